Context: an optimization exercise on an open-source flow, tuned for small area and a short achievable clock period. The choices shown serve that exercise and are no tape-out recipe.
Where RTL was checked, it was by simulation tests only, not by an equivalence proof against the original.
Runs are listed by start time; runs that overlapped did not see each other's results, and the first one shown may already differ from the original design.
Some runs may be left out. An edit can pass the tests and still lose a function that they never use.
No functional check of the RTL was part of runs 2 to 15, 17 and 21.
Power and IR drop assume default switching activity.

==> flow/design.v <==
`timescale 1ns / 100ps
module pre_norm(clk, rmode, add, opa, opb, opa_nan, opb_nan, fracta_out,
		fractb_out, exp_dn_out, sign, nan_sign, result_zero_sign,
		fasu_op);
input		clk;
input	[1:0]	rmode;
input		add;
input	[31:0]	opa, opb;
input		opa_nan, opb_nan;
output	[26:0]	fracta_out, fractb_out;
output	[7:0]	exp_dn_out;
output		sign;
output		nan_sign, result_zero_sign;
output		fasu_op;			 
wire		signa, signb;		 
wire	[7:0]	expa, expb;		 
wire	[22:0]	fracta, fractb;		 
wire		expa_lt_expb;		 
wire		fractb_lt_fracta;	 
reg	[7:0]	exp_dn_out;		 
wire	[7:0]	exp_small, exp_large;
wire	[7:0]	exp_diff;		 
wire	[22:0]	adj_op;			 
wire	[26:0]	adj_op_tmp;
wire	[26:0]	adj_op_out;		 
wire	[26:0]	fracta_n, fractb_n;	 
wire	[26:0]	fracta_s, fractb_s;	 
reg	[26:0]	fracta_out, fractb_out;	 
reg		sign, sign_d;		 
reg		add_d;			 
reg		fasu_op;		 
wire		expa_dn, expb_dn;
reg		sticky;
reg		result_zero_sign;
reg		add_r, signa_r, signb_r;
wire	[4:0]	exp_diff_sft;
wire		exp_lt_27;
wire		op_dn;
wire	[26:0]	adj_op_out_sft;
reg		fracta_lt_fractb, fracta_eq_fractb;
wire		nan_sign1;
reg		nan_sign;
assign  signa = opa[31];
assign  signb = opb[31];
assign   expa = opa[30:23];
assign   expb = opb[30:23];
assign fracta = opa[22:0];
assign fractb = opb[22:0];
assign expa_lt_expb = expa > expb;		 
assign expa_dn = !(|expa);			 
assign expb_dn = !(|expb);			 
wire	[7:0]	exp_diff1, exp_diff1a, exp_diff2;
assign exp_small  = expa_lt_expb ? expb : expa;
assign exp_large  = expa_lt_expb ? expa : expb;
assign exp_diff1  = exp_large - exp_small;
assign exp_diff1a = exp_diff1-1;
assign exp_diff2  = (expa_dn | expb_dn) ? exp_diff1a : exp_diff1;
assign  exp_diff  = (expa_dn & expb_dn) ? 8'h0 : exp_diff2;
always @(posedge clk)	 
	exp_dn_out <= (!add_d & expa==expb & fracta==fractb) ? 8'h0 : exp_large;
assign op_dn	  = expa_lt_expb ? expb_dn : expa_dn;
assign adj_op     = expa_lt_expb ? fractb : fracta;
assign adj_op_tmp = { ~op_dn, adj_op, 3'b0 };	 
assign exp_lt_27	= exp_diff  > 8'd27;
assign exp_diff_sft	= exp_lt_27 ? 5'd27 : exp_diff[4:0];
assign adj_op_out_sft	= adj_op_tmp >> exp_diff_sft;
assign adj_op_out	= {adj_op_out_sft[26:1], adj_op_out_sft[0] | sticky };
always @(exp_diff_sft or adj_op_tmp)
   case(exp_diff_sft)
	00: sticky = 1'h0;
	01: sticky =  adj_op_tmp[0]; 
	02: sticky = |adj_op_tmp[01:0];
	03: sticky = |adj_op_tmp[02:0];
	04: sticky = |adj_op_tmp[03:0];
	05: sticky = |adj_op_tmp[04:0];
	06: sticky = |adj_op_tmp[05:0];
	07: sticky = |adj_op_tmp[06:0];
	08: sticky = |adj_op_tmp[07:0];
	09: sticky = |adj_op_tmp[08:0];
	10: sticky = |adj_op_tmp[09:0];
	11: sticky = |adj_op_tmp[10:0];
	12: sticky = |adj_op_tmp[11:0];
	13: sticky = |adj_op_tmp[12:0];
	14: sticky = |adj_op_tmp[13:0];
	15: sticky = |adj_op_tmp[14:0];
	16: sticky = |adj_op_tmp[15:0];
	17: sticky = |adj_op_tmp[16:0];
	18: sticky = |adj_op_tmp[17:0];
	19: sticky = |adj_op_tmp[18:0];
	20: sticky = |adj_op_tmp[19:0];
	21: sticky = |adj_op_tmp[20:0];
	22: sticky = |adj_op_tmp[21:0];
	23: sticky = |adj_op_tmp[22:0];
	24: sticky = |adj_op_tmp[23:0];
	25: sticky = |adj_op_tmp[24:0];
	26: sticky = |adj_op_tmp[25:0];
	27: sticky = |adj_op_tmp[26:0];
	default: sticky = 1'h0;
   endcase
assign fracta_n = expa_lt_expb ? {~expa_dn, fracta, 3'b0} : adj_op_out;
assign fractb_n = expa_lt_expb ? adj_op_out : {~expb_dn, fractb, 3'b0};
assign fractb_lt_fracta = fractb_n > fracta_n;	 
assign fracta_s = fractb_lt_fracta ? fractb_n : fracta_n;
assign fractb_s = fractb_lt_fracta ? fracta_n : fractb_n;
always @(posedge clk)
	fracta_out <= fracta_s;
always @(posedge clk)
	fractb_out <= fractb_s;
always @(signa or signb or add or fractb_lt_fracta)
   case({signa, signb, add})
	3'b0_0_1: sign_d = 0;
	3'b0_1_1: sign_d = fractb_lt_fracta;
	3'b1_0_1: sign_d = !fractb_lt_fracta;
	3'b1_1_1: sign_d = 1;
	3'b0_0_0: sign_d = fractb_lt_fracta;
	3'b0_1_0: sign_d = 0;
	3'b1_0_0: sign_d = 1;
	3'b1_1_0: sign_d = !fractb_lt_fracta;
   endcase
always @(posedge clk)
	sign <= sign_d;
always @(posedge clk)
	signa_r <= signa;
always @(posedge clk)
	signb_r <= signb;
always @(posedge clk)
	add_r <= add;
always @(posedge clk)
	result_zero_sign <= ( add_r &  signa_r &  signb_r) |
				(!add_r &  signa_r & !signb_r) |
				( add_r & (signa_r |  signb_r) & (rmode==3)) |
				(!add_r & (signa_r == signb_r) & (rmode==3));
always @(posedge clk)
	fracta_lt_fractb <= fracta < fractb;
always @(posedge clk)
	fracta_eq_fractb <= fracta == fractb;
assign nan_sign1 = fracta_eq_fractb ? (signa_r & signb_r) : fracta_lt_fractb ? signb_r : signa_r;
always @(posedge clk)
	nan_sign <= (opa_nan & opb_nan) ? nan_sign1 : opb_nan ? signb_r : signa_r;
always @(signa or signb or add)
   case({signa, signb, add})
	3'b0_0_1: add_d = 1;
	3'b0_1_1: add_d = 0;
	3'b1_0_1: add_d = 0;
	3'b1_1_1: add_d = 1;
	3'b0_0_0: add_d = 0;
	3'b0_1_0: add_d = 1;
	3'b1_0_0: add_d = 1;
	3'b1_1_0: add_d = 0;
   endcase
always @(posedge clk)
	fasu_op <= add_d;
endmodule
==> flow/run.sh <==
#!/bin/bash
# synth_recipe.tcl (not shown) runs the flow's synth.tcl, then flattens the netlist and writes it again
# the make line also repeats each setting of config.mk as NAME=value (left out here)
make -C /OpenROAD-flow-scripts/flow DESIGN_CONFIG=/design/flow/config.mk WORK_HOME=/design/flow/orfs CLKGATE_MAP_FILE= SYNTH_SCRIPT=/design/flow/synth_recipe.tcl finish
==> flow/config.mk <==
export PLATFORM = sky130hd
export DESIGN_NAME = pre_norm
export DESIGN_NICKNAME = pre_norm
export VERILOG_FILES = /design/flow/design.v
export SDC_FILE = /design/flow/constraint.sdc
export NUM_CORES = 4
export LEC_CHECK = 0
export CAP_MARGIN = 20
export CORE_MARGIN = 2
export CORE_UTILIZATION = 40
export SETUP_SLACK_MARGIN = 0.3
export SLEW_MARGIN = 20
==> flow/constraint.sdc <==
create_clock -name core_clock -period 9.5 [get_ports {clk}]
set_input_delay 1.9000 -clock core_clock [delete_from_list [all_inputs] [get_ports {clk}]]
set_output_delay 1.9000 -clock core_clock [all_outputs]
set_load 0.01 [all_outputs]
==> notes.md, run 1 <==
Status = finished clean
R2R depth = 6
Root Driver = clkbuf_16
Worst Path Required = 9710 ps
Prevailing post-synth register cell = dfxtp_1
Synth area leader = dfxtp_1
Mapped Area = 0.00775 sq mm
Number of CTS-inserted buffers = 9
Port-buffer cells = 135
Asr flop ratio synth = 0%
Detailed placer's ending HPWL = 24,300 um
Post-synth top area share = 18.3%
Largest net degree at the start of global routing = 78
Startpoint Class = input port
Hold Crit Start = signa_r
Final ANT Viol Nets = 0
Worst VDD drop = 0.0893 mV
Hold Slack = 546 ps
Share of cells above drive strength 1 = 18.0%
Synth unique cells = 85
Worst Setup Path Type = input port to register
Multi-input combinational cell area = 0.00620 sq mm
Register area share after synthesis = 18.3%
Slew @ Worst Pin = 832 ps
Overall Power = 1.75 mW
Slowest-stage cell, CP = clkdlybuf4s50_1
Skew final = 1.84 ps
Worst-skew pair later-pin latency = 330 ps
TritonCTS clock tree = yes
Post-synth EDFFs = 0
First-pass GRT wire length = 47,200 um
Final Max Slew Viols = 0
Clk slew on worst S/H paths = 60 ps
Setup WS pre-CTS = -51.9 ps
Via count = 9,071
RSZ-0062 raised after global routing = no
Pleak = 4.58 nW
Bufs on Longest Clock Path = 2
#FFs+latches synth = 71
N_diodes = 0
Via-to-Cell Ratio = 5.98
H-tree depth = 3
Tcrit/Tclk final = 93.8%
Final setup fails = 0
Setup ws final = 588 ps
CORE AREA = 0.0188 sq mm
Clock sink count = 71
M1 GR Usage = 43.4%
Top cell by count, worst path = o21ai_1
Worst hold path class = register to register
Hold buffer count at CTS = 0
DRT iter0 DRCs = 1,034
Syn-to-layout area delta = 38.3%
Nets = 1,386
Grt ovf = 0
RR Endpoint = nan_sign
Setup TNS Final = 0 ps
Max_slew headroom = 44.2%
Hold Vio Cnt, Final = 0
Max-cap violations = 0
Final Critical Period = 8910 ps
GRT met3 Usage = 6.44%
Fillcell total = 1,810
IO Count = 136
Worst Hold End = nan_sign
Global routing usage on met2 = 44.0%
DRC = 0
Number of global-route vias before repair = 8,276
Register area = 0.00142 sq mm
Post-Syn Instances = 1,055
Starting Density = 41.1%
PD cells = 164 mW/mm^2
Synth area leaders = dfxtp_1 18%, ha_1 10%, a21oi_1 7.8%, mux2i_1 6.5%, nand2_1 5.0%
Most Used Layer, Global Route = met2
WL/cell = 20.5 um
CP max FO = 9
Pre-Repair DR Iteration Count = 7
Initial antenna violation count = 0
Worst path arrival time = 9120 ps
CP peak stage delay = 530 ps
Worst reg2reg startpoint = signb_r
Total wire length = 31,200 um
Hold Crit Depth = 2
Die Y-Extent = 143 um
Max Clock Freq = 112 MHz
Site Rows = 50
Crit. End Element = register
Chip width = 143 um
GP Congestion = 1.02
Tot GR Track Use = 29.6%
Die area = 0.0205 sq mm
Syn avg cell area = 7.34 sq um
FF-to-FF setup slack = 8440 ps
Yosys warning count = 1
Final Util = 56.9%
state kept, by name, summed over array words and instances, names as in the netlist:
name              cells
add_r                 1
exp_dn_out            8
fasu_op               1
fracta_eq_fractb      1
fracta_lt_fractb      1
fracta_out           27
fractb_out           27
nan_sign              1
result_zero_sign      1
sign                  1
signa_r               1
signb_r               1
cells by family after synthesis:
kind of cell / Yosys count / share of synthesized area, %
flip-flops: 71 / 18.3
XOR/XNOR: 7 / 0.969
AND/OR/NAND/NOR: 366 / 23.8
multiplexers: 69 / 9.22
adder cells (fa/ha/maj): 63 / 10.2
AO/OA/AOI/OAI: 355 / 30.5
buffers and inverters: 124 / 7.01
area by class of cell:
| cell class | instances | share of cell area (%) |
|---|---|---|
| Clock buffer | 11 | 2.36 |
| Clock inverter | 5 | 0.304 |
| Inverter | 64 | 2.24 |
| Tap cell | 260 | 3.04 |
| Multi-Input combinational cell | 861 | 57.9 |
| Timing Repair Buffer | 246 | 20.9 |
| Sequential cell | 71 | 13.3 |
placed cells by master (no fill, tap or decap), types with 8 or more instances in the layout:
| cell | Yosys | routed |
|---|---|---|
| nor4_1 | 19 | 14 |
| a211o_1 | 8 | 8 |
| clkbuf_16 | 0 | 9 |
| and2_1 | 11 | 9 |
| nand2_1 | 103 | 99 |
| clkdlybuf4s50_1 | 0 | 133 |
| mux2i_1 | 50 | 49 |
| mux2_2 | 12 | 11 |
| buf_4 | 7 | 104 |
| ha_1 | 63 | 58 |
| o211ai_1 | 13 | 13 |
| nand4_1 | 18 | 18 |
| o21ai_0 | 62 | 53 |
| inv_1 | 64 | 61 |
| a21oi_1 | 121 | 117 |
| nand2b_1 | 15 | 15 |
| a21o_1 | 19 | 19 |
| o21ai_1 | 6 | 13 |
| nand3_1 | 19 | 18 |
| nor2_1 | 82 | 79 |
| nor3_1 | 34 | 29 |
| dfxtp_1 | 71 | 71 |
| o22ai_1 | 13 | 12 |
| and3_1 | 11 | 11 |
| nor2b_1 | 21 | 19 |
critical path, delay by kind of cell:
family / cells / cell delay [ps]
AOI/OAI and AO/OA: 14 / 2900
and+or+nand+nor: 13 / 1710
muxes: 2 / 550
buffers and inverters: 6 / 1240
adders and majority gates: 3 / 810
cell usage after synthesis, types with 5 or more instances:
cell type,count
o211ai_1,13
a31oi_1,13
dfxtp_1,71
a221o_1,6
o21ai_0,62
nor2b_1,21
a221oi_1,9
nor3_1,34
ha_1,63
nand2_1,103
mux2_1,7
and3_1,11
a22oi_1,7
a21oi_1,121
nor4_1,19
buf_2,10
and2_1,11
a21o_1,19
o31ai_1,8
nor2_1,82
mux2i_1,50
or3_1,7
a211oi_1,6
clkbuf_1,34
o22a_1,5
buf_1,5
buf_4,7
mux2_2,12
o21ai_1,6
nand3_1,19
a211o_1,8
inv_1,64
nand4_1,18
nand2b_1,15
o22ai_1,13
what timing repair did:
action                                  4_1_cts  5_1_grt
setup buffers                                 3        8
gates resized for setup                       0       70
endpoints found under the setup margin       10       55
cloned                                        0        2
pin swaps                                     1       16
worst max-delay path by stage:
stage / from / endpoint / slack, ps / cells past startpoint
after floorplan: opb[26] / fracta_out[22] / 310 / 42
after CTS: opb[29] / fracta_out[13] / 330 / 36
final: opb[30] / fractb_out[19] / 590 / 38
after detailed placement: opb[29] / fracta_out[13] / -50 / 40
after global routing: opb[24] / fracta_out[4] / 240 / 36
after global placement: opb[29] / fractb_out[8] / 40 / 40
through the flow:
step | cells | area (sq um)
finish | 1518 | 10700
global route | 1518 | 10700
CTS | 1508 | 10300
detailed placement | 1489 | 9980
global placement | 1489 | 9980
floorplan | 1055 | 7900
layer usage:
metal	vias up	share of wire, %	wire length, um
met5	-	0	0
met4	0	2.0	608
met3	58	9.2	2870
met2	455	42	13200
met1	4228	47	14500
li1	4330	-	-
power breakdown:
part / leakage, nW / total (mW) / switching [mW] / internal, mW
clock: 0.134 / 0.311 / 0.121 / 0.190
sequential: 0.594 / 0.386 / 0.0193 / 0.366
combinational: 3.85 / 1.06 / 0.588 / 0.468
==> run 2, diff against run 1 <==
==> flow/design.v (replaced) <==
`timescale 1ns / 100ps
module pre_norm(clk, rmode, add, opa, opb, opa_nan, opb_nan, fracta_out,
		fractb_out, exp_dn_out, sign, nan_sign, result_zero_sign,
		fasu_op);
input		clk;
input	[1:0]	rmode;
input		add;
input	[31:0]	opa, opb;
input		opa_nan, opb_nan;
output	[26:0]	fracta_out, fractb_out;
output	[7:0]	exp_dn_out;
output		sign;
output		nan_sign, result_zero_sign;
output		fasu_op;
reg	[26:0]	fracta_out, fractb_out;
reg	[7:0]	exp_dn_out;
reg		sign, fasu_op, nan_sign, result_zero_sign;
reg		signa_r, signb_r, nan_sign1_r;
wire		signa = opa[31];
wire		signb = opb[31];
wire	[7:0]	expa = opa[30:23];
wire	[7:0]	expb = opb[30:23];
wire	[22:0]	fracta = opa[22:0];
wire	[22:0]	fractb = opb[22:0];
wire		expa_nz = |expa;
wire		expb_nz = |expb;
wire		b_gt_a = opb[30:0] > opa[30:0];
wire		mag_eq = opb[30:0] == opa[30:0];
wire		add_d = add ^ signa ^ signb;	 
wire	[7:0]	ea = {expa[7:1], expa[0] | ~expa_nz};
wire	[7:0]	eb = {expb[7:1], expb[0] | ~expb_nz};
wire	[8:0]	d_ab = {1'b0, ea} - {1'b0, eb};
wire	[8:0]	d_ba = {1'b0, eb} - {1'b0, ea};
wire	[7:0]	exp_diff = d_ab[8] ? d_ba[7:0] : d_ab[7:0];
wire		diff_big = |exp_diff[7:5];
wire	[26:0]	small = b_gt_a ? {expa_nz, fracta, 3'b0} : {expb_nz, fractb, 3'b0};
wire	[26:0]	large = b_gt_a ? {expb_nz, fractb, 3'b0} : {expa_nz, fracta, 3'b0};
wire	[26:0]	small_sft = diff_big ? 27'h0 : small >> exp_diff[4:0];
wire	[31:0]	lowmask = ~(32'hffffffff << exp_diff[4:0]);
wire		sticky = diff_big ? |small : |(small & lowmask[26:0]);
always @(posedge clk) begin
	fracta_out <= large;
	fractb_out <= {small_sft[26:1], small_sft[0] | sticky};
	exp_dn_out <= (!add_d & mag_eq) ? 8'h0 : (b_gt_a ? expb : expa);
	sign       <= b_gt_a ? (signb ^ ~add) : signa;
	fasu_op    <= add_d;
end
always @(posedge clk) begin
	signa_r     <= signa;
	signb_r     <= signb;
	nan_sign1_r <= (fracta == fractb) ? (signa & signb) :
		       (fracta < fractb) ? signb : signa;
end
wire		add_r = fasu_op ^ signa_r ^ signb_r;
wire		rm3 = rmode == 2'd3;
always @(posedge clk) begin
	result_zero_sign <= ( add_r &  signa_r &  signb_r) |
			    (!add_r &  signa_r & !signb_r) |
			    ( add_r & (signa_r |  signb_r) & rm3) |
			    (!add_r & (signa_r == signb_r) & rm3);
	nan_sign <= (opa_nan & opb_nan) ? nan_sign1_r :
		    opb_nan ? signb_r : signa_r;
end
endmodule
==> notes.md, run 2 <==
Status = finished clean
Total wire length = 20,800 um (-33%)
N_diodes = 0 (unchanged)
Most flops, register = fractb_out
#FFs+latches synth = 66 (-7.0%)
Clock sink count = 66 (-7.0%)
Root Driver = clkbuf_16
Synth area leaders = dfxtp_1 21%, ha_1 12%, mux2i_1 11%, a21oi_1 5.0%, mux4_2 4.9%
Tot GR Track Use = 24.8% (-4.8 points)
Yosys warning count = 1 (unchanged)
Asr flop ratio synth = 0% (unchanged)
Hold Vio Cnt, Final = 0 (unchanged)
Setup TNS Final = 0 ps (unchanged)
Crit. Startpoint = opb[28]
IO Count = 136 (unchanged)
Pre-Repair DR Iteration Count = 5 (-2)
Flip-flop count of the largest register after layout = 27
DRT iter0 DRCs = 592 (-43%)
Syn avg cell area = 7.95 sq um (+8.2%)
Worst hold path class = register to register
Share of cells above drive strength 1 = 6.32% (-12 points)
Tcrit/Tclk final = 66.6% (-27 points)
Startpoint Class = input port
RSZ-0062 raised after global routing = no
Initial antenna violation count = 0 (unchanged)
Fin cells = 1,133 (-25%)
Fillcell total = 1,611 (-11%)
Synth area leader = dfxtp_1
Syn-to-layout area delta = 26.1%
Bufs on Longest Clock Path = 2 (unchanged)
Port-buffer cells = 132 (-2.2%)
Via count = 6,344 (-30%)
Worst path arrival time = 6540 ps (-2580 ps)
Slew @ Worst Pin = 1080 ps (+252 ps)
CORE AREA = 0.0158 sq mm (-16%)
P_int = 0.789 mW (-23%)
Setup ws final = 3170 ps (+2590 ps)
Chip width = 131 um (-8.8%)
Dpl cell area = 0.00778 sq mm (-22%)
Grt ovf = 0 (unchanged)
Post-CTS sizing = 0 (unchanged)
Max_slew headroom = 27.5% (-17 points)
Number of CTS-inserted buffers = 9 (unchanged)
Worst-skew pair later-pin latency = 340 ps (about the same)
Die Y-Extent = 131 um (-8.8%)
Overall Power = 1.30 mW (-26%)
Via-to-Cell Ratio = 5.60 (-6.3%)
Switching share of power = 39.2% (-2.3 points)
Dpl cells = 1,117 (-25%)
Worst Setup Path Type = input port to register
Nets = 1,048 (-24%)
Die area = 0.0171 sq mm (-17%)
Site Rows = 46 (-8.0%)
First-pass GRT wire length = 32,400 um (-31%)
Cell with the most instances after synthesis = nand2_1
Prevailing post-synth register cell = dfxtp_1
Final Max Slew Viols = 0 (unchanged)
Worst Path Required = 9720 ps (about the same)
Switching power = 0.509 mW (-30%)
Post-Syn Instances = 807 (-24%)
Clock power share = 27.1% (+9.4 points)
Max Clock Freq = 158 MHz (+41%)
Most frequent cells in the layout = 132 x clkdlybuf4s50_1, 84 x nand2_1, 71 x inv_1, 71 x mux2i_1, 66 x dfxtp_1
Register area share after synthesis = 20.6% (+2.2 points)
GP Congestion = 0.912 (-10%)
H-tree depth = 3 (unchanged)
Starting Density = 40.7% (-0.46 points)
Final instance area = 0.00809 sq mm (-25%)
Post-synth EDFFs = 0 (unchanged)
Combinational power share = 48.6% (-12 points)
Skew final = 1.42 ps (-0.420 ps)
CP max FO = 41 (+32)
Setup WS pre-CTS = 2850 ps (+2900 ps)
Synth unique cells = 66 (-22%)
PD cells = 161 mW/mm^2 (-1.8%)
Final Util = 51.3% (-5.6 points)
Number of global-route vias before repair = 5,925 (-28%)
Post-CTS Setup Repair Bufs = 0 (-3)
WL/cell = 18.4 um (-11%)
Top cells by count, synth = 84 x nand2_1, 71 x inv_1, 71 x mux2i_1
Post-synth top area share = 20.6% (+2.2 points)
DRC = 0 (unchanged)
Worst VDD drop = 0.108 mV (+21%)
TritonCTS clock tree = yes
Max-cap violations = 0 (unchanged)
Hold buffer count at CTS = 0 (unchanged)
Top flop regs = fractb_out x27, fracta_out x24, exp_dn_out x8
Crit. End Element = register
Hold Slack = 518 ps (-28.8 ps)
Most common library cell in the layout ignoring fill and taps = clkdlybuf4s50_1
Flop pwr share = 24.3% (+2.3 points)
Clk slew on worst S/H paths = 60 ps (about the same)
Detailed placer's ending HPWL = 15,900 um (-35%)
Worst reg2reg startpoint = signa_r
Pleak = 3.57 nW (-22%)
Final ANT Viol Nets = 0 (unchanged)
Hold Crit Start = fasu_op
Largest net degree at the start of global routing = 69 (-12%)
Mapped Area = 0.00642 sq mm (-17%)
Final Critical Period = 6330 ps (-2590 ps)
Final setup fails = 0 (unchanged)
run 2: kinds of logic after synthesis:
group,after synthesis,synth area share (%)
AOI/OAI and AO/OA,211,20.9
xor gates and xnor gates,11,1.62
adders and majority gates,66,13.1
buffers and inverters,120,8.97
DFF,66,20.6
muxes,94,17.7
other,1,0.0584
and+or+nand+nor,238,17.1
run 2: cell type report:
type                    instances  area [sq um]  share of cell area [%]
clock buffers                  12           256                    3.17
clock inverters                 4          50.0                   0.619
inverters                      71           267                    3.30
multi-input cells             623          4530                    56.1
flip-flops and latches         66          1320                    16.3
well taps                     216           270                    3.34
repair buffers                141          1390                    17.2
run 2: worst paths after layout:
kind	cells past startpoint	endpoint	slack, ps
max	16	fractb_out[10]	3170
min	1	result_zero_sign	520
max reg2reg	4	result_zero_sign	8340
min reg2reg	1	result_zero_sign	520
run 2: per-layer routing:
metal,global-route usage (%),up-vias,wire [um]
li1,-,3093,-
met1,34.0,2950,9420
met2,39.2,269,9380
met3,5.01,32,1450
met4,8.26,0,548
met5,0,-,0
run 2: critical path: stages:
cell and delay [ps]:
clkdlybuf4s50_1 450, nor4_1 320, nand2_1 140, nand2b_1 120, ha_1 170, inv_1 50, fa_1 460, and3_1 250
o21ai_2 150, nor2b_4 400, mux2_4 670, mux2i_1 280, mux2i_1 210, mux4_2 560, a221oi_1 300, nor2_1 70
run 2: power by group through the flow:
| stage | clock, mW | combinational [mW] | sequential [mW] |
|---|---|---|---|
| 2_1_floorplan | 0 | 0.412 | 0.337 |
| 3_3_place_gp | 0 | 0.616 | 0.323 |
| 3_5_place_dp | 0 | 0.619 | 0.322 |
| 4_1_cts | 0.359 | 0.622 | 0.317 |
| 5_1_grt | 0.369 | 0.687 | 0.319 |
| 6_report | 0.352 | 0.631 | 0.316 |
==> run 3, diff against run 2 <==
--- a/flow/config.mk
+++ b/flow/config.mk
@@ -8,5 +8,5 @@
 export CAP_MARGIN = 20
 export CORE_MARGIN = 2
 export CORE_UTILIZATION = 40
-export SETUP_SLACK_MARGIN = 0.3
+export SETUP_SLACK_MARGIN = 4.0
 export SLEW_MARGIN = 20
==> notes.md, run 3 <==
Largest net degree at the start of global routing = 50 (-28%)
Tot GR Track Use = 27.1% (+2.3 points)
Yosys warning count = 1 (unchanged)
Post-Synth XOR/XNOR Area = 1.62% (unchanged)
Via-to-Cell Ratio = 5.78 (+3.2%)
Crit. Startpoint = opa[14]
Root Driver = clkbuf_16
Nets = 1,106 (+5.5%)
Hold buffer count at CTS = 0 (unchanged)
IO Count = 136 (unchanged)
Cell with the most instances after synthesis = nand2_1
Share of cells above drive strength 1 = 18.2% (+12 points)
Max-cap violations = 0 (unchanged)
Most frequent cells in the layout = 96 x clkdlybuf4s50_1, 81 x nand2_1, 70 x inv_1
PD cells = 162 mW/mm^2 (+0.61%)
Final setup fails = 0 (unchanged)
Setup TNS Final = 0 ps (unchanged)
Port-buffer cells = 132 (unchanged)
TritonCTS clock tree = yes
Pre-Repair DR Iteration Count = 7 (+2)
Worst path arrival time = 5660 ps (-880 ps)
Clk slew on worst S/H paths = 60 ps (about the same)
DR top layer = met4
CORE AREA = 0.0158 sq mm (unchanged)
Syn-to-layout area delta = 42.4%
Synth unique cells = 66 (unchanged)
Asr flop ratio synth = 0% (unchanged)
Final Max Slew Viols = 0 (unchanged)
Worst Path Required = 9690 ps (-30 ps)
Worst hold path class = register to register
DRC = 0 (unchanged)
Post-Syn Instances = 807 (unchanged)
Met3 WL = 2090 um (+44%)
Worst reg2reg startpoint = signa_r
Worst Setup Path Type = input port to register
Largest family of logic cells by synthesized area = compound AO/OA/AOI/OAI gates
Post-synth EDFFs = 0 (unchanged)
Synth area leader = dfxtp_1
Register area share after synthesis = 20.6% (unchanged)
Chip width = 131 um (unchanged)
Syn avg cell area = 7.95 sq um (unchanged)
Most flops, register = fractb_out
Hold Crit Start = fasu_op
Worst-skew pair later-pin latency = 350 ps (about the same)
Post-Synth Simple-Gate Area = 17.1% (unchanged)
Overall Power = 1.48 mW (+14%)
Die Y-Extent = 131 um (unchanged)
Total wire length = 23,600 um (+14%)
Top flop regs = fractb_out x27, fracta_out x24, exp_dn_out x8
Bufs on Longest Clock Path = 2 (unchanged)
Via count = 6,883 (+8.5%)
Most common library cell in the layout ignoring fill and taps = clkdlybuf4s50_1
Max_slew headroom = 49.9% (+22 points)
DRT met1 WL = 10,100 um (+7.0%)
CP max FO = 17 (-59%)
DRT iter0 DRCs = 689 (+16%)
Final ANT Viol Nets = 0 (unchanged)
Prevailing post-synth register cell = dfxtp_1
Site Rows = 46 (unchanged)
RSZ-0062 raised after global routing = yes
Flip-flop count of the largest register after layout = 27 (unchanged)
Hold Vio Cnt, Final = 0 (unchanged)
Synth area leaders = dfxtp_1 21%, ha_1 12%, mux2i_1 11%, a21oi_1 5.0%, mux4_2 4.9%
Setup WS pre-CTS = 2850 ps (unchanged)
WL/cell = 19.8 um (+8.0%)
Detailed placer's ending HPWL = 15,900 um (unchanged)
Number of global-route vias before repair = 6,402 (+8.1%)
N_diodes = 0 (unchanged)
Max Clock Freq = 183 MHz (+16%)
Die area = 0.0171 sq mm (unchanged)
Status = finished clean
Crit. End Element = register
Clock sink count = 66 (unchanged)
Setup ws final = 4040 ps (+864 ps)
First-pass GRT wire length = 35,200 um (+8.4%)
GP Congestion = 0.912 (unchanged)
Top cells by count, synth = 84 x nand2_1, 71 x inv_1, 71 x mux2i_1
Hold Slack = 513 ps (-4.48 ps)
Final Util = 57.9% (+6.6 points)
Tcrit/Tclk final = 57.5% (-9.1 points)
H-tree depth = 3 (unchanged)
Mux contribution to synthesized area = 17.7% (unchanged)
Starting Density = 40.7% (unchanged)
#FFs+latches synth = 66 (unchanged)
Initial antenna violation count = 0 (unchanged)
Grt ovf = 0 (unchanged)
Mapped Area = 0.00642 sq mm (unchanged)
Adder-Cell Fraction of Synth Area = 13.1% (unchanged)
Skew final = 2.55 ps (+1.13 ps)
Worst VDD drop = 0.109 mV (+0.91%)
Startpoint Class = input port
Final Critical Period = 5460 ps (-864 ps)
Complex-gate fraction of the synthesized area = 20.9% (unchanged)
Number of CTS-inserted buffers = 9 (unchanged)
Post-synth top area share = 20.6% (unchanged)
WL met2 = 10,500 um (+12%)
Slew @ Worst Pin = 751 ps (-333 ps)
Pleak = 4.16 nW (+16%)
## run 3: cell counts after synthesis
Identical to the previous run, type by type.
## run 3: per-stage QoR
step	cells	instance area [sq um]
after floorplan	809	6420
after global placement	1117	7780
after detailed placement	1117	7780
after CTS	1174	8780
after global routing	1191	9140
final	1191	9140
## run 3: report_power, final
group	switching, mW	internal (mW)
Combinational	0.438	0.369
Sequential	0.00875	0.307
Clock	0.135	0.217
## run 3: cell type report
cell class,instances,area (sq um)
inverters,71,267
repair buffers,193,1980
clock buffers,12,256
flip-flops and latches,66,1320
fillers,1482,6630
clock inverters,4,50.0
multi-input cells,629,4990
well taps,216,270
## run 3: per-layer routing
metal | global-route usage [%] | up-vias
li1 | - | 3219
met1 | 35.8 | 3192
met2 | 42.4 | 396
met3 | 6.31 | 76
met4 | 11.6 | 0
met5 | 0 | -
## run 3: final timing paths
| kind | to | slack (ps) | depth (start not counted) |
|---|---|---|---|
| hold reg to reg | result_zero_sign | 510 | 1 |
| setup reg to reg | result_zero_sign | 8340 | 4 |
| setup / recovery | fractb_out[2] | 4040 | 13 |
| hold / removal | result_zero_sign | 510 | 1 |
## run 3: kinds of logic after synthesis
logic type                 Yosys count
AOI/OAI and AO/OA                  211
xor gates and xnor gates            11
adders and majority gates           66
buffers and inverters              120
DFF                                 66
muxes                               94
other                                1
and+or+nand+nor                    238
## run 3: critical path, stage by stage
cell and delay (ps):
dlygate4sd2_1 430, inv_1 140, ha_1 370, and4_1 260
a221oi_2 420, nand2_1 160, a32oi_4 400, buf_12 240
mux4_2 530, mux2i_2 270, a211oi_1 150, a211oi_1 290
a211oi_1 80
## run 3: repair_timing
item | CTS | global route
resized for setup | 79 | 84
gates cloned | 12 | 3
endpoints found under the setup margin | 27 | 27
pin swaps | 20 | 23
setup buffers | 29 | 14
==> run 4, diff against run 3 <==
--- a/flow/design.v
+++ b/flow/design.v
@@ -12,7 +12,7 @@
 output		sign;
 output		nan_sign, result_zero_sign;
 output		fasu_op;
-reg	[26:0]	fracta_out, fractb_out;
+reg	[26:0]	fracta_out;
 reg	[7:0]	exp_dn_out;
 reg		sign, fasu_op, nan_sign, result_zero_sign;
 reg		signa_r, signb_r, nan_sign1_r;
@@ -33,18 +33,24 @@
 wire	[8:0]	d_ba = {1'b0, eb} - {1'b0, ea};
 wire	[7:0]	exp_diff = d_ab[8] ? d_ba[7:0] : d_ab[7:0];
 wire		diff_big = |exp_diff[7:5];
-wire	[26:0]	small = b_gt_a ? {expa_nz, fracta, 3'b0} : {expb_nz, fractb, 3'b0};
-wire	[26:0]	large = b_gt_a ? {expb_nz, fractb, 3'b0} : {expa_nz, fracta, 3'b0};
-wire	[26:0]	small_sft = diff_big ? 27'h0 : small >> exp_diff[4:0];
-wire	[31:0]	lowmask = ~(32'hffffffff << exp_diff[4:0]);
-wire		sticky = diff_big ? |small : |(small & lowmask[26:0]);
+wire	[23:0]	small = b_gt_a ? {expa_nz, fracta} : {expb_nz, fractb};
+wire	[23:0]	large = b_gt_a ? {expb_nz, fractb} : {expa_nz, fracta};
+wire	[4:0]	shamt = diff_big ? 5'd31 : exp_diff[4:0];
+reg	[23:0]	small_r;
+reg	[4:0]	shamt_r;
 always @(posedge clk) begin
-	fracta_out <= large;
-	fractb_out <= {small_sft[26:1], small_sft[0] | sticky};
+	fracta_out <= {large, 3'b0};
+	small_r    <= small;
+	shamt_r    <= shamt;
 	exp_dn_out <= (!add_d & mag_eq) ? 8'h0 : (b_gt_a ? expb : expa);
 	sign       <= b_gt_a ? (signb ^ ~add) : signa;
 	fasu_op    <= add_d;
 end
+wire	[26:0]	small_f = {small_r, 3'b0};
+wire	[26:0]	small_sft = small_f >> shamt_r;
+wire	[31:0]	lowmask = ~(32'hffffffff << shamt_r);
+wire		sticky = |(small_f & lowmask[26:0]);
+assign fractb_out = {small_sft[26:1], small_sft[0] | sticky};
 always @(posedge clk) begin
 	signa_r     <= signa;
 	signb_r     <= signb;
--- a/flow/config.mk
+++ b/flow/config.mk
@@ -8,5 +8,5 @@
 export CAP_MARGIN = 20
 export CORE_MARGIN = 2
 export CORE_UTILIZATION = 40
-export SETUP_SLACK_MARGIN = 4.0
+export SETUP_SLACK_MARGIN = 0.3
 export SLEW_MARGIN = 20
==> notes.md, run 4 <==
Status = finished clean
H-tree depth = 3 (unchanged)
CP Cell Sequence = clkdlybuf4s50_1 -> inv_1 -> ha_1 -> nand4_1 -> nor4_2 -> and2_1 -> a221o_2 -> buf_4 -> mux2_1
Tot GR Track Use = 20.3% (-6.7 points)
Hold Crit Start = fasu_op
Initial antenna violation count = 0 (unchanged)
Top flop regs = fracta_out x24, small_r x24, exp_dn_out x8
PD cells = 162 mW/mm^2 (+0.40%)
#FFs+latches synth = 68 (+3.0%)
GP Congestion = 0.872 (-4.4%)
Clk slew on worst S/H paths = 50 ps (about the same)
Starting Density = 41.2% (+0.52 points)
Pleak = 3.53 nW (-15%)
P_int = 0.800 mW (-10%)
Share of cells above drive strength 1 = 5.64% (-13 points)
Yosys warning count = 1 (unchanged)
Hold Vio Cnt, Final = 0 (unchanged)
Slew @ Worst Pin = 912 ps (+161 ps)
Die area = 0.0146 sq mm (-14%)
Setup TNS Final = 0 ps (unchanged)
Top cells by count, synth = 84 x mux2i_1, 70 x inv_1, 68 x dfxtp_1
Number of CTS-inserted buffers = 9 (unchanged)
Worst Path Required = 9710 ps (+20 ps)
First-pass GRT wire length = 23,900 um (-32%)
Synth area leader = dfxtp_1
CORE AREA = 0.0133 sq mm (-16%)
Die Y-Extent = 121 um (-7.4%)
Final Critical Period = 5140 ps (-325 ps)
RR Endpoint = result_zero_sign
Bufs on Longest Clock Path = 2 (unchanged)
Clock power share = 33.6% (+9.8 points)
Delay-heaviest family, CP = buffers and inverters
Fin cells = 938 (-21%)
TritonCTS clock tree = yes
Synth unique cells = 56 (-15%)
Hold Crit Depth = 1 (unchanged)
Hold buffer count at CTS = 0 (unchanged)
Final Max Slew Viols = 0 (unchanged)
Most frequent cells in the layout = 132 x clkdlybuf4s50_1, 84 x mux2i_1, 70 x inv_1
Worst VDD drop = 0.111 mV (+1.7%)
DRC = 0 (unchanged)
Clock sink count = 68 (+3.0%)
Port-buffer cells = 132 (unchanged)
Slowest-stage cell, CP = a221o_2
Fillcell total = 1,257 (-15%)
Register area = 0.00136 sq mm (+3.1%)
Post-Syn Instances = 644 (-20%)
Register area share after synthesis = 24.8% (+4.3 points)
DRT iter0 DRCs = 302 (-56%)
N_diodes = 0 (unchanged)
Worst Hold End = result_zero_sign
WL/cell = 15.8 um (-21%)
Switching power = 0.373 mW (-36%)
Synth area leaders = dfxtp_1 25%, mux2i_1 15%, ha_1 15%, a21oi_1 5.0%, inv_1 4.8%
Post-synth top area share = 24.8% (+4.3 points)
Crit. End Element = register
Detailed placer's ending HPWL = 11,700 um (-26%)
Multi-input combinational cell area = 0.00367 sq mm (-26%)
Syn avg cell area = 8.51 sq um (+7.0%)
Max-cap violations = 0 (unchanged)
Dpl cells = 922 (-17%)
FF-to-FF setup slack = 8370 ps (+30 ps)
Cell with the most instances after synthesis = mux2i_1
Nets = 893 (-19%)
Final setup fails = 0 (unchanged)
Worst reg2reg startpoint = signa_r
Site Rows = 42 (-8.7%)
Number of global-route vias before repair = 4,976 (-22%)
Via-to-Cell Ratio = 5.33 (-7.7%)
R2R depth = 4 (unchanged)
Total wire length = 14,800 um (-37%)
Final ANT Viol Nets = 0 (unchanged)
IO Count = 136 (unchanged)
Mapped Area = 0.00548 sq mm (-15%)
Worst Setup Path Type = input port to register
Combinational power share = 36.0% (-19 points)
Worst path arrival time = 5350 ps (-310 ps)
Pre-Repair DR Iteration Count = 4 (-3)
Flop pwr share = 30.3% (+8.9 points)
CP peak stage delay = 630 ps (+100 ps)
Chip width = 121 um (-7.4%)
CP max FO = 35 (+18)
Prevailing post-synth register cell = dfxtp_1
Skew final = 0.611 ps (-1.94 ps)
Asr flop ratio synth = 0% (unchanged)
Worst-skew pair later-pin latency = 330 ps (-20 ps)
Via count = 5,001 (-27%)
Post-CTS Setup Repair Bufs = 0 (-100%)
Worst hold path class = register to register
Max_slew headroom = 39.2% (-11 points)
Most common library cell in the layout ignoring fill and taps = clkdlybuf4s50_1
Max Clock Freq = 195 MHz (+6.3%)
Tcrit/Tclk final = 54.1% (-3.4 points)
RSZ-0062 raised after global routing = no
Grt ovf = 0 (unchanged)
Root Driver = clkbuf_16
Startpoint Class = input port
Largest net degree at the start of global routing = 58 (+16%)
Post-CTS sizing = 0 (-100%)
Switching share of power = 31.8% (-7.6 points)
Worst Path Buf+Inv = 3 (unchanged)
Syn-to-layout area delta = 32.1%
Post-synth EDFFs = 0 (unchanged)
[run 4: stage by stage]
step	hold slack [ps]	setup WS [ps]	utilization [%]	area, sq um	power, mW
final	502	4360	54.4	7240	1.17
after global routing	537	4160	54.4	7240	1.24
after CTS	514	4340	54.4	7240	1.18
after detailed placement	497	4010	51.7	6880	0.784
after global placement	506	4070	51.7	6880	0.781
after floorplan	487	5400	-	5490	0.632
[run 4: metal layers]
layer | up-vias | part of all wire [%] | routed length (um) | track usage (%)
met4 | 0 | 1.8 | 266 | 6.76
met3 | 21 | 4.6 | 679 | 3.81
met2 | 152 | 49 | 7260 | 35.1
met5 | - | 0 | 0 | 0
li1 | 2517 | - | - | -
met1 | 2311 | 45 | 6580 | 25.4
[run 4: worst max path at each step]
stage | from | to | slack (ps) | cells after the start
6_report | opa[22] | fracta_out[26] | 4360 | 9
5_1_grt | opa[22] | fracta_out[26] | 4160 | 9
4_1_cts | opa[22] | fracta_out[26] | 4340 | 9
3_5_place_dp | opa[22] | small_r[23] | 4010 | 9
3_3_place_gp | opa[22] | small_r[23] | 4070 | 9
2_1_floorplan | opa[23] | shamt_r[1] | 5400 | 11
[run 4: power by group through the flow]
stage | clock network, mW | logic, mW | registers [mW]
6_report | 0.394 | 0.423 | 0.356
4_1_cts | 0.403 | 0.425 | 0.356
5_1_grt | 0.416 | 0.466 | 0.361
2_1_floorplan | 0 | 0.275 | 0.356
3_5_place_dp | 0 | 0.422 | 0.362
3_3_place_gp | 0 | 0.420 | 0.361
[run 4: worst register-to-register path: stages, from the launching register on]
cell and delay (ps):
dfxtp_1 360, inv_1 60, ha_1 270, mux2i_1 70
a32o_1 260
[run 4: layout make-up]
class                      instances  share of cell area, %
clock buffer                      11                   3.49
tap                              176                   3.04
clock inverter                     5                   1.49
sequential                        68                   18.8
timing repair buffer             137                   18.8
inverter                          70                   3.63
multi-input combinational        471                   50.7
[run 4: cells by family after synthesis]
| kind of cell | count (synthesis) | synth area share, % |
|---|---|---|
| compound gates | 163 | 18.2 |
| simple gates | 129 | 11.1 |
| buf+inv | 107 | 8.29 |
| mux | 100 | 20.5 |
| flops | 68 | 24.8 |
| fa+ha+maj | 67 | 15.5 |
| xor+xnor | 9 | 1.44 |
| other cells | 1 | 0.0684 |
==> run 5, diff against run 4 <==
==> flow/flow/run.sh (new file) <==
#!/bin/bash
set -euo pipefail
bash standard.sh "BUFFER_PORTS_ARGS=-buffer_cell sky130_fd_sc_hd__buf_1" finish > standard_make.log 2>&1
==> flow/standard.sh (new file) <==
#!/bin/bash
# synth_recipe.tcl (not shown) runs the flow's synth.tcl, then flattens the netlist and writes it again
# the make line also repeats each setting of config.mk as NAME=value (left out here)
make -C /OpenROAD-flow-scripts/flow DESIGN_CONFIG=/design/flow/config.mk WORK_HOME=/design/flow/orfs CLKGATE_MAP_FILE= SYNTH_SCRIPT=/design/flow/synth_recipe.tcl "${@:-finish}"
removed: flow/run.sh
==> notes.md, run 5 <==
M1 GR Usage = 24.2% (-1.1 points)
Die area = 0.0146 sq mm (unchanged)
Number of global-route vias before repair = 4,796 (-3.6%)
Final Util = 47.7% (-6.7 points)
Skew final = 0.569 ps (-0.0421 ps)
Worst VDD drop = 0.0900 mV (-19%)
CP max FO = 35 (unchanged)
Worst path arrival time = 4920 ps (-430 ps)
Post-CTS sizing = 0 (unchanged)
Final setup fails = 0 (unchanged)
Nets = 893 (unchanged)
Grt ovf = 0 (unchanged)
Top cells by count, synth = 84 x mux2i_1, 70 x inv_1, 68 x dfxtp_1
Final instance area = 0.00635 sq mm (-12%)
Switching share of power = 34.9% (+3.1 points)
Switching power = 0.368 mW (-1.6%)
Total wire length = 14,500 um (-2.2%)
Startpoint Class = input port
DRC = 0 (unchanged)
Combinational power share = 35.1% (-0.9 points)
CP peak stage delay = 620 ps (about the same)
Multi-input combinational cell area = 0.00367 sq mm (unchanged)
Mux contribution to synthesized area = 20.5% (unchanged)
Prevailing post-synth register cell = dfxtp_1
Worst Path Required = 9710 ps (about the same)
Clk slew on worst S/H paths = 50 ps (about the same)
Hold buffer count at CTS = 0 (unchanged)
Final Critical Period = 4710 ps (-432 ps)
Bufs on Longest Clock Path = 2 (unchanged)
Pleak = 3.15 nW (-11%)
Asr flop ratio synth = 0% (unchanged)
Post-Syn Instances = 644 (unchanged)
TritonCTS clock tree = yes
N_diodes = 0 (unchanged)
Most frequent cells in the layout = 132 x buf_1, 84 x mux2i_1, 70 x inv_1
Via count = 5,040 (+0.78%)
Most Used Layer, Global Route = met2
Clock power share = 31.1% (-2.5 points)
WL/cell = 15.4 um (-2.2%)
PD cells = 166 mW/mm^2 (+2.3%)
Final Max Slew Viols = 0 (unchanged)
Via-to-Cell Ratio = 5.37 (+0.78%)
Post-synth top area share = 24.8% (unchanged)
Top flop regs = fracta_out x24, small_r x24, exp_dn_out x8
First-pass GRT wire length = 23,000 um (-3.6%)
Synth unique cells = 56 (unchanged)
Setup TNS Final = 0 ps (unchanged)
RSZ-0062 raised after global routing = no
Root Driver = clkbuf_16
H-tree depth = 3 (unchanged)
Slowest-stage cell, CP = a221o_2
Worst hold path class = register to register
Number of CTS-inserted buffers = 9 (unchanged)
Die Y-Extent = 121 um (unchanged)
GP Congestion = 0.891 (+2.2%)
Hold Slack = 517 ps (+14.2 ps)
Post-Synth XOR/XNOR Area = 1.44% (unchanged)
Register area = 0.00136 sq mm (unchanged)
Largest net degree at the start of global routing = 58 (unchanged)
Post-synth EDFFs = 0 (unchanged)
Crit. End Element = register
Worst-skew pair later-pin latency = 330 ps (about the same)
Chip width = 121 um (unchanged)
Dpl cell area = 0.00605 sq mm (-12%)
Global routing usage on met2 = 34.2% (-0.95 points)
Register area share after synthesis = 24.8% (unchanged)
Site Rows = 42 (unchanged)
Post-Synth Simple-Gate Area = 11.1% (unchanged)
CP Cell Sequence = buf_1 -> inv_1 -> ha_1 -> nand4_1 -> nor4_2 -> and2_1 -> a221o_2 -> buf_4 -> mux2_1
Pre-Repair DR Iteration Count = 5 (+1)
Slew @ Worst Pin = 910 ps (-1.29 ps)
Starting Density = 41.2% (unchanged)
Hold Vio Cnt, Final = 0 (unchanged)
Post-CTS Setup Repair Bufs = 0 (unchanged)
Tcrit/Tclk final = 49.5% (-4.5 points)
Clock sink count = 68 (unchanged)
Synth area leaders = dfxtp_1 25%, mux2i_1 15%, ha_1 15%, a21oi_1 5.0%, inv_1 4.8%
Share of cells above drive strength 1 = 5.38% (-0.26 points)
Most common library cell in the layout ignoring fill and taps = buf_1
Fin cells = 938 (unchanged)
Status = finished clean
Dpl cells = 922 (unchanged)
Largest family of logic cells by synthesized area = multiplexers
CORE AREA = 0.0133 sq mm (unchanged)
Mapped Area = 0.00548 sq mm (unchanged)
#FFs+latches synth = 68 (unchanged)
Flop pwr share = 33.8% (+3.5 points)
Synth area leader = dfxtp_1
Max Clock Freq = 213 MHz (+9.2%)
Max-cap violations = 0 (unchanged)
Yosys warning count = 1 (unchanged)
Tot GR Track Use = 19.7% (-0.69 points)
Port-buffer cells = 132 (unchanged)
Final ANT Viol Nets = 0 (unchanged)
Cell with the most instances after synthesis = mux2i_1
P_int = 0.686 mW (-14%)
DRT iter0 DRCs = 342 (+13%)
Worst Setup Path Type = input port to register
Syn-to-layout area delta = 15.8%
GRT met3 Usage = 3.95% (+0.14 points)
Syn avg cell area = 8.51 sq um (unchanged)
IO Count = 136 (unchanged)
Initial antenna violation count = 0 (unchanged)
Fillcell total = 1,288 (+2.5%)
Adder-Cell Fraction of Synth Area = 15.5% (unchanged)
Complex-gate fraction of the synthesized area = 18.2% (unchanged)
Detailed placer's ending HPWL = 11,500 um (-2.3%)
Max_slew headroom = 39.3% (+0.086 points)
## run 5: cell types whose count changed in the layout (fill, tap and decap cells not counted)
cell and change:
clkdlybuf4s50_1 -132, bufinv_16 -2, clkbuf_1 +2, clkbuf_8 -1, clkinv_2 +2, buf_1 +132, clkinv_4 -1
## run 5: cell type report
type | count | share of cell area, %
inverter | 70 | 4.14
timing repair buffer | 137 | 8.40
clock buffer | 12 | 3.88
multi-input combinational | 471 | 57.9
clock inverter | 4 | 0.769
sequential | 68 | 21.5
tap | 176 | 3.47
## run 5: worst paths after layout
kind                              start                to  slack [ps]  cells after the start
worst max-delay path            opa[21]       small_r[23]        4790                      9
worst max register to register  signa_r  result_zero_sign        8370                      4
worst min register to register  fasu_op  result_zero_sign         520                      1
worst min-delay path            fasu_op  result_zero_sign         520                      1
## run 5: metrics by stage
| step | total power, mW | setup slack [ps] |
|---|---|---|
| 6_report | 1.05 | 4790 |
| 5_1_grt | 1.12 | 4570 |
| 4_1_cts | 1.06 | 4770 |
| 3_5_place_dp | 0.730 | 4440 |
| 3_3_place_gp | 0.724 | 4510 |
| 2_1_floorplan | 0.632 | 5400 |
## run 5: kinds of logic (layout without fill, tap and decap cells)
family	Yosys count	after routing
fa+ha+maj	67	67
buf+inv	107	223
mux	100	100
xor+xnor	9	9
flops	68	68
compound gates	163	163
simple gates	129	129
other cells	1	3
## run 5: routing by layer
metal | share of wire [%] | wire length (um)
met1 | 44 | 6310
met2 | 49 | 7140
met3 | 5.5 | 791
met4 | 1.6 | 232
met5 | 0 | 0
## run 5: power groups by stage
| stage | Sequential [mW] | Combinational, mW | Clock (mW) |
|---|---|---|---|
| 2_1_floorplan | 0.356 | 0.275 | 0 |
| 3_3_place_gp | 0.360 | 0.364 | 0 |
| 3_5_place_dp | 0.361 | 0.368 | 0 |
| 4_1_cts | 0.356 | 0.370 | 0.337 |
| 5_1_grt | 0.360 | 0.410 | 0.352 |
| 6_report | 0.356 | 0.370 | 0.328 |
## run 5: critical path, delay by kind of cell
family	cells	cell delay (ps)
muxes	1	380
buffers and inverters	3	780
adders and majority gates	1	360
AOI/OAI and AO/OA	1	620
and+or+nand+nor	3	860
==> run 6, diff against run 5 <==
--- a/flow/design.v
+++ b/flow/design.v
@@ -24,8 +24,27 @@
 wire	[22:0]	fractb = opb[22:0];
 wire		expa_nz = |expa;
 wire		expb_nz = |expb;
-wire		b_gt_a = opb[30:0] > opa[30:0];
-wire		mag_eq = opb[30:0] == opa[30:0];
+function [1:0] cmp_gt_eq;	 
+	input [31:0] x, y;
+	integer i, w;
+	reg [31:0] g, e;
+	begin
+		g = x & ~y;
+		e = ~(x ^ y);
+		for (w = 1; w < 32; w = w * 2)
+			for (i = 0; i < 32; i = i + 2 * w) begin
+				g[i] = g[i + w] | (e[i + w] & g[i]);
+				e[i] = e[i + w] & e[i];
+			end
+		cmp_gt_eq = {g[0], e[0]};
+	end
+endfunction
+wire	[1:0]	f_cmp = cmp_gt_eq({9'b0, fractb}, {9'b0, fracta});
+wire	[1:0]	e_cmp = cmp_gt_eq({24'b0, expb}, {24'b0, expa});
+wire		fb_gt_fa = f_cmp[1];
+wire		f_eq = f_cmp[0];
+wire		b_gt_a = e_cmp[1] | (e_cmp[0] & fb_gt_fa);
+wire		mag_eq = e_cmp[0] & f_eq;
 wire		add_d = add ^ signa ^ signb;	 
 wire	[7:0]	ea = {expa[7:1], expa[0] | ~expa_nz};
 wire	[7:0]	eb = {expb[7:1], expb[0] | ~expb_nz};
@@ -54,8 +73,7 @@
 always @(posedge clk) begin
 	signa_r     <= signa;
 	signb_r     <= signb;
-	nan_sign1_r <= (fracta == fractb) ? (signa & signb) :
-		       (fracta < fractb) ? signb : signa;
+	nan_sign1_r <= f_eq ? (signa & signb) : fb_gt_fa ? signb : signa;
 end
 wire		add_r = fasu_op ^ signa_r ^ signb_r;
 wire		rm3 = rmode == 2'd3;
==> notes.md, run 6 <==
Asr flop ratio synth = 0% (unchanged)
Post-Synth XOR/XNOR Area = 1.52% (+0.085 points)
Synth area leader = dfxtp_1
Flop pwr share = 34.9% (+1.1 points)
Starting Density = 41.0% (-0.22 points)
RSZ-0062 raised after global routing = no
PD cells = 169 mW/mm^2 (+1.9%)
Fin cells = 894 (-4.7%)
Combinational power share = 33.5% (-1.6 points)
Top flop regs = fracta_out x24, small_r x24, exp_dn_out x8
Slew @ Worst Pin = 931 ps (+21.1 ps)
Fillcell total = 1,296 (+0.62%)
Setup ws final = 4800 ps (+3.04 ps)
DRT met1 WL = 6490 um (+2.9%)
Post-Synth Simple-Gate Area = 12.8% (+1.7 points)
Met3 WL = 783 um (-1.0%)
Site Rows = 41 (-2.4%)
Synth area leaders = dfxtp_1 26%, ha_1 9.9%, mux2i_1 8.7%, mux2_2 7.4%, mux2_1 4.8%
Startpoint Class = input port
Clock power share = 31.6% (+0.5 points)
Tot GR Track Use = 18.9% (-0.77 points)
R2R depth = 4 (unchanged)
Final ANT Viol Nets = 0 (unchanged)
Status = finished clean
Tcrit/Tclk final = 49.5% (about the same)
Crit. End Element = register
Die Y-Extent = 118 um (-2.7%)
Mux contribution to synthesized area = 24.4% (+3.9 points)
Via count = 4,716 (-6.4%)
Nets = 830 (-7.1%)
Mapped Area = 0.00517 sq mm (-5.6%)
Detailed placer's ending HPWL = 10,300 um (-10%)
Most common library cell in the layout ignoring fill and taps = buf_1
Max Clock Freq = 213 MHz (about the same)
First-pass GRT wire length = 21,800 um (-5.5%)
Worst hold path class = register to register
Share of cells above drive strength 1 = 9.42% (+4.0 points)
DR top layer = met4
Final Critical Period = 4700 ps (-3.04 ps)
Complex-gate fraction of the synthesized area = 16.6% (-1.6 points)
Post-CTS Setup Repair Bufs = 0 (unchanged)
Worst reg2reg startpoint = signa_r
GP Congestion = 0.874 (-1.9%)
P_int = 0.671 mW (-2.2%)
Top cells by count, synth = 68 x dfxtp_1, 59 x nand2_1, 50 x inv_1
Hold Crit Depth = 1 (unchanged)
Port-buffer cells = 132 (unchanged)
Syn avg cell area = 8.54 sq um (+0.32%)
Clock sink count = 68 (unchanged)
DRC = 0 (unchanged)
Number of CTS-inserted buffers = 9 (unchanged)
Post-Syn Instances = 606 (-5.9%)
Prevailing post-synth register cell = dfxtp_1
Hold buffer count at CTS = 0 (unchanged)
CORE AREA = 0.0126 sq mm (-5.1%)
RR Endpoint = result_zero_sign
H-tree depth = 3 (unchanged)
Cell with the most instances after synthesis = dfxtp_1
Worst Setup Path Type = input port to register
Total wire length = 13,400 um (-7.4%)
Register area share after synthesis = 26.3% (+1.5 points)
Top cell by count, worst path = a221o_1
Slowest-stage cell, CP = buf_4
CP Cell Sequence = buf_1 -> inv_1 -> ha_1 -> a21o_1 -> a221o_1 -> a221o_1 -> o211a_1 -> a211oi_4 -> buf_4 -> mux2_2
Setup WS pre-CTS = 3980 ps (-462 ps)
DRT iter0 DRCs = 302 (-12%)
Yosys warning count = 1 (unchanged)
Setup TNS Final = 0 ps (unchanged)
CP peak stage delay = 520 ps (-100 ps)
Chip width = 118 um (-2.7%)
Syn-to-layout area delta = 16.8%
Hold Crit Start = fasu_op
Number of global-route vias before repair = 4,503 (-6.1%)
WL met2 = 5930 um (-17%)
Crit. Startpoint = opa[6]
Worst VDD drop = 0.111 mV (+23%)
Root Driver = clkbuf_16
#FFs+latches synth = 68 (unchanged)
Worst path arrival time = 4910 ps (about the same)
Final setup fails = 0 (unchanged)
Hold Vio Cnt, Final = 0 (unchanged)
Initial antenna violation count = 0 (unchanged)
Largest net degree at the start of global routing = 60 (+3.4%)
TritonCTS clock tree = yes
WL/cell = 15.0 um (-2.8%)
Switching share of power = 34.4% (-0.55 points)
Post-synth EDFFs = 0 (unchanged)
Post-synth top area share = 26.3% (+1.5 points)
Adder-Cell Fraction of Synth Area = 10.9% (-4.6 points)
Max-cap violations = 0 (unchanged)
FF-to-FF setup slack = 8350 ps (-20 ps)
Worst-skew pair later-pin latency = 320 ps (about the same)
Largest family of logic cells by synthesized area = multiplexers
Dpl cells = 877 (-4.9%)
Worst Hold End = result_zero_sign
Max_slew headroom = 37.9% (-1.4 points)
Overall Power = 1.02 mW (-3.0%)
Synth unique cells = 55 (-1.8%)
N_diodes = 0 (unchanged)
CP max FO = 37 (+5.7%)
Most frequent cells in the layout = 132 x buf_1, 66 x dfxtp_1, 59 x nand2_1
Post-CTS sizing = 0 (unchanged)
Skew final = 1.56 ps (+0.988 ps)
Switching power = 0.351 mW (-4.5%)
Via-to-Cell Ratio = 5.28 (-1.8%)
IO Count = 136 (unchanged)
Final Max Slew Viols = 0 (unchanged)
Die area = 0.0139 sq mm (-5.4%)
Worst Path Required = 9700 ps (about the same)
Clk slew on worst S/H paths = 50 ps (about the same)
Bufs on Longest Clock Path = 2 (unchanged)
Grt ovf = 0 (unchanged)
Pre-Repair DR Iteration Count = 5 (unchanged)
Pleak = 2.76 nW (-12%)
==> run 6: changes by cell type after synthesis, moves of 6 or more <==
| cell | change |
|---|---|
| a21oi_1 | -6 |
| ha_1 | -23 |
| mux2_1 | +19 |
| inv_1 | -20 |
| o21ai_0 | -8 |
| o2bb2ai_1 | -8 |
| nor2_1 | +9 |
| clkbuf_1 | +7 |
| mux2_2 | +30 |
| nand2_1 | +8 |
| mux2i_1 | -39 |
==> run 6: through the flow <==
stage	util, %	cell area, sq um	hold slack (ps)
2_1_floorplan	-	5180	487
3_3_place_gp	45.5	5740	529
3_5_place_dp	45.5	5740	531
4_1_cts	47.8	6030	550
5_1_grt	47.9	6040	578
6_report	47.9	6040	541
==> run 6: worst max-delay path: cells and delay by family <==
family                     cells  cell delay (ps)
adders and majority gates      1              310
AOI/OAI and AO/OA              5             1580
muxes                          1              400
buffers and inverters          3              700
==> run 6: logic make-up (layout without fill, tap and decap cells) <==
family	after synthesis	in the layout
DFF	68	68
buffers and inverters	89	203
other	1	3
and+or+nand+nor	146	146
AOI/OAI and AO/OA	140	140
adders and majority gates	44	44
muxes	109	109
xor gates and xnor gates	9	9
==> run 6: power by group through the flow <==
stage | Sequential (mW) | Combinational [mW] | Clock (mW)
floorplan | 0.350 | 0.258 | 0
global placement | 0.360 | 0.333 | 0
detailed placement | 0.361 | 0.339 | 0
CTS | 0.356 | 0.342 | 0.330
global route | 0.361 | 0.380 | 0.343
finish | 0.357 | 0.343 | 0.323
==> run 6: final cells by class <==
class | count | area, sq um | area share [%]
clock buffers | 9 | 225 | 3.73
clock inverters | 7 | 66.3 | 1.10
inverters | 50 | 188 | 3.11
multi-input cells | 451 | 3450 | 57.1
flip-flops and latches | 68 | 1360 | 22.6
well taps | 172 | 215 | 3.56
repair buffers | 137 | 537 | 8.88
==> run 6: layer usage <==
metal  GRT usage, %  vias to the layer above
li1               -                     2378
met4           6.17                        0
met3           3.73                       19
met2           29.7                      147
met1           26.0                     2172
met5              0                        -
==> run 6: worst max path at each step <==
stage,slack [ps],cells past startpoint,endpoint
after floorplan,5210,12,shamt_r[3]
after global placement,4050,10,small_r[6]
after detailed placement,3980,10,small_r[18]
after CTS,4310,10,small_r[18]
after global routing,4580,13,shamt_r[3]
final,4800,10,small_r[18]
==> run 7, diff against run 6 <==
--- a/flow/config.mk
+++ b/flow/config.mk
@@ -8,5 +8,5 @@
 export CAP_MARGIN = 20
 export CORE_MARGIN = 2
 export CORE_UTILIZATION = 40
-export SETUP_SLACK_MARGIN = 0.3
+export SETUP_SLACK_MARGIN = 5.0
 export SLEW_MARGIN = 20
==> notes.md, run 7 <==
Cell with the most instances after synthesis = dfxtp_1
Bufs on Longest Clock Path = 2 (unchanged)
H-tree depth = 3 (unchanged)
Startpoint Class = input port
#FFs+latches synth = 68 (unchanged)
Pleak = 2.80 nW (+1.4%)
DR top layer = met4
Prevailing post-synth register cell = dfxtp_1
Via count = 4,790 (+1.6%)
CORE AREA = 0.0126 sq mm (unchanged)
R2R depth = 4 (unchanged)
DRT iter0 DRCs = 301 (-0.33%)
CP max FO = 10 (-73%)
Clk slew on worst S/H paths = 50 ps (about the same)
Port-buffer cells = 132 (unchanged)
Fin cells = 898 (+0.45%)
Yosys warning count = 1 (unchanged)
Slowest-stage cell, CP = a211oi_4
Worst Path Required = 9710 ps (about the same)
Dpl cells = 877 (unchanged)
Hold buffer count at CTS = 0 (unchanged)
Status = finished clean
RSZ-0062 raised after global routing = no
DRT met1 WL = 6620 um (+2.0%)
Worst reg2reg startpoint = signa_r
TritonCTS clock tree = yes
Detailed placer's ending HPWL = 10,300 um (unchanged)
CP peak stage delay = 630 ps (+110 ps)
Hold Crit Start = fasu_op
Tot GR Track Use = 19.1% (+0.24 points)
Most frequent cells in the layout = 132 x buf_1, 66 x dfxtp_1, 58 x nand2_1
Max-cap violations = 0 (unchanged)
Register area share after synthesis = 26.3% (unchanged)
Fillcell total = 1,276 (-1.5%)
Synth unique cells = 55 (unchanged)
Worst path arrival time = 4600 ps (-310 ps)
Clock sink count = 68 (unchanged)
IO Count = 136 (unchanged)
WL/cell = 15.3 um (+2.0%)
Final setup fails = 0 (unchanged)
Final Critical Period = 4390 ps (-308 ps)
Starting Density = 41.0% (unchanged)
Worst VDD drop = 0.108 mV (-2.5%)
Syn avg cell area = 8.54 sq um (unchanged)
Tcrit/Tclk final = 46.3% (-3.2 points)
GP Congestion = 0.874 (unchanged)
Final Max Slew Viols = 0 (unchanged)
Largest net degree at the start of global routing = 60 (unchanged)
WL met2 = 6120 um (+3.3%)
DRC = 0 (unchanged)
Worst Setup Path Type = input port to register
N_diodes = 0 (unchanged)
Asr flop ratio synth = 0% (unchanged)
Setup TNS Final = 0 ps (unchanged)
RR Endpoint = result_zero_sign
CP Cell Sequence = buf_1 -> inv_1 -> ha_1 -> a21o_1 -> a221o_1 -> a221o_1 -> o211a_1 -> a211oi_4 -> mux2_1
Die Y-Extent = 118 um (unchanged)
PD cells = 168 mW/mm^2 (-0.90%)
Grt ovf = 0 (unchanged)
Hold Crit Depth = 1 (unchanged)
Synth area leaders = dfxtp_1 26%, ha_1 9.9%, mux2i_1 8.7%, mux2_2 7.4%, mux2_1 4.8%
Synth area leader = dfxtp_1
Post-Syn Instances = 606 (unchanged)
Slew @ Worst Pin = 954 ps (+22.3 ps)
Worst Hold End = result_zero_sign
Crit. End Element = register
Mapped Area = 0.00517 sq mm (unchanged)
First-pass GRT wire length = 22,000 um (+1.2%)
Post-synth top area share = 26.3% (unchanged)
Hold Vio Cnt, Final = 0 (unchanged)
Total wire length = 13,700 um (+2.4%)
Top cells by count, synth = 68 x dfxtp_1, 59 x nand2_1, 50 x inv_1
Die area = 0.0139 sq mm (unchanged)
Delay-heaviest family, CP = compound AO/OA/AOI/OAI gates
Via-to-Cell Ratio = 5.33 (+1.1%)
Syn-to-layout area delta = 19.2%
Final ANT Viol Nets = 0 (unchanged)
Root Driver = clkbuf_16
Max_slew headroom = 35.7% (-2.2 points)
Logic depth of the worst path, buffers included = 9 (-1)
Initial antenna violation count = 0 (unchanged)
Nets = 834 (+0.48%)
Worst Path Buf+Inv = 2 (-1)
Skew final = 1.90 ps (+0.343 ps)
FF-to-FF setup slack = 8350 ps (about the same)
Top cell by count, worst path = a221o_1
Max Clock Freq = 228 MHz (+7.0%)
Met3 WL = 775 um (-1.0%)
Top flop regs = fracta_out x24, small_r x24, exp_dn_out x8
Register area = 0.00137 sq mm (+0.37%)
Most common library cell in the layout ignoring fill and taps = buf_1
Share of cells above drive strength 1 = 11.4% (+2.0 points)
Multi-input combinational cell area = 0.00353 sq mm (+2.5%)
Number of CTS-inserted buffers = 9 (unchanged)
Number of global-route vias before repair = 4,546 (+0.95%)
Pre-Repair DR Iteration Count = 5 (unchanged)
Worst-skew pair later-pin latency = 320 ps (about the same)
Post-synth EDFFs = 0 (unchanged)
Worst hold path class = register to register
Site Rows = 41 (unchanged)
Chip width = 118 um (unchanged)
[run 7: cell counts after synthesis]
No cell type changed its count.
[run 7: report_power, final]
| part | leakage (nW) | internal, mW | switching (mW) |
|---|---|---|---|
| logic | 2.08 | 0.155 | 0.202 |
| registers | 0.572 | 0.320 | 0.0352 |
| clock network | 0.145 | 0.202 | 0.120 |
| total | 2.80 | 0.676 | 0.358 |
[run 7: timing repair]
item | 4_1_cts | 5_1_grt
setup endpoints to repair | 76 | 76
pin swaps | 1 | 5
buffers inserted | 1 | 2
resized for setup | 7 | 14
cloned | 1 | 1
[run 7: metal layers]
metal  global-route usage, %  up-vias
li1                        -     2388
met1                    26.3     2221
met2                    30.3      162
met3                    3.44       19
met4                    6.33        0
met5                       0        -
[run 7: worst max-delay path by stage]
stage,start,end
after CTS,opa[6],fracta_out[25]
after floorplan,opa[23],shamt_r[3]
after global routing,opa[28],shamt_r[3]
after detailed placement,opa[6],small_r[18]
after global placement,opa[6],small_r[6]
final,opa[6],fracta_out[25]
[run 7: cell type report]
| class | instances | area share [%] |
|---|---|---|
| clock inverter | 7 | 1.08 |
| sequential | 68 | 22.2 |
| inverter | 50 | 3.10 |
| clock buffer | 9 | 3.65 |
| timing repair inverter | 1 | 0.0812 |
| timing repair buffer | 139 | 9.13 |
| tap | 172 | 3.49 |
| multi-input combinational | 452 | 57.3 |
[run 7: cells by family (layout without fill, tap and decap cells)]
logic type | count (synthesis) | after routing | synth area share [%]
and+or+nand+nor | 146 | 146 | 12.8
AOI/OAI and AO/OA | 140 | 141 | 16.6
muxes | 109 | 109 | 24.4
buffers and inverters | 89 | 206 | 7.33
DFF | 68 | 68 | 26.3
adders and majority gates | 44 | 44 | 10.9
xor gates and xnor gates | 9 | 9 | 1.52
other | 1 | 3 | 0.0725
[run 7: worst register-to-register path, stage by stage (launching register included)]
cell     delay, ps
dfxtp_1        390
inv_1           60
ha_1           270
mux2i_1         70
a32o_1         260
[run 7: stage by stage]
step	util, %	hold slack (ps)	worst slack [ps]	area, sq um	power [mW]
detailed placement	45.5	531	3980	5740	0.701
floorplan	-	487	5210	5180	0.609
finish	48.9	541	5110	6170	1.03
CTS	48.1	550	4890	6070	1.03
global placement	45.5	529	4050	5740	0.694
global route	48.9	578	4990	6170	1.10
==> run 8, diff against run 7 <==
==> flow/flow/run.sh (replaced) <==
#!/bin/bash
set -euo pipefail
bash standard.sh "BUFFER_PORTS_ARGS=-buffer_cell sky130_fd_sc_hd__buf_1" SETUP_SLACK_MARGIN=6.0 finish > standard_make.log 2>&1
==> notes.md, run 8 <==
Final ANT Viol Nets = 0 (unchanged)
Site Rows = 41 (unchanged)
Final setup fails = 0 (unchanged)
Share of cells above drive strength 1 = 36.7% (+25 points)
Worst-skew pair later-pin latency = 340 ps (+20 ps)
Tcrit/Tclk final = 44.0% (-2.2 points)
Most frequent cells in the layout = 91 x buf_1, 65 x dfxtp_1, 52 x mux2_4
Post-Syn Instances = 606 (unchanged)
Chip width = 118 um (unchanged)
Worst VDD drop = 0.136 mV (+26%)
N_diodes = 0 (unchanged)
Prevailing post-synth register cell = dfxtp_1
CP max FO = 6 (-4)
Setup WS pre-CTS = 4750 ps (+775 ps)
Fillcell total = 1,053 (-17%)
Post-synth EDFFs = 0 (unchanged)
GP Congestion = 0.857 (-2.0%)
Clk slew on worst S/H paths = 50 ps (about the same)
Pre-Repair DR Iteration Count = 4 (-1)
Final Critical Period = 4180 ps (-211 ps)
TritonCTS clock tree = yes
Synth unique cells = 55 (unchanged)
Die area = 0.0139 sq mm (unchanged)
Hold Vio Cnt, Final = 0 (unchanged)
CP Cell Sequence = mux4_2 -> nor2_1 -> a21oi_1 -> a22o_1 -> o22ai_4 -> nand2_2 -> buf_6
Worst hold path class = register to register
Largest net degree at the start of global routing = 60 (unchanged)
First-pass GRT wire length = 26,100 um (+18%)
Bufs on Longest Clock Path = 2 (unchanged)
Total wire length = 16,700 um (+21%)
Slowest-stage cell, CP = mux4_2
Synth area leaders = dfxtp_1 26%, ha_1 9.9%, mux2i_1 8.7%, mux2_2 7.4%, mux2_1 4.8%
Setup ws final = 5320 ps (+211 ps)
Crit. End Element = primary output
Grt ovf = 0 (unchanged)
Pleak = 3.70 nW (+32%)
WL/cell = 17.4 um (+14%)
Multi-input combinational cell area = 0.00419 sq mm (+19%)
Worst path arrival time = 2280 ps (-2320 ps)
Via count = 5,281 (+10%)
Initial antenna violation count = 0 (unchanged)
Port-buffer cells = 132 (unchanged)
Syn avg cell area = 8.54 sq um (unchanged)
Starting Density = 41.0% (unchanged)
Synth area leader = dfxtp_1
DR top layer = met4
Max_slew headroom = 65.4% (+30 points)
DRT iter0 DRCs = 298 (-1.0%)
Worst Path Required = 7600 ps (-2110 ps)
Status = finished clean
Clock sink count = 68 (unchanged)
Nets = 898 (+7.7%)
Root Driver = clkbuf_16
H-tree depth = 3 (unchanged)
CP peak stage delay = 570 ps (-60 ps)
Mapped Area = 0.00517 sq mm (unchanged)
Most common library cell in the layout ignoring fill and taps = buf_1
Number of global-route vias before repair = 5,165 (+14%)
Number of CTS-inserted buffers = 9 (unchanged)
DRT met1 WL = 6960 um (+5.1%)
Slew @ Worst Pin = 514 ps (-440 ps)
Tot GR Track Use = 23.3% (+4.1 points)
Max-cap violations = 0 (unchanged)
Met3 WL = 1230 um (+59%)
CORE AREA = 0.0126 sq mm (unchanged)
Hold buffer count at CTS = 0 (unchanged)
Detailed placer's ending HPWL = 10,400 um (+1.0%)
Max Clock Freq = 239 MHz (+5.0%)
#FFs+latches synth = 68 (unchanged)
Skew final = 3.27 ps (+1.37 ps)
Syn-to-layout area delta = 53.7%
Yosys warning count = 1 (unchanged)
Asr flop ratio synth = 0% (unchanged)
Final Max Slew Viols = 0 (unchanged)
Register area = 0.00137 sq mm (about the same)
RSZ-0062 raised after global routing = yes
Via-to-Cell Ratio = 5.51 (+3.2%)
Setup TNS Final = 0 ps (unchanged)
Top flop regs = fracta_out x24, small_r x24, exp_dn_out x8
Worst Setup Path Type = register to primary output
Startpoint Class = register
IO Count = 136 (unchanged)
Register area share after synthesis = 26.3% (unchanged)
DRC = 0 (unchanged)
Post-synth top area share = 26.3% (unchanged)
Cell with the most instances after synthesis = dfxtp_1
Die Y-Extent = 118 um (unchanged)
PD cells = 157 mW/mm^2 (-6.4%)
WL met2 = 8080 um (+32%)
Top cells by count, synth = 68 x dfxtp_1, 59 x nand2_1, 50 x inv_1
run 8: cell counts after synthesis:
Identical to the previous run, type by type.
run 8: area by class of cell:
| cell class | count | share of cell area, % |
|---|---|---|
| clock buffers | 11 | 3.18 |
| clock inverters | 2 | 0.157 |
| inverters | 50 | 2.50 |
| multi-input cells | 451 | 52.7 |
| flip-flops and latches | 68 | 17.2 |
| well taps | 172 | 2.71 |
| repair buffers | 204 | 21.4 |
| repair inverters | 1 | 0.0945 |
run 8: routing by layer:
layer  track usage [%]  vias up
met5                 0        -
met4              7.53        0
met3              5.77       36
met2              39.8      235
met1              28.6     2491
li1                  -     2519
run 8: path summary, 6_finish.rpt:
check,startpoint,to,slack (ps),depth (start not counted)
worst min register to register,fasu_op,result_zero_sign,510,1
worst max-delay path,shamt_r[0],fractb_out[0],5320,7
worst min-delay path,fasu_op,result_zero_sign,510,1
worst max register to register,signa_r,result_zero_sign,8370,4
run 8: kinds of logic after synthesis:
group,Yosys count,share of synthesized area [%]
muxes,109,24.4
and+or+nand+nor,146,12.8
AOI/OAI and AO/OA,140,16.6
other,1,0.0725
buffers and inverters,89,7.33
DFF,68,26.3
adders and majority gates,44,10.9
xor gates and xnor gates,9,1.52
run 8: critical path: cells and delay by family, from the launching register on:
family | cells | cell delay, ps
AOI/OAI and AO/OA | 3 | 590
muxes | 1 | 570
DFF | 1 | 430
and+or+nand+nor | 2 | 230
buffers and inverters | 1 | 130
run 8: per-stage QoR:
step                      power (mW)  std cells  cell area, sq um  utilization, %  hold slack (ps)
final                           1.25        959              7950            63.0              513
after global routing            1.31        959              7950            63.0              537
after CTS                       1.19        946              7480            59.3              520
after detailed placement       0.717        878              5920            46.9              505
after global placement         0.711        878              5920            46.9              508
after floorplan                0.628        608              5380               -              487
run 8: repair_timing:
item	in CTS	in global routing
buffers inserted	42	12
gates resized for setup	171	103
setup endpoints to repair	89	90
gates cloned	13	1
pin swaps	33	30
run 8: where the power goes:
part	switching [mW]	internal, mW	leakage (nW)	total [mW]
Sequential	0.0320	0.320	0.571	0.352
Combinational	0.282	0.310	3.00	0.592
Clock	0.117	0.186	0.129	0.303
Total	0.432	0.815	3.70	1.25
==> run 9, diff against run 8 <==
==> flow/flow/run.sh (replaced) <==
#!/bin/bash
set -euo pipefail
bash standard.sh "BUFFER_PORTS_ARGS=-buffer_cell sky130_fd_sc_hd__buf_1" SETUP_SLACK_MARGIN=7.0 finish > standard_make.log 2>&1
==> notes.md, run 9 <==
N_diodes = 0 (unchanged)
Post-Syn Instances = 606 (unchanged)
Die Y-Extent = 118 um (unchanged)
Most common library cell in the layout ignoring fill and taps = buf_1
Via count = 5,226 (-1.0%)
Max-cap violations = 0 (unchanged)
DRC = 0 (unchanged)
CP max FO = 6 (unchanged)
PD cells = 159 mW/mm^2 (+1.7%)
Worst VDD drop = 0.112 mV (-18%)
Die area = 0.0139 sq mm (unchanged)
Hold buffer count at CTS = 0 (unchanged)
Setup WS pre-CTS = 4770 ps (+11.4 ps)
Top cells by count, synth = 68 x dfxtp_1, 59 x nand2_1, 50 x inv_1
WL/cell = 17.8 um (+2.5%)
Startpoint Class = input port
Setup ws final = 5350 ps (+36.9 ps)
Worst-skew pair later-pin latency = 330 ps (about the same)
Pre-Repair DR Iteration Count = 5 (+1)
GP Congestion = 0.882 (+2.9%)
First-pass GRT wire length = 26,000 um (-0.18%)
Number of CTS-inserted buffers = 9 (unchanged)
Prevailing post-synth register cell = dfxtp_1
Register area share after synthesis = 26.3% (unchanged)
Max Clock Freq = 241 MHz (+0.89%)
Detailed placer's ending HPWL = 10,500 um (+1.3%)
Syn avg cell area = 8.54 sq um (unchanged)
TritonCTS clock tree = yes
Pleak = 3.81 nW (+3.0%)
Final Max Slew Viols = 0 (unchanged)
Via-to-Cell Ratio = 5.42 (-1.6%)
#FFs+latches synth = 68 (unchanged)
Site Rows = 41 (unchanged)
Dpl cells = 877 (-0.11%)
Total wire length = 17,200 um (+3.0%)
Tcrit/Tclk final = 43.7% (-0.39 points)
Yosys warning count = 1 (unchanged)
CORE AREA = 0.0126 sq mm (unchanged)
Post-synth top area share = 26.3% (unchanged)
Bufs on Longest Clock Path = 2 (unchanged)
Synth area leaders = dfxtp_1 26%, ha_1 9.9%, mux2i_1 8.7%, mux2_2 7.4%, mux2_1 4.8%
Grt ovf = 0 (unchanged)
Final Critical Period = 4150 ps (-36.9 ps)
Largest net degree at the start of global routing = 32 (-47%)
Final setup fails = 0 (unchanged)
Chip width = 118 um (unchanged)
Root Driver = clkbuf_16
Worst Path Required = 9760 ps (+2160 ps)
Skew final = 2.10 ps (-1.17 ps)
Cell with the most instances after synthesis = dfxtp_1
Synth unique cells = 55 (unchanged)
Max_slew headroom = 56.5% (-8.9 points)
Final ANT Viol Nets = 0 (unchanged)
Clock sink count = 68 (unchanged)
Slew @ Worst Pin = 646 ps (+132 ps)
IO Count = 136 (unchanged)
Top flop regs = fracta_out x24, small_r x24, exp_dn_out x8
Worst path arrival time = 4410 ps (+2130 ps)
Setup TNS Final = 0 ps (unchanged)
Initial antenna violation count = 0 (unchanged)
Syn-to-layout area delta = 58.2%
Post-synth EDFFs = 0 (unchanged)
Starting Density = 41.0% (unchanged)
Status = finished clean
Asr flop ratio synth = 0% (unchanged)
Multi-input combinational cell area = 0.00425 sq mm (+1.4%)
Worst Setup Path Type = input port to register
DRT iter0 DRCs = 221 (-26%)
Tot GR Track Use = 22.9% (-0.39 points)
Nets = 900 (+0.22%)
Fin cells = 964 (+0.52%)
H-tree depth = 3 (unchanged)
Synth area leader = dfxtp_1
Fillcell total = 1,034 (-1.8%)
Register area = 0.00140 sq mm (+2.5%)
Port-buffer cells = 132 (unchanged)
Number of global-route vias before repair = 5,140 (-0.48%)
Crit. End Element = register
Worst hold path class = register to register
Clk slew on worst S/H paths = 60 ps (about the same)
Mapped Area = 0.00517 sq mm (unchanged)
Most frequent cells in the layout = 59 x buf_1, 54 x mux2_4, 53 x nand2_1
Hold Vio Cnt, Final = 0 (unchanged)
Share of cells above drive strength 1 = 44.6% (+7.8 points)
RSZ-0062 raised after global routing = yes
==> run 9: cell counts after synthesis <==
No cell type changed its count.
==> run 9: path summary, 6_finish.rpt <==
path	slack (ps)	startpoint	endpoint	cells past startpoint
worst min register to register	530	signa_r	nan_sign	2
worst max-delay path	5350	opa[6]	exp_dn_out[5]	14
worst max register to register	8170	fasu_op	result_zero_sign	6
worst min-delay path	530	signa_r	nan_sign	2
==> run 9: repair_timing <==
action,in CTS,in global routing
gates resized for setup,199,96
setup endpoints to repair,126,126
cloned,8,3
pin swaps,36,20
setup buffers,44,16
==> run 9: per-stage QoR <==
stage | hold WS, ps | area (sq um) | total power, mW | utilization, %
4_1_cts | 534 | 7640 | 1.23 | 60.5
6_report | 530 | 8180 | 1.30 | 64.8
5_1_grt | 578 | 8180 | 1.37 | 64.8
3_5_place_dp | 527 | 6110 | 0.747 | 48.4
2_1_floorplan | 487 | 5690 | 0.668 | -
3_3_place_gp | 514 | 6110 | 0.741 | 48.4
==> run 9: area by class of cell <==
type | count | share of cell area, %
Tap cell | 172 | 2.63
Timing Repair inverter | 1 | 0.0918
Sequential cell | 68 | 17.2
Multi-Input combinational cell | 451 | 52.0
Clock inverter | 7 | 0.918
Timing Repair Buffer | 206 | 22.1
Inverter | 50 | 2.40
Clock buffer | 9 | 2.75
==> run 9: power by group <==
| part | total, mW | switching, mW | internal (mW) | leakage (nW) |
|---|---|---|---|---|
| clock network | 0.333 | 0.129 | 0.204 | 0.138 |
| registers | 0.364 | 0.0422 | 0.322 | 0.571 |
| logic | 0.607 | 0.282 | 0.325 | 3.10 |
| total | 1.30 | 0.453 | 0.852 | 3.81 |
==> run 9: critical path, stage by stage <==
cell	delay, ps
buf_8	100
inv_4	50
ha_4	200
a21o_1	180
a221o_1	310
a221o_1	400
o211a_1	260
a211oi_4	190
buf_6	180
buf_12	110
buf_16	120
buf_8	120
buf_6	100
mux2i_1	170
==> run 9: cell families after synthesis <==
family,Yosys count,synth area share [%]
compound gates,140,16.6
buf+inv,89,7.33
flops,68,26.3
other cells,1,0.0725
mux,109,24.4
fa+ha+maj,44,10.9
xor+xnor,9,1.52
simple gates,146,12.8
==> run 9: per-layer routing <==
metal / wire length, um / GRT usage (%) / share of wire [%]
met1: 7420 / 29.2 / 43
met4: 230 / 5.12 / 1.3
met5: 0 / 0 / 0
met3: 957 / 4.02 / 5.6
met2: 8550 / 40.2 / 50
==> run 10, diff against run 9 <==
==> flow/flow/run.sh (replaced) <==
#!/bin/bash
set -euo pipefail
bash standard.sh "BUFFER_PORTS_ARGS=-buffer_cell sky130_fd_sc_hd__buf_1" finish > standard_make.log 2>&1
--- a/flow/config.mk
+++ b/flow/config.mk
@@ -8,5 +8,7 @@
 export CAP_MARGIN = 20
 export CORE_MARGIN = 2
 export CORE_UTILIZATION = 40
+export CTS_BUF_LIST = sky130_fd_sc_hd__clkbuf_8
+export CTS_CLUSTER_SIZE = 40
 export SETUP_SLACK_MARGIN = 5.0
 export SLEW_MARGIN = 20
==> notes.md, run 10 <==
DRT iter0 DRCs = 320 (+45%)
Number of CTS-inserted buffers = 9 (unchanged)
Bufs on Longest Clock Path = 2 (unchanged)
Worst VDD drop = 0.0897 mV (-20%)
Most common library cell in the layout ignoring fill and taps = buf_1
Top flop regs = fracta_out x24, small_r x24, exp_dn_out x8
Post-Syn Instances = 606 (unchanged)
Yosys warning count = 1 (unchanged)
Port-buffer cells = 132 (unchanged)
Worst Setup Path Type = input port to register
Slowest-stage cell, CP = mux2_2
Final Critical Period = 4390 ps (+246 ps)
Grt ovf = 0 (unchanged)
Fillcell total = 1,290 (+25%)
Cell with the most instances after synthesis = dfxtp_1
Nets = 834 (-7.3%)
Top cell by count, worst path = a221o_1
Hold Vio Cnt, Final = 0 (unchanged)
TritonCTS clock tree = yes
Pre-Repair DR Iteration Count = 5 (unchanged)
Via count = 4,742 (-9.3%)
Tcrit/Tclk final = 46.2% (+2.6 points)
DRC = 0 (unchanged)
WL/cell = 15.1 um (-15%)
Worst hold path class = register to register
Mapped Area = 0.00517 sq mm (unchanged)
Site Rows = 41 (unchanged)
Final Max Slew Viols = 0 (unchanged)
CP Cell Sequence = buf_1 -> inv_1 -> ha_1 -> a21o_1 -> a221o_1 -> a221o_1 -> o211a_1 -> a211oi_4 -> buf_6 -> mux2_2
Syn avg cell area = 8.54 sq um (unchanged)
Prevailing post-synth register cell = dfxtp_1
RSZ-0062 raised after global routing = no
Worst-skew pair later-pin latency = 340 ps (about the same)
First-pass GRT wire length = 21,800 um (-16%)
Syn-to-layout area delta = 17.0%
Max_slew headroom = 38.0% (-19 points)
Via-to-Cell Ratio = 5.28 (-2.6%)
Detailed placer's ending HPWL = 10,300 um (-2.3%)
Synth area leaders = dfxtp_1 26%, ha_1 9.9%, mux2i_1 8.7%, mux2_2 7.4%, mux2_1 4.8%
Total wire length = 13,600 um (-21%)
Slew @ Worst Pin = 921 ps (+275 ps)
Root Driver = clkbuf_8
CORE AREA = 0.0126 sq mm (unchanged)
CP peak stage delay = 390 ps (about the same)
Max Clock Freq = 228 MHz (-5.6%)
Register area share after synthesis = 26.3% (unchanged)
Asr flop ratio synth = 0% (unchanged)
Top cells by count, synth = 68 x dfxtp_1, 59 x nand2_1, 50 x inv_1
Skew final = 1.05 ps (-1.05 ps)
GP Congestion = 0.874 (-0.85%)
Largest net degree at the start of global routing = 60 (+88%)
Final ANT Viol Nets = 0 (unchanged)
Final setup fails = 0 (unchanged)
PD cells = 155 mW/mm^2 (-2.9%)
Initial antenna violation count = 0 (unchanged)
N_diodes = 0 (unchanged)
Worst path arrival time = 4610 ps (+200 ps)
Worst Path Required = 9720 ps (-40 ps)
Post-synth top area share = 26.3% (unchanged)
CP max FO = 37 (+31)
Starting Density = 41.0% (unchanged)
Startpoint Class = input port
Die Y-Extent = 118 um (unchanged)
Most frequent cells in the layout = 132 x buf_1, 66 x dfxtp_1, 59 x nand2_1
Pleak = 2.75 nW (-28%)
Number of global-route vias before repair = 4,500 (-12%)
Chip width = 118 um (unchanged)
Clock sink count = 68 (unchanged)
Share of cells above drive strength 1 = 11.0% (-34 points)
Post-synth EDFFs = 0 (unchanged)
Synth unique cells = 55 (unchanged)
Tot GR Track Use = 18.9% (-3.9 points)
IO Count = 136 (unchanged)
Crit. End Element = register
Synth area leader = dfxtp_1
Die area = 0.0139 sq mm (unchanged)
Setup TNS Final = 0 ps (unchanged)
Status = finished clean
Max-cap violations = 0 (unchanged)
H-tree depth = 3 (unchanged)
Overall Power = 0.937 mW (-28%)
Clk slew on worst S/H paths = 70 ps (about the same)
#FFs+latches synth = 68 (unchanged)
[run 10: final cells by class]
type                    instances  area (sq um)  area share, %
clock buffers                   9           124           2.05
clock inverters                 7          66.3           1.10
inverters                      50           191           3.16
multi-input cells             452          3520           58.2
flip-flops and latches         68          1370           22.6
well taps                     172           215           3.56
repair buffers                139           559           9.24
repair inverters                1          5.00         0.0827
[run 10: power breakdown]
part	internal [mW]	switching, mW
registers	0.319	0.0351
logic	0.154	0.201
clock network	0.120	0.108
[run 10: logic make-up after synthesis]
| kind of cell | synth area share, % |
|---|---|
| simple gates | 12.8 |
| mux | 24.4 |
| other cells | 0.0725 |
| flops | 26.3 |
| compound gates | 16.6 |
| buf+inv | 7.33 |
| fa+ha+maj | 10.9 |
| xor+xnor | 1.52 |
[run 10: routing by layer]
layer / global-route usage, % / routed length, um / up-vias
li1: - / - / 2389
met1: 26.1 / 6480 / 2187
met2: 29.9 / 6090 / 151
met3: 3.44 / 835 / 15
met4: 6.10 / 189 / 0
met5: 0 / 0 / -
[run 10: repair_timing]
| action | 4_1_cts | 5_1_grt |
|---|---|---|
| pin swaps | 1 | 3 |
| setup buffers | 1 | 2 |
| endpoints found under the setup margin | 76 | 77 |
| hold buffers | 0 | 0 |
| resized for setup | 6 | 10 |
| gates cloned | 1 | 1 |
[run 10: path summary, 6_finish.rpt]
path / start / end / slack (ps) / cells past startpoint
worst max-delay path: opa[6] / small_r[18] / 5110 / 10
worst max register to register: signa_r / result_zero_sign / 8340 / 4
worst min register to register: fasu_op / result_zero_sign / 550 / 1
worst min-delay path: fasu_op / result_zero_sign / 550 / 1
[run 10: metrics by stage]
step	cell area [sq um]	instances	util (%)	setup slack, ps	hold WS, ps
finish	6050	898	48.0	5110	547
global route	6050	898	48.0	4980	582
CTS	5970	895	47.3	4930	555
detailed placement	5740	877	45.5	3980	531
global placement	5740	877	45.5	4050	529
floorplan	5180	608	-	5210	487
[run 10: worst max-delay path, delay by kind of cell]
family / cells / cell delay (ps)
AOI/OAI and AO/OA: 5 / 1460
buffers and inverters: 3 / 530
muxes: 1 / 390
adders and majority gates: 1 / 310
==> run 11, diff against run 10 <==
--- a/flow/config.mk
+++ b/flow/config.mk
@@ -7,8 +7,7 @@
 export LEC_CHECK = 0
 export CAP_MARGIN = 20
 export CORE_MARGIN = 2
-export CORE_UTILIZATION = 40
-export CTS_BUF_LIST = sky130_fd_sc_hd__clkbuf_8
-export CTS_CLUSTER_SIZE = 40
+export CORE_UTILIZATION = 70
+export PLACE_DENSITY = 0.8
 export SETUP_SLACK_MARGIN = 5.0
 export SLEW_MARGIN = 20
==> notes.md, run 11 <==
Tot GR Track Use = 32.4% (+13 points)
Dpl cell area = 0.00565 sq mm (-1.5%)
Final ANT Viol Nets = 0 (unchanged)
GP Congestion = 0.959 (+9.7%)
DRT iter0 DRCs = 260 (-19%)
Grt ovf = 0 (unchanged)
Largest net degree at the start of global routing = 60 (unchanged)
Tcrit/Tclk final = 46.2% (-0.079 points)
Chip width = 90.0 um (-24%)
Post-Syn Instances = 606 (unchanged)
Worst hold path class = register to register
Worst path arrival time = 2490 ps (-2120 ps)
Final setup fails = 0 (unchanged)
Syn-to-layout area delta = 14.7%
Max-cap violations = 0 (unchanged)
Root Driver = clkbuf_8
Starting Density = 71.7% (+31 points)
Detailed placer's ending HPWL = 9770 um (-4.9%)
GRT met3 Usage = 4.44% (+1.0 points)
First-pass GRT wire length = 21,900 um (+0.16%)
Post-synth EDFFs = 0 (unchanged)
Hold Slack = 524 ps (-22.8 ps)
Pre-Repair DR Iteration Count = 5 (unchanged)
Synth area leaders = dfxtp_1 26%, ha_1 9.9%, mux2i_1 8.7%, mux2_2 7.4%, mux2_1 4.8%
Mapped Area = 0.00517 sq mm (unchanged)
PD cells = 161 mW/mm^2 (+4.1%)
CP peak stage delay = 700 ps (+310 ps)
Via count = 5,003 (+5.5%)
Worst-skew pair later-pin latency = 350 ps (about the same)
Slew @ Worst Pin = 748 ps (-173 ps)
CP max FO = 39 (+5.4%)
Max_slew headroom = 50.1% (+12 points)
Post-synth top area share = 26.3% (unchanged)
Most frequent cells in the layout = 132 x buf_1, 67 x dfxtp_1, 59 x nand2_1
WL/cell = 16.1 um (+6.2%)
Delay-heaviest family, CP = flip-flops
Overall Power = 0.956 mW (+2.0%)
Die area = 0.00809 sq mm (-42%)
Skew final = 1.11 ps (+0.0630 ps)
Prevailing post-synth register cell = dfxtp_1
Asr flop ratio synth = 0% (unchanged)
Setup TNS Final = 0 ps (unchanged)
H-tree depth = 3 (unchanged)
Synth unique cells = 55 (unchanged)
Final Max Slew Viols = 0 (unchanged)
Port-buffer cells = 132 (unchanged)
Worst Path Required = 7600 ps (-2120 ps)
Via-to-Cell Ratio = 6.06 (+15%)
N_diodes = 0 (unchanged)
Setup WS pre-CTS = 4070 ps (+92.0 ps)
Status = finished clean
Setup ws final = 5110 ps (+7.48 ps)
Global routing usage on met2 = 58.6% (+29 points)
Clock sink count = 68 (unchanged)
CORE AREA = 0.00721 sq mm (-43%)
Total wire length = 13,300 um (-2.5%)
CP Cell Sequence = mux4_2 -> nor2_1 -> a21oi_1 -> a22o_1 -> o22ai_1 -> nand2_1 -> buf_1
Die Y-Extent = 90.0 um (-24%)
Syn avg cell area = 8.54 sq um (unchanged)
Crit. End Element = primary output
Site Rows = 31 (-24%)
Hold Vio Cnt, Final = 0 (unchanged)
DRC = 0 (unchanged)
Startpoint Class = register
Worst VDD drop = 0.114 mV (+27%)
Final Critical Period = 4390 ps (-7.48 ps)
TritonCTS clock tree = yes
Share of cells above drive strength 1 = 10.5% (-0.55 points)
Worst Path Buf+Inv = 1 (-2)
Nets = 834 (unchanged)
Slowest-stage cell, CP = dfxtp_4
Clk slew on worst S/H paths = 80 ps (about the same)
Top cells by count, synth = 68 x dfxtp_1, 59 x nand2_1, 50 x inv_1
Hold buffer count at CTS = 0 (unchanged)
Yosys warning count = 1 (unchanged)
Initial antenna violation count = 0 (unchanged)
#FFs+latches synth = 68 (unchanged)
Top flop regs = fracta_out x24, small_r x24, exp_dn_out x8
Cell with the most instances after synthesis = dfxtp_1
Pleak = 2.75 nW (about the same)
Synth area leader = dfxtp_1
Most common library cell in the layout ignoring fill and taps = buf_1
Most Used Layer, Global Route = met2
Bufs on Longest Clock Path = 2 (unchanged)
Worst Setup Path Type = register to primary output
Number of global-route vias before repair = 4,889 (+8.6%)
Final instance area = 0.00593 sq mm (-2.0%)
Number of CTS-inserted buffers = 9 (unchanged)
RSZ-0062 raised after global routing = no
Max Clock Freq = 228 MHz (+0.17%)
IO Count = 136 (unchanged)
Register area share after synthesis = 26.3% (unchanged)
M1 GR Usage = 38.3% (+12 points)
## run 11: cell families (layout without fill, tap and decap cells)
| kind of cell | count (synthesis) | after routing | synth area share (%) |
|---|---|---|---|
| simple gates | 146 | 146 | 12.8 |
| compound gates | 140 | 140 | 16.6 |
| mux | 109 | 109 | 24.4 |
| buf+inv | 89 | 207 | 7.33 |
| flops | 68 | 68 | 26.3 |
| fa+ha+maj | 44 | 44 | 10.9 |
| xor+xnor | 9 | 9 | 1.52 |
| other cells | 1 | 3 | 0.0725 |
## run 11: power breakdown
part           total (mW)  leakage (nW)  switching (mW)  internal (mW)
logic               0.355          2.08           0.201          0.154
registers           0.349         0.572          0.0299          0.319
clock network       0.252         0.106           0.116          0.136
## run 11: layout make-up
class	count	area, sq um
clock inverters	5	60.1
repair buffers	141	567
clock buffers	11	151
well taps	99	124
inverters	50	188
fillers	521	1280
flip-flops and latches	68	1370
multi-input cells	451	3480
## run 11: stage by stage
stage	std cells	utilization [%]
finish	825	82.2
global route	825	82.2
CTS	823	81.7
detailed placement	805	78.4
global placement	805	78.4
floorplan	608	-
## run 11: tightest hold or removal path: stages (launching register included)
cell     delay [ps]
dfxtp_1         340
nor2_1          100
a21oi_1          40
## run 11: metal layers
layer | wire length [um] | vias up
li1 | - | 2380
met1 | 5380 | 2386
met2 | 6760 | 186
met3 | 667 | 51
met4 | 450 | 0
met5 | 0 | -
## run 11: worst paths after layout
kind / startpoint / end / slack [ps] / depth (start not counted)
setup / recovery: shamt_r[0] / fractb_out[0] / 5110 / 7
hold / removal: signa_r / nan_sign / 520 / 2
setup reg to reg: signa_r / result_zero_sign / 8350 / 4
hold reg to reg: signa_r / nan_sign / 520 / 2
## run 11: what timing repair did
action,4_1_cts,5_1_grt
gates resized for setup,4,6
setup buffers,2,2
setup endpoints to repair,54,40
pin swaps,2,3
==> run 12, diff against run 11 <==
==> flow/flow/run.sh (replaced) <==
#!/bin/bash
# The standard layout (standard.sh), with three changes:
#  - synthesis maps the logic with flow/abc_map.script in place of ORFS's
#    abc_speed.script (same Yosys script otherwise, so the same registers);
#  - the port buffers are buf_1 cells;
#  - repair aims at the setup margin given below.
# Each tool's full output goes to ORFS's own logs under orfs/logs/, and
# make's output to standard_make.log here.
set -euo pipefail
here=$(pwd)
sed "s#log_cmd abc {\*}\$abc_args#log_cmd abc -script $here/flow/abc_map.script {*}[lrange \$abc_args 2 end]#" \
  "$FLOW_HOME/scripts/synth.tcl" > "$here/synth_own.tcl"
grep -q "flow/abc_map.script" "$here/synth_own.tcl"
sed "s#\$::env(SCRIPTS_DIR)/synth.tcl#$here/synth_own.tcl#" synth_recipe.tcl > "$here/synth_recipe_own.tcl"
grep -q "synth_own.tcl" "$here/synth_recipe_own.tcl"
bash standard.sh SYNTH_SCRIPT="$here/synth_recipe_own.tcl" \
  "BUFFER_PORTS_ARGS=-buffer_cell sky130_fd_sc_hd__buf_1" \
  SETUP_SLACK_MARGIN=${OWN_SETUP_MARGIN:-5.0} finish > standard_make.log 2>&1
==> flow/flow/abc_map.script (new file) <==
strash
dch
map
topo
stime -c
buffer -c
upsize -c
dnsize -c
--- a/flow/config.mk
+++ b/flow/config.mk
@@ -8,6 +8,7 @@
 export CAP_MARGIN = 20
 export CORE_MARGIN = 2
 export CORE_UTILIZATION = 70
+export CTS_BUF_LIST = sky130_fd_sc_hd__clkbuf_8
 export PLACE_DENSITY = 0.8
 export SETUP_SLACK_MARGIN = 5.0
 export SLEW_MARGIN = 20
==> notes.md, run 12 <==
Final Max Slew Viols = 0 (unchanged)
CP peak stage delay = 900 ps (+200 ps)
Initial antenna violation count = 0 (unchanged)
Detailed placer's ending HPWL = 11,100 um (+13%)
GP Congestion = 0.987 (+2.9%)
Max_slew headroom = 29.9% (-20 points)
Via count = 5,714 (+14%)
Hold buffer count at CTS = 0 (unchanged)
Slowest-stage cell, CP = o21a_2
TritonCTS clock tree = yes
Bufs on Longest Clock Path = 2 (unchanged)
Clock sink count = 68 (unchanged)
Starting Density = 71.3% (-0.40 points)
Prevailing post-synth register cell = dfxtp_1
Switching power = 0.414 mW (+19%)
P_int = 0.580 mW (-4.8%)
Worst-skew pair later-pin latency = 360 ps (about the same)
Post-Syn Instances = 718 (+18%)
Post-synth EDFFs = 0 (unchanged)
DRT iter0 DRCs = 454 (+75%)
#FFs+latches synth = 68 (unchanged)
Tot GR Track Use = 36.6% (+4.2 points)
Setup ws final = 4970 ps (-145 ps)
Register area share after synthesis = 26.6% (+0.29 points)
Startpoint Class = input port
Hold Slack = 549 ps (+25.2 ps)
Delay-heaviest family, CP = compound AO/OA/AOI/OAI gates
Clock power share = 25.4% (-1.0 points)
Crit. End Element = register
Largest net degree at the start of global routing = 47 (-22%)
Syn avg cell area = 7.13 sq um (-17%)
Die Y-Extent = 89.5 um (-0.52%)
Switching share of power = 41.7% (+5.4 points)
Root Driver = clkbuf_8
Grt ovf = 0 (unchanged)
Chip width = 89.5 um (-0.52%)
Pleak = 2.56 nW (-6.8%)
CP Cell Sequence = buf_1 -> inv_1 -> ha_1 -> a21o_1 -> a21oi_1 -> nand2_1 -> o21bai_4 -> a21oi_4 -> o21a_2 -> nand2_1 -> o21ai_2
Site Rows = 31 (unchanged)
First-pass GRT wire length = 22,900 um (+4.7%)
Final setup fails = 0 (unchanged)
N_diodes = 0 (unchanged)
Syn-to-layout area delta = 12.5%
Setup WS pre-CTS = 4640 ps (+570 ps)
CORE AREA = 0.00718 sq mm (-0.54%)
Mapped Area = 0.00512 sq mm (-1.1%)
Worst hold path class = register to register
Port-buffer cells = 132 (unchanged)
Flop pwr share = 36.3% (-0.2 points)
Number of CTS-inserted buffers = 9 (unchanged)
Dpl cell area = 0.00551 sq mm (-2.5%)
Pre-Repair DR Iteration Count = 5 (unchanged)
H-tree depth = 3 (unchanged)
Share of cells above drive strength 1 = 7.21% (-3.3 points)
Hold Vio Cnt, Final = 0 (unchanged)
Top flop regs = fracta_out x24, small_r x24, exp_dn_out x8
WL/cell = 16.5 um (+3.0%)
Top cell by count, worst path = nand2_1
Worst Setup Path Type = input port to register
Synth unique cells = 51 (-7.3%)
Clk slew on worst S/H paths = 90 ps (about the same)
Synth area leader = dfxtp_1
Top cells by count, synth = 150 x nand2_1, 76 x inv_1, 68 x dfxtp_1
Slew @ Worst Pin = 1050 ps (+304 ps)
Tcrit/Tclk final = 47.7% (+1.5 points)
Asr flop ratio synth = 0% (unchanged)
Worst VDD drop = 0.144 mV (+26%)
Fin cells = 931 (+13%)
Final instance area = 0.00575 sq mm (-3.0%)
Worst path arrival time = 4800 ps (+2310 ps)
Final Critical Period = 4530 ps (+145 ps)
Synth area leaders = dfxtp_1 27%, nand2_1 11%, ha_1 10%, inv_1 5.6%, o21ai_1 4.6%
DRC = 0 (unchanged)
Cell with the most instances after synthesis = nand2_1
IO Count = 136 (unchanged)
Die area = 0.00801 sq mm (-1.0%)
Setup TNS Final = 0 ps (unchanged)
Worst Path Required = 9770 ps (+2170 ps)
Skew final = 0.496 ps (-0.619 ps)
Max-cap violations = 0 (unchanged)
RSZ-0062 raised after global routing = yes
Dpl cells = 913 (+13%)
Yosys warning count = 1 (unchanged)
Nets = 940 (+13%)
Combinational power share = 38.3% (+1.1 points)
Most common library cell in the layout ignoring fill and taps = nand2_1
Via-to-Cell Ratio = 6.14 (+1.2%)
Status = finished clean
Post-synth top area share = 26.6% (+0.29 points)
Most frequent cells in the layout = 150 x nand2_1, 132 x buf_1, 75 x inv_1
Max Clock Freq = 221 MHz (-3.2%)
PD cells = 173 mW/mm^2 (+7.2%)
Final ANT Viol Nets = 0 (unchanged)
Total wire length = 15,400 um (+16%)
Worst Path Buf+Inv = 2 (+1)
Number of global-route vias before repair = 5,103 (+4.4%)
CP max FO = 46 (+18%)
[run 12: worst register-to-register path, cell delays in order (launching register included)]
cell and delay [ps]:
dfxtp_1 420, xnor2_1 160, xor2_1 200, nor3b_1 260, a21oi_1 80, o31ai_1 70
[run 12: metal layers]
metal | track usage [%] | part of all wire [%]
met5 | 0 | 0
met4 | 19.3 | 4.7
met3 | 7.29 | 8.6
met2 | 64.8 | 50
met1 | 41.3 | 36
[run 12: logic make-up (layout without fill, tap and decap cells)]
group                    after synthesis  after routing  synth area share [%]
adder cells (fa/ha/maj)               43             43                  10.8
buffers and inverters                120            231                  10.6
AO/OA/AOI/OAI                        216            217                  26.5
other                                  1              3                0.0733
AND/OR/NAND/NOR                      241            241                  20.1
flip-flops                            68             68                  26.6
XOR/XNOR                              16             16                  2.74
multiplexers                          13             13                  2.57
[run 12: timing repair]
item	in CTS	in global routing
endpoints found under the setup margin	12	34
pin swaps	1	0
buffers inserted	0	1
gates cloned	1	0
gates resized for setup	1	4
[run 12: power groups by stage]
| stage | logic (mW) | registers (mW) | clock network [mW] |
|---|---|---|---|
| global route | 0.418 | 0.363 | 0.261 |
| global placement | 0.348 | 0.362 | 0 |
| floorplan | 0.272 | 0.358 | 0 |
| detailed placement | 0.361 | 0.363 | 0 |
| CTS | 0.368 | 0.358 | 0.250 |
| finish | 0.381 | 0.360 | 0.252 |
[run 12: final cells by class]
class,count,area (sq um)
inverter,81,308
timing repair buffer,134,514
sequential,68,1360
multi-input combinational,533,3240
clock buffer,9,124
tap,99,124
clock inverter,7,82.6
fill,501,1420
[run 12: path summary, 6_finish.rpt]
kind	endpoint	slack (ps)	from	cells past startpoint
worst max-delay path	small_r[15]	4970	opa[15]	11
worst min-delay path	nan_sign	550	signb_r	2
worst max register to register	result_zero_sign	8230	fasu_op	5
worst min register to register	nan_sign	550	signb_r	2
[run 12: stage by stage]
stage / power [mW] / utilization [%]
after floorplan: 0.630 / -
after global placement: 0.711 / 76.8
after detailed placement: 0.724 / 76.8
after CTS: 0.976 / 79.9
after global routing: 1.04 / 80.2
final: 0.994 / 80.2
==> run 13, diff against run 12 <==
==> flow/flow/run.sh (replaced) <==
#!/bin/bash
set -euo pipefail
bash standard.sh "BUFFER_PORTS_ARGS=-buffer_cell sky130_fd_sc_hd__buf_1" finish > standard_make.log 2>&1
removed: flow/flow/abc_map.script
==> notes.md, run 13 <==
Multi-input combinational cell area = 0.00348 sq mm (+7.4%)
Total wire length = 13,300 um (-14%)
H-tree depth = 3 (unchanged)
Clk slew on worst S/H paths = 80 ps (about the same)
Via-to-Cell Ratio = 6.06 (-1.2%)
Synth area leader = dfxtp_1
Setup TNS Final = 0 ps (unchanged)
Top cells by count, synth = 68 x dfxtp_1, 59 x nand2_1, 50 x inv_1
Yosys warning count = 1 (unchanged)
Post-synth EDFFs = 0 (unchanged)
Starting Density = 71.7% (+0.40 points)
Prevailing post-synth register cell = dfxtp_1
Most frequent cells in the layout = 132 x buf_1, 67 x dfxtp_1, 59 x nand2_1
Worst Setup Path Type = register to primary output
Most common library cell in the layout ignoring fill and taps = buf_1
#FFs+latches synth = 68 (unchanged)
Syn avg cell area = 8.54 sq um (+20%)
Worst-skew pair later-pin latency = 350 ps (about the same)
Slowest-stage cell, CP = dfxtp_4
Tcrit/Tclk final = 46.2% (-1.5 points)
GP Congestion = 0.959 (-2.8%)
Site Rows = 31 (unchanged)
Via count = 5,003 (-12%)
Nets = 834 (-11%)
Pleak = 2.75 nW (+7.3%)
Share of cells above drive strength 1 = 10.5% (+3.3 points)
CP max FO = 39 (-15%)
PD cells = 161 mW/mm^2 (-6.7%)
WL/cell = 16.1 um (-2.9%)
Worst hold path class = register to register
Synth area leaders = dfxtp_1 26%, ha_1 9.9%, mux2i_1 8.7%, mux2_2 7.4%, mux2_1 4.8%
Initial antenna violation count = 0 (unchanged)
Final Critical Period = 4390 ps (-145 ps)
Tot GR Track Use = 32.4% (-4.2 points)
N_diodes = 0 (unchanged)
Clock sink count = 68 (unchanged)
Top flop regs = fracta_out x24, small_r x24, exp_dn_out x8
Hold buffer count at CTS = 0 (unchanged)
First-pass GRT wire length = 21,900 um (-4.5%)
Asr flop ratio synth = 0% (unchanged)
Final ANT Viol Nets = 0 (unchanged)
Final Max Slew Viols = 0 (unchanged)
DRC = 0 (unchanged)
Register area = 0.00137 sq mm (about the same)
Grt ovf = 0 (unchanged)
Fin cells = 825 (-11%)
Post-Syn Instances = 606 (-16%)
CP peak stage delay = 700 ps (-200 ps)
Die area = 0.00809 sq mm (+1.1%)
Status = finished clean
CP Cell Sequence = mux4_2 -> nor2_1 -> a21oi_1 -> a22o_1 -> o22ai_1 -> nand2_1 -> buf_1
Worst path arrival time = 2490 ps (-2310 ps)
Slew @ Worst Pin = 748 ps (-304 ps)
Root Driver = clkbuf_8
Die Y-Extent = 90.0 um (+0.53%)
DRT iter0 DRCs = 260 (-43%)
Cell with the most instances after synthesis = dfxtp_1
Max-cap violations = 0 (unchanged)
Largest net degree at the start of global routing = 60 (+28%)
Final setup fails = 0 (unchanged)
Worst VDD drop = 0.114 mV (-21%)
Dpl cells = 805 (-12%)
Skew final = 1.11 ps (+0.619 ps)
Bufs on Longest Clock Path = 2 (unchanged)
TritonCTS clock tree = yes
RSZ-0062 raised after global routing = no
Crit. End Element = primary output
Worst Path Required = 7600 ps (-2170 ps)
Post-synth top area share = 26.3% (-0.29 points)
Chip width = 90.0 um (+0.53%)
Number of global-route vias before repair = 4,889 (-4.2%)
Fillcell total = 521 (+4.0%)
Number of CTS-inserted buffers = 9 (unchanged)
Startpoint Class = register
Hold Vio Cnt, Final = 0 (unchanged)
Pre-Repair DR Iteration Count = 5 (unchanged)
Register area share after synthesis = 26.3% (-0.29 points)
Mapped Area = 0.00517 sq mm (+1.1%)
Port-buffer cells = 132 (unchanged)
Max_slew headroom = 50.1% (+20 points)
CORE AREA = 0.00721 sq mm (+0.54%)
Max Clock Freq = 228 MHz (+3.3%)
Synth unique cells = 55 (+7.8%)
Syn-to-layout area delta = 14.7%
IO Count = 136 (unchanged)
Detailed placer's ending HPWL = 9770 um (-12%)
==> run 13: changes by cell type in the layout (fill, tap and decap cells not counted), sizes merged, moves of 33 or more <==
cell	before	now
o21ai	110	32
nand2	152	59
mux2	1	56
inv	83	50
mux2i	12	45
==> run 13: stage by stage <==
| step | setup slack (ps) | power, mW | hold WS (ps) | instance area [sq um] | util, % |
|---|---|---|---|---|---|
| final | 5110 | 0.956 | 524 | 5930 | 82.2 |
| after global routing | 5000 | 1.01 | 568 | 5930 | 82.2 |
| after CTS | 5010 | 0.950 | 519 | 5890 | 81.7 |
| after detailed placement | 4070 | 0.696 | 512 | 5650 | 78.4 |
| after global placement | 4230 | 0.683 | 487 | 5650 | 78.4 |
| after floorplan | 5210 | 0.609 | 487 | 5180 | - |
==> run 13: area by class of cell <==
class                      count  share of cell area [%]
clock buffer                  11                    2.55
clock inverter                 5                    1.01
inverter                      50                    3.16
multi-input combinational    451                    58.6
sequential                    68                    23.0
tap                           99                    2.09
timing repair buffer         141                    9.55
==> run 13: cell families (layout without fill, tap and decap cells) <==
| group | Yosys count | after routing | share of synthesized area [%] |
|---|---|---|---|
| XOR/XNOR | 9 | 9 | 1.52 |
| flip-flops | 68 | 68 | 26.3 |
| AO/OA/AOI/OAI | 140 | 140 | 16.6 |
| buffers and inverters | 89 | 207 | 7.33 |
| other | 1 | 3 | 0.0725 |
| adder cells (fa/ha/maj) | 44 | 44 | 10.9 |
| AND/OR/NAND/NOR | 146 | 146 | 12.8 |
| multiplexers | 109 | 109 | 24.4 |
==> run 13: worst paths after layout <==
check | from | to | slack, ps | cells past startpoint
setup / recovery | shamt_r[0] | fractb_out[0] | 5110 | 7
setup reg to reg | signa_r | result_zero_sign | 8350 | 4
hold reg to reg | signa_r | nan_sign | 520 | 2
hold / removal | signa_r | nan_sign | 520 | 2
==> run 13: report_power, final <==
group	internal, mW	switching [mW]
clock	0.136	0.116
combinational	0.154	0.201
sequential	0.319	0.0299
total	0.609	0.347
==> run 13: per-layer routing <==
layer / up-vias / GRT usage (%) / wire [um]
met2: 186 / 58.6 / 6760
met5: - / 0 / 0
met4: 0 / 14.4 / 450
met3: 51 / 4.44 / 667
li1: 2380 / - / -
met1: 2386 / 38.3 / 5380
==> run 13: repair_timing <==
| item | in CTS | in global routing |
|---|---|---|
| cloned | 0 | 0 |
| gates resized for setup | 4 | 6 |
| setup buffers | 2 | 2 |
| pin swaps | 2 | 3 |
| setup endpoints to repair | 54 | 40 |
==> run 13: worst max-delay path: cells and delay by family (launching register included) <==
family	cells	cell delay (ps)
mux	1	620
simple gates	2	180
flops	1	700
buf+inv	1	120
compound gates	3	510
==> run 14, diff against run 13 <==
--- a/flow/design.v
+++ b/flow/design.v
@@ -48,27 +48,48 @@
 wire		add_d = add ^ signa ^ signb;	 
 wire	[7:0]	ea = {expa[7:1], expa[0] | ~expa_nz};
 wire	[7:0]	eb = {expb[7:1], expb[0] | ~expb_nz};
-wire	[8:0]	d_ab = {1'b0, ea} - {1'b0, eb};
-wire	[8:0]	d_ba = {1'b0, eb} - {1'b0, ea};
+function [8:0] sub8;
+	input [7:0] x, y;
+	integer i, w;
+	reg [7:0] g, p, c;
+	begin
+		g = ~x & y;		 
+		p = ~(x ^ y);		 
+		c = g;
+		for (w = 1; w < 8; w = w * 2)
+			for (i = 7; i >= w; i = i - 1) begin
+				c[i] = c[i] | (p[i] & c[i - w]);
+				p[i] = p[i] & p[i - w];
+			end
+		sub8 = {c[7], (x ^ y) ^ {c[6:0], 1'b0}};
+	end
+endfunction
+wire	[8:0]	d_ab = sub8(ea, eb);
+wire	[8:0]	d_ba = sub8(eb, ea);
 wire	[7:0]	exp_diff = d_ab[8] ? d_ba[7:0] : d_ab[7:0];
 wire		diff_big = |exp_diff[7:5];
 wire	[23:0]	small = b_gt_a ? {expa_nz, fracta} : {expb_nz, fractb};
 wire	[23:0]	large = b_gt_a ? {expb_nz, fractb} : {expa_nz, fracta};
-wire	[4:0]	shamt = diff_big ? 5'd31 : exp_diff[4:0];
-reg	[23:0]	small_r;
-reg	[4:0]	shamt_r;
+wire	[1:0]	sh_lo = b_gt_a ? d_ba[1:0] : d_ab[1:0];
+wire	[2:0]	shamt = diff_big ? 3'd7 : exp_diff[4:2];
+wire	[26:0]	small_p = {small, 3'b0} >> sh_lo;
+reg	[26:0]	small_r;
+reg	[2:0]	shamt_r;
 always @(posedge clk) begin
 	fracta_out <= {large, 3'b0};
-	small_r    <= small;
+	small_r    <= small_p;
 	shamt_r    <= shamt;
 	exp_dn_out <= (!add_d & mag_eq) ? 8'h0 : (b_gt_a ? expb : expa);
 	sign       <= b_gt_a ? (signb ^ ~add) : signa;
 	fasu_op    <= add_d;
 end
-wire	[26:0]	small_f = {small_r, 3'b0};
-wire	[26:0]	small_sft = small_f >> shamt_r;
-wire	[31:0]	lowmask = ~(32'hffffffff << shamt_r);
-wire		sticky = |(small_f & lowmask[26:0]);
+wire	[26:0]	sft0 = small_r;
+wire	[26:0]	sft1 = shamt_r[2] ? {16'b0, sft0[26:16]} : sft0;
+wire		stk1 = shamt_r[2] & |sft0[15:0];
+wire	[26:0]	sft2 = shamt_r[1] ? {8'b0, sft1[26:8]} : sft1;
+wire		stk2 = stk1 | (shamt_r[1] & |sft1[7:0]);
+wire	[26:0]	small_sft = shamt_r[0] ? {4'b0, sft2[26:4]} : sft2;
+wire		sticky = stk2 | (shamt_r[0] & |sft2[3:0]);
 assign fractb_out = {small_sft[26:1], small_sft[0] | sticky};
 always @(posedge clk) begin
 	signa_r     <= signa;
==> flow/flow/run.sh (replaced) <==
#!/bin/bash
# The standard layout (standard.sh), with three changes:
#  - synthesis maps the logic with flow/abc_map.script in place of ORFS's
#    abc_speed.script (same Yosys script otherwise, so the same registers);
#  - the port buffers are buf_1 cells;
#  - repair aims at the setup margin given below.
# Each tool's full output goes to ORFS's own logs under orfs/logs/, and
# make's output to standard_make.log here.
set -euo pipefail
here=$(pwd)
sed "s#log_cmd abc {\*}\$abc_args#log_cmd abc -script $here/flow/abc_map.script {*}[lrange \$abc_args 2 end]#" \
  "$FLOW_HOME/scripts/synth.tcl" > "$here/synth_own.tcl"
grep -q "flow/abc_map.script" "$here/synth_own.tcl"
sed "s#\$::env(SCRIPTS_DIR)/synth.tcl#$here/synth_own.tcl#" synth_recipe.tcl > "$here/synth_recipe_own.tcl"
grep -q "synth_own.tcl" "$here/synth_recipe_own.tcl"
bash standard.sh SYNTH_SCRIPT="$here/synth_recipe_own.tcl" \
  "BUFFER_PORTS_ARGS=-buffer_cell sky130_fd_sc_hd__buf_1" \
  SETUP_SLACK_MARGIN=${OWN_SETUP_MARGIN:-5.0} finish > standard_make.log 2>&1
==> flow/flow/abc_map.script (new file) <==
strash
dch
map
topo
stime -c
buffer -c
upsize -c
dnsize -c
==> notes.md, run 14 <==
Setup TNS Final = 0 ps (unchanged)
Startpoint Class = input port
Top cell by count, worst path = nand2_1
Status = finished clean
N_diodes = 0 (unchanged)
Initial antenna violation count = 0 (unchanged)
Chip width = 88.7 um (-1.4%)
Switching power = 0.449 mW (+29%)
P_int = 0.602 mW (-1.1%)
IO Count = 136 (unchanged)
Synth unique cells = 48 (-13%)
PD cells = 180 mW/mm^2 (+12%)
DRC = 0 (unchanged)
Nets = 958 (+15%)
Final setup fails = 0 (unchanged)
GP Congestion = 0.912 (-4.9%)
Tot GR Track Use = 37.9% (+5.5 points)
Prevailing post-synth register cell = dfxtp_1
First-pass GRT wire length = 23,700 um (+8.5%)
Final Critical Period = 4530 ps (+143 ps)
Delay-heaviest family, CP = compound AO/OA/AOI/OAI gates
Bufs on Longest Clock Path = 2 (unchanged)
Slowest-stage cell, CP = o211ai_1
Top flop regs = small_r x27, fracta_out x24, exp_dn_out x8
Skew final = 0.728 ps (-0.386 ps)
CORE AREA = 0.00687 sq mm (-4.8%)
Most frequent cells in the layout = 140 x nand2_1, 132 x buf_1, 100 x nand3_1
Flop pwr share = 37.4% (+0.9 points)
DRT iter0 DRCs = 817 (+210%)
Syn-to-layout area delta = 16.1%
Yosys warning count = 1 (unchanged)
CP Cell Sequence = buf_1 -> inv_1 -> ha_1 -> nand2_1 -> o21a_1 -> o211ai_1 -> a21oi_4 -> o21bai_4 -> clkbuf_16 -> nand2_1 -> o21ai_4 -> nand3_1 -> nand2_1
Worst hold path class = register to register
Mapped Area = 0.00502 sq mm (-3.0%)
WL/cell = 18.0 um (+12%)
Detailed placer's ending HPWL = 10,800 um (+10%)
Register area share after synthesis = 27.5% (+1.2 points)
Grt ovf = 0 (unchanged)
Worst path arrival time = 4830 ps (+2340 ps)
Synth area leader = dfxtp_1
Max-cap violations = 0 (unchanged)
TritonCTS clock tree = yes
Share of cells above drive strength 1 = 5.64% (-4.8 points)
Worst VDD drop = 0.114 mV (about the same)
Clock sink count = 69 (+1.5%)
RSZ-0062 raised after global routing = yes
Top cells by count, synth = 140 x nand2_1, 100 x nand3_1, 80 x inv_1
Synth area leaders = dfxtp_1 28%, nand2_1 10%, ha_1 10%, nand3_1 10%, o21ai_0 7.3%
Pleak = 2.66 nW (-3.3%)
Cell with the most instances after synthesis = nand2_1
Combinational power share = 38.4% (+1.2 points)
Number of global-route vias before repair = 5,276 (+7.9%)
Post-synth EDFFs = 0 (unchanged)
Flip-flop count of the largest register after layout = 27
Most flops, register = small_r
Starting Density = 73.1% (+1.4 points)
Site Rows = 30 (-3.2%)
Max_slew headroom = 34.3% (-16 points)
Dpl cells = 921 (+14%)
Worst-skew pair later-pin latency = 370 ps (+20 ps)
Pre-Repair DR Iteration Count = 7 (+2)
Number of CTS-inserted buffers = 9 (unchanged)
Hold buffer count at CTS = 0 (unchanged)
Post-synth top area share = 27.5% (+1.2 points)
Largest net degree at the start of global routing = 96 (+60%)
Syn avg cell area = 6.87 sq um (-20%)
CP peak stage delay = 570 ps (-130 ps)
Port-buffer cells = 132 (unchanged)
Via count = 6,163 (+23%)
Slew @ Worst Pin = 977 ps (+229 ps)
Die area = 0.00786 sq mm (-2.8%)
Tcrit/Tclk final = 47.7% (+1.5 points)
Crit. End Element = register
Worst Setup Path Type = input port to register
Total wire length = 17,100 um (+29%)
Most common library cell in the layout ignoring fill and taps = nand2_1
Asr flop ratio synth = 0% (unchanged)
Via-to-Cell Ratio = 6.51 (+7.3%)
Clk slew on worst S/H paths = 90 ps (about the same)
Max Clock Freq = 221 MHz (-3.2%)
Root Driver = clkbuf_8
Die Y-Extent = 88.7 um (-1.4%)
#FFs+latches synth = 69 (+1.5%)
Fin cells = 947 (+15%)
CP max FO = 48 (+23%)
Final ANT Viol Nets = 0 (unchanged)
Worst Path Required = 9800 ps (+2200 ps)
H-tree depth = 3 (unchanged)
Switching share of power = 42.7% (+6.4 points)
Final Max Slew Viols = 0 (unchanged)
Post-Syn Instances = 731 (+21%)
Worst Path Buf+Inv = 3 (+2)
Hold Vio Cnt, Final = 0 (unchanged)
Clock power share = 24.2% (-2.2 points)
[run 14: changes by cell type in the layout (fill, tap and decap cells not counted), sizes merged, moves of 20 or more]
cell    change
inv        +37
o21ai      +45
mux2       -56
nand2      +82
a21oi      -20
o211ai     +24
nand3      +95
mux2i      -36
[run 14: what timing repair did]
action	CTS	global route
endpoints found under the hold margin	0	0
pin swaps	2	5
setup endpoints to repair	28	50
gates cloned	2	4
resized for setup	6	13
buffers inserted	0	4
[run 14: worst paths after layout]
kind | start | to | slack, ps | cells past startpoint
setup reg to reg | fasu_op | result_zero_sign | 8420 | 5
hold / removal | fasu_op | result_zero_sign | 500 | 2
hold reg to reg | fasu_op | result_zero_sign | 500 | 2
setup / recovery | opa[19] | small_r[16] | 4970 | 13
[run 14: cells by family (layout without fill, tap and decap cells)]
logic type	count (synthesis)	in the layout	share of synthesized area [%]
AND/OR/NAND/NOR	313	314	27.9
AO/OA/AOI/OAI	159	163	19.4
buffers and inverters	127	240	10.6
flip-flops	69	69	27.5
adder cells (fa/ha/maj)	42	42	10.8
XOR/XNOR	11	11	1.92
multiplexers	9	9	1.79
other	1	3	0.0747
[run 14: per-layer routing]
layer / part of all wire (%) / track usage [%]
met5: 0 / 0
met4: 6.8 / 17.2
met3: 12 / 7.84
met2: 47 / 66.6
met1: 35 / 44.1
[run 14: power by group through the flow]
stage | Sequential [mW] | Combinational (mW) | Clock, mW
2_1_floorplan | 0.384 | 0.263 | 0
3_3_place_gp | 0.393 | 0.334 | 0
3_5_place_dp | 0.395 | 0.348 | 0
4_1_cts | 0.389 | 0.361 | 0.246
5_1_grt | 0.397 | 0.438 | 0.263
6_report | 0.393 | 0.404 | 0.254
[run 14: worst min-delay path, delay by kind of cell (launching register included)]
kind	cells	cell delay, ps
DFF	1	340
and+or+nand+nor	2	120
[run 14: cell type report]
| class | instances | area [sq um] |
|---|---|---|
| clock buffers | 9 | 124 |
| clock inverters | 7 | 75.1 |
| fillers | 427 | 1040 |
| inverters | 86 | 328 |
| multi-input cells | 542 | 3220 |
| flip-flops and latches | 69 | 1380 |
| well taps | 96 | 120 |
| repair buffers | 138 | 574 |
[run 14: through the flow]
step	power [mW]	area (sq um)	hold WS [ps]	worst slack [ps]	util (%)
global route	1.10	5830	518	4930	84.8
finish	1.05	5830	498	4970	84.8
detailed placement	0.743	5440	479	4010	79.2
CTS	0.995	5680	491	5020	82.8
floorplan	0.647	5030	458	5390	-
global placement	0.727	5440	460	4280	79.2
==> run 15, diff against run 14 <==
==> flow/flow/run.sh (replaced) <==
#!/bin/bash
set -euo pipefail
bash standard.sh "BUFFER_PORTS_ARGS=-buffer_cell sky130_fd_sc_hd__buf_1" finish > standard_make.log 2>&1
removed: flow/flow/abc_map.script
==> notes.md, run 15 <==
#FFs+latches synth = 69 (unchanged)
Clk slew on worst S/H paths = 80 ps (about the same)
RR Endpoint = result_zero_sign
Fillcell total = 324 (-24%)
Number of global-route vias before repair = 4,770 (-9.6%)
Share of cells above drive strength 1 = 22.6% (+17 points)
Clock power share = 28.5% (+4.3 points)
Grt ovf = 0 (unchanged)
Slew @ Worst Pin = 1040 ps (+63.2 ps)
Root Driver = clkbuf_8
CP peak stage delay = 400 ps (-170 ps)
Fin cells = 761 (-20%)
Worst Setup Path Type = input port to register
DRT iter0 DRCs = 469 (-43%)
Final Max Slew Viols = 0 (unchanged)
Tcrit/Tclk final = 49.0% (+1.4 points)
Max_slew headroom = 30.5% (-3.9 points)
Final setup fails = 0 (unchanged)
Port-buffer cells = 132 (unchanged)
DRC = 0 (unchanged)
Worst path arrival time = 4890 ps (+60 ps)
Pleak = 2.63 nW (-1.1%)
Most flops, register = small_r
Startpoint Class = input port
Clock sink count = 69 (unchanged)
GP Congestion = 1.07 (+18%)
CORE AREA = 0.00687 sq mm (unchanged)
Final ANT Viol Nets = 0 (unchanged)
Hold buffer count at CTS = 0 (unchanged)
Most frequent cells in the layout = 123 x buf_1, 67 x dfxtp_1, 49 x a21oi_1
Largest net degree at the start of global routing = 60 (-38%)
Flip-flop count of the largest register after layout = 27 (unchanged)
Via-to-Cell Ratio = 6.80 (+4.5%)
Die area = 0.00787 sq mm (+0.12%)
Final Critical Period = 4660 ps (+130 ps)
Top flop regs = small_r x27, fracta_out x24, exp_dn_out x8
Worst VDD drop = 0.132 mV (+16%)
Most common library cell in the layout ignoring fill and taps = buf_1
Combinational power share = 34.2% (-4.2 points)
Worst Path Buf+Inv = 4 (+1)
N_diodes = 0 (unchanged)
Initial antenna violation count = 0 (unchanged)
Worst hold path class = register to register
Hold Vio Cnt, Final = 0 (unchanged)
Dpl cell area = 0.00551 sq mm (+1.4%)
H-tree depth = 3 (unchanged)
Worst Path Required = 9730 ps (-70 ps)
Top cell by count, worst path = inv_2
Flop pwr share = 37.3% (about the same)
Logic depth of the worst path, buffers included = 16 (+3)
Tot GR Track Use = 37.5% (-0.36 points)
Hold Crit Start = fasu_op
Setup TNS Final = 0 ps (unchanged)
Crit. Startpoint = opa[25]
Bufs on Longest Clock Path = 2 (unchanged)
Setup ws final = 4840 ps (-130 ps)
Worst reg2reg startpoint = signb_r
Pre-Repair DR Iteration Count = 5 (-2)
FF-to-FF setup slack = 8350 ps (-70 ps)
Synth area leader = dfxtp_1
Top cells by count, synth = 69 x dfxtp_1, 50 x inv_1, 49 x a21oi_1
P_int = 0.698 mW (+16%)
Number of CTS-inserted buffers = 9 (unchanged)
CP max FO = 5 (-90%)
Status = finished clean
Max-cap violations = 0 (unchanged)
First-pass GRT wire length = 22,500 um (-5.1%)
PD cells = 178 mW/mm^2 (-1.5%)
Syn-to-layout area delta = 20.2%
Total wire length = 16,600 um (-2.6%)
Nets = 772 (-19%)
Chip width = 88.7 um (about the same)
Switching share of power = 35.0% (-7.7 points)
Slowest-stage cell, CP = fa_2
Site Rows = 30 (unchanged)
Switching power = 0.375 mW (-16%)
Critical Path Sink = shamt_r[2]
Register area share after synthesis = 27.5% (-0.034 points)
Detailed placer's ending HPWL = 10,500 um (-3.1%)
TritonCTS clock tree = yes
CP Cell Sequence = clkbuf_2 -> inv_2 -> nand4_1 -> nor2_2 -> inv_2 -> nand2_2 -> inv_2 -> ha_4 -> fa_2 -> a21o_1 -> a21o_1 -> a21o_4 -> mux2_4 -> a221o_1 -> a211oi_2 -> nand4_1
Crit. End Element = register
Post-synth top area share = 27.5% (-0.034 points)
Starting Density = 73.2% (+0.091 points)
Worst-skew pair later-pin latency = 360 ps (about the same)
Skew final = 0.434 ps (-0.294 ps)
R2R depth = 4 (-1)
Post-synth EDFFs = 0 (unchanged)
Asr flop ratio synth = 0% (unchanged)
Synth area leaders = dfxtp_1 27%, mux4_2 10%, ha_1 10%, mux2_2 9.6%, mux2i_1 5.4%
Max Clock Freq = 215 MHz (-2.8%)
Syn avg cell area = 9.61 sq um (+40%)
Overall Power = 1.07 mW (+2.1%)
Mapped Area = 0.00503 sq mm (+0.12%)
WL/cell = 21.8 um (+21%)
Setup WS pre-CTS = 4390 ps (+383 ps)
Final instance area = 0.00604 sq mm (+3.7%)
Synth unique cells = 55 (+15%)
Prevailing post-synth register cell = dfxtp_1
Cell with the most instances after synthesis = dfxtp_1
Dpl cells = 727 (-21%)
IO Count = 136 (unchanged)
Post-Syn Instances = 523 (-28%)
Delay-heaviest family, CP = compound AO/OA/AOI/OAI gates
Die Y-Extent = 88.7 um (about the same)
Via count = 5,175 (-16%)
RSZ-0062 raised after global routing = yes
Yosys warning count = 1 (unchanged)
[run 15: cell types whose count changed after synthesis, sizes merged, moves of 26 or more]
cell,delta
nand2,-115
nand3,-94
o21ai,-56
mux2,+52
inv,-34
o211ai,-26
[run 15: power groups by stage]
stage	sequential (mW)	clock (mW)	combinational (mW)
floorplan	0.382	0	0.250
global placement	0.400	0	0.314
detailed placement	0.401	0	0.325
CTS	0.396	0.302	0.336
global route	0.403	0.317	0.391
finish	0.400	0.306	0.367
[run 15: final cells by class]
type / instances / area [sq um] / area share [%]
well taps: 96 / 120 / 1.99
clock buffers: 10 / 138 / 2.28
flip-flops and latches: 69 / 1380 / 22.9
repair buffers: 151 / 731 / 12.1
inverters: 50 / 196 / 3.25
clock inverters: 6 / 110 / 1.82
multi-input cells: 379 / 3360 / 55.7
[run 15: through the flow]
step	utilization (%)	hold WS, ps
final	88.0	531
after global placement	80.3	505
after global routing	88.0	551
after CTS	84.7	535
after floorplan	-	486
after detailed placement	80.3	513
[run 15: logic make-up after synthesis]
| group | Yosys count | share of synthesized area, % |
|---|---|---|
| other cells | 1 | 0.0746 |
| flops | 69 | 27.5 |
| simple gates | 118 | 11.9 |
| xor+xnor | 6 | 1.05 |
| buf+inv | 77 | 6.77 |
| mux | 102 | 28.0 |
| fa+ha+maj | 42 | 10.8 |
| compound gates | 108 | 14.0 |
[run 15: worst min path at each step]
stage | endpoint | slack, ps | cells past startpoint
2_1_floorplan | result_zero_sign | 490 | 1
3_3_place_gp | nan_sign | 510 | 2
3_5_place_dp | result_zero_sign | 510 | 1
4_1_cts | result_zero_sign | 540 | 1
5_1_grt | result_zero_sign | 550 | 1
6_report | result_zero_sign | 530 | 1
[run 15: timing repair]
action,CTS,global route
buffers inserted,5,12
setup endpoints to repair,38,28
gates resized for setup,7,47
gates cloned,0,1
pin swaps,4,11
[run 15: per-layer routing]
layer	vias up	wire length, um	global-route usage, %
met5	-	0	0
met4	0	1200	21.8
met3	149	1580	8.21
met2	435	8110	65.9
met1	2410	5730	41.6
li1	2181	-	-
[run 15: worst register-to-register path: stages, from the launching register on]
cell     delay (ps)
dfxtp_1         390
inv_1            70
ha_1            270
mux2i_1          60
a32o_1          250
==> run 16, diff against run 15 <==
--- a/flow/design.v
+++ b/flow/design.v
@@ -48,48 +48,27 @@
 wire		add_d = add ^ signa ^ signb;	 
 wire	[7:0]	ea = {expa[7:1], expa[0] | ~expa_nz};
 wire	[7:0]	eb = {expb[7:1], expb[0] | ~expb_nz};
-function [8:0] sub8;
-	input [7:0] x, y;
-	integer i, w;
-	reg [7:0] g, p, c;
-	begin
-		g = ~x & y;		 
-		p = ~(x ^ y);		 
-		c = g;
-		for (w = 1; w < 8; w = w * 2)
-			for (i = 7; i >= w; i = i - 1) begin
-				c[i] = c[i] | (p[i] & c[i - w]);
-				p[i] = p[i] & p[i - w];
-			end
-		sub8 = {c[7], (x ^ y) ^ {c[6:0], 1'b0}};
-	end
-endfunction
-wire	[8:0]	d_ab = sub8(ea, eb);
-wire	[8:0]	d_ba = sub8(eb, ea);
+wire	[8:0]	d_ab = {1'b0, ea} - {1'b0, eb};
+wire	[8:0]	d_ba = {1'b0, eb} - {1'b0, ea};
 wire	[7:0]	exp_diff = d_ab[8] ? d_ba[7:0] : d_ab[7:0];
 wire		diff_big = |exp_diff[7:5];
-wire	[23:0]	small = b_gt_a ? {expa_nz, fracta} : {expb_nz, fractb};
-wire	[23:0]	large = b_gt_a ? {expb_nz, fractb} : {expa_nz, fracta};
-wire	[1:0]	sh_lo = b_gt_a ? d_ba[1:0] : d_ab[1:0];
-wire	[2:0]	shamt = diff_big ? 3'd7 : exp_diff[4:2];
-wire	[26:0]	small_p = {small, 3'b0} >> sh_lo;
-reg	[26:0]	small_r;
-reg	[2:0]	shamt_r;
+wire	[23:0]	op_small = b_gt_a ? {expa_nz, fracta} : {expb_nz, fractb};
+wire	[23:0]	op_large = b_gt_a ? {expb_nz, fractb} : {expa_nz, fracta};
+wire	[4:0]	shamt = diff_big ? 5'd31 : exp_diff[4:0];
+reg	[23:0]	small_r;
+reg	[4:0]	shamt_r;
 always @(posedge clk) begin
-	fracta_out <= {large, 3'b0};
-	small_r    <= small_p;
+	fracta_out <= {op_large, 3'b0};
+	small_r    <= op_small;
 	shamt_r    <= shamt;
 	exp_dn_out <= (!add_d & mag_eq) ? 8'h0 : (b_gt_a ? expb : expa);
 	sign       <= b_gt_a ? (signb ^ ~add) : signa;
 	fasu_op    <= add_d;
 end
-wire	[26:0]	sft0 = small_r;
-wire	[26:0]	sft1 = shamt_r[2] ? {16'b0, sft0[26:16]} : sft0;
-wire		stk1 = shamt_r[2] & |sft0[15:0];
-wire	[26:0]	sft2 = shamt_r[1] ? {8'b0, sft1[26:8]} : sft1;
-wire		stk2 = stk1 | (shamt_r[1] & |sft1[7:0]);
-wire	[26:0]	small_sft = shamt_r[0] ? {4'b0, sft2[26:4]} : sft2;
-wire		sticky = stk2 | (shamt_r[0] & |sft2[3:0]);
+wire	[26:0]	small_f = {small_r, 3'b0};
+wire	[26:0]	small_sft = small_f >> shamt_r;
+wire	[31:0]	lowmask = ~(32'hffffffff << shamt_r);
+wire		sticky = |(small_f & lowmask[26:0]);
 assign fractb_out = {small_sft[26:1], small_sft[0] | sticky};
 always @(posedge clk) begin
 	signa_r     <= signa;
==> notes.md, run 16 <==
Status = finished clean
Crit. End Element = register
PD cells = 161 mW/mm^2 (-9.4%)
Mapped Area = 0.00517 sq mm (+2.9%)
Asr flop ratio synth = 0% (unchanged)
Setup WS pre-CTS = 4070 ps (-321 ps)
Synth area leader = dfxtp_1
Worst Path Buf+Inv = 3 (-1)
Initial antenna violation count = 0 (unchanged)
Nets = 834 (+8.0%)
Clock power share = 26.3% (-2.2 points)
Root Driver = clkbuf_8
Tot GR Track Use = 32.4% (-5.1 points)
Worst Path Required = 9730 ps (about the same)
Slew @ Worst Pin = 748 ps (-293 ps)
Total wire length = 13,200 um (-21%)
Prevailing post-synth register cell = dfxtp_1
TritonCTS clock tree = yes
Skew final = 1.04 ps (+0.602 ps)
Setup TNS Final = 0 ps (unchanged)
Chip width = 90.0 um (+1.4%)
Multi-input combinational cell area = 0.00348 sq mm (+3.4%)
Clk slew on worst S/H paths = 80 ps (about the same)
Yosys warning count = 1 (unchanged)
Final ANT Viol Nets = 0 (unchanged)
Pleak = 2.75 nW (+4.6%)
Number of CTS-inserted buffers = 9 (unchanged)
Worst hold path class = register to register
Setup ws final = 5120 ps (+275 ps)
CP max FO = 39 (+34)
Fillcell total = 521 (+61%)
Grt ovf = 0 (unchanged)
Largest net degree at the start of global routing = 60 (unchanged)
Final setup fails = 0 (unchanged)
Logic depth of the worst path, buffers included = 10 (-6)
Site Rows = 31 (+3.3%)
Most frequent cells in the layout = 132 x buf_1, 67 x dfxtp_1, 59 x nand2_1
Pre-Repair DR Iteration Count = 5 (unchanged)
Worst Setup Path Type = input port to register
IO Count = 136 (unchanged)
N_diodes = 0 (unchanged)
Tcrit/Tclk final = 46.1% (-2.9 points)
Critical Path Sink = small_r[22]
Register area share after synthesis = 26.3% (-1.2 points)
Post-synth top area share = 26.3% (-1.2 points)
Synth unique cells = 55 (unchanged)
Slowest-stage cell, CP = a221o_1
Combinational power share = 37.2% (+3.0 points)
Worst reg2reg startpoint = signa_r
RSZ-0062 raised after global routing = no
Final Util = 82.2% (-5.7 points)
Hold Slack = 528 ps (-3.23 ps)
Syn avg cell area = 8.54 sq um (-11%)
DRC = 0 (unchanged)
Synth area leaders = dfxtp_1 26%, ha_1 9.9%, mux2i_1 8.7%, mux2_2 7.4%, mux2_1 4.8%
Clock sink count = 68 (-1.4%)
H-tree depth = 3 (unchanged)
WL/cell = 16.0 um (-27%)
Worst VDD drop = 0.114 mV (-14%)
#FFs+latches synth = 68 (-1.4%)
Top cell by count, worst path = a221o_1
Syn-to-layout area delta = 14.7%
CP Cell Sequence = buf_1 -> inv_1 -> ha_1 -> a21o_1 -> a221o_1 -> a221o_1 -> o211a_1 -> a211oi_4 -> buf_6 -> mux2_2
Startpoint Class = input port
Switching share of power = 36.2% (+1.3 points)
RR Endpoint = result_zero_sign
CP peak stage delay = 410 ps (about the same)
Delay-heaviest family, CP = compound AO/OA/AOI/OAI gates
Port-buffer cells = 132 (unchanged)
Starting Density = 71.7% (-1.5 points)
Switching power = 0.346 mW (-7.8%)
Max-cap violations = 0 (unchanged)
Max_slew headroom = 50.1% (+20 points)
Die Y-Extent = 90.0 um (+1.4%)
Post-Syn Instances = 606 (+16%)
Bufs on Longest Clock Path = 2 (unchanged)
Register area = 0.00137 sq mm (-1.4%)
Number of global-route vias before repair = 4,889 (+2.5%)
Final Critical Period = 4380 ps (-275 ps)
Cell with the most instances after synthesis = dfxtp_1
Share of cells above drive strength 1 = 10.5% (-12 points)
Max Clock Freq = 228 MHz (+6.3%)
Flop pwr share = 36.5% (-0.8 points)
Die area = 0.00809 sq mm (+2.8%)
Final Max Slew Viols = 0 (unchanged)
DRT iter0 DRCs = 263 (-44%)
Via-to-Cell Ratio = 6.01 (-12%)
R2R depth = 4 (unchanged)
Detailed placer's ending HPWL = 9770 um (-6.5%)
First-pass GRT wire length = 21,900 um (-2.9%)
Via count = 4,961 (-4.1%)
P_int = 0.609 mW (-13%)
FF-to-FF setup slack = 8340 ps (about the same)
Worst-skew pair later-pin latency = 350 ps (about the same)
Hold Vio Cnt, Final = 0 (unchanged)
Crit. Startpoint = opa[6]
Top cells by count, synth = 68 x dfxtp_1, 59 x nand2_1, 50 x inv_1
Top flop regs = fracta_out x24, small_r x24, exp_dn_out x8
CORE AREA = 0.00721 sq mm (+5.0%)
Most common library cell in the layout ignoring fill and taps = buf_1
Worst path arrival time = 4620 ps (-270 ps)
Overall Power = 0.955 mW (-11%)
Post-synth EDFFs = 0 (unchanged)
GP Congestion = 0.959 (-11%)
-- run 16: cell count changes after synthesis, sizes merged, moves of 5 or more --
cell,change
a21o,+5
and2,-9
clkbuf,+12
mux2i,+18
mux4,-15
nand2,+33
nand4,-5
nor3,+7
o21ai,+13
o22ai,+7
-- run 16: stage by stage --
step	std cells	area [sq um]
5_1_grt	825	5930
3_3_place_gp	805	5650
3_5_place_dp	805	5650
4_1_cts	823	5890
6_report	825	5930
2_1_floorplan	608	5180
-- run 16: worst min-delay path, delay by kind of cell, from the launching register on --
kind,cells,cell delay [ps]
compound gates,1,120
flops,1,320
mux,1,60
-- run 16: repair_timing --
item / 4_1_cts / 5_1_grt
setup buffers: 2 / 2
hold buffers: 0 / 0
pin swaps: 2 / 3
gates resized for setup: 4 / 6
endpoints found under the setup margin: 54 / 40
-- run 16: layout make-up --
cell class	count	share of cell area (%)
clock inverters	5	1.01
repair buffers	141	9.55
clock buffers	11	2.55
inverters	50	3.16
well taps	99	2.09
flip-flops and latches	68	23.0
multi-input cells	451	58.6
-- run 16: logic make-up after synthesis --
family | count (synthesis) | synth area share [%]
other cells | 1 | 0.0725
xor+xnor | 9 | 1.52
mux | 109 | 24.4
buf+inv | 89 | 7.33
fa+ha+maj | 44 | 10.9
flops | 68 | 26.3
simple gates | 146 | 12.8
compound gates | 140 | 16.6
-- run 16: power by group through the flow --
stage / Sequential, mW / Clock (mW) / Combinational [mW]
final: 0.349 / 0.251 / 0.355
after global routing: 0.352 / 0.265 / 0.393
after CTS: 0.348 / 0.254 / 0.348
after detailed placement: 0.354 / 0 / 0.342
after global placement: 0.353 / 0 / 0.330
after floorplan: 0.350 / 0 / 0.258
-- run 16: how the worst min path moves through the flow --
stage | startpoint | end | slack (ps) | cells after the start
6_report | nan_sign1_r | nan_sign | 530 | 2
5_1_grt | nan_sign1_r | nan_sign | 570 | 2
3_3_place_gp | fasu_op | result_zero_sign | 490 | 1
4_1_cts | signa_r | nan_sign | 520 | 2
3_5_place_dp | signa_r | nan_sign | 510 | 2
2_1_floorplan | signa_r | result_zero_sign | 490 | 1
-- run 16: per-layer routing --
layer / part of all wire (%) / GRT usage [%]
met5: 0 / 0
met4: 3.5 / 14.4
met3: 4.3 / 4.44
met2: 51 / 58.6
met1: 41 / 38.3
==> run 17, diff against run 16 <==
--- a/flow/design.v
+++ b/flow/design.v
@@ -48,27 +48,50 @@
 wire		add_d = add ^ signa ^ signb;	 
 wire	[7:0]	ea = {expa[7:1], expa[0] | ~expa_nz};
 wire	[7:0]	eb = {expb[7:1], expb[0] | ~expb_nz};
-wire	[8:0]	d_ab = {1'b0, ea} - {1'b0, eb};
-wire	[8:0]	d_ba = {1'b0, eb} - {1'b0, ea};
+function [8:0] sub8;
+	input [7:0] x, y;
+	integer i, w;
+	reg [7:0] g, p, c;
+	begin
+		g = ~x & y;		 
+		p = ~(x ^ y);		 
+		c = g;
+		for (w = 1; w < 8; w = w * 2)
+			for (i = 7; i >= w; i = i - 1) begin
+				c[i] = c[i] | (p[i] & c[i - w]);
+				p[i] = p[i] & p[i - w];
+			end
+		sub8 = {c[7], (x ^ y) ^ {c[6:0], 1'b0}};
+	end
+endfunction
+wire	[8:0]	d_ab = sub8(ea, eb);
+wire	[8:0]	d_ba = sub8(eb, ea);
 wire	[7:0]	exp_diff = d_ab[8] ? d_ba[7:0] : d_ab[7:0];
 wire		diff_big = |exp_diff[7:5];
 wire	[23:0]	op_small = b_gt_a ? {expa_nz, fracta} : {expb_nz, fractb};
 wire	[23:0]	op_large = b_gt_a ? {expb_nz, fractb} : {expa_nz, fracta};
-wire	[4:0]	shamt = diff_big ? 5'd31 : exp_diff[4:0];
-reg	[23:0]	small_r;
-reg	[4:0]	shamt_r;
+wire		sh0 = b_gt_a ? d_ba[0] : d_ab[0];
+wire	[3:0]	shamt = diff_big ? 4'd15 : exp_diff[4:1];
+wire	[24:0]	small_p = sh0 ? {1'b0, op_small} : {op_small, 1'b0};
+reg	[24:0]	small_r;
+reg	[3:0]	shamt_r;
 always @(posedge clk) begin
 	fracta_out <= {op_large, 3'b0};
-	small_r    <= op_small;
+	small_r    <= small_p;
 	shamt_r    <= shamt;
 	exp_dn_out <= (!add_d & mag_eq) ? 8'h0 : (b_gt_a ? expb : expa);
 	sign       <= b_gt_a ? (signb ^ ~add) : signa;
 	fasu_op    <= add_d;
 end
-wire	[26:0]	small_f = {small_r, 3'b0};
-wire	[26:0]	small_sft = small_f >> shamt_r;
-wire	[31:0]	lowmask = ~(32'hffffffff << shamt_r);
-wire		sticky = |(small_f & lowmask[26:0]);
+wire	[26:0]	sft0 = {small_r, 2'b0};
+wire	[26:0]	sft1 = shamt_r[3] ? {16'b0, sft0[26:16]} : sft0;
+wire		stk1 = shamt_r[3] & |sft0[15:0];
+wire	[26:0]	sft2 = shamt_r[2] ? {8'b0, sft1[26:8]} : sft1;
+wire		stk2 = stk1 | (shamt_r[2] & |sft1[7:0]);
+wire	[26:0]	sft3 = shamt_r[1] ? {4'b0, sft2[26:4]} : sft2;
+wire		stk3 = stk2 | (shamt_r[1] & |sft2[3:0]);
+wire	[26:0]	small_sft = shamt_r[0] ? {2'b0, sft3[26:2]} : sft3;
+wire		sticky = stk3 | (shamt_r[0] & |sft3[1:0]);
 assign fractb_out = {small_sft[26:1], small_sft[0] | sticky};
 always @(posedge clk) begin
 	signa_r     <= signa;
==> flow/flow/run.sh (replaced) <==
#!/bin/bash
# The standard layout (standard.sh), with three changes:
#  - synthesis maps the logic with flow/abc_map.script in place of ORFS's
#    abc_speed.script (same Yosys script otherwise, so the same registers);
#  - the port buffers are buf_1 cells;
#  - repair aims at the setup margin given below.
# Each tool's full output goes to ORFS's own logs under orfs/logs/, and
# make's output to standard_make.log here.
set -euo pipefail
here=$(pwd)
sed "s#log_cmd abc {\*}\$abc_args#log_cmd abc -script $here/flow/abc_map.script {*}[lrange \$abc_args 2 end]#" \
  "$FLOW_HOME/scripts/synth.tcl" > "$here/synth_own.tcl"
grep -q "flow/abc_map.script" "$here/synth_own.tcl"
sed "s#\$::env(SCRIPTS_DIR)/synth.tcl#$here/synth_own.tcl#" synth_recipe.tcl > "$here/synth_recipe_own.tcl"
grep -q "synth_own.tcl" "$here/synth_recipe_own.tcl"
bash standard.sh SYNTH_SCRIPT="$here/synth_recipe_own.tcl" \
  "BUFFER_PORTS_ARGS=-buffer_cell sky130_fd_sc_hd__buf_1" \
  SETUP_SLACK_MARGIN=${OWN_SETUP_MARGIN:-5.0} finish > standard_make.log 2>&1
==> flow/flow/abc_map.script (new file) <==
strash
dch
map
topo
stime -c
buffer -c
upsize -c
dnsize -c
==> notes.md, run 17 <==
Fillcell total = 438 (-16%)
Worst Path Required = 9790 ps (+60 ps)
Synth area leader = dfxtp_1
Mapped Area = 0.00506 sq mm (-2.2%)
N_diodes = 0 (unchanged)
Synth unique cells = 48 (-13%)
PD cells = 157 mW/mm^2 (-2.5%)
Most common library cell in the layout ignoring fill and taps = nand2_1
Worst-skew pair later-pin latency = 350 ps (about the same)
Detailed placer's ending HPWL = 10,200 um (+4.6%)
Chip width = 89 um (-1.1%)
FF-to-FF setup slack = 8300 ps (-40 ps)
Post-synth EDFFs = 0 (unchanged)
Clk slew on worst S/H paths = 80 ps (about the same)
Site Rows = 30 (-3.2%)
Die Y-Extent = 89 um (-1.1%)
Via count = 5,814 (+17%)
Worst path arrival time = 4690 ps (+70 ps)
Syn-to-layout area delta = 13.7%
Nets = 982 (+18%)
Yosys warning count = 1 (unchanged)
Most frequent cells in the layout = 178 x nand2_1, 132 x buf_1, 102 x inv_1
Top cells by count, synth = 178 x nand2_1, 103 x inv_1, 79 x o21ai_0
Pleak = 2.69 nW (-2.1%)
Final instance area = 0.00575 sq mm (-3.0%)
Port-buffer cells = 132 (unchanged)
Number of global-route vias before repair = 4,994 (+2.1%)
Top flop regs = small_r x25, fracta_out x24, exp_dn_out x8
Share of cells above drive strength 1 = 4.33% (-6.1 points)
WL/cell = 15.3 um (-4.1%)
Syn avg cell area = 6.60 sq um (-23%)
IO Count = 136 (unchanged)
Slowest-stage cell, CP = a21oi_4
Setup TNS Final = 0 ps (unchanged)
Slew @ Worst Pin = 815 ps (+67.8 ps)
DRT iter0 DRCs = 494 (+88%)
Synth area leaders = dfxtp_1 27%, nand2_1 13%, ha_1 9.9%, o21ai_0 7.8%, inv_1 7.6%
DRC = 0 (unchanged)
Clock sink count = 68 (unchanged)
Starting Density = 73.2% (+1.5 points)
Dpl cell area = 0.00547 sq mm (-3.3%)
Final Max Slew Viols = 0 (unchanged)
Worst Path Buf+Inv = 3 (unchanged)
Hold Vio Cnt, Final = 0 (unchanged)
Total wire length = 14,900 um (+13%)
Delay-heaviest family, CP = compound AO/OA/AOI/OAI gates
Via-to-Cell Ratio = 5.98 (-0.63%)
H-tree depth = 3 (unchanged)
Max_slew headroom = 45.5% (-4.6 points)
Startpoint Class = input port
CP max FO = 59 (+51%)
Worst VDD drop = 0.110 mV (-3.4%)
Most flops, register = small_r
Crit. End Element = register
Max-cap violations = 0 (unchanged)
Status = finished clean
Tot GR Track Use = 36.3% (+3.9 points)
Post-synth top area share = 26.9% (+0.60 points)
Largest net degree at the start of global routing = 60 (unchanged)
Grt ovf = 0 (unchanged)
Pre-Repair DR Iteration Count = 6 (+1)
CP Cell Sequence = buf_1 -> inv_1 -> ha_1 -> a21oi_1 -> o21ai_0 -> a21oi_1 -> o21bai_1 -> a21oi_4 -> o21bai_4 -> buf_6 -> nand2_1 -> nand3_1 -> nand2_1
Prevailing post-synth register cell = dfxtp_1
First-pass GRT wire length = 22,800 um (+4.3%)
RSZ-0062 raised after global routing = yes
Worst hold path class = register to register
Register area share after synthesis = 26.9% (+0.60 points)
CORE AREA = 0.00691 sq mm (-4.3%)
Cell with the most instances after synthesis = nand2_1
Worst Setup Path Type = input port to register
Flip-flop count of the largest register after layout = 25
Tcrit/Tclk final = 46.4% (+0.21 points)
Root Driver = clkbuf_8
Final Critical Period = 4400 ps (+19.7 ps)
Post-Syn Instances = 766 (+26%)
Bufs on Longest Clock Path = 2 (unchanged)
Number of CTS-inserted buffers = 9 (unchanged)
#FFs+latches synth = 68 (unchanged)
Final ANT Viol Nets = 0 (unchanged)
Die area = 0.00792 sq mm (-2.1%)
Asr flop ratio synth = 0% (unchanged)
Max Clock Freq = 227 MHz (-0.45%)
CP peak stage delay = 680 ps (+270 ps)
Initial antenna violation count = 0 (unchanged)
TritonCTS clock tree = yes
Final setup fails = 0 (unchanged)
GP Congestion = 0.902 (-6.0%)
Skew final = 0.796 ps (-0.240 ps)
run 17: changes by cell type in the layout (fill, tap and decap cells not counted), moves of 22 or more:
cell      previous run  this run
o21ai_0             31        79
mux2_2              34         0
mux2_1              22         0
inv_1               50       102
mux2i_1             45         5
o211ai_1             2        31
nand2_1             59       178
nand3_1              5        70
run 17: kinds of logic after synthesis:
kind of cell	count (synthesis)	synth area share, %
buffers and inverters	149	12.4
DFF	68	26.9
xor gates and xnor gates	6	1.04
muxes	5	0.990
and+or+nand+nor	312	26.9
adders and majority gates	40	9.90
AOI/OAI and AO/OA	185	21.8
other	1	0.0741
run 17: area by class of cell:
class | instances | area, sq um | area share, %
inverter | 103 | 390 | 6.79
sequential | 68 | 1370 | 23.8
tap | 96 | 120 | 2.09
timing repair buffer | 136 | 529 | 9.20
clock inverter | 5 | 58.8 | 1.02
timing repair inverter | 1 | 5.00 | 0.0870
clock buffer | 11 | 151 | 2.63
multi-input combinational | 553 | 3130 | 54.4
run 17: power breakdown:
group	switching (mW)	total (mW)	internal, mW
logic	0.193	0.288	0.0946
clock network	0.122	0.258	0.136
registers	0.0289	0.357	0.328
total	0.344	0.903	0.559
run 17: layer usage:
layer,routed length [um],track usage (%),vias to the layer above
met2,6850,60.2,388
met1,6070,45.9,2564
li1,-,-,2790
met5,0,0,-
met3,1420,7.20,72
met4,578,15.7,0
run 17: final timing paths:
kind / start / endpoint / cells past startpoint
max: opa[5] / small_r[18] / 13
min: fasu_op / result_zero_sign / 2
max reg2reg: signa_r / result_zero_sign / 7
min reg2reg: fasu_op / result_zero_sign / 2
run 17: tightest hold or removal path, delay by kind of cell, from the launching register on:
family	cells	cell delay [ps]
AO/OA/AOI/OAI	1	70
flip-flops	1	340
buffers and inverters	1	70
run 17: through the flow:
stage	setup WS [ps]	std cells	hold WS [ps]	util [%]	total power [mW]
2_1_floorplan	5630	768	477	-	0.556
3_3_place_gp	4390	952	488	79.1	0.616
3_5_place_dp	4190	952	499	79.1	0.627
4_1_cts	5010	969	529	82.7	0.886
5_1_grt	4970	973	539	83.3	0.947
6_report	5100	973	533	83.3	0.903
run 17: repair_timing:
item / 4_1_cts / 5_1_grt
gates resized for setup: 5 / 3
hold buffers: 0 / 0
pin swaps: 1 / 2
setup buffers: 0 / 2
endpoints found under the setup margin: 49 / 39
gates cloned: 1 / 2
==> run 18, diff against run 17 <==
--- a/flow/design.v
+++ b/flow/design.v
@@ -70,28 +70,28 @@
 wire		diff_big = |exp_diff[7:5];
 wire	[23:0]	op_small = b_gt_a ? {expa_nz, fracta} : {expb_nz, fractb};
 wire	[23:0]	op_large = b_gt_a ? {expb_nz, fractb} : {expa_nz, fracta};
-wire		sh0 = b_gt_a ? d_ba[0] : d_ab[0];
-wire	[3:0]	shamt = diff_big ? 4'd15 : exp_diff[4:1];
-wire	[24:0]	small_p = sh0 ? {1'b0, op_small} : {op_small, 1'b0};
-reg	[24:0]	small_r;
-reg	[3:0]	shamt_r;
+wire	[4:0]	shamt = diff_big ? 5'd31 : exp_diff[4:0];
+reg	[23:0]	small_r;
+reg	[4:0]	shamt_r;
 always @(posedge clk) begin
 	fracta_out <= {op_large, 3'b0};
-	small_r    <= small_p;
+	small_r    <= op_small;
 	shamt_r    <= shamt;
 	exp_dn_out <= (!add_d & mag_eq) ? 8'h0 : (b_gt_a ? expb : expa);
 	sign       <= b_gt_a ? (signb ^ ~add) : signa;
 	fasu_op    <= add_d;
 end
-wire	[26:0]	sft0 = {small_r, 2'b0};
-wire	[26:0]	sft1 = shamt_r[3] ? {16'b0, sft0[26:16]} : sft0;
-wire		stk1 = shamt_r[3] & |sft0[15:0];
-wire	[26:0]	sft2 = shamt_r[2] ? {8'b0, sft1[26:8]} : sft1;
-wire		stk2 = stk1 | (shamt_r[2] & |sft1[7:0]);
-wire	[26:0]	sft3 = shamt_r[1] ? {4'b0, sft2[26:4]} : sft2;
-wire		stk3 = stk2 | (shamt_r[1] & |sft2[3:0]);
-wire	[26:0]	small_sft = shamt_r[0] ? {2'b0, sft3[26:2]} : sft3;
-wire		sticky = stk3 | (shamt_r[0] & |sft3[1:0]);
+wire	[26:0]	sft0 = {small_r, 3'b0};
+wire	[26:0]	sft1 = shamt_r[4] ? {16'b0, sft0[26:16]} : sft0;
+wire		stk1 = shamt_r[4] & |sft0[15:0];
+wire	[26:0]	sft2 = shamt_r[3] ? {8'b0, sft1[26:8]} : sft1;
+wire		stk2 = stk1 | (shamt_r[3] & |sft1[7:0]);
+wire	[26:0]	sft3 = shamt_r[2] ? {4'b0, sft2[26:4]} : sft2;
+wire		stk3 = stk2 | (shamt_r[2] & |sft2[3:0]);
+wire	[26:0]	sft4 = shamt_r[1] ? {2'b0, sft3[26:2]} : sft3;
+wire		stk4 = stk3 | (shamt_r[1] & |sft3[1:0]);
+wire	[26:0]	small_sft = shamt_r[0] ? {1'b0, sft4[26:1]} : sft4;
+wire		sticky = stk4 | (shamt_r[0] & sft4[0]);
 assign fractb_out = {small_sft[26:1], small_sft[0] | sticky};
 always @(posedge clk) begin
 	signa_r     <= signa;
==> flow/flow/run.sh (replaced) <==
#!/bin/bash
# The standard layout (standard.sh), with these changes:
#  - synthesis maps the logic with flow/abc_map.script in place of ORFS's
#    abc_speed.script (same Yosys script otherwise, so the same registers);
#  - the port buffers are buf_1 cells;
#  - clock tree synthesis inserts no dummy loads;
#  - repair aims at the setup margin given below.
# Each tool's full output goes to ORFS's own logs under orfs/logs/, and
# make's output to standard_make.log here.
set -euo pipefail
here=$(pwd)
args=()
if [[ -f flow/abc_map.script ]]; then
  sed "s#log_cmd abc {\*}\$abc_args#log_cmd abc -script $here/flow/abc_map.script {*}[lrange \$abc_args 2 end]#" \
    "$FLOW_HOME/scripts/synth.tcl" > "$here/synth_own.tcl"
  grep -q "flow/abc_map.script" "$here/synth_own.tcl"
  sed "s#\$::env(SCRIPTS_DIR)/synth.tcl#$here/synth_own.tcl#" synth_recipe.tcl > "$here/synth_recipe_own.tcl"
  grep -q "synth_own.tcl" "$here/synth_recipe_own.tcl"
  args+=(SYNTH_SCRIPT="$here/synth_recipe_own.tcl")
fi
bash standard.sh ${args[@]+"${args[@]}"} \
  "BUFFER_PORTS_ARGS=-buffer_cell sky130_fd_sc_hd__buf_1" \
  "CTS_ARGS=-sink_clustering_enable -repair_clock_nets -buf_list sky130_fd_sc_hd__clkbuf_8 -dont_use_dummy_load" \
  SETUP_SLACK_MARGIN=5.0 finish > standard_make.log 2>&1
==> notes.md, run 18 <==
Hold Crit Start = nan_sign1_r
Via count = 5,562 (-4.3%)
Number of global-route vias before repair = 4,728 (-5.3%)
Worst VDD drop = 0.127 mV (+15%)
Bufs on Longest Clock Path = 2 (unchanged)
Yosys warning count = 1 (unchanged)
IO Count = 136 (unchanged)
Worst-skew pair later-pin latency = 360 ps (about the same)
Port-buffer cells = 132 (unchanged)
GP Congestion = 0.946 (+4.9%)
Die area = 0.00771 sq mm (-2.7%)
Worst Path Required = 9690 ps (-100 ps)
Synth area leaders = dfxtp_1 28%, nand2_1 14%, o21ai_0 12%, ha_1 10%, inv_1 6.6%
Top flop regs = fracta_out x24, small_r x24, exp_dn_out x8
Slowest-stage cell, CP = a21oi_2
Synth unique cells = 52 (+8.3%)
Starting Density = 72.4% (-0.87 points)
Detailed placer's ending HPWL = 9960 um (-2.6%)
Final ANT Viol Nets = 0 (unchanged)
Worst path arrival time = 4480 ps (-210 ps)
Status = finished clean
Max-cap violations = 0 (unchanged)
Register area share after synthesis = 27.7% (+0.77 points)
Most frequent cells in the layout = 178 x nand2_1, 132 x buf_1, 116 x o21ai_0
Clk slew on worst S/H paths = 80 ps (about the same)
CP Cell Sequence = buf_1 -> inv_1 -> ha_1 -> and2_1 -> a21oi_1 -> nand2_1 -> o21bai_1 -> a21oi_2 -> o21a_1 -> buf_4 -> o21ai_0
Final Max Slew Viols = 0 (unchanged)
RSZ-0062 raised after global routing = no
Max Clock Freq = 233 MHz (+2.5%)
Pre-Repair DR Iteration Count = 6 (unchanged)
Delay-heaviest family, CP = compound AO/OA/AOI/OAI gates
Top cells by count, synth = 179 x nand2_1, 116 x o21ai_0, 86 x inv_1
#FFs+latches synth = 68 (unchanged)
Initial antenna violation count = 0 (unchanged)
Cell with the most instances after synthesis = nand2_1
Dpl cell area = 0.00533 sq mm (-2.5%)
Via-to-Cell Ratio = 5.89 (-1.4%)
PD cells = 153 mW/mm^2 (-2.3%)
Post-synth EDFFs = 0 (unchanged)
WL/cell = 14.9 um (-3.1%)
Final instance area = 0.00554 sq mm (-3.8%)
Syn-to-layout area delta = 12.6%
Syn avg cell area = 6.68 sq um (+1.2%)
Prevailing post-synth register cell = dfxtp_1
CP peak stage delay = 700 ps (+20 ps)
Hold Slack = 526 ps (-6.94 ps)
R2R depth = 5 (-2)
Hold Crit Depth = 2 (unchanged)
Post-Syn Instances = 736 (-3.9%)
TritonCTS clock tree = yes
Max_slew headroom = 42.7% (-2.8 points)
Slew @ Worst Pin = 859 ps (+43.7 ps)
Tcrit/Tclk final = 45.2% (-1.2 points)
Tot GR Track Use = 34.3% (-2.0 points)
Final Critical Period = 4290 ps (-109 ps)
Mapped Area = 0.00492 sq mm (-2.8%)
Site Rows = 30 (unchanged)
Synth area leader = dfxtp_1
Hold Vio Cnt, Final = 0 (unchanged)
Worst hold path class = register to register
RR Endpoint = result_zero_sign
First-pass GRT wire length = 21,200 um (-7.1%)
Crit. End Element = register
Asr flop ratio synth = 0% (unchanged)
Final setup fails = 0 (unchanged)
N_diodes = 0 (unchanged)
Post-synth top area share = 27.7% (+0.77 points)
FF-to-FF setup slack = 8240 ps (-60 ps)
Pleak = 2.49 nW (-7.5%)
Die Y-Extent = 87.8 um (-1.3%)
Largest net degree at the start of global routing = 47 (-22%)
DRC = 0 (unchanged)
Grt ovf = 0 (unchanged)
CORE AREA = 0.00679 sq mm (-1.6%)
Chip width = 87.8 um (-1.3%)
DRT iter0 DRCs = 474 (-4.0%)
Logic depth of the worst path, buffers included = 11 (-2)
Startpoint Class = input port
Nets = 960 (-2.2%)
Skew final = 17.4 ps (+16.6 ps)
Worst Setup Path Type = input port to register
Clock sink count = 68 (unchanged)
CP max FO = 46 (-22%)
Worst reg2reg startpoint = signa_r
Worst Hold End = nan_sign
Root Driver = clkbuf_8
Setup TNS Final = 0 ps (unchanged)
Most common library cell in the layout ignoring fill and taps = nand2_1
H-tree depth = 3 (unchanged)
Number of CTS-inserted buffers = 9 (unchanged)
Share of cells above drive strength 1 = 5.07% (+0.74 points)
Worst Path Buf+Inv = 3 (unchanged)
Total wire length = 14,000 um (-6.0%)
run 18: cell types whose count changed after synthesis, sizes merged, moves of 4 or more:
cell    previous run  this run
clkbuf            24        19
o21ai             88       128
o31ai              5         1
nand3             70        13
nand3b             1         7
inv              103        87
nor2              30        40
a31oi              5        16
or2                0         4
a211oi             4         0
o211ai            31        14
run 18: how the worst max path moves through the flow:
stage                     startpoint  slack (ps)              to
final                        opa[15]        5210     small_r[20]
after global routing         opa[15]        5040     small_r[20]
after CTS                    opa[28]        4990   exp_dn_out[3]
after detailed placement     opa[28]        4700   exp_dn_out[2]
after global placement       opa[28]        4890  fracta_out[17]
after floorplan              opa[27]        5710      shamt_r[0]
run 18: report_power, final:
part / switching [mW] / internal, mW
sequential: 0.0342 / 0.325
clock: 0.0961 / 0.0842
combinational: 0.203 / 0.106
total: 0.333 / 0.516
run 18: layer usage:
metal  track usage [%]  wire length [um]  vias up
met5                 0                 0        -
met4              12.7               515        0
met3              7.63              1150       60
met2              59.0              6910      316
met1              42.0              5430     2499
li1                  -                 -     2687
run 18: stage by stage:
step	total power [mW]	instances	setup WS, ps	utilization (%)
global placement	0.646	928	4890	78.4
global route	0.901	944	5040	81.5
finish	0.849	944	5210	81.5
detailed placement	0.656	928	4700	78.4
CTS	0.835	938	4990	80.5
floorplan	0.576	738	5710	-
run 18: logic make-up (layout without fill, tap and decap cells):
| logic type | after synthesis | count (layout) | synth area share, % |
|---|---|---|---|
| AOI/OAI and AO/OA | 213 | 215 | 24.8 |
| buffers and inverters | 126 | 234 | 11.1 |
| other | 1 | 3 | 0.0763 |
| and+or+nand+nor | 278 | 278 | 24.3 |
| DFF | 68 | 68 | 27.7 |
| muxes | 4 | 4 | 0.814 |
| adders and majority gates | 40 | 40 | 10.2 |
| xor gates and xnor gates | 6 | 6 | 1.07 |
run 18: worst reg2reg max path, stage by stage (launching register included):
cell and delay [ps]:
dfxtp_1 340, xnor2_1 210, xor2_1 240, nor3b_1 250, a21oi_1 80, o31ai_1 60
run 18: layout make-up:
type | count | area (sq um)
Multi-Input combinational cell | 546 | 3050
Sequential cell | 68 | 1370
Fill cell | 483 | 1260
Timing Repair Buffer | 136 | 526
Inverter | 87 | 334
Clock buffer | 9 | 124
Tap cell | 96 | 120
Timing Repair inverter | 2 | 10.0
run 18: repair_timing:
item,in CTS,in global routing
cloned,1,3
gates resized for setup,2,7
endpoints found under the setup margin,19,56
pin swaps,1,2
hold buffers,0,0
setup buffers,0,3
==> run 19, diff against run 18 <==
--- a/flow/flow/run.sh
+++ b/flow/flow/run.sh
@@ -21,4 +21,4 @@
 bash standard.sh ${args[@]+"${args[@]}"} \
   "BUFFER_PORTS_ARGS=-buffer_cell sky130_fd_sc_hd__buf_1" \
   "CTS_ARGS=-sink_clustering_enable -repair_clock_nets -buf_list sky130_fd_sc_hd__clkbuf_8 -dont_use_dummy_load" \
-  SETUP_SLACK_MARGIN=5.0 finish > standard_make.log 2>&1
+  SETUP_SLACK_MARGIN=5.6 finish > standard_make.log 2>&1
==> notes.md, run 19 <==
Mapped Area = 0.00492 sq mm (unchanged)
TritonCTS clock tree = yes
Slew @ Worst Pin = 577 ps (-282 ps)
Hold buffer count at CTS = 0 (unchanged)
WL/cell = 21.3 um (+43%)
Slowest-stage cell, CP = o21ai_0
DRT iter0 DRCs = 1,258 (+170%)
Chip width = 87.8 um (unchanged)
Post-synth EDFFs = 0 (unchanged)
CP Cell Sequence = buf_1 -> inv_1 -> ha_1 -> nand2_1 -> inv_1 -> nand2_1 -> nand2_1 -> nand2_1 -> nand2_2 -> inv_2 -> o21a_1 -> buf_12 -> o21ai_0
Final ANT Viol Nets = 0 (unchanged)
Complex-gate fraction of the synthesized area = 24.8% (unchanged)
Root Driver = clkbuf_8
IO Count = 136 (unchanged)
Hold Crit Start = nan_sign1_r
RSZ-0062 raised after global routing = yes
Most frequent cells in the layout = 175 x nand2_1, 114 x buf_1, 78 x inv_1
Worst Path Required = 9680 ps (about the same)
Pleak = 2.80 nW (+12%)
CP peak stage delay = 490 ps (-210 ps)
RR Endpoint = result_zero_sign
Startpoint Class = input port
Via count = 6,800 (+22%)
PD cells = 158 mW/mm^2 (+2.9%)
Die Y-Extent = 87.8 um (unchanged)
Detailed placer's ending HPWL = 9960 um (unchanged)
Clock sink count = 68 (unchanged)
Post-Syn Instances = 736 (unchanged)
Register area share after synthesis = 27.7% (unchanged)
Skew final = 13.2 ps (-4.19 ps)
Tot GR Track Use = 39.4% (+5.0 points)
Synth area leaders = dfxtp_1 28%, nand2_1 14%, o21ai_0 12%, ha_1 10%, inv_1 6.6%
#FFs+latches synth = 68 (unchanged)
Post-Synth XOR/XNOR Area = 1.07% (unchanged)
Number of CTS-inserted buffers = 9 (unchanged)
Worst reg2reg startpoint = signa_r
Hold Vio Cnt, Final = 0 (unchanged)
Tcrit/Tclk final = 43.8% (-1.4 points)
Total wire length = 20,900 um (+49%)
Multi-input combinational cell area = 0.00337 sq mm (+11%)
Status = finished clean
Syn-to-layout area delta = 26.9%
Most common library cell in the layout ignoring fill and taps = nand2_1
Final Critical Period = 4160 ps (-135 ps)
Asr flop ratio synth = 0% (unchanged)
Register area = 0.00138 sq mm (+0.64%)
Synth area leader = dfxtp_1
Worst path arrival time = 4340 ps (-140 ps)
Top flop regs = fracta_out x24, small_r x24, exp_dn_out x8
Largest family of logic cells by synthesized area = compound AO/OA/AOI/OAI gates
Port-buffer cells = 132 (unchanged)
Synth unique cells = 52 (unchanged)
Nets = 996 (+3.8%)
Max Clock Freq = 240 MHz (+3.2%)
Post-synth top area share = 27.7% (unchanged)
Max_slew headroom = 61.1% (+18 points)
Crit. End Element = register
GP Congestion = 0.946 (unchanged)
Final Max Slew Viols = 0 (unchanged)
Worst VDD drop = 0.127 mV (about the same)
H-tree depth = 3 (unchanged)
Top cell by count, worst path = nand2_1
Cell with the most instances after synthesis = nand2_1
Hold Slack = 526 ps (+0.698 ps)
Worst Hold End = nan_sign
Yosys warning count = 1 (unchanged)
Setup TNS Final = 0 ps (unchanged)
Grt ovf = 0 (unchanged)
R2R depth = 5 (unchanged)
Die area = 0.00771 sq mm (unchanged)
Fillcell total = 275 (-43%)
Syn avg cell area = 6.68 sq um (unchanged)
Share of cells above drive strength 1 = 16.6% (+12 points)
Largest net degree at the start of global routing = 47 (unchanged)
Worst hold path class = register to register
Top cells by count, synth = 179 x nand2_1, 116 x o21ai_0, 86 x inv_1
Number of global-route vias before repair = 5,284 (+12%)
Worst-skew pair later-pin latency = 360 ps (about the same)
DRC = 0 (unchanged)
Starting Density = 72.4% (unchanged)
Overall Power = 0.985 mW (+16%)
Via-to-Cell Ratio = 6.94 (+18%)
Max-cap violations = 0 (unchanged)
Adder-Cell Fraction of Synth Area = 10.2% (unchanged)
CP max FO = 46 (unchanged)
Pre-Repair DR Iteration Count = 15 (+9)
Mux contribution to synthesized area = 0.814% (unchanged)
First-pass GRT wire length = 24,000 um (+13%)
Prevailing post-synth register cell = dfxtp_1
N_diodes = 0 (unchanged)
Worst Setup Path Type = input port to register
Initial antenna violation count = 0 (unchanged)
Post-Synth Simple-Gate Area = 24.3% (unchanged)
Bufs on Longest Clock Path = 2 (unchanged)
CORE AREA = 0.00679 sq mm (unchanged)
FF-to-FF setup slack = 8240 ps (about the same)
Hold Crit Depth = 2 (unchanged)
Clk slew on worst S/H paths = 80 ps (about the same)
Site Rows = 30 (unchanged)
Final setup fails = 0 (unchanged)
==> run 19: through the flow <==
stage	util (%)	setup slack (ps)	instances	area, sq um
floorplan	-	5710	738	4920
global placement	78.4	4890	928	5330
detailed placement	78.4	4700	928	5330
CTS	83.8	5530	953	5690
global route	91.8	5290	980	6240
finish	91.8	5340	980	6240
==> run 19: where the power goes <==
part           internal, mW  switching [mW]  leakage [nW]
combinational         0.150           0.282          2.16
sequential            0.326          0.0364         0.572
clock                0.0846           0.107        0.0647
total                 0.560           0.425          2.80
==> run 19: area by class of cell <==
class,instances,share of cell area [%]
Multi-Input combinational cell,547,54.1
Timing Repair inverter,5,0.562
Inverter,87,5.48
Sequential cell,68,22.1
Tap cell,96,1.93
Timing Repair Buffer,168,13.8
Clock buffer,9,1.99
==> run 19: cell families after synthesis <==
logic type	after synthesis
xor gates and xnor gates	6
and+or+nand+nor	278
muxes	4
DFF	68
adders and majority gates	40
buffers and inverters	126
AOI/OAI and AO/OA	213
other	1
==> run 19: per-layer routing <==
metal | part of all wire (%) | wire [um] | track usage [%]
met1 | 31 | 6520 | 46.6
met2 | 43 | 8970 | 65.9
met3 | 14 | 3030 | 9.33
met4 | 11 | 2360 | 21.0
met5 | 0 | 0 | 0
==> run 19: how the worst max path moves through the flow <==
stage / depth (start not counted) / start / endpoint
2_1_floorplan: 14 / opa[27] / shamt_r[0]
3_3_place_gp: 8 / opa[28] / fracta_out[17]
3_5_place_dp: 9 / opa[28] / exp_dn_out[2]
4_1_cts: 15 / opb[28] / shamt_r[3]
5_1_grt: 13 / opa[26] / small_r[22]
6_report: 13 / opa[26] / small_r[22]
==> run 19: critical path: cells and delay by family <==
kind / cells / cell delay (ps)
adder cells (fa/ha/maj): 1 / 430
AND/OR/NAND/NOR: 5 / 600
buffers and inverters: 5 / 740
AO/OA/AOI/OAI: 2 / 670
==> run 19: timing repair <==
action                     CTS  global route
resized for setup           41           133
setup buffers                9            26
setup endpoints to repair   88            61
hold endpoints to repair     0             0
pin swaps                    5            23
gates cloned                 7             1
==> run 20, diff against run 19 <==
--- a/flow/flow/run.sh
+++ b/flow/flow/run.sh
@@ -21,4 +21,4 @@
 bash standard.sh ${args[@]+"${args[@]}"} \
   "BUFFER_PORTS_ARGS=-buffer_cell sky130_fd_sc_hd__buf_1" \
   "CTS_ARGS=-sink_clustering_enable -repair_clock_nets -buf_list sky130_fd_sc_hd__clkbuf_8 -dont_use_dummy_load" \
-  SETUP_SLACK_MARGIN=5.6 finish > standard_make.log 2>&1
+  SETUP_SLACK_MARGIN=5.0 finish > standard_make.log 2>&1
==> flow/flow/abc_map.script (replaced) <==
&get -n
&st
&dch
&nf
&put
topo
stime -c
buffer -c
upsize -c
dnsize -c
==> notes.md, run 20 <==
CP peak stage delay = 350 ps (-140 ps)
Grt ovf = 0 (unchanged)
Initial antenna violation count = 0 (unchanged)
Complex-gate fraction of the synthesized area = 17.4% (-7.4 points)
Detailed placer's ending HPWL = 9570 um (-4.0%)
Syn-to-layout area delta = 13.4%
Post-synth EDFFs = 0 (unchanged)
Synth unique cells = 53 (+1.9%)
Via-to-Cell Ratio = 5.81 (-16%)
GP Congestion = 0.915 (-3.3%)
Largest family of logic cells by synthesized area = multiplexers
Post-Syn Instances = 589 (-20%)
Worst Setup Path Type = input port to register
Post-synth top area share = 27.4% (-0.29 points)
Max_slew headroom = 48.4% (-13 points)
First-pass GRT wire length = 20,000 um (-17%)
Nets = 817 (-18%)
Worst path arrival time = 4600 ps (+260 ps)
Clock sink count = 68 (unchanged)
WL/cell = 15.7 um (-26%)
Die area = 0.00779 sq mm (+1.0%)
Max Clock Freq = 228 MHz (-5.0%)
Post-Synth Simple-Gate Area = 15.0% (-9.3 points)
Asr flop ratio synth = 0% (unchanged)
Tot GR Track Use = 32.7% (-6.6 points)
Worst reg2reg startpoint = signa_r
Synth area leaders = dfxtp_1 27%, ha_1 10%, mux2_2 8.4%, a21oi_1 6.0%, mux2_4 6.0%
RSZ-0062 raised after global routing = no
Prevailing post-synth register cell = dfxtp_1
Setup ws final = 5120 ps (-221 ps)
Hold Vio Cnt, Final = 0 (unchanged)
Total wire length = 12,600 um (-40%)
Clk slew on worst S/H paths = 80 ps (about the same)
Setup WS pre-CTS = 4170 ps (-536 ps)
Startpoint Class = input port
Most common library cell in the layout ignoring fill and taps = buf_1
Synth area leader = dfxtp_1
R2R depth = 5 (unchanged)
Via count = 4,650 (-32%)
Worst VDD drop = 0.103 mV (-19%)
TritonCTS clock tree = yes
Syn avg cell area = 8.43 sq um (+26%)
FF-to-FF setup slack = 8360 ps (+120 ps)
Root Driver = clkbuf_8
Bufs on Longest Clock Path = 2 (unchanged)
DRT iter0 DRCs = 198 (-84%)
Status = finished clean
DRC = 0 (unchanged)
Worst hold path class = register to register
Mux contribution to synthesized area = 20.5% (+20 points)
Final Max Slew Viols = 0 (unchanged)
Tcrit/Tclk final = 46.1% (+2.3 points)
Crit. End Element = register
Top cells by count, synth = 68 x dfxtp_1, 60 x a21oi_1, 51 x nand2_1
CP Cell Sequence = buf_1 -> nor4_2 -> nand4_1 -> o21ai_2 -> buf_4 -> ha_1 -> a21oi_2 -> o21ai_2 -> a21oi_4 -> mux2i_1 -> xnor2_1 -> a2111oi_4 -> buf_4 -> nand2_1
Cell with the most instances after synthesis = dfxtp_1
Pre-Repair DR Iteration Count = 5 (-10)
Most frequent cells in the layout = 132 x buf_1, 66 x dfxtp_1, 59 x a21oi_1
Yosys warning count = 1 (unchanged)
H-tree depth = 3 (unchanged)
PD cells = 153 mW/mm^2 (-2.9%)
Starting Density = 72.7% (+0.35 points)
CP max FO = 8 (-83%)
N_diodes = 0 (unchanged)
Max-cap violations = 0 (unchanged)
Number of global-route vias before repair = 4,398 (-17%)
Mapped Area = 0.00497 sq mm (+1.0%)
CORE AREA = 0.00683 sq mm (+0.55%)
Setup TNS Final = 0 ps (unchanged)
Adder-Cell Fraction of Synth Area = 10.1% (-0.11 points)
IO Count = 136 (unchanged)
Hold Crit Start = fasu_op
Die Y-Extent = 88.2 um (+0.50%)
Final Critical Period = 4380 ps (+221 ps)
Port-buffer cells = 132 (unchanged)
#FFs+latches synth = 68 (unchanged)
Skew final = 0.486 ps (-12.7 ps)
Slowest-stage cell, CP = nor4_2
Final Util = 82.5% (-9.3 points)
Top flop regs = fracta_out x24, small_r x24, exp_dn_out x8
Site Rows = 30 (unchanged)
Dpl cells = 787 (-15%)
Register area share after synthesis = 27.4% (-0.29 points)
Worst Path Required = 9720 ps (+40 ps)
RR Endpoint = result_zero_sign
Worst Hold End = result_zero_sign
Worst-skew pair later-pin latency = 350 ps (about the same)
Final setup fails = 0 (unchanged)
Largest net degree at the start of global routing = 47 (unchanged)
Slew @ Worst Pin = 768 ps (+191 ps)
Number of CTS-inserted buffers = 9 (unchanged)
Final ANT Viol Nets = 0 (unchanged)
Pleak = 2.47 nW (-12%)
Post-Synth XOR/XNOR Area = 1.76% (+0.69 points)
Fin cells = 801 (-18%)
Hold Crit Depth = 2 (unchanged)
Share of cells above drive strength 1 = 13.9% (-2.7 points)
Chip width = 88.2 um (+0.50%)
[run 20: kinds of logic (layout without fill, tap and decap cells)]
kind of cell,count (synthesis),after routing
buffers and inverters,84,198
AO/OA/AOI/OAI,146,146
adder cells (fa/ha/maj),40,40
AND/OR/NAND/NOR,153,153
XOR/XNOR,10,10
multiplexers,87,87
flip-flops,68,68
other,1,3
[run 20: power breakdown]
group | leakage, nW | total (mW) | internal, mW | switching, mW
combinational | 1.84 | 0.343 | 0.145 | 0.198
clock | 0.0647 | 0.175 | 0.0842 | 0.0911
sequential | 0.571 | 0.346 | 0.321 | 0.0246
[run 20: metrics by stage]
step / area [sq um] / hold WS (ps) / power, mW
finish: 5630 / 549 / 0.864
global route: 5630 / 579 / 0.916
CTS: 5580 / 547 / 0.857
detailed placement: 5420 / 518 / 0.678
global placement: 5420 / 509 / 0.667
floorplan: 4970 / 466 / 0.597
[run 20: worst max path at each step]
stage	startpoint	to	slack [ps]	depth (start not counted)
5_1_grt	opb[30]	shamt_r[4]	4990	14
3_5_place_dp	opa[21]	small_r[21]	4170	10
3_3_place_gp	opa[21]	small_r[15]	4340	10
6_report	opb[30]	shamt_r[4]	5120	14
2_1_floorplan	opb[28]	shamt_r[0]	5300	12
4_1_cts	opb[28]	shamt_r[4]	5020	13
[run 20: layout make-up]
type,instances,area [sq um]
well taps,96,120
repair buffers,141,567
clock buffers,9,124
inverters,48,180
flip-flops and latches,68,1370
fillers,466,1200
multi-input cells,439,3280
[run 20: worst max-delay path, delay by kind of cell]
kind	cells	cell delay [ps]
xor+xnor	1	140
fa+ha+maj	1	240
buf+inv	3	430
compound gates	5	1020
simple gates	3	630
mux	1	230
[run 20: per-layer routing]
layer	vias to the layer above	part of all wire (%)	GRT usage (%)
met5	-	0	0
li1	2301	-	-
met4	0	2.4	11.0
met3	33	6.1	6.16
met2	181	51	60.6
met1	2135	40	37.7
[run 20: timing repair]
item,in CTS,in global routing
gates cloned,0,0
hold buffers,0,0
setup endpoints to repair,41,44
pin swaps,1,5
buffers inserted,1,4
resized for setup,5,9
==> run 21, diff against run 20 <==
--- a/flow/design.v
+++ b/flow/design.v
@@ -72,25 +72,32 @@
 wire	[23:0]	op_large = b_gt_a ? {expb_nz, fractb} : {expa_nz, fracta};
 wire	[4:0]	shamt = diff_big ? 5'd31 : exp_diff[4:0];
 reg	[23:0]	small_r;
-reg	[4:0]	shamt_r;
+reg	[4:0]	shamt_r, shamt_n_r;	 
 always @(posedge clk) begin
 	fracta_out <= {op_large, 3'b0};
 	small_r    <= op_small;
 	shamt_r    <= shamt;
+	shamt_n_r  <= ~shamt;
 	exp_dn_out <= (!add_d & mag_eq) ? 8'h0 : (b_gt_a ? expb : expa);
 	sign       <= b_gt_a ? (signb ^ ~add) : signa;
 	fasu_op    <= add_d;
 end
+function [26:0] step;	 
+	input [26:0] x;
+	input integer k;
+	input s, sn;
+	step = ({27{s}} & (x >> k)) | ({27{sn}} & x);
+endfunction
 wire	[26:0]	sft0 = {small_r, 3'b0};
-wire	[26:0]	sft1 = shamt_r[4] ? {16'b0, sft0[26:16]} : sft0;
+wire	[26:0]	sft1 = step(sft0, 16, shamt_r[4], shamt_n_r[4]);
 wire		stk1 = shamt_r[4] & |sft0[15:0];
-wire	[26:0]	sft2 = shamt_r[3] ? {8'b0, sft1[26:8]} : sft1;
+wire	[26:0]	sft2 = step(sft1, 8, shamt_r[3], shamt_n_r[3]);
 wire		stk2 = stk1 | (shamt_r[3] & |sft1[7:0]);
-wire	[26:0]	sft3 = shamt_r[2] ? {4'b0, sft2[26:4]} : sft2;
+wire	[26:0]	sft3 = step(sft2, 4, shamt_r[2], shamt_n_r[2]);
 wire		stk3 = stk2 | (shamt_r[2] & |sft2[3:0]);
-wire	[26:0]	sft4 = shamt_r[1] ? {2'b0, sft3[26:2]} : sft3;
+wire	[26:0]	sft4 = step(sft3, 2, shamt_r[1], shamt_n_r[1]);
 wire		stk4 = stk3 | (shamt_r[1] & |sft3[1:0]);
-wire	[26:0]	small_sft = shamt_r[0] ? {1'b0, sft4[26:1]} : sft4;
+wire	[26:0]	small_sft = step(sft4, 1, shamt_r[0], shamt_n_r[0]);
 wire		sticky = stk4 | (shamt_r[0] & sft4[0]);
 assign fractb_out = {small_sft[26:1], small_sft[0] | sticky};
 always @(posedge clk) begin
==> flow/flow/abc_map.script (replaced) <==
strash
dch
map
topo
stime -c
buffer -c
upsize -c
dnsize -c
==> notes.md, run 21 <==
Status = finished clean
Hold Slack = 486 ps (-63.0 ps)
Worst-skew pair later-pin latency = 350 ps (about the same)
DRT iter0 DRCs = 462 (+130%)
CP Cell Sequence = buf_1 -> nor4_1 -> nand4_1 -> inv_1 -> nor2_1 -> inv_1 -> ha_1 -> a21oi_1 -> o21ai_1 -> nand2_1 -> nand2_2 -> o211ai_1 -> nand2_1 -> nand2_1 -> nand2_1 -> o2111a_1
Synth area leaders = dfxtp_1 30%, ha_1 10%, nand2_1 9.9%, o21ai_0 6.6%, inv_1 6.1%
Final Util = 81.8% (-0.64 points)
Max_slew headroom = 48.5% (+0.13 points)
Most common library cell in the layout ignoring fill and taps = buf_1
Delay-heaviest family, CP = simple AND/OR/NAND/NOR gates
Clk slew on worst S/H paths = 80 ps (about the same)
Site Rows = 30 (unchanged)
N_diodes = 0 (unchanged)
Hold Vio Cnt, Final = 0 (unchanged)
WL/cell = 15.8 um (+0.70%)
Post-synth top area share = 29.5% (+2.1 points)
Startpoint Class = input port
Slew @ Worst Pin = 773 ps (+4.41 ps)
Pleak = 2.36 nW (-4.6%)
CP peak stage delay = 340 ps (about the same)
Number of CTS-inserted buffers = 9 (unchanged)
Post-synth EDFFs = 0 (unchanged)
Skew final = 16.1 ps (+15.6 ps)
Final setup fails = 0 (unchanged)
Worst Setup Path Type = input port to register
Top cell by count, worst path = nand2_1
Asr flop ratio synth = 0% (unchanged)
Worst VDD drop = 0.109 mV (+5.9%)
Combinational power share = 32.3% (-7.4 points)
Worst Path Buf+Inv = 3 (unchanged)
Pre-Repair DR Iteration Count = 6 (+1)
P_int = 0.523 mW (-5.0%)
Synth area leader = dfxtp_1
R2R depth = 7 (+2)
Switching share of power = 37.6% (+1.3 points)
Number of global-route vias before repair = 4,815 (+9.5%)
Die Y-Extent = 88.1 um (-0.15%)
PD cells = 150 mW/mm^2 (-2.3%)
DRC = 0 (unchanged)
Top flop regs = fracta_out x24, small_r x24, exp_dn_out x8
Tot GR Track Use = 34.7% (+2.0 points)
Mapped Area = 0.00495 sq mm (-0.30%)
Setup TNS Final = 0 ps (unchanged)
TritonCTS clock tree = yes
Die area = 0.00776 sq mm (-0.29%)
Nets = 919 (+12%)
Port-buffer cells = 132 (unchanged)
Share of cells above drive strength 1 = 4.34% (-9.6 points)
Largest net degree at the start of global routing = 47 (unchanged)
Post-Syn Instances = 696 (+18%)
Detailed placer's ending HPWL = 10,200 um (+6.5%)
CP max FO = 15 (+7)
Crit. End Element = register
Grt ovf = 0 (unchanged)
Syn-to-layout area delta = 12.9%
Root Driver = clkbuf_8
Max Clock Freq = 230 MHz (+0.72%)
Fin cells = 903 (+13%)
Via count = 5,569 (+20%)
Clock sink count = 73 (+7.4%)
Max-cap violations = 0 (unchanged)
H-tree depth = 3 (unchanged)
Initial antenna violation count = 0 (unchanged)
Prevailing post-synth register cell = dfxtp_1
Worst hold path class = register to register
Tcrit/Tclk final = 45.8% (-0.33 points)
Syn avg cell area = 7.12 sq um (-16%)
Hold Crit Depth = 2 (unchanged)
Final Critical Period = 4350 ps (-31.5 ps)
Total wire length = 14,300 um (+14%)
First-pass GRT wire length = 21,400 um (+7.2%)
#FFs+latches synth = 73 (+7.4%)
Logic depth of the worst path, buffers included = 16 (+2)
CORE AREA = 0.00683 sq mm (unchanged)
Via-to-Cell Ratio = 6.17 (+6.2%)
RSZ-0062 raised after global routing = no
Final ANT Viol Nets = 0 (unchanged)
Slowest-stage cell, CP = nor4_1
Hold buffer count at CTS = 0 (unchanged)
Starting Density = 72.5% (-0.22 points)
Worst Path Required = 9770 ps (+50 ps)
Dpl cells = 886 (+13%)
GP Congestion = 0.959 (+4.8%)
Clock power share = 22.1% (+1.8 points)
Cell with the most instances after synthesis = nand2_1
Most frequent cells in the layout = 132 x buf_1, 130 x nand2_1, 80 x inv_1
Chip width = 88.1 um (-0.15%)
Synth unique cells = 49 (-7.5%)
Register area share after synthesis = 29.5% (+2.1 points)
Switching power = 0.315 mW (+0.50%)
Top cells by count, synth = 130 x nand2_1, 80 x inv_1, 73 x dfxtp_1
Yosys warning count = 1 (unchanged)
Bufs on Longest Clock Path = 2 (unchanged)
Worst path arrival time = 4620 ps (+20 ps)
Flop pwr share = 45.6% (+5.6 points)
Final Max Slew Viols = 0 (unchanged)
IO Count = 136 (unchanged)
Fillcell total = 461 (-1.1%)
run 21: cells by family (layout without fill, tap and decap cells):
group | count (synthesis) | after routing | synth area share [%]
adder cells (fa/ha/maj) | 40 | 40 | 10.1
XOR/XNOR | 3 | 3 | 0.531
flip-flops | 73 | 73 | 29.5
AO/OA/AOI/OAI | 234 | 237 | 29.6
AND/OR/NAND/NOR | 222 | 222 | 19.5
other | 1 | 3 | 0.0757
buffers and inverters | 123 | 229 | 10.7
run 21: worst min-delay path, stage by stage (launching register included):
cell and delay [ps]:
dfxtp_1 320, inv_1 70, o21ai_0 70
run 21: worst paths after layout:
kind	startpoint	end	slack (ps)
setup reg to reg	signa_r	result_zero_sign	8360
hold / removal	fasu_op	result_zero_sign	490
setup / recovery	opb[28]	shamt_n_r[3]	5150
hold reg to reg	fasu_op	result_zero_sign	490
run 21: power by group through the flow:
stage	registers [mW]	logic, mW	clock network (mW)
after floorplan	0.380	0.189	0
after global placement	0.385	0.243	0
after detailed placement	0.385	0.253	0
after CTS	0.379	0.258	0.183
after global routing	0.386	0.299	0.194
final	0.382	0.271	0.185
run 21: routing by layer:
layer / wire, um / GRT usage, %
met1: 5670 / 43.0
met2: 6870 / 60.5
met3: 1400 / 7.26
met4: 351 / 10.7
met5: 0 / 0
run 21: per-stage QoR:
step / setup slack (ps) / area, sq um / power [mW]
3_3_place_gp: 4600 / 5360 / 0.628
2_1_floorplan: 5670 / 4960 / 0.569
5_1_grt: 4930 / 5590 / 0.879
3_5_place_dp: 4520 / 5360 / 0.638
6_report: 5150 / 5590 / 0.838
4_1_cts: 5030 / 5500 / 0.820
run 21: area by class of cell:
type                       instances  area, sq um  share of cell area (%)
multi-input combinational        505         3030                    54.3
clock buffer                       9          124                    2.22
tap                               96          120                    2.15
sequential                        73         1470                    26.2
timing repair buffer             137          533                    9.54
inverter                          83          312                    5.57
run 21: repair_timing:
item                       4_1_cts  5_1_grt
pin swaps                        1        3
setup endpoints to repair       41       72
gates cloned                     1        2
setup buffers                    0        5
gates resized for setup          2        5
==> run 22, diff against run 21 <==
--- a/flow/design.v
+++ b/flow/design.v
@@ -72,32 +72,25 @@
 wire	[23:0]	op_large = b_gt_a ? {expb_nz, fractb} : {expa_nz, fracta};
 wire	[4:0]	shamt = diff_big ? 5'd31 : exp_diff[4:0];
 reg	[23:0]	small_r;
-reg	[4:0]	shamt_r, shamt_n_r;	 
+reg	[4:0]	shamt_r;
 always @(posedge clk) begin
 	fracta_out <= {op_large, 3'b0};
 	small_r    <= op_small;
 	shamt_r    <= shamt;
-	shamt_n_r  <= ~shamt;
 	exp_dn_out <= (!add_d & mag_eq) ? 8'h0 : (b_gt_a ? expb : expa);
 	sign       <= b_gt_a ? (signb ^ ~add) : signa;
 	fasu_op    <= add_d;
 end
-function [26:0] step;	 
-	input [26:0] x;
-	input integer k;
-	input s, sn;
-	step = ({27{s}} & (x >> k)) | ({27{sn}} & x);
-endfunction
 wire	[26:0]	sft0 = {small_r, 3'b0};
-wire	[26:0]	sft1 = step(sft0, 16, shamt_r[4], shamt_n_r[4]);
+wire	[26:0]	sft1 = shamt_r[4] ? {16'b0, sft0[26:16]} : sft0;
 wire		stk1 = shamt_r[4] & |sft0[15:0];
-wire	[26:0]	sft2 = step(sft1, 8, shamt_r[3], shamt_n_r[3]);
+wire	[26:0]	sft2 = shamt_r[3] ? {8'b0, sft1[26:8]} : sft1;
 wire		stk2 = stk1 | (shamt_r[3] & |sft1[7:0]);
-wire	[26:0]	sft3 = step(sft2, 4, shamt_r[2], shamt_n_r[2]);
+wire	[26:0]	sft3 = shamt_r[2] ? {4'b0, sft2[26:4]} : sft2;
 wire		stk3 = stk2 | (shamt_r[2] & |sft2[3:0]);
-wire	[26:0]	sft4 = step(sft3, 2, shamt_r[1], shamt_n_r[1]);
+wire	[26:0]	sft4 = shamt_r[1] ? {2'b0, sft3[26:2]} : sft3;
 wire		stk4 = stk3 | (shamt_r[1] & |sft3[1:0]);
-wire	[26:0]	small_sft = step(sft4, 1, shamt_r[0], shamt_n_r[0]);
+wire	[26:0]	small_sft = shamt_r[0] ? {1'b0, sft4[26:1]} : sft4;
 wire		sticky = stk4 | (shamt_r[0] & sft4[0]);
 assign fractb_out = {small_sft[26:1], small_sft[0] | sticky};
 always @(posedge clk) begin
==> flow/flow/run.sh (replaced) <==
#!/bin/bash
# The standard layout (standard.sh), with three changes:
#  - synthesis maps the logic with flow/abc_map.script in place of ORFS's
#    abc_speed.script (same Yosys script otherwise, so the same registers);
#  - the port buffers are buf_1 cells;
#  - repair aims at the setup margin given below.
# Each tool's full output goes to ORFS's own logs under orfs/logs/, and
# make's output to standard_make.log here.
set -euo pipefail
here=$(pwd)
sed "s#log_cmd abc {\*}\$abc_args#log_cmd abc -script $here/flow/abc_map.script {*}[lrange \$abc_args 2 end]#" \
  "$FLOW_HOME/scripts/synth.tcl" > "$here/synth_own.tcl"
grep -q "flow/abc_map.script" "$here/synth_own.tcl"
sed "s#\$::env(SCRIPTS_DIR)/synth.tcl#$here/synth_own.tcl#" synth_recipe.tcl > "$here/synth_recipe_own.tcl"
grep -q "synth_own.tcl" "$here/synth_recipe_own.tcl"
bash standard.sh SYNTH_SCRIPT="$here/synth_recipe_own.tcl" \
  "BUFFER_PORTS_ARGS=-buffer_cell sky130_fd_sc_hd__buf_1" \
  SETUP_SLACK_MARGIN=${OWN_SETUP_MARGIN:-5.0} finish > standard_make.log 2>&1
==> notes.md, run 22 <==
Tot GR Track Use = 33.2% (-1.5 points)
CORE AREA = 0.00679 sq mm (-0.55%)
Detailed placer's ending HPWL = 9960 um (-2.3%)
DRT iter0 DRCs = 361 (-22%)
Root Driver = clkbuf_8
Crit. End Element = primary output
Setup TNS Final = 0 ps (unchanged)
Worst Hold End = nan_sign
Setup WS pre-CTS = 4700 ps (+187 ps)
Via count = 5,389 (-3.2%)
Worst-skew pair later-pin latency = 360 ps (about the same)
Slew @ Worst Pin = 831 ps (+58.9 ps)
Worst hold path class = register to register
Register area = 0.00137 sq mm (-6.5%)
Final ANT Viol Nets = 0 (unchanged)
Hold Slack = 521 ps (+35.7 ps)
Hold Crit Start = nan_sign1_r
Share of cells above drive strength 1 = 5.41% (+1.1 points)
PD cells = 158 mW/mm^2 (+5.4%)
Worst reg2reg startpoint = signa_r
R2R depth = 5 (-2)
#FFs+latches synth = 68 (-6.8%)
Final Critical Period = 4220 ps (-130 ps)
Worst Setup Path Type = register to primary output
Fillcell total = 475 (+3.0%)
Max Clock Freq = 237 MHz (+3.1%)
Post-Syn Instances = 736 (+5.7%)
Setup ws final = 5280 ps (+130 ps)
Largest net degree at the start of global routing = 61 (+30%)
RR Endpoint = result_zero_sign
Max-cap violations = 0 (unchanged)
Die Y-Extent = 87.8 um (-0.35%)
Prevailing post-synth register cell = dfxtp_1
P_int = 0.527 mW (+0.75%)
Asr flop ratio synth = 0% (unchanged)
Switching power = 0.352 mW (+12%)
WL/cell = 13.9 um (-12%)
Yosys warning count = 1 (unchanged)
GP Congestion = 0.946 (-1.4%)
Combinational power share = 34.6% (+2.3 points)
Status = finished clean
Mapped Area = 0.00492 sq mm (-0.73%)
Fin cells = 948 (+5.0%)
DRC = 0 (unchanged)
Hold Vio Cnt, Final = 0 (unchanged)
Clk slew on worst S/H paths = 80 ps (about the same)
Post-synth EDFFs = 0 (unchanged)
Most common library cell in the layout ignoring fill and taps = nand2_1
Overall Power = 0.878 mW (+4.8%)
Synth area leaders = dfxtp_1 28%, nand2_1 14%, o21ai_0 12%, ha_1 10%, inv_1 6.6%
Worst VDD drop = 0.137 mV (+26%)
Cell with the most instances after synthesis = nand2_1
Dpl cells = 928 (+4.7%)
Skew final = 2.56 ps (-13.6 ps)
Starting Density = 72.4% (-0.13 points)
Number of CTS-inserted buffers = 9 (unchanged)
Clock power share = 24.6% (+2.5 points)
Chip width = 87.8 um (-0.35%)
Syn avg cell area = 6.68 sq um (-6.1%)
FF-to-FF setup slack = 8250 ps (-110 ps)
Grt ovf = 0 (unchanged)
Hold Crit Depth = 2 (unchanged)
TritonCTS clock tree = yes
Site Rows = 30 (unchanged)
Switching share of power = 40.0% (+2.4 points)
Total wire length = 13,200 um (-7.5%)
Synth unique cells = 52 (+6.1%)
Register area share after synthesis = 27.7% (-1.8 points)
Startpoint Class = register
Post-synth top area share = 27.7% (-1.8 points)
Synth area leader = dfxtp_1
Final setup fails = 0 (unchanged)
First-pass GRT wire length = 20,400 um (-4.8%)
H-tree depth = 3 (unchanged)
Pre-Repair DR Iteration Count = 9 (+3)
Dpl cell area = 0.00533 sq mm (-0.58%)
Pleak = 2.50 nW (+6.0%)
Number of global-route vias before repair = 4,586 (-4.8%)
Nets = 956 (+4.0%)
Final instance area = 0.00556 sq mm (-0.58%)
Initial antenna violation count = 0 (unchanged)
Multi-input combinational cell area = 0.00302 sq mm (-0.45%)
Final Max Slew Viols = 0 (unchanged)
Max_slew headroom = 44.5% (-4.0 points)
Die area = 0.00771 sq mm (-0.70%)
CP max FO = 24 (+9)
Most frequent cells in the layout = 178 x nand2_1, 132 x buf_1, 116 x o21ai_0
Top flop regs = fracta_out x24, small_r x24, exp_dn_out x8
Final Util = 81.8% (about the same)
Syn-to-layout area delta = 13.0%
Worst path arrival time = 2320 ps (-2300 ps)
RSZ-0062 raised after global routing = no
IO Count = 136 (unchanged)
Worst Path Required = 7600 ps (-2170 ps)
Top cells by count, synth = 179 x nand2_1, 116 x o21ai_0, 86 x inv_1
Port-buffer cells = 132 (unchanged)
Bufs on Longest Clock Path = 2 (unchanged)
Clock sink count = 68 (-6.8%)
Via-to-Cell Ratio = 5.68 (-7.8%)
Flop pwr share = 40.8% (-4.8 points)
Tcrit/Tclk final = 44.4% (-1.4 points)
[run 22: cell count changes in the layout (fill, tap and decap cells not counted), sizes merged, moves of 5 or more]
cell	previous run	this run
dfxtp	73	68
clkinvlp	0	6
a32oi	8	0
o21ai	80	128
nand2	132	181
o21bai	7	2
o22ai	33	3
a21oi	49	36
a31oi	3	16
a22oi	21	1
nand3b	0	7
[run 22: critical path, stage by stage (launching register included)]
cell        delay [ps]
dfxtp_4            490
clkinvlp_2         390
a31oi_1            330
nand2_1             80
o21ai_0            120
nor2_1              60
a31oi_1            220
mux2i_1            110
buf_1              160
[run 22: power groups by stage]
stage	clock (mW)	combinational (mW)	sequential, mW
global placement	0	0.284	0.362
CTS	0.216	0.296	0.356
detailed placement	0	0.294	0.362
finish	0.216	0.304	0.359
global route	0.228	0.341	0.364
floorplan	0	0.222	0.354
[run 22: layout make-up]
class | count | share of cell area (%)
Tap cell | 96 | 2.16
Clock inverter | 7 | 0.923
Multi-Input combinational cell | 544 | 54.4
Sequential cell | 68 | 24.7
Inverter | 87 | 6.01
Clock buffer | 9 | 2.23
Antenna cell | 1 | 0.0450
Timing Repair Buffer | 134 | 9.41
Timing Repair inverter | 2 | 0.180
[run 22: per-layer routing]
layer	track usage (%)	share of wire, %	routed length [um]
met5	0	0	0
met4	11.7	2.8	365
met3	8.48	7.5	995
met2	56.7	50	6550
met1	40.4	40	5310
[run 22: what timing repair did]
| item | CTS | global route |
|---|---|---|
| resized for setup | 2 | 7 |
| setup endpoints to repair | 18 | 27 |
| hold buffers | 0 | 0 |
| cloned | 0 | 2 |
| pin swaps | 0 | 0 |
| buffers inserted | 0 | 0 |
[run 22: how the worst max path moves through the flow]
stage,startpoint,to,slack [ps]
after global routing,shamt_r[0],fractb_out[23],5090
after detailed placement,opa[28],exp_dn_out[2],4700
final,shamt_r[3],fractb_out[7],5280
after floorplan,opa[27],shamt_r[0],5710
after CTS,shamt_r[2],fractb_out[11],5040
after global placement,opa[28],fracta_out[17],4890
[run 22: kinds of logic (layout without fill, tap and decap cells)]
kind of cell / Yosys count / after routing / synth area share, %
XOR/XNOR: 6 / 6 / 1.07
adder cells (fa/ha/maj): 40 / 40 / 10.2
multiplexers: 4 / 4 / 0.814
AND/OR/NAND/NOR: 278 / 278 / 24.3
buffers and inverters: 126 / 239 / 11.1
flip-flops: 68 / 68 / 27.7
AO/OA/AOI/OAI: 213 / 213 / 24.8
other: 1 / 4 / 0.0763
==> run 23, diff against run 22 <==
==> flow/flow/run.sh (replaced) <==
#!/bin/bash
# The standard layout (standard.sh), with these changes:
#  - synthesis maps the logic with flow/abc_map.script in place of ORFS's
#    abc_speed.script (same Yosys script otherwise, so the same registers);
#  - the port buffers are buf_1 cells;
#  - clock tree synthesis inserts no dummy loads;
#  - repair aims at the setup margin given below.
# Each tool's full output goes to ORFS's own logs under orfs/logs/, and
# make's output to standard_make.log here.
set -euo pipefail
here=$(pwd)
args=()
if [[ -f flow/abc_map.script ]]; then
  sed "s#log_cmd abc {\*}\$abc_args#log_cmd abc -script $here/flow/abc_map.script {*}[lrange \$abc_args 2 end]#" \
    "$FLOW_HOME/scripts/synth.tcl" > "$here/synth_own.tcl"
  grep -q "flow/abc_map.script" "$here/synth_own.tcl"
  sed "s#\$::env(SCRIPTS_DIR)/synth.tcl#$here/synth_own.tcl#" synth_recipe.tcl > "$here/synth_recipe_own.tcl"
  grep -q "synth_own.tcl" "$here/synth_recipe_own.tcl"
  args+=(SYNTH_SCRIPT="$here/synth_recipe_own.tcl")
fi
bash standard.sh ${args[@]+"${args[@]}"} \
  "BUFFER_PORTS_ARGS=-buffer_cell sky130_fd_sc_hd__buf_1" \
  "CTS_ARGS=-sink_clustering_enable -repair_clock_nets -buf_list sky130_fd_sc_hd__clkbuf_8 -dont_use_dummy_load" \
  SETUP_SLACK_MARGIN=4.0 finish > standard_make.log 2>&1
==> notes.md, run 23 <==
Status = finished clean
Clock sink count = 68 (unchanged)
Worst-skew pair later-pin latency = 360 ps (about the same)
Starting Density = 72.4% (unchanged)
IO Count = 136 (unchanged)
Worst path arrival time = 2800 ps (+480 ps)
N_diodes = 0 (-1)
Top flop regs = fracta_out x24, small_r x24, exp_dn_out x8
RSZ-0062 raised after global routing = no
Asr flop ratio synth = 0% (unchanged)
DRT iter0 DRCs = 406 (+12%)
M1 GR Usage = 41.0% (+0.62 points)
Detailed placer's ending HPWL = 9960 um (unchanged)
Adder-Cell Fraction of Synth Area = 10.2% (unchanged)
Synth area leaders = dfxtp_1 28%, nand2_1 14%, o21ai_0 12%, ha_1 10%, inv_1 6.6%
Slew @ Worst Pin = 827 ps (-4.07 ps)
Chip width = 87.8 um (unchanged)
H-tree depth = 3 (unchanged)
Pleak = 2.50 nW (about the same)
Die area = 0.00771 sq mm (unchanged)
CORE AREA = 0.00679 sq mm (unchanged)
First-pass GRT wire length = 20,700 um (+1.5%)
Most Used Layer, Global Route = met2
CP max FO = 24 (unchanged)
Most frequent cells in the layout = 179 x nand2_1, 132 x buf_1, 116 x o21ai_0
Syn-to-layout area delta = 11.4%
Skew final = 15.1 ps (+12.6 ps)
Hold buffer count at CTS = 0 (unchanged)
Fillcell total = 496 (+4.4%)
Root Driver = clkbuf_8
Tcrit/Tclk final = 49.5% (+5.1 points)
Yosys warning count = 1 (unchanged)
Largest family of logic cells by synthesized area = compound AO/OA/AOI/OAI gates
Crit. End Element = primary output
Hold Slack = 523 ps (+2.13 ps)
Final Max Slew Viols = 0 (unchanged)
Post-Synth Simple-Gate Area = 24.3% (unchanged)
Startpoint Class = register
WL/cell = 14.0 um (+0.33%)
Setup WS pre-CTS = 4700 ps (unchanged)
PD cells = 153 mW/mm^2 (-2.9%)
Post-Synth XOR/XNOR Area = 1.07% (unchanged)
Crit. Startpoint = shamt_r[3]
Synth area leader = dfxtp_1
DRC = 0 (unchanged)
Post-synth EDFFs = 0 (unchanged)
Share of cells above drive strength 1 = 3.68% (-1.7 points)
Post-synth top area share = 27.7% (unchanged)
Final ANT Viol Nets = 0 (unchanged)
Final setup fails = 0 (unchanged)
Initial antenna violation count = 0 (unchanged)
Global routing usage on met2 = 57.6% (+0.90 points)
Dpl cell area = 0.00533 sq mm (unchanged)
Register area share after synthesis = 27.7% (unchanged)
Bufs on Longest Clock Path = 2 (unchanged)
Post-Syn Instances = 736 (unchanged)
Worst Path Required = 7600 ps (about the same)
Clk slew on worst S/H paths = 80 ps (about the same)
Setup TNS Final = 0 ps (unchanged)
Complex-gate fraction of the synthesized area = 24.8% (unchanged)
Worst hold path class = register to register
Syn avg cell area = 6.68 sq um (unchanged)
Worst reg2reg startpoint = signa_r
Tot GR Track Use = 33.4% (+0.27 points)
Top cells by count, synth = 179 x nand2_1, 116 x o21ai_0, 86 x inv_1
Final Critical Period = 4700 ps (+481 ps)
Synth unique cells = 52 (unchanged)
Largest net degree at the start of global routing = 61 (unchanged)
Max-cap violations = 0 (unchanged)
Post-CTS Setup Repair Bufs = 0 (unchanged)
Worst VDD drop = 0.133 mV (-2.4%)
Hold Vio Cnt, Final = 0 (unchanged)
Number of global-route vias before repair = 4,668 (+1.8%)
GRT met3 Usage = 7.73% (-0.75 points)
Prevailing post-synth register cell = dfxtp_1
Total wire length = 13,100 um (-0.73%)
Mapped Area = 0.00492 sq mm (unchanged)
Final instance area = 0.00547 sq mm (-1.5%)
Max_slew headroom = 44.8% (+0.27 points)
Post-CTS sizing = 0 (-2)
GP Congestion = 0.946 (unchanged)
Via-to-Cell Ratio = 5.75 (+1.2%)
Max Clock Freq = 213 MHz (-10%)
Most common library cell in the layout ignoring fill and taps = nand2_1
Die Y-Extent = 87.8 um (unchanged)
Setup ws final = 4800 ps (-481 ps)
Port-buffer cells = 132 (unchanged)
Grt ovf = 0 (unchanged)
Hold Crit Start = nan_sign1_r
TritonCTS clock tree = yes
#FFs+latches synth = 68 (unchanged)
Site Rows = 30 (unchanged)
Pre-Repair DR Iteration Count = 6 (-3)
Via count = 5,398 (+0.17%)
Mux contribution to synthesized area = 0.814% (unchanged)
Cell with the most instances after synthesis = nand2_1
Number of CTS-inserted buffers = 9 (unchanged)
Nets = 954 (-0.21%)
Worst Setup Path Type = register to primary output
run 23: final cells by class:
class                   instances  area, sq um  area share [%]
repair buffers                134          523            9.55
well taps                      96          120            2.19
multi-input cells             544         3020            55.1
flip-flops and latches         68         1360            24.9
clock buffers                   9          124            2.26
inverters                      87          327            5.97
run 23: cell families after synthesis:
family | after synthesis
buffers and inverters | 126
adder cells (fa/ha/maj) | 40
XOR/XNOR | 6
AO/OA/AOI/OAI | 213
other | 1
AND/OR/NAND/NOR | 278
multiplexers | 4
flip-flops | 68
run 23: power breakdown:
part	switching (mW)	internal (mW)	total (mW)	leakage, nW
Sequential	0.0330	0.325	0.358	0.572
Clock	0.0954	0.0843	0.180	0.0647
Combinational	0.197	0.106	0.302	1.86
run 23: metal layers:
layer  vias up  share of wire [%]
li1       2671                  -
met1      2427                 40
met2       258                 50
met3        42                7.1
met4         0                2.6
met5         -                  0
run 23: path summary, 6_finish.rpt:
path	endpoint	slack (ps)	cells after the start
hold / removal	nan_sign	520	2
hold reg to reg	nan_sign	520	2
setup / recovery	fractb_out[11]	4800	10
setup reg to reg	result_zero_sign	8250	5
run 23: critical path, cell delays in order (launching register included):
cell	delay (ps)
dfxtp_1	730
inv_1	470
o21ai_0	170
o21ai_0	140
or2_2	310
o21ai_0	90
nand2_1	70
nand2_1	100
nor2_1	40
a31oi_1	160
buf_1	160
run 23: through the flow:
stage / instances / power [mW] / util (%)
2_1_floorplan: 738 / 0.576 / -
3_3_place_gp: 928 / 0.646 / 78.4
3_5_place_dp: 928 / 0.656 / 78.4
4_1_cts: 937 / 0.833 / 80.3
5_1_grt: 938 / 0.894 / 80.6
6_report: 938 / 0.840 / 80.6
==> run 24, diff against run 23 <==
--- a/flow/flow/run.sh
+++ b/flow/flow/run.sh
@@ -21,4 +21,4 @@
 bash standard.sh ${args[@]+"${args[@]}"} \
   "BUFFER_PORTS_ARGS=-buffer_cell sky130_fd_sc_hd__buf_1" \
   "CTS_ARGS=-sink_clustering_enable -repair_clock_nets -buf_list sky130_fd_sc_hd__clkbuf_8 -dont_use_dummy_load" \
-  SETUP_SLACK_MARGIN=4.0 finish > standard_make.log 2>&1
+  SETUP_SLACK_MARGIN=5.0 finish > standard_make.log 2>&1
==> flow/flow/abc_map.script (replaced) <==
strash
dch
map -D 1500
topo
stime -c
buffer -c
upsize -c
dnsize -c
==> notes.md, run 24 <==
Status = finished clean
Final Max Slew Viols = 0 (unchanged)
Hold Vio Cnt, Final = 0 (unchanged)
Adder-Cell Fraction of Synth Area = 10.7% (+0.49 points)
RR Endpoint = result_zero_sign
Dpl cell area = 0.00511 sq mm (-4.0%)
Site Rows = 29 (-3.3%)
Via count = 5,051 (-6.4%)
Largest net degree at the start of global routing = 65 (+6.6%)
Final Critical Period = 4370 ps (-334 ps)
First-pass GRT wire length = 19,200 um (-7.3%)
Post-CTS Setup Repair Bufs = 0 (unchanged)
Worst Hold End = result_zero_sign
Final setup fails = 0 (unchanged)
Via-to-Cell Ratio = 5.77 (+0.31%)
Max_slew headroom = 44.8% (about the same)
Worst reg2reg startpoint = fasu_op
Worst Setup Path Type = input port to register
Post-Synth XOR/XNOR Area = 2.05% (+0.98 points)
R2R depth = 5 (unchanged)
DRC = 0 (unchanged)
Most common library cell in the layout ignoring fill and taps = buf_1
Mux contribution to synthesized area = 3.41% (+2.6 points)
N_diodes = 0 (unchanged)
Asr flop ratio synth = 0% (unchanged)
Setup TNS Final = 0 ps (unchanged)
Synth area leaders = dfxtp_1 29%, o21ai_0 11%, ha_1 11%, nand2_1 9.8%, inv_1 7.5%
Top cells by count, synth = 122 x nand2_1, 105 x o21ai_0, 94 x inv_1
Clk slew on worst S/H paths = 70 ps (about the same)
PD cells = 157 mW/mm^2 (+2.6%)
FF-to-FF setup slack = 8320 ps (+70 ps)
Synth area leader = dfxtp_1
Yosys warning count = 1 (unchanged)
Chip width = 85.9 um (-2.2%)
Tot GR Track Use = 31.6% (-1.8 points)
Cell with the most instances after synthesis = nand2_1
Final instance area = 0.00527 sq mm (-3.7%)
WL met2 = 5880 um (-10%)
Port-buffer cells = 132 (unchanged)
Post-synth top area share = 29.0% (+1.3 points)
Startpoint Class = input port
Most frequent cells in the layout = 132 x buf_1, 122 x nand2_1, 105 x o21ai_0
Slew @ Worst Pin = 822 ps (-4.98 ps)
Number of CTS-inserted buffers = 9 (unchanged)
Bufs on Longest Clock Path = 2 (unchanged)
Total wire length = 11,800 um (-9.8%)
WL/cell = 13.5 um (-3.3%)
TritonCTS clock tree = yes
Worst hold path class = register to register
CP max FO = 64 (+170%)
Die Y-Extent = 85.9 um (-2.2%)
Share of cells above drive strength 1 = 3.63% (-0.048 points)
Hold Crit Depth = 2 (unchanged)
Detailed placer's ending HPWL = 9150 um (-8.2%)
Pleak = 2.49 nW (-0.39%)
Largest family of logic cells by synthesized area = compound AO/OA/AOI/OAI gates
Hold Crit Start = signa_r
Prevailing post-synth register cell = dfxtp_1
Root Driver = clkbuf_8
Max-cap violations = 0 (unchanged)
Max Clock Freq = 229 MHz (+7.6%)
Crit. End Element = register
Post-synth EDFFs = 0 (unchanged)
Worst-skew pair later-pin latency = 330 ps (-30 ps)
Post-Synth Simple-Gate Area = 20.0% (-4.3 points)
Worst VDD drop = 0.108 mV (-19%)
RSZ-0062 raised after global routing = no
Tcrit/Tclk final = 45.9% (-3.5 points)
Register area share after synthesis = 29.0% (+1.3 points)
Grt ovf = 0 (unchanged)
Final ANT Viol Nets = 0 (unchanged)
Syn avg cell area = 6.81 sq um (+1.9%)
IO Count = 136 (unchanged)
Mapped Area = 0.00469 sq mm (-4.6%)
DR top layer = met4
Clock sink count = 68 (unchanged)
Syn-to-layout area delta = 12.4%
Nets = 910 (-4.6%)
Post-Syn Instances = 689 (-6.4%)
Worst Path Required = 9690 ps (+2090 ps)
Number of global-route vias before repair = 4,459 (-4.5%)
Skew final = 1.89 ps (-13.2 ps)
Initial antenna violation count = 0 (unchanged)
Top flop regs = fracta_out x24, small_r x24, exp_dn_out x8
Met3 WL = 936 um (+0.97%)
Worst path arrival time = 4560 ps (+1760 ps)
DRT met1 WL = 4720 um (-11%)
#FFs+latches synth = 68 (unchanged)
Synth unique cells = 45 (-13%)
Final Util = 82.1% (+1.5 points)
DRT iter0 DRCs = 469 (+16%)
Pre-Repair DR Iteration Count = 23 (+17)
H-tree depth = 3 (unchanged)
Complex-gate fraction of the synthesized area = 23.0% (-1.8 points)
CORE AREA = 0.00642 sq mm (-5.5%)
Die area = 0.00737 sq mm (-4.4%)
GP Congestion = 0.931 (-1.5%)
Starting Density = 73.0% (+0.68 points)
## run 24: changes by cell type after synthesis, moves of 6 or more
cell	delta
a21oi_1	+18
buf_4	-6
o211ai_1	-12
a211oi_1	+8
inv_1	+8
mux2i_1	+12
a31oi_1	-8
o21ai_1	-7
nand3b_1	-6
nand2_1	-57
nor2_1	+21
o21ai_0	-11
## run 24: power breakdown
part           internal (mW)  total, mW  switching [mW]
registers              0.325      0.360          0.0349
clock network         0.0843      0.177          0.0923
logic                  0.102      0.293           0.191
## run 24: area by class of cell
type | count | area (sq um)
repair inverters | 1 | 7.51
well taps | 77 | 96.3
fillers | 458 | 1150
clock buffers | 9 | 124
repair buffers | 133 | 507
inverters | 96 | 368
multi-input cells | 491 | 2800
flip-flops and latches | 68 | 1370
## run 24: kinds of logic after synthesis
logic type               count (synthesis)
adder cells (fa/ha/maj)                 40
flip-flops                              68
AO/OA/AOI/OAI                          196
other                                    1
multiplexers                            16
XOR/XNOR                                11
buffers and inverters                  133
AND/OR/NAND/NOR                        224
## run 24: how the worst max path moves through the flow
stage,from,end,slack (ps),cells after the start
after floorplan,opb[28],shamt_r[0],5630,16
final,opa[3],fracta_out[25],5130,12
after global routing,shamt_r[3],fractb_out[3],5010,8
after detailed placement,opa[11],fracta_out[25],4590,13
after global placement,opa[11],fracta_out[16],4700,13
after CTS,shamt_r[3],fractb_out[4],5010,10
## run 24: routing by layer
layer | global-route usage [%] | vias to the layer above
met5 | 0 | -
met2 | 55.4 | 274
met3 | 6.74 | 42
met4 | 11.0 | 0
met1 | 38.2 | 2232
li1 | - | 2503
## run 24: per-stage QoR
step | hold slack [ps] | worst slack (ps) | instances | total power [mW]
floorplan | 477 | 5630 | 691 | 0.571
global placement | 497 | 4700 | 864 | 0.638
detailed placement | 518 | 4590 | 864 | 0.649
CTS | 534 | 5010 | 874 | 0.825
global route | 573 | 5010 | 875 | 0.886
finish | 534 | 5130 | 875 | 0.830
## run 24: repair_timing
item / 4_1_cts / 5_1_grt
hold endpoints to repair: 0 / 0
hold buffers: 0 / 0
setup endpoints to repair: 45 / 56
resized for setup: 1 / 8
cloned: 1 / 1
pin swaps: 1 / 0
## run 24: critical path, stage by stage
cell and delay, ps:
buf_1 70, inv_1 70, ha_1 340, a21oi_1 160
o21ai_1 100, a21oi_1 280, o2111ai_1 220, a221oi_2 590
o21ai_4 290, buf_6 310, nand2_1 100, o21ai_0 100
==> run 25, diff against run 24 <==
--- a/flow/design.v
+++ b/flow/design.v
@@ -12,7 +12,7 @@
 output		sign;
 output		nan_sign, result_zero_sign;
 output		fasu_op;
-reg	[26:0]	fracta_out;
+reg	[25:3]	fracta_r;	 
 reg	[7:0]	exp_dn_out;
 reg		sign, fasu_op, nan_sign, result_zero_sign;
 reg		signa_r, signb_r, nan_sign1_r;
@@ -74,7 +74,7 @@
 reg	[23:0]	small_r;
 reg	[4:0]	shamt_r;
 always @(posedge clk) begin
-	fracta_out <= {op_large, 3'b0};
+	fracta_r   <= op_large[22:0];
 	small_r    <= op_small;
 	shamt_r    <= shamt;
 	exp_dn_out <= (!add_d & mag_eq) ? 8'h0 : (b_gt_a ? expb : expa);
@@ -92,6 +92,7 @@
 wire		stk4 = stk3 | (shamt_r[1] & |sft3[1:0]);
 wire	[26:0]	small_sft = shamt_r[0] ? {1'b0, sft4[26:1]} : sft4;
 wire		sticky = stk4 | (shamt_r[0] & sft4[0]);
+assign fracta_out = {(|exp_dn_out) | small_r[23], fracta_r, 3'b0};
 assign fractb_out = {small_sft[26:1], small_sft[0] | sticky};
 always @(posedge clk) begin
 	signa_r     <= signa;
--- a/flow/flow/run.sh
+++ b/flow/flow/run.sh
@@ -20,5 +20,5 @@
 fi
 bash standard.sh ${args[@]+"${args[@]}"} \
   "BUFFER_PORTS_ARGS=-buffer_cell sky130_fd_sc_hd__buf_1" \
-  "CTS_ARGS=-sink_clustering_enable -repair_clock_nets -buf_list sky130_fd_sc_hd__clkbuf_8 -dont_use_dummy_load" \
+  "CTS_ARGS=-sink_clustering_enable -repair_clock_nets -buf_list sky130_fd_sc_hd__clkbuf_4 -dont_use_dummy_load" \
   SETUP_SLACK_MARGIN=5.0 finish > standard_make.log 2>&1
--- a/flow/config.mk
+++ b/flow/config.mk
@@ -7,8 +7,7 @@
 export LEC_CHECK = 0
 export CAP_MARGIN = 20
 export CORE_MARGIN = 2
-export CORE_UTILIZATION = 70
-export CTS_BUF_LIST = sky130_fd_sc_hd__clkbuf_8
-export PLACE_DENSITY = 0.8
+export CORE_UTILIZATION = 60
+export PLACE_DENSITY = 0.7
 export SETUP_SLACK_MARGIN = 5.0
 export SLEW_MARGIN = 20
==> notes.md, run 25 <==
Switching power = 0.316 mW (-0.59%)
DRC = 0 (unchanged)
Site Rows = 32 (+10%)
Tcrit/Tclk final = 44.8% (-1.1 points)
Critical Path Sink = fractb_out[0]
Flop pwr share = 45.6% (+2.2 points)
Register area = 0.00135 sq mm (-1.3%)
Post-Syn Instances = 688 (-0.15%)
Syn-to-layout area delta = 12.1%
Post-Synth Simple-Gate Area = 19.8% (-0.18 points)
Worst Setup Path Type = register to primary output
Largest net degree at the start of global routing = 71 (+9.2%)
TritonCTS clock tree = yes
Worst hold path class = register to register
FF-to-FF setup slack = 8410 ps (+90 ps)
Chip width = 92.1 um (+7.3%)
Status = finished clean
IO Count = 136 (unchanged)
Cell with the most instances after synthesis = nand2_1
Mux contribution to synthesized area = 3.44% (+0.025 points)
Port-buffer cells = 132 (unchanged)
CP Cell Sequence = clkinv_1 -> nand3_1 -> o21ai_0 -> o21ai_0 -> o221ai_1 -> nand2_1 -> o2111ai_1 -> buf_1
Syn avg cell area = 6.77 sq um (-0.58%)
DRT iter0 DRCs = 255 (-46%)
Initial antenna violation count = 0 (unchanged)
Synth area leaders = dfxtp_1 29%, ha_1 11%, nand2_1 10%, o21ai_0 8.5%, inv_1 7.3%
Startpoint Class = register
Setup TNS Final = 0 ps (unchanged)
H-tree depth = 3 (unchanged)
Slowest-stage cell, CP = dfxtp_4
Largest family of logic cells by synthesized area = compound AO/OA/AOI/OAI gates
CORE AREA = 0.00761 sq mm (+18%)
Final Util = 68.6% (-13 points)
Post-synth EDFFs = 0 (unchanged)
Adder-Cell Fraction of Synth Area = 10.7% (+0.077 points)
Synth unique cells = 42 (-6.7%)
Worst reg2reg startpoint = signa_r
Post-synth top area share = 28.8% (-0.22 points)
CP peak stage delay = 560 ps (-30 ps)
Die Y-Extent = 92.1 um (+7.3%)
Crit. End Element = primary output
Top flop regs = small_r x24, fracta_r x23, exp_dn_out x8
Combinational power share = 38.3% (+3.0 points)
Bufs on Longest Clock Path = 2 (unchanged)
Clock sink count = 67 (-1.5%)
Flip-flop count of the largest register after layout = 24
Worst VDD drop = 0.126 mV (+17%)
Clock power share = 16.1% (-5.2 points)
Final Max Slew Viols = 0 (unchanged)
Pre-Repair DR Iteration Count = 5 (-78%)
WL/cell = 13.5 um (+0.11%)
N_diodes = 0 (unchanged)
Max_slew headroom = 39.9% (-4.9 points)
Root Driver = clkbuf_4
RSZ-0062 raised after global routing = yes
Crit. Startpoint = shamt_r[4]
Post-Synth XOR/XNOR Area = 1.88% (-0.17 points)
Starting Density = 61.2% (-12 points)
Synth area leader = dfxtp_1
Top cell by count, worst path = o21ai_0
Most flops, register = small_r
Via count = 4,879 (-3.4%)
Max-cap violations = 0 (unchanged)
Grt ovf = 0 (unchanged)
GP Congestion = 0.953 (+2.3%)
Mapped Area = 0.00466 sq mm (-0.72%)
Clk slew on worst S/H paths = 120 ps (+50 ps)
#FFs+latches synth = 67 (-1.5%)
RR Endpoint = result_zero_sign
Dpl cell area = 0.00511 sq mm (about the same)
Final setup fails = 0 (unchanged)
Worst Path Required = 7600 ps (-2090 ps)
Share of cells above drive strength 1 = 3.63% (unchanged)
P_int = 0.469 mW (-8.4%)
CP max FO = 38 (-41%)
Pleak = 2.46 nW (-1.2%)
Final ANT Viol Nets = 0 (unchanged)
Total wire length = 12,200 um (+3.0%)
Worst path arrival time = 2360 ps (-2200 ps)
Via-to-Cell Ratio = 5.42 (-6.1%)
Die area = 0.00848 sq mm (+15%)
First-pass GRT wire length = 19,100 um (-0.15%)
Most frequent cells in the layout = 132 x buf_1, 130 x nand2_1, 89 x inv_1
Register area share after synthesis = 28.8% (-0.22 points)
Final Critical Period = 4260 ps (-106 ps)
Asr flop ratio synth = 0% (unchanged)
Number of global-route vias before repair = 4,242 (-4.9%)
R2R depth = 5 (unchanged)
Nets = 910 (unchanged)
PD cells = 150 mW/mm^2 (-4.4%)
Complex-gate fraction of the synthesized area = 23.6% (+0.60 points)
Prevailing post-synth register cell = dfxtp_1
Slew @ Worst Pin = 895 ps (+72.6 ps)
Skew final = 1.02 ps (-0.875 ps)
Worst-skew pair later-pin latency = 410 ps (+80 ps)
Multi-input combinational cell area = 0.00279 sq mm (-0.40%)
Detailed placer's ending HPWL = 9700 um (+6.0%)
Hold Vio Cnt, Final = 0 (unchanged)
Max Clock Freq = 235 MHz (+2.5%)
Tot GR Track Use = 28.0% (-3.6 points)
Top cells by count, synth = 130 x nand2_1, 90 x inv_1, 79 x o21ai_0
Fillcell total = 704 (+54%)
Yosys warning count = 1 (unchanged)
Most common library cell in the layout ignoring fill and taps = buf_1
Final instance area = 0.00522 sq mm (-1.0%)
Number of CTS-inserted buffers = 9 (unchanged)
Switching share of power = 40.3% (+1.9 points)
-- run 25: cell count changes in the layout (fill, tap and decap cells not counted), sizes merged, moves of 2 or more --
| cell | delta |
|---|---|
| clkinv | +2 |
| nand2 | +7 |
| o2111ai | +2 |
| nor2 | -4 |
| nor4 | +2 |
| inv | -2 |
-- run 25: power by group through the flow --
stage | combinational [mW] | sequential, mW | clock (mW)
2_1_floorplan | 0.222 | 0.349 | 0
3_3_place_gp | 0.288 | 0.361 | 0
3_5_place_dp | 0.294 | 0.361 | 0
4_1_cts | 0.297 | 0.357 | 0.131
5_1_grt | 0.339 | 0.363 | 0.142
6_report | 0.301 | 0.358 | 0.127
-- run 25: layout make-up --
cell class / instances / share of cell area [%]
clock buffer: 9 / 1.29
timing repair buffer: 134 / 9.85
inverter: 95 / 6.93
multi-input combinational: 492 / 53.5
timing repair inverter: 1 / 0.144
tap: 102 / 2.44
sequential: 67 / 25.9
-- run 25: how the worst min path moves through the flow --
stage,startpoint,cells past startpoint,end
CTS,signa_r,2,result_zero_sign
floorplan,signa_r,2,result_zero_sign
global placement,signa_r,2,result_zero_sign
detailed placement,signa_r,2,result_zero_sign
finish,signa_r,2,result_zero_sign
global route,signa_r,2,result_zero_sign
-- run 25: critical path, delay by kind of cell (launching register included) --
family          cells  cell delay (ps)
simple gates        2              240
flops               1              560
buf+inv             2              450
compound gates      4              710
-- run 25: kinds of logic (layout without fill, tap and decap cells) --
family | Yosys count | in the layout
simple gates | 226 | 226
compound gates | 196 | 197
buf+inv | 132 | 239
flops | 67 | 67
fa+ha+maj | 40 | 40
mux | 16 | 16
xor+xnor | 10 | 10
other cells | 1 | 3
-- run 25: what timing repair did --
item	in CTS	in global routing
hold endpoints to repair	0	0
setup buffers	0	1
pin swaps	1	0
hold buffers	0	0
endpoints found under the setup margin	52	60
gates cloned	2	0
resized for setup	5	5
-- run 25: routing by layer --
layer  up-vias  routed length, um  global-route usage, %
met1      2180               5050                   34.7
met4         0                162                   6.84
met5         -                  0                      0
met2       172               6200                   49.3
met3        18                771                   6.24
li1       2509                  -                      -
-- run 25: per-stage QoR --
stage	worst slack [ps]	power (mW)	hold WS, ps	instances
CTS	4970	0.784	483	899
finish	5240	0.785	482	900
detailed placement	4530	0.655	465	888
global route	4990	0.844	533	900
floorplan	5630	0.571	448	690
global placement	4620	0.650	464	888
==> run 26, diff against run 25 <==
--- a/flow/config.mk
+++ b/flow/config.mk
@@ -7,7 +7,7 @@
 export LEC_CHECK = 0
 export CAP_MARGIN = 20
 export CORE_MARGIN = 2
-export CORE_UTILIZATION = 60
-export PLACE_DENSITY = 0.7
+export CORE_UTILIZATION = 70
+export PLACE_DENSITY = 0.8
 export SETUP_SLACK_MARGIN = 5.0
 export SLEW_MARGIN = 20
==> notes.md, run 26 <==
R2R depth = 5 (unchanged)
DRT met1 WL = 4800 um (-5.1%)
Max-cap violations = 0 (unchanged)
FF-to-FF setup slack = 8440 ps (+30 ps)
Worst Setup Path Type = register to primary output
Worst-skew pair later-pin latency = 400 ps (about the same)
Starting Density = 72.9% (+12 points)
Post-Syn Instances = 688 (unchanged)
Synth unique cells = 42 (unchanged)
First-pass GRT wire length = 19,400 um (+1.6%)
H-tree depth = 3 (unchanged)
Final ANT Viol Nets = 0 (unchanged)
N_diodes = 0 (unchanged)
Via count = 5,041 (+3.3%)
Final Critical Period = 4260 ps (-0.470 ps)
Register area = 0.00135 sq mm (-0.28%)
Status = finished clean
Cell with the most instances after synthesis = nand2_1
Site Rows = 29 (-9.4%)
Worst Hold End = result_zero_sign
Max_slew headroom = 43.6% (+3.7 points)
Most common library cell in the layout ignoring fill and taps = buf_1
Port-buffer cells = 132 (unchanged)
Hold Crit Depth = 2 (unchanged)
Yosys warning count = 1 (unchanged)
Synth area leaders = dfxtp_1 29%, ha_1 11%, nand2_1 10%, o21ai_0 8.5%, inv_1 7.3%
Skew final = 0.558 ps (-0.462 ps)
Grt ovf = 0 (unchanged)
Final Util = 81.1% (+12 points)
Max Clock Freq = 235 MHz (about the same)
Hold buffer count at CTS = 0 (unchanged)
Die area = 0.00732 sq mm (-14%)
Via-to-Cell Ratio = 5.77 (+6.4%)
Syn-to-layout area delta = 11.2%
DRC = 0 (unchanged)
Root Driver = clkbuf_4
Worst hold path class = register to register
Total wire length = 12,000 um (-1.4%)
RR Endpoint = result_zero_sign
Synth area leader = dfxtp_1
Top flop regs = small_r x24, fracta_r x23, exp_dn_out x8
PD cells = 152 mW/mm^2 (+0.84%)
Final setup fails = 0 (unchanged)
Prevailing post-synth register cell = dfxtp_1
Nets = 909 (-0.11%)
WL/cell = 13.8 um (+1.6%)
Hold Crit Start = signa_r
Tcrit/Tclk final = 44.8% (about the same)
WL met2 = 6050 um (-2.4%)
IO Count = 136 (unchanged)
Die Y-Extent = 85.6 um (-7.1%)
Dpl cell area = 0.00509 sq mm (-0.47%)
Crit. End Element = primary output
Pre-Repair DR Iteration Count = 8 (+3)
Number of global-route vias before repair = 4,497 (+6.0%)
Clock sink count = 67 (unchanged)
Mapped Area = 0.00466 sq mm (unchanged)
Slew @ Worst Pin = 840 ps (-55.0 ps)
Chip width = 85.6 um (-7.1%)
Syn avg cell area = 6.77 sq um (unchanged)
Fillcell total = 480 (-32%)
Largest net degree at the start of global routing = 95 (+34%)
Final Max Slew Viols = 0 (unchanged)
Initial antenna violation count = 0 (unchanged)
Register area share after synthesis = 28.8% (unchanged)
Met3 WL = 866 um (+12%)
Number of CTS-inserted buffers = 9 (unchanged)
Bufs on Longest Clock Path = 2 (unchanged)
DRT iter0 DRCs = 479 (+88%)
Most frequent cells in the layout = 132 x buf_1, 130 x nand2_1, 89 x inv_1
CORE AREA = 0.00639 sq mm (-16%)
Worst reg2reg startpoint = signa_r
Setup TNS Final = 0 ps (unchanged)
Startpoint Class = register
Hold Vio Cnt, Final = 0 (unchanged)
Tot GR Track Use = 32.5% (+4.5 points)
Top cells by count, synth = 130 x nand2_1, 90 x inv_1, 79 x o21ai_0
Multi-input combinational cell area = 0.00278 sq mm (-0.31%)
Most flops, register = small_r
Flip-flop count of the largest register after layout = 24 (unchanged)
Post-synth top area share = 28.8% (unchanged)
Worst path arrival time = 2360 ps (about the same)
GP Congestion = 0.936 (-1.8%)
Share of cells above drive strength 1 = 3.39% (-0.25 points)
Detailed placer's ending HPWL = 9480 um (-2.3%)
DR top layer = met4
Clk slew on worst S/H paths = 120 ps (about the same)
#FFs+latches synth = 67 (unchanged)
Asr flop ratio synth = 0% (unchanged)
CP max FO = 38 (unchanged)
Worst VDD drop = 0.139 mV (+9.9%)
Post-synth EDFFs = 0 (unchanged)
TritonCTS clock tree = yes
Pleak = 2.46 nW (about the same)
RSZ-0062 raised after global routing = no
Final instance area = 0.00518 sq mm (-0.77%)
Worst Path Required = 7600 ps (about the same)
run 26: area by class of cell:
type	instances	area share, %
Clock buffer	9	1.30
Inverter	95	6.98
Multi-Input combinational cell	491	53.7
Sequential cell	67	26.0
Tap cell	77	1.86
Timing Repair Buffer	134	10.0
Timing Repair inverter	1	0.145
run 26: report_power, final:
part	switching (mW)	leakage (nW)	internal [mW]
clock	0.0842	0.0414	0.0440
sequential	0.0330	0.563	0.320
combinational	0.200	1.85	0.105
run 26: critical path, cell delays in order, from the launching register on:
cell and delay (ps):
dfxtp_1 340, buf_6 230, clkinv_1 260, nand3_1 130, o21ai_0 120, o21ai_0 280
o221ai_1 200, nand2_1 110, o2111ai_1 110, buf_1 160
run 26: kinds of logic (layout without fill, tap and decap cells):
family	Yosys count	after routing	share of synthesized area [%]
flops	67	67	28.8
compound gates	196	196	23.6
simple gates	226	226	19.8
xor+xnor	10	10	1.88
fa+ha+maj	40	40	10.7
buf+inv	132	239	11.6
other cells	1	3	0.0805
mux	16	16	3.44
run 26: per-stage QoR:
step | hold WS (ps) | cells | total power [mW] | worst slack, ps
floorplan | 448 | 690 | 0.571 | 5630
global placement | 459 | 864 | 0.641 | 4900
detailed placement | 473 | 864 | 0.654 | 4690
CTS | 490 | 874 | 0.781 | 5070
global route | 515 | 874 | 0.840 | 5030
finish | 494 | 874 | 0.786 | 5240
run 26: worst max path at each step:
stage                     from             end  slack [ps]  depth (start not counted)
floorplan              opa[27]      shamt_r[0]        5630                         17
global placement        opa[3]     small_r[16]        4900                         11
detailed placement      opa[3]      small_r[3]        4690                         12
CTS                 shamt_r[1]  fractb_out[21]        5070                          7
global route        shamt_r[3]   fractb_out[3]        5030                          8
finish              shamt_r[4]   fractb_out[0]        5240                          9
run 26: layer usage:
layer | global-route usage [%] | vias to the layer above
met3 | 5.97 | 34
li1 | - | 2511
met4 | 10.2 | 0
met2 | 57.8 | 253
met5 | 0 | -
met1 | 39.7 | 2243
run 26: repair_timing:
action                     4_1_cts  5_1_grt
cloned                           1        0
setup endpoints to repair       20       72
resized for setup                4        5
setup buffers                    0        0
==> run 27, diff against run 26 <==
--- a/flow/design.v
+++ b/flow/design.v
@@ -12,7 +12,7 @@
 output		sign;
 output		nan_sign, result_zero_sign;
 output		fasu_op;
-reg	[25:3]	fracta_r;	 
+reg	[26:0]	fracta_out;
 reg	[7:0]	exp_dn_out;
 reg		sign, fasu_op, nan_sign, result_zero_sign;
 reg		signa_r, signb_r, nan_sign1_r;
@@ -74,7 +74,7 @@
 reg	[23:0]	small_r;
 reg	[4:0]	shamt_r;
 always @(posedge clk) begin
-	fracta_r   <= op_large[22:0];
+	fracta_out <= {op_large, 3'b0};
 	small_r    <= op_small;
 	shamt_r    <= shamt;
 	exp_dn_out <= (!add_d & mag_eq) ? 8'h0 : (b_gt_a ? expb : expa);
@@ -92,7 +92,6 @@
 wire		stk4 = stk3 | (shamt_r[1] & |sft3[1:0]);
 wire	[26:0]	small_sft = shamt_r[0] ? {1'b0, sft4[26:1]} : sft4;
 wire		sticky = stk4 | (shamt_r[0] & sft4[0]);
-assign fracta_out = {(|exp_dn_out) | small_r[23], fracta_r, 3'b0};
 assign fractb_out = {small_sft[26:1], small_sft[0] | sticky};
 always @(posedge clk) begin
 	signa_r     <= signa;
--- a/flow/flow/run.sh
+++ b/flow/flow/run.sh
@@ -20,5 +20,5 @@
 fi
 bash standard.sh ${args[@]+"${args[@]}"} \
   "BUFFER_PORTS_ARGS=-buffer_cell sky130_fd_sc_hd__buf_1" \
-  "CTS_ARGS=-sink_clustering_enable -repair_clock_nets -buf_list sky130_fd_sc_hd__clkbuf_4 -dont_use_dummy_load" \
+  "CTS_ARGS=-sink_clustering_enable -repair_clock_nets -buf_list sky130_fd_sc_hd__clkbuf_8 -dont_use_dummy_load" \
   SETUP_SLACK_MARGIN=5.0 finish > standard_make.log 2>&1
==> flow/flow/abc_map.script (replaced) <==
strash
dch
map -D 1100
topo
stime -c
buffer -c
upsize -c
dnsize -c
--- a/flow/config.mk
+++ b/flow/config.mk
@@ -8,6 +8,7 @@
 export CAP_MARGIN = 20
 export CORE_MARGIN = 2
 export CORE_UTILIZATION = 70
+export CTS_BUF_LIST = sky130_fd_sc_hd__clkbuf_8
 export PLACE_DENSITY = 0.8
 export SETUP_SLACK_MARGIN = 5.0
 export SLEW_MARGIN = 20
==> notes.md, run 27 <==
Via count = 5,077 (+0.71%)
Mux contribution to synthesized area = 1.28% (-2.2 points)
Largest family of logic cells by synthesized area = simple AND/OR/NAND/NOR gates
Pre-Repair DR Iteration Count = 24 (+16)
DRC = 0 (unchanged)
Number of CTS-inserted buffers = 9 (unchanged)
Nets = 917 (+0.88%)
Worst hold path class = register to register
Post-Syn Instances = 695 (+1.0%)
PD cells = 161 mW/mm^2 (+6.0%)
GP Congestion = 0.934 (-0.24%)
CP max FO = 7 (-82%)
Chip width = 85.9 um (+0.36%)
Share of cells above drive strength 1 = 3.98% (+0.59 points)
Post-Synth XOR/XNOR Area = 2.03% (+0.15 points)
Complex-gate fraction of the synthesized area = 23.3% (-0.34 points)
H-tree depth = 3 (unchanged)
Site Rows = 29 (unchanged)
Cell with the most instances after synthesis = nand2_1
Grt ovf = 0 (unchanged)
Post-synth top area share = 29.0% (+0.21 points)
Post-Synth Simple-Gate Area = 23.4% (+3.6 points)
Tot GR Track Use = 34.0% (+1.6 points)
Largest net degree at the start of global routing = 82 (-14%)
Max-cap violations = 0 (unchanged)
Starting Density = 73.1% (+0.13 points)
Overall Power = 0.848 mW (+7.9%)
Tcrit/Tclk final = 44.3% (-0.54 points)
Mapped Area = 0.00469 sq mm (+0.75%)
Final setup fails = 0 (unchanged)
Final Critical Period = 4210 ps (-51.7 ps)
Fillcell total = 456 (-5.0%)
Port-buffer cells = 132 (unchanged)
Post-synth EDFFs = 0 (unchanged)
RR Endpoint = result_zero_sign
Worst reg2reg startpoint = fasu_op
Skew final = 0.832 ps (+0.274 ps)
Crit. End Element = register
Clk slew on worst S/H paths = 90 ps (-30 ps)
Adder-Cell Fraction of Synth Area = 10.7% (-0.080 points)
Hold Crit Start = signa_r
Die area = 0.00737 sq mm (+0.71%)
Hold Vio Cnt, Final = 0 (unchanged)
Hold Slack = 527 ps (+33.1 ps)
Initial antenna violation count = 0 (unchanged)
Worst VDD drop = 0.122 mV (-12%)
Worst path arrival time = 4400 ps (+2040 ps)
Max Clock Freq = 238 MHz (+1.2%)
Root Driver = clkbuf_8
Worst Path Required = 9700 ps (+2100 ps)
Number of global-route vias before repair = 4,771 (+6.1%)
Via-to-Cell Ratio = 5.76 (-0.20%)
Worst-skew pair later-pin latency = 350 ps (-50 ps)
Most frequent cells in the layout = 138 x nand2_1, 132 x buf_1, 98 x o21ai_0
Hold Crit Depth = 2 (unchanged)
Top flop regs = fracta_out x24, small_r x24, exp_dn_out x8
Asr flop ratio synth = 0% (unchanged)
N_diodes = 0 (unchanged)
#FFs+latches synth = 68 (+1.5%)
Slew @ Worst Pin = 998 ps (+158 ps)
Detailed placer's ending HPWL = 9260 um (-2.3%)
Status = finished clean
Setup TNS Final = 0 ps (unchanged)
FF-to-FF setup slack = 8360 ps (-80 ps)
Worst Setup Path Type = input port to register
Synth unique cells = 49 (+17%)
Worst Hold End = result_zero_sign
Max_slew headroom = 32.9% (-11 points)
IO Count = 136 (unchanged)
Die Y-Extent = 85.9 um (+0.36%)
Multi-input combinational cell area = 0.00287 sq mm (+3.3%)
Hold buffer count at CTS = 0 (unchanged)
Yosys warning count = 1 (unchanged)
Clock sink count = 68 (+1.5%)
Bufs on Longest Clock Path = 2 (unchanged)
Top cells by count, synth = 138 x nand2_1, 98 x o21ai_0, 76 x inv_1
TritonCTS clock tree = yes
Register area share after synthesis = 29.0% (+0.21 points)
Register area = 0.00137 sq mm (+1.8%)
Final ANT Viol Nets = 0 (unchanged)
Syn-to-layout area delta = 12.4%
Startpoint Class = input port
Syn avg cell area = 6.75 sq um (-0.26%)
Total wire length = 12,200 um (+1.6%)
Prevailing post-synth register cell = dfxtp_1
Synth area leader = dfxtp_1
WL/cell = 13.8 um (+0.66%)
Most common library cell in the layout ignoring fill and taps = nand2_1
RSZ-0062 raised after global routing = no
First-pass GRT wire length = 20,500 um (+5.2%)
Final Max Slew Viols = 0 (unchanged)
Synth area leaders = dfxtp_1 29%, nand2_1 11%, ha_1 11%, o21ai_0 10%, inv_1 6.1%
CORE AREA = 0.00642 sq mm (+0.57%)
R2R depth = 5 (unchanged)
Pleak = 2.40 nW (-2.1%)
DRT iter0 DRCs = 415 (-13%)
run 27: changes by cell type after synthesis, moves of 4 or more:
cell and delta:
o21ai_1 -27, o21ai_0 +19, nor2_1 +16, inv_1 -14
mux2i_1 -10, a31oi_1 +9, nand2_1 +8, nand3b_1 +4
run 27: power breakdown:
group | switching, mW | internal (mW) | total (mW)
combinational | 0.201 | 0.107 | 0.308
clock | 0.0962 | 0.0843 | 0.181
sequential | 0.0344 | 0.326 | 0.360
total | 0.331 | 0.517 | 0.848
run 27: stage by stage:
step	util, %	cell area (sq um)	std cells	worst slack [ps]
after floorplan	-	4700	697	5720
after global routing	82.1	5270	882	5010
after detailed placement	79.8	5120	872	4720
final	82.1	5270	882	5290
after global placement	79.8	5120	872	4860
after CTS	81.8	5250	881	5040
run 27: what timing repair did:
item                       4_1_cts  5_1_grt
setup buffers                    0        0
resized for setup                4        5
setup endpoints to repair       22       67
pin swaps                        0        1
gates cloned                     0        1
run 27: layer usage:
layer | track usage (%) | share of wire [%] | vias to the layer above
met2 | 62.6 | 53 | 206
met4 | 12.6 | 2.5 | 0
li1 | - | - | 2538
met3 | 6.83 | 5.3 | 37
met5 | 0 | 0 | -
met1 | 38.5 | 39 | 2296
run 27: worst max-delay path by stage:
stage,startpoint,endpoint,slack [ps],depth (start not counted)
after CTS,opa[15],exp_dn_out[7],5040,12
after detailed placement,opa[28],exp_dn_out[7],4720,10
after global placement,opa[15],exp_dn_out[0],4860,13
after floorplan,opb[28],shamt_r[1],5720,15
final,opa[27],shamt_r[3],5290,14
after global routing,opa[27],shamt_r[3],5010,14
run 27: critical path, cell delays in order:
cell      delay (ps)
buf_1            120
nor4_1           400
nand4_1          160
inv_1            110
nor2_1            60
ha_1             190
a21oi_1          220
o21ai_0          150
nand2_1          110
nand2_1          180
o21ai_0          310
or2_0            150
nand3_1          130
nand3b_1         210
run 27: cell type report:
type | count | area share [%]
multi-input cells | 515 | 54.5
clock buffers | 9 | 2.35
well taps | 77 | 1.83
repair buffers | 133 | 9.61
inverters | 80 | 5.74
flip-flops and latches | 68 | 26.0
run 27: cells by family (layout without fill, tap and decap cells):
family                     Yosys count  after routing
buffers and inverters              115            222
xor gates and xnor gates            10             10
DFF                                 68             68
muxes                                6              6
AOI/OAI and AO/OA                  196            197
adders and majority gates           40             40
other                                1              3
and+or+nand+nor                    259            259
==> run 28, diff against run 27 <==
--- a/flow/design.v
+++ b/flow/design.v
@@ -12,7 +12,7 @@
 output		sign;
 output		nan_sign, result_zero_sign;
 output		fasu_op;
-reg	[26:0]	fracta_out;
+reg	[25:3]	fracta_r;	 
 reg	[7:0]	exp_dn_out;
 reg		sign, fasu_op, nan_sign, result_zero_sign;
 reg		signa_r, signb_r, nan_sign1_r;
@@ -74,7 +74,7 @@
 reg	[23:0]	small_r;
 reg	[4:0]	shamt_r;
 always @(posedge clk) begin
-	fracta_out <= {op_large, 3'b0};
+	fracta_r   <= op_large[22:0];
 	small_r    <= op_small;
 	shamt_r    <= shamt;
 	exp_dn_out <= (!add_d & mag_eq) ? 8'h0 : (b_gt_a ? expb : expa);
@@ -92,6 +92,7 @@
 wire		stk4 = stk3 | (shamt_r[1] & |sft3[1:0]);
 wire	[26:0]	small_sft = shamt_r[0] ? {1'b0, sft4[26:1]} : sft4;
 wire		sticky = stk4 | (shamt_r[0] & sft4[0]);
+assign fracta_out = {(|exp_dn_out) | small_r[23], fracta_r, 3'b0};
 assign fractb_out = {small_sft[26:1], small_sft[0] | sticky};
 always @(posedge clk) begin
 	signa_r     <= signa;
--- a/flow/config.mk
+++ b/flow/config.mk
@@ -8,7 +8,6 @@
 export CAP_MARGIN = 20
 export CORE_MARGIN = 2
 export CORE_UTILIZATION = 70
-export CTS_BUF_LIST = sky130_fd_sc_hd__clkbuf_8
 export PLACE_DENSITY = 0.8
 export SETUP_SLACK_MARGIN = 5.0
 export SLEW_MARGIN = 20
==> notes.md, run 28 <==
Synth unique cells = 50 (+2.0%)
TritonCTS clock tree = yes
Top cell by count, worst path = a31oi_1
Via count = 5,158 (+1.6%)
Final setup fails = 0 (unchanged)
First-pass GRT wire length = 20,100 um (-1.9%)
Port-buffer cells = 132 (unchanged)
IO Count = 136 (unchanged)
GP Congestion = 0.941 (+0.79%)
Starting Density = 73.0% (-0.078 points)
Final Critical Period = 4290 ps (+78.4 ps)
Post-synth top area share = 28.6% (-0.40 points)
Tot GR Track Use = 33.6% (-0.48 points)
Status = finished clean
Synth area leader = dfxtp_1
Worst VDD drop = 0.135 mV (+10%)
Worst path arrival time = 2390 ps (-2010 ps)
Chip width = 85.8 um (about the same)
Prevailing post-synth register cell = dfxtp_1
Crit. End Element = primary output
Share of cells above drive strength 1 = 4.60% (+0.62 points)
Syn-to-layout area delta = 12.8%
Worst-skew pair later-pin latency = 360 ps (about the same)
Asr flop ratio synth = 0% (unchanged)
Most flops, register = small_r
Max-cap violations = 0 (unchanged)
Worst Setup Path Type = register to primary output
Largest net degree at the start of global routing = 63 (-23%)
Top cells by count, synth = 159 x nand2_1, 119 x o21ai_0, 79 x inv_1
H-tree depth = 3 (unchanged)
Worst hold path class = register to register
Startpoint Class = register
CP Cell Sequence = clkinv_2 -> nor3_1 -> a31oi_1 -> mux2i_1 -> nand2_1 -> o21ai_0 -> nor2_1 -> a31oi_1 -> buf_1
Most common library cell in the layout ignoring fill and taps = nand2_1
Number of CTS-inserted buffers = 9 (unchanged)
Pre-Repair DR Iteration Count = 22 (-8.3%)
Flip-flop count of the largest register after layout = 24
N_diodes = 0 (unchanged)
Bufs on Longest Clock Path = 2 (unchanged)
Synth area leaders = dfxtp_1 29%, nand2_1 13%, o21ai_0 13%, ha_1 11%, inv_1 6.3%
Max_slew headroom = 44.6% (+12 points)
Max Clock Freq = 233 MHz (-1.8%)
Syn avg cell area = 6.75 sq um (about the same)
Hold Vio Cnt, Final = 0 (unchanged)
Via-to-Cell Ratio = 5.85 (+1.6%)
CP peak stage delay = 580 ps (+180 ps)
Cell with the most instances after synthesis = nand2_1
Die area = 0.00737 sq mm (-0.10%)
Mapped Area = 0.00469 sq mm (-0.11%)
CP max FO = 27 (+20)
Detailed placer's ending HPWL = 9540 um (+3.0%)
Slowest-stage cell, CP = dfxtp_2
DRT iter0 DRCs = 330 (-20%)
Site Rows = 29 (unchanged)
CORE AREA = 0.00642 sq mm (unchanged)
DRC = 0 (unchanged)
Root Driver = clkbuf_8
Final ANT Viol Nets = 0 (unchanged)
Worst Path Required = 7600 ps (-2100 ps)
Post-CTS Setup Repair Bufs = 0 (unchanged)
Yosys warning count = 1 (unchanged)
Slew @ Worst Pin = 830 ps (-168 ps)
Die Y-Extent = 85.8 um (about the same)
WL/cell = 14.5 um (+5.1%)
Number of global-route vias before repair = 4,633 (-2.9%)
Fin cells = 882 (unchanged)
Tcrit/Tclk final = 45.1% (+0.83 points)
Skew final = 1.21 ps (+0.380 ps)
Setup TNS Final = 0 ps (unchanged)
Clock sink count = 67 (-1.5%)
Top flop regs = small_r x24, fracta_r x23, exp_dn_out x8
Post-synth EDFFs = 0 (unchanged)
Total wire length = 12,800 um (+5.1%)
PD cells = 161 mW/mm^2 (-0.20%)
Most frequent cells in the layout = 159 x nand2_1, 132 x buf_1, 119 x o21ai_0
Initial antenna violation count = 0 (unchanged)
Register area share after synthesis = 28.6% (-0.40 points)
Pleak = 2.40 nW (-0.39%)
Final Util = 82.3% (+0.21 points)
Clk slew on worst S/H paths = 80 ps (about the same)
RSZ-0062 raised after global routing = no
Post-Syn Instances = 694 (-0.14%)
Final Max Slew Viols = 0 (unchanged)
Nets = 917 (unchanged)
Grt ovf = 0 (unchanged)
Dpl cells = 871 (-0.11%)
Overall Power = 0.849 mW (about the same)
#FFs+latches synth = 67 (-1.5%)
## run 28: final timing paths
check | start | end | slack (ps) | cells past startpoint
setup / recovery | shamt_r[3] | fractb_out[10] | 5210 | 9
setup reg to reg | signa_r | result_zero_sign | 8420 | 5
hold / removal | signa_r | result_zero_sign | 480 | 2
hold reg to reg | signa_r | result_zero_sign | 480 | 2
## run 28: where the power goes
group | switching [mW] | total [mW] | internal, mW
clock network | 0.0958 | 0.180 | 0.0842
logic | 0.208 | 0.314 | 0.107
registers | 0.0329 | 0.354 | 0.321
total | 0.336 | 0.849 | 0.512
## run 28: cell type report
class / count / area [sq um]
multi-input cells: 510 / 2870
flip-flops and latches: 67 / 1350
fillers: 450 / 1130
repair buffers: 134 / 531
inverters: 84 / 322
clock buffers: 9 / 124
well taps: 77 / 96.3
repair inverters: 1 / 5.00
## run 28: kinds of logic after synthesis
group | Yosys count | share of synthesized area [%]
simple gates | 253 | 22.7
compound gates | 198 | 24.2
buf+inv | 119 | 10.4
flops | 67 | 28.6
fa+ha+maj | 40 | 10.7
xor+xnor | 10 | 2.03
mux | 6 | 1.28
other cells | 1 | 0.0800
## run 28: critical path: cells and delay by family, from the launching register on
kind	cells	cell delay (ps)
buf+inv	2	460
mux	1	200
simple gates	3	400
flops	1	580
compound gates	3	410
## run 28: layer usage
metal	GRT usage (%)	vias up	share of wire (%)
met5	0	-	0
met1	39.7	2328	38
met2	59.3	247	51
li1	-	2545	-
met4	13.0	0	2.5
met3	7.12	38	8.0
## run 28: through the flow
stage          worst slack, ps  instance area, sq um  hold slack (ps)
2_1_floorplan             5730                  4690              448
3_3_place_gp              5060                  5120              459
3_5_place_dp              4890                  5120              471
4_1_cts                   5090                  5250              483
5_1_grt                   5040                  5290              515
6_report                  5210                  5290              480
## run 28: repair_timing
item,CTS,global route
gates cloned,0,1
hold buffers,0,0
resized for setup,3,3
endpoints found under the setup margin,22,19
endpoints found under the hold margin,0,0
==> run 29, diff against run 28 <==
==> flow/flow/abc_map.script (replaced) <==
strash
dch
map -D 1200
topo
stime -c
buffer -c
upsize -c
dnsize -c
==> notes.md, run 29 <==
Max-cap violations = 0 (unchanged)
Tcrit/Tclk final = 44.5% (-0.57 points)
Final Max Slew Viols = 0 (unchanged)
Most frequent cells in the layout = 158 x nand2_1, 132 x buf_1, 126 x o21ai_0
Worst VDD drop = 0.164 mV (+21%)
Detailed placer's ending HPWL = 9360 um (-1.9%)
Worst Path Required = 7600 ps (about the same)
Top cells by count, synth = 158 x nand2_1, 126 x o21ai_0, 80 x inv_1
Site Rows = 29 (unchanged)
TritonCTS clock tree = yes
Most flops, register = small_r
N_diodes = 0 (unchanged)
FF-to-FF setup slack = 8460 ps (+40 ps)
CP Cell Sequence = clkinv_2 -> nor2_1 -> inv_1 -> o22ai_1 -> nand2_1 -> o21ai_0 -> buf_1
CP peak stage delay = 690 ps (+110 ps)
CP max FO = 25 (-7.4%)
Max_slew headroom = 47.1% (+2.5 points)
Mapped Area = 0.00467 sq mm (-0.29%)
#FFs+latches synth = 67 (unchanged)
Clock sink count = 67 (unchanged)
Final Util = 82.7% (+0.37 points)
Slowest-stage cell, CP = dfxtp_1
Final instance area = 0.00528 sq mm (-0.12%)
Top flop regs = small_r x24, fracta_r x23, exp_dn_out x8
Delay-heaviest family, CP = buffers and inverters
Pleak = 2.38 nW (-0.63%)
Cell with the most instances after synthesis = nand2_1
Post-synth EDFFs = 0 (unchanged)
Prevailing post-synth register cell = dfxtp_1
DRC = 0 (unchanged)
Post-synth top area share = 28.7% (+0.084 points)
Final setup fails = 0 (unchanged)
IO Count = 136 (unchanged)
Root Driver = clkbuf_8
Starting Density = 73.2% (+0.20 points)
Worst path arrival time = 2330 ps (-60 ps)
CORE AREA = 0.00639 sq mm (-0.57%)
Worst-skew pair later-pin latency = 350 ps (about the same)
Post-Syn Instances = 690 (-0.58%)
Pre-Repair DR Iteration Count = 6 (-73%)
Initial antenna violation count = 0 (unchanged)
RSZ-0062 raised after global routing = no
PD cells = 158 mW/mm^2 (-1.7%)
Setup TNS Final = 0 ps (unchanged)
Chip width = 85.7 um (-0.14%)
Flip-flop count of the largest register after layout = 24 (unchanged)
H-tree depth = 3 (unchanged)
Die Y-Extent = 85.7 um (-0.14%)
Bufs on Longest Clock Path = 2 (unchanged)
Largest net degree at the start of global routing = 51 (-19%)
Asr flop ratio synth = 0% (unchanged)
Worst Setup Path Type = register to primary output
First-pass GRT wire length = 19,900 um (-0.76%)
Final Critical Period = 4230 ps (-54.0 ps)
Status = finished clean
Via-to-Cell Ratio = 5.78 (-1.1%)
WL/cell = 13.8 um (-4.9%)
Via count = 5,072 (-1.7%)
Startpoint Class = register
Register area share after synthesis = 28.7% (+0.084 points)
Most common library cell in the layout ignoring fill and taps = nand2_1
Crit. End Element = primary output
Hold buffer count at CTS = 0 (unchanged)
Final ANT Viol Nets = 0 (unchanged)
Grt ovf = 0 (unchanged)
Die area = 0.00735 sq mm (-0.28%)
Yosys warning count = 1 (unchanged)
DRT iter0 DRCs = 370 (+12%)
GP Congestion = 0.931 (-1.0%)
Worst hold path class = register to register
Synth area leader = dfxtp_1
Synth unique cells = 48 (-4.0%)
Number of global-route vias before repair = 4,533 (-2.2%)
Clk slew on worst S/H paths = 80 ps (about the same)
Post-CTS Setup Repair Bufs = 0 (unchanged)
Nets = 912 (-0.55%)
Worst Path Buf+Inv = 3 (+1)
Hold Vio Cnt, Final = 0 (unchanged)
Syn avg cell area = 6.77 sq um (+0.28%)
Total wire length = 12,100 um (-5.4%)
Dpl cell area = 0.00513 sq mm (+0.22%)
Slew @ Worst Pin = 792 ps (-37.7 ps)
Max Clock Freq = 236 MHz (+1.3%)
Share of cells above drive strength 1 = 3.88% (-0.72 points)
Port-buffer cells = 132 (unchanged)
Synth area leaders = dfxtp_1 29%, o21ai_0 13%, nand2_1 13%, ha_1 11%, inv_1 6.4%
Overall Power = 0.833 mW (-1.8%)
Skew final = 0.855 ps (-0.357 ps)
Syn-to-layout area delta = 13.0%
Tot GR Track Use = 33.4% (-0.20 points)
Number of CTS-inserted buffers = 9 (unchanged)
## run 29: cell count changes after synthesis, sizes merged, moves of 2 or more
cell	previous run	this run
nor2	48	44
a31oi	17	12
a211oi	9	11
o21ai	123	129
nand3	11	15
a21oi	31	27
nand4	11	6
nor3	12	10
mux2i	6	10
## run 29: logic make-up (layout without fill, tap and decap cells)
kind of cell	Yosys count	count (layout)	synth area share [%]
and+or+nand+nor	245	245	22.0
AOI/OAI and AO/OA	198	198	24.2
buffers and inverters	119	227	10.3
DFF	67	67	28.7
adders and majority gates	40	40	10.7
xor gates and xnor gates	10	10	1.87
muxes	10	10	2.14
other	1	3	0.0802
## run 29: worst paths after layout
kind                                    endpoint  startpoint  cells past startpoint
worst min register to register  result_zero_sign     signa_r                      2
worst max register to register  result_zero_sign     fasu_op                      5
worst max-delay path              fractb_out[21]  shamt_r[1]                      7
worst min-delay path            result_zero_sign     signa_r                      2
## run 29: what timing repair did
action / 4_1_cts / 5_1_grt
resized for setup: 5 / 4
setup endpoints to repair: 18 / 19
cloned: 1 / 0
## run 29: worst reg2reg max path: cells and delay by family, from the launching register on
kind	cells	cell delay, ps
compound gates	1	70
flops	1	390
xor+xnor	2	340
simple gates	2	130
## run 29: layer usage
metal  track usage (%)  share of wire, %  vias up
met4              12.7               2.8        0
met2              57.1                49      248
li1                  -                 -     2527
met5                 0                 0        -
met3              7.99               7.8       46
met1              40.6                40     2251
## run 29: area by class of cell
cell class | instances | area [sq um]
Multi-Input combinational cell | 506 | 2860
Sequential cell | 67 | 1350
Timing Repair inverter | 1 | 7.51
Clock buffer | 9 | 124
Fill cell | 459 | 1100
Inverter | 84 | 324
Tap cell | 77 | 96.3
Timing Repair Buffer | 133 | 523
## run 29: power breakdown
part | leakage (nW) | internal, mW | switching (mW)
registers | 0.563 | 0.322 | 0.0364
clock network | 0.0647 | 0.0843 | 0.0914
logic | 1.75 | 0.103 | 0.196
total | 2.38 | 0.509 | 0.324
## run 29: per-stage QoR
| stage | hold WS, ps | instances | worst slack (ps) |
|---|---|---|---|
| floorplan | 448 | 692 | 5690 |
| global placement | 458 | 866 | 5090 |
| detailed placement | 464 | 867 | 5090 |
| CTS | 477 | 877 | 5140 |
| global route | 502 | 877 | 5050 |
| finish | 476 | 877 | 5270 |
==> run 30, diff against run 29 <==
==> flow/flow/abc_map.script (replaced) <==
strash
dch
map -D 1200
topo
stime -c
upsize -c
dnsize -c
==> notes.md, run 30 <==
Pleak = 2.07 nW (-13%)
Status = finished clean
#FFs+latches synth = 67 (unchanged)
Flip-flop count of the largest register after layout = 24 (unchanged)
Worst VDD drop = 0.113 mV (-31%)
Max-cap violations = 0 (unchanged)
Slew @ Worst Pin = 1110 ps (+323 ps)
Setup TNS Final = 0 ps (unchanged)
N_diodes = 0 (unchanged)
Post-CTS Setup Repair Bufs = 0 (unchanged)
GP Congestion = 0.948 (+1.8%)
Number of CTS-inserted buffers = 9 (unchanged)
Hold Vio Cnt, Final = 0 (unchanged)
Largest net degree at the start of global routing = 51 (unchanged)
Detailed placer's ending HPWL = 9930 um (+6.1%)
Most frequent cells in the layout = 159 x nand2_1, 132 x buf_1, 119 x o21ai_0
Post-Syn Instances = 658 (-4.6%)
Worst Setup Path Type = input port to register
PD cells = 162 mW/mm^2 (+2.5%)
RSZ-0062 raised after global routing = no
Total wire length = 13,000 um (+7.1%)
Nets = 911 (-0.11%)
H-tree depth = 3 (unchanged)
Tcrit/Tclk final = 45.6% (+1.0 points)
Die area = 0.00707 sq mm (-3.7%)
Register area = 0.00135 sq mm (about the same)
Post-synth top area share = 29.9% (+1.2 points)
Port-buffer cells = 132 (unchanged)
CORE AREA = 0.00628 sq mm (-1.7%)
TritonCTS clock tree = yes
Multi-input combinational cell area = 0.00282 sq mm (-1.1%)
Final Max Slew Viols = 0 (unchanged)
Yosys warning count = 1 (unchanged)
Top cells by count, synth = 159 x nand2_1, 120 x o21ai_0, 79 x clkinv_1
Cell with the most instances after synthesis = nand2_1
Overall Power = 0.847 mW (+1.6%)
Clk slew on worst S/H paths = 60 ps (-20 ps)
First-pass GRT wire length = 20,900 um (+5.0%)
Pre-Repair DR Iteration Count = 5 (-1)
Skew final = 0.363 ps (-0.492 ps)
WL/cell = 14.8 um (+7.3%)
Fillcell total = 387 (-16%)
Register area share after synthesis = 29.9% (+1.2 points)
Mapped Area = 0.00449 sq mm (-3.9%)
DRT iter0 DRCs = 335 (-9.5%)
Synth unique cells = 38 (-21%)
Final Critical Period = 4330 ps (+96.8 ps)
Chip width = 84.1 um (-1.9%)
Asr flop ratio synth = 0% (unchanged)
Grt ovf = 0 (unchanged)
Via-to-Cell Ratio = 5.93 (+2.5%)
Die Y-Extent = 84.1 um (-1.9%)
Worst path arrival time = 4550 ps (+2220 ps)
Top flop regs = small_r x24, fracta_r x23, exp_dn_out x8
Initial antenna violation count = 0 (unchanged)
Most flops, register = small_r
Clock sink count = 67 (unchanged)
Crit. End Element = register
Post-synth EDFFs = 0 (unchanged)
Root Driver = clkbuf_8
Via count = 5,193 (+2.4%)
Synth area leader = dfxtp_1
Max Clock Freq = 231 MHz (-2.2%)
Syn avg cell area = 6.82 sq um (+0.74%)
Share of cells above drive strength 1 = 3.75% (-0.12 points)
Prevailing post-synth register cell = dfxtp_1
Worst Path Required = 9720 ps (+2120 ps)
Startpoint Class = input port
Worst-skew pair later-pin latency = 350 ps (about the same)
Starting Density = 71.5% (-1.7 points)
Final ANT Viol Nets = 0 (unchanged)
Worst hold path class = register to register
Max_slew headroom = 25.1% (-22 points)
Site Rows = 29 (unchanged)
Most common library cell in the layout ignoring fill and taps = nand2_1
Tot GR Track Use = 36.4% (+3.1 points)
CP max FO = 50 (+100%)
Synth area leaders = dfxtp_1 30%, o21ai_0 13%, nand2_1 13%, ha_1 11%, clkinv_1 6.6%
Number of global-route vias before repair = 4,802 (+5.9%)
Final setup fails = 0 (unchanged)
DRC = 0 (unchanged)
Syn-to-layout area delta = 16.6%
IO Count = 136 (unchanged)
Bufs on Longest Clock Path = 2 (unchanged)
## run 30: cell count changes after synthesis, moves of 3 or more
cell / previous run / this run
o21ai_1: 2 / 7
o21ai_0: 126 / 120
buf_2: 8 / 0
buf_1: 3 / 0
inv_1: 80 / 0
clkbuf_1: 19 / 0
inv_2: 1 / 5
clkinv_1: 3 / 79
## run 30: kinds of logic (layout without fill, tap and decap cells)
family,after synthesis,count (layout),share of synthesized area (%)
multiplexers,10,10,2.23
AND/OR/NAND/NOR,245,245,22.5
buffers and inverters,87,226,7.52
adder cells (fa/ha/maj),40,40,11.1
XOR/XNOR,10,10,1.95
AO/OA/AOI/OAI,198,198,24.7
flip-flops,67,67,29.9
other,1,3,0.0835
## run 30: power by group
part | leakage [nW] | switching [mW] | internal, mW
registers | 0.562 | 0.0386 | 0.322
clock network | 0.0647 | 0.0973 | 0.0842
logic | 1.45 | 0.201 | 0.104
## run 30: critical path, stage by stage
cell      delay (ps)
buf_1            170
clkinv_1          90
ha_1             430
a21oi_1          250
nor3_1            70
a211oi_1         330
a21boi_1         400
o21a_4           500
nor2_1           120
a211oi_1         300
## run 30: metal layers
layer	vias up	share of wire (%)	routed length, um	track usage (%)
met3	64	7.3	944	8.31
met2	249	49	6380	63.0
li1	2530	-	-	-
met5	-	0	0	0
met1	2350	40	5150	41.6
met4	0	4.1	527	19.1
## run 30: through the flow
step / cells / hold slack, ps / utilization (%) / cell area (sq um) / worst slack [ps]
floorplan: 660 / 452 / - / 4500 / 5500
global placement: 866 / 475 / 80.7 / 5070 / 4910
detailed placement: 867 / 498 / 81.1 / 5090 / 4860
CTS: 876 / 505 / 83.2 / 5220 / 5180
global route: 876 / 527 / 83.4 / 5240 / 4980
finish: 876 / 507 / 83.4 / 5240 / 5170
## run 30: layout make-up
type,instances,area share [%]
sequential,67,25.8
clock buffer,9,2.37
multi-input combinational,506,53.9
tap,77,1.84
timing repair buffer,133,9.99
inverter,84,6.12
## run 30: final timing paths
check,from,to,slack (ps),cells after the start
setup / recovery,opa[28],exp_dn_out[0],5170,10
hold / removal,signa_r,result_zero_sign,510,2
setup reg to reg,signa_r,result_zero_sign,8360,5
hold reg to reg,signa_r,result_zero_sign,510,2
## run 30: timing repair
action                                  CTS  global route
endpoints found under the setup margin   15            36
gates resized for setup                   3             8
hold buffers                              0             0
==> run 31, diff against run 30 <==
--- a/flow/flow/run.sh
+++ b/flow/flow/run.sh
@@ -21,4 +21,4 @@
 bash standard.sh ${args[@]+"${args[@]}"} \
   "BUFFER_PORTS_ARGS=-buffer_cell sky130_fd_sc_hd__buf_1" \
   "CTS_ARGS=-sink_clustering_enable -repair_clock_nets -buf_list sky130_fd_sc_hd__clkbuf_8 -dont_use_dummy_load" \
-  SETUP_SLACK_MARGIN=5.0 finish > standard_make.log 2>&1
+  SETUP_SLACK_MARGIN=5.4 finish > standard_make.log 2>&1
==> flow/flow/abc_map.script (replaced) <==
strash
dch
map -D 1200
topo
stime -c
buffer -c
upsize -c
dnsize -c
==> notes.md, run 31 <==
DRC = 0 (unchanged)
Fin cells = 880 (+0.46%)
CP peak stage delay = 470 ps (-30 ps)
Post-synth top area share = 28.7% (-1.2 points)
Grt ovf = 0 (unchanged)
Most common library cell in the layout ignoring fill and taps = nand2_1
Complex-gate fraction of the synthesized area = 24.2% (-0.46 points)
Via-to-Cell Ratio = 5.83 (-1.7%)
Clock sink count = 67 (unchanged)
Mapped Area = 0.00467 sq mm (+4.1%)
Worst-skew pair later-pin latency = 350 ps (about the same)
Starting Density = 73.2% (+1.7 points)
Hold Vio Cnt, Final = 0 (unchanged)
Post-Syn Instances = 690 (+4.9%)
CP max FO = 50 (unchanged)
Setup TNS Final = 0 ps (unchanged)
WL/cell = 14.1 um (-4.8%)
IO Count = 136 (unchanged)
Largest family of logic cells by synthesized area = compound AO/OA/AOI/OAI gates
Post-synth EDFFs = 0 (unchanged)
Via count = 5,129 (-1.2%)
Worst Setup Path Type = input port to register
Startpoint Class = input port
Hold buffer count at CTS = 0 (unchanged)
Detailed placer's ending HPWL = 9360 um (-5.7%)
Asr flop ratio synth = 0% (unchanged)
Crit. End Element = register
DR top layer = met4
Top flop regs = small_r x24, fracta_r x23, exp_dn_out x8
Flip-flop count of the largest register after layout = 24 (unchanged)
First-pass GRT wire length = 19,900 um (-4.7%)
Skew final = 1.18 ps (+0.821 ps)
Die Y-Extent = 85.7 um (+1.9%)
Site Rows = 29 (unchanged)
Number of global-route vias before repair = 4,537 (-5.5%)
Total wire length = 12,400 um (-4.3%)
Status = finished clean
Prevailing post-synth register cell = dfxtp_1
Final Critical Period = 4030 ps (-297 ps)
Tot GR Track Use = 33.4% (-3.0 points)
Mux contribution to synthesized area = 2.14% (-0.088 points)
Slowest-stage cell, CP = o21a_4
RSZ-0062 raised after global routing = yes
Worst path arrival time = 4200 ps (-350 ps)
DRT met1 WL = 4990 um (-3.1%)
Met3 WL = 956 um (+1.3%)
Post-Synth Simple-Gate Area = 22.0% (-0.57 points)
Bufs on Longest Clock Path = 2 (unchanged)
H-tree depth = 3 (unchanged)
Worst VDD drop = 0.163 mV (+44%)
Worst hold path class = register to register
Final setup fails = 0 (unchanged)
Syn avg cell area = 6.77 sq um (-0.73%)
Max-cap violations = 0 (unchanged)
N_diodes = 0 (unchanged)
Syn-to-layout area delta = 14.6%
CP Cell Sequence = buf_1 -> inv_1 -> ha_1 -> a21oi_1 -> nor3_1 -> a211oi_4 -> a21boi_2 -> o21a_4 -> o21ai_0
Die area = 0.00735 sq mm (+3.9%)
Dpl cells = 867 (unchanged)
Port-buffer cells = 132 (unchanged)
Max Clock Freq = 248 MHz (+7.4%)
#FFs+latches synth = 67 (unchanged)
Synth area leader = dfxtp_1
Root Driver = clkbuf_8
Initial antenna violation count = 0 (unchanged)
Slew @ Worst Pin = 615 ps (-500 ps)
Most frequent cells in the layout = 158 x nand2_1, 132 x buf_1, 118 x o21ai_0
Synth area leaders = dfxtp_1 29%, o21ai_0 13%, nand2_1 13%, ha_1 11%, inv_1 6.4%
Setup WS pre-CTS = 5090 ps (+225 ps)
WL met2 = 6140 um (-3.7%)
Worst Path Required = 9670 ps (-50 ps)
Clk slew on worst S/H paths = 80 ps (+20 ps)
Share of cells above drive strength 1 = 5.73% (+2.0 points)
Final Util = 83.9% (+0.48 points)
Number of CTS-inserted buffers = 9 (unchanged)
DRT iter0 DRCs = 364 (+8.7%)
Max_slew headroom = 58.8% (+34 points)
Yosys warning count = 1 (unchanged)
Top cells by count, synth = 158 x nand2_1, 126 x o21ai_0, 80 x inv_1
Largest net degree at the start of global routing = 51 (unchanged)
Register area share after synthesis = 28.7% (-1.2 points)
GP Congestion = 0.931 (-1.8%)
Pleak = 2.40 nW (+16%)
Fillcell total = 439 (+13%)
TritonCTS clock tree = yes
Most flops, register = small_r
Final ANT Viol Nets = 0 (unchanged)
Cell with the most instances after synthesis = nand2_1
CORE AREA = 0.00639 sq mm (+1.7%)
Synth unique cells = 48 (+26%)
Setup ws final = 5470 ps (+297 ps)
Nets = 915 (+0.44%)
Pre-Repair DR Iteration Count = 9 (+4)
Adder-Cell Fraction of Synth Area = 10.7% (-0.44 points)
Tcrit/Tclk final = 42.4% (-3.1 points)
Final Max Slew Viols = 0 (unchanged)
PD cells = 157 mW/mm^2 (-2.7%)
Overall Power = 0.843 mW (-0.41%)
Post-Synth XOR/XNOR Area = 1.87% (-0.077 points)
Chip width = 85.7 um (+1.9%)
==> run 31: cell types whose count changed in the layout (fill, tap and decap cells not counted), moves of 3 or more <==
cell,change
clkinv_1,-77
inv_2,-4
nor4_2,+3
nor4_1,-3
clkinvlp_4,+3
inv_1,+79
==> run 31: critical path, delay by kind of cell <==
kind / cells / cell delay [ps]
compound gates: 5 / 1480
fa+ha+maj: 1 / 410
buf+inv: 2 / 290
simple gates: 1 / 110
==> run 31: per-layer routing <==
layer  vias up  track usage, %
met5         -               0
met4         0            12.7
met3        44            8.08
met2       269            57.3
met1      2278            40.5
li1       2538               -
==> run 31: per-stage QoR <==
step                      instance area (sq um)  hold slack [ps]
after floorplan                            4680              448
after CTS                                  5280              477
after global placement                     5100              458
final                                      5360              476
after detailed placement                   5130              464
after global routing                       5360              502
==> run 31: final timing paths <==
path | startpoint | endpoint | slack, ps | depth (start not counted)
hold reg to reg | signa_r | result_zero_sign | 480 | 2
setup / recovery | opa[28] | small_r[9] | 5470 | 9
setup reg to reg | fasu_op | result_zero_sign | 8460 | 5
hold / removal | signa_r | result_zero_sign | 480 | 2
==> run 31: cells by family after synthesis <==
| kind of cell | Yosys count |
|---|---|
| AO/OA/AOI/OAI | 198 |
| XOR/XNOR | 10 |
| adder cells (fa/ha/maj) | 40 |
| buffers and inverters | 119 |
| flip-flops | 67 |
| multiplexers | 10 |
| other | 1 |
| AND/OR/NAND/NOR | 245 |
==> run 31: area by class of cell <==
class,count,area [sq um],share of cell area [%]
sequential,67,1360,25.3
clock buffer,9,124,2.31
timing repair inverter,2,15.0,0.280
multi-input combinational,506,2900,54.1
tap,77,96.3,1.80
inverter,84,327,6.10
timing repair buffer,135,542,10.1
==> run 31: timing repair <==
action / 4_1_cts / 5_1_grt
cloned: 1 / 1
setup buffers: 0 / 2
endpoints found under the setup margin: 26 / 53
gates resized for setup: 10 / 22
pin swaps: 0 / 3
==> run 31: power breakdown <==
part / total, mW / leakage [nW] / switching (mW) / internal, mW
clock: 0.175 / 0.0647 / 0.0910 / 0.0842
sequential: 0.356 / 0.563 / 0.0344 / 0.322
combinational: 0.311 / 1.77 / 0.204 / 0.107
==> run 32, diff against run 31 <==
--- a/flow/flow/run.sh
+++ b/flow/flow/run.sh
@@ -21,4 +21,4 @@
 bash standard.sh ${args[@]+"${args[@]}"} \
   "BUFFER_PORTS_ARGS=-buffer_cell sky130_fd_sc_hd__buf_1" \
   "CTS_ARGS=-sink_clustering_enable -repair_clock_nets -buf_list sky130_fd_sc_hd__clkbuf_8 -dont_use_dummy_load" \
-  SETUP_SLACK_MARGIN=5.4 finish > standard_make.log 2>&1
+  SETUP_SLACK_MARGIN=5.25 finish > standard_make.log 2>&1
==> notes.md, run 32 <==
Status = finished clean
Final Util = 83.3% (-0.61 points)
R2R depth = 5 (unchanged)
Slew @ Worst Pin = 749 ps (+134 ps)
Grt ovf = 0 (unchanged)
Setup ws final = 5460 ps (-9.35 ps)
Via count = 5,059 (-1.4%)
Die Y-Extent = 85.7 um (unchanged)
Multi-input combinational cell area = 0.00287 sq mm (-0.91%)
Post-synth EDFFs = 0 (unchanged)
Crit. Startpoint = shamt_r[3]
Post-synth top area share = 28.7% (unchanged)
H-tree depth = 3 (unchanged)
Critical Path Sink = fractb_out[11]
Flip-flop count of the largest register after layout = 24 (unchanged)
IO Count = 136 (unchanged)
Number of CTS-inserted buffers = 9 (unchanged)
Logic depth of the worst path, buffers included = 9 (unchanged)
Worst hold path class = register to register
Asr flop ratio synth = 0% (unchanged)
Worst Path Required = 7600 ps (-2070 ps)
Die area = 0.00735 sq mm (unchanged)
Fillcell total = 451 (+2.7%)
Chip width = 85.7 um (unchanged)
Clk slew on worst S/H paths = 80 ps (about the same)
Share of cells above drive strength 1 = 4.74% (-0.99 points)
Top flop regs = small_r x24, fracta_r x23, exp_dn_out x8
Final Max Slew Viols = 0 (unchanged)
Synth area leader = dfxtp_1
Hold Vio Cnt, Final = 0 (unchanged)
CP Cell Sequence = clkinvlp_2 -> nor3_1 -> a31oi_1 -> mux2i_1 -> nand2_1 -> nand2_1 -> nor2_1 -> a31oi_1 -> buf_1
Top cells by count, synth = 158 x nand2_1, 126 x o21ai_0, 80 x inv_1
DR top layer = met4
Pre-Repair DR Iteration Count = 5 (-4)
GP Congestion = 0.931 (unchanged)
Mapped Area = 0.00467 sq mm (unchanged)
Via-to-Cell Ratio = 5.76 (-1.3%)
WL met2 = 6030 um (-1.8%)
#FFs+latches synth = 67 (unchanged)
Met3 WL = 889 um (-7.0%)
DRT met1 WL = 5010 um (+0.46%)
Clock sink count = 67 (unchanged)
Worst reg2reg startpoint = fasu_op
Worst-skew pair later-pin latency = 350 ps (about the same)
PD cells = 158 mW/mm^2 (+0.11%)
Port-buffer cells = 132 (unchanged)
Dpl cell area = 0.00513 sq mm (unchanged)
Setup WS pre-CTS = 5090 ps (unchanged)
Syn-to-layout area delta = 13.8%
Delay-heaviest family, CP = flip-flops
CP max FO = 24 (-52%)
Register area = 0.00135 sq mm (about the same)
Number of global-route vias before repair = 4,533 (-0.088%)
RR Endpoint = result_zero_sign
Skew final = 1.18 ps (-0.00688 ps)
Worst path arrival time = 2140 ps (-2060 ps)
CORE AREA = 0.00639 sq mm (unchanged)
Post-Syn Instances = 690 (unchanged)
Pleak = 2.39 nW (-0.19%)
Setup TNS Final = 0 ps (unchanged)
Synth area leaders = dfxtp_1 29%, o21ai_0 13%, nand2_1 13%, ha_1 11%, inv_1 6.4%
Tcrit/Tclk final = 42.5% (+0.098 points)
Final instance area = 0.00532 sq mm (-0.72%)
Largest net degree at the start of global routing = 51 (unchanged)
Register area share after synthesis = 28.7% (unchanged)
WL/cell = 14.0 um (-1.2%)
Bufs on Longest Clock Path = 2 (unchanged)
CP peak stage delay = 510 ps (+40 ps)
Final setup fails = 0 (unchanged)
Hold buffer count at CTS = 0 (unchanged)
Total wire length = 12,300 um (-1.3%)
Starting Density = 73.2% (unchanged)
Prevailing post-synth register cell = dfxtp_1
Worst Path Buf+Inv = 2 (unchanged)
Startpoint Class = register
TritonCTS clock tree = yes
Final Critical Period = 4040 ps (+9.35 ps)
RSZ-0062 raised after global routing = yes
Root Driver = clkbuf_8
Crit. End Element = primary output
Detailed placer's ending HPWL = 9360 um (unchanged)
FF-to-FF setup slack = 8460 ps (about the same)
Slowest-stage cell, CP = dfxtp_4
DRT iter0 DRCs = 360 (-1.1%)
Site Rows = 29 (unchanged)
Initial antenna violation count = 0 (unchanged)
Worst VDD drop = 0.165 mV (+0.93%)
Most common library cell in the layout ignoring fill and taps = nand2_1
Synth unique cells = 48 (unchanged)
Max Clock Freq = 247 MHz (-0.23%)
Tot GR Track Use = 33.4% (-0.040 points)
Syn avg cell area = 6.77 sq um (unchanged)
Max_slew headroom = 50.0% (-8.8 points)
Most flops, register = small_r
Max-cap violations = 0 (unchanged)
Final ANT Viol Nets = 0 (unchanged)
DRC = 0 (unchanged)
First-pass GRT wire length = 19,900 um (-0.11%)
Yosys warning count = 1 (unchanged)
Nets = 914 (-0.11%)
Cell with the most instances after synthesis = nand2_1
Most frequent cells in the layout = 158 x nand2_1, 132 x buf_1, 126 x o21ai_0
Worst Setup Path Type = register to primary output
N_diodes = 0 (unchanged)
[run 32: worst min-delay path by stage]
stage	start	endpoint	slack, ps	cells past startpoint
after global routing	signa_r	result_zero_sign	500	2
after global placement	signa_r	result_zero_sign	460	2
final	signa_r	result_zero_sign	480	2
after floorplan	signa_r	result_zero_sign	450	2
after CTS	signa_r	result_zero_sign	480	2
after detailed placement	signa_r	result_zero_sign	460	2
[run 32: timing repair]
item,CTS,global route
buffers inserted,0,1
cloned,1,1
pin swaps,0,3
endpoints found under the setup margin,26,29
resized for setup,8,7
[run 32: metal layers]
| layer | GRT usage, % | vias up |
|---|---|---|
| met4 | 12.7 | 0 |
| met3 | 7.99 | 43 |
| met1 | 40.6 | 2240 |
| met5 | 0 | - |
| li1 | - | 2531 |
| met2 | 57.1 | 245 |
[run 32: final cells by class]
| cell class | count | area share, % |
|---|---|---|
| well taps | 77 | 1.81 |
| repair buffers | 134 | 10.0 |
| inverters | 84 | 6.12 |
| multi-input cells | 506 | 54.0 |
| repair inverters | 2 | 0.235 |
| clock buffers | 9 | 2.33 |
| flip-flops and latches | 67 | 25.5 |
[run 32: power by group]
part,leakage (nW),total (mW),switching [mW],internal (mW)
clock network,0.0647,0.175,0.0910,0.0842
logic,1.77,0.306,0.201,0.105
registers,0.563,0.357,0.0347,0.322
total,2.39,0.838,0.327,0.511
[run 32: through the flow]
stage	std cells	hold WS [ps]	power [mW]
2_1_floorplan	692	448	0.568
6_report	879	476	0.838
3_3_place_gp	866	458	0.640
4_1_cts	877	477	0.829
3_5_place_dp	867	464	0.653
5_1_grt	879	502	0.895
[run 32: cell families (layout without fill, tap and decap cells)]
logic type | after synthesis | in the layout | share of synthesized area, %
adders and majority gates | 40 | 40 | 10.7
buffers and inverters | 119 | 229 | 10.3
xor gates and xnor gates | 10 | 10 | 1.87
AOI/OAI and AO/OA | 198 | 198 | 24.2
other | 1 | 3 | 0.0802
and+or+nand+nor | 245 | 245 | 22.0
muxes | 10 | 10 | 2.14
DFF | 67 | 67 | 28.7
[run 32: worst register-to-register path, cell delays in order (launching register included)]
cell and delay (ps):
dfxtp_1 390, xnor2_1 150, xor2_1 190, nand2_1 70, o2111ai_1 70, nand2_1 60
==> run 33, diff against run 32 <==
==> flow/flow/abc_map.script (replaced) <==
strash
dch
map -D 1300
topo
stime -c
buffer -c
upsize -c
dnsize -c
==> notes.md, run 33 <==
Status = finished clean
Tot GR Track Use = 34.1% (+0.69 points)
Setup TNS Final = 0 ps (unchanged)
Site Rows = 29 (unchanged)
M1 GR Usage = 39.7% (-0.87 points)
Clock power share = 21.0% (about the same)
Grt ovf = 0 (unchanged)
Final Max Slew Viols = 0 (unchanged)
Startpoint Class = register
Max-cap violations = 0 (unchanged)
GP Congestion = 1.01 (+8.7%)
Post-synth top area share = 28.8% (+0.11 points)
Switching share of power = 39.0% (about the same)
Final instance area = 0.00530 sq mm (-0.40%)
Hold Vio Cnt, Final = 0 (unchanged)
Via count = 5,055 (-0.079%)
Worst Setup Path Type = register to primary output
Post-synth EDFFs = 0 (unchanged)
Final Critical Period = 4060 ps (+17.4 ps)
Die Y-Extent = 85.6 um (-0.18%)
Yosys warning count = 1 (unchanged)
P_int = 0.512 mW (+0.20%)
Port-buffer cells = 132 (unchanged)
Syn-to-layout area delta = 13.8% (about the same)
Global routing usage on met2 = 62.1% (+5.0 points)
Tcrit/Tclk final = 42.7% (+0.18 points)
Max_slew headroom = 40.5% (-9.5 points)
Delay-heaviest family, CP = buffers and inverters
Most frequent cells in the layout = 132 x buf_1, 129 x nand2_1, 100 x o21ai_0
Switching power = 0.327 mW (+0.17%)
Asr flop ratio synth = 0% (unchanged)
Syn avg cell area = 6.74 sq um (-0.52%)
Root Driver = clkbuf_8
Die area = 0.00732 sq mm (-0.35%)
Worst-skew pair later-pin latency = 350 ps (about the same)
DRT iter0 DRCs = 347 (-3.6%)
Setup ws final = 5440 ps (-17.4 ps)
Hold buffer count at CTS = 0 (unchanged)
Synth area leader = dfxtp_1
Hold Slack = 477 ps (+0.935 ps)
Synth unique cells = 45 (-6.3%)
Synth area leaders = dfxtp_1 29%, o21ai_0 11%, ha_1 11%, nand2_1 10%, inv_1 7.3%
Clock sink count = 67 (unchanged)
Cell with the most instances after synthesis = nand2_1
Pleak = 2.47 nW (+3.2%)
Top flop regs = small_r x24, fracta_r x23, exp_dn_out x8
WL/cell = 13.7 um (-1.6%)
Top cells by count, synth = 129 x nand2_1, 102 x o21ai_0, 91 x inv_1
Pre-Repair DR Iteration Count = 6 (+1)
Detailed placer's ending HPWL = 9290 um (-0.71%)
H-tree depth = 3 (unchanged)
GRT met3 Usage = 6.26% (-1.7 points)
Number of CTS-inserted buffers = 9 (unchanged)
DRC = 0 (unchanged)
Worst hold path class = register to register
Final setup fails = 0 (unchanged)
Worst Path Required = 7600 ps (about the same)
Via-to-Cell Ratio = 5.74 (-0.19%)
Starting Density = 72.9% (-0.27 points)
CORE AREA = 0.00639 sq mm (unchanged)
CP Cell Sequence = clkinvlp_2 -> nor3_1 -> a31oi_1 -> mux2i_1 -> mux2i_1 -> inv_1 -> nand2_1 -> o21ai_0 -> buf_1
CP peak stage delay = 490 ps (-20 ps)
Final ANT Viol Nets = 0 (unchanged)
RSZ-0062 raised after global routing = no
Nets = 915 (+0.11%)
PD cells = 158 mW/mm^2 (+0.59%)
Setup WS pre-CTS = 4880 ps (-211 ps)
Hold Crit Depth = 2 (unchanged)
Worst path arrival time = 2160 ps (+20 ps)
Chip width = 85.6 um (-0.18%)
Flip-flop count of the largest register after layout = 24 (unchanged)
Largest net degree at the start of global routing = 95 (+86%)
Logic depth of the worst path, buffers included = 9 (unchanged)
Max Clock Freq = 246 MHz (-0.43%)
Initial antenna violation count = 0 (unchanged)
Prevailing post-synth register cell = dfxtp_1
Final Util = 83.0% (-0.33 points)
Most flops, register = small_r
Most common library cell in the layout ignoring fill and taps = buf_1
Slew @ Worst Pin = 886 ps (+137 ps)
Mapped Area = 0.00466 sq mm (-0.37%)
Top cell by count, worst path = mux2i_1
Combinational power share = 36.4% (about the same)
Total wire length = 12,100 um (-1.5%)
CP max FO = 21 (-13%)
Share of cells above drive strength 1 = 4.73% (-0.0059 points)
Bufs on Longest Clock Path = 2 (unchanged)
Dpl cell area = 0.00509 sq mm (-0.90%)
R2R depth = 5 (unchanged)
Worst Path Buf+Inv = 3 (+1)
Worst VDD drop = 0.148 mV (-10%)
TritonCTS clock tree = yes
Skew final = 0.165 ps (-1.01 ps)
Slowest-stage cell, CP = dfxtp_4
First-pass GRT wire length = 20,500 um (+2.9%)
Register area share after synthesis = 28.8% (+0.11 points)
N_diodes = 0 (unchanged)
#FFs+latches synth = 67 (unchanged)
Number of global-route vias before repair = 4,856 (+7.1%)
Crit. End Element = primary output
IO Count = 136 (unchanged)
Flop pwr share = 42.7% (about the same)
Post-Syn Instances = 691 (+0.14%)
Clk slew on worst S/H paths = 90 ps (about the same)
Most Used Layer, Global Route = met2
## run 33: final cells by class
| class | instances | area [sq um] |
|---|---|---|
| timing repair inverter | 3 | 17.5 |
| inverter | 94 | 365 |
| tap | 77 | 96.3 |
| clock buffer | 9 | 124 |
| timing repair buffer | 134 | 527 |
| multi-input combinational | 496 | 2820 |
| sequential | 67 | 1350 |
| fill | 437 | 1090 |
## run 33: repair_timing
item | CTS | global route
endpoints found under the hold margin | 0 | 0
buffers inserted | 0 | 1
endpoints found under the setup margin | 28 | 66
cloned | 2 | 1
pin swaps | 0 | 3
gates resized for setup | 11 | 12
## run 33: worst paths after layout
| path | slack [ps] | to | startpoint |
|---|---|---|---|
| setup / recovery | 5440 | fractb_out[12] | shamt_r[3] |
| hold / removal | 480 | result_zero_sign | signa_r |
| setup reg to reg | 8460 | result_zero_sign | fasu_op |
| hold reg to reg | 480 | result_zero_sign | signa_r |
## run 33: layer usage
metal	part of all wire, %	vias to the layer above
li1	-	2518
met3	7.1	29
met5	0	-
met2	51	243
met4	1.9	0
met1	40	2265
## run 33: through the flow
step                cells  power [mW]
detailed placement    867       0.651
global placement      867       0.640
finish                880       0.839
floorplan             693       0.569
global route          880       0.894
CTS                   878       0.828
## run 33: power by group through the flow
stage | clock network [mW] | logic [mW] | registers, mW
5_1_grt | 0.187 | 0.346 | 0.362
3_3_place_gp | 0 | 0.280 | 0.360
3_5_place_dp | 0 | 0.290 | 0.361
2_1_floorplan | 0 | 0.220 | 0.349
6_report | 0.176 | 0.305 | 0.358
4_1_cts | 0.177 | 0.293 | 0.358
## run 33: cell families after synthesis
group           after synthesis  synth area share (%)
flops                        67                  28.8
mux                          15                  3.22
compound gates              195                  23.4
other cells                   1                0.0805
xor+xnor                     10                  1.88
fa+ha+maj                    40                  10.7
buf+inv                     130                  11.4
simple gates                233                  20.5
## run 33: worst reg2reg max path, delay by kind of cell (launching register included)
family	cells	cell delay [ps]
xor+xnor	2	350
flops	1	390
simple gates	2	130
compound gates	1	70
==> run 34, diff against run 33 <==
==> flow/flow/abc_map.script (replaced) <==
strash
dch
map -D 1200
topo
stime -c
buffer -c
upsize -c
dnsize -c
--- a/flow/config.mk
+++ b/flow/config.mk
@@ -7,7 +7,7 @@
 export LEC_CHECK = 0
 export CAP_MARGIN = 20
 export CORE_MARGIN = 2
-export CORE_UTILIZATION = 70
-export PLACE_DENSITY = 0.8
+export CORE_UTILIZATION = 60
+export PLACE_DENSITY = 0.7
 export SETUP_SLACK_MARGIN = 5.0
 export SLEW_MARGIN = 20
==> notes.md, run 34 <==
Worst hold path class = register to register
Final Max Slew Viols = 0 (unchanged)
Worst Path Required = 7600 ps (about the same)
Multi-input combinational cell area = 0.00287 sq mm (+1.8%)
Dpl cell area = 0.00517 sq mm (+1.7%)
Max_slew headroom = 58.6% (+18 points)
Crit. End Element = primary output
Fin cells = 906 (+3.0%)
Most common library cell in the layout ignoring fill and taps = nand2_1
Startpoint Class = register
Hold Slack = 482 ps (+4.98 ps)
Final Util = 70.4% (-13 points)
Worst-skew pair later-pin latency = 340 ps (about the same)
Worst Setup Path Type = register to primary output
Clk slew on worst S/H paths = 80 ps (about the same)
DRC = 0 (unchanged)
Synth unique cells = 48 (+6.7%)
Total wire length = 11,800 um (-2.5%)
IO Count = 136 (unchanged)
Final instance area = 0.00538 sq mm (+1.6%)
P_int = 0.515 mW (+0.61%)
Worst VDD drop = 0.109 mV (-26%)
Slew @ Worst Pin = 619 ps (-267 ps)
Fillcell total = 675 (+54%)
R2R depth = 5 (unchanged)
Clock power share = 21.1% (about the same)
CORE AREA = 0.00765 sq mm (+20%)
Bufs on Longest Clock Path = 2 (unchanged)
DRT met1 WL = 5160 um (+5.5%)
Nets = 916 (+0.11%)
Worst Hold End = result_zero_sign
Synth area leader = dfxtp_1
Starting Density = 61.1% (-12 points)
Mapped Area = 0.00467 sq mm (+0.38%)
Hold Vio Cnt, Final = 0 (unchanged)
GP Congestion = 0.922 (-8.9%)
Switching power = 0.325 mW (-0.83%)
Root Driver = clkbuf_8
DR top layer = met4
Final setup fails = 0 (unchanged)
Number of CTS-inserted buffers = 9 (unchanged)
Asr flop ratio synth = 0% (unchanged)
Port-buffer cells = 132 (unchanged)
Cell with the most instances after synthesis = nand2_1
Skew final = 9.74 ps (+9.58 ps)
Die Y-Extent = 92.3 um (+7.8%)
#FFs+latches synth = 67 (unchanged)
Top cell by count, worst path = o21ai_0
Clock sink count = 67 (unchanged)
Combinational power share = 36.6% (+0.2 points)
Final ANT Viol Nets = 0 (unchanged)
RR Endpoint = result_zero_sign
FF-to-FF setup slack = 8440 ps (-20 ps)
Pre-Repair DR Iteration Count = 5 (-1)
Delay-heaviest family, CP = compound AO/OA/AOI/OAI gates
Die area = 0.00851 sq mm (+16%)
Dpl cells = 893 (+3.0%)
Top flop regs = small_r x24, fracta_r x23, exp_dn_out x8
Overall Power = 0.840 mW (about the same)
Tcrit/Tclk final = 42.7% (about the same)
Met3 WL = 828 um (-2.9%)
Grt ovf = 0 (unchanged)
Setup TNS Final = 0 ps (unchanged)
Hold Crit Depth = 2 (unchanged)
Worst path arrival time = 2160 ps (about the same)
Post-Syn Instances = 690 (-0.14%)
Via count = 4,871 (-3.6%)
Hold Crit Start = signa_r
Top cells by count, synth = 158 x nand2_1, 126 x o21ai_0, 80 x inv_1
Number of global-route vias before repair = 4,426 (-8.9%)
Max Clock Freq = 246 MHz (about the same)
Flop pwr share = 42.2% (-0.5 points)
Largest net degree at the start of global routing = 51 (-46%)
Flip-flop count of the largest register after layout = 24 (unchanged)
Share of cells above drive strength 1 = 4.98% (+0.24 points)
Register area share after synthesis = 28.7% (-0.11 points)
DRT iter0 DRCs = 248 (-29%)
Register area = 0.00135 sq mm (-0.19%)
N_diodes = 0 (unchanged)
Setup ws final = 5440 ps (+0.770 ps)
Chip width = 92.3 um (+7.8%)
Synth area leaders = dfxtp_1 29%, o21ai_0 13%, nand2_1 13%, ha_1 11%, inv_1 6.4%
Switching share of power = 38.7% (-0.34 points)
CP max FO = 20 (-4.8%)
Yosys warning count = 1 (unchanged)
Most flops, register = small_r
Site Rows = 32 (+10%)
Post-CTS Setup Repair Bufs = 0 (unchanged)
Detailed placer's ending HPWL = 9280 um (-0.14%)
TritonCTS clock tree = yes
Most frequent cells in the layout = 158 x nand2_1, 132 x buf_1, 126 x o21ai_0
Slowest-stage cell, CP = dfxtp_2
WL met2 = 5670 um (-7.3%)
Post-synth top area share = 28.7% (-0.11 points)
RSZ-0062 raised after global routing = no
Post-synth EDFFs = 0 (unchanged)
PD cells = 156 mW/mm^2 (-1.5%)
Max-cap violations = 0 (unchanged)
Worst reg2reg startpoint = signa_r
WL/cell = 13.0 um (-5.3%)
Status = finished clean
CP peak stage delay = 350 ps (-140 ps)
CP Cell Sequence = buf_12 -> o21ai_0 -> nor2_1 -> a31oi_1 -> nand2_1 -> o21ai_0 -> o22ai_1 -> a31oi_1 -> o21ai_0 -> buf_1
Pleak = 2.41 nW (-2.4%)
First-pass GRT wire length = 19,400 um (-5.5%)
Via-to-Cell Ratio = 5.38 (-6.4%)
Initial antenna violation count = 0 (unchanged)
Prevailing post-synth register cell = dfxtp_1
H-tree depth = 3 (unchanged)
Syn-to-layout area delta = 15.2%
Final Critical Period = 4060 ps (-0.770 ps)
Syn avg cell area = 6.77 sq um (+0.52%)
Worst Path Buf+Inv = 2 (-1)
Tot GR Track Use = 27.8% (-6.2 points)
Setup WS pre-CTS = 5100 ps (+227 ps)
## run 34: cell count changes in the layout (fill, tap and decap cells not counted), moves of 2 or more
cell     delta
nand4_1     -2
o21ai_1     -5
nand2_1    +29
nand3_1     +2
a21oi_2     -2
inv_1      -10
o21ai_0    +26
nor2_1     -20
mux2i_1     -5
a21oi_1    -23
a31oi_1     +3
## run 34: worst max-delay path by stage
stage / from / end / slack (ps) / depth (start not counted)
2_1_floorplan: opa[27] / shamt_r[0] / 5690 / 15
3_3_place_gp: opa[3] / exp_dn_out[5] / 5080 / 12
3_5_place_dp: opa[28] / shamt_r[3] / 5100 / 16
4_1_cts: shamt_r[3] / fractb_out[13] / 5260 / 9
5_1_grt: shamt_r[4] / fractb_out[1] / 5250 / 10
6_report: shamt_r[4] / fractb_out[1] / 5440 / 10
## run 34: final cells by class
cell class	instances	area share (%)
flip-flops and latches	67	25.1
well taps	102	2.37
clock buffers	9	2.30
repair inverters	3	0.372
repair buffers	135	10.6
multi-input cells	506	53.3
inverters	84	6.05
## run 34: repair_timing
action	4_1_cts	5_1_grt
cloned	1	3
setup endpoints to repair	26	28
pin swaps	0	0
hold buffers	0	0
resized for setup	6	11
## run 34: layer usage
metal	vias up	track usage [%]
li1	2522	-
met5	-	0
met3	12	5.67
met2	179	48.4
met4	0	6.22
met1	2158	35.6
## run 34: power groups by stage
stage                     Clock [mW]  Combinational (mW)  Sequential [mW]
after global routing           0.193               0.351            0.360
after detailed placement           0               0.299            0.356
after global placement             0               0.288            0.356
final                          0.178               0.308            0.355
after CTS                      0.182               0.300            0.352
after floorplan                    0               0.218            0.350
## run 34: logic make-up after synthesis
logic type / share of synthesized area, %
muxes: 2.14
buffers and inverters: 10.3
other: 0.0802
and+or+nand+nor: 22.0
AOI/OAI and AO/OA: 24.2
xor gates and xnor gates: 1.87
adders and majority gates: 10.7
DFF: 28.7
## run 34: worst reg2reg max path, cell delays in order, from the launching register on
cell	delay, ps
dfxtp_1	330
xnor2_1	190
xor2_1	220
nand2_1	70
o2111ai_1	70
nand2_1	70

==> afterwards: timing with drivers on the ports <==
No port has a modelled driver above. Below, the same layouts with a new extraction and two added sets of constraints. Step 1 (the two cells are an assumption about what drives the block):
set clk [get_ports {clk}]
set_driving_cell -lib_cell sky130_fd_sc_hd__clkbuf_16 $clk
set_driving_cell -lib_cell sky130_fd_sc_hd__buf_2 [delete_from_list [all_inputs] $clk]
Step 2 adds t to the input delays and takes it off the output delays; t is the mean of the earliest and latest rising clock arrival at the registers after step 1. Input paths then give back, and output paths get back, about the clock's delay inside the block. Slacks: ideal ports / drivers / drivers and shift; pairs: ideal ports / drivers.
| run | shift t [ns] | slack for setup (ns) | worst data-port slew with drivers (ns) |
|---|---|---|---|
| run 1 | 0.368 | 0.588 / 0.600 / 0.232 | 0.06 |
| run 2 | 0.388 | 3.174 / 3.196 / 2.808 | 0.04 |
| run 3 | 0.394 | 4.038 / 4.057 / 3.663 | 0.05 |
| run 4 | 0.363 | 4.362 / 4.377 / 4.014 | 0.05 |
| run 5 | 0.364 | 4.794 / 4.812 / 4.447 | 0.05 |
| run 6 | 0.357 | 4.797 / 4.793 / 4.455 | 0.05 |
| run 7 | 0.356 | 5.106 / 5.121 / 4.765 | 0.05 |
| run 8 | 0.371 | 5.316 / 5.279 / 4.987 | 0.06 |
| run 9 | 0.361 | 5.353 / 5.333 / 4.972 | 0.06 |
| run 10 | 0.367 | 5.107 / 5.117 / 4.750 | 0.05 |
| run 11 | 0.376 | 5.114 / 5.082 / 4.752 | 0.05 |
| run 12 | 0.383 | 4.969 / 4.969 / 4.586 | 0.05 |
| run 13 | 0.376 | 5.114 / 5.082 / 4.752 | 0.05 |
| run 14 | 0.386 | 4.971 / 4.971 / 4.585 | 0.05 |
| run 15 | 0.395 | 4.842 / 4.838 / 4.443 | 0.07 |
| run 16 | 0.371 | 5.116 / 5.086 / 4.751 | 0.05 |
| run 17 | 0.381 | 5.097 / 5.075 / 4.694 | 0.06 |
| run 18 | 0.376 | 5.206 / 5.207 / 4.831 | 0.07 |
| run 19 | 0.380 | 5.341 / 5.346 / 4.966 | 0.06 |
| run 20 | 0.372 | 5.120 / 5.118 / 4.764 | 0.04 |
| run 21 | 0.378 | 5.152 / 5.165 / 4.788 | 0.05 |
| run 22 | 0.386 | 5.282 / 5.253 / 4.989 | 0.10 |
| run 23 | 0.372 | 4.801 / 4.772 / 4.905 | 0.05 |
| run 24 | 0.352 | 5.135 / 5.143 / 4.791 | 0.05 |
| run 25 | 0.418 | 5.241 / 5.213 / 4.840 | 0.04 |
| run 26 | 0.412 | 5.241 / 5.213 / 4.841 | 0.05 |
| run 27 | 0.366 | 5.293 / 5.263 / 4.939 | 0.05 |
| run 28 | 0.376 | 5.215 / 5.180 / 4.887 | 0.05 |
| run 29 | 0.365 | 5.269 / 5.238 / 5.029 | 0.06 |
| run 30 | 0.381 | 5.172 / 5.162 / 4.781 | 0.05 |
| run 31 | 0.364 | 5.469 / 5.471 / 5.107 | 0.06 |
| run 32 | 0.367 | 5.459 / 5.428 / 5.140 | 0.05 |
| run 33 | 0.361 | 5.442 / 5.411 / 5.112 | 0.04 |
| run 34 | 0.362 | 5.443 / 5.410 / 5.137 | 0.04 |
After both steps setup and hold are still met in every run listed. The setup slack of run 17, which loses most, moves by -0.022 ns with the drivers and by -0.403 ns with both steps.
